This is an optimization exercise on Yosys and OpenROAD, whose aim is small area, a short achievable clock period and few clock cycles per item, not a production implementation. At most, simulation tests tie the RTL to the original design; equivalence was not proved. Order is by start time. A run may have started before the one above it ended, and the first run may already hold edits. Not every run is shown, and edits may drop behaviour that the tests do not exercise. No functional check of the RTL was part of runs 1 to 9, 12 to 17, 24, 25, 27 to 30, 33, 34, 36 to 39, 43, 44, 46, 47 and 50. No activity file was given, so power comes from the tool's default toggle rates.

===== flow/config.mk =====
export PLATFORM = sky130hd
export DESIGN_NAME = ysyx_divunit
export DESIGN_NICKNAME = ysyx_divunit
export VERILOG_FILES = /design/flow/design.v
export SDC_FILE = /design/flow/constraint.sdc
export NUM_CORES = 8
export LEC_CHECK = 0
export CAP_MARGIN = 20
export CORE_MARGIN = 2
export CORE_UTILIZATION = 50
export PLACE_DENSITY = 0.6
export SETUP_SLACK_MARGIN = 5
export SLEW_MARGIN = 20

===== flow/constraint.sdc =====
create_clock -name core_clock -period 10.0 [get_ports {clk}]
set_input_delay 2.0000 -clock core_clock [delete_from_list [all_inputs] [get_ports {clk}]]
set_output_delay 2.0000 -clock core_clock [all_outputs]
set_load 0.01 [all_outputs]

===== flow/design.v =====
module ysyx_divunit (
    input             clk,
    input             rstn,
    input             div_valid,
    input             div_word,
    input             div_sign,
    input             alu_sec,
    input      [63:0] dividend,
    input      [63:0] divisor,
    output            res_rdy,
    output     [63:0] div_res
);
localparam S_IDLE = 2'd0, S_SHIFT = 2'd1, S_ITER = 2'd2, S_DONE = 2'd3;
reg  [1:0]  state;
reg  [63:0] rem;      
reg  [64:0] dsr;      
reg  [63:0] quo;      
reg  [6:0]  la, lb;   
reg  [4:0]  cnt;
reg         nb_r, neg_r, sec_r, w_r, bz_r;
wire [63:0] a64 = div_word ? {{32{div_sign & dividend[31]}}, dividend[31:0]} : dividend;
wire [63:0] b64 = div_word ? {{32{div_sign & divisor[31]}},  divisor[31:0]}  : divisor;
wire        na  = div_sign & a64[63];
wire        nb  = div_sign & b64[63];
wire [63:0] xa  = a64 ^ {64{na}};    
wire [63:0] xb  = b64 ^ {64{nb}};    
function [6:0] bitlen64(input [63:0] x);
    reg [31:0] v1; reg [1*32-1:0] p1;
    reg [15:0] v2; reg [2*16-1:0] p2;
    reg [7:0]  v3; reg [3*8-1:0]  p3;
    reg [3:0]  v4; reg [4*4-1:0]  p4;
    reg [1:0]  v5; reg [5*2-1:0]  p5;
    reg        v6; reg [5:0]      p6;
    integer i;
    begin
        for (i = 0; i < 32; i = i + 1) begin
            v1[i] = x[2*i+1] | x[2*i];
            p1[i] = x[2*i+1];
        end
        for (i = 0; i < 16; i = i + 1) begin
            v2[i] = v1[2*i+1] | v1[2*i];
            p2[2*i +: 2] = v1[2*i+1] ? {1'b1, p1[(2*i+1)*1 +: 1]} : {1'b0, p1[(2*i)*1 +: 1]};
        end
        for (i = 0; i < 8; i = i + 1) begin
            v3[i] = v2[2*i+1] | v2[2*i];
            p3[3*i +: 3] = v2[2*i+1] ? {1'b1, p2[(2*i+1)*2 +: 2]} : {1'b0, p2[(2*i)*2 +: 2]};
        end
        for (i = 0; i < 4; i = i + 1) begin
            v4[i] = v3[2*i+1] | v3[2*i];
            p4[4*i +: 4] = v3[2*i+1] ? {1'b1, p3[(2*i+1)*3 +: 3]} : {1'b0, p3[(2*i)*3 +: 3]};
        end
        for (i = 0; i < 2; i = i + 1) begin
            v5[i] = v4[2*i+1] | v4[2*i];
            p5[5*i +: 5] = v4[2*i+1] ? {1'b1, p4[(2*i+1)*4 +: 4]} : {1'b0, p4[(2*i)*4 +: 4]};
        end
        v6 = v5[1] | v5[0];
        p6 = v5[1] ? {1'b1, p5[9:5]} : {1'b0, p5[4:0]};
        bitlen64 = v6 ? {1'b0, p6} + 7'd1 : 7'd0;
    end
endfunction
wire [6:0] bla = bitlen64(xa);
wire [6:0] blb = bitlen64(xb);
wire       xb_zero = (blb == 7'd0);
wire [7:0] sdiff = {1'b0, la} - {1'b0, lb};    
wire       k0    = bz_r | sdiff[7];            
wire [4:0] t     = sdiff[5:1];
wire [64:0] y0 = {dsr[63:0], nb_r};
wire [64:0] y1 = t[0] ? {y0[62:0], {2{nb_r}}}  : y0;
wire [64:0] y2 = t[1] ? {y1[60:0], {4{nb_r}}}  : y1;
wire [64:0] y3 = t[2] ? {y2[56:0], {8{nb_r}}}  : y2;
wire [64:0] y4 = t[3] ? {y3[48:0], {16{nb_r}}} : y3;
wire [64:0] y5 = t[4] ? {y4[32:0], {32{nb_r}}} : y4;
wire        cin = ~nb_r;
wire [65:0] s1  = {2'b0, rem} + {1'b0, ~dsr} + cin;
wire        q1  = s1[65];
wire [63:0] r1  = q1 ? s1[63:0] : rem;
wire [64:0] d1  = dsr >> 1;
wire [65:0] s2  = {2'b0, r1} + {1'b0, ~d1} + cin;
wire        q2  = s2[65];
wire [63:0] r2  = q2 ? s2[63:0] : r1;
always @(posedge clk or negedge rstn) begin
    if (!rstn) begin
        state <= S_IDLE;
    end else begin
        case (state)
            S_IDLE:  if (div_valid) state <= S_SHIFT;
            S_SHIFT: state <= k0 ? S_DONE : S_ITER;
            S_ITER:  if (cnt == 5'd0) state <= S_DONE;
            default: state <= S_IDLE;
        endcase
    end
end
always @(posedge clk) begin
    case (state)
        S_IDLE: begin
            rem   <= xa + {63'd0, na};
            dsr   <= {1'b0, xb};
            la    <= bla + {6'd0, na};
            lb    <= xb_zero ? 7'd1 : blb;
            bz_r  <= xb_zero & ~nb;
            quo   <= {64{xb_zero & ~nb}};
            nb_r  <= nb;
            neg_r <= alu_sec ? na : (na ^ nb);
            sec_r <= alu_sec;
            w_r   <= div_word;
        end
        S_SHIFT: begin
            dsr <= y5;
            cnt <= t;
        end
        S_ITER: begin
            rem <= r2;
            dsr <= dsr >> 2;
            quo <= {quo[61:0], q1, q2};
            cnt <= cnt - 5'd1;
        end
        default: ;
    endcase
end
wire [63:0] sel = sec_r ? rem : quo;
wire [63:0] res = (sel ^ {64{neg_r}}) + {63'd0, neg_r};
assign div_res = w_r ? {32'd0, res[31:0]} : res;
assign res_rdy = (state == S_DONE);
endmodule

===== flow/run.sh =====
#!/bin/bash
# synth_recipe.tcl (not shown) runs the flow's synth.tcl, then flattens the netlist and writes it again
# the make line also repeats each setting of config.mk as NAME=value (left out here)
make -C /OpenROAD-flow-scripts/flow DESIGN_CONFIG=/design/flow/config.mk WORK_HOME=/design/flow/orfs CLKGATE_MAP_FILE= SYNTH_SCRIPT=/design/flow/synth_recipe.tcl finish

==> results of run 1 <==
[layer usage]
| layer | routed length, um | share of wire, % | track usage (%) |
|---|---|---|---|
| met1 | 56400 | 38 | 54.5 |
| met2 | 63300 | 43 | 62.9 |
| met3 | 18200 | 12 | 8.98 |
| met4 | 9860 | 6.7 | 21.0 |
| met5 | 0 | 0 | 0 |
[layout by cell type (no fill, tap or decap), types with 31 or more instances in the layout]
cell type	instances
a211oi_1	48
a21o_1	67
a21oi_1	332
a21oi_2	33
a31oi_1	79
and2_1	41
and3_1	32
buf_2	60
buf_4	241
buf_6	72
clkbuf_16	38
clkdlybuf4s50_1	41
dlymetal6s2s_1	48
edfxtp_1	217
ha_1	65
ha_2	31
ha_4	51
inv_1	132
mux2_2	33
mux2i_1	173
nand2_1	551
nand2b_1	35
nand3_1	94
nand4_1	84
nor2_1	345
nor2b_1	36
nor3_1	55
o211ai_1	34
o21a_1	33
o21ai_0	217
xnor2_1	270
xor2_1	59
[critical path: cells and delay by family (launching register included)]
family	cells	cell delay [ps]
fa+ha+maj	2	610
buf+inv	7	1040
mux	2	630
flops	1	430
simple gates	4	900
compound gates	11	2630
[stage by stage]
stage                     hold slack [ps]  setup slack [ps]
after floorplan                       519              4120
after global placement                530              1980
after detailed placement              539              1940
after CTS                             553              3690
after global routing                  591              3450
final                                 552              3570
[logic make-up (layout without fill, tap and decap cells)]
kind of cell	Yosys count	in the layout
DFF	219	219
buffers and inverters	480	791
adders and majority gates	152	152
and+or+nand+nor	1561	1570
xor gates and xnor gates	365	365
muxes	257	257
AOI/OAI and AO/OA	1280	1280
other	0	2
[flip-flops by register name (all words and copies together) (netlist names), 2 cells and up]
name and cells:
cnt 5, dsr 65, la 7, lb 7, quo 64, rem 64
state 2
[worst paths after layout]
kind	startpoint	to	slack, ps	cells after the start
max	dsr[26]	rem[50]	3570	26
min	quo[56]	quo[58]	550	2
max reg2reg	dsr[26]	rem[50]	3570	26
min reg2reg	quo[56]	quo[58]	550	2
max in group asynchronous	rstn	state[0]	8330	1
min in group asynchronous	rstn	state[1]	1550	1
[timing repair]
action / CTS / global route
setup endpoints to repair: 208 / 193
buffers inserted: 191 / 113
gates cloned: 20 / 8
gates resized for setup: 749 / 357
pin swaps: 137 / 134
[area by class of cell]
type | instances | area [um2]
Clock inverter | 16 | 209
Timing Repair Buffer | 560 | 5530
Clock buffer | 39 | 806
Tap cell | 846 | 1060
Fill cell | 5312 | 21200
Timing Repair inverter | 1 | 5.00
Sequential cell | 219 | 6570
Inverter | 175 | 717
Antenna cell | 2 | 5.00
Multi-Input combinational cell | 3624 | 27200
==> impl_metrics.yaml, run 1 <==
drt:
  drcViolationCount: 0
  via_per_inst: 6.77
  wl_per_cell_um: 27.0
  postRouteAntennaNets: 0
  finalWirelength_um: 148000
  first_iter_violations: 5251
  vias: 37100
  firstDrtPassIters: 9
logic_synthesis:
  async_flop_share_pct: 0.913
  yosys.area.top_type: "edfxtp_1"
  muxShareOfSynthArea_pct: 8.83
  synth_compound_area_share_pct: 25.8
  synthXorXnorAreaFrac_pct: 10.1
  synthFlopType: "edfxtp_1"
  avgSynthCellArea_um2: 7.44
  synth_top_family_by_area: "compound AO/OA/AOI/OAI gates"
  syn_inst: 4314
  ys_seq_elements: 219
  yosysMostFrequentCell: "nand2_1"
  ys_warn_count: 1
  syn_nets: 4600
  ys_types: 97
  synthTopCellsByCount: "576 x nand2_1, 374 x a21oi_1, 374 x nor2_1"
  ys_seq_area_share_pct: 20.5
  netlist_area_um2: 32100
  synth.area.top_cells: "edfxtp_1 20%, xnor2_1 8.2%, nand2_1 6.7%"
  yosys.area_share.adder_pct: 6.05
  synth_edf_count: 217
  synth.top_cell.area_share_pct: 20.3
  synth-simple-area-share_pct: 23.1
worst_hold_path:
  hp-class: "flop to flop"
worst_setup_path:
  crit_arrival_ps: 6870
  cp-end-kind: "flop"
  critPathKind: "flop to flop"
  cp_max_fo: 7
  critPathLaunchType: "flop"
  cp_slowest_stage_delay_ps: 520
  slowest_stage: "or4b_4"
  cp_common_cell: "buf_4"
  critPathRequiredTime_ps: 10440
place:
  dpl.hpwl_um: 101000
  dp.cells: 5093
  place_area_um2: 35000
  gp_congestion: 1.02
  portBuffers: 198
clock_network:
  clk_latency_ps: 620
  clk_pin_slew_ps: 60
  numCtsBuffers: 30
  cts_root_buffer: "clkbuf_16"
  cts-hold-fix-buffers: 0
  tritoncts: "yes"
  cts_buffer_depth: 3
  cts_sinks: 219
  htreeDepth: 1
sta:
  finalMaxSlewViolations: 0
  finalClockSkew_ps: 21.6
  setup_tns_ps: 0
  fmax_mhz: 156
  slew_headroom_pct: 26.0
  worst_pin_slew_ps: 1110
  setup-violations-final: 0
  finalHoldViolations: 0
  min_period_over_period_pct: 64.3
  rsz0062_at_grt: "yes"
  layout_min_cycle_time_ps: 6430
grt:
  grt_pass1_wl_um: 210000
  grt_pass1_vias: 33400
  grt.overflow.total: 0
  antenna_found_initial: 2
  grt_max_degree: 161
  grt_usage_pct: 41.1
flow_run:
  max_cap_viol_count: 0
run_status:
  status: "no timing/DRC/antenna violations"
finish:
  fin_cells: 5482
  utilization_pct: 66.6
  nNetsFinal: 4897
  drive_gt1_share_pct: 23.4
  fin_area_um2: 42100
  area_growth_syn_to_layout_pct: 31.4
die:
  core_region_area_um2: 63300
  start_util_pct: 50.7
  io_pins: 199
  dieArea_um2: 66200
  die_y_um: 257
  dieWidth_um: 257
  rows: 92
Power of run 1 is left out: the tool's default activity adds up to more than one toggle a clock period on the data nets, which glitch-free logic cannot reach.
==> run 2: changes to the inputs <==
--- a/flow/config.mk
+++ b/flow/config.mk
@@ -7,7 +7,7 @@
 export LEC_CHECK = 0
 export CAP_MARGIN = 20
 export CORE_MARGIN = 2
-export CORE_UTILIZATION = 50
-export PLACE_DENSITY = 0.6
-export SETUP_SLACK_MARGIN = 5
+export CORE_UTILIZATION = 35
+export GPL_ROUTABILITY_DRIVEN = 1
+export PLACE_DENSITY = 0.45
 export SLEW_MARGIN = 20
==> impl_metrics.yaml, run 2 <==
worst_setup_path:
  crit_path_end: "rem[23]"
  critPathKind: "flop to flop"
  rrSetupSlack_ps: 1370
  crit_arrival_ps: 8910
  critPathRequiredTime_ps: 10280
  cp-end-kind: "flop"
  reg2reg_from: "nb_r"
  cp_max_fo: 27
  reg2reg_to: "rem[23]"
  critPathLaunchType: "flop"
  r2r_cells: 23
  startpoint: "nb_r"
die:
  die_y_um: 307
  core_region_area_um2: 91200
  dieArea_um2: 94100
  start_util_pct: 35.2
  io_pins: 199
  rows: 111
  dieWidth_um: 307
clock_network:
  cts_sinks: 219
  numCtsBuffers: 35
  clk_latency_ps: 570
  post_cts_buffers: 0
  clk_pin_slew_ps: 60
  htreeDepth: 2
  cts.repair.resized: 0
  cts-hold-fix-buffers: 0
  tritoncts: "yes"
  cts_buffer_depth: 3
  cts_root_buffer: "clkbuf_16"
grt:
  grt_pass1_wl_um: 209000
  grt_pass1_vias: 31800
  antenna_found_initial: 4
  grt_usage_pct: 29.2
  grt_max_degree: 107
  grt.overflow.total: 0
sta:
  finalMaxSlewViolations: 0
  rsz0062_at_grt: "no"
  slew_headroom_pct: 22.2
  layout_min_cycle_time_ps: 8630
  setup_tns_ps: 0
  finalHoldViolations: 0
  finalClockSkew_ps: 22.6
  fmax_mhz: 116
  min_period_over_period_pct: 86.3
  worst_pin_slew_ps: 1150
  setup-violations-final: 0
finish:
  layout_commonest_cell: "nand2_1"
  largest_reg_flops: 65
  top_regs: "dsr: 65 flops, quo: 64 flops, rem: 64 flops"
  final_cell_mix: "574 x nand2_1, 374 x a21oi_1, 371 x nor2_1"
  drive_gt1_share_pct: 5.90
  num-fill-cells: 9587
  nNetsFinal: 4588
  fin_area_um2: 36100
  area_growth_syn_to_layout_pct: 12.5
  top_register: "dsr"
place:
  portBuffers: 198
  dpl.hpwl_um: 113000
  place_area_um2: 34900
  gp_congestion: 0.948
worst_hold_path:
  hp-class: "flop to flop"
logic_synthesis:
  syn_nets: 4600
  synthTopCellsByCount: "576 x nand2_1, 374 x a21oi_1, 374 x nor2_1"
  synth_edf_count: 217
  yosysMostFrequentCell: "nand2_1"
  ys_seq_area_share_pct: 20.5
  synth.top_cell.area_share_pct: 20.3
  yosys.area.top_type: "edfxtp_1"
  syn_inst: 4314
  avgSynthCellArea_um2: 7.44
  async_flop_share_pct: 0.913
  netlist_area_um2: 32100
  ys_seq_elements: 219
  synthFlopType: "edfxtp_1"
  ys_types: 97
  ys_warn_count: 1
  synth.area.top_cells: "edfxtp_1 20%, xnor2_1 8.2%, nand2_1 6.7%"
run_status:
  status: "no timing/DRC/antenna violations"
drt:
  wl_per_cell_um: 25.7
  via_per_inst: 6.06
  firstDrtPassIters: 6
  vias: 33400
  first_iter_violations: 3141
  drcViolationCount: 0
  finalWirelength_um: 142000
  postRouteAntennaNets: 0
flow_run:
  max_cap_viol_count: 0
run 2: cell counts after synthesis:
Identical to the previous run, type by type.
run 2: cell families after synthesis:
| family | Yosys count | synth area share, % |
|---|---|---|
| buffers and inverters | 480 | 5.79 |
| and+or+nand+nor | 1561 | 23.1 |
| AOI/OAI and AO/OA | 1280 | 25.8 |
| DFF | 219 | 20.5 |
| xor gates and xnor gates | 365 | 10.1 |
| muxes | 257 | 8.83 |
| adders and majority gates | 152 | 6.05 |
run 2: final cells by class:
class                   instances  area [um2]  area share, %
multi-input cells            3615       23800           65.9
flip-flops and latches        219        6570           18.2
repair buffers                256        2420           6.71
well taps                    1186        1480           4.11
clock buffers                  40         926           2.57
inverters                     175         657           1.82
clock inverters                19         254          0.704
diodes                          1        2.50        0.00694
run 2: worst min path at each step:
| stage | to | cells past startpoint | from |
|---|---|---|---|
| after floorplan | quo[18] | 2 | quo[16] |
| after global placement | quo[18] | 2 | quo[16] |
| after detailed placement | quo[56] | 2 | quo[54] |
| after CTS | quo[62] | 2 | quo[60] |
| after global routing | quo[62] | 2 | quo[60] |
| final | quo[62] | 2 | quo[60] |
run 2: per-stage QoR:
stage	setup WS, ps	util, %	cells	hold slack (ps)
floorplan	2910	-	4314	521
global placement	1550	38.2	5451	529
detailed placement	1510	38.2	5451	534
CTS	1450	39.5	5510	546
global route	684	39.5	5511	585
finish	1370	39.5	5511	546
run 2: critical path, stage by stage (launching register included):
cell and delay, ps:
edfxtp_1 630, inv_1 250, fa_1 280, a211oi_1 120, o21a_1 210, or3_1 410, o211ai_1 390, a21oi_1 250
o221a_2 440, nor2_4 610, buf_4 440, mux2_2 400, ha_1 420, nand2_1 150, nor3_1 400, nand4_1 230
nor3_1 190, a31oi_1 290, a2111oi_0 860, o2111ai_1 310, nand2_2 290, buf_4 390, mux2i_1 250, mux2i_1 90
run 2: per-layer routing:
layer | track usage [%] | up-vias | share of wire, %
li1 | - | 15900 | -
met4 | 8.81 | 4 | 3.3
met1 | 41.0 | 16100 | 46
met3 | 3.31 | 194 | 6.0
met5 | 0 | - | 0.022
met2 | 47.0 | 1148 | 45
Power of run 2 is left out for the same reason.
--- run 3: outline of the changes from run 2 ---
flow/design.v: 124 -> 139 lines; modules unchanged: 0
  ysyx_divunit: edited, 124 -> 139 lines, shown in part
==> module ysyx_divunit, changes in run 3, first 19 of 171 lines <==
@@ -10,27 +10,25 @@
     output            res_rdy,
     output     [63:0] div_res
 );
-localparam S_IDLE = 2'd0, S_SHIFT = 2'd1, S_ITER = 2'd2, S_DONE = 2'd3;
-reg  [1:0]  state;
+localparam S_IDLE = 3'd0, S_BL = 3'd1, S_SHIFT = 3'd2, S_ITER = 3'd3, S_NEG = 3'd4, S_DONE = 3'd5;
+reg  [2:0]  state;
 reg  [63:0] rem;      
-reg  [64:0] dsr;      
+reg  [63:0] dsr;      
 reg  [63:0] quo;      
-reg  [6:0]  la, lb;   
-reg  [4:0]  cnt;
-reg         nb_r, neg_r, sec_r, w_r, bz_r;
+reg  [5:0]  cnt;      
+reg         na_r, nb_r, sec_r, w_r, cin_r, negd_r, done_r;
 wire [63:0] a64 = div_word ? {{32{div_sign & dividend[31]}}, dividend[31:0]} : dividend;
 wire [63:0] b64 = div_word ? {{32{div_sign & divisor[31]}},  divisor[31:0]}  : divisor;
--- a/flow/config.mk
+++ b/flow/config.mk
@@ -7,7 +7,7 @@
 export LEC_CHECK = 0
 export CAP_MARGIN = 20
 export CORE_MARGIN = 2
-export CORE_UTILIZATION = 35
-export GPL_ROUTABILITY_DRIVEN = 1
-export PLACE_DENSITY = 0.45
+export CORE_UTILIZATION = 50
+export PLACE_DENSITY = 0.6
+export SETUP_SLACK_MARGIN = 5
 export SLEW_MARGIN = 20
==> impl_metrics.yaml, run 3 <==
worst_setup_path:
  crit_arrival_ps: 5410
  reg2reg_from: "quo[55]"
  rrSetupSlack_ps: 4890
  critPathKind: "flop to flop"
  r2r_cells: 14
  cp-end-kind: "flop"
  cp_max_fo: 8
  critPathLaunchType: "flop"
  reg2reg_to: "cnt[5]"
  critPathRequiredTime_ps: 10300
sta:
  finalClockSkew_ps: 19.8
  fmax_mhz: 196
  setup-violations-final: 0
  worst_pin_slew_ps: 1120
  rsz0062_at_grt: "yes"
  min_period_over_period_pct: 51.1
  layout_min_cycle_time_ps: 5110
  slew_headroom_pct: 25.5
  setup_tns_ps: 0
  finalHoldViolations: 0
  finalMaxSlewViolations: 0
logic_synthesis:
  synthFlopType: "edfxtp_1"
  syn_nets: 2743
  async_flop_share_pct: 1.92
  avgSynthCellArea_um2: 8.64
  ys_types: 93
  synth_edf_count: 204
  netlist_area_um2: 21800
  synth.top_cell.area_share_pct: 28.1
  ys_seq_elements: 208
  ys_seq_area_share_pct: 28.6
  syn_inst: 2521
  yosys.area.top_type: "edfxtp_1"
  yosysMostFrequentCell: "nand2_1"
  synthTopCellsByCount: "280 x nand2_1, 237 x o21ai_0, 213 x a21oi_1"
  ys_warn_count: 1
  synth.area.top_cells: "edfxtp_1 28%, mux4_2 5.7%, mux2i_1 5.6%"
die:
  rows: 76
  start_util_pct: 50.6
  io_pins: 199
  dieArea_um2: 45300
  core_region_area_um2: 43100
  dieWidth_um: 213
  die_y_um: 213
run_status:
  status: "no timing/DRC/antenna violations"
flow_run:
  max_cap_viol_count: 0
place:
  gp_congestion: 1.00
  place_area_um2: 24000
  portBuffers: 198
  dp.cells: 3144
  dpl.hpwl_um: 61800
grt:
  grt_pass1_vias: 19300
  grt_usage_pct: 35.1
  antenna_found_initial: 7
  grt_max_degree: 89
  grt_pass1_wl_um: 119000
  grt.overflow.total: 0
clock_network:
  tritoncts: "yes"
  clk_pin_slew_ps: 70
  htreeDepth: 1
  cts_buffer_depth: 3
  cts_sinks: 208
  numCtsBuffers: 25
  cts_root_buffer: "clkbuf_16"
  cts-hold-fix-buffers: 0
  clk_latency_ps: 560
finish:
  utilization_pct: 59.4
  area_growth_syn_to_layout_pct: 17.4
  fin_area_um2: 25600
  fin_cells: 3243
  drive_gt1_share_pct: 11.3
  layout_commonest_cell: "nand2_1"
  top_regs: "dsr: 64 flops, quo: 64 flops, rem: 64 flops"
  final_cell_mix: "272 x nand2_1, 234 x o21ai_0, 212 x a21oi_1"
  nNetsFinal: 2858
worst_hold_path:
  whs_endpoint: "dsr[56]"
  hold_start: "dsr[57]"
  hold_path_depth: 2
  hp-class: "flop to flop"
drt:
  via_per_inst: 6.43
  finalWirelength_um: 81300
  wl_per_cell_um: 25.1
  postRouteAntennaNets: 0
  drcViolationCount: 0
  vias: 20900
  first_iter_violations: 2968
  firstDrtPassIters: 6
-- run 3: cell types whose count changed after synthesis, sizes merged, moves of 60 or more --
cell    before  now
xnor2      300  140
nor2       375  175
ha         147   86
a21oi      374  214
a31oi       88   12
nand4       85   25
nand3      108   23
mux2i      192  123
clkbuf     233  144
xor2        63  125
nand2      576  280
-- run 3: through the flow --
stage          setup WS [ps]  hold slack, ps
2_1_floorplan           5180             532
3_3_place_gp            3730             550
3_5_place_dp            3630             570
4_1_cts                 4980             585
5_1_grt                 4990             615
6_report                4890             580
-- run 3: cells by family (layout without fill, tap and decap cells) --
group / count (synthesis) / count (layout) / synth area share (%)
compound gates: 756 / 757 / 21.8
xor+xnor: 265 / 265 / 10.7
fa+ha+maj: 88 / 88 / 5.12
buf+inv: 335 / 467 / 6.38
flops: 208 / 208 / 28.6
mux: 220 / 220 / 13.5
other cells: 0 / 3 / 0
simple gates: 649 / 650 / 14.0
-- run 3: repair_timing --
action | CTS | global route
pin swaps | 6 | 15
cloned | 2 | 1
gates resized for setup | 36 | 35
setup buffers | 13 | 34
endpoints found under the setup margin | 158 | 130
-- run 3: critical path: stages (launching register included) --
cell      delay, ps
edfxtp_1        590
nor4_2          460
nand4_1         340
nor3_1          830
nand4_1         660
nand2_1         240
ha_1            270
ha_1            300
a21o_1          180
a21oi_1         210
o21bai_1        100
a21oi_1         180
xnor2_1         100
xnor2_1         290
a21oi_1         110
-- run 3: worst max-delay path by stage --
| stage | end | cells after the start | startpoint |
|---|---|---|---|
| 3_3_place_gp | rem[43] | 19 | rem[63] |
| 2_1_floorplan | rem[0] | 17 | rem[63] |
| 6_report | cnt[5] | 14 | quo[55] |
| 4_1_cts | rem[43] | 19 | rem[56] |
| 3_5_place_dp | rem[43] | 19 | rem[63] |
| 5_1_grt | rem[0] | 16 | quo[9] |
-- run 3: layout make-up --
class	count	area, um2
flip-flops and latches	208	6230
repair buffers	277	2640
clock inverters	18	155
inverters	144	542
clock buffers	28	637
fillers	3914	17500
well taps	585	732
multi-input cells	1980	14700
diodes	3	7.51
-- run 3: routing by layer --
| metal | GRT usage [%] | up-vias | share of wire (%) |
|---|---|---|---|
| met1 | 50.8 | 10100 | 42 |
| met3 | 6.53 | 130 | 11 |
| met4 | 8.66 | 8 | 2.4 |
| met5 | 0 | - | 0.070 |
| met2 | 54.1 | 1091 | 45 |
| li1 | - | 9501 | - |
Power of run 3 is left out for the same reason.
==> run 4: changes to the inputs <==
==> flow/flow/run.sh (new file) <==
#!/bin/bash
# Standard ORFS layout, with timing repair aimed below the clock period.
set -euo pipefail
bash standard.sh SETUP_SLACK_MARGIN=6.7 finish > standard.log 2>&1
==> flow/standard.sh (new file) <==
#!/bin/bash
# synth_recipe.tcl (not shown) runs the flow's synth.tcl, then flattens the netlist and writes it again
# the make line also repeats each setting of config.mk as NAME=value (left out here)
make -C /OpenROAD-flow-scripts/flow DESIGN_CONFIG=/design/flow/config.mk WORK_HOME=/design/flow/orfs CLKGATE_MAP_FILE= SYNTH_SCRIPT=/design/flow/synth_recipe.tcl "${@:-finish}"
--- a/flow/config.mk
+++ b/flow/config.mk
@@ -9,5 +9,4 @@
 export CORE_MARGIN = 2
 export CORE_UTILIZATION = 50
 export PLACE_DENSITY = 0.6
-export SETUP_SLACK_MARGIN = 5
 export SLEW_MARGIN = 20
removed: flow/run.sh
==> impl_metrics.yaml, run 4 <==
run_status:
  status: "no timing/DRC/antenna violations"
clock_network:
  clk_latency_ps: 580
  cts_sinks: 208
  tritoncts: "yes"
  clk_pin_slew_ps: 60
  cts_buffer_depth: 3
  htreeDepth: 1
  cts_root_buffer: "clkbuf_16"
  numCtsBuffers: 26
die:
  dieArea_um2: 45300
  core_region_area_um2: 43100
  start_util_pct: 50.6
  dieWidth_um: 213
  io_pins: 199
  die_y_um: 213
  rows: 76
logic_synthesis:
  synthFlopType: "edfxtp_1"
  netlist_area_um2: 21800
  ys_types: 93
  synth.top_cell.area_share_pct: 28.1
  async_flop_share_pct: 1.92
  ys_seq_elements: 208
  synth_edf_count: 204
  syn_nets: 2743
  ys_warn_count: 1
  yosysMostFrequentCell: "nand2_1"
  yosys.area.top_type: "edfxtp_1"
  avgSynthCellArea_um2: 8.64
  syn_inst: 2521
  synth.area.top_cells: "edfxtp_1 28%, mux4_2 5.7%, mux2i_1 5.6%"
  synthTopCellsByCount: "280 x nand2_1, 237 x o21ai_0, 213 x a21oi_1"
  ys_seq_area_share_pct: 28.6
drt:
  via_per_inst: 6.38
  wl_per_cell_um: 25.4
  first_iter_violations: 2961
  drcViolationCount: 0
  finalWirelength_um: 87600
  firstDrtPassIters: 6
  vias: 22000
  postRouteAntennaNets: 0
flow_run:
  max_cap_viol_count: 0
place:
  place_area_um2: 24200
  dpl.hpwl_um: 61100
  gp_congestion: 1.02
  post-place-ws_ps: 4000
  portBuffers: 198
worst_setup_path:
  cp-end-kind: "flop"
  cp_common_cell: "buf_12"
  cp_max_fo: 9
  critPathRequiredTime_ps: 10270
  slowest_stage: "or4_4"
  critPathBufInv: 4
  critical-path-top-delay-family: "compound AO/OA/AOI/OAI gates"
  critPathLaunchType: "flop"
  crit_arrival_ps: 5060
  critPathKind: "flop to flop"
  cp_slowest_stage_delay_ps: 620
  crit_chain: "or4_4 > nor2_4 > o311ai_1 > a211oi_4 > ha_1 > a21o_1 > a21oi_1 > nor2b_1 > o21ai_1 > nand3_1 > a311o_2 > o211ai_4 > o21a_4 > buf_4 > buf_12 > buf_12 > buf_16 > mux2i_1"
grt:
  grt_pass1_vias: 20000
  grt_max_degree: 90
  grt_pass1_wl_um: 124000
  grt_usage_pct: 36.7
  grt.overflow.total: 0
  antenna_found_initial: 6
finish:
  nNetsFinal: 3071
  utilization_pct: 66.4
  top_regs: "dsr: 64 flops, quo: 64 flops, rem: 64 flops"
  final_cell_mix: "269 x nand2_1, 221 x o21ai_0, 214 x buf_4"
  area_growth_syn_to_layout_pct: 31.2
  fin_area_um2: 28600
  layout_commonest_cell: "nand2_1"
  drive_gt1_share_pct: 23.8
worst_hold_path:
  hp-class: "flop to flop"
sta:
  finalHoldViolations: 0
  layout_min_cycle_time_ps: 4790
  slew_headroom_pct: 22.6
  min_period_over_period_pct: 47.9
  finalClockSkew_ps: 26.1
  setup_tns_ps: 0
  worst_pin_slew_ps: 1160
  rsz0062_at_grt: "yes"
  fmax_mhz: 209
  finalWorstSetupSlack_ps: 5210
  finalMaxSlewViolations: 0
  setup-violations-final: 0
run 4: cell types whose count changed in the layout (fill, tap and decap cells not counted), sizes merged:
cell | before | now
buf | 78 | 347
clkdlybuf4s50 | 198 | 131
nand2 | 281 | 287
clkbuf | 29 | 34
inv | 143 | 139
dlygate4sd2 | 0 | 3
clkinv | 14 | 16
diode | 3 | 1
o21a | 11 | 10
run 4: timing repair:
action / in CTS / in global routing
cloned: 18 / 2
setup buffers: 71 / 170
pin swaps: 24 / 72
hold buffers: 0 / 0
setup endpoints to repair: 322 / 266
resized for setup: 381 / 154
run 4: cells by family after synthesis:
group	synth area share [%]
XOR/XNOR	10.7
flip-flops	28.6
multiplexers	13.5
buffers and inverters	6.38
AO/OA/AOI/OAI	21.8
AND/OR/NAND/NOR	14.0
adder cells (fa/ha/maj)	5.12
run 4: metal layers:
metal	global-route usage [%]	wire [um]	vias up
met5	0	29	-
met1	50.8	35700	10700
met2	57.5	39700	1242
met3	7.56	8730	187
met4	11.7	3430	4
li1	-	-	9902
run 4: layout make-up:
| class | count | area [um2] |
|---|---|---|
| Multi-Input combinational cell | 1985 | 15700 |
| Fill cell | 3468 | 14500 |
| Sequential cell | 208 | 6230 |
| Timing Repair Buffer | 484 | 4540 |
| Tap cell | 585 | 732 |
| Clock buffer | 31 | 669 |
| Inverter | 144 | 549 |
| Clock inverter | 16 | 149 |
| Antenna cell | 1 | 2.50 |
run 4: final timing paths:
path,start,end,slack [ps],cells past startpoint
hold reg to reg,dsr[17],dsr[16],570,2
setup / recovery,quo[15],rem[27],5210,18
min in group asynchronous,rstn,done_r,1670,1
setup reg to reg,quo[15],rem[27],5210,18
hold / removal,dsr[17],dsr[16],570,2
max in group asynchronous,rstn,state[2],8120,1
run 4: through the flow:
| step | hold WS (ps) | cells |
|---|---|---|
| 6_report | 575 | 3454 |
| 5_1_grt | 600 | 3453 |
| 4_1_cts | 565 | 3279 |
| 3_5_place_dp | 552 | 3143 |
| 3_3_place_gp | 552 | 3143 |
| 2_1_floorplan | 532 | 2521 |
run 4: worst reg2reg max path: stages, from the launching register on:
cell	delay (ps)
edfxtp_1	550
or4_4	630
nor2_4	230
o311ai_1	250
a211oi_4	550
ha_1	340
a21o_1	160
a21oi_1	140
nor2b_1	60
o21ai_1	120
nand3_1	80
a311o_2	380
o211ai_4	230
o21a_4	190
buf_4	130
buf_12	120
buf_12	130
buf_16	130
mux2i_1	80
Power of run 4 is left out for the same reason.
==> run 5: changes to the inputs <==
--- a/flow/design.v
+++ b/flow/design.v
@@ -59,8 +59,9 @@
 wire       va = ma[6], vb = mb[6];
 wire [5:0] pa = ma[5:0], pb = mb[5:0];
 wire       bz   = ~vb & ~nb_r;                                
-wire       lt0  = pa < pb;
-wire       lt1  = {1'b0, pa} + 7'd1 < {1'b0, pb};
+wire [6:0] dab  = {1'b0, pa} - {1'b0, pb};
+wire       lt0  = dab[6];                   
+wire       lt1  = dab[6] & ~(&dab);         
 wire       k0   = bz | (na_r ? (vb & (va ? lt1 : (pb != 6'd0))) : (~va | (vb & lt0)));
 wire [5:0] sdif = (va ? pa + 6'd1 : 6'd0) + {5'd0, na_r} - (vb ? pb + 6'd1 : 6'd1);
 wire [63:0] y0 = quo;
@@ -70,9 +71,9 @@
 wire [63:0] y4 = cnt[3] ? {y3[55:0], {8{nb_r}}}  : y3;
 wire [63:0] y5 = cnt[4] ? {y4[47:0], {16{nb_r}}} : y4;
 wire [63:0] y6 = cnt[5] ? {y5[31:0], {32{nb_r}}} : y5;
-wire [65:0] sum = {1'b0, rem, 1'b1} + {1'b0, ~dsr, cin_r};
-wire        q   = sum[65];
-wire [63:0] t   = sum[64:1];
+wire        q;
+wire [63:0] t;
+add64 u_add (.a(rem), .b(~dsr), .ci(cin_r), .s(t), .co(q));
 wire last  = (cnt == 6'd0);
 wire negq  = ~sec_r & (na_r ^ nb_r);
 wire negr  = sec_r & na_r;
@@ -137,3 +138,26 @@
 assign div_res = {(rem[63:32] ^ {32{negd_r}}) & {32{~w_r}}, rem[31:0] ^ {32{negd_r}}};
 assign res_rdy = done_r;
 endmodule
+module add64 (
+    input  [63:0] a,
+    input  [63:0] b,
+    input         ci,
+    output [63:0] s,
+    output        co
+);
+localparam N = 65;    
+reg [N-1:0] g, p;
+integer d, i;
+always @* begin
+    g = {a & b, ci};
+    p = {a ^ b, 1'b0};
+    for (d = 1; d < N; d = d * 2)
+        for (i = N-1; i >= 0; i = i - 1)
+            if ((i / d) % 2 == 1) begin
+                g[i] = g[i] | (p[i] & g[(i/d)*d - 1]);
+                p[i] = p[i] & p[(i/d)*d - 1];
+            end
+end
+assign s  = (a ^ b) ^ g[N-2:0];
+assign co = g[N-1];
+endmodule
==> flow/flow/run.sh (replaced) <==
#!/bin/bash
# Standard ORFS layout, with timing repair aimed below the clock period.
set -euo pipefail
bash standard.sh SETUP_SLACK_MARGIN=6.7 TNS_END_PERCENT=100 finish > standard.log 2>&1
==> impl_metrics.yaml, run 5 <==
run_status:
  status: "failed layout checks"
  so_faults: "max-capacitance violations, max-slew violations"
logic_synthesis:
  ys_seq_area_share_pct: 30.7
  synth_edf_count: 204
  synthFlopType: "edfxtp_1"
  avgSynthCellArea_um2: 8.87
  ys_types: 78
  syn_inst: 2288
  ys_warn_count: 2
  yosys.area.top_type: "edfxtp_1"
  ys_seq_elements: 208
  yosysMostFrequentCell: "nand2_1"
  async_flop_share_pct: 1.92
  syn_nets: 2514
  netlist_area_um2: 20300
  synth.top_cell.area_share_pct: 30.2
  synth.area.top_cells: "edfxtp_1 30%, mux4_2 6.8%, xnor2_1 5.6%"
  synthTopCellsByCount: "252 x nand2_1, 213 x o21ai_0, 204 x edfxtp_1"
finish:
  top_regs: "dsr: 64 flops, quo: 64 flops, rem: 64 flops"
  nNetsFinal: 2816
  area_growth_syn_to_layout_pct: 31.9
  layout_commonest_cell: "nand2_1"
  num-fill-cells: 3280
  final_cell_mix: "228 x nand2_1, 204 x edfxtp_1, 202 x o21ai_0"
  drive_gt1_share_pct: 25.3
  regArea_um2: 6230
  multi_input_area_um2: 14300
grt:
  antenna_found_initial: 1
  grt.overflow.total: 0
  grt_max_degree: 74
  grt_pass1_wl_um: 119000
  grt_pass1_vias: 19100
  grt_usage_pct: 37.7
sta:
  finalMaxSlewViolations: 9
  min_period_over_period_pct: 49.3
  setup_tns_ps: 0
  worst_pin_slew_ps: 1560
  finalWorstSetupSlack_ps: 5070
  layout_min_cycle_time_ps: 4930
  slew_headroom_pct: -3.96
  fmax_mhz: 203
  setup-violations-final: 0
  finalHoldViolations: 0
  finalClockSkew_ps: 28.6
  rsz0062_at_grt: "yes"
clock_network:
  htreeDepth: 1
  clk_pin_slew_ps: 60
  tritoncts: "yes"
  cts_buffer_depth: 3
  cts-hold-fix-buffers: 0
  cts_root_buffer: "clkbuf_16"
  clk_latency_ps: 580
  numCtsBuffers: 27
  cts_sinks: 208
worst_setup_path:
  reg2reg_from: "rem[14]"
  critPathLaunchType: "flop"
  startpoint: "rem[14]"
  critPathKind: "flop to flop"
  critPathRequiredTime_ps: 10390
  cp-end-kind: "flop"
  crit_arrival_ps: 5320
  cp_max_fo: 8
  r2r_cells: 17
place:
  post-place-ws_ps: 3770
  portBuffers: 198
  dpl.hpwl_um: 54300
  gp_congestion: 0.986
flow_run:
  max_cap_viol_count: 1
drt:
  drcViolationCount: 0
  finalWirelength_um: 82700
  first_iter_violations: 2364
  vias: 20300
  met1_length_um: 32200
  dr_wl_met2_um: 38300
  firstDrtPassIters: 6
  top_layer_used: "met4"
  wl_met3_um: 9210
  via_per_inst: 6.47
  postRouteAntennaNets: 0
  wl_per_cell_um: 26.4
die:
  core_region_area_um2: 39900
  io_pins: 199
  dieArea_um2: 42200
  die_y_um: 205
  start_util_pct: 50.8
  dieWidth_um: 205
  rows: 73
worst_hold_path:
  hold_path_depth: 2
  hp-class: "flop to flop"
  hold_start: "dsr[29]"
==> run 5: changes by cell type in the layout (fill, tap and decap cells not counted), sizes merged, moves of 10 or more <==
cell,before,now
a21o,42,15
nor2b,24,12
nor4,35,24
nand4,25,13
a221o,13,47
a21oi,214,179
mux2i,123,68
xnor2,140,129
nand2,287,259
or4,6,16
buf,347,296
a221oi,66,33
==> run 5: cells by family after synthesis <==
kind of cell	share of synthesized area, %
AOI/OAI and AO/OA	20.9
xor gates and xnor gates	10.9
adders and majority gates	6.01
buffers and inverters	5.79
DFF	30.7
muxes	12.4
and+or+nand+nor	13.3
==> run 5: metrics by stage <==
stage	util (%)	std cells	area [um2]	hold WS [ps]
finish	67.1	3137	26800	562
CTS	64.5	3089	25700	570
global placement	56.7	2871	22600	553
floorplan	-	2288	20400	531
detailed placement	56.7	2871	22600	557
global route	67.1	3137	26800	605
==> run 5: repair_timing <==
item	4_1_cts	5_1_grt
setup endpoints to repair	305	211
endpoints found under the hold margin	0	0
gates cloned	19	9
buffers inserted	149	38
pin swaps	52	25
gates resized for setup	449	122
==> run 5: critical path, cell delays in order, from the launching register on <==
cell and delay, ps:
edfxtp_1 430, or4_4 600, nor2_4 200, o31ai_2 160, a21oi_2 210, nor3b_1 80, or3_4 380, ha_1 330
o21ai_0 120, a2111o_1 390, o211ai_1 120, nand4_1 120, a221o_1 410, a2111oi_4 370, nor2_4 90, buf_12 160
bufbuf_16 290, o31ai_2 250
==> run 5: routing by layer <==
metal	vias up	global-route usage [%]
met5	-	0
met4	0	11.4
met3	178	8.57
met2	1173	60.4
met1	9898	50.8
li1	9037	-
==> run 5: area by class of cell <==
| class | count | share of cell area, % |
|---|---|---|
| clock buffer | 30 | 2.57 |
| clock inverter | 20 | 0.505 |
| tap | 525 | 2.45 |
| sequential | 208 | 23.3 |
| multi-input combinational | 1783 | 53.5 |
| timing repair buffer | 436 | 15.8 |
| inverter | 134 | 1.91 |
| antenna | 1 | 0.00935 |
==> run 5: path summary, 6_finish.rpt <==
check | to | slack, ps
worst max-delay path | rem[41] | 5070
worst min-delay path | dsr[28] | 560
worst max register to register | rem[41] | 5070
worst min register to register | dsr[28] | 560
max in group asynchronous | done_r | 8150
min in group asynchronous | state[1] | 1640
Power of run 5 is left out for the same reason.
--- run 6: outline of the changes from run 5 ---
flow/design.v: 163 -> 193 lines; modules unchanged: 0
  ysyx_divunit: edited, 140 -> 170 lines, not shown
  add_pfx: new, 23 lines, not shown
  removed: add64
removed: flow/flow/run.sh
removed: flow/standard.sh
==> flow/run.sh (new file) <==
#!/bin/bash
# synth_recipe.tcl (not shown) runs the flow's synth.tcl, then flattens the netlist and writes it again
# the make line also repeats each setting of config.mk as NAME=value (left out here)
make -C /OpenROAD-flow-scripts/flow DESIGN_CONFIG=/design/flow/config.mk WORK_HOME=/design/flow/orfs CLKGATE_MAP_FILE= SYNTH_SCRIPT=/design/flow/synth_recipe.tcl finish
--- a/flow/config.mk
+++ b/flow/config.mk
@@ -9,4 +9,5 @@
 export CORE_MARGIN = 2
 export CORE_UTILIZATION = 50
 export PLACE_DENSITY = 0.6
+export SETUP_SLACK_MARGIN = 5
 export SLEW_MARGIN = 20
==> impl_metrics.yaml, run 6 <==
run_status:
  status: "no timing/DRC/antenna violations"
finish:
  final_cell_mix: "258 x nand2_1, 248 x a21oi_1, 209 x edfxtp_1"
  top_regs: "dsr: 65 flops, quo: 64 flops, rem: 64 flops"
  largest_reg_flops: 65
  fin_area_um2: 36000
  layout_commonest_cell: "nand2_1"
  top_register: "dsr"
  drive_gt1_share_pct: 20.5
  nNetsFinal: 3957
  num-fill-cells: 4494
  regArea_um2: 6380
  multi_input_area_um2: 21900
  area_growth_syn_to_layout_pct: 31.1
sta:
  fmax_mhz: 170
  layout_min_cycle_time_ps: 5870
  whs_ps: 573
  finalHoldViolations: 0
  slew_headroom_pct: 23.4
  finalMaxSlewViolations: 0
  finalClockSkew_ps: 13.9
  rsz0062_at_grt: "yes"
  worst_pin_slew_ps: 1140
  finalWorstSetupSlack_ps: 4130
  setup_tns_ps: 0
  setup-violations-final: 0
  min_period_over_period_pct: 58.7
logic_synthesis:
  ys_seq_elements: 213
  syn_nets: 3618
  synth_edf_count: 209
  async_flop_share_pct: 1.88
  synth.top_cell.area_share_pct: 22.9
  synth.area.top_cells: "edfxtp_1 23%, ha_1 9.5%, fa_1 6.1%"
  yosys.area.top_type: "edfxtp_1"
  avgSynthCellArea_um2: 8.61
  netlist_area_um2: 27500
  synthFlopType: "edfxtp_1"
  ys_warn_count: 3
  synthTopCellsByCount: "279 x nand2_1, 269 x a21oi_1, 221 x nor2_1"
  ys_seq_area_share_pct: 23.2
  syn_inst: 3191
  yosysMostFrequentCell: "nand2_1"
  ys_types: 92
grt:
  antenna_found_initial: 8
  grt_usage_pct: 44.4
  grt_pass1_vias: 28300
  grt.overflow.total: 0
  grt_max_degree: 79
  grt_pass1_wl_um: 187000
drt:
  drcViolationCount: 0
  first_iter_violations: 4167
  postRouteAntennaNets: 0
  via_per_inst: 6.92
  vias: 29400
  wl_per_cell_um: 30.8
  firstDrtPassIters: 8
  finalWirelength_um: 131000
die:
  start_util_pct: 50.8
  die_y_um: 238
  core_region_area_um2: 54000
  dieArea_um2: 56800
  dieWidth_um: 238
  rows: 85
  io_pins: 199
worst_setup_path:
  critPathLaunchType: "flop"
  r2r_cells: 21
  cp-end-kind: "flop"
  cp_slowest_stage_delay_ps: 620
  cp_max_fo: 7
  crit_chain: "nor4_2 > nand2_1 > a21oi_1 > a2bb2oi_2 > nand3_1 > xnor2_1 > ha_1 > ha_4 > inv_1 > a31oi_1 > o21ai_1 > a211oi_4 > mux2i_1 > a21oi_2 > o211ai_4 > xnor2_4 > buf_8 > nand2_4 > o21ai_4 > buf_6 > a211o_1"
  crit_arrival_ps: 6330
  critPathKind: "flop to flop"
  critPathRequiredTime_ps: 10460
  slowest_stage: "a21oi_1"
clock_network:
  clk_latency_ps: 620
  tritoncts: "yes"
  cts_root_buffer: "clkbuf_16"
  clk_pin_slew_ps: 70
  cts_buffer_depth: 3
  htreeDepth: 1
  cts_sinks: 213
  cts-hold-fix-buffers: 0
  numCtsBuffers: 29
flow_run:
  max_cap_viol_count: 0
place:
  post-place-ws_ps: 2470
  place_area_um2: 30100
  portBuffers: 198
  gp_congestion: 1.05
  dpl.hpwl_um: 86200
worst_hold_path:
  hold_path_depth: 1
  hp-class: "flop to flop"
[run 6: metal layers]
layer,track usage [%],part of all wire (%),up-vias
li1,-,-,12600
met1,57.6,38,14200
met5,0,0.036,-
met3,15.5,14,469
met4,20.9,5.8,8
met2,66.0,42,2109
[run 6: logic make-up (layout without fill, tap and decap cells)]
logic type | Yosys count | count (layout) | synth area share, %
AOI/OAI and AO/OA | 987 | 990 | 23.5
xor gates and xnor gates | 283 | 284 | 9.09
adders and majority gates | 293 | 293 | 15.6
buffers and inverters | 330 | 686 | 4.79
DFF | 213 | 213 | 23.2
muxes | 207 | 207 | 8.36
other | 0 | 3 | 0
and+or+nand+nor | 878 | 880 | 15.4
[run 6: what timing repair did]
| action | CTS | global route |
|---|---|---|
| resized for setup | 342 | 161 |
| setup buffers | 184 | 34 |
| cloned | 30 | 6 |
| setup endpoints to repair | 207 | 200 |
| pin swaps | 93 | 61 |
[run 6: per-stage QoR]
| stage | utilization, % | cells |
|---|---|---|
| 5_1_grt | 66.6 | 4249 |
| 3_3_place_gp | 55.7 | 3939 |
| 3_5_place_dp | 55.7 | 3939 |
| 4_1_cts | 64.5 | 4207 |
| 2_1_floorplan | - | 3191 |
| 6_report | 66.7 | 4252 |
[run 6: worst paths after layout]
check                             start  endpoint  slack (ps)
worst max-delay path            rem[37]   dsr[15]        4130
worst min-delay path            dsr[34]   dsr[32]         570
worst max register to register  rem[37]   dsr[15]        4130
worst min register to register  dsr[34]   dsr[32]         570
max in group asynchronous          rstn  state[1]        8130
min in group asynchronous          rstn    done_r        1620
[run 6: cell type report]
cell class	instances	share of cell area [%]
timing repair buffer	486	14.9
clock inverter	17	0.493
clock buffer	37	2.18
antenna	3	0.0208
tap	696	2.42
inverter	146	1.54
multi-input combinational	2654	60.7
sequential	213	17.7
[run 6: worst max-delay path: cells and delay by family (launching register included)]
kind	cells	cell delay [ps]
buffers and inverters	3	530
and+or+nand+nor	4	870
muxes	1	140
DFF	1	580
xor gates and xnor gates	2	500
adders and majority gates	2	690
AOI/OAI and AO/OA	9	2360
Power of run 6 is left out for the same reason.
==> run 7: changes to the inputs <==
--- a/flow/config.mk
+++ b/flow/config.mk
@@ -9,5 +9,5 @@
 export CORE_MARGIN = 2
 export CORE_UTILIZATION = 50
 export PLACE_DENSITY = 0.6
-export SETUP_SLACK_MARGIN = 5
+export SETUP_SLACK_MARGIN = 3
 export SLEW_MARGIN = 20
==> impl_metrics.yaml, run 7 <==
run_status:
  status: "no timing/DRC/antenna violations"
grt:
  grt_max_degree: 78
  grt_usage_pct: 37.2
  grt.overflow.total: 0
  grt_pass1_wl_um: 160000
  grt_pass1_vias: 25300
  antenna_found_initial: 10
worst_setup_path:
  r2r_cells: 17
  critPathKind: "flop to flop"
  critPathRequiredTime_ps: 10480
  critical-path-top-delay-family: "compound AO/OA/AOI/OAI gates"
  cp_slowest_stage_delay_ps: 830
  critPathBufInv: 2
  reg2reg_from: "rem[51]"
  crit_chain: "nor4_2 > nand2_1 > a2111oi_0 > o21ai_0 > a32o_1 > ha_1 > and2_1 > ha_1 > fa_4 > xnor2_2 > buf_4 > buf_6 > mux2i_1 > mux2i_1 > mux2i_1 > a2111oi_0 > a2111o_1"
  critPathLaunchType: "flop"
  startpoint: "rem[51]"
  cp_common_cell: "mux2i_1"
  crit_arrival_ps: 7350
  rrSetupSlack_ps: 3140
  reg2reg_to: "dsr[54]"
  cp-end-kind: "flop"
  cp_max_fo: 54
  slowest_stage: "a2111oi_0"
clock_network:
  htreeDepth: 1
  clk_latency_ps: 620
  cts_buffer_depth: 3
  tritoncts: "yes"
  cts_sinks: 213
  cts_root_buffer: "clkbuf_16"
  numCtsBuffers: 29
  clk_pin_slew_ps: 60
finish:
  nNetsFinal: 3715
  area_growth_syn_to_layout_pct: 13.6
  num-fill-cells: 4942
  final_cell_mix: "274 x nand2_1, 269 x a21oi_1, 217 x nor2_1, 217 x o21ai_0"
  top_regs: "dsr: 65 flops, quo: 64 flops, rem: 64 flops"
  drive_gt1_share_pct: 7.46
  top_register: "dsr"
  largest_reg_flops: 65
  layout_commonest_cell: "nand2_1"
  utilization_pct: 57.7
  antennaDiodeCount: 0
place:
  dpl.hpwl_um: 82500
  gp_congestion: 0.978
  portBuffers: 198
logic_synthesis:
  avgSynthCellArea_um2: 8.61
  ys_warn_count: 3
  synthTopCellsByCount: "279 x nand2_1, 269 x a21oi_1, 221 x nor2_1"
  synthFlopType: "edfxtp_1"
  synth.area.top_cells: "edfxtp_1 23%, ha_1 9.5%, fa_1 6.1%"
  syn_nets: 3618
  yosys.area.top_type: "edfxtp_1"
  ys_seq_area_share_pct: 23.2
  netlist_area_um2: 27500
  synth_edf_count: 209
  yosysMostFrequentCell: "nand2_1"
  syn_inst: 3191
  async_flop_share_pct: 1.88
  synth.top_cell.area_share_pct: 22.9
  ys_seq_elements: 213
  ys_types: 92
sta:
  fmax_mhz: 146
  rsz0062_at_grt: "no"
  slew_headroom_pct: 22.7
  finalMaxSlewViolations: 0
  setup_tns_ps: 0
  finalHoldViolations: 0
  setup-violations-final: 0
  layout_min_cycle_time_ps: 6860
  finalClockSkew_ps: 15.1
  worst_pin_slew_ps: 1150
  min_period_over_period_pct: 68.6
drt:
  drcViolationCount: 0
  wl_per_cell_um: 27.0
  postRouteAntennaNets: 0
  vias: 26700
  via_per_inst: 6.67
  first_iter_violations: 3005
  finalWirelength_um: 108000
  firstDrtPassIters: 6
worst_hold_path:
  hold_path_depth: 1
  hold_start: "dsr[27]"
  hp-class: "flop to flop"
  whs_endpoint: "dsr[25]"
die:
  dieWidth_um: 238
  core_region_area_um2: 54000
  io_pins: 199
  die_y_um: 238
  dieArea_um2: 56800
  start_util_pct: 50.8
  rows: 85
flow_run:
  max_cap_viol_count: 0
## run 7: cell counts after synthesis
Identical to the previous run, type by type.
## run 7: what timing repair did
item                       4_1_cts  5_1_grt
buffers inserted                 0        4
pin swaps                        1        2
hold buffers                     0        0
resized for setup                5       11
gates cloned                     1        0
setup endpoints to repair       23       91
## run 7: worst max-delay path by stage
stage / depth (start not counted) / to / slack [ps]
6_report: 17 / dsr[54] / 3140
5_1_grt: 22 / rem[22] / 3000
4_1_cts: 22 / dsr[4] / 3060
3_5_place_dp: 22 / dsr[4] / 2710
3_3_place_gp: 22 / dsr[4] / 2750
2_1_floorplan: 19 / rem[0] / 3710
## run 7: final cells by class
class                           count  area, um2  share of cell area (%)
Clock buffer                       29        726                    2.33
Clock inverter                     23        264                   0.847
Inverter                          146        548                    1.76
Multi-Input combinational cell   2649      20000                    64.0
Sequential cell                   213       6380                    20.4
Tap cell                          696        871                    2.79
Timing Repair Buffer              249       2440                    7.81
## run 7: routing by layer
| layer | part of all wire [%] | vias up | GRT usage, % | routed length, um |
|---|---|---|---|---|
| met1 | 43 | 13100 | 53.1 | 46000 |
| li1 | - | 12100 | - | - |
| met5 | 0.051 | - | 0 | 55 |
| met4 | 3.8 | 8 | 12.8 | 4100 |
| met3 | 9.4 | 200 | 6.09 | 10200 |
| met2 | 44 | 1376 | 57.1 | 47700 |
## run 7: cell families after synthesis
logic type	Yosys count	share of synthesized area (%)
and+or+nand+nor	878	15.4
muxes	207	8.36
adders and majority gates	293	15.6
AOI/OAI and AO/OA	987	23.5
buffers and inverters	330	4.79
DFF	213	23.2
xor gates and xnor gates	283	9.09
## run 7: metrics by stage
stage	setup WS [ps]	instances	area (um2)	hold slack (ps)
floorplan	3710	3191	27500	524
global placement	2750	3946	30000	549
detailed placement	2710	3947	30000	550
CTS	3060	4000	31100	566
global route	3000	4005	31200	595
finish	3140	4005	31200	567
## run 7: worst reg2reg max path, stage by stage, from the launching register on
cell,delay (ps)
edfxtp_1,540
nor4_2,480
nand2_1,230
a2111oi_0,540
o21ai_0,300
a32o_1,360
ha_1,300
and2_1,150
ha_1,330
fa_4,480
xnor2_2,180
buf_4,430
buf_6,540
mux2i_1,210
mux2i_1,450
mux2i_1,170
a2111oi_0,830
a2111o_1,210
Power of run 7 is left out for the same reason.
--- run 8: outline of the changes from run 7 ---
flow/design.v: 193 -> 176 lines; modules unchanged: 1
  ysyx_divunit: edited, 170 -> 153 lines, shown in part
==> module ysyx_divunit, changes in run 8, first 22 of 180 lines <==
@@ -10,13 +10,13 @@
     output            res_rdy,
     output     [63:0] div_res
 );
-localparam S_IDLE = 3'd0, S_BL = 3'd1, S_ITER = 3'd3, S_NEG = 3'd4, S_DONE = 3'd5;
+localparam S_IDLE = 3'd0, S_SHIFT = 3'd1, S_ITER = 3'd2, S_NEG = 3'd3, S_DONE = 3'd4;
 reg  [2:0]  state;
 reg  [63:0] rem;      
-reg  [64:0] dsr;      
+reg  [63:0] dsr;      
 reg  [63:0] quo;      
-reg  [4:0]  cnt;      
-reg         na_r, nb_r, sec_r, w_r, cin_r, done_r;
+reg  [5:0]  cnt;      
+reg         nb_r, sec_r, w_r, cin_r, negq_r, negr_r, done_r;
 reg  [2:0]  f1, f0;
 wire [63:0] a64 = div_word ? {{32{div_sign & dividend[31]}}, dividend[31:0]} : dividend;
 wire [63:0] b64 = div_word ? {{32{div_sign & divisor[31]}},  divisor[31:0]}  : divisor;
@@ -55,48 +55,31 @@
         msb64 = {v5[1] | v5[0], v5[1] ? {1'b1, p5[9:5]} : {1'b0, p5[4:0]}};
     end
 endfunction
--- a/flow/config.mk
+++ b/flow/config.mk
@@ -9,5 +9,5 @@
 export CORE_MARGIN = 2
 export CORE_UTILIZATION = 50
 export PLACE_DENSITY = 0.6
-export SETUP_SLACK_MARGIN = 3
+export SETUP_SLACK_MARGIN = 5
 export SLEW_MARGIN = 20
==> impl_metrics.yaml, run 8 <==
sta:
  setup-violations-final: 0
  rsz0062_at_grt: "yes"
  layout_min_cycle_time_ps: 5940
  slew_headroom_pct: 28.3
  setup_tns_ps: 0
  worst_pin_slew_ps: 1080
  fmax_mhz: 168
  min_period_over_period_pct: 59.4
  finalMaxSlewViolations: 0
  finalHoldViolations: 0
  finalClockSkew_ps: 26.3
logic_synthesis:
  ys_types: 102
  yosysMostFrequentCell: "nand2_1"
  syn_inst: 2563
  ys_seq_elements: 214
  synth.top_cell.area_share_pct: 28.1
  ys_seq_area_share_pct: 28.5
  netlist_area_um2: 22400
  synthFlopType: "edfxtp_1"
  synth_edf_count: 210
  synth.area.top_cells: "edfxtp_1 28%, mux4_2 6.1%, xnor2_1 5.9%"
  ys_warn_count: 2
  syn_nets: 2788
  yosys.area.top_type: "edfxtp_1"
  async_flop_share_pct: 1.87
  synthTopCellsByCount: "286 x nand2_1, 244 x o21ai_0, 210 x edfxtp_1"
  avgSynthCellArea_um2: 8.76
clock_network:
  numCtsBuffers: 27
  cts_sinks: 214
  cts_root_buffer: "clkbuf_16"
  cts_buffer_depth: 3
  clk_pin_slew_ps: 60
  tritoncts: "yes"
  htreeDepth: 1
  clk_latency_ps: 570
place:
  gp_congestion: 0.966
  portBuffers: 198
  dpl.hpwl_um: 60800
finish:
  multi_input_area_um2: 15900
  nNetsFinal: 2946
  top_regs: "dsr: 64 flops, quo: 64 flops, rem: 64 flops"
  area_growth_syn_to_layout_pct: 23.1
  antennaDiodeCount: 0
  drive_gt1_share_pct: 20.7
  final_cell_mix: "279 x nand2_1, 231 x o21ai_0, 210 x edfxtp_1"
  layout_commonest_cell: "nand2_1"
  num-fill-cells: 3792
  utilization_pct: 62.5
  regArea_um2: 6410
drt:
  wl_per_cell_um: 25.4
  first_iter_violations: 2593
  finalWirelength_um: 84700
  firstDrtPassIters: 6
  via_per_inst: 6.58
  vias: 21900
  postRouteAntennaNets: 0
  drcViolationCount: 0
worst_setup_path:
  slowest_stage: "a221o_1"
  critPathBufInv: 3
  crit_chain: "dlygate4sd2_1 > nand4_1 > buf_4 > a31oi_1 > o21ai_1 > a221o_1 > a211oi_2 > o22ai_2 > buf_6 > ha_4 > and2b_1 > ha_4 > ha_4 > a21o_1 > a21oi_2 > o21bai_1 > a21oi_1 > xnor2_1 > xnor2_2 > mux2_4 > nor3_2 > nor3_2"
  critPathRequiredTime_ps: 10310
  cp-end-kind: "flop"
  crit_arrival_ps: 6260
  cp_slowest_stage_delay_ps: 360
  critical-path-top-delay-family: "compound AO/OA/AOI/OAI gates"
  reg2reg_from: "dsr[42]"
  critPathLaunchType: "input pin"
  critPathKind: "input pin to flop"
  rrSetupSlack_ps: 5130
  cp_common_cell: "ha_4"
  r2r_cells: 19
  cp_max_fo: 3
  reg2reg_to: "rem[30]"
pwr:
  p_sw_mw: 4.77
  clkPwrFrac_pct: 10.1
  power_frac_comb_pct: 67.4
  p_int_mw: 4.98
  leakage_nw: 10.8
  peakVddDrop_mv: 0.228
  p_sw_share_pct: 49.0
  pwr_density_cell_nw_per_um2: 353
  seqPwrFrac_pct: 22.5
die:
  dieArea_um2: 46600
  start_util_pct: 50.8
  core_region_area_um2: 44200
  io_pins: 199
  rows: 77
  die_y_um: 216
  dieWidth_um: 216
worst_hold_path:
  hold_path_depth: 2
  hp-class: "flop to flop"
  whs_endpoint: "dsr[7]"
  hold_start: "dsr[8]"
grt:
  grt_max_degree: 85
  grt_usage_pct: 35.3
  antenna_found_initial: 2
  grt_pass1_vias: 21000
  grt.overflow.total: 0
  grt_pass1_wl_um: 127000
run_status:
  status: "no timing/DRC/antenna violations"
flow_run:
  max_cap_viol_count: 0
[run 8: worst max-delay path by stage]
stage	startpoint	to	slack [ps]	cells after the start
detailed placement	div_word	cnt[5]	1820	22
CTS	divisor[63]	cnt[5]	4090	23
floorplan	dividend[63]	cnt[5]	3740	21
finish	dividend[38]	cnt[5]	4060	22
global placement	dividend[63]	cnt[5]	1950	21
global route	dividend[21]	cnt[5]	3940	23
[run 8: timing repair]
action / CTS / global route
pin swaps: 79 / 44
resized for setup: 392 / 58
gates cloned: 14 / 0
setup endpoints to repair: 143 / 137
hold buffers: 0 / 0
buffers inserted: 69 / 16
[run 8: cells by family after synthesis]
group | synth area share (%)
DFF | 28.5
muxes | 14.5
AOI/OAI and AO/OA | 24.0
and+or+nand+nor | 14.7
adders and majority gates | 5.37
buffers and inverters | 6.08
xor gates and xnor gates | 6.75
[run 8: metrics by stage]
step / hold slack, ps / worst slack [ps] / cell area [um2] / power (mW) / std cells
5_1_grt: 603 / 3940 / 27600 / 10.3 / 3333
4_1_cts: 572 / 4090 / 27300 / 9.52 / 3315
6_report: 569 / 4060 / 27600 / 9.75 / 3333
3_5_place_dp: 563 / 1820 / 24700 / 8.26 / 3183
2_1_floorplan: 517 / 3740 / 22600 / 6.21 / 2563
3_3_place_gp: 550 / 1950 / 24700 / 8.18 / 3183
[run 8: per-layer routing]
| metal | global-route usage (%) | routed length (um) | part of all wire [%] | vias up |
|---|---|---|---|---|
| met5 | 0 | 8 | 0.0094 | - |
| met4 | 11.0 | 2970 | 3.5 | 2 |
| met3 | 6.78 | 8290 | 9.8 | 181 |
| met2 | 56.5 | 38500 | 46 | 1174 |
| met1 | 48.4 | 34900 | 41 | 10600 |
| li1 | - | - | - | 9967 |
[run 8: area by class of cell]
class                      count  share of cell area, %
clock buffer                  30                   2.48
clock inverter                19                  0.638
inverter                     146                   2.10
multi-input combinational   2010                   57.4
sequential                   214                   23.2
tap                          592                   2.68
timing repair buffer         320                   11.4
timing repair inverter         2                 0.0634
[run 8: worst min-delay path, cell delays in order (launching register included)]
cell,delay [ps]
edfxtp_1,340
a21oi_1,60
nand2_1,70
[run 8: power groups by stage]
| stage | clock network (mW) | registers, mW | logic (mW) |
|---|---|---|---|
| after floorplan | 0 | 1.97 | 4.23 |
| after global placement | 0 | 2.19 | 5.98 |
| after detailed placement | 0 | 2.21 | 6.05 |
| after CTS | 0.983 | 2.20 | 6.34 |
| after global routing | 1.02 | 2.25 | 7.03 |
| final | 0.981 | 2.20 | 6.57 |
--- run 9: outline of the changes from run 8 ---
flow/design.v: 176 -> 194 lines; modules unchanged: 1
  ysyx_divunit: edited, 153 -> 171 lines, shown in part
==> module ysyx_divunit, changes in run 9, first 24 of 138 lines <==
@@ -10,13 +10,13 @@
     output            res_rdy,
     output     [63:0] div_res
 );
-localparam S_IDLE = 3'd0, S_SHIFT = 3'd1, S_ITER = 3'd2, S_NEG = 3'd3, S_DONE = 3'd4;
+localparam S_IDLE = 3'd0, S_SHIFT = 3'd1, S_ITER = 3'd3, S_NEG = 3'd4, S_DONE = 3'd5;
 reg  [2:0]  state;
 reg  [63:0] rem;      
-reg  [63:0] dsr;      
+reg  [64:0] dsr;      
 reg  [63:0] quo;      
-reg  [5:0]  cnt;      
-reg         nb_r, sec_r, w_r, cin_r, negq_r, negr_r, done_r;
+reg  [4:0]  cnt;      
+reg         na_r, nb_r, sec_r, w_r, cin_r, done_r;
 reg  [2:0]  f1, f0;
 wire [63:0] a64 = div_word ? {{32{div_sign & dividend[31]}}, dividend[31:0]} : dividend;
 wire [63:0] b64 = div_word ? {{32{div_sign & divisor[31]}},  divisor[31:0]}  : divisor;
@@ -65,21 +65,38 @@
 wire       lt1  = dab[6] & ~(&dab);                           
 wire       k0   = bz | (na ? (vb & (va ? lt1 : (pb != 6'd0))) : (~va | (vb & lt0)));
 wire [5:0] sdif = (va ? pa + 6'd1 : 6'd0) + {5'd0, na} - (vb ? pb + 6'd1 : 6'd1);
-wire [63:0] y0 = quo;
-wire [63:0] y1 = cnt[0] ? {y0[62:0], {1{nb_r}}}  : y0;
==> impl_metrics.yaml, run 9 <==
worst_setup_path:
  crit_arrival_ps: 6720
  critPathLaunchType: "input pin"
  cp-end-kind: "flop"
  cp_max_fo: 6
  slowest_stage: "or4_1"
  critPathKind: "input pin to flop"
  cp_slowest_stage_delay_ps: 410
  critPathRequiredTime_ps: 10330
  critPathBufInv: 7
  cp_common_cell: "buf_4"
  critical-path-top-delay-family: "compound AO/OA/AOI/OAI gates"
drt:
  postRouteAntennaNets: 0
  first_iter_violations: 4008
  drcViolationCount: 0
  finalWirelength_um: 126000
  vias: 32000
  firstDrtPassIters: 6
  wl_per_cell_um: 26.8
  via_per_inst: 6.82
grt:
  grt_pass1_wl_um: 184000
  antenna_found_initial: 1
  grt_pass1_vias: 30300
  grt_usage_pct: 37.9
  grt.overflow.total: 0
  grt_max_degree: 103
clock_network:
  tritoncts: "yes"
  cts_root_buffer: "clkbuf_16"
  clk_latency_ps: 580
  cts_buffer_depth: 3
  cts_sinks: 213
  clk_pin_slew_ps: 70
  htreeDepth: 1
  cts-hold-fix-buffers: 0
  numCtsBuffers: 27
finish:
  top_regs: "dsr: 65 flops, quo: 64 flops, rem: 64 flops"
  drive_gt1_share_pct: 19.9
  utilization_pct: 63.2
  area_growth_syn_to_layout_pct: 25.9
  nNetsFinal: 4317
  final_cell_mix: "297 x nand2_1, 278 x o21ai_0, 274 x a21oi_1"
  num-fill-cells: 5079
  largest_reg_flops: 65
  layout_commonest_cell: "nand2_1"
  fin_area_um2: 38000
  top_register: "dsr"
logic_synthesis:
  syn_nets: 4044
  yosys.area.top_type: "edfxtp_1"
  yosysMostFrequentCell: "o21ai_0"
  ys_warn_count: 3
  ys_types: 105
  avgSynthCellArea_um2: 8.34
  ys_seq_area_share_pct: 21.1
  synthTopCellsByCount: "333 x o21ai_0, 303 x nand2_1, 293 x a21oi_1"
  netlist_area_um2: 30200
  ys_seq_elements: 213
  synth.top_cell.area_share_pct: 20.8
  async_flop_share_pct: 1.88
  synth_edf_count: 209
  synthFlopType: "edfxtp_1"
  synth.area.top_cells: "edfxtp_1 21%, ha_1 8.7%, fa_1 5.6%"
  syn_inst: 3617
sta:
  finalHoldViolations: 0
  rsz0062_at_grt: "yes"
  worst_pin_slew_ps: 1030
  layout_min_cycle_time_ps: 6390
  setup-violations-final: 0
  finalMaxSlewViolations: 0
  finalClockSkew_ps: 24.5
  setup_tns_ps: 0
  slew_headroom_pct: 30.9
  min_period_over_period_pct: 63.9
  fmax_mhz: 156
place:
  portBuffers: 198
  place_area_um2: 32700
  gp_congestion: 0.973
  dpl.hpwl_um: 87700
die:
  dieArea_um2: 62300
  core_region_area_um2: 60000
  die_y_um: 250
  io_pins: 199
  start_util_pct: 50.2
  dieWidth_um: 250
  rows: 90
run_status:
  status: "no timing/DRC/antenna violations"
worst_hold_path:
  hp-class: "flop to flop"
flow_run:
  max_cap_viol_count: 0
## run 9: repair_timing
| action | 4_1_cts | 5_1_grt |
|---|---|---|
| resized for setup | 483 | 229 |
| buffers inserted | 142 | 54 |
| pin swaps | 107 | 104 |
| gates cloned | 22 | 9 |
| endpoints found under the setup margin | 141 | 141 |
## run 9: routing by layer
layer / routed length (um) / part of all wire, % / GRT usage [%] / vias to the layer above
met4: 7770 / 6.2 / 18.2 / 0
met5: 0 / 0 / 0 / -
met2: 57300 / 46 / 61.7 / 1808
met1: 49300 / 39 / 49.3 / 15500
met3: 11500 / 9.2 / 6.14 / 385
li1: - / - / - / 14300
## run 9: cell families (layout without fill, tap and decap cells)
logic type	count (synthesis)	in the layout	synth area share, %
AO/OA/AOI/OAI	1260	1260	27.2
buffers and inverters	379	661	5.09
XOR/XNOR	225	225	6.53
flip-flops	213	213	21.1
multiplexers	230	231	9.28
adder cells (fa/ha/maj)	293	293	14.2
other	0	1	0
AND/OR/NAND/NOR	1017	1026	16.5
## run 9: worst paths after layout
kind                               from  endpoint  slack (ps)  cells after the start
setup reg to reg                 dsr[1]   rem[53]        4730                     23
setup / recovery           dividend[63]    cnt[4]        3610                     27
hold reg to reg                     w_r     f0[2]         580                      1
min in group asynchronous          rstn  state[0]        1690                      1
hold / removal                      w_r     f0[2]         580                      1
max in group asynchronous          rstn  state[1]        8060                      1
## run 9: final cells by class
type | count | area, um2 | area share [%]
Antenna cell | 1 | 2.50 | 0.00659
Clock buffer | 28 | 679 | 1.79
Clock inverter | 20 | 284 | 0.748
Inverter | 163 | 646 | 1.70
Multi-Input combinational cell | 3035 | 24300 | 64.0
Sequential cell | 213 | 6380 | 16.8
Tap cell | 782 | 978 | 2.58
Timing Repair Buffer | 448 | 4680 | 12.3
Timing Repair inverter | 2 | 20.0 | 0.0527
## run 9: worst register-to-register path, stage by stage (launching register included)
cell	delay [ps]
edfxtp_1	460
inv_2	100
buf_6	100
fa_2	200
a21o_1	140
nand4_1	140
buf_4	180
a31oi_4	200
o211ai_1	100
buf_4	170
a2111oi_4	360
buf_6	180
o2111ai_4	140
and4_4	190
nor3b_2	180
o21a_1	190
nor2_4	50
fa_2	410
buf_6	140
or2_4	320
buf_12	180
or4_4	490
a32oi_4	260
mux2i_1	120
## run 9: through the flow
step / cells / setup slack, ps / hold WS (ps)
after floorplan: 3617 / 3550 / 532
after global placement: 4414 / 1470 / 558
after detailed placement: 4414 / 1370 / 561
after CTS: 4626 / 3770 / 575
after global routing: 4691 / 3560 / 590
final: 4692 / 3610 / 576
Power of run 9 is not shown: default switching activity piles up to over one toggle a cycle in this logic, so the estimate is an artifact.
--- run 10: outline of the changes from run 9 ---
flow/design.v: 194 -> 175 lines; modules unchanged: 1
  ysyx_divunit: edited, 171 -> 152 lines, shown in part
==> module ysyx_divunit, changes in run 10, first 28 of 154 lines <==
@@ -10,13 +10,13 @@
     output            res_rdy,
     output     [63:0] div_res
 );
-localparam S_IDLE = 3'd0, S_SHIFT = 3'd1, S_ITER = 3'd3, S_NEG = 3'd4, S_DONE = 3'd5;
+localparam S_IDLE = 3'd0, S_SHIFT = 3'd1, S_ITER = 3'd2, S_NEG = 3'd3, S_DONE = 3'd4;
 reg  [2:0]  state;
 reg  [63:0] rem;      
-reg  [64:0] dsr;      
+reg  [63:0] dsr;      
 reg  [63:0] quo;      
-reg  [4:0]  cnt;      
-reg         na_r, nb_r, sec_r, w_r, cin_r, done_r;
+reg  [5:0]  cnt;      
+reg         nb_r, sec_r, w_r, cin_r, negq_r, negr_r, done_r;
 reg  [2:0]  f1, f0;
 wire [63:0] a64 = div_word ? {{32{div_sign & dividend[31]}}, dividend[31:0]} : dividend;
 wire [63:0] b64 = div_word ? {{32{div_sign & divisor[31]}},  divisor[31:0]}  : divisor;
@@ -55,48 +55,30 @@
         msb64 = {v5[1] | v5[0], v5[1] ? {1'b1, p5[9:5]} : {1'b0, p5[4:0]}};
     end
 endfunction
-wire [6:0] ma = msb64(xa);
+wire [63:0] xa2 = na ? {~a64[62:0], 1'b1} : a64;
+wire [6:0] ma = msb64(xa2);
 wire [6:0] mb = msb64(xb);
 wire       va = ma[6], vb = mb[6];
-wire [5:0] pa = ma[5:0], pb = mb[5:0];
==> impl_metrics.yaml, run 10 <==
sta:
  finalWorstSetupSlack_ps: 4160
  setup-violations-final: 0
  layout_min_cycle_time_ps: 5840
  rsz0062_at_grt: "yes"
  min_period_over_period_pct: 58.4
  finalClockSkew_ps: 28.8
  worst_pin_slew_ps: 1110
  finalHoldViolations: 0
  fmax_mhz: 171
  setup_tns_ps: 0
  finalMaxSlewViolations: 0
  slew_headroom_pct: 26.3
finish:
  utilization_pct: 62.7
  nNetsFinal: 2887
  layout_commonest_cell: "nand2_1"
  top_regs: "dsr: 64 flops, quo: 64 flops, rem: 64 flops"
  drive_gt1_share_pct: 18.7
  final_cell_mix: "309 x nand2_1, 265 x o21ai_0, 210 x edfxtp_1"
  area_growth_syn_to_layout_pct: 24.2
clock_network:
  clk_latency_ps: 570
  numCtsBuffers: 27
  cts_sinks: 214
  clk_pin_slew_ps: 60
  tritoncts: "yes"
  htreeDepth: 1
  cts-hold-fix-buffers: 0
  cts_root_buffer: "clkbuf_16"
  cts_buffer_depth: 3
logic_synthesis:
  ys_seq_elements: 214
  synth_top_family_by_area: "compound AO/OA/AOI/OAI gates"
  ys_seq_area_share_pct: 29.6
  synthTopCellsByCount: "316 x nand2_1, 274 x o21ai_0, 210 x edfxtp_1"
  syn_inst: 2518
  synth-simple-area-share_pct: 14.4
  synth_compound_area_share_pct: 23.9
  synthFlopType: "edfxtp_1"
  synth.top_cell.area_share_pct: 29.1
  ys_warn_count: 2
  synthXorXnorAreaFrac_pct: 6.67
  synth.area.top_cells: "edfxtp_1 29%, mux4_2 6.3%, o21ai_0 6.3%"
  avgSynthCellArea_um2: 8.60
  ys_types: 86
  async_flop_share_pct: 1.87
  yosys.area.top_type: "edfxtp_1"
  yosysMostFrequentCell: "nand2_1"
  syn_nets: 2730
  muxShareOfSynthArea_pct: 14.9
  yosys.area_share.adder_pct: 4.78
  netlist_area_um2: 21700
  synth_edf_count: 210
worst_setup_path:
  crit_chain: "buf_12 > buf_12 > buf_4 > a2111oi_4 > a41oi_2 > a211oi_2 > o211ai_1 > or2_1 > buf_4 > a2111oi_0 > o21ai_0 > ha_4 > a21oi_2 > nor2_1 > nor2_1 > nor2b_1 > o21a_1 > o21a_1 > o41a_4 > or4b_4 > a21oi_2"
  rrSetupSlack_ps: 5100
  critPathLaunchType: "input pin"
  cp_slowest_stage_delay_ps: 510
  cp-end-kind: "flop"
  crit_arrival_ps: 6320
  critPathBufInv: 4
  slowest_stage: "or4b_4"
  reg2reg_to: "rem[37]"
  reg2reg_from: "rem[3]"
  critPathRequiredTime_ps: 10490
  critPathKind: "input pin to flop"
  r2r_cells: 20
  critical-path-top-delay-family: "compound AO/OA/AOI/OAI gates"
  cp_max_fo: 8
grt:
  grt_pass1_wl_um: 128000
  grt_pass1_vias: 20600
  grt_usage_pct: 37.7
  grt_max_degree: 85
  antenna_found_initial: 3
  grt.overflow.total: 0
pwr:
  pwr_density_cell_nw_per_um2: 365
  peakVddDrop_mv: 0.224
  leakage_nw: 10.2
drt:
  drcViolationCount: 0
  vias: 21700
  firstDrtPassIters: 8
  finalWirelength_um: 86300
  first_iter_violations: 2898
  via_per_inst: 6.60
  postRouteAntennaNets: 0
  wl_per_cell_um: 26.3
die:
  rows: 76
  core_region_area_um2: 42900
  dieWidth_um: 212
  die_y_um: 212
  start_util_pct: 50.5
  dieArea_um2: 45000
  io_pins: 199
worst_hold_path:
  hp-class: "flop to flop"
  whs_endpoint: "dsr[20]"
  hold_path_depth: 2
  hold_start: "dsr[21]"
place:
  dpl.hpwl_um: 61300
  gp_congestion: 1.03
  post-place-ws_ps: 1880
  portBuffers: 198
flow_run:
  max_cap_viol_count: 0
run_status:
  status: "no timing/DRC/antenna violations"
==> run 10: kinds of logic (layout without fill, tap and decap cells) <==
group                    count (synthesis)  count (layout)
AO/OA/AOI/OAI                          823             824
AND/OR/NAND/NOR                        679             683
buffers and inverters                  326             499
multiplexers                           233             233
flip-flops                             214             214
XOR/XNOR                               165             165
adder cells (fa/ha/maj)                 78              78
other                                    0               2
==> run 10: per-stage QoR <==
stage | hold slack, ps | cell area [um2] | power, mW | instances
floorplan | 529 | 21900 | 6.16 | 2518
global placement | 554 | 24000 | 8.17 | 3129
detailed placement | 554 | 24000 | 8.26 | 3129
CTS | 574 | 26400 | 9.51 | 3262
global route | 600 | 26900 | 10.4 | 3281
finish | 574 | 26900 | 9.82 | 3283
==> run 10: worst min-delay path: cells and delay by family, from the launching register on <==
kind / cells / cell delay (ps)
and+or+nand+nor: 1 / 60
AOI/OAI and AO/OA: 1 / 70
DFF: 1 / 340
==> run 10: metal layers <==
metal  wire, um  global-route usage, %  vias up
met1      35200                   51.5    10400
met4       3930                   15.4        2
met5         13                      0        -
met2      39100                   59.9     1289
met3       8120                   5.54      239
li1           -                      -     9749
==> run 10: worst max path at each step <==
stage / startpoint / endpoint / slack (ps) / cells after the start
global route: div_sign / done_r / 4020 / 21
detailed placement: div_word / done_r / 1880 / 24
global placement: div_word / done_r / 2040 / 24
finish: div_sign / done_r / 4160 / 21
floorplan: divisor[63] / done_r / 4210 / 23
CTS: div_word / done_r / 4420 / 25
==> run 10: final cells by class <==
type / count / area [um2]
Sequential cell: 214 / 6410
Inverter: 129 / 524
Multi-Input combinational cell: 1983 / 15100
Fill cell: 3722 / 16000
Timing Repair inverter: 1 / 8.76
Clock buffer: 34 / 702
Timing Repair Buffer: 319 / 3290
Antenna cell: 2 / 5.00
Tap cell: 585 / 732
Clock inverter: 16 / 129
==> run 10: where the power goes <==
part / internal (mW) / leakage [nW] / switching, mW
sequential: 1.71 / 2.16 / 0.556
combinational: 2.73 / 7.65 / 3.86
clock: 0.546 / 0.408 / 0.415
total: 4.99 / 10.2 / 4.83
==> run 10: timing repair <==
action	in CTS	in global routing
gates resized for setup	247	63
setup buffers	68	18
cloned	15	0
setup endpoints to repair	143	126
pin swaps	34	23
Testbench counts for the RTL of run 10, summed over its fixed seeds: cycles 36,333, divs 3,200.
==> run 11: changes to the inputs <==
--- a/flow/config.mk
+++ b/flow/config.mk
@@ -7,7 +7,7 @@
 export LEC_CHECK = 0
 export CAP_MARGIN = 20
 export CORE_MARGIN = 2
-export CORE_UTILIZATION = 50
-export PLACE_DENSITY = 0.6
+export CORE_UTILIZATION = 65
+export PLACE_DENSITY = 0.75
 export SETUP_SLACK_MARGIN = 5
 export SLEW_MARGIN = 20
==> impl_metrics.yaml, run 11 <==
logic_synthesis:
  synth.area.top_cells: "edfxtp_1 29%, mux4_2 6.3%, o21ai_0 6.3%"
  syn_inst: 2518
  avgSynthCellArea_um2: 8.60
  yosysMostFrequentCell: "nand2_1"
  synth_edf_count: 210
  async_flop_share_pct: 1.87
  ys_warn_count: 2
  synth_compound_area_share_pct: 23.9
  ys_types: 86
  yosys.area_share.adder_pct: 4.78
  syn_nets: 2730
  muxShareOfSynthArea_pct: 14.9
  synthXorXnorAreaFrac_pct: 6.67
  synthTopCellsByCount: "316 x nand2_1, 274 x o21ai_0, 210 x edfxtp_1"
  synth.top_cell.area_share_pct: 29.1
  ys_seq_area_share_pct: 29.6
  synth-simple-area-share_pct: 14.4
  synthFlopType: "edfxtp_1"
  netlist_area_um2: 21700
  synth_top_family_by_area: "compound AO/OA/AOI/OAI gates"
  ys_seq_elements: 214
  yosys.area.top_type: "edfxtp_1"
grt:
  grt.overflow.total: 0
  grt_max_degree: 100
  antenna_found_initial: 5
  grt_usage_pct: 44.9
  grt_pass1_vias: 21400
  grt_pass1_wl_um: 123000
worst_setup_path:
  cp-end-kind: "flop"
  critical-path-top-delay-family: "buffers and inverters"
  crit_chain: "clkdlybuf4s50_1 > nand4_1 > o211ai_1 > nand4_1 > nor2_1 > a21oi_1 > o21ai_0 > a221oi_2 > ha_2 > inv_2 > fa_2 > a21oi_2 > nor2_2 > nor2_2 > buf_4 > buf_4 > buf_4 > buf_4 > buf_4 > buf_4 > buf_4 > xor2_2 > a21oi_1"
  critPathLaunchType: "input pin"
  critPathBufInv: 9
  rrSetupSlack_ps: 5000
  reg2reg_from: "dsr[5]"
  reg2reg_to: "rem[45]"
  slowest_stage: "clkdlybuf4s50_1"
  cp_slowest_stage_delay_ps: 660
  cp_common_cell: "buf_4"
  crit_arrival_ps: 6330
  critPathRequiredTime_ps: 10290
  r2r_cells: 19
  critPathKind: "input pin to flop"
  cp_max_fo: 4
worst_hold_path:
  hp-class: "flop to flop"
  hold_start: "dsr[27]"
  whs_endpoint: "dsr[26]"
  hold_path_depth: 2
clock_network:
  cts_sinks: 214
  numCtsBuffers: 24
  cts_root_buffer: "clkbuf_16"
  tritoncts: "yes"
  htreeDepth: 1
  cts_buffer_depth: 3
  clk_latency_ps: 550
  cts-hold-fix-buffers: 0
  clk_pin_slew_ps: 70
finish:
  num-fill-cells: 2082
  nNetsFinal: 2873
  area_growth_syn_to_layout_pct: 21.6
  multi_input_area_um2: 14800
  regArea_um2: 6410
  drive_gt1_share_pct: 17.8
  final_cell_mix: "310 x nand2_1, 263 x o21ai_0, 210 x edfxtp_1"
  top_regs: "dsr: 64 flops, quo: 64 flops, rem: 64 flops"
  utilization_pct: 80.5
  layout_commonest_cell: "nand2_1"
sta:
  setup-violations-final: 0
  finalClockSkew_ps: 19.9
  slew_headroom_pct: 15.4
  finalWorstSetupSlack_ps: 3960
  min_period_over_period_pct: 60.4
  worst_pin_slew_ps: 1260
  finalMaxSlewViolations: 0
  fmax_mhz: 165
  setup_tns_ps: 0
  layout_min_cycle_time_ps: 6040
  finalHoldViolations: 0
  rsz0062_at_grt: "yes"
die:
  io_pins: 199
  dieWidth_um: 187
  die_y_um: 187
  core_region_area_um2: 32700
  dieArea_um2: 34800
  start_util_pct: 66.2
  rows: 66
place:
  post-place-ws_ps: 2240
  dpl.hpwl_um: 56300
  portBuffers: 198
  gp_congestion: 1.06
drt:
  first_iter_violations: 3385
  vias: 23000
  finalWirelength_um: 83900
  firstDrtPassIters: 9
  wl_per_cell_um: 26.9
  drcViolationCount: 0
  via_per_inst: 7.36
  postRouteAntennaNets: 0
run_status:
  status: "no timing/DRC/antenna violations"
flow_run:
  max_cap_viol_count: 0
[run 11: cell types whose count changed in the layout (fill, tap and decap cells not counted), moves of 7 or more]
cell             delta
ha_1               +10
clkdlybuf4s50_1    +11
dlygate4sd2_1       -7
ha_4                -9
[run 11: routing by layer]
layer / vias to the layer above / global-route usage, % / part of all wire [%]
li1: 9714 / - / -
met5: - / 0 / 0.032
met4: 4 / 22.7 / 7.0
met2: 2127 / 72.8 / 45
met3: 514 / 11.4 / 14
met1: 10600 / 55.9 / 34
[run 11: repair_timing]
item,CTS,global route
buffers inserted,56,19
cloned,14,2
hold endpoints to repair,0,0
endpoints found under the setup margin,143,133
pin swaps,40,31
gates resized for setup,199,64
[run 11: worst min-delay path, delay by kind of cell (launching register included)]
kind	cells	cell delay, ps
DFF	1	350
and+or+nand+nor	1	60
AOI/OAI and AO/OA	1	60
[run 11: worst max path at each step]
stage,startpoint,endpoint,slack [ps],cells after the start
6_report,dividend[61],cnt[4],3960,23
5_1_grt,dividend[54],state[2],3980,22
4_1_cts,div_sign,done_r,4280,23
3_5_place_dp,div_word,done_r,2240,23
3_3_place_gp,div_word,done_r,2400,23
2_1_floorplan,divisor[63],done_r,4210,23
[run 11: through the flow]
step	cell area, um2	cells	hold WS [ps]
2_1_floorplan	21900	2518	529
3_3_place_gp	23800	2985	549
3_5_place_dp	23800	2985	554
4_1_cts	25900	3099	562
5_1_grt	26300	3121	584
6_report	26300	3123	574
[run 11: cell type report]
type | count | area share (%)
timing repair inverter | 4 | 0.133
inverter | 129 | 2.02
multi-input combinational | 1982 | 56.4
clock inverter | 12 | 0.798
clock buffer | 32 | 2.55
sequential | 214 | 24.3
tap | 442 | 2.10
timing repair buffer | 306 | 11.6
antenna | 2 | 0.0190
[run 11: cells by family after synthesis]
logic type,Yosys count
fa+ha+maj,78
buf+inv,326
mux,233
flops,214
simple gates,679
compound gates,823
xor+xnor,165
Power of run 11 is not shown: the default activity estimate is doubtful for this run.
--- run 12: outline of the changes from run 11 ---
flow/design.v: 175 -> 184 lines; modules unchanged: 1
  ysyx_divunit: edited, 152 -> 161 lines, not shown
--- a/flow/config.mk
+++ b/flow/config.mk
@@ -7,7 +7,7 @@
 export LEC_CHECK = 0
 export CAP_MARGIN = 20
 export CORE_MARGIN = 2
-export CORE_UTILIZATION = 65
-export PLACE_DENSITY = 0.75
+export CORE_UTILIZATION = 50
+export PLACE_DENSITY = 0.6
 export SETUP_SLACK_MARGIN = 5
 export SLEW_MARGIN = 20
==> impl_metrics.yaml, run 12 <==
logic_synthesis:
  netlist_area_um2: 22000
  syn_inst: 2569
  avgSynthCellArea_um2: 8.55
  yosys.area_share.adder_pct: 4.89
  synth_compound_area_share_pct: 22.5
  syn_nets: 2784
  synth.top_cell.area_share_pct: 27.9
  synthXorXnorAreaFrac_pct: 7.70
  ys_types: 101
  synthTopCellsByCount: "293 x nand2_1, 285 x o21ai_0, 232 x nor2_1"
  ys_seq_area_share_pct: 29.1
  ys_seq_elements: 216
  yosys.area.top_type: "edfxtp_1"
  muxShareOfSynthArea_pct: 14.3
  yosysMostFrequentCell: "nand2_1"
  ys_warn_count: 2
  synth_top_family_by_area: "compound AO/OA/AOI/OAI gates"
  synth.area.top_cells: "edfxtp_1 28%, xnor2_1 6.5%, o21ai_0 6.5%"
  async_flop_share_pct: 2.78
  synthFlopType: "edfxtp_1"
  synth-simple-area-share_pct: 16.4
  synth_edf_count: 204
die:
  core_region_area_um2: 43200
  rows: 76
  dieWidth_um: 214
  die_y_um: 214
  io_pins: 199
  dieArea_um2: 45600
  start_util_pct: 50.9
worst_setup_path:
  r2r_cells: 17
  rrSetupSlack_ps: 5290
  critPathLaunchType: "input pin"
  cp-end-kind: "flop"
  critPathRequiredTime_ps: 10300
  crit_arrival_ps: 6110
  reg2reg_from: "rem[0]"
  reg2reg_to: "rem[0]"
  critPathKind: "input pin to flop"
  cp_max_fo: 5
clock_network:
  numCtsBuffers: 26
  tritoncts: "yes"
  htreeDepth: 1
  cts_root_buffer: "clkbuf_16"
  clk_latency_ps: 560
  cts-hold-fix-buffers: 0
  cts_sinks: 216
  cts_buffer_depth: 3
  clk_pin_slew_ps: 60
sta:
  layout_min_cycle_time_ps: 5810
  fmax_mhz: 172
  rsz0062_at_grt: "yes"
  worst_pin_slew_ps: 1130
  whs_ps: 625
  slew_headroom_pct: 24.4
  setup-violations-final: 0
  finalMaxSlewViolations: 0
  finalClockSkew_ps: 23.0
  finalHoldViolations: 0
  setup_tns_ps: 0
  min_period_over_period_pct: 58.1
drt:
  postRouteAntennaNets: 0
  finalWirelength_um: 82200
  vias: 21400
  first_iter_violations: 2747
  firstDrtPassIters: 6
  wl_per_cell_um: 24.9
  drcViolationCount: 0
  via_per_inst: 6.48
pwr:
  p_sw_mw: 4.60
  p_sw_share_pct: 49.0
  clkPwrFrac_pct: 10.3
  peakVddDrop_mv: 0.242
  seqPwrFrac_pct: 24.4
  total_power_mw: 9.38
  power_frac_comb_pct: 65.3
  p_int_mw: 4.78
  leakage_nw: 10.4
  pwr_density_cell_nw_per_um2: 354
finish:
  top_regs: "dn: 64 flops, quo: 64 flops, rem: 64 flops"
  antennaDiodeCount: 0
  nNetsFinal: 2907
  fin_cells: 3297
  final_cell_mix: "290 x nand2_1, 272 x o21ai_0, 230 x nor2_1"
  fin_area_um2: 26500
  layout_commonest_cell: "nand2_1"
  drive_gt1_share_pct: 16.0
  area_growth_syn_to_layout_pct: 20.8
place:
  dp.cells: 3178
  portBuffers: 198
  place_area_um2: 24100
  gp_congestion: 0.992
  dpl.hpwl_um: 60900
grt:
  grt_pass1_vias: 19600
  grt_pass1_wl_um: 121000
  grt.overflow.total: 0
  antenna_found_initial: 0
  grt_max_degree: 71
  grt_usage_pct: 35.1
run_status:
  status: "no timing/DRC/antenna violations"
worst_hold_path:
  hp-class: "flop to flop"
  hold_path_depth: 2
  whs_endpoint: "dn[19]"
  hold_start: "dn[20]"
flow_run:
  max_cap_viol_count: 0
-- run 12: metal layers --
metal	global-route usage [%]	wire length, um	vias to the layer above	part of all wire, %
li1	-	-	9770	-
met1	51.6	35500	10300	43
met2	54.1	36600	1184	44
met3	4.45	7640	141	9.3
met4	10.3	2560	0	3.1
met5	0	0	-	0
-- run 12: worst max-delay path, cell delays in order --
cell and delay, ps:
clkdlybuf4s50_1 540, or2_2 370, o22ai_2 210, nand3_2 120, a21oi_4 210, buf_4 160
o31ai_1 90, o22ai_2 210, nor3_2 90, ha_2 200, fa_2 390, nor2b_1 120
o21ai_1 70, nand2b_1 140, xor2_2 100, nand3_1 90, nor4_2 50, a221oi_2 290
nor3_2 90, a31o_2 310, o31a_1 250
-- run 12: final cells by class --
cell class / instances / area, um2
multi-input combinational: 2092 / 15300
tap: 585 / 732
clock inverter: 2 / 15.0
sequential: 216 / 6400
timing repair buffer: 288 / 2980
timing repair inverter: 1 / 8.76
inverter: 67 / 273
fill: 3911 / 16600
clock buffer: 46 / 858
-- run 12: power by group through the flow --
stage / logic, mW / clock network [mW] / registers [mW]
after global placement: 5.78 / 0 / 2.28
after floorplan: 4.13 / 0 / 2.01
after detailed placement: 5.85 / 0 / 2.29
final: 6.13 / 0.968 / 2.29
after global routing: 6.59 / 1.01 / 2.34
after CTS: 5.96 / 0.973 / 2.28
-- run 12: through the flow --
| stage | util [%] | setup WS (ps) |
|---|---|---|
| 6_report | 61.5 | 4190 |
| 5_1_grt | 61.5 | 4030 |
| 4_1_cts | 60.6 | 4250 |
| 3_5_place_dp | 55.8 | 1820 |
| 3_3_place_gp | 55.8 | 1910 |
| 2_1_floorplan | - | 4080 |
-- run 12: logic make-up (layout without fill, tap and decap cells) --
family	after synthesis	after routing
XOR/XNOR	193	193
adder cells (fa/ha/maj)	81	81
flip-flops	216	216
buffers and inverters	267	404
multiplexers	243	243
AND/OR/NAND/NOR	782	787
AO/OA/AOI/OAI	787	788
-- run 12: what timing repair did --
action                                  in CTS  in global routing
endpoints found under the setup margin     105                 48
pin swaps                                   47                 37
resized for setup                          252                 72
endpoints found under the hold margin        0                  0
setup buffers                               46                 10
gates cloned                                13                  1
-- run 12: worst max-delay path by stage --
stage,cells past startpoint,slack (ps),start,endpoint
after floorplan,24,4080,div_sign,f1[0]
after global placement,21,1910,dividend[63],f1[0]
after detailed placement,21,1820,dividend[63],f1[0]
after CTS,18,4250,dividend[40],at_r
after global routing,23,4030,div_word,f1[0]
final,21,4190,dividend[51],f1[0]
==> run 13: changes to the inputs <==
--- a/flow/design.v
+++ b/flow/design.v
@@ -16,7 +16,9 @@
 reg  [63:0] dn;       
 reg  [63:0] quo;      
 reg  [5:0]  cnt;      
-reg         nb_r, sec_r, w_r, cin_r, negq_r, negr_r, done_r;
+reg  [5:0]  pa_r, pb_r;   
+reg         va_r, na_r;
+reg         vb_r, nb_r, sec_r, w_r, cin_r, negq_r, negr_r, done_r;
 reg         at_r, bt_r;   
 reg  [2:0]  f1, f0;
 wire [63:0] a64 = div_word ? {{32{div_sign & dividend[31]}}, dividend[31:0]} : dividend;
@@ -58,21 +60,19 @@
 endfunction
 wire [6:0] ma = msb64(xa);
 wire [6:0] mb = msb64(xb);
-wire       va = ma[6], vb = mb[6];
-wire [5:0] pa = ma[5:0];
-wire [5:0] pb = vb ? mb[5:0] : 6'd0;
-wire       bz   = ~vb & ~nb;                                  
-wire [6:0] dab  = {1'b0, pa} - {1'b0, pb};                    
-wire       k0   = bz | (va ? (dab[6] & (~na | ~(&dab))) : (~na | (pb != 6'd0)));
-wire [5:0] sdif = va ? dab[5:0] + {5'd0, na} : 6'd0;
+wire       bz   = (pb_r == 6'd0) & ~vb_r & ~nb_r;              
+wire [6:0] dab  = {1'b0, pa_r} - {1'b0, pb_r};                
+wire       k0   = bz | (va_r ? (dab[6] & (~na_r | ~(&dab))) : (~na_r | (pb_r != 6'd0)));
+wire [5:0] sdif = va_r ? dab[5:0] + {5'd0, na_r} : 6'd0;
 wire        fl = ~nb_r;
+wire [5:0]  sh = sdif;
 wire [63:0] y0 = quo;
-wire [63:0] y1 = cnt[0] ? {y0[62:0], {1{fl}}}  : y0;
-wire [63:0] y2 = cnt[1] ? {y1[61:0], {2{fl}}}  : y1;
-wire [63:0] y3 = cnt[2] ? {y2[59:0], {4{fl}}}  : y2;
-wire [63:0] y4 = cnt[3] ? {y3[55:0], {8{fl}}}  : y3;
-wire [63:0] y5 = cnt[4] ? {y4[47:0], {16{fl}}} : y4;
-wire [63:0] y6 = cnt[5] ? {y5[31:0], {32{fl}}} : y5;
+wire [63:0] y1 = sh[0] ? {y0[62:0], {1{fl}}}  : y0;
+wire [63:0] y2 = sh[1] ? {y1[61:0], {2{fl}}}  : y1;
+wire [63:0] y3 = sh[2] ? {y2[59:0], {4{fl}}}  : y2;
+wire [63:0] y4 = sh[3] ? {y3[55:0], {8{fl}}}  : y3;
+wire [63:0] y5 = sh[4] ? {y4[47:0], {16{fl}}} : y4;
+wire [63:0] y6 = sh[5] ? {y5[31:0], {32{fl}}} : y5;
 wire        q;
 wire [64:0] sum;
 add_pfx #(.N(65)) u_add (.a({at_r, rem}), .b({bt_r, dn}), .ci(cin_r), .s(sum), .co(q));
@@ -86,16 +86,15 @@
 always @* begin
     nxt = state;
     case (state)
-        S_IDLE:  if (div_valid) nxt = k0 ? S_DONE : S_SHIFT;
-        S_SHIFT: nxt = S_ITER;
+        S_IDLE:  if (div_valid) nxt = S_SHIFT;
+        S_SHIFT: nxt = k0 ? ((sec_r & na_r) ? S_NEG : S_DONE) : S_ITER;
         S_ITER:  if (last) nxt = (negq_r | negr_r) ? S_NEG : S_DONE;
         S_NEG:   nxt = S_DONE;
         default: nxt = S_IDLE;
     endcase
 end
-wire [5:0] cnt_nxt  = (state == S_IDLE) ? sdif : (s_iter ? cnt - 6'd1 : cnt);
-wire [5:0] cnt_it   = s_iter ? cnt - 6'd1 : cnt;
-wire       mvq_nxt  = (nxt == S_ITER) & (cnt_it == 6'd0) & ~sec_r;
+wire [5:0] cnt_nxt  = (state == S_SHIFT) ? sdif : cnt - 6'd1;
+wire       mvq_nxt  = (nxt == S_ITER) & (cnt_nxt == 6'd0) & ~sec_r;
 always @(posedge clk or negedge rstn) begin
     if (!rstn) begin
         state  <= S_IDLE;
@@ -122,21 +121,23 @@
             cin_r  <= na;
             negq_r <= ~alu_sec & (na ^ nb);
             negr_r <= alu_sec & na;
-            if (!k0) begin
+            na_r   <= na;
+            va_r   <= ma[6];
+            vb_r   <= mb[6];
+            pa_r   <= ma[5:0];
+            pb_r   <= mb[6] ? mb[5:0] : 6'd0;
+        end
+        S_SHIFT: begin
+            dn    <= k0 ? {64{1'b1}} : y6;
+            quo   <= 64'd0;
+            cin_r <= ~nb_r & ~k0;
+            if (!k0 || sec_r) begin
                 f1 <= 3'b111;
                 f0 <= 3'b000;
-            end else if (alu_sec) begin    
-                f1 <= {~na & ~div_word, ~na, ~na};
-                f0 <= {na & ~div_word, na, na};
             end else begin                 
-                f1 <= {bz & ~na & ~div_word, bz & ~na, bz};
-                f0 <= {bz & ~na & ~div_word, bz & ~na, bz};
+                f1 <= {bz & ~na_r & ~w_r, bz & ~na_r, bz};
+                f0 <= {bz & ~na_r & ~w_r, bz & ~na_r, bz};
             end
-        end
-        S_SHIFT: begin
-            dn    <= y6;
-            quo   <= 64'd0;
-            cin_r <= ~nb_r;
         end
         S_ITER: begin
             dn  <= last ? {64{1'b1}} : {1'b1, dn[63:1]};
==> impl_metrics.yaml, run 13 <==
run_status:
  status: "no timing/DRC/antenna violations"
logic_synthesis:
  netlist_area_um2: 22000
  yosysMostFrequentCell: "o21ai_0"
  synth.area.top_cells: "edfxtp_1 30%, mux2i_1 11%, xnor2_1 6.0%"
  synth_edf_count: 219
  ys_warn_count: 2
  syn_nets: 2722
  synth.top_cell.area_share_pct: 29.9
  ys_types: 86
  ys_seq_area_share_pct: 31.1
  syn_inst: 2507
  synthFlopType: "edfxtp_1"
  async_flop_share_pct: 2.60
  avgSynthCellArea_um2: 8.79
  yosys.area.top_type: "edfxtp_1"
  ys_seq_elements: 231
  synthTopCellsByCount: "247 x o21ai_0, 233 x mux2i_1, 223 x a21oi_1"
sta:
  finalMaxSlewViolations: 0
  min_period_over_period_pct: 48.4
  setup_tns_ps: 0
  finalHoldViolations: 0
  setup-violations-final: 0
  finalClockSkew_ps: 17.6
  fmax_mhz: 207
  slew_headroom_pct: 26.4
  rsz0062_at_grt: "yes"
  layout_min_cycle_time_ps: 4840
  worst_pin_slew_ps: 1100
die:
  core_region_area_um2: 43300
  start_util_pct: 50.9
  dieWidth_um: 214
  die_y_um: 214
  rows: 76
  io_pins: 199
  dieArea_um2: 45800
grt:
  grt_pass1_wl_um: 115000
  use_met2_pct: 51.6
  grtUsageMet3_pct: 3.75
  grt_max_degree: 105
  use_met1_pct: 45.8
  grt_pass1_vias: 19400
  antenna_found_initial: 2
  grt_usage_pct: 32.2
  grt.overflow.total: 0
  busiest_layer: "met2"
worst_setup_path:
  slowest_stage: "clkdlybuf4s50_1"
  rrSetupSlack_ps: 5270
  critPathKind: "input pin to flop"
  cp_max_fo: 57
  critPathRequiredTime_ps: 10320
  critPathBufInv: 3
  cp_slowest_stage_delay_ps: 460
  cp-end-kind: "flop"
  crit_chain: "clkdlybuf4s50_1 > buf_4 > and2_2 > clkbuf_8 > a311oi_1 > or2_2 > or3_1 > nor2_1 > nand2_1 > o32a_1"
  critPathLaunchType: "input pin"
  crit_arrival_ps: 5160
  critical-path-top-delay-family: "simple AND/OR/NAND/NOR gates"
place:
  place_area_um2: 24200
  gp_congestion: 0.964
  dpl.hpwl_um: 57700
  portBuffers: 198
clock_network:
  cts_buffer_depth: 3
  clk_pin_slew_ps: 70
  tritoncts: "yes"
  numCtsBuffers: 29
  htreeDepth: 1
  cts_sinks: 231
  clk_latency_ps: 580
  cts_root_buffer: "clkbuf_16"
drt:
  vias: 20400
  via_per_inst: 6.41
  finalWirelength_um: 76900
  drcViolationCount: 0
  wl_per_cell_um: 24.1
  postRouteAntennaNets: 0
  first_iter_violations: 2249
  firstDrtPassIters: 6
finish:
  layout_commonest_cell: "o21ai_0"
  nNetsFinal: 2798
  multi_input_area_um2: 14200
  num-fill-cells: 3923
  area_growth_syn_to_layout_pct: 14.9
  top_regs: "dn: 64 flops, quo: 64 flops, rem: 64 flops"
  fin_area_um2: 25300
  regArea_um2: 6850
  utilization_pct: 58.5
  final_cell_mix: "247 x o21ai_0, 233 x mux2i_1, 222 x a21oi_1"
  drive_gt1_share_pct: 8.98
flow_run:
  max_cap_viol_count: 0
worst_hold_path:
  hp-class: "flop to flop"
## run 13: cell count changes after synthesis, sizes merged, moves of 18 or more
cell   previous run  this run
a21oi           186       224
a22oi            28        10
mux2             81       102
mux2i           113       233
mux4             49        12
nand2           297       220
nand3            57        33
nor2            232       168
o21ai           292       255
## run 13: per-layer routing
| metal | part of all wire [%] | vias to the layer above |
|---|---|---|
| met5 | 0.010 | - |
| met4 | 2.8 | 2 |
| met3 | 7.6 | 146 |
| met2 | 45 | 861 |
| met1 | 44 | 9899 |
| li1 | - | 9532 |
## run 13: final cells by class
type / count / area share [%]
clock inverter: 20 / 0.845
inverter: 75 / 1.13
sequential: 231 / 27.0
timing repair inverter: 1 / 0.0198
clock buffer: 33 / 3.01
multi-input combinational: 2014 / 56.1
antenna: 1 / 0.00989
timing repair buffer: 231 / 8.97
tap: 585 / 2.89
## run 13: cells by family (layout without fill, tap and decap cells)
group / after synthesis / count (layout) / share of synthesized area, %
buffers and inverters: 262 / 360 / 4.78
AO/OA/AOI/OAI: 777 / 777 / 21.8
multiplexers: 347 / 347 / 17.0
adder cells (fa/ha/maj): 81 / 81 / 4.87
other: 0 / 1 / 0
flip-flops: 231 / 231 / 31.1
AND/OR/NAND/NOR: 634 / 634 / 13.3
XOR/XNOR: 175 / 175 / 7.09
## run 13: worst paths after layout
| check | startpoint | to | depth (start not counted) |
|---|---|---|---|
| worst min-delay path | w_r | f0[2] | 1 |
| min in group asynchronous | rstn | state[1] | 1 |
| worst max-delay path | div_sign | pb_r[0] | 10 |
| worst min register to register | w_r | f0[2] | 1 |
| worst max register to register | rem[0] | rem[19] | 15 |
| max in group asynchronous | rstn | state[0] | 1 |
## run 13: what timing repair did
action	4_1_cts	5_1_grt
hold buffers	0	0
gates cloned	1	0
resized for setup	4	7
setup buffers	0	4
setup endpoints to repair	108	99
pin swaps	0	1
## run 13: metrics by stage
| step | hold WS (ps) | setup slack [ps] | std cells |
|---|---|---|---|
| after CTS | 541 | 4940 | 3184 |
| after floorplan | 510 | 5260 | 2507 |
| after global routing | 549 | 4990 | 3190 |
| after detailed placement | 548 | 4140 | 3130 |
| final | 543 | 5160 | 3191 |
| after global placement | 536 | 4200 | 3130 |
Power of run 13 is not shown: default switching activity piles up to over one toggle a cycle in this logic, so the estimate is an artifact.
==> run 14: changes to the inputs <==
==> flow/flow/run.sh (new file) <==
#!/bin/bash
# The standard ORFS layout; the port buffers are buf_1 cells instead of the
# resizer's default pick (a delay buffer). Full make output goes to standard.log.
set -euo pipefail
bash standard.sh "BUFFER_PORTS_ARGS=-buffer_cell sky130_fd_sc_hd__buf_1" finish > standard.log 2>&1
==> flow/standard.sh (new file) <==
#!/bin/bash
# synth_recipe.tcl (not shown) runs the flow's synth.tcl, then flattens the netlist and writes it again
# the make line also repeats each setting of config.mk as NAME=value (left out here)
make -C /OpenROAD-flow-scripts/flow DESIGN_CONFIG=/design/flow/config.mk WORK_HOME=/design/flow/orfs CLKGATE_MAP_FILE= SYNTH_SCRIPT=/design/flow/synth_recipe.tcl "${@:-finish}"
removed: flow/run.sh
==> impl_metrics.yaml, run 14 <==
worst_setup_path:
  critPathKind: "input pin to flop"
  critPathRequiredTime_ps: 10310
  critPathLaunchType: "input pin"
  r2r_cells: 14
  crit_arrival_ps: 5160
  cp-end-kind: "flop"
  cp_max_fo: 57
logic_synthesis:
  synth.top_cell.area_share_pct: 29.9
  synthFlopType: "edfxtp_1"
  async_flop_share_pct: 2.60
  avgSynthCellArea_um2: 8.79
  ys_seq_area_share_pct: 31.1
  syn_nets: 2722
  ys_types: 86
  synth.area.top_cells: "edfxtp_1 30%, mux2i_1 11%, xnor2_1 6.0%"
  ys_seq_elements: 231
  synth_edf_count: 219
  yosys.area.top_type: "edfxtp_1"
  ys_warn_count: 2
  netlist_area_um2: 22000
  yosysMostFrequentCell: "o21ai_0"
  synthTopCellsByCount: "247 x o21ai_0, 233 x mux2i_1, 223 x a21oi_1"
  syn_inst: 2507
die:
  core_region_area_um2: 43300
  dieArea_um2: 45800
  start_util_pct: 50.9
  rows: 76
  dieWidth_um: 214
  die_y_um: 214
  io_pins: 199
sta:
  worst_pin_slew_ps: 1100
  rsz0062_at_grt: "yes"
  finalHoldViolations: 0
  setup_tns_ps: 0
  whs_ps: 574
  layout_min_cycle_time_ps: 4850
  finalClockSkew_ps: 21.3
  fmax_mhz: 206
  min_period_over_period_pct: 48.5
  finalMaxSlewViolations: 0
  slew_headroom_pct: 26.9
  setup-violations-final: 0
finish:
  top_regs: "dn: 64 flops, quo: 64 flops, rem: 64 flops"
  drive_gt1_share_pct: 8.65
  area_growth_syn_to_layout_pct: 9.17
  final_cell_mix: "247 x o21ai_0, 233 x mux2i_1, 222 x a21oi_1"
  antennaDiodeCount: 0
  layout_commonest_cell: "o21ai_0"
  utilization_pct: 55.6
  nNetsFinal: 2795
place:
  gp_congestion: 1.02
  dpl.hpwl_um: 57200
  portBuffers: 198
clock_network:
  clk_pin_slew_ps: 60
  clk_latency_ps: 580
  cts_buffer_depth: 3
  tritoncts: "yes"
  cts-hold-fix-buffers: 0
  htreeDepth: 1
  numCtsBuffers: 28
  cts_sinks: 231
  cts_root_buffer: "clkbuf_16"
drt:
  first_iter_violations: 2057
  via_per_inst: 6.34
  vias: 20200
  drcViolationCount: 0
  postRouteAntennaNets: 0
  wl_per_cell_um: 24.0
  finalWirelength_um: 76500
  firstDrtPassIters: 6
grt:
  grt_max_degree: 105
  grt_pass1_wl_um: 116000
  grt.overflow.total: 0
  grt_usage_pct: 32.2
  grt_pass1_vias: 19100
  antenna_found_initial: 6
run_status:
  status: "no timing/DRC/antenna violations"
flow_run:
  max_cap_viol_count: 0
worst_hold_path:
  hold_path_depth: 1
  hp-class: "flop to flop"
[run 14: cell counts after synthesis]
Identical to the previous run, type by type.
[run 14: worst max-delay path, cell delays in order]
cell and delay [ps]:
buf_1 430, and2_2 230, buf_4 560, a311oi_1 340, or2_2 420, or3_1 470, nor2_1 300, nand2_1 80
o32a_1 300
[run 14: logic make-up (layout without fill, tap and decap cells)]
| group | after synthesis | count (layout) | share of synthesized area [%] |
|---|---|---|---|
| xor gates and xnor gates | 175 | 175 | 7.09 |
| adders and majority gates | 81 | 81 | 4.87 |
| muxes | 347 | 347 | 17.0 |
| buffers and inverters | 262 | 357 | 4.78 |
| and+or+nand+nor | 634 | 634 | 13.3 |
| DFF | 231 | 231 | 31.1 |
| AOI/OAI and AO/OA | 777 | 777 | 21.8 |
[run 14: metal layers]
layer,track usage (%),part of all wire (%)
met1,46.8,45
met2,50.9,45
met3,3.95,6.9
met4,7.97,2.5
met5,0,0.075
[run 14: path summary, 6_finish.rpt]
check / slack (ps) / startpoint / endpoint
min in group asynchronous: 1340 / rstn / done_r
worst min register to register: 570 / negq_r / state[2]
worst max-delay path: 5150 / divisor[63] / pb_r[0]
worst max register to register: 5170 / rem[0] / rem[19]
max in group asynchronous: 8350 / rstn / at_r
worst min-delay path: 570 / negq_r / state[2]
[run 14: repair_timing]
action / CTS / global route
setup buffers: 0 / 2
gates resized for setup: 5 / 6
gates cloned: 1 / 0
pin swaps: 0 / 1
endpoints found under the setup margin: 59 / 51
[run 14: stage by stage]
stage | instance area, um2 | std cells | setup WS [ps]
global placement | 23000 | 3131 | 3970
global route | 24000 | 3187 | 5000
finish | 24000 | 3187 | 5150
detailed placement | 23000 | 3131 | 3920
floorplan | 22000 | 2507 | 5260
CTS | 24000 | 3184 | 4870
[run 14: cell type report]
cell class,instances,area [um2]
multi-input cells,2014,14200
fillers,4051,19200
clock buffers,33,741
well taps,585,732
inverters,75,290
repair inverters,1,5.00
clock inverters,19,223
flip-flops and latches,231,6850
repair buffers,229,1020
Power of run 14 is left out for the same reason.
==> run 15: changes to the inputs <==
--- a/flow/design.v
+++ b/flow/design.v
@@ -109,12 +109,16 @@
     end
 end
 always @(posedge clk) begin
+    dn  <= s_idle ? 64'd0 :
+           (state == S_SHIFT) ? (k0 ? {64{1'b1}} : y6) :
+           (s_iter & ~last) ? {1'b1, dn[63:1]} : {64{1'b1}};
+    quo <= s_idle ? ~xb : (state == S_SHIFT) ? 64'd0 : {quo[62:0], qb};
+end
+always @(posedge clk) begin
     rem <= q ? t : alt;
     cnt <= cnt_nxt;
     case (state)
         S_IDLE: begin
-            quo    <= ~xb;
-            dn     <= 64'd0;
             nb_r   <= nb;
             sec_r  <= alu_sec;
             w_r    <= div_word;
@@ -128,8 +132,6 @@
             pb_r   <= mb[6] ? mb[5:0] : 6'd0;
         end
         S_SHIFT: begin
-            dn    <= k0 ? {64{1'b1}} : y6;
-            quo   <= 64'd0;
             cin_r <= ~nb_r & ~k0;
             if (!k0 || sec_r) begin
                 f1 <= 3'b111;
@@ -140,8 +142,6 @@
             end
         end
         S_ITER: begin
-            dn  <= last ? {64{1'b1}} : {1'b1, dn[63:1]};
-            quo <= {quo[62:0], qb};
             if (last) cin_r <= 1'b0;
         end
         S_NEG: begin
==> flow/run.sh (new file) <==
#!/bin/bash
# synth_recipe.tcl (not shown) runs the flow's synth.tcl, then flattens the netlist and writes it again
# the make line also repeats each setting of config.mk as NAME=value (left out here)
make -C /OpenROAD-flow-scripts/flow DESIGN_CONFIG=/design/flow/config.mk WORK_HOME=/design/flow/orfs CLKGATE_MAP_FILE= SYNTH_SCRIPT=/design/flow/synth_recipe.tcl finish
removed: flow/flow/run.sh
removed: flow/standard.sh
==> impl_metrics.yaml, run 15 <==
flow_run:
  max_cap_viol_count: 0
worst_setup_path:
  cp_max_fo: 55
  critPathRequiredTime_ps: 10410
  rrSetupSlack_ps: 5450
  startpoint: "dividend[63]"
  critPathKind: "input pin to flop"
  cp_common_cell: "o21ai_0"
  r2r_cells: 15
  crit_chain: "clkdlybuf4s50_1 > mux2_2 > nand2_8 > inv_2 > buf_8 > nand2_1 > o21ai_0 > o21ai_0 > a22oi_1 > a211oi_1 > o32ai_1 > a31oi_1 > nor3_1"
  slowest_stage: "clkdlybuf4s50_1"
  critPathBufInv: 3
  reg2reg_from: "pa_r[0]"
  worstSetupPathDepth: 13
  reg2reg_to: "dn[51]"
  critical-path-top-delay-family: "compound AO/OA/AOI/OAI gates"
  crit_arrival_ps: 5280
  critPathLaunchType: "input pin"
  cp_slowest_stage_delay_ps: 640
  cp-end-kind: "flop"
logic_synthesis:
  muxShareOfSynthArea_pct: 20.3
  synth_compound_area_share_pct: 20.0
  synth_edf_count: 91
  async_flop_share_pct: 2.60
  yosys.area_share.adder_pct: 5.14
  synth.area.top_cells: "mux2i_1 14%, edfxtp_1 13%, dfxtp_1 13%"
  ys_seq_elements: 231
  ys_types: 98
  ys_seq_area_share_pct: 26.7
  yosysMostFrequentCell: "mux2i_1"
  avgSynthCellArea_um2: 8.45
  synthFlopType: "dfxtp_1"
  yosys.area.top_type: "mux2i_1"
  netlist_area_um2: 20900
  synthTopCellsByCount: "284 x mux2i_1, 236 x nand2_1, 196 x o21ai_0"
  synth-simple-area-share_pct: 15.2
  syn_nets: 2687
  synth.top_cell.area_share_pct: 13.6
  synth_top_family_by_area: "multiplexers"
  synthXorXnorAreaFrac_pct: 7.77
  ys_warn_count: 2
  syn_inst: 2472
grt:
  use_met1_pct: 47.2
  use_met2_pct: 50.4
  grtUsageMet3_pct: 2.67
  grt_pass1_vias: 18300
  grt_max_degree: 99
  grt_usage_pct: 32.3
  grt.overflow.total: 0
  busiest_layer: "met2"
  antenna_found_initial: 0
  grt_pass1_wl_um: 110000
place:
  dpl.hpwl_um: 55800
  gp_congestion: 1.01
  portBuffers: 198
run_status:
  status: "no timing/DRC/antenna violations"
clock_network:
  post_cts_buffers: 0
  tritoncts: "yes"
  cts_root_buffer: "clkbuf_16"
  clk_pin_slew_ps: 60
  htreeDepth: 1
  numCtsBuffers: 28
  clk_latency_ps: 580
  cts-hold-fix-buffers: 0
  cts_buffer_depth: 3
  cts_sinks: 231
sta:
  finalClockSkew_ps: 25.4
  worst_pin_slew_ps: 1090
  layout_min_cycle_time_ps: 4870
  finalHoldViolations: 0
  rsz0062_at_grt: "yes"
  fmax_mhz: 205
  setup-violations-final: 0
  min_period_over_period_pct: 48.7
  slew_headroom_pct: 27.1
  setup_tns_ps: 0
  finalMaxSlewViolations: 0
finish:
  final_cell_mix: "284 x mux2i_1, 232 x nand2_1, 196 x o21ai_0"
  antennaDiodeCount: 0
  drive_gt1_share_pct: 9.69
  top_regs: "dn: 64 flops, quo: 64 flops, rem: 64 flops"
  layout_commonest_cell: "mux2i_1"
  nNetsFinal: 2763
  regArea_um2: 5570
  area_growth_syn_to_layout_pct: 14.8
  multi_input_area_um2: 14400
  num-fill-cells: 3808
drt:
  firstDrtPassIters: 7
  via_per_inst: 6.26
  first_iter_violations: 2058
  vias: 19400
  drcViolationCount: 0
  wl_per_cell_um: 23.2
  finalWirelength_um: 71900
  postRouteAntennaNets: 0
worst_hold_path:
  whs_endpoint: "quo[40]"
  hold_start: "quo[39]"
  hold_path_depth: 2
  hp-class: "flop to flop"
die:
  dieArea_um2: 43400
  rows: 74
  io_pins: 199
  start_util_pct: 50.9
  die_y_um: 208
  dieWidth_um: 208
  core_region_area_um2: 41000
run 15: cell count changes in the layout (fill, tap and decap cells not counted), moves of 32 or more:
cell	previous run	this run
buf_1	197	0
clkdlybuf4s50_1	0	195
dfxtp_1	6	134
edfxtp_1	219	91
mux2i_1	233	284
o21ai_0	247	196
a21oi_1	222	173
o211ai_1	47	12
o221a_2	0	32
run 15: through the flow:
stage / cell area [um2] / std cells / setup WS (ps) / hold slack, ps / util [%]
6_report: 24000 / 3102 / 5130 / 478 / 58.4
5_1_grt: 24000 / 3102 / 4890 / 499 / 58.4
4_1_cts: 24000 / 3102 / 5040 / 473 / 58.4
3_5_place_dp: 22900 / 3050 / 4100 / 465 / 55.9
3_3_place_gp: 22900 / 3050 / 4150 / 464 / 55.9
2_1_floorplan: 20900 / 2472 / 5660 / 440 / -
run 15: tightest hold or removal path, cell delays in order (launching register included):
cell and delay [ps]:
dfxtp_1 340, nand2_1 60, nand2_1 40
run 15: area by class of cell:
cell class | instances | share of cell area, %
clock buffers | 40 | 3.72
flip-flops and latches | 231 | 23.2
clock inverters | 12 | 0.339
repair buffers | 214 | 8.78
inverters | 72 | 1.15
well taps | 532 | 2.78
multi-input cells | 2001 | 60.0
run 15: cell families after synthesis:
group / Yosys count
AND/OR/NAND/NOR: 689
adder cells (fa/ha/maj): 81
XOR/XNOR: 182
flip-flops: 231
multiplexers: 398
AO/OA/AOI/OAI: 651
buffers and inverters: 240
run 15: worst max-delay path by stage:
stage / endpoint / slack [ps]
2_1_floorplan: rem[0] / 5660
3_3_place_gp: pb_r[2] / 4150
3_5_place_dp: pa_r[1] / 4100
4_1_cts: pa_r[1] / 5040
5_1_grt: pa_r[1] / 4890
6_report: pa_r[1] / 5130
run 15: timing repair:
item,4_1_cts,5_1_grt
setup endpoints to repair,6,6
pin swaps,0,0
gates resized for setup,8,7
run 15: layer usage:
layer | wire, um | up-vias | part of all wire, %
li1 | - | 9255 | -
met1 | 33500 | 9276 | 47
met2 | 31500 | 750 | 44
met3 | 4480 | 138 | 6.2
met4 | 2370 | 0 | 3.3
met5 | 0 | - | 0
Power of run 15 is left out for the same reason.
==> run 16: changes to the inputs <==
==> flow/flow/run.sh (new file) <==
#!/bin/bash
# The standard ORFS layout; the port buffers are buf_1 cells instead of the
# resizer's default pick (a delay buffer). Full make output goes to standard.log.
set -euo pipefail
bash standard.sh "BUFFER_PORTS_ARGS=-buffer_cell sky130_fd_sc_hd__buf_1" finish > standard.log 2>&1
==> flow/standard.sh (new file) <==
#!/bin/bash
# synth_recipe.tcl (not shown) runs the flow's synth.tcl, then flattens the netlist and writes it again
# the make line also repeats each setting of config.mk as NAME=value (left out here)
make -C /OpenROAD-flow-scripts/flow DESIGN_CONFIG=/design/flow/config.mk WORK_HOME=/design/flow/orfs CLKGATE_MAP_FILE= SYNTH_SCRIPT=/design/flow/synth_recipe.tcl "${@:-finish}"
--- a/flow/config.mk
+++ b/flow/config.mk
@@ -8,6 +8,8 @@
 export CAP_MARGIN = 20
 export CORE_MARGIN = 2
 export CORE_UTILIZATION = 50
+export CTS_BUF_LIST = sky130_fd_sc_hd__clkbuf_4 sky130_fd_sc_hd__clkbuf_8
+export CTS_CLUSTER_SIZE = 24
 export PLACE_DENSITY = 0.6
 export SETUP_SLACK_MARGIN = 5
 export SLEW_MARGIN = 20
removed: flow/run.sh
==> impl_metrics.yaml, run 16 <==
grt:
  grt_max_degree: 106
  antenna_found_initial: 0
  grt_usage_pct: 32.3
  grt.overflow.total: 0
  grt_pass1_vias: 18000
  grt_pass1_wl_um: 108000
logic_synthesis:
  synthTopCellsByCount: "284 x mux2i_1, 236 x nand2_1, 196 x o21ai_0"
  ys_seq_area_share_pct: 26.7
  syn_inst: 2472
  yosys.area.top_type: "mux2i_1"
  syn_nets: 2687
  synth_edf_count: 91
  synth.area.top_cells: "mux2i_1 14%, edfxtp_1 13%, dfxtp_1 13%"
  synthFlopType: "dfxtp_1"
  avgSynthCellArea_um2: 8.45
  synth.top_cell.area_share_pct: 13.6
  ys_warn_count: 2
  netlist_area_um2: 20900
  ys_types: 98
  ys_seq_elements: 231
  yosysMostFrequentCell: "mux2i_1"
  async_flop_share_pct: 2.60
clock_network:
  cts_buffer_depth: 3
  clk_pin_slew_ps: 70
  numCtsBuffers: 43
  cts-hold-fix-buffers: 0
  cts_sinks: 231
  cts_root_buffer: "clkbuf_8"
  htreeDepth: 2
  post_cts_buffers: 0
  clk_latency_ps: 600
  tritoncts: "yes"
die:
  core_region_area_um2: 41000
  rows: 74
  start_util_pct: 50.9
  dieWidth_um: 208
  die_y_um: 208
  dieArea_um2: 43400
  io_pins: 199
drt:
  firstDrtPassIters: 5
  drcViolationCount: 0
  wl_per_cell_um: 23.1
  vias: 19400
  via_per_inst: 6.19
  finalWirelength_um: 72200
  first_iter_violations: 1781
  postRouteAntennaNets: 0
worst_setup_path:
  critPathRequiredTime_ps: 10340
  cp-end-kind: "flop"
  critPathBufInv: 3
  slowest_stage: "or3_1"
  crit_arrival_ps: 5190
  cp_slowest_stage_delay_ps: 430
  critPathKind: "input pin to flop"
  cp_max_fo: 65
  critical-path-top-delay-family: "compound AO/OA/AOI/OAI gates"
  critPathLaunchType: "input pin"
  crit_chain: "clkbuf_2 > buf_6 > mux2_4 > nand2_4 > inv_4 > or3_1 > a31oi_1 > o21ai_1 > o21a_1 > a221o_1 > o2bb2ai_1 > o31ai_1 > nand4_1"
finish:
  antennaDiodeCount: 0
  area_growth_syn_to_layout_pct: 9.27
  final_cell_mix: "284 x mux2i_1, 232 x nand2_1, 197 x buf_1"
  layout_commonest_cell: "mux2i_1"
  nNetsFinal: 2778
  top_regs: "dn: 64 flops, quo: 64 flops, rem: 64 flops"
  num-fill-cells: 3905
  drive_gt1_share_pct: 10.6
sta:
  finalHoldViolations: 0
  setup-violations-final: 0
  worst_pin_slew_ps: 1090
  slew_headroom_pct: 27.4
  min_period_over_period_pct: 48.6
  layout_min_cycle_time_ps: 4860
  finalMaxSlewViolations: 0
  fmax_mhz: 206
  setup_tns_ps: 0
  finalClockSkew_ps: 17.5
  rsz0062_at_grt: "yes"
worst_hold_path:
  hp-class: "flop to flop"
flow_run:
  max_cap_viol_count: 0
place:
  dpl.hpwl_um: 55800
  gp_congestion: 0.996
  portBuffers: 198
run_status:
  status: "no timing/DRC/antenna violations"
[run 16: cell families (layout without fill, tap and decap cells)]
family	after synthesis	after routing	share of synthesized area, %
buffers and inverters	240	365	4.93
adders and majority gates	81	81	5.14
DFF	231	231	26.7
AOI/OAI and AO/OA	651	651	20.0
xor gates and xnor gates	182	182	7.77
muxes	398	398	20.3
and+or+nand+nor	689	689	15.2
[run 16: path summary, 6_finish.rpt]
kind / startpoint / to / slack (ps) / cells past startpoint
worst min register to register: quo[37] / quo[38] / 470 / 2
worst max-delay path: div_word / pb_r[0] / 5140 / 13
worst min-delay path: quo[37] / quo[38] / 470 / 2
worst max register to register: pb_r[0] / dn[57] / 5530 / 12
max in group asynchronous: rstn / state[1] / 8400 / 1
min in group asynchronous: rstn / at_r / 1300 / 1
[run 16: per-stage QoR]
| stage | setup slack, ps | cell area [um2] | instances | hold WS (ps) | util (%) |
|---|---|---|---|---|---|
| floorplan | 5660 | 20900 | 2472 | 440 | - |
| global placement | 4270 | 21700 | 3050 | 466 | 52.9 |
| detailed placement | 4240 | 21700 | 3050 | 471 | 53.0 |
| CTS | 5010 | 22800 | 3129 | 475 | 55.6 |
| global route | 4890 | 22800 | 3129 | 488 | 55.6 |
| finish | 5140 | 22800 | 3129 | 473 | 55.6 |
[run 16: final cells by class]
| type | count | area (um2) | area share, % |
|---|---|---|---|
| multi-input combinational | 2001 | 14400 | 63.0 |
| sequential | 231 | 5570 | 24.4 |
| inverter | 72 | 275 | 1.21 |
| tap | 532 | 666 | 2.92 |
| clock inverter | 21 | 308 | 1.35 |
| timing repair buffer | 214 | 875 | 3.83 |
| clock buffer | 58 | 761 | 3.33 |
[run 16: timing repair]
item / CTS / global route
endpoints found under the setup margin: 4 / 6
resized for setup: 1 / 6
pin swaps: 0 / 0
[run 16: tightest hold or removal path: cells and delay by family, from the launching register on]
family | cells | cell delay (ps)
and+or+nand+nor | 2 | 100
DFF | 1 | 330
[run 16: metal layers]
layer	vias up	track usage, %	part of all wire [%]
met5	-	0	0
met1	9271	46.5	47
met4	0	10.6	3.0
li1	9270	-	-
met2	724	48.7	43
met3	114	5.60	6.9
Power of run 16 is left out for the same reason.
==> run 17: changes to the inputs <==
==> flow/flow/run.sh (replaced) <==
#!/bin/bash
# The standard ORFS layout; the port buffers are buf_1 cells instead of the
# resizer's default pick (a delay buffer). Full make output goes to standard.log.
set -euo pipefail
bash standard.sh "BUFFER_PORTS_ARGS=-buffer_cell sky130_fd_sc_hd__buf_1" SETUP_SLACK_MARGIN=5.5 finish > standard.log 2>&1
--- a/flow/config.mk
+++ b/flow/config.mk
@@ -8,8 +8,6 @@
 export CAP_MARGIN = 20
 export CORE_MARGIN = 2
 export CORE_UTILIZATION = 50
-export CTS_BUF_LIST = sky130_fd_sc_hd__clkbuf_4 sky130_fd_sc_hd__clkbuf_8
-export CTS_CLUSTER_SIZE = 24
 export PLACE_DENSITY = 0.6
 export SETUP_SLACK_MARGIN = 5
 export SLEW_MARGIN = 20
==> impl_metrics.yaml, run 17 <==
run_status:
  status: "no timing/DRC/antenna violations"
die:
  dieWidth_um: 208
  die_y_um: 208
  io_pins: 199
  rows: 74
  start_util_pct: 50.9
  dieArea_um2: 43400
  core_region_area_um2: 41000
place:
  dpl.hpwl_um: 55800
  portBuffers: 198
  place_area_um2: 21700
  post-place-ws_ps: 4240
  gp_congestion: 0.996
sta:
  setup-violations-final: 0
  rsz0062_at_grt: "yes"
  finalMaxSlewViolations: 0
  finalWorstSetupSlack_ps: 5640
  layout_min_cycle_time_ps: 4360
  fmax_mhz: 230
  worst_pin_slew_ps: 1070
  slew_headroom_pct: 28.6
  min_period_over_period_pct: 43.6
  finalHoldViolations: 0
  setup_tns_ps: 0
  finalClockSkew_ps: 25.5
worst_setup_path:
  critPathRequiredTime_ps: 10280
  crit_arrival_ps: 4640
  cp_max_fo: 58
  cp-end-kind: "flop"
  critPathKind: "input pin to flop"
  critPathLaunchType: "input pin"
clock_network:
  clk_latency_ps: 560
  numCtsBuffers: 28
  tritoncts: "yes"
  cts_buffer_depth: 3
  cts_root_buffer: "clkbuf_16"
  htreeDepth: 1
  clk_pin_slew_ps: 60
  cts_sinks: 231
drt:
  postRouteAntennaNets: 0
  firstDrtPassIters: 8
  vias: 19400
  via_per_inst: 6.24
  wl_per_cell_um: 23.5
  drcViolationCount: 0
  finalWirelength_um: 73000
  first_iter_violations: 1960
logic_synthesis:
  syn_nets: 2687
  synth_top_family_by_area: "multiplexers"
  netlist_area_um2: 20900
  synthFlopType: "dfxtp_1"
  async_flop_share_pct: 2.60
  avgSynthCellArea_um2: 8.45
  yosys.area_share.adder_pct: 5.14
  muxShareOfSynthArea_pct: 20.3
  ys_seq_area_share_pct: 26.7
  yosys.area.top_type: "mux2i_1"
  synth.area.top_cells: "mux2i_1 14%, edfxtp_1 13%, dfxtp_1 13%"
  synth_edf_count: 91
  syn_inst: 2472
  synth.top_cell.area_share_pct: 13.6
  yosysMostFrequentCell: "mux2i_1"
  synth_compound_area_share_pct: 20.0
  ys_types: 98
  synth-simple-area-share_pct: 15.2
  ys_warn_count: 2
  ys_seq_elements: 231
  synthXorXnorAreaFrac_pct: 7.77
  synthTopCellsByCount: "284 x mux2i_1, 236 x nand2_1, 196 x o21ai_0"
grt:
  grt.overflow.total: 0
  grt_max_degree: 106
  grt_usage_pct: 32.1
  antenna_found_initial: 0
  grt_pass1_vias: 18000
  grt_pass1_wl_um: 109000
finish:
  drive_gt1_share_pct: 9.89
  top_regs: "dn: 64 flops, quo: 64 flops, rem: 64 flops"
  multi_input_area_um2: 14500
  nNetsFinal: 2772
  layout_commonest_cell: "mux2i_1"
  area_growth_syn_to_layout_pct: 9.44
  final_cell_mix: "284 x mux2i_1, 232 x nand2_1, 196 x buf_1"
  num-fill-cells: 3914
  regArea_um2: 5570
  antennaDiodeCount: 0
  fin_area_um2: 22900
worst_hold_path:
  hp-class: "flop to flop"
flow_run:
  max_cap_viol_count: 0
-- run 17: cell counts after synthesis --
Identical to the previous run, type by type.
-- run 17: worst max-delay path, cell delays in order --
cell and delay [ps]:
clkbuf_4 180, buf_12 180, mux2_4 380, nand2_8 160, inv_2 60, buf_12 200
o311ai_0 330, a21boi_0 130, a2bb2oi_1 160, o21ai_0 130, o21ai_0 150, a31oi_1 290
a311o_1 160, o211ai_1 80
-- run 17: kinds of logic (layout without fill, tap and decap cells) --
kind of cell               after synthesis  in the layout
xor gates and xnor gates               182            182
muxes                                  398            398
DFF                                    231            231
AOI/OAI and AO/OA                      651            651
buffers and inverters                  240            345
adders and majority gates               81             81
and+or+nand+nor                        689            691
-- run 17: final timing paths --
path	slack, ps	start	depth (start not counted)	end
worst min register to register	480	quo[37]	2	quo[38]
max in group asynchronous	8370	rstn	1	state[1]
worst max-delay path	5640	div_word	14	pa_r[0]
min in group asynchronous	1350	rstn	1	at_r
worst max register to register	5740	pa_r[0]	14	dn[51]
worst min-delay path	480	quo[37]	2	quo[38]
-- run 17: what timing repair did --
item / 4_1_cts / 5_1_grt
pin swaps: 0 / 2
hold buffers: 0 / 0
buffers inserted: 0 / 5
endpoints found under the setup margin: 26 / 44
gates resized for setup: 13 / 17
cloned: 1 / 3
-- run 17: area by class of cell --
cell class | count | area share (%)
Multi-Input combinational cell | 2003 | 63.2
Sequential cell | 231 | 24.4
Timing Repair Buffer | 221 | 4.33
Clock buffer | 49 | 3.85
Tap cell | 532 | 2.91
Inverter | 72 | 1.24
Clock inverter | 3 | 0.0657
-- run 17: per-layer routing --
layer | vias to the layer above | GRT usage, % | wire (um)
li1 | 9258 | - | -
met1 | 9293 | 46.9 | 33600
met2 | 742 | 49.2 | 32000
met3 | 121 | 4.11 | 5110
met4 | 0 | 9.63 | 2280
met5 | - | 0 | 0
-- run 17: stage by stage --
| stage | cells | util (%) | hold WS (ps) |
|---|---|---|---|
| floorplan | 2472 | - | 440 |
| global placement | 3050 | 52.9 | 466 |
| detailed placement | 3050 | 53.0 | 471 |
| CTS | 3103 | 55.3 | 476 |
| global route | 3111 | 55.7 | 490 |
| finish | 3111 | 55.7 | 476 |
Power of run 17 is left out for the same reason.
==> run 18: changes to the inputs <==
--- a/flow/design.v
+++ b/flow/design.v
@@ -27,7 +27,7 @@
 wire        nb  = div_sign & b64[63];
 wire [63:0] xa  = a64 ^ {64{na}};    
 wire [63:0] xb  = b64 ^ {64{nb}};    
-function [6:0] msb64(input [63:0] x);
+function [14:0] msb64(input [63:0] x);    
     reg [31:0] v1; reg [1*32-1:0] p1;
     reg [15:0] v2; reg [2*16-1:0] p2;
     reg [7:0]  v3; reg [3*8-1:0]  p3;
@@ -55,11 +55,20 @@
             v5[i] = v4[2*i+1] | v4[2*i];
             p5[5*i +: 5] = v4[2*i+1] ? {1'b1, p4[(2*i+1)*4 +: 4]} : {1'b0, p4[(2*i)*4 +: 4]};
         end
-        msb64 = {v5[1] | v5[0], v5[1] ? {1'b1, p5[9:5]} : {1'b0, p5[4:0]}};
+        msb64 = {v3, v5[1] | v5[0], v5[1] ? {1'b1, p5[9:5]} : {1'b0, p5[4:0]}};
     end
 endfunction
-wire [6:0] ma = msb64(xa);
-wire [6:0] mb = msb64(xb);
+wire [14:0] ma = msb64(xa);
+wire [14:0] mb = msb64(xb);
+wire [7:0] ab = ma[14:7], bb = mb[14:7];
+wire [7:0] ahi;    
+genvar gj;
+generate
+    for (gj = 0; gj < 8; gj = gj + 1) begin : g_ahi
+        assign ahi[gj] = |ab[7:gj];
+    end
+endgenerate
+wire       k0e = na ? |(bb[7:1] & ~ahi[6:0]) : |(bb & ~ahi);
 wire       bz   = (pb_r == 6'd0) & ~vb_r & ~nb_r;              
 wire [6:0] dab  = {1'b0, pa_r} - {1'b0, pb_r};                
 wire       k0   = bz | (va_r ? (dab[6] & (~na_r | ~(&dab))) : (~na_r | (pb_r != 6'd0)));
@@ -86,7 +95,7 @@
 always @* begin
     nxt = state;
     case (state)
-        S_IDLE:  if (div_valid) nxt = S_SHIFT;
+        S_IDLE:  if (div_valid) nxt = k0e ? S_DONE : S_SHIFT;
         S_SHIFT: nxt = k0 ? ((sec_r & na_r) ? S_NEG : S_DONE) : S_ITER;
         S_ITER:  if (last) nxt = (negq_r | negr_r) ? S_NEG : S_DONE;
         S_NEG:   nxt = S_DONE;
@@ -130,6 +139,8 @@
             vb_r   <= mb[6];
             pa_r   <= ma[5:0];
             pb_r   <= mb[6] ? mb[5:0] : 6'd0;
+            f1     <= alu_sec ? {~na & ~div_word, ~na, ~na} : 3'b000;
+            f0     <= alu_sec ? {na & ~div_word, na, na} : 3'b000;
         end
         S_SHIFT: begin
             cin_r <= ~nb_r & ~k0;
==> flow/flow/run.sh (replaced) <==
#!/bin/bash
# The standard ORFS layout, with two changes: the port buffers are buf_1
# cells instead of the resizer's default pick (a delay buffer), and clock tree
# synthesis adds no dummy loads. Full make output goes to standard.log.
set -euo pipefail
bash standard.sh "BUFFER_PORTS_ARGS=-buffer_cell sky130_fd_sc_hd__buf_1" \
  "CTS_ARGS=-sink_clustering_enable -repair_clock_nets -dont_use_dummy_load" \
  finish > standard.log 2>&1
==> impl_metrics.yaml, run 18 <==
run_status:
  status: "no timing/DRC/antenna violations"
logic_synthesis:
  synth_edf_count: 91
  ys_seq_area_share_pct: 26.2
  syn_inst: 2583
  ys_warn_count: 2
  yosysMostFrequentCell: "mux2i_1"
  async_flop_share_pct: 2.60
  syn_nets: 2798
  ys_types: 85
  synth.top_cell.area_share_pct: 13.2
  yosys.area.top_type: "mux2i_1"
  synthFlopType: "dfxtp_1"
  avgSynthCellArea_um2: 8.24
  netlist_area_um2: 21300
  synthTopCellsByCount: "280 x mux2i_1, 254 x a21oi_1, 232 x nand2_1"
  ys_seq_elements: 231
  synth.area.top_cells: "mux2i_1 13%, edfxtp_1 13%, dfxtp_1 13%"
clock_network:
  clk_pin_slew_ps: 60
  cts_buffer_depth: 3
  htreeDepth: 1
  cts_sinks: 231
  clk_latency_ps: 580
  tritoncts: "yes"
  cts_root_buffer: "clkbuf_16"
  numCtsBuffers: 30
worst_setup_path:
  critPathLaunchType: "input pin"
  worstSetupPathDepth: 13
  crit_chain: "clkbuf_2 > buf_4 > nand2_8 > a211oi_1 > or4b_4 > nor2_1 > and3_1 > inv_2 > and4b_1 > a221o_1 > o211ai_2 > a31oi_1 > o31ai_1"
  slowest_stage: "or4b_4"
  reg2reg_to: "dn[60]"
  critPathRequiredTime_ps: 10450
  critical-path-top-delay-family: "simple AND/OR/NAND/NOR gates"
  cp_max_fo: 44
  r2r_cells: 13
  reg2reg_from: "pb_r[0]"
  critPathKind: "input pin to flop"
  critPathBufInv: 3
  cp-end-kind: "flop"
  crit_path_end: "at_r"
  startpoint: "div_sign"
  crit_arrival_ps: 5190
  rrSetupSlack_ps: 5300
  cp_slowest_stage_delay_ps: 620
sta:
  slew_headroom_pct: 28.8
  setup-violations-final: 0
  setup_tns_ps: 0
  rsz0062_at_grt: "no"
  finalWorstSetupSlack_ps: 5260
  fmax_mhz: 211
  finalClockSkew_ps: 63.2
  finalHoldViolations: 0
  min_period_over_period_pct: 47.4
  worst_pin_slew_ps: 1070
  layout_min_cycle_time_ps: 4740
  finalMaxSlewViolations: 0
drt:
  wl_per_cell_um: 23.8
  firstDrtPassIters: 6
  via_per_inst: 6.37
  drcViolationCount: 0
  postRouteAntennaNets: 0
  vias: 20400
  first_iter_violations: 2160
  finalWirelength_um: 75900
die:
  start_util_pct: 50.7
  dieWidth_um: 210
  die_y_um: 210
  rows: 75
  io_pins: 199
  dieArea_um2: 44200
  core_region_area_um2: 41900
grt:
  busiest_layer: "met1"
  use_met2_pct: 49.7
  antenna_found_initial: 0
  grt_pass1_wl_um: 113000
  grt.overflow.total: 0
  grtUsageMet3_pct: 4.07
  grt_pass1_vias: 18600
  use_met1_pct: 49.8
  grt_usage_pct: 33.2
  grt_max_degree: 100
finish:
  final_cell_mix: "280 x mux2i_1, 253 x a21oi_1, 230 x o21ai_0"
  antennaDiodeCount: 0
  nNetsFinal: 2872
  area_growth_syn_to_layout_pct: 8.33
  top_regs: "dn: 64 flops, quo: 64 flops, rem: 64 flops"
  layout_commonest_cell: "mux2i_1"
  drive_gt1_share_pct: 8.25
place:
  dpl.hpwl_um: 58400
  portBuffers: 198
  gp_congestion: 0.984
  post-place-ws_ps: 3810
flow_run:
  max_cap_viol_count: 0
worst_hold_path:
  hp-class: "flop to flop"
run 18: changes by cell type after synthesis, moves of 17 or more:
cell	previous run	this run
a21oi_1	173	254
nor2_1	190	147
clkbuf_1	86	122
o21ai_0	196	231
o221a_2	32	2
buf_2	53	28
nand2b_1	19	37
a31oi_1	27	44
run 18: final cells by class:
class | instances | area [um2]
Fill cell | 4009 | 18900
Multi-Input combinational cell | 2088 | 14800
Sequential cell | 231 | 5570
Timing Repair Buffer | 226 | 995
Clock buffer | 30 | 751
Tap cell | 539 | 674
Inverter | 79 | 300
Timing Repair inverter | 1 | 5.00
run 18: worst min path at each step:
stage / to / from / depth (start not counted)
after floorplan: quo[15] / quo[14] / 2
after global placement: quo[25] / quo[24] / 2
after detailed placement: quo[20] / quo[19] / 2
after CTS: quo[20] / quo[19] / 2
after global routing: quo[21] / quo[20] / 2
final: quo[20] / quo[19] / 2
run 18: cells by family (layout without fill, tap and decap cells):
logic type | count (synthesis) | count (layout) | share of synthesized area (%)
buf+inv | 264 | 336 | 5.09
mux | 386 | 386 | 19.1
xor+xnor | 184 | 184 | 7.70
flops | 231 | 231 | 26.2
fa+ha+maj | 81 | 81 | 5.05
compound gates | 761 | 761 | 21.5
simple gates | 676 | 676 | 15.3
run 18: worst min-delay path: stages, from the launching register on:
cell and delay, ps:
dfxtp_1 330, nand2_1 60, o21ai_0 60
run 18: what timing repair did:
| item | CTS | global route |
|---|---|---|
| hold endpoints to repair | 0 | 0 |
| resized for setup | 7 | 6 |
| gates cloned | 1 | 0 |
| hold buffers | 0 | 0 |
| pin swaps | 1 | 1 |
| buffers inserted | 0 | 3 |
| endpoints found under the setup margin | 44 | 29 |
run 18: per-layer routing:
metal  vias to the layer above  part of all wire, %
met5                         -                    0
met4                         0                  2.9
met3                       116                  7.6
met2                       851                   43
met1                      9767                   47
li1                       9620                    -
run 18: through the flow:
stage / cells / area, um2 / util (%) / hold slack, ps
finish: 3194 / 23000 / 54.9 / 501
global route: 3194 / 23000 / 54.9 / 534
CTS: 3189 / 23000 / 54.8 / 501
detailed placement: 3158 / 22200 / 52.9 / 495
global placement: 3158 / 22200 / 52.9 / 490
floorplan: 2583 / 21300 / - / 461
Testbench counts for the RTL of run 18, summed over its fixed seeds: cycles 37,018, divs 3,200.
Power of run 18 is left out for the same reason.
==> run 19: changes to the inputs <==
--- a/flow/flow/run.sh
+++ b/flow/flow/run.sh
@@ -5,4 +5,4 @@
 set -euo pipefail
 bash standard.sh "BUFFER_PORTS_ARGS=-buffer_cell sky130_fd_sc_hd__buf_1" \
   "CTS_ARGS=-sink_clustering_enable -repair_clock_nets -dont_use_dummy_load" \
-  finish > standard.log 2>&1
+  SETUP_SLACK_MARGIN=6.0 finish > standard.log 2>&1
==> impl_metrics.yaml, run 19 <==
run_status:
  status: "no timing/DRC/antenna violations"
clock_network:
  tritoncts: "yes"
  numCtsBuffers: 29
  cts_root_buffer: "clkbuf_16"
  cts_buffer_depth: 3
  clk_pin_slew_ps: 60
  cts-hold-fix-buffers: 0
  htreeDepth: 1
  cts_sinks: 231
  clk_latency_ps: 580
sta:
  setup_tns_ps: 0
  setup-violations-final: 0
  fmax_mhz: 244
  finalMaxSlewViolations: 0
  rsz0062_at_grt: "yes"
  slew_headroom_pct: 29.8
  min_period_over_period_pct: 40.9
  finalClockSkew_ps: 43.9
  layout_min_cycle_time_ps: 4090
  worst_pin_slew_ps: 1050
  finalHoldViolations: 0
logic_synthesis:
  ys_seq_area_share_pct: 26.2
  synthFlopType: "dfxtp_1"
  synthTopCellsByCount: "280 x mux2i_1, 254 x a21oi_1, 232 x nand2_1"
  synth.top_cell.area_share_pct: 13.2
  netlist_area_um2: 21300
  synth_edf_count: 91
  ys_warn_count: 2
  ys_types: 85
  yosysMostFrequentCell: "mux2i_1"
  yosys.area.top_type: "mux2i_1"
  avgSynthCellArea_um2: 8.24
  syn_inst: 2583
  syn_nets: 2798
  async_flop_share_pct: 2.60
  synth.area.top_cells: "mux2i_1 13%, edfxtp_1 13%, dfxtp_1 13%"
  ys_seq_elements: 231
drt:
  vias: 21000
  wl_per_cell_um: 25.3
  drcViolationCount: 0
  postRouteAntennaNets: 0
  first_iter_violations: 2347
  via_per_inst: 6.45
  finalWirelength_um: 82300
  firstDrtPassIters: 5
finish:
  final_cell_mix: "270 x mux2i_1, 244 x a21oi_1, 224 x nand2_1"
  num-fill-cells: 3950
  top_regs: "dn: 64 flops, quo: 64 flops, rem: 64 flops"
  multi_input_area_um2: 15400
  regArea_um2: 5570
  area_growth_syn_to_layout_pct: 15.5
  antennaDiodeCount: 0
  fin_area_um2: 24600
  layout_commonest_cell: "mux2i_1"
  nNetsFinal: 2935
  drive_gt1_share_pct: 13.3
die:
  start_util_pct: 50.7
  dieWidth_um: 210
  die_y_um: 210
  core_region_area_um2: 41900
  dieArea_um2: 44200
  io_pins: 199
  rows: 75
worst_setup_path:
  critPathRequiredTime_ps: 10440
  crit_arrival_ps: 4530
  slowest_stage: "a221oi_2"
  cp-end-kind: "flop"
  critPathLaunchType: "input pin"
  cp_slowest_stage_delay_ps: 460
  crit_chain: "clkbuf_16 > buf_12 > buf_4 > mux2i_2 > o211ai_1 > a221oi_2 > and2_4 > and4b_1 > a221o_1 > o211ai_2 > a31oi_2 > o31ai_1"
  critPathKind: "input pin to flop"
  cp_max_fo: 5
worst_hold_path:
  hp-class: "flop to flop"
grt:
  antenna_found_initial: 0
  grt_pass1_wl_um: 121000
  grt_pass1_vias: 19400
  grt_max_degree: 91
  grt_usage_pct: 35.7
  grt.overflow.total: 0
place:
  gp_congestion: 1.00
  portBuffers: 198
  dpl.hpwl_um: 58100
  place_area_um2: 22300
flow_run:
  max_cap_viol_count: 0
-- run 19: cell counts after synthesis --
No cell type changed its count.
-- run 19: critical path: cells and delay by family --
kind,cells,cell delay (ps)
buffers and inverters,3,380
AO/OA/AOI/OAI,6,1320
multiplexers,1,320
AND/OR/NAND/NOR,2,510
-- run 19: area by class of cell --
cell class | count | area share (%)
flip-flops and latches | 231 | 22.6
clock buffers | 29 | 2.95
inverters | 79 | 1.25
multi-input cells | 2097 | 62.7
repair inverters | 1 | 0.0204
well taps | 539 | 2.74
repair buffers | 281 | 7.73
-- run 19: logic make-up (layout without fill, tap and decap cells) --
kind of cell	Yosys count	count (layout)	share of synthesized area (%)
flops	231	231	26.2
compound gates	761	762	21.5
simple gates	676	684	15.3
mux	386	386	19.1
xor+xnor	184	184	7.70
buf+inv	264	390	5.09
fa+ha+maj	81	81	5.05
-- run 19: what timing repair did --
action / CTS / global route
setup buffers: 30 / 17
gates resized for setup: 107 / 52
pin swaps: 21 / 26
endpoints found under the setup margin: 280 / 124
gates cloned: 17 / 4
-- run 19: per-layer routing --
metal / global-route usage [%] / vias to the layer above / wire [um]
li1: - / 9762 / -
met1: 51.7 / 10100 / 37200
met2: 54.7 / 958 / 35600
met3: 4.54 / 176 / 6200
met4: 12.1 / 0 / 3360
met5: 0 / - / 0
-- run 19: path summary, 6_finish.rpt --
kind	end	cells after the start	slack, ps	from
worst max-delay path	at_r	12	5910	div_word
worst min-delay path	quo[15]	2	500	quo[14]
worst max register to register	rem[63]	13	6070	rem[4]
worst min register to register	quo[15]	2	500	quo[14]
max in group asynchronous	bt_r	1	8300	rstn
min in group asynchronous	done_r	1	1340	rstn
-- run 19: metrics by stage --
| step | cells | util [%] | worst slack, ps | hold slack (ps) |
|---|---|---|---|---|
| finish | 3257 | 58.6 | 5910 | 498 |
| global route | 3257 | 58.6 | 5820 | 517 |
| CTS | 3235 | 57.4 | 5920 | 498 |
| detailed placement | 3159 | 53.1 | 3910 | 495 |
| global placement | 3159 | 53.1 | 3950 | 493 |
| floorplan | 2583 | - | 5660 | 461 |
Power of run 19 is left out for the same reason.
==> run 20: changes to the inputs <==
--- a/flow/flow/run.sh
+++ b/flow/flow/run.sh
@@ -5,4 +5,4 @@
 set -euo pipefail
 bash standard.sh "BUFFER_PORTS_ARGS=-buffer_cell sky130_fd_sc_hd__buf_1" \
   "CTS_ARGS=-sink_clustering_enable -repair_clock_nets -dont_use_dummy_load" \
-  SETUP_SLACK_MARGIN=6.0 finish > standard.log 2>&1
+  SETUP_SLACK_MARGIN=6.5 finish > standard.log 2>&1
==> impl_metrics.yaml, run 20 <==
run_status:
  status: "no timing/DRC/antenna violations"
drt:
  first_iter_violations: 2632
  drcViolationCount: 0
  firstDrtPassIters: 6
  postRouteAntennaNets: 0
  finalWirelength_um: 88900
  wl_per_cell_um: 26.5
  via_per_inst: 6.61
  vias: 22200
clock_network:
  numCtsBuffers: 29
  clk_latency_ps: 570
  tritoncts: "yes"
  cts_root_buffer: "clkbuf_16"
  cts_buffer_depth: 3
  clk_pin_slew_ps: 60
  cts-hold-fix-buffers: 0
  cts_sinks: 231
  htreeDepth: 1
die:
  dieWidth_um: 210
  dieArea_um2: 44200
  io_pins: 199
  die_y_um: 210
  rows: 75
  start_util_pct: 50.7
  core_region_area_um2: 41900
sta:
  finalMaxSlewViolations: 0
  layout_min_cycle_time_ps: 4060
  setup-violations-final: 0
  setup_tns_ps: 0
  finalClockSkew_ps: 33.0
  slew_headroom_pct: 32.2
  fmax_mhz: 247
  min_period_over_period_pct: 40.6
  rsz0062_at_grt: "yes"
  worst_pin_slew_ps: 1020
  finalHoldViolations: 0
finish:
  antennaDiodeCount: 0
  drive_gt1_share_pct: 25.2
  nNetsFinal: 3031
  layout_commonest_cell: "nand2_1"
  top_regs: "dn: 64 flops, quo: 64 flops, rem: 64 flops"
  area_growth_syn_to_layout_pct: 30.0
  final_cell_mix: "218 x nand2_1, 202 x a21oi_1, 183 x o21ai_0"
  num-fill-cells: 3449
grt:
  grt_pass1_wl_um: 124000
  antenna_found_initial: 1
  grt_usage_pct: 36.7
  grt_pass1_vias: 20100
  grt.overflow.total: 0
  grt_max_degree: 91
worst_setup_path:
  critPathBufInv: 3
  critPathLaunchType: "input pin"
  crit_chain: "clkbuf_16 > bufbuf_16 > a211o_1 > o22ai_1 > a21oi_2 > buf_4 > a21oi_1 > o21ai_0 > a221o_1 > o211ai_2 > nor2_2 > a211oi_2 > nor3_1"
  cp_slowest_stage_delay_ps: 380
  critical-path-top-delay-family: "compound AO/OA/AOI/OAI gates"
  cp-end-kind: "flop"
  slowest_stage: "a221o_1"
  crit_arrival_ps: 4460
  cp_max_fo: 23
  critPathRequiredTime_ps: 10400
  critPathKind: "input pin to flop"
logic_synthesis:
  synthFlopType: "dfxtp_1"
  synth.top_cell.area_share_pct: 13.2
  ys_types: 85
  avgSynthCellArea_um2: 8.24
  yosys.area.top_type: "mux2i_1"
  ys_seq_elements: 231
  netlist_area_um2: 21300
  synth_edf_count: 91
  yosysMostFrequentCell: "mux2i_1"
  async_flop_share_pct: 2.60
  synth.area.top_cells: "mux2i_1 13%, edfxtp_1 13%, dfxtp_1 13%"
  synthTopCellsByCount: "280 x mux2i_1, 254 x a21oi_1, 232 x nand2_1"
  syn_nets: 2798
  ys_warn_count: 2
  syn_inst: 2583
  ys_seq_area_share_pct: 26.2
flow_run:
  max_cap_viol_count: 0
place:
  portBuffers: 198
  dpl.hpwl_um: 57600
  gp_congestion: 0.977
worst_hold_path:
  hp-class: "flop to flop"
==> run 20: path summary, 6_finish.rpt <==
kind                           from        to  slack (ps)  cells after the start
setup / recovery           div_sign    done_r        5940                     13
hold / removal               dn[41]    dn[40]         510                      2
setup reg to reg           state[2]      at_r        6070                      7
hold reg to reg              dn[41]    dn[40]         510                      2
max in group asynchronous      rstn  state[2]        8420                      1
min in group asynchronous      rstn      at_r        1310                      1
==> run 20: metal layers <==
| layer | vias to the layer above | GRT usage (%) | wire, um |
|---|---|---|---|
| met5 | - | 0 | 0 |
| met4 | 0 | 15.1 | 4340 |
| met3 | 252 | 4.47 | 8150 |
| met2 | 1261 | 56.8 | 39100 |
| met1 | 10700 | 52.0 | 37200 |
| li1 | 9999 | - | - |
==> run 20: kinds of logic (layout without fill, tap and decap cells) <==
group           Yosys count  count (layout)  share of synthesized area [%]
buf+inv                 264             478                           5.09
compound gates          761             762                           21.5
simple gates            676             692                           15.3
fa+ha+maj                81              81                           5.05
mux                     386             386                           19.1
xor+xnor                184             184                           7.70
flops                   231             231                           26.2
==> run 20: stage by stage <==
| stage | std cells | hold slack (ps) | worst slack (ps) | utilization, % | cell area (um2) |
|---|---|---|---|---|---|
| 2_1_floorplan | 2583 | 461 | 5660 | - | 21500 |
| 3_3_place_gp | 3159 | 492 | 3950 | 53.1 | 22300 |
| 3_5_place_dp | 3159 | 490 | 3880 | 53.2 | 22300 |
| 4_1_cts | 3291 | 507 | 5900 | 60.9 | 25500 |
| 5_1_grt | 3353 | 545 | 5810 | 65.9 | 27700 |
| 6_report | 3353 | 505 | 5940 | 65.9 | 27700 |
==> run 20: repair_timing <==
item / CTS / global route
setup endpoints to repair: 312 / 273
gates resized for setup: 284 / 366
buffers inserted: 78 / 49
cloned: 25 / 13
pin swaps: 70 / 71
hold endpoints to repair: 0 / 0
==> run 20: area by class of cell <==
| type | instances | area [um2] | area share (%) |
|---|---|---|---|
| Timing Repair Buffer | 369 | 3280 | 11.9 |
| Sequential cell | 231 | 5570 | 20.1 |
| Clock buffer | 29 | 726 | 2.62 |
| Multi-Input combinational cell | 2105 | 17100 | 61.8 |
| Inverter | 79 | 315 | 1.14 |
| Timing Repair inverter | 1 | 7.51 | 0.0271 |
| Tap cell | 539 | 674 | 2.44 |
==> run 20: tightest hold or removal path, stage by stage (launching register included) <==
cell	delay, ps
dfxtp_1	330
o21ai_0	80
o21ai_0	60
Power of run 20 is left out for the same reason.
==> run 21: changes to the inputs <==
==> flow/flow/run.sh (replaced) <==
#!/bin/bash
set -euo pipefail
bash standard.sh "BUFFER_PORTS_ARGS=-buffer_cell sky130_fd_sc_hd__buf_1" \
  "CTS_ARGS=-sink_clustering_enable -repair_clock_nets -dont_use_dummy_load" \
  SETUP_SLACK_MARGIN=6.0 finish > standard.log 2>&1
==> impl_metrics.yaml, run 21 <==
place:
  dpl.hpwl_um: 58100
  gp_congestion: 1.00
  portBuffers: 198
die:
  start_util_pct: 50.7
  io_pins: 199
  core_region_area_um2: 41900
  die_y_um: 210
  rows: 75
  dieWidth_um: 210
  dieArea_um2: 44200
logic_synthesis:
  synth-simple-area-share_pct: 15.3
  async_flop_share_pct: 2.60
  ys_warn_count: 2
  avgSynthCellArea_um2: 8.24
  ys_seq_elements: 231
  yosysMostFrequentCell: "mux2i_1"
  synthTopCellsByCount: "280 x mux2i_1, 254 x a21oi_1, 232 x nand2_1"
  ys_seq_area_share_pct: 26.2
  syn_nets: 2798
  synth.area.top_cells: "mux2i_1 13%, edfxtp_1 13%, dfxtp_1 13%"
  synth_compound_area_share_pct: 21.5
  ys_types: 85
  synthFlopType: "dfxtp_1"
  yosys.area.top_type: "mux2i_1"
  synth_top_family_by_area: "compound AO/OA/AOI/OAI gates"
  synth.top_cell.area_share_pct: 13.2
  yosys.area_share.adder_pct: 5.05
  netlist_area_um2: 21300
  synthXorXnorAreaFrac_pct: 7.70
  syn_inst: 2583
  muxShareOfSynthArea_pct: 19.1
  synth_edf_count: 91
grt:
  grt.overflow.total: 0
  grt_pass1_wl_um: 121000
  grt_usage_pct: 35.7
  grt_pass1_vias: 19400
  antenna_found_initial: 0
  grt_max_degree: 91
clock_network:
  clk_pin_slew_ps: 60
  htreeDepth: 1
  cts_buffer_depth: 3
  cts_root_buffer: "clkbuf_16"
  cts_sinks: 231
  cts-hold-fix-buffers: 0
  tritoncts: "yes"
  numCtsBuffers: 29
  clk_latency_ps: 580
run_status:
  status: "no timing/DRC/antenna violations"
flow_run:
  max_cap_viol_count: 0
worst_setup_path:
  cp_max_fo: 5
  critPathKind: "input pin to flop"
  critPathLaunchType: "input pin"
  r2r_cells: 13
  crit_chain: "clkbuf_16 > buf_12 > buf_4 > mux2i_2 > o211ai_1 > a221oi_2 > and2_4 > and4b_1 > a221o_1 > o211ai_2 > a31oi_2 > o31ai_1"
  critPathRequiredTime_ps: 10440
  crit_arrival_ps: 4530
  slowest_stage: "a221oi_2"
  cp-end-kind: "flop"
  cp_slowest_stage_delay_ps: 460
finish:
  regArea_um2: 5570
  multi_input_area_um2: 15400
  antennaDiodeCount: 0
  final_cell_mix: "270 x mux2i_1, 244 x a21oi_1, 224 x nand2_1"
  layout_commonest_cell: "mux2i_1"
  drive_gt1_share_pct: 13.3
  num-fill-cells: 3950
  nNetsFinal: 2935
  top_regs: "dn: 64 flops, quo: 64 flops, rem: 64 flops"
  area_growth_syn_to_layout_pct: 15.5
  utilization_pct: 58.6
sta:
  worst_pin_slew_ps: 1050
  setup-violations-final: 0
  slew_headroom_pct: 29.8
  finalMaxSlewViolations: 0
  finalHoldViolations: 0
  fmax_mhz: 244
  setup_tns_ps: 0
  finalClockSkew_ps: 43.9
  rsz0062_at_grt: "yes"
  min_period_over_period_pct: 40.9
  layout_min_cycle_time_ps: 4090
drt:
  wl_per_cell_um: 25.3
  drcViolationCount: 0
  first_iter_violations: 2347
  postRouteAntennaNets: 0
  vias: 21000
  via_per_inst: 6.45
  finalWirelength_um: 82300
  firstDrtPassIters: 5
worst_hold_path:
  hp-class: "flop to flop"
  hold_path_depth: 2
## run 21: cell counts after synthesis
Identical to the previous run, type by type.
## run 21: cell type report
class                   instances  share of cell area (%)
well taps                     539                    2.74
repair inverters                1                  0.0204
multi-input cells            2097                    62.7
flip-flops and latches        231                    22.6
repair buffers                281                    7.73
inverters                      79                    1.25
clock buffers                  29                    2.95
## run 21: routing by layer
metal / part of all wire [%] / GRT usage [%]
met4: 4.1 / 12.1
met3: 7.5 / 4.54
met5: 0 / 0
met2: 43 / 54.7
met1: 45 / 51.7
## run 21: critical path: cells and delay by family
kind	cells	cell delay [ps]
AOI/OAI and AO/OA	6	1320
and+or+nand+nor	2	510
buffers and inverters	3	380
muxes	1	320
## run 21: through the flow
step	area (um2)	std cells	setup WS (ps)	hold slack (ps)
4_1_cts	24100	3235	5920	498
2_1_floorplan	21400	2583	5660	461
5_1_grt	24600	3257	5820	517
6_report	24600	3257	5910	498
3_5_place_dp	22300	3159	3910	495
3_3_place_gp	22300	3159	3950	493
## run 21: final timing paths
| kind | from | endpoint | slack [ps] |
|---|---|---|---|
| min reg2reg | quo[14] | quo[15] | 500 |
| min | quo[14] | quo[15] | 500 |
| min in group asynchronous | rstn | done_r | 1340 |
| max in group asynchronous | rstn | bt_r | 8300 |
| max | div_word | at_r | 5910 |
| max reg2reg | rem[4] | rem[63] | 6070 |
## run 21: cell families (layout without fill, tap and decap cells)
group,count (synthesis),in the layout
AO/OA/AOI/OAI,761,762
XOR/XNOR,184,184
adder cells (fa/ha/maj),81,81
buffers and inverters,264,390
flip-flops,231,231
multiplexers,386,386
AND/OR/NAND/NOR,676,684
## run 21: repair_timing
action                                  CTS  global route
setup buffers                            30            17
endpoints found under the setup margin  280           124
gates resized for setup                 107            52
pin swaps                                21            26
gates cloned                             17             4
Power of run 21 is left out for the same reason.
==> run 22: changes to the inputs <==
--- a/flow/config.mk
+++ b/flow/config.mk
@@ -7,7 +7,7 @@
 export LEC_CHECK = 0
 export CAP_MARGIN = 20
 export CORE_MARGIN = 2
-export CORE_UTILIZATION = 50
-export PLACE_DENSITY = 0.6
+export CORE_UTILIZATION = 60
+export PLACE_DENSITY = 0.7
 export SETUP_SLACK_MARGIN = 5
 export SLEW_MARGIN = 20
==> impl_metrics.yaml, run 22 <==
sta:
  worst_pin_slew_ps: 1060
  finalHoldViolations: 0
  min_period_over_period_pct: 41.1
  finalMaxSlewViolations: 0
  rsz0062_at_grt: "yes"
  layout_min_cycle_time_ps: 4110
  slew_headroom_pct: 29.1
  setup_tns_ps: 0
  finalClockSkew_ps: 34.1
  whs_ps: 505
  fmax_mhz: 243
  setup-violations-final: 0
worst_setup_path:
  critPathKind: "input pin to flop"
  cp_max_fo: 6
  slowest_stage: "or4b_4"
  crit_chain: "clkbuf_16 > buf_12 > mux2i_4 > or4b_4 > a221oi_4 > o211ai_1 > a221o_1 > a221o_1 > o211ai_2 > nor2_2 > a211oi_2 > nor3_1"
  cp_slowest_stage_delay_ps: 510
  critPathRequiredTime_ps: 10410
  cp_common_cell: "a221o_1"
  critPathLaunchType: "input pin"
  cp-end-kind: "flop"
  crit_arrival_ps: 4520
finish:
  drive_gt1_share_pct: 12.7
  area_growth_syn_to_layout_pct: 14.0
  fin_cells: 3167
  final_cell_mix: "271 x mux2i_1, 246 x a21oi_1, 226 x nand2_1"
  nNetsFinal: 2928
  layout_commonest_cell: "mux2i_1"
  top_regs: "dn: 64 flops, quo: 64 flops, rem: 64 flops"
logic_synthesis:
  netlist_area_um2: 21300
  synth.area.top_cells: "mux2i_1 13%, edfxtp_1 13%, dfxtp_1 13%"
  synth.top_cell.area_share_pct: 13.2
  yosysMostFrequentCell: "mux2i_1"
  syn_inst: 2583
  async_flop_share_pct: 2.60
  synthTopCellsByCount: "280 x mux2i_1, 254 x a21oi_1, 232 x nand2_1"
  ys_types: 85
  avgSynthCellArea_um2: 8.24
  yosys.area.top_type: "mux2i_1"
  synth_edf_count: 91
  ys_seq_area_share_pct: 26.2
  synthFlopType: "dfxtp_1"
  ys_seq_elements: 231
  syn_nets: 2798
  ys_warn_count: 2
grt:
  grt_max_degree: 100
  antenna_found_initial: 3
  use_met1_pct: 55.8
  grt_pass1_wl_um: 112000
  use_met2_pct: 60.1
  grt_usage_pct: 39.4
  grtUsageMet3_pct: 6.71
  grt_pass1_vias: 19100
  grt.overflow.total: 0
  busiest_layer: "met2"
die:
  rows: 68
  core_region_area_um2: 34700
  io_pins: 199
  dieWidth_um: 192
  dieArea_um2: 37000
  start_util_pct: 61.3
  die_y_um: 192
drt:
  via_per_inst: 6.71
  firstDrtPassIters: 6
  finalWirelength_um: 76400
  wl_per_cell_um: 24.1
  first_iter_violations: 2726
  vias: 21300
  postRouteAntennaNets: 0
  drcViolationCount: 0
clock_network:
  cts_root_buffer: "clkbuf_16"
  tritoncts: "yes"
  cts_buffer_depth: 3
  htreeDepth: 1
  cts_sinks: 231
  numCtsBuffers: 27
  clk_pin_slew_ps: 60
  clk_latency_ps: 550
place:
  gp_congestion: 1.03
  dp.cells: 3072
  portBuffers: 198
  dpl.hpwl_um: 54300
flow_run:
  max_cap_viol_count: 0
worst_hold_path:
  hp-class: "flop to flop"
run_status:
  status: "no timing/DRC/antenna violations"
-- run 22: final cells by class --
type / count / area [um2]
fill: 2899 / 10500
multi-input combinational: 2096 / 15300
sequential: 231 / 5570
tap: 455 / 569
inverter: 79 / 305
clock buffer: 27 / 676
timing repair inverter: 1 / 5.00
antenna: 1 / 2.50
timing repair buffer: 277 / 1790
-- run 22: cell families after synthesis --
kind of cell	count (synthesis)	synth area share, %
compound gates	761	21.5
xor+xnor	184	7.70
fa+ha+maj	81	5.05
buf+inv	264	5.09
flops	231	26.2
mux	386	19.1
simple gates	676	15.3
-- run 22: what timing repair did --
item / 4_1_cts / 5_1_grt
hold buffers: 0 / 0
gates resized for setup: 91 / 45
pin swaps: 18 / 18
cloned: 16 / 2
setup endpoints to repair: 273 / 136
setup buffers: 27 / 22
endpoints found under the hold margin: 0 / 0
-- run 22: layer usage --
| metal | up-vias | part of all wire (%) |
|---|---|---|
| met5 | - | 0.016 |
| met4 | 2 | 4.4 |
| met3 | 205 | 11 |
| met2 | 1236 | 43 |
| met1 | 10100 | 42 |
| li1 | 9761 | - |
-- run 22: worst max-delay path, delay by kind of cell --
family / cells / cell delay (ps)
AND/OR/NAND/NOR: 3 / 640
buffers and inverters: 2 / 250
multiplexers: 1 / 210
AO/OA/AOI/OAI: 6 / 1400
-- run 22: final timing paths --
kind | start | to | slack, ps | cells past startpoint
worst max-delay path | div_word | state[2] | 5890 | 12
worst min-delay path | dn[47] | dn[46] | 500 | 2
worst max register to register | pa_r[0] | at_r | 5990 | 13
worst min register to register | dn[47] | dn[46] | 500 | 2
max in group asynchronous | rstn | state[1] | 8410 | 1
min in group asynchronous | rstn | state[2] | 1330 | 1
-- run 22: metrics by stage --
stage | cell area [um2] | setup WS [ps] | utilization [%]
3_3_place_gp | 22100 | 3970 | 63.8
2_1_floorplan | 21400 | 5660 | -
6_report | 24200 | 5890 | 69.8
3_5_place_dp | 22100 | 3950 | 63.8
5_1_grt | 24200 | 5770 | 69.8
4_1_cts | 23800 | 5940 | 68.5
Power of run 22 is left out for the same reason.
==> run 23: changes to the inputs <==
==> flow/flow/run.sh (replaced) <==
#!/bin/bash
set -euo pipefail
bash standard.sh "BUFFER_PORTS_ARGS=-buffer_cell sky130_fd_sc_hd__buf_1" \
  "CTS_ARGS=-sink_clustering_enable -repair_clock_nets -dont_use_dummy_load" \
  SETUP_SLACK_MARGIN=5.75 finish > standard.log 2>&1
--- a/flow/config.mk
+++ b/flow/config.mk
@@ -7,7 +7,7 @@
 export LEC_CHECK = 0
 export CAP_MARGIN = 20
 export CORE_MARGIN = 2
-export CORE_UTILIZATION = 60
-export PLACE_DENSITY = 0.7
+export CORE_UTILIZATION = 50
+export PLACE_DENSITY = 0.6
 export SETUP_SLACK_MARGIN = 5
 export SLEW_MARGIN = 20
==> impl_metrics.yaml, run 23 <==
grt:
  grt_pass1_vias: 18900
  grt_pass1_wl_um: 117000
  grtUsageMet3_pct: 3.40
  use_met2_pct: 52.6
  busiest_layer: "met2"
  grt.overflow.total: 0
  grt_max_degree: 91
  antenna_found_initial: 0
  grt_usage_pct: 34.3
  use_met1_pct: 50.7
worst_setup_path:
  crit_chain: "buf_2 > buf_12 > mux2i_4 > or4b_4 > a221oi_4 > o211ai_1 > a221o_1 > a221o_1 > o211ai_4 > nor2_2 > a211oi_2 > nor3_1"
  cp_common_cell: "a221o_1"
  cp-end-kind: "flop"
  reg2reg_from: "rem[4]"
  slowest_stage: "or4b_4"
  rrSetupSlack_ps: 5860
  startpoint: "div_word"
  crit_arrival_ps: 4640
  r2r_cells: 13
  cp_slowest_stage_delay_ps: 520
  critPathBufInv: 2
  reg2reg_to: "rem[7]"
  critPathKind: "input pin to flop"
  critPathLaunchType: "input pin"
  critical-path-top-delay-family: "compound AO/OA/AOI/OAI gates"
  cp_max_fo: 8
  critPathRequiredTime_ps: 10440
logic_synthesis:
  synth.area.top_cells: "mux2i_1 13%, edfxtp_1 13%, dfxtp_1 13%"
  ys_seq_area_share_pct: 26.2
  ys_seq_elements: 231
  synthTopCellsByCount: "280 x mux2i_1, 254 x a21oi_1, 232 x nand2_1"
  avgSynthCellArea_um2: 8.24
  syn_inst: 2583
  ys_warn_count: 2
  async_flop_share_pct: 2.60
  netlist_area_um2: 21300
  synthFlopType: "dfxtp_1"
  syn_nets: 2798
  yosysMostFrequentCell: "mux2i_1"
  synth.top_cell.area_share_pct: 13.2
  ys_types: 85
  synth_edf_count: 91
  yosys.area.top_type: "mux2i_1"
die:
  io_pins: 199
  start_util_pct: 50.7
  dieWidth_um: 210
  core_region_area_um2: 41900
  rows: 75
  die_y_um: 210
  dieArea_um2: 44200
finish:
  regArea_um2: 5570
  area_growth_syn_to_layout_pct: 12.1
  layout_commonest_cell: "mux2i_1"
  nNetsFinal: 2906
  drive_gt1_share_pct: 11.0
  utilization_pct: 56.9
  top_regs: "dn: 64 flops, quo: 64 flops, rem: 64 flops"
  multi_input_area_um2: 15100
  final_cell_mix: "279 x mux2i_1, 250 x a21oi_1, 226 x o21ai_0"
  num-fill-cells: 4024
  antennaDiodeCount: 0
sta:
  finalHoldViolations: 0
  min_period_over_period_pct: 42.0
  finalClockSkew_ps: 55.9
  setup_tns_ps: 0
  worst_pin_slew_ps: 1110
  finalMaxSlewViolations: 0
  fmax_mhz: 238
  rsz0062_at_grt: "yes"
  setup-violations-final: 0
  slew_headroom_pct: 26.1
  layout_min_cycle_time_ps: 4200
worst_hold_path:
  hp-class: "flop to flop"
  whs_endpoint: "dn[40]"
  hold_path_depth: 2
  hold_start: "dn[41]"
drt:
  finalWirelength_um: 79800
  wl_per_cell_um: 24.7
  drcViolationCount: 0
  postRouteAntennaNets: 0
  first_iter_violations: 2305
  vias: 20800
  via_per_inst: 6.43
  firstDrtPassIters: 6
run_status:
  status: "no timing/DRC/antenna violations"
clock_network:
  clk_pin_slew_ps: 50
  htreeDepth: 1
  tritoncts: "yes"
  cts-hold-fix-buffers: 0
  numCtsBuffers: 28
  cts_root_buffer: "clkbuf_16"
  cts_buffer_depth: 3
  cts_sinks: 231
  clk_latency_ps: 580
flow_run:
  max_cap_viol_count: 0
place:
  gp_congestion: 0.994
  portBuffers: 198
  dpl.hpwl_um: 58100
[run 23: cell count changes in the layout (fill, tap and decap cells not counted), sizes merged, moves of 2 or more]
cell    before  now
buf        267  242
clkbuf      32   38
nand2      239  236
nand3       52   54
[run 23: layout make-up]
cell class              instances  area share, %
well taps                     539           2.83
inverters                      79           1.27
clock buffers                  28           2.94
repair inverters                1         0.0210
multi-input cells            2094           63.3
repair buffers                256           6.28
flip-flops and latches        231           23.3
[run 23: logic make-up (layout without fill, tap and decap cells)]
group	Yosys count	count (layout)	synth area share, %
fa+ha+maj	81	81	5.05
compound gates	761	761	21.5
xor+xnor	184	184	7.70
simple gates	676	682	15.3
flops	231	231	26.2
buf+inv	264	364	5.09
mux	386	386	19.1
[run 23: tightest hold or removal path, delay by kind of cell, from the launching register on]
family,cells,cell delay (ps)
flip-flops,1,330
AO/OA/AOI/OAI,2,140
[run 23: repair_timing]
item,CTS,global route
setup buffers,2,22
gates resized for setup,45,53
pin swaps,2,17
endpoints found under the setup margin,179,150
gates cloned,8,8
[run 23: worst max path at each step]
stage,to,slack [ps],cells after the start
after CTS,done_r,5700,12
final,done_r,5800,12
after floorplan,done_r,5660,11
after global routing,dn[45],5640,13
after detailed placement,done_r,4200,13
after global placement,pb_r[1],4240,14
[run 23: metal layers]
layer / part of all wire, % / routed length [um]
met3: 6.9 / 5510
met4: 3.4 / 2750
met2: 44 / 35000
met1: 46 / 36600
met5: 0 / 0
[run 23: stage by stage]
| stage | hold WS (ps) | cells | worst slack [ps] | area [um2] |
|---|---|---|---|---|
| floorplan | 461 | 2583 | 5660 | 21300 |
| global placement | 499 | 3159 | 4240 | 22200 |
| detailed placement | 489 | 3159 | 4200 | 22200 |
| CTS | 506 | 3197 | 5700 | 23300 |
| global route | 534 | 3228 | 5640 | 23900 |
| finish | 508 | 3228 | 5800 | 23900 |
Power of run 23 is left out for the same reason.
==> run 24: changes to the inputs <==
--- a/flow/design.v
+++ b/flow/design.v
@@ -27,39 +27,33 @@
 wire        nb  = div_sign & b64[63];
 wire [63:0] xa  = a64 ^ {64{na}};    
 wire [63:0] xb  = b64 ^ {64{nb}};    
-function [14:0] msb64(input [63:0] x);    
-    reg [31:0] v1; reg [1*32-1:0] p1;
-    reg [15:0] v2; reg [2*16-1:0] p2;
-    reg [7:0]  v3; reg [3*8-1:0]  p3;
-    reg [3:0]  v4; reg [4*4-1:0]  p4;
-    reg [1:0]  v5; reg [5*2-1:0]  p5;
-    integer i;
+function [3:0] msb8(input [7:0] x);
     begin
-        for (i = 0; i < 32; i = i + 1) begin
-            v1[i] = x[2*i+1] | x[2*i];
-            p1[i] = x[2*i+1];
-        end
-        for (i = 0; i < 16; i = i + 1) begin
-            v2[i] = v1[2*i+1] | v1[2*i];
-            p2[2*i +: 2] = v1[2*i+1] ? {1'b1, p1[(2*i+1)*1 +: 1]} : {1'b0, p1[(2*i)*1 +: 1]};
-        end
-        for (i = 0; i < 8; i = i + 1) begin
-            v3[i] = v2[2*i+1] | v2[2*i];
-            p3[3*i +: 3] = v2[2*i+1] ? {1'b1, p2[(2*i+1)*2 +: 2]} : {1'b0, p2[(2*i)*2 +: 2]};
-        end
-        for (i = 0; i < 4; i = i + 1) begin
-            v4[i] = v3[2*i+1] | v3[2*i];
-            p4[4*i +: 4] = v3[2*i+1] ? {1'b1, p3[(2*i+1)*3 +: 3]} : {1'b0, p3[(2*i)*3 +: 3]};
-        end
-        for (i = 0; i < 2; i = i + 1) begin
-            v5[i] = v4[2*i+1] | v4[2*i];
-            p5[5*i +: 5] = v4[2*i+1] ? {1'b1, p4[(2*i+1)*4 +: 4]} : {1'b0, p4[(2*i)*4 +: 4]};
-        end
-        msb64 = {v3, v5[1] | v5[0], v5[1] ? {1'b1, p5[9:5]} : {1'b0, p5[4:0]}};
+        msb8[3]   = |x;
+        msb8[2:0] = x[7] ? 3'd7 : x[6] ? 3'd6 : x[5] ? 3'd5 : x[4] ? 3'd4 :
+                    x[3] ? 3'd3 : x[2] ? 3'd2 : x[1] ? 3'd1 : 3'd0;
     end
 endfunction
-wire [14:0] ma = msb64(xa);
-wire [14:0] mb = msb64(xb);
+function [14:0] lead64(input [63:0] x, input s, input hz);
+    reg [7:0] nz;
+    reg [23:0] ps;
+    reg [3:0] m1, m0, t;
+    reg [2:0] pos;
+    integer j;
+    begin
+        for (j = 0; j < 8; j = j + 1) begin
+            m1 = msb8(x[8*j +: 8]);
+            m0 = msb8(~x[8*j +: 8]);
+            nz[j] = ((j >= 4) & hz) ? 1'b0 : (s ? m0[3] : m1[3]);
+            ps[3*j +: 3] = s ? m0[2:0] : m1[2:0];
+        end
+        t   = msb8(nz);
+        pos = ps[3*t[2:0] +: 3];
+        lead64 = {nz, t[3], t[2:0], pos};
+    end
+endfunction
+wire [14:0] ma = lead64(dividend, na, div_word);
+wire [14:0] mb = lead64(divisor, nb, div_word);
 wire [7:0] ab = ma[14:7], bb = mb[14:7];
 wire [7:0] ahi;    
 genvar gj;
@@ -84,7 +78,8 @@
 wire [63:0] y6 = sh[5] ? {y5[31:0], {32{fl}}} : y5;
 wire        q;
 wire [64:0] sum;
-add_pfx #(.N(65)) u_add (.a({at_r, rem}), .b({bt_r, dn}), .ci(cin_r), .s(sum), .co(q));
+wire        bt = bt_r & ~((state == S_SHIFT) & k0);
+add_pfx #(.N(65)) u_add (.a({at_r, rem}), .b({bt, dn}), .ci(cin_r), .s(sum), .co(q));
 wire [63:0] t = sum[63:0];
 wire        qb = q | (sum[64] & ~at_r);
 wire last   = (cnt == 6'd0);
@@ -96,7 +91,7 @@
     nxt = state;
     case (state)
         S_IDLE:  if (div_valid) nxt = k0e ? S_DONE : S_SHIFT;
-        S_SHIFT: nxt = k0 ? ((sec_r & na_r) ? S_NEG : S_DONE) : S_ITER;
+        S_SHIFT: nxt = k0 ? S_DONE : S_ITER;
         S_ITER:  if (last) nxt = (negq_r | negr_r) ? S_NEG : S_DONE;
         S_NEG:   nxt = S_DONE;
         default: nxt = S_IDLE;
@@ -143,10 +138,13 @@
             f0     <= alu_sec ? {na & ~div_word, na, na} : 3'b000;
         end
         S_SHIFT: begin
-            cin_r <= ~nb_r & ~k0;
-            if (!k0 || sec_r) begin
+            cin_r <= ~nb_r;
+            if (!k0) begin
                 f1 <= 3'b111;
                 f0 <= 3'b000;
+            end else if (sec_r) begin      
+                f1 <= {~na_r & ~w_r, ~na_r, ~na_r};
+                f0 <= {na_r & ~w_r, na_r, na_r};
             end else begin                 
                 f1 <= {bz & ~na_r & ~w_r, bz & ~na_r, bz};
                 f0 <= {bz & ~na_r & ~w_r, bz & ~na_r, bz};
==> impl_metrics.yaml, run 24 <==
run_status:
  status: "no timing/DRC/antenna violations"
logic_synthesis:
  yosys.area.top_type: "mux2i_1"
  synth.top_cell.area_share_pct: 18.1
  synthFlopType: "dfxtp_1"
  synth.area.top_cells: "mux2i_1 18%, edfxtp_1 13%, dfxtp_1 13%"
  ys_seq_area_share_pct: 26.1
  netlist_area_um2: 21400
  synth_edf_count: 91
  yosysMostFrequentCell: "mux2i_1"
  synthTopCellsByCount: "387 x mux2i_1, 232 x nand2_1, 161 x nor2_1"
  ys_warn_count: 2
  ys_seq_elements: 231
  syn_nets: 2655
  syn_inst: 2440
  async_flop_share_pct: 2.60
  ys_types: 97
  avgSynthCellArea_um2: 8.75
clock_network:
  tritoncts: "yes"
  cts_buffer_depth: 3
  htreeDepth: 1
  numCtsBuffers: 28
  cts_sinks: 231
  cts_root_buffer: "clkbuf_16"
  clk_latency_ps: 570
  clk_pin_slew_ps: 60
finish:
  area_growth_syn_to_layout_pct: 12.8
  drive_gt1_share_pct: 14.3
  antennaDiodeCount: 0
  fin_cells: 3098
  final_cell_mix: "383 x mux2i_1, 223 x nand2_1, 183 x buf_1"
  nNetsFinal: 2776
  layout_commonest_cell: "mux2i_1"
  num-fill-cells: 3933
  top_regs: "dn: 64 flops, quo: 64 flops, rem: 64 flops"
grt:
  grt.overflow.total: 0
  grt_max_degree: 97
  grt_pass1_wl_um: 115000
  antenna_found_initial: 2
  grt_usage_pct: 34.4
  grt_pass1_vias: 18500
sta:
  worst_pin_slew_ps: 1370
  layout_min_cycle_time_ps: 4250
  setup_tns_ps: 0
  fmax_mhz: 235
  setup-violations-final: 0
  finalHoldViolations: 0
  min_period_over_period_pct: 42.5
  rsz0062_at_grt: "yes"
  finalMaxSlewViolations: 0
  finalClockSkew_ps: 22.1
  slew_headroom_pct: 8.18
die:
  die_y_um: 211
  start_util_pct: 50.8
  core_region_area_um2: 42000
  io_pins: 199
  dieArea_um2: 44400
  dieWidth_um: 211
  rows: 75
worst_setup_path:
  critPathRequiredTime_ps: 10450
  critPathLaunchType: "flop"
  cp_max_fo: 37
  cp-end-kind: "flop"
  critPathKind: "flop to flop"
  crit_arrival_ps: 4700
drt:
  finalWirelength_um: 80200
  first_iter_violations: 1980
  wl_per_cell_um: 25.9
  drcViolationCount: 0
  postRouteAntennaNets: 0
  vias: 19900
  firstDrtPassIters: 6
  via_per_inst: 6.42
place:
  gp_congestion: 1.02
  dp.cells: 3011
  portBuffers: 198
  dpl.hpwl_um: 58800
worst_hold_path:
  hp-class: "flop to flop"
flow_run:
  max_cap_viol_count: 0
==> run 24: changes by cell type after synthesis, moves of 19 or more <==
cell,change
nand2b_1,-28
xor2_1,+23
mux2i_1,+107
o21ai_0,-79
xnor2_1,-29
o221a_2,+56
a21oi_1,-129
mux2_2,-19
==> run 24: worst paths after layout <==
kind	startpoint	to	slack [ps]	cells after the start
max	pb_r[0]	dn[51]	5750	11
min	quo[38]	quo[39]	470	2
max reg2reg	pb_r[0]	dn[51]	5750	11
min reg2reg	quo[38]	quo[39]	470	2
max in group asynchronous	rstn	bt_r	8450	1
min in group asynchronous	rstn	state[0]	1290	1
==> run 24: kinds of logic (layout without fill, tap and decap cells) <==
kind of cell	after synthesis	in the layout	synth area share, %
mux	483	483	23.5
xor+xnor	177	177	7.32
compound gates	595	596	19.4
flops	231	231	26.1
fa+ha+maj	81	81	5.03
simple gates	618	626	13.4
buf+inv	255	365	5.32
==> run 24: area by class of cell <==
type | count | area (um2) | share of cell area [%]
timing repair inverter | 2 | 17.5 | 0.0727
tap | 539 | 674 | 2.80
multi-input combinational | 1963 | 15300 | 63.7
clock buffer | 28 | 701 | 2.91
inverter | 73 | 313 | 1.30
timing repair buffer | 262 | 1480 | 6.15
sequential | 231 | 5570 | 23.1
==> run 24: routing by layer <==
layer	wire, um	GRT usage, %	share of wire, %
met1	34500	47.0	43
met2	35200	53.3	44
met3	6310	4.67	7.9
met4	4180	17.0	5.2
met5	13	0	0.016
==> run 24: what timing repair did <==
item	4_1_cts	5_1_grt
endpoints found under the hold margin	0	0
hold buffers	0	0
pin swaps	9	25
setup buffers	18	23
gates cloned	13	5
resized for setup	55	61
setup endpoints to repair	191	166
==> run 24: per-stage QoR <==
step	setup WS (ps)	hold slack, ps	util [%]	cell area [um2]
2_1_floorplan	5600	443	-	21500
3_3_place_gp	4010	465	52.8	22200
3_5_place_dp	3900	473	52.8	22200
4_1_cts	5720	476	56.0	23500
5_1_grt	5680	501	57.3	24100
6_report	5750	473	57.3	24100
==> run 24: critical path: stages, from the launching register on <==
cell and delay (ps):
edfxtp_1 420, ha_1 220, inv_1 70, fa_2 460, ha_2 200, or2_2 310, nand3_4 460, a21boi_1 490
mux2_2 390, mux2i_1 590, mux2i_1 210, o221a_2 290
Power of run 24 is left out for the same reason.
==> run 25: changes to the inputs <==
--- a/flow/design.v
+++ b/flow/design.v
@@ -27,33 +27,39 @@
 wire        nb  = div_sign & b64[63];
 wire [63:0] xa  = a64 ^ {64{na}};    
 wire [63:0] xb  = b64 ^ {64{nb}};    
-function [3:0] msb8(input [7:0] x);
+function [14:0] msb64(input [63:0] x);    
+    reg [31:0] v1; reg [1*32-1:0] p1;
+    reg [15:0] v2; reg [2*16-1:0] p2;
+    reg [7:0]  v3; reg [3*8-1:0]  p3;
+    reg [3:0]  v4; reg [4*4-1:0]  p4;
+    reg [1:0]  v5; reg [5*2-1:0]  p5;
+    integer i;
     begin
-        msb8[3]   = |x;
-        msb8[2:0] = x[7] ? 3'd7 : x[6] ? 3'd6 : x[5] ? 3'd5 : x[4] ? 3'd4 :
-                    x[3] ? 3'd3 : x[2] ? 3'd2 : x[1] ? 3'd1 : 3'd0;
+        for (i = 0; i < 32; i = i + 1) begin
+            v1[i] = x[2*i+1] | x[2*i];
+            p1[i] = x[2*i+1];
+        end
+        for (i = 0; i < 16; i = i + 1) begin
+            v2[i] = v1[2*i+1] | v1[2*i];
+            p2[2*i +: 2] = v1[2*i+1] ? {1'b1, p1[(2*i+1)*1 +: 1]} : {1'b0, p1[(2*i)*1 +: 1]};
+        end
+        for (i = 0; i < 8; i = i + 1) begin
+            v3[i] = v2[2*i+1] | v2[2*i];
+            p3[3*i +: 3] = v2[2*i+1] ? {1'b1, p2[(2*i+1)*2 +: 2]} : {1'b0, p2[(2*i)*2 +: 2]};
+        end
+        for (i = 0; i < 4; i = i + 1) begin
+            v4[i] = v3[2*i+1] | v3[2*i];
+            p4[4*i +: 4] = v3[2*i+1] ? {1'b1, p3[(2*i+1)*3 +: 3]} : {1'b0, p3[(2*i)*3 +: 3]};
+        end
+        for (i = 0; i < 2; i = i + 1) begin
+            v5[i] = v4[2*i+1] | v4[2*i];
+            p5[5*i +: 5] = v4[2*i+1] ? {1'b1, p4[(2*i+1)*4 +: 4]} : {1'b0, p4[(2*i)*4 +: 4]};
+        end
+        msb64 = {v3, v5[1] | v5[0], v5[1] ? {1'b1, p5[9:5]} : {1'b0, p5[4:0]}};
     end
 endfunction
-function [14:0] lead64(input [63:0] x, input s, input hz);
-    reg [7:0] nz;
-    reg [23:0] ps;
-    reg [3:0] m1, m0, t;
-    reg [2:0] pos;
-    integer j;
-    begin
-        for (j = 0; j < 8; j = j + 1) begin
-            m1 = msb8(x[8*j +: 8]);
-            m0 = msb8(~x[8*j +: 8]);
-            nz[j] = ((j >= 4) & hz) ? 1'b0 : (s ? m0[3] : m1[3]);
-            ps[3*j +: 3] = s ? m0[2:0] : m1[2:0];
-        end
-        t   = msb8(nz);
-        pos = ps[3*t[2:0] +: 3];
-        lead64 = {nz, t[3], t[2:0], pos};
-    end
-endfunction
-wire [14:0] ma = lead64(dividend, na, div_word);
-wire [14:0] mb = lead64(divisor, nb, div_word);
+wire [14:0] ma = msb64(xa);
+wire [14:0] mb = msb64(xb);
 wire [7:0] ab = ma[14:7], bb = mb[14:7];
 wire [7:0] ahi;    
 genvar gj;
--- a/flow/config.mk
+++ b/flow/config.mk
@@ -7,7 +7,7 @@
 export LEC_CHECK = 0
 export CAP_MARGIN = 20
 export CORE_MARGIN = 2
-export CORE_UTILIZATION = 50
-export PLACE_DENSITY = 0.6
+export CORE_UTILIZATION = 60
+export PLACE_DENSITY = 0.7
 export SETUP_SLACK_MARGIN = 5
 export SLEW_MARGIN = 20
==> impl_metrics.yaml, run 25 <==
worst_setup_path:
  slowest_stage: "a2111o_1"
  critPathRequiredTime_ps: 10440
  crit_arrival_ps: 4670
  critPathBufInv: 2
  r2r_cells: 12
  cp_max_fo: 8
  crit_chain: "clkbuf_4 > buf_12 > mux2_4 > a2111o_1 > o32ai_4 > nor4b_4 > a221oi_1 > a22o_1 > a32o_2 > a21o_1"
  worstSetupPathDepth: 10
  cp_slowest_stage_delay_ps: 440
  critPathLaunchType: "input pin"
  critPathKind: "input pin to flop"
  cp-end-kind: "flop"
  critical-path-top-delay-family: "compound AO/OA/AOI/OAI gates"
die:
  dieWidth_um: 193
  start_util_pct: 60.5
  core_region_area_um2: 35400
  dieArea_um2: 37200
  rows: 69
  die_y_um: 193
  io_pins: 199
sta:
  finalClockSkew_ps: 25.9
  finalMaxSlewViolations: 0
  setup_tns_ps: 0
  fmax_mhz: 236
  finalWorstSetupSlack_ps: 5770
  slew_headroom_pct: 25.8
  worst_pin_slew_ps: 1110
  min_period_over_period_pct: 42.3
  finalHoldViolations: 0
  setup-violations-final: 0
  layout_min_cycle_time_ps: 4230
  rsz0062_at_grt: "yes"
clock_network:
  htreeDepth: 1
  clk_latency_ps: 550
  cts_sinks: 231
  numCtsBuffers: 27
  cts-hold-fix-buffers: 0
  cts_buffer_depth: 3
  cts_root_buffer: "clkbuf_16"
  tritoncts: "yes"
  clk_pin_slew_ps: 60
grt:
  grt_usage_pct: 37.8
  busiest_layer: "met2"
  grt_max_degree: 114
  use_met2_pct: 59.0
  grt_pass1_wl_um: 108000
  use_met1_pct: 54.1
  grtUsageMet3_pct: 4.96
  antenna_found_initial: 1
  grt.overflow.total: 0
  grt_pass1_vias: 18400
logic_synthesis:
  avgSynthCellArea_um2: 8.56
  yosys.area.top_type: "mux2i_1"
  yosysMostFrequentCell: "mux2i_1"
  ys_warn_count: 2
  synth_edf_count: 91
  syn_nets: 2717
  ys_seq_elements: 231
  synthFlopType: "dfxtp_1"
  synth.top_cell.area_share_pct: 15.8
  syn_inst: 2502
  synthTopCellsByCount: "338 x mux2i_1, 218 x o21ai_0, 195 x nand2_1"
  synth.area.top_cells: "mux2i_1 16%, edfxtp_1 13%, dfxtp_1 13%"
  ys_types: 90
  ys_seq_area_share_pct: 26.0
  async_flop_share_pct: 2.60
  netlist_area_um2: 21400
place:
  post-place-ws_ps: 3690
  portBuffers: 198
  dpl.hpwl_um: 54100
  gp_congestion: 0.991
finish:
  area_growth_syn_to_layout_pct: 12.1
  nNetsFinal: 2829
  utilization_pct: 67.8
  layout_commonest_cell: "mux2i_1"
  final_cell_mix: "336 x mux2i_1, 210 x o21ai_0, 191 x buf_1"
  top_regs: "dn: 64 flops, quo: 64 flops, rem: 64 flops"
  drive_gt1_share_pct: 13.1
worst_hold_path:
  hold_path_depth: 2
  hp-class: "flop to flop"
flow_run:
  max_cap_viol_count: 0
drt:
  via_per_inst: 6.73
  vias: 20700
  firstDrtPassIters: 6
  drcViolationCount: 0
  finalWirelength_um: 74600
  first_iter_violations: 2376
  wl_per_cell_um: 24.3
  postRouteAntennaNets: 0
run_status:
  status: "no timing/DRC/antenna violations"
==> run 25: cells by family (layout without fill, tap and decap cells) <==
group / count (synthesis) / in the layout / synth area share, %
compound gates: 679 / 681 / 20.5
xor+xnor: 180 / 180 / 7.43
fa+ha+maj: 81 / 81 / 5.01
buf+inv: 256 / 361 / 4.69
flops: 231 / 231 / 26.0
mux: 457 / 457 / 22.3
other cells: 0 / 1 / 0
simple gates: 618 / 621 / 14.1
==> run 25: per-stage QoR <==
| step | area [um2] | hold WS (ps) | std cells |
|---|---|---|---|
| global placement | 22200 | 478 | 2998 |
| global route | 24000 | 522 | 3073 |
| CTS | 23500 | 486 | 3049 |
| floorplan | 21500 | 444 | 2502 |
| detailed placement | 22200 | 481 | 2998 |
| finish | 24000 | 494 | 3074 |
==> run 25: path summary, 6_finish.rpt <==
path | start | end | slack, ps
worst max-delay path | div_word | at_r | 5770
worst min-delay path | quo[59] | quo[60] | 490
worst max register to register | pb_r[0] | dn[27] | 5850
worst min register to register | quo[59] | quo[60] | 490
max in group asynchronous | rstn | state[1] | 8330
min in group asynchronous | rstn | state[2] | 1360
==> run 25: per-layer routing <==
| layer | vias up | part of all wire [%] | wire, um |
|---|---|---|---|
| met3 | 154 | 9.5 | 7080 |
| met1 | 9838 | 43 | 31900 |
| met2 | 1129 | 44 | 33000 |
| li1 | 9561 | - | - |
| met4 | 2 | 3.4 | 2560 |
| met5 | - | 0.017 | 13 |
==> run 25: worst register-to-register path: cells and delay by family, from the launching register on <==
kind / cells / cell delay (ps)
mux: 5 / 1500
fa+ha+maj: 3 / 1160
simple gates: 2 / 640
flops: 1 / 400
compound gates: 1 / 270
buf+inv: 1 / 70
==> run 25: area by class of cell <==
cell class / count / area [um2]
repair inverters: 1 / 5.00
well taps: 461 / 577
repair buffers: 256 / 1520
multi-input cells: 2020 / 15300
inverters: 77 / 309
fillers: 3000 / 11400
clock buffers: 27 / 676
diodes: 1 / 2.50
flip-flops and latches: 231 / 5570
==> run 25: timing repair <==
| item | 4_1_cts | 5_1_grt |
|---|---|---|
| hold endpoints to repair | 0 | 0 |
| buffers inserted | 15 | 18 |
| endpoints found under the setup margin | 166 | 154 |
| pin swaps | 10 | 18 |
| gates cloned | 9 | 6 |
| resized for setup | 52 | 65 |
Power of run 25 is left out for the same reason.
==> run 26: changes to the inputs <==
--- a/flow/design.v
+++ b/flow/design.v
@@ -84,8 +84,7 @@
 wire [63:0] y6 = sh[5] ? {y5[31:0], {32{fl}}} : y5;
 wire        q;
 wire [64:0] sum;
-wire        bt = bt_r & ~((state == S_SHIFT) & k0);
-add_pfx #(.N(65)) u_add (.a({at_r, rem}), .b({bt, dn}), .ci(cin_r), .s(sum), .co(q));
+add_pfx #(.N(65)) u_add (.a({at_r, rem}), .b({bt_r, dn}), .ci(cin_r), .s(sum), .co(q));
 wire [63:0] t = sum[63:0];
 wire        qb = q | (sum[64] & ~at_r);
 wire last   = (cnt == 6'd0);
@@ -97,7 +96,7 @@
     nxt = state;
     case (state)
         S_IDLE:  if (div_valid) nxt = k0e ? S_DONE : S_SHIFT;
-        S_SHIFT: nxt = k0 ? S_DONE : S_ITER;
+        S_SHIFT: nxt = k0 ? ((sec_r & na_r) ? S_NEG : S_DONE) : S_ITER;
         S_ITER:  if (last) nxt = (negq_r | negr_r) ? S_NEG : S_DONE;
         S_NEG:   nxt = S_DONE;
         default: nxt = S_IDLE;
@@ -144,13 +143,10 @@
             f0     <= alu_sec ? {na & ~div_word, na, na} : 3'b000;
         end
         S_SHIFT: begin
-            cin_r <= ~nb_r;
-            if (!k0) begin
+            cin_r <= ~nb_r & ~k0;
+            if (!k0 || sec_r) begin
                 f1 <= 3'b111;
                 f0 <= 3'b000;
-            end else if (sec_r) begin      
-                f1 <= {~na_r & ~w_r, ~na_r, ~na_r};
-                f0 <= {na_r & ~w_r, na_r, na_r};
             end else begin                 
                 f1 <= {bz & ~na_r & ~w_r, bz & ~na_r, bz};
                 f0 <= {bz & ~na_r & ~w_r, bz & ~na_r, bz};
==> impl_metrics.yaml, run 26 <==
finish:
  nNetsFinal: 2892
  drive_gt1_share_pct: 10.8
  layout_commonest_cell: "mux2i_1"
  num-fill-cells: 2914
  top_regs: "dn: 64 flops, quo: 64 flops, rem: 64 flops"
  multi_input_area_um2: 15100
  final_cell_mix: "278 x mux2i_1, 248 x a21oi_1, 228 x o21ai_0"
  antennaDiodeCount: 0
  regArea_um2: 5570
  area_growth_syn_to_layout_pct: 11.3
place:
  gp_congestion: 1.01
  post-place-ws_ps: 4210
  portBuffers: 198
  dpl.hpwl_um: 54700
worst_hold_path:
  hold_path_depth: 2
  whs_endpoint: "dn[58]"
  hold_start: "dn[59]"
  hp-class: "flop to flop"
sta:
  finalHoldViolations: 0
  layout_min_cycle_time_ps: 4210
  min_period_over_period_pct: 42.1
  setup-violations-final: 0
  worst_pin_slew_ps: 1190
  fmax_mhz: 238
  rsz0062_at_grt: "yes"
  setup_tns_ps: 0
  slew_headroom_pct: 20.6
  finalClockSkew_ps: 24.8
  finalMaxSlewViolations: 0
  finalWorstSetupSlack_ps: 5790
clock_network:
  clk_pin_slew_ps: 60
  tritoncts: "yes"
  cts_sinks: 231
  numCtsBuffers: 27
  htreeDepth: 1
  cts-hold-fix-buffers: 0
  cts_buffer_depth: 3
  clk_latency_ps: 550
  cts_root_buffer: "clkbuf_16"
logic_synthesis:
  synthXorXnorAreaFrac_pct: 7.70
  synth_edf_count: 91
  synth_compound_area_share_pct: 21.5
  syn_inst: 2583
  synthTopCellsByCount: "280 x mux2i_1, 254 x a21oi_1, 232 x nand2_1"
  async_flop_share_pct: 2.60
  ys_seq_elements: 231
  synth-simple-area-share_pct: 15.3
  muxShareOfSynthArea_pct: 19.1
  yosys.area_share.adder_pct: 5.05
  netlist_area_um2: 21300
  synthFlopType: "dfxtp_1"
  avgSynthCellArea_um2: 8.24
  ys_types: 85
  synth.area.top_cells: "mux2i_1 13%, edfxtp_1 13%, dfxtp_1 13%"
  synth_top_family_by_area: "compound AO/OA/AOI/OAI gates"
  yosys.area.top_type: "mux2i_1"
  syn_nets: 2798
  yosysMostFrequentCell: "mux2i_1"
  synth.top_cell.area_share_pct: 13.2
  ys_warn_count: 2
  ys_seq_area_share_pct: 26.2
drt:
  postRouteAntennaNets: 0
  finalWirelength_um: 75800
  vias: 21200
  firstDrtPassIters: 6
  first_iter_violations: 2647
  wl_per_cell_um: 24.2
  drcViolationCount: 0
  via_per_inst: 6.76
worst_setup_path:
  slowest_stage: "or4b_4"
  critPathKind: "input pin to flop"
  crit_chain: "buf_1 > and4_1 > a211oi_2 > or4b_4 > nor2_4 > and3_4 > inv_2 > and4b_1 > a221o_1 > o211ai_2 > a31oi_2 > o31ai_1"
  rrSetupSlack_ps: 5790
  reg2reg_from: "va_r"
  cp_slowest_stage_delay_ps: 600
  crit_arrival_ps: 4610
  critPathRequiredTime_ps: 10400
  cp-end-kind: "flop"
  critPathLaunchType: "input pin"
  critical-path-top-delay-family: "simple AND/OR/NAND/NOR gates"
  reg2reg_to: "dn[47]"
  cp_max_fo: 5
  r2r_cells: 8
  startpoint: "dividend[50]"
  critPathBufInv: 2
die:
  rows: 68
  dieWidth_um: 192
  core_region_area_um2: 34700
  die_y_um: 192
  dieArea_um2: 37000
  io_pins: 199
  start_util_pct: 61.3
grt:
  grt_pass1_wl_um: 111000
  antenna_found_initial: 1
  grt_max_degree: 100
  grt_usage_pct: 39.0
  grt_pass1_vias: 19000
  grt.overflow.total: 0
flow_run:
  max_cap_viol_count: 0
run_status:
  status: "no timing/DRC/antenna violations"
## run 26: cells by family (layout without fill, tap and decap cells)
logic type / count (synthesis) / after routing
AO/OA/AOI/OAI: 761 / 763
AND/OR/NAND/NOR: 676 / 679
multiplexers: 386 / 386
buffers and inverters: 264 / 351
flip-flops: 231 / 231
XOR/XNOR: 184 / 184
adder cells (fa/ha/maj): 81 / 81
## run 26: repair_timing
item / in CTS / in global routing
gates cloned: 10 / 4
resized for setup: 46 / 63
setup buffers: 7 / 10
pin swaps: 6 / 12
setup endpoints to repair: 189 / 138
## run 26: area by class of cell
| cell class | count | area share (%) |
|---|---|---|
| clock buffers | 27 | 2.85 |
| inverters | 79 | 1.29 |
| multi-input cells | 2093 | 63.9 |
| flip-flops and latches | 231 | 23.5 |
| well taps | 455 | 2.40 |
| repair buffers | 244 | 6.06 |
| repair inverters | 1 | 0.0211 |
## run 26: worst max path at each step
stage | cells past startpoint | to | slack, ps
after detailed placement | 14 | pa_r[0] | 4210
after floorplan | 11 | done_r | 5660
after global routing | 13 | dn[47] | 5680
after global placement | 14 | pb_r[1] | 4240
final | 12 | at_r | 5790
after CTS | 13 | dn[47] | 5750
## run 26: tightest hold or removal path, stage by stage, from the launching register on
cell	delay (ps)
dfxtp_1	320
o21ai_0	80
o21ai_0	60
## run 26: layer usage
metal | track usage, % | vias up | routed length (um)
li1 | - | 9671 | -
met1 | 55.8 | 10000 | 32400
met2 | 60.0 | 1256 | 33000
met3 | 5.93 | 200 | 7380
met4 | 13.1 | 0 | 2970
met5 | 0 | - | 0
## run 26: through the flow
stage	instances	util [%]	hold WS [ps]	instance area, um2
2_1_floorplan	2583	-	461	21300
3_3_place_gp	3072	63.6	490	22100
3_5_place_dp	3072	63.7	481	22100
4_1_cts	3116	67.1	490	23300
5_1_grt	3130	68.2	529	23700
6_report	3130	68.2	484	23700
Testbench counts for the RTL of run 26, summed over its fixed seeds: cycles 37,018, divs 3,200.
Power of run 26 is left out for the same reason.
==> run 27: changes to the inputs <==
--- a/flow/design.v
+++ b/flow/design.v
@@ -84,10 +84,16 @@
 wire [63:0] y6 = sh[5] ? {y5[31:0], {32{fl}}} : y5;
 wire        q;
 wire [64:0] sum;
-add_pfx #(.N(65)) u_add (.a({at_r, rem}), .b({bt_r, dn}), .ci(cin_r), .s(sum), .co(q));
+wire        bt = bt_r & ~((state == S_SHIFT) & k0);
+add_pfx #(.N(65)) u_add (.a({at_r, rem}), .b({bt, dn}), .ci(cin_r), .s(sum), .co(q));
 wire [63:0] t = sum[63:0];
 wire        qb = q | (sum[64] & ~at_r);
+wire        q2;
+wire [63:0] sum2_unused;
+add_pfx #(.N(64)) u_cmp (.a(rem), .b({1'b1, dn[63:1]}), .ci(cin_r), .s(sum2_unused), .co(q2));
 wire last   = (cnt == 6'd0);
+wire can2   = (state == S_ITER) & (cnt[5:1] != 5'd0);      
+wire skip   = can2 & ~q & ~q2;
 wire s_idle = (state == S_IDLE), s_iter = (state == S_ITER);
 wire mvq    = s_iter & last & ~sec_r;                 
 wire [63:0] alt = s_idle ? xa : (mvq ? {quo[62:0], qb} : rem);
@@ -96,14 +102,16 @@
     nxt = state;
     case (state)
         S_IDLE:  if (div_valid) nxt = k0e ? S_DONE : S_SHIFT;
-        S_SHIFT: nxt = k0 ? ((sec_r & na_r) ? S_NEG : S_DONE) : S_ITER;
+        S_SHIFT: nxt = k0 ? S_DONE : S_ITER;
         S_ITER:  if (last) nxt = (negq_r | negr_r) ? S_NEG : S_DONE;
         S_NEG:   nxt = S_DONE;
         default: nxt = S_IDLE;
     endcase
 end
-wire [5:0] cnt_nxt  = (state == S_SHIFT) ? sdif : cnt - 6'd1;
-wire       mvq_nxt  = (nxt == S_ITER) & (cnt_nxt == 6'd0) & ~sec_r;
+wire [5:0] cnt_nxt  = (state == S_SHIFT) ? sdif : cnt - (skip ? 6'd2 : 6'd1);
+wire [5:0] cnt_m1   = (state == S_SHIFT) ? sdif : cnt - 6'd1;
+wire [5:0] cnt_m2   = cnt - 6'd2;
+wire       mvq_nxt  = (nxt == S_ITER) & ~sec_r & (skip ? (cnt_m2 == 6'd0) : (cnt_m1 == 6'd0));
 always @(posedge clk or negedge rstn) begin
     if (!rstn) begin
         state  <= S_IDLE;
@@ -120,8 +128,8 @@
 always @(posedge clk) begin
     dn  <= s_idle ? 64'd0 :
            (state == S_SHIFT) ? (k0 ? {64{1'b1}} : y6) :
-           (s_iter & ~last) ? {1'b1, dn[63:1]} : {64{1'b1}};
-    quo <= s_idle ? ~xb : (state == S_SHIFT) ? 64'd0 : {quo[62:0], qb};
+           (s_iter & ~last) ? (skip ? {2'b11, dn[63:2]} : {1'b1, dn[63:1]}) : {64{1'b1}};
+    quo <= s_idle ? ~xb : (state == S_SHIFT) ? 64'd0 : skip ? {quo[61:0], 2'b00} : {quo[62:0], qb};
 end
 always @(posedge clk) begin
     rem <= q ? t : alt;
@@ -143,10 +151,13 @@
             f0     <= alu_sec ? {na & ~div_word, na, na} : 3'b000;
         end
         S_SHIFT: begin
-            cin_r <= ~nb_r & ~k0;
-            if (!k0 || sec_r) begin
+            cin_r <= ~nb_r;
+            if (!k0) begin
                 f1 <= 3'b111;
                 f0 <= 3'b000;
+            end else if (sec_r) begin      
+                f1 <= {~na_r & ~w_r, ~na_r, ~na_r};
+                f0 <= {na_r & ~w_r, na_r, na_r};
             end else begin                 
                 f1 <= {bz & ~na_r & ~w_r, bz & ~na_r, bz};
                 f0 <= {bz & ~na_r & ~w_r, bz & ~na_r, bz};
--- a/flow/config.mk
+++ b/flow/config.mk
@@ -7,7 +7,7 @@
 export LEC_CHECK = 0
 export CAP_MARGIN = 20
 export CORE_MARGIN = 2
-export CORE_UTILIZATION = 60
-export PLACE_DENSITY = 0.7
+export CORE_UTILIZATION = 50
+export PLACE_DENSITY = 0.6
 export SETUP_SLACK_MARGIN = 5
 export SLEW_MARGIN = 20
==> impl_metrics.yaml, run 27 <==
sta:
  layout_min_cycle_time_ps: 4390
  fmax_mhz: 228
  setup-violations-final: 0
  finalMaxSlewViolations: 0
  rsz0062_at_grt: "yes"
  slew_headroom_pct: 23.7
  min_period_over_period_pct: 43.9
  worst_pin_slew_ps: 1140
  finalWorstSetupSlack_ps: 5610
  finalHoldViolations: 0
  setup_tns_ps: 0
  finalClockSkew_ps: 40.6
worst_setup_path:
  cp-end-kind: "flop"
  critPathLaunchType: "flop"
  r2r_cells: 22
  cp_max_fo: 5
  crit_chain: "inv_2 > ha_4 > inv_2 > fa_2 > a21o_1 > a21oi_2 > xnor2_2 > nand3_1 > or3_1 > and3_4 > o21ai_2 > and2_4 > ha_4 > o21a_1 > nor2_2 > a21oi_4 > buf_4 > buf_12 > buf_12 > clkbuf_16 > a221oi_2 > a21oi_1"
  crit_arrival_ps: 4690
  critPathRequiredTime_ps: 10300
  critPathKind: "flop to flop"
  slowest_stage: "a221oi_2"
  cp_slowest_stage_delay_ps: 480
  reg2reg_from: "pa_r[0]"
  rrSetupSlack_ps: 5610
  reg2reg_to: "rem[34]"
drt:
  finalWirelength_um: 91800
  via_per_inst: 6.56
  drcViolationCount: 0
  first_iter_violations: 2478
  vias: 23000
  firstDrtPassIters: 5
  wl_per_cell_um: 26.2
  postRouteAntennaNets: 0
worst_hold_path:
  whs_endpoint: "dn[40]"
  hp-class: "flop to flop"
  hold_start: "dn[42]"
  hold_path_depth: 2
die:
  io_pins: 199
  dieArea_um2: 48500
  dieWidth_um: 220
  core_region_area_um2: 46400
  die_y_um: 220
  start_util_pct: 50.5
  rows: 79
clock_network:
  tritoncts: "yes"
  cts_buffer_depth: 3
  clk_pin_slew_ps: 60
  numCtsBuffers: 30
  htreeDepth: 1
  cts-hold-fix-buffers: 0
  cts_root_buffer: "clkbuf_16"
  cts_sinks: 231
  clk_latency_ps: 580
logic_synthesis:
  synth.top_cell.area_share_pct: 14.5
  syn_nets: 3043
  async_flop_share_pct: 2.60
  yosysMostFrequentCell: "mux2i_1"
  ys_warn_count: 3
  synth.area.top_cells: "mux2i_1 14%, edfxtp_1 12%, dfxtp_1 11%"
  ys_seq_elements: 231
  synthTopCellsByCount: "338 x mux2i_1, 238 x a21oi_1, 185 x nand2_1"
  synth_edf_count: 91
  ys_types: 81
  yosys.area.top_type: "mux2i_1"
  syn_inst: 2759
  ys_seq_area_share_pct: 23.8
  synthFlopType: "dfxtp_1"
  avgSynthCellArea_um2: 8.48
  netlist_area_um2: 23400
flow_run:
  max_cap_viol_count: 0
place:
  dpl.hpwl_um: 64600
  dp.cells: 3381
  post-place-ws_ps: 3660
  gp_congestion: 1.00
  place_area_um2: 24300
  portBuffers: 198
finish:
  final_cell_mix: "331 x mux2i_1, 230 x a21oi_1, 196 x buf_1"
  drive_gt1_share_pct: 13.5
  layout_commonest_cell: "mux2i_1"
  fin_cells: 3499
  fin_area_um2: 27100
  nNetsFinal: 3177
  area_growth_syn_to_layout_pct: 16.0
  top_regs: "dn: 64 flops, quo: 64 flops, rem: 64 flops"
grt:
  grt_pass1_wl_um: 128000
  antenna_found_initial: 4
  grt_usage_pct: 34.7
  grt.overflow.total: 0
  grt_pass1_vias: 20800
  grt_max_degree: 99
run_status:
  status: "no timing/DRC/antenna violations"
-- run 27: cell types whose count changed after synthesis, sizes merged, moves of 18 or more --
cell / delta
o22ai: +34
a22oi: -24
a221oi: +35
nand2: -47
a31oi: -23
o21ai: -62
nand3: +26
mux2i: +57
ha: +68
a211oi: +39
nand4: +23
nor2: +30
and3: +18
-- run 27: kinds of logic after synthesis --
kind of cell / after synthesis / synth area share (%)
AOI/OAI and AO/OA: 804 / 22.2
xor gates and xnor gates: 193 / 7.28
adders and majority gates: 150 / 8.31
buffers and inverters: 277 / 5.15
DFF: 231 / 23.8
muxes: 436 / 19.8
and+or+nand+nor: 668 / 13.6
-- run 27: repair_timing --
action / in CTS / in global routing
setup buffers: 23 / 28
pin swaps: 18 / 58
cloned: 13 / 21
setup endpoints to repair: 277 / 266
resized for setup: 68 / 124
-- run 27: worst max-delay path by stage --
stage	from	endpoint
finish	pa_r[0]	rem[34]
global route	pb_r[1]	cnt[5]
CTS	div_word	pb_r[1]
detailed placement	div_word	pb_r[1]
global placement	div_word	pb_r[1]
floorplan	pa_r[0]	cnt[2]
-- run 27: worst max-delay path: cells and delay by family, from the launching register on --
kind,cells,cell delay (ps)
AOI/OAI and AO/OA,7,1250
and+or+nand+nor,5,900
buffers and inverters,6,730
adders and majority gates,3,680
DFF,1,380
xor gates and xnor gates,1,140
-- run 27: area by class of cell --
type | instances | area [um2]
clock buffers | 30 | 751
repair inverters | 1 | 5.00
fillers | 4266 | 19200
multi-input cells | 2257 | 17600
repair buffers | 299 | 2220
inverters | 73 | 282
diodes | 1 | 2.50
well taps | 607 | 759
flip-flops and latches | 231 | 5570
-- run 27: per-layer routing --
metal	track usage, %	share of wire [%]	up-vias
met5	0	0.014	-
met4	10.4	3.8	2
met3	4.04	8.2	172
met2	55.1	45	1037
met1	49.3	43	11100
li1	-	-	10600
-- run 27: stage by stage --
| step | util, % | hold WS, ps |
|---|---|---|
| 3_5_place_dp | 52.4 | 573 |
| 5_1_grt | 58.6 | 620 |
| 2_1_floorplan | - | 517 |
| 4_1_cts | 55.7 | 586 |
| 3_3_place_gp | 52.4 | 579 |
| 6_report | 58.6 | 590 |
Power of run 27 is left out for the same reason.
==> run 28: changes to the inputs <==
--- a/flow/design.v
+++ b/flow/design.v
@@ -89,11 +89,12 @@
 wire [63:0] t = sum[63:0];
 wire        qb = q | (sum[64] & ~at_r);
 wire        q2;
-wire [63:0] sum2_unused;
-add_pfx #(.N(64)) u_cmp (.a(rem), .b({1'b1, dn[63:1]}), .ci(cin_r), .s(sum2_unused), .co(q2));
+wire [63:0] t2;
+add_pfx #(.N(64)) u_add2 (.a(rem), .b({1'b1, dn[63:1]}), .ci(cin_r), .s(t2), .co(q2));
 wire last   = (cnt == 6'd0);
 wire can2   = (state == S_ITER) & (cnt[5:1] != 5'd0);      
-wire skip   = can2 & ~q & ~q2;
+wire skip   = can2 & ~q;                                   
+wire take2  = skip & q2;
 wire s_idle = (state == S_IDLE), s_iter = (state == S_ITER);
 wire mvq    = s_iter & last & ~sec_r;                 
 wire [63:0] alt = s_idle ? xa : (mvq ? {quo[62:0], qb} : rem);
@@ -108,10 +109,12 @@
         default: nxt = S_IDLE;
     endcase
 end
-wire [5:0] cnt_nxt  = (state == S_SHIFT) ? sdif : cnt - (skip ? 6'd2 : 6'd1);
-wire [5:0] cnt_m1   = (state == S_SHIFT) ? sdif : cnt - 6'd1;
+wire [5:0] cnt_m1   = cnt - 6'd1;
 wire [5:0] cnt_m2   = cnt - 6'd2;
-wire       mvq_nxt  = (nxt == S_ITER) & ~sec_r & (skip ? (cnt_m2 == 6'd0) : (cnt_m1 == 6'd0));
+wire [5:0] cnt_nxt  = (state == S_SHIFT) ? sdif : (skip ? cnt_m2 : cnt_m1);
+wire       sd0      = (sdif == 6'd0);
+wire       lst_nxt  = (state == S_SHIFT) ? sd0 : (skip ? (cnt == 6'd2) : (cnt == 6'd1));
+wire       mvq_nxt  = (nxt == S_ITER) & ~sec_r & lst_nxt;
 always @(posedge clk or negedge rstn) begin
     if (!rstn) begin
         state  <= S_IDLE;
@@ -129,10 +132,10 @@
     dn  <= s_idle ? 64'd0 :
            (state == S_SHIFT) ? (k0 ? {64{1'b1}} : y6) :
            (s_iter & ~last) ? (skip ? {2'b11, dn[63:2]} : {1'b1, dn[63:1]}) : {64{1'b1}};
-    quo <= s_idle ? ~xb : (state == S_SHIFT) ? 64'd0 : skip ? {quo[61:0], 2'b00} : {quo[62:0], qb};
+    quo <= s_idle ? ~xb : (state == S_SHIFT) ? 64'd0 : skip ? {quo[61:0], 1'b0, q2} : {quo[62:0], qb};
 end
 always @(posedge clk) begin
-    rem <= q ? t : alt;
+    rem <= q ? t : take2 ? t2 : alt;
     cnt <= cnt_nxt;
     case (state)
         S_IDLE: begin
==> flow/flow/run.sh (replaced) <==
#!/bin/bash
set -euo pipefail
bash standard.sh "BUFFER_PORTS_ARGS=-buffer_cell sky130_fd_sc_hd__buf_1" \
  "CTS_ARGS=-sink_clustering_enable -repair_clock_nets -dont_use_dummy_load" \
  SETUP_SLACK_MARGIN=6.0 finish > standard.log 2>&1
--- a/flow/config.mk
+++ b/flow/config.mk
@@ -7,7 +7,7 @@
 export LEC_CHECK = 0
 export CAP_MARGIN = 20
 export CORE_MARGIN = 2
-export CORE_UTILIZATION = 50
-export PLACE_DENSITY = 0.6
+export CORE_UTILIZATION = 60
+export PLACE_DENSITY = 0.7
 export SETUP_SLACK_MARGIN = 5
 export SLEW_MARGIN = 20
==> impl_metrics.yaml, run 28 <==
worst_setup_path:
  critPathRequiredTime_ps: 10330
  cp_max_fo: 6
  cp-end-kind: "flop"
  rrSetupSlack_ps: 5350
  critPathLaunchType: "flop"
  crit_chain: "ha_4 > nand3_4 > or3_4 > nor3_4 > o211a_4 > o211ai_1 > a21oi_4 > a31oi_4 > a21oi_2 > o21a_1 > nor2_2 > ha_4 > buf_6 > nand2b_4 > o211ai_1 > o21ai_0 > nor2_4 > a21oi_2"
  slowest_stage: "edfxtp_1"
  crit_arrival_ps: 4980
  reg2reg_to: "rem[31]"
  critPathKind: "flop to flop"
  critical-path-top-delay-family: "compound AO/OA/AOI/OAI gates"
  critPathBufInv: 1
  reg2reg_from: "rem[26]"
  r2r_cells: 18
  cp_slowest_stage_delay_ps: 450
logic_synthesis:
  yosys.area.top_type: "mux2i_1"
  async_flop_share_pct: 2.60
  netlist_area_um2: 25400
  synth.area.top_cells: "mux2i_1 12%, edfxtp_1 11%, dfxtp_1 10%"
  syn_nets: 3426
  ys_warn_count: 3
  ys_seq_area_share_pct: 21.9
  synthTopCellsByCount: "309 x nand2_1, 298 x mux2i_1, 242 x a21oi_1"
  ys_types: 107
  ys_seq_elements: 231
  synthFlopType: "dfxtp_1"
  yosysMostFrequentCell: "nand2_1"
  syn_inst: 3138
  synth_edf_count: 92
  synth.top_cell.area_share_pct: 11.7
  avgSynthCellArea_um2: 8.10
drt:
  wl_per_cell_um: 30.3
  vias: 30100
  drcViolationCount: 0
  postRouteAntennaNets: 0
  first_iter_violations: 4799
  finalWirelength_um: 122000
  via_per_inst: 7.49
  firstDrtPassIters: 8
clock_network:
  cts_sinks: 231
  clk_latency_ps: 600
  cts_buffer_depth: 3
  clk_pin_slew_ps: 60
  tritoncts: "yes"
  htreeDepth: 1
  numCtsBuffers: 29
  cts_root_buffer: "clkbuf_16"
die:
  dieWidth_um: 210
  dieArea_um2: 44000
  core_region_area_um2: 41900
  die_y_um: 210
  rows: 75
  io_pins: 199
  start_util_pct: 60.7
sta:
  finalClockSkew_ps: 40.9
  finalWorstSetupSlack_ps: 5350
  finalHoldViolations: 0
  layout_min_cycle_time_ps: 4650
  setup-violations-final: 0
  min_period_over_period_pct: 46.5
  slew_headroom_pct: 23.5
  whs_ps: 548
  worst_pin_slew_ps: 1150
  rsz0062_at_grt: "yes"
  setup_tns_ps: 0
  finalMaxSlewViolations: 0
  fmax_mhz: 215
finish:
  final_cell_mix: "279 x mux2i_1, 240 x nand2_1, 202 x a21oi_1"
  nNetsFinal: 3767
  utilization_pct: 81.4
  drive_gt1_share_pct: 25.8
  layout_commonest_cell: "mux2i_1"
  area_growth_syn_to_layout_pct: 34.1
  top_regs: "dn: 64 flops, quo: 64 flops, rem: 64 flops"
place:
  gp_congestion: 1.01
  dpl.hpwl_um: 68600
  post-place-ws_ps: 3740
  portBuffers: 198
grt:
  antenna_found_initial: 5
  grt_pass1_vias: 27400
  grt_pass1_wl_um: 166000
  grt_usage_pct: 49.1
  grt.overflow.total: 0
  grt_max_degree: 80
flow_run:
  max_cap_viol_count: 0
worst_hold_path:
  hold_start: "dn[23]"
  hp-class: "flop to flop"
  whs_endpoint: "dn[21]"
  hold_path_depth: 2
run_status:
  status: "no timing/DRC/antenna violations"
## run 28: cell types whose count changed after synthesis, sizes merged, moves of 24 or more
cell / before / now
a31oi: 23 / 47
nor2: 178 / 216
a311oi: 6 / 48
nand2: 185 / 310
o21ai: 173 / 221
mux2i: 338 / 299
xnor2: 155 / 185
## run 28: worst min-delay path, cell delays in order (launching register included)
cell and delay, ps:
dfxtp_2 360, nand2_2 60, a31oi_1 70
## run 28: layer usage
layer	part of all wire, %	vias to the layer above	GRT usage, %	wire, um
met4	11	6	35.8	12800
met2	41	2802	73.8	50100
li1	-	12500	-	-
met5	0.036	-	0	44
met1	34	13900	61.3	41100
met3	15	935	12.3	17700
## run 28: through the flow
stage,instances,cell area [um2]
after floorplan,3138,25800
after detailed placement,3691,26400
after CTS,3921,31800
after global placement,3691,26400
final,4021,34100
after global routing,4016,34100
## run 28: what timing repair did
action,4_1_cts,5_1_grt
resized for setup,453,299
buffers inserted,144,88
pin swaps,116,100
gates cloned,57,7
setup endpoints to repair,343,275
hold buffers,0,0
## run 28: logic make-up (layout without fill, tap and decap cells)
logic type | Yosys count | count (layout) | synth area share [%]
AOI/OAI and AO/OA | 961 | 961 | 24.7
buffers and inverters | 307 | 641 | 5.00
DFF | 231 | 231 | 21.9
muxes | 403 | 403 | 16.7
adders and majority gates | 154 | 154 | 7.99
and+or+nand+nor | 860 | 865 | 15.9
xor gates and xnor gates | 222 | 222 | 7.76
other | 0 | 5 | 0
## run 28: layout make-up
class	count	area (um2)
tap	539	674
fill	2566	7770
inverter	92	393
clock buffer	29	726
sequential	231	5590
antenna	5	12.5
timing repair inverter	3	33.8
multi-input combinational	2605	21400
timing repair buffer	517	5290
## run 28: worst max path at each step
stage                      start       to  depth (start not counted)
floorplan           dividend[55]     at_r                         11
global placement        div_word  pb_r[1]                         13
detailed placement      div_word     at_r                         13
CTS                 dividend[54]     at_r                         11
global route             pa_r[0]   dn[41]                         23
finish                   rem[26]  rem[31]                         18
Power of run 28 is left out for the same reason.
==> run 29: changes to the inputs <==
==> flow/flow/run.sh (replaced) <==
#!/bin/bash
set -euo pipefail
bash standard.sh "BUFFER_PORTS_ARGS=-buffer_cell sky130_fd_sc_hd__buf_1" \
  "CTS_ARGS=-sink_clustering_enable -repair_clock_nets -dont_use_dummy_load" \
  SETUP_SLACK_MARGIN=5.5 finish > standard.log 2>&1
--- a/flow/config.mk
+++ b/flow/config.mk
@@ -7,7 +7,7 @@
 export LEC_CHECK = 0
 export CAP_MARGIN = 20
 export CORE_MARGIN = 2
-export CORE_UTILIZATION = 60
-export PLACE_DENSITY = 0.7
+export CORE_UTILIZATION = 50
+export PLACE_DENSITY = 0.6
 export SETUP_SLACK_MARGIN = 5
 export SLEW_MARGIN = 20
==> impl_metrics.yaml, run 29 <==
finish:
  num-fill-cells: 4619
  multi_input_area_um2: 19400
  nNetsFinal: 3576
  top_regs: "dn: 64 flops, quo: 64 flops, rem: 64 flops"
  antennaDiodeCount: 0
  final_cell_mix: "300 x nand2_1, 297 x mux2i_1, 230 x a21oi_1"
  regArea_um2: 5580
  drive_gt1_share_pct: 13.5
  area_growth_syn_to_layout_pct: 16.1
  layout_commonest_cell: "nand2_1"
drt:
  dr_wl_met2_um: 45800
  first_iter_violations: 2829
  postRouteAntennaNets: 0
  drcViolationCount: 0
  firstDrtPassIters: 5
  wl_per_cell_um: 25.5
  vias: 26200
  top_layer_used: "met5"
  wl_met3_um: 7240
  via_per_inst: 6.61
  met1_length_um: 43600
  finalWirelength_um: 101000
logic_synthesis:
  ys_warn_count: 3
  netlist_area_um2: 25400
  synth.top_cell.area_share_pct: 11.7
  yosysMostFrequentCell: "nand2_1"
  yosys.area.top_type: "mux2i_1"
  synthTopCellsByCount: "309 x nand2_1, 298 x mux2i_1, 242 x a21oi_1"
  synth_edf_count: 92
  ys_seq_area_share_pct: 21.9
  syn_nets: 3426
  syn_inst: 3138
  synth.area.top_cells: "mux2i_1 12%, edfxtp_1 11%, dfxtp_1 10%"
  ys_seq_elements: 231
  avgSynthCellArea_um2: 8.10
  synthFlopType: "dfxtp_1"
  async_flop_share_pct: 2.60
  ys_types: 107
clock_network:
  clk_latency_ps: 550
  htreeDepth: 2
  cts_buffer_depth: 3
  clk_pin_slew_ps: 60
  cts_sinks: 231
  tritoncts: "yes"
  numCtsBuffers: 34
  cts_root_buffer: "clkbuf_16"
  cts-hold-fix-buffers: 0
sta:
  min_period_over_period_pct: 45.6
  finalClockSkew_ps: 39.6
  rsz0062_at_grt: "yes"
  layout_min_cycle_time_ps: 4560
  finalMaxSlewViolations: 0
  setup-violations-final: 0
  fmax_mhz: 219
  slew_headroom_pct: 30.1
  setup_tns_ps: 0
  finalHoldViolations: 0
  worst_pin_slew_ps: 1050
worst_setup_path:
  r2r_cells: 18
  cp_max_fo: 31
  critical-path-top-delay-family: "compound AO/OA/AOI/OAI gates"
  cp-end-kind: "flop"
  slowest_stage: "a221oi_1"
  crit_chain: "ha_4 > a211o_1 > a21oi_4 > o221ai_4 > o211a_4 > o211ai_1 > a21oi_4 > a31oi_4 > a21oi_2 > o21a_1 > nor2_1 > ha_2 > nor2_4 > buf_12 > a221oi_1 > a21oi_1 > nor2_1 > a21oi_1"
  cp_slowest_stage_delay_ps: 700
  critPathBufInv: 1
  critPathRequiredTime_ps: 10270
  critPathKind: "flop to flop"
  crit_arrival_ps: 4830
  crit_path_end: "rem[33]"
  reg2reg_to: "rem[33]"
  reg2reg_from: "rem[8]"
  startpoint: "rem[8]"
  worstSetupPathDepth: 18
  critPathLaunchType: "flop"
  rrSetupSlack_ps: 5440
die:
  dieWidth_um: 229
  dieArea_um2: 52700
  io_pins: 199
  start_util_pct: 50.7
  die_y_um: 229
  core_region_area_um2: 50200
  rows: 82
run_status:
  status: "no timing/DRC/antenna violations"
grt:
  grt_pass1_wl_um: 146000
  grt_max_degree: 89
  antenna_found_initial: 1
  grt.overflow.total: 0
  grt_pass1_vias: 24000
  grt_usage_pct: 35.6
place:
  dpl.hpwl_um: 71800
  portBuffers: 198
  gp_congestion: 0.986
worst_hold_path:
  hp-class: "flop to flop"
flow_run:
  max_cap_viol_count: 0
## run 29: cell counts after synthesis
No cell type changed its count.
## run 29: logic make-up (layout without fill, tap and decap cells)
family / after synthesis / count (layout) / synth area share, %
buf+inv: 307 / 453 / 5.00
simple gates: 860 / 862 / 15.9
flops: 231 / 231 / 21.9
compound gates: 961 / 961 / 24.7
fa+ha+maj: 154 / 154 / 7.99
mux: 403 / 403 / 16.7
xor+xnor: 222 / 222 / 7.76
## run 29: how the worst min path moves through the flow
stage	from	end	depth (start not counted)
floorplan	dn[12]	dn[10]	2
global placement	cnt[3]	cnt[3]	2
detailed placement	dn[33]	dn[31]	2
CTS	dn[33]	dn[31]	2
global route	dn[12]	dn[10]	2
finish	dn[12]	dn[10]	2
## run 29: cell type report
| cell class | count | share of cell area, % |
|---|---|---|
| flip-flops and latches | 231 | 18.9 |
| multi-input cells | 2602 | 65.9 |
| well taps | 672 | 2.85 |
| repair inverters | 1 | 0.0297 |
| repair buffers | 326 | 8.21 |
| clock buffers | 34 | 2.88 |
| inverters | 92 | 1.26 |
## run 29: metrics by stage
step           instances  hold slack (ps)  instance area (um2)  utilization (%)  setup slack, ps
2_1_floorplan       3138              481                25600                -             5260
3_3_place_gp        3826              520                26600             53.0             3800
3_5_place_dp        3826              535                26600             53.0             3650
4_1_cts             3881              540                28200             56.2             5320
5_1_grt             3958              568                29500             58.8             5340
6_report            3958              539                29500             58.8             5440
## run 29: layer usage
| layer | vias to the layer above | track usage (%) |
|---|---|---|
| met5 | - | 0 |
| met4 | 2 | 12.1 |
| li1 | 12100 | - |
| met2 | 1213 | 57.1 |
| met1 | 12600 | 49.6 |
| met3 | 227 | 3.80 |
## run 29: worst min-delay path: stages (launching register included)
cell and delay (ps):
dfxtp_1 350, nand2_1 70, a31oi_1 80
## run 29: timing repair
| item | in CTS | in global routing |
|---|---|---|
| pin swaps | 12 | 36 |
| setup endpoints to repair | 263 | 244 |
| gates resized for setup | 84 | 125 |
| gates cloned | 9 | 14 |
| buffers inserted | 12 | 59 |
Power of run 29 is left out for the same reason.
--- run 30: outline of the changes from run 29 ---
flow/design.v: 210 -> 194 lines; modules unchanged: 1
  ysyx_divunit: edited, 187 -> 171 lines, shown in part
==> module ysyx_divunit, changes in run 30, first 13 of 106 lines <==
@@ -27,7 +27,7 @@
 wire        nb  = div_sign & b64[63];
 wire [63:0] xa  = a64 ^ {64{na}};    
 wire [63:0] xb  = b64 ^ {64{nb}};    
-function [14:0] msb64(input [63:0] x);    
+function [10:0] msb64(input [63:0] x);    
     reg [31:0] v1; reg [1*32-1:0] p1;
     reg [15:0] v2; reg [2*16-1:0] p2;
     reg [7:0]  v3; reg [3*8-1:0]  p3;
@@ -55,20 +55,14 @@
             v5[i] = v4[2*i+1] | v4[2*i];
             p5[5*i +: 5] = v4[2*i+1] ? {1'b1, p4[(2*i+1)*4 +: 4]} : {1'b0, p4[(2*i)*4 +: 4]};
         end
==> flow/flow/run.sh (replaced) <==
#!/bin/bash
set -euo pipefail
bash standard.sh "BUFFER_PORTS_ARGS=-buffer_cell sky130_fd_sc_hd__buf_1" \
  "CTS_ARGS=-sink_clustering_enable -repair_clock_nets -dont_use_dummy_load" \
  SETUP_SLACK_MARGIN=6.0 finish > standard.log 2>&1
--- a/flow/config.mk
+++ b/flow/config.mk
@@ -7,7 +7,7 @@
 export LEC_CHECK = 0
 export CAP_MARGIN = 20
 export CORE_MARGIN = 2
-export CORE_UTILIZATION = 50
-export PLACE_DENSITY = 0.6
+export CORE_UTILIZATION = 60
+export PLACE_DENSITY = 0.7
 export SETUP_SLACK_MARGIN = 5
 export SLEW_MARGIN = 20
==> impl_metrics.yaml, run 30 <==
run_status:
  status: "no timing/DRC/antenna violations"
sta:
  slew_headroom_pct: 20.9
  finalHoldViolations: 0
  min_period_over_period_pct: 40.2
  worst_pin_slew_ps: 1180
  setup-violations-final: 0
  finalClockSkew_ps: 36.9
  fmax_mhz: 249
  rsz0062_at_grt: "yes"
  finalMaxSlewViolations: 0
  setup_tns_ps: 0
  layout_min_cycle_time_ps: 4020
logic_synthesis:
  synthFlopType: "dfxtp_1"
  ys_seq_area_share_pct: 25.5
  ys_seq_elements: 231
  yosys.area.top_type: "dfxtp_1"
  yosysMostFrequentCell: "mux2i_1"
  avgSynthCellArea_um2: 8.46
  netlist_area_um2: 21000
  synthTopCellsByCount: "282 x mux2i_1, 243 x nand2_1, 205 x o21ai_0"
  async_flop_share_pct: 2.60
  ys_types: 88
  ys_warn_count: 2
  synth.area.top_cells: "dfxtp_1 15%, mux2i_1 13%, edfxtp_1 10%"
  synth.top_cell.area_share_pct: 14.7
  syn_inst: 2485
  syn_nets: 2700
  synth_edf_count: 71
grt:
  antenna_found_initial: 1
  grt_max_degree: 112
  grt_pass1_vias: 18600
  grt_pass1_wl_um: 111000
  grt_usage_pct: 39.6
  grt.overflow.total: 0
worst_setup_path:
  rrSetupSlack_ps: 6080
  cp-end-kind: "flop"
  slowest_stage: "or3_4"
  crit_arrival_ps: 4410
  reg2reg_from: "pa_r[0]"
  critPathRequiredTime_ps: 10390
  critPathKind: "input pin to flop"
  critPathLaunchType: "input pin"
  cp_slowest_stage_delay_ps: 450
  cp_common_cell: "buf_4"
  crit_chain: "clkbuf_16 > clkinvlp_4 > buf_4 > buf_4 > o21ai_0 > o22ai_2 > and4bb_4 > buf_4 > o221ai_2 > a41oi_2 > or3_4"
  r2r_cells: 13
  reg2reg_to: "dn[48]"
  cp_max_fo: 43
clock_network:
  cts_root_buffer: "clkbuf_16"
  cts_sinks: 231
  cts-hold-fix-buffers: 0
  tritoncts: "yes"
  htreeDepth: 1
  clk_latency_ps: 540
  cts_buffer_depth: 3
  clk_pin_slew_ps: 60
  numCtsBuffers: 26
drt:
  drcViolationCount: 0
  postRouteAntennaNets: 0
  via_per_inst: 6.67
  finalWirelength_um: 75500
  first_iter_violations: 2513
  wl_per_cell_um: 24.6
  firstDrtPassIters: 6
  vias: 20500
place:
  dp.cells: 2982
  gp_congestion: 1.02
  portBuffers: 198
  dpl.hpwl_um: 53500
  place_area_um2: 21800
worst_hold_path:
  whs_endpoint: "quo[60]"
  hp-class: "flop to flop"
  hold_start: "quo[59]"
  hold_path_depth: 2
die:
  dieArea_um2: 36500
  start_util_pct: 60.8
  core_region_area_um2: 34500
  rows: 68
  dieWidth_um: 191
  io_pins: 199
  die_y_um: 191
finish:
  top_regs: "dn: 64 flops, quo: 64 flops, rem: 64 flops"
  nNetsFinal: 2826
  final_cell_mix: "278 x mux2i_1, 236 x nand2_1, 199 x o21ai_0"
  drive_gt1_share_pct: 14.3
  fin_area_um2: 23800
  num-fill-cells: 2856
  layout_commonest_cell: "mux2i_1"
  utilization_pct: 68.8
  area_growth_syn_to_layout_pct: 13.2
  fin_cells: 3065
flow_run:
  max_cap_viol_count: 0
-- run 30: kinds of logic after synthesis --
group	after synthesis	synth area share [%]
xor+xnor	189	8.09
flops	231	25.5
buf+inv	247	4.87
compound gates	667	20.0
simple gates	652	14.6
mux	418	21.8
fa+ha+maj	81	5.11
-- run 30: metal layers --
layer	track usage, %	share of wire [%]
met5	0	0
met4	15.2	4.9
met3	5.78	9.5
met2	61.1	44
met1	55.8	42
-- run 30: layout make-up --
class | instances | area, um2 | share of cell area [%]
Timing Repair Buffer | 267 | 1690 | 7.09
Clock buffer | 26 | 651 | 2.74
Inverter | 70 | 277 | 1.16
Timing Repair inverter | 1 | 5.00 | 0.0210
Tap cell | 455 | 569 | 2.39
Antenna cell | 1 | 2.50 | 0.0105
Sequential cell | 231 | 5370 | 22.6
Multi-Input combinational cell | 2014 | 15200 | 64.0
-- run 30: critical path, delay by kind of cell --
family | cells | cell delay, ps
simple gates | 2 | 730
compound gates | 4 | 820
buf+inv | 5 | 840
-- run 30: stage by stage --
step                      hold WS, ps  setup WS [ps]
after CTS                         480           5990
final                             481           5980
after global placement            467           4630
after detailed placement          473           4520
after floorplan                   440           5830
after global routing              501           5880
-- run 30: worst max path at each step --
stage / start / endpoint / slack (ps) / cells after the start
2_1_floorplan: dividend[31] / done_r / 5830 / 10
3_3_place_gp: div_word / pb_r[1] / 4630 / 12
3_5_place_dp: div_sign / done_r / 4520 / 10
4_1_cts: div_word / done_r / 5990 / 11
5_1_grt: rem[37] / rem[0] / 5880 / 13
6_report: div_sign / pa_r[1] / 5980 / 11
-- run 30: repair_timing --
item,4_1_cts,5_1_grt
setup endpoints to repair,269,235
pin swaps,15,22
gates cloned,12,5
gates resized for setup,83,48
buffers inserted,24,15
Power of run 30 is not shown: the default activity estimate is doubtful for this run.
==> run 31: changes to the inputs <==
--- a/flow/design.v
+++ b/flow/design.v
@@ -27,7 +27,7 @@
 wire        nb  = div_sign & b64[63];
 wire [63:0] xa  = a64 ^ {64{na}};    
 wire [63:0] xb  = b64 ^ {64{nb}};    
-function [10:0] msb64(input [63:0] x);    
+function [14:0] msb64(input [63:0] x);    
     reg [31:0] v1; reg [1*32-1:0] p1;
     reg [15:0] v2; reg [2*16-1:0] p2;
     reg [7:0]  v3; reg [3*8-1:0]  p3;
@@ -55,14 +55,20 @@
             v5[i] = v4[2*i+1] | v4[2*i];
             p5[5*i +: 5] = v4[2*i+1] ? {1'b1, p4[(2*i+1)*4 +: 4]} : {1'b0, p4[(2*i)*4 +: 4]};
         end
-        msb64 = {v4, v5[1] | v5[0], v5[1] ? {1'b1, p5[9:5]} : {1'b0, p5[4:0]}};
+        msb64 = {v3, v5[1] | v5[0], v5[1] ? {1'b1, p5[9:5]} : {1'b0, p5[4:0]}};
     end
 endfunction
-wire [10:0] ma = msb64(xa);
-wire [10:0] mb = msb64(xb);
-wire [3:0] ag = ma[10:7], bg = mb[10:7];
-wire [3:0] ahi = {ag[3], |ag[3:2], |ag[3:1], |ag};    
-wire       k0e = na ? |(bg[3:1] & ~ahi[2:0]) : |(bg & ~ahi);
+wire [14:0] ma = msb64(xa);
+wire [14:0] mb = msb64(xb);
+wire [7:0] ab = ma[14:7], bb = mb[14:7];
+wire [7:0] ahi;    
+genvar gj;
+generate
+    for (gj = 0; gj < 8; gj = gj + 1) begin : g_ahi
+        assign ahi[gj] = |ab[7:gj];
+    end
+endgenerate
+wire       k0e = na ? |(bb[7:1] & ~ahi[6:0]) : |(bb & ~ahi);
 wire       bz   = (pb_r == 6'd0) & ~vb_r & ~nb_r;              
 wire [6:0] dab  = {1'b0, pa_r} - {1'b0, pb_r};                
 wire       k0   = bz | (va_r ? (dab[6] & (~na_r | ~(&dab))) : (~na_r | (pb_r != 6'd0)));
==> impl_metrics.yaml, run 31 <==
finish:
  antennaDiodeCount: 0
  area_growth_syn_to_layout_pct: 13.5
  fin_cells: 3074
  nNetsFinal: 2830
  top_regs: "dn: 64 flops, quo: 64 flops, rem: 64 flops"
  num-fill-cells: 2909
  regArea_um2: 5370
  layout_commonest_cell: "mux2i_1"
  drive_gt1_share_pct: 14.0
  multi_input_area_um2: 15500
  final_cell_mix: "356 x mux2i_1, 194 x buf_1, 175 x nand2_1"
logic_synthesis:
  ys_seq_elements: 231
  yosysMostFrequentCell: "mux2i_1"
  avgSynthCellArea_um2: 8.62
  syn_nets: 2688
  synth_edf_count: 71
  netlist_area_um2: 21300
  yosys.area.top_type: "mux2i_1"
  synth_compound_area_share_pct: 21.3
  synth-simple-area-share_pct: 13.8
  yosys.area_share.adder_pct: 5.04
  synthXorXnorAreaFrac_pct: 7.50
  synth.area.top_cells: "mux2i_1 17%, dfxtp_1 14%, edfxtp_1 10%"
  synthTopCellsByCount: "365 x mux2i_1, 183 x nand2_1, 180 x o21ai_0"
  muxShareOfSynthArea_pct: 22.3
  syn_inst: 2473
  synthFlopType: "dfxtp_1"
  ys_types: 92
  synth.top_cell.area_share_pct: 17.1
  ys_seq_area_share_pct: 25.2
  async_flop_share_pct: 2.60
  ys_warn_count: 2
  synth_top_family_by_area: "multiplexers"
die:
  io_pins: 199
  start_util_pct: 60.4
  dieArea_um2: 37100
  dieWidth_um: 192
  die_y_um: 192
  rows: 69
  core_region_area_um2: 35300
worst_setup_path:
  critPathLaunchType: "input pin"
  cp_max_fo: 7
  rrSetupSlack_ps: 6080
  reg2reg_to: "rem[0]"
  reg2reg_from: "rem[8]"
  r2r_cells: 14
  critPathRequiredTime_ps: 10450
  critPathKind: "input pin to flop"
  cp-end-kind: "flop"
  crit_arrival_ps: 4450
clock_network:
  cts-hold-fix-buffers: 0
  cts_sinks: 231
  numCtsBuffers: 27
  tritoncts: "yes"
  cts_root_buffer: "clkbuf_16"
  clk_pin_slew_ps: 60
  htreeDepth: 1
  cts_buffer_depth: 3
  clk_latency_ps: 550
drt:
  postRouteAntennaNets: 0
  wl_per_cell_um: 25.2
  firstDrtPassIters: 6
  via_per_inst: 6.81
  finalWirelength_um: 77400
  vias: 20900
  first_iter_violations: 2155
  drcViolationCount: 0
sta:
  fmax_mhz: 250
  setup_tns_ps: 0
  rsz0062_at_grt: "yes"
  slew_headroom_pct: 28.5
  finalClockSkew_ps: 17.8
  layout_min_cycle_time_ps: 4000
  whs_ps: 498
  min_period_over_period_pct: 40.0
  finalMaxSlewViolations: 0
  worst_pin_slew_ps: 1070
  finalHoldViolations: 0
  setup-violations-final: 0
worst_hold_path:
  whs_endpoint: "quo[62]"
  hold_start: "quo[61]"
  hp-class: "flop to flop"
  hold_path_depth: 2
grt:
  antenna_found_initial: 0
  grtUsageMet3_pct: 8.13
  grt.overflow.total: 0
  busiest_layer: "met2"
  grt_max_degree: 111
  grt_usage_pct: 40.3
  use_met1_pct: 56.7
  grt_pass1_vias: 19000
  use_met2_pct: 59.9
  grt_pass1_wl_um: 114000
run_status:
  status: "no timing/DRC/antenna violations"
flow_run:
  max_cap_viol_count: 0
place:
  portBuffers: 198
  dp.cells: 2974
  gp_congestion: 1.02
  dpl.hpwl_um: 54100
[run 31: cell type report]
| type | instances | share of cell area [%] |
|---|---|---|
| Multi-Input combinational cell | 1995 | 64.1 |
| Sequential cell | 231 | 22.2 |
| Timing Repair Buffer | 280 | 7.29 |
| Clock buffer | 27 | 2.79 |
| Tap cell | 461 | 2.38 |
| Inverter | 80 | 1.26 |
[run 31: through the flow]
| stage | utilization (%) | area (um2) | setup slack, ps |
|---|---|---|---|
| final | 68.5 | 24200 | 6000 |
| after CTS | 67.8 | 23900 | 5940 |
| after detailed placement | 62.6 | 22100 | 4480 |
| after floorplan | - | 21400 | 5780 |
| after global routing | 68.5 | 24200 | 5880 |
| after global placement | 62.6 | 22100 | 4560 |
[run 31: critical path: stages]
cell and delay, ps:
buf_1 220, or4_1 650, a211oi_2 260, a21oi_2 120
o211ai_1 210, a221o_1 180, a211oi_2 90, a22oi_2 240
nand4_1 190, a221oi_2 270
[run 31: cells by family after synthesis]
kind of cell	Yosys count
AO/OA/AOI/OAI	659
flip-flops	231
buffers and inverters	255
multiplexers	457
XOR/XNOR	181
AND/OR/NAND/NOR	609
adder cells (fa/ha/maj)	81
[run 31: how the worst max path moves through the flow]
| stage | from | to | cells after the start |
|---|---|---|---|
| global route | dividend[27] | done_r | 10 |
| finish | dividend[11] | state[2] | 10 |
| floorplan | divisor[63] | bt_r | 10 |
| CTS | pa_r[0] | dn[50] | 12 |
| detailed placement | div_sign | state[2] | 11 |
| global placement | div_sign | state[2] | 11 |
[run 31: repair_timing]
item / in CTS / in global routing
resized for setup: 84 / 43
setup endpoints to repair: 279 / 174
gates cloned: 15 / 1
buffers inserted: 48 / 9
endpoints found under the hold margin: 0 / 0
pin swaps: 26 / 22
[run 31: metal layers]
| metal | up-vias | wire length [um] |
|---|---|---|
| met3 | 196 | 8210 |
| met2 | 1170 | 33000 |
| li1 | 9546 | - |
| met5 | - | 0 |
| met4 | 0 | 3320 |
| met1 | 10000 | 32800 |
Testbench counts for the RTL of run 31, summed over its fixed seeds: cycles 36,922, divs 3,200.
Power of run 31 is not shown: the default activity estimate is doubtful for this run.
==> run 32: changes to the inputs <==
==> flow/flow/run.sh (replaced) <==
#!/bin/bash
set -euo pipefail
bash standard.sh "BUFFER_PORTS_ARGS=-buffer_cell sky130_fd_sc_hd__buf_1" \
  "CTS_ARGS=-sink_clustering_enable -repair_clock_nets -dont_use_dummy_load" \
  SETUP_SLACK_MARGIN=6.0 TNS_END_PERCENT=10 finish > standard.log 2>&1
==> impl_metrics.yaml, run 32 <==
run_status:
  status: "failed layout checks"
  so_faults: "max-capacitance violations, max-slew violations"
drt:
  wl_per_cell_um: 24.6
  vias: 20500
  drcViolationCount: 0
  via_per_inst: 6.76
  firstDrtPassIters: 6
  first_iter_violations: 2092
  postRouteAntennaNets: 0
  finalWirelength_um: 74800
sta:
  rsz0062_at_grt: "yes"
  setup_tns_ps: 0
  finalMaxSlewViolations: 5
  worst_pin_slew_ps: 1630
  setup-violations-final: 0
  slew_headroom_pct: -10.0
  finalHoldViolations: 0
  fmax_mhz: 242
  finalWorstSetupSlack_ps: 5860
  layout_min_cycle_time_ps: 4140
  finalClockSkew_ps: 50.9
  min_period_over_period_pct: 41.4
logic_synthesis:
  yosysMostFrequentCell: "mux2i_1"
  yosys.area.top_type: "mux2i_1"
  ys_warn_count: 2
  syn_inst: 2473
  netlist_area_um2: 21300
  async_flop_share_pct: 2.60
  synth.area.top_cells: "mux2i_1 17%, dfxtp_1 14%, edfxtp_1 10%"
  synth_edf_count: 71
  synthFlopType: "dfxtp_1"
  ys_seq_area_share_pct: 25.2
  ys_types: 92
  synthTopCellsByCount: "365 x mux2i_1, 183 x nand2_1, 180 x o21ai_0"
  ys_seq_elements: 231
  synth.top_cell.area_share_pct: 17.1
  avgSynthCellArea_um2: 8.62
  syn_nets: 2688
worst_setup_path:
  critPathKind: "input pin to flop"
  rrSetupSlack_ps: 5930
  critPathLaunchType: "input pin"
  r2r_cells: 17
  reg2reg_to: "rem[53]"
  critPathRequiredTime_ps: 10390
  reg2reg_from: "pb_r[0]"
  cp_max_fo: 4
  crit_arrival_ps: 4520
  cp-end-kind: "flop"
clock_network:
  clk_latency_ps: 560
  cts_root_buffer: "clkbuf_16"
  tritoncts: "yes"
  cts_sinks: 231
  cts-hold-fix-buffers: 0
  htreeDepth: 1
  clk_pin_slew_ps: 60
  numCtsBuffers: 26
  cts_buffer_depth: 3
die:
  dieArea_um2: 37100
  dieWidth_um: 192
  core_region_area_um2: 35300
  start_util_pct: 60.4
  io_pins: 199
  die_y_um: 192
  rows: 69
finish:
  drive_gt1_share_pct: 12.0
  top_regs: "dn: 64 flops, quo: 64 flops, rem: 64 flops"
  area_growth_syn_to_layout_pct: 11.0
  nNetsFinal: 2795
  layout_commonest_cell: "mux2i_1"
  final_cell_mix: "363 x mux2i_1, 195 x buf_1, 178 x o21ai_0"
  num-fill-cells: 2992
place:
  portBuffers: 198
  dpl.hpwl_um: 54600
  gp_congestion: 0.988
  post-place-ws_ps: 4180
grt:
  grt_pass1_wl_um: 109000
  grt_max_degree: 116
  grtUsageMet3_pct: 5.67
  use_met2_pct: 59.7
  use_met1_pct: 54.7
  busiest_layer: "met2"
  grt_usage_pct: 38.5
  grt_pass1_vias: 18500
  grt.overflow.total: 0
  antenna_found_initial: 3
worst_hold_path:
  hold_start: "quo[61]"
  hold_path_depth: 2
  hp-class: "flop to flop"
  whs_endpoint: "quo[62]"
flow_run:
  max_cap_viol_count: 1
==> run 32: cell counts after synthesis <==
No cell type changed its count.
==> run 32: through the flow <==
| step | hold slack (ps) | util, % | instance area (um2) | std cells |
|---|---|---|---|---|
| after floorplan | 444 | - | 21400 | 2473 |
| after global placement | 483 | 62.5 | 22100 | 2972 |
| after detailed placement | 480 | 62.5 | 22100 | 2972 |
| after CTS | 485 | 65.9 | 23300 | 3020 |
| after global routing | 518 | 67.0 | 23700 | 3040 |
| final | 493 | 67.0 | 23700 | 3040 |
==> run 32: per-layer routing <==
layer / share of wire (%) / vias up
met1: 43 / 9799
met3: 9.4 / 176
met5: 0.028 / -
li1: - / 9466
met4: 3.7 / 4
met2: 44 / 1103
==> run 32: critical path, stage by stage <==
cell,delay (ps)
clkbuf_8,140
buf_12,130
mux2_4,330
a2111o_1,410
a221oi_4,330
o211ai_1,140
a221o_1,320
a211oi_2,320
a22oi_2,150
nand4_1,170
a221oi_2,90
==> run 32: layout make-up <==
class / count / area, um2 / area share, %
timing repair inverter: 1 / 5.00 / 0.0212
timing repair buffer: 247 / 1390 / 5.86
inverter: 80 / 304 / 1.29
antenna: 1 / 2.50 / 0.0106
tap: 461 / 577 / 2.44
clock buffer: 26 / 651 / 2.75
sequential: 231 / 5370 / 22.7
multi-input combinational: 1993 / 15400 / 64.9
==> run 32: logic make-up after synthesis <==
kind of cell | share of synthesized area, %
adder cells (fa/ha/maj) | 5.04
XOR/XNOR | 7.50
AO/OA/AOI/OAI | 21.3
multiplexers | 22.3
AND/OR/NAND/NOR | 13.8
flip-flops | 25.2
buffers and inverters | 4.98
==> run 32: repair_timing <==
action                                  CTS  global route
pin swaps                                14            20
cloned                                    9             3
resized for setup                        56            34
endpoints found under the setup margin  278           266
setup buffers                            13            15
==> run 32: how the worst max path moves through the flow <==
stage	from	cells after the start	to	slack, ps
after global placement	dividend[63]	10	done_r	4410
after global routing	div_word	11	done_r	5780
final	div_word	11	done_r	5860
after detailed placement	dividend[63]	10	done_r	4180
after CTS	rem[7]	14	rem[0]	5770
after floorplan	divisor[63]	10	bt_r	5780
Power of run 32 is not shown: the default activity estimate is doubtful for this run.
==> run 33: changes to the inputs <==
--- a/flow/design.v
+++ b/flow/design.v
@@ -10,15 +10,14 @@
     output            res_rdy,
     output     [63:0] div_res
 );
-localparam S_IDLE = 3'd0, S_SHIFT = 3'd1, S_ITER = 3'd2, S_NEG = 3'd3, S_DONE = 3'd4;
-reg  [2:0]  state;
+reg         st_sh, st_it, st_ng, st_dn;
 reg  [63:0] rem;      
 reg  [63:0] dn;       
 reg  [63:0] quo;      
 reg  [5:0]  cnt;      
 reg  [5:0]  pa_r, pb_r;   
 reg         va_r, na_r;
-reg         vb_r, nb_r, sec_r, w_r, cin_r, negq_r, negr_r, done_r;
+reg         vb_r, nb_r, sec_r, w_r, cin_r, negq_r, negr_r;
 reg         at_r, bt_r;   
 reg  [2:0]  f1, f0;
 wire [63:0] a64 = div_word ? {{32{div_sign & dividend[31]}}, dividend[31:0]} : dividend;
@@ -84,38 +83,36 @@
 wire [63:0] y6 = sh[5] ? {y5[31:0], {32{fl}}} : y5;
 wire        q;
 wire [64:0] sum;
-wire        bt = bt_r & ~((state == S_SHIFT) & k0);
+wire        bt = bt_r & ~(st_sh & k0);
 add_pfx #(.N(65)) u_add (.a({at_r, rem}), .b({bt, dn}), .ci(cin_r), .s(sum), .co(q));
 wire [63:0] t = sum[63:0];
 wire        qb = q | (sum[64] & ~at_r);
 wire last   = (cnt == 6'd0);
-wire s_idle = (state == S_IDLE), s_iter = (state == S_ITER);
+wire s_idle = ~(st_sh | st_it | st_ng | st_dn), s_iter = st_it;
 wire mvq    = s_iter & last & ~sec_r;                 
 wire [63:0] alt = s_idle ? xa : (mvq ? {quo[62:0], qb} : rem);
-reg  [2:0] nxt;
-always @* begin
-    nxt = state;
-    case (state)
-        S_IDLE:  if (div_valid) nxt = k0e ? S_DONE : S_SHIFT;
-        S_SHIFT: nxt = k0 ? S_DONE : S_ITER;
-        S_ITER:  if (last) nxt = (negq_r | negr_r) ? S_NEG : S_DONE;
-        S_NEG:   nxt = S_DONE;
-        default: nxt = S_IDLE;
-    endcase
-end
-wire [5:0] cnt_nxt  = (state == S_SHIFT) ? sdif : cnt - 6'd1;
-wire       mvq_nxt  = (nxt == S_ITER) & (cnt_nxt == 6'd0) & ~sec_r;
+wire go      = s_idle & div_valid;
+wire to_sh   = go & ~k0e;
+wire to_it   = (st_sh & ~k0) | (st_it & ~last);
+wire to_ng   = st_it & last & (negq_r | negr_r);
+wire to_dn   = (go & k0e) | (st_sh & k0) | (st_it & last & ~(negq_r | negr_r)) | st_ng;
+wire [5:0] cnt_nxt  = st_sh ? sdif : cnt - 6'd1;
+wire       mvq_nxt  = to_it & (cnt_nxt == 6'd0) & ~sec_r;
 always @(posedge clk or negedge rstn) begin
     if (!rstn) begin
-        state  <= S_IDLE;
-        done_r <= 1'b0;
-        at_r   <= 1'b0;
-        bt_r   <= 1'b0;
+        st_sh <= 1'b0;
+        st_it <= 1'b0;
+        st_ng <= 1'b0;
+        st_dn <= 1'b0;
+        at_r  <= 1'b0;
+        bt_r  <= 1'b0;
     end else begin
-        state  <= nxt;
-        done_r <= (nxt == S_DONE);
-        at_r   <= (nxt == S_SHIFT) | (nxt == S_NEG) | ((nxt == S_ITER) & ~mvq_nxt);
-        bt_r   <= (nxt == S_SHIFT) | (nxt == S_NEG);
+        st_sh <= to_sh;
+        st_it <= to_it;
+        st_ng <= to_ng;
+        st_dn <= to_dn;
+        at_r  <= to_sh | to_ng | (to_it & ~mvq_nxt);
+        bt_r  <= to_sh | to_ng;
     end
 end
 always @(posedge clk) begin
@@ -130,20 +127,20 @@
     pa_r   <= ma[5:0];
     pb_r   <= mb[5:0];
     dn  <= s_idle ? 64'd0 :
-           (state == S_SHIFT) ? (k0 ? {64{1'b1}} : y6) :
+           st_sh ? (k0 ? {64{1'b1}} : y6) :
            (s_iter & ~last) ? {1'b1, dn[63:1]} : {64{1'b1}};
-    quo <= s_idle ? ~xb : (state == S_SHIFT) ? 64'd0 : {quo[62:0], qb};
+    quo <= s_idle ? ~xb : st_sh ? 64'd0 : {quo[62:0], qb};
 end
 always @(posedge clk) begin
     rem <= q ? t : alt;
     cnt <= cnt_nxt;
-    case (state)
-        S_IDLE: begin
+    case (1'b1)
+        s_idle: begin
             cin_r  <= na;
             f1     <= alu_sec ? {~na & ~div_word, ~na, ~na} : 3'b000;
             f0     <= alu_sec ? {na & ~div_word, na, na} : 3'b000;
         end
-        S_SHIFT: begin
+        st_sh: begin
             cin_r <= ~nb_r;
             if (!k0) begin
                 f1 <= 3'b111;
@@ -156,10 +153,10 @@
                 f0 <= {bz & ~na_r & ~w_r, bz & ~na_r, bz};
             end
         end
-        S_ITER: begin
+        st_it: begin
             if (last) cin_r <= 1'b0;
         end
-        S_NEG: begin
+        st_ng: begin
             f1 <= 3'b000;
             f0 <= {~w_r, 2'b11};
         end
@@ -173,7 +170,7 @@
         assign div_res[gi] = rem[gi] ? f1[G] : f0[G];
     end
 endgenerate
-assign res_rdy = done_r;
+assign res_rdy = st_dn;
 endmodule
 module add_pfx #(parameter N = 64) (
     input  [N-1:0] a,
==> flow/flow/run.sh (replaced) <==
#!/bin/bash
set -euo pipefail
bash standard.sh "BUFFER_PORTS_ARGS=-buffer_cell sky130_fd_sc_hd__buf_1" \
  "CTS_ARGS=-sink_clustering_enable -repair_clock_nets -dont_use_dummy_load" \
  SETUP_SLACK_MARGIN=6.0 finish > standard.log 2>&1
==> impl_metrics.yaml, run 33 <==
logic_synthesis:
  netlist_area_um2: 20600
  syn_nets: 2741
  syn_inst: 2525
  async_flop_share_pct: 2.60
  ys_types: 87
  avgSynthCellArea_um2: 8.17
  synth.top_cell.area_share_pct: 15.0
  synthFlopType: "dfxtp_1"
  ys_seq_area_share_pct: 26.0
  ys_warn_count: 2
  synth.area.top_cells: "dfxtp_1 15%, mux2i_1 12%, edfxtp_1 10%"
  yosys.area.top_type: "dfxtp_1"
  synthTopCellsByCount: "239 x mux2i_1, 220 x nand2_1, 213 x a21oi_1"
  ys_seq_elements: 231
  synth_edf_count: 71
  yosysMostFrequentCell: "mux2i_1"
sta:
  finalClockSkew_ps: 27.7
  worst_pin_slew_ps: 1120
  finalMaxSlewViolations: 0
  rsz0062_at_grt: "yes"
  setup_tns_ps: 0
  finalHoldViolations: 0
  fmax_mhz: 238
  slew_headroom_pct: 24.9
  layout_min_cycle_time_ps: 4190
  min_period_over_period_pct: 41.9
  setup-violations-final: 0
  whs_ps: 515
finish:
  area_growth_syn_to_layout_pct: 12.7
  nNetsFinal: 2866
  layout_commonest_cell: "mux2i_1"
  top_regs: "dn: 64 flops, quo: 64 flops, rem: 64 flops"
  fin_cells: 3097
  drive_gt1_share_pct: 12.7
  final_cell_mix: "237 x mux2i_1, 214 x nand2_1, 207 x a21oi_1"
drt:
  firstDrtPassIters: 9
  drcViolationCount: 0
  vias: 20800
  via_per_inst: 6.72
  wl_per_cell_um: 24.1
  first_iter_violations: 2589
  finalWirelength_um: 74800
  postRouteAntennaNets: 0
clock_network:
  cts-hold-fix-buffers: 0
  tritoncts: "yes"
  numCtsBuffers: 26
  clk_latency_ps: 550
  cts_buffer_depth: 3
  cts_root_buffer: "clkbuf_16"
  cts_sinks: 231
  htreeDepth: 1
  clk_pin_slew_ps: 60
worst_setup_path:
  slowest_stage: "a222oi_1"
  crit_chain: "clkbuf_16 > buf_12 > mux2_4 > nand2_8 > inv_16 > or3_4 > a222oi_1 > and3_4 > buf_4 > a221oi_2 > o211ai_1 > a21oi_2 > a211o_1"
  reg2reg_from: "pa_r[0]"
  critPathKind: "input pin to flop"
  reg2reg_to: "dn[41]"
  critPathLaunchType: "input pin"
  rrSetupSlack_ps: 6040
  crit_arrival_ps: 4610
  worstSetupPathDepth: 13
  crit_path_end: "at_r"
  r2r_cells: 14
  cp_slowest_stage_delay_ps: 430
  critical-path-top-delay-family: "compound AO/OA/AOI/OAI gates"
  cp-end-kind: "flop"
  cp_max_fo: 5
  critPathRequiredTime_ps: 10420
  startpoint: "div_word"
  critPathBufInv: 4
die:
  die_y_um: 189
  dieArea_um2: 35900
  io_pins: 199
  core_region_area_um2: 33700
  rows: 67
  start_util_pct: 61.2
  dieWidth_um: 189
place:
  portBuffers: 198
  dp.cells: 3011
  dpl.hpwl_um: 53400
  gp_congestion: 1.02
run_status:
  status: "no timing/DRC/antenna violations"
worst_hold_path:
  hp-class: "flop to flop"
grt:
  antenna_found_initial: 4
  grt_max_degree: 93
  grt_usage_pct: 40.1
  grt.overflow.total: 0
  grt_pass1_wl_um: 112000
  grt_pass1_vias: 19200
flow_run:
  max_cap_viol_count: 0
-- run 33: tightest hold or removal path: cells and delay by family (launching register included) --
kind / cells / cell delay, ps
DFF: 1 / 340
and+or+nand+nor: 2 / 140
-- run 33: final cells by class --
class / instances / area [um2]
timing repair buffer: 273 / 1600
clock buffer: 26 / 651
tap: 448 / 561
fill: 2854 / 10500
timing repair inverter: 2 / 17.5
multi-input combinational: 2038 / 14700
antenna: 1 / 2.50
inverter: 78 / 309
sequential: 231 / 5370
-- run 33: timing repair --
| action | 4_1_cts | 5_1_grt |
|---|---|---|
| gates resized for setup | 50 | 57 |
| setup endpoints to repair | 244 | 206 |
| setup buffers | 30 | 19 |
| pin swaps | 13 | 32 |
| cloned | 9 | 1 |
-- run 33: cell families after synthesis --
logic type	after synthesis	share of synthesized area (%)
buffers and inverters	259	4.98
muxes	332	17.0
DFF	231	26.0
adders and majority gates	82	5.27
and+or+nand+nor	689	15.5
AOI/OAI and AO/OA	754	23.5
xor gates and xnor gates	178	7.69
-- run 33: worst min-delay path by stage --
stage,from,endpoint,cells past startpoint
2_1_floorplan,negq_r,st_ng,2
3_3_place_gp,negq_r,st_ng,2
3_5_place_dp,negq_r,st_ng,2
4_1_cts,cnt[0],cnt[0],1
5_1_grt,quo[45],quo[46],2
6_report,quo[45],quo[46],2
-- run 33: metal layers --
layer  routed length [um]  vias up  GRT usage, %
met3                 7920      210          7.12
li1                     -     9534             -
met1                31400     9823          56.7
met2                32000     1239          61.0
met5                   14        -             0
met4                 3430        2          14.8
-- run 33: through the flow --
stage,area (um2),utilization (%),worst slack [ps]
floorplan,20700,-,4530
global placement,21500,63.8,4310
detailed placement,21500,63.8,4250
CTS,22800,67.6,5820
global route,23200,68.9,5750
finish,23200,68.9,5810
Power of run 33 is not shown: the default activity estimate is doubtful for this run.
==> run 34: changes to the inputs <==
--- a/flow/design.v
+++ b/flow/design.v
@@ -10,14 +10,15 @@
     output            res_rdy,
     output     [63:0] div_res
 );
-reg         st_sh, st_it, st_ng, st_dn;
+localparam S_IDLE = 3'd0, S_SHIFT = 3'd1, S_ITER = 3'd2, S_NEG = 3'd3, S_DONE = 3'd4;
+reg  [2:0]  state;
 reg  [63:0] rem;      
 reg  [63:0] dn;       
 reg  [63:0] quo;      
 reg  [5:0]  cnt;      
 reg  [5:0]  pa_r, pb_r;   
 reg         va_r, na_r;
-reg         vb_r, nb_r, sec_r, w_r, cin_r, negq_r, negr_r;
+reg         vb_r, nb_r, sec_r, w_r, cin_r, negq_r, negr_r, done_r;
 reg         at_r, bt_r;   
 reg  [2:0]  f1, f0;
 wire [63:0] a64 = div_word ? {{32{div_sign & dividend[31]}}, dividend[31:0]} : dividend;
@@ -59,11 +60,15 @@
 endfunction
 wire [14:0] ma = msb64(xa);
 wire [14:0] mb = msb64(xb);
-wire [7:0] ab = ma[14:7], bb = mb[14:7];
+wire [7:0] ab, bb;
 wire [7:0] ahi;    
 genvar gj;
 generate
     for (gj = 0; gj < 8; gj = gj + 1) begin : g_ahi
+        wire [7:0] ay = dividend[8*gj +: 8], by = divisor[8*gj +: 8];
+        wire       hz = (gj >= 4) & div_word;
+        assign ab[gj]  = ~hz & (na ? ~&ay : |ay);
+        assign bb[gj]  = ~hz & (nb ? ~&by : |by);
         assign ahi[gj] = |ab[7:gj];
     end
 endgenerate
@@ -83,36 +88,38 @@
 wire [63:0] y6 = sh[5] ? {y5[31:0], {32{fl}}} : y5;
 wire        q;
 wire [64:0] sum;
-wire        bt = bt_r & ~(st_sh & k0);
+wire        bt = bt_r & ~((state == S_SHIFT) & k0);
 add_pfx #(.N(65)) u_add (.a({at_r, rem}), .b({bt, dn}), .ci(cin_r), .s(sum), .co(q));
 wire [63:0] t = sum[63:0];
 wire        qb = q | (sum[64] & ~at_r);
 wire last   = (cnt == 6'd0);
-wire s_idle = ~(st_sh | st_it | st_ng | st_dn), s_iter = st_it;
+wire s_idle = (state == S_IDLE), s_iter = (state == S_ITER);
 wire mvq    = s_iter & last & ~sec_r;                 
 wire [63:0] alt = s_idle ? xa : (mvq ? {quo[62:0], qb} : rem);
-wire go      = s_idle & div_valid;
-wire to_sh   = go & ~k0e;
-wire to_it   = (st_sh & ~k0) | (st_it & ~last);
-wire to_ng   = st_it & last & (negq_r | negr_r);
-wire to_dn   = (go & k0e) | (st_sh & k0) | (st_it & last & ~(negq_r | negr_r)) | st_ng;
-wire [5:0] cnt_nxt  = st_sh ? sdif : cnt - 6'd1;
-wire       mvq_nxt  = to_it & (cnt_nxt == 6'd0) & ~sec_r;
+reg  [2:0] nxt;
+always @* begin
+    nxt = state;
+    case (state)
+        S_IDLE:  if (div_valid) nxt = k0e ? S_DONE : S_SHIFT;
+        S_SHIFT: nxt = k0 ? S_DONE : S_ITER;
+        S_ITER:  if (last) nxt = (negq_r | negr_r) ? S_NEG : S_DONE;
+        S_NEG:   nxt = S_DONE;
+        default: nxt = S_IDLE;
+    endcase
+end
+wire [5:0] cnt_nxt  = (state == S_SHIFT) ? sdif : cnt - 6'd1;
+wire       mvq_nxt  = (nxt == S_ITER) & (cnt_nxt == 6'd0) & ~sec_r;
 always @(posedge clk or negedge rstn) begin
     if (!rstn) begin
-        st_sh <= 1'b0;
-        st_it <= 1'b0;
-        st_ng <= 1'b0;
-        st_dn <= 1'b0;
-        at_r  <= 1'b0;
-        bt_r  <= 1'b0;
+        state  <= S_IDLE;
+        done_r <= 1'b0;
+        at_r   <= 1'b0;
+        bt_r   <= 1'b0;
     end else begin
-        st_sh <= to_sh;
-        st_it <= to_it;
-        st_ng <= to_ng;
-        st_dn <= to_dn;
-        at_r  <= to_sh | to_ng | (to_it & ~mvq_nxt);
-        bt_r  <= to_sh | to_ng;
+        state  <= nxt;
+        done_r <= (nxt == S_DONE);
+        at_r   <= (nxt == S_SHIFT) | (nxt == S_NEG) | ((nxt == S_ITER) & ~mvq_nxt);
+        bt_r   <= (nxt == S_SHIFT) | (nxt == S_NEG);
     end
 end
 always @(posedge clk) begin
@@ -127,20 +134,20 @@
     pa_r   <= ma[5:0];
     pb_r   <= mb[5:0];
     dn  <= s_idle ? 64'd0 :
-           st_sh ? (k0 ? {64{1'b1}} : y6) :
+           (state == S_SHIFT) ? (k0 ? {64{1'b1}} : y6) :
            (s_iter & ~last) ? {1'b1, dn[63:1]} : {64{1'b1}};
-    quo <= s_idle ? ~xb : st_sh ? 64'd0 : {quo[62:0], qb};
+    quo <= s_idle ? ~xb : (state == S_SHIFT) ? 64'd0 : {quo[62:0], qb};
 end
 always @(posedge clk) begin
     rem <= q ? t : alt;
     cnt <= cnt_nxt;
-    case (1'b1)
-        s_idle: begin
+    case (state)
+        S_IDLE: begin
             cin_r  <= na;
             f1     <= alu_sec ? {~na & ~div_word, ~na, ~na} : 3'b000;
             f0     <= alu_sec ? {na & ~div_word, na, na} : 3'b000;
         end
-        st_sh: begin
+        S_SHIFT: begin
             cin_r <= ~nb_r;
             if (!k0) begin
                 f1 <= 3'b111;
@@ -153,10 +160,10 @@
                 f0 <= {bz & ~na_r & ~w_r, bz & ~na_r, bz};
             end
         end
-        st_it: begin
+        S_ITER: begin
             if (last) cin_r <= 1'b0;
         end
-        st_ng: begin
+        S_NEG: begin
             f1 <= 3'b000;
             f0 <= {~w_r, 2'b11};
         end
@@ -170,7 +177,7 @@
         assign div_res[gi] = rem[gi] ? f1[G] : f0[G];
     end
 endgenerate
-assign res_rdy = st_dn;
+assign res_rdy = done_r;
 endmodule
 module add_pfx #(parameter N = 64) (
     input  [N-1:0] a,
==> impl_metrics.yaml, run 34 <==
worst_hold_path:
  hold_start: "quo[55]"
  whs_endpoint: "quo[56]"
  hp-class: "flop to flop"
  hold_path_depth: 2
clock_network:
  cts_buffer_depth: 3
  clk_pin_slew_ps: 60
  tritoncts: "yes"
  cts_root_buffer: "clkbuf_16"
  cts_sinks: 231
  htreeDepth: 1
  clk_latency_ps: 560
  numCtsBuffers: 28
  cts-hold-fix-buffers: 0
run_status:
  status: "no timing/DRC/antenna violations"
sta:
  finalClockSkew_ps: 42.1
  setup-violations-final: 0
  finalWorstSetupSlack_ps: 5790
  slew_headroom_pct: 28.8
  min_period_over_period_pct: 42.1
  rsz0062_at_grt: "yes"
  fmax_mhz: 237
  finalMaxSlewViolations: 0
  finalHoldViolations: 0
  worst_pin_slew_ps: 1070
  layout_min_cycle_time_ps: 4210
  setup_tns_ps: 0
place:
  post-place-ws_ps: 4210
  portBuffers: 198
  place_area_um2: 22100
  dpl.hpwl_um: 55600
  gp_congestion: 0.994
die:
  start_util_pct: 60.4
  rows: 69
  dieArea_um2: 37100
  core_region_area_um2: 35300
  io_pins: 199
  dieWidth_um: 193
  die_y_um: 193
grt:
  grt_usage_pct: 41.4
  grt_max_degree: 102
  grt_pass1_vias: 19800
  grtUsageMet3_pct: 8.29
  busiest_layer: "met2"
  grt_pass1_wl_um: 117000
  use_met1_pct: 54.9
  grt.overflow.total: 0
  antenna_found_initial: 5
  use_met2_pct: 65.8
worst_setup_path:
  r2r_cells: 21
  cp_max_fo: 8
  reg2reg_from: "pa_r[0]"
  rrSetupSlack_ps: 5790
  slowest_stage: "or4_4"
  reg2reg_to: "rem[36]"
  critPathKind: "flop to flop"
  critPathRequiredTime_ps: 10370
  critical-path-top-delay-family: "simple AND/OR/NAND/NOR gates"
  crit_chain: "inv_1 > ha_2 > inv_2 > fa_2 > a21o_1 > a21oi_4 > xnor2_2 > or4_4 > o21ai_2 > a21oi_2 > nor2_2 > nor2_2 > nor2b_1 > ha_2 > nor2_4 > nor2_4 > o31a_4 > clkinvlp_4 > buf_12 > buf_12 > o31ai_2"
  cp_slowest_stage_delay_ps: 510
  crit_arrival_ps: 4580
  critPathBufInv: 5
  cp-end-kind: "flop"
  critPathLaunchType: "flop"
logic_synthesis:
  syn_nets: 2777
  synth.area.top_cells: "mux2i_1 15%, dfxtp_1 14%, edfxtp_1 10%"
  synthXorXnorAreaFrac_pct: 6.80
  synth_compound_area_share_pct: 22.3
  ys_types: 76
  yosysMostFrequentCell: "mux2i_1"
  ys_seq_area_share_pct: 25.2
  synthTopCellsByCount: "318 x mux2i_1, 213 x nand2_1, 205 x nor2_1"
  synth-simple-area-share_pct: 15.3
  yosys.area.top_type: "mux2i_1"
  netlist_area_um2: 21300
  ys_warn_count: 2
  synth_edf_count: 71
  muxShareOfSynthArea_pct: 19.9
  syn_inst: 2562
  synth_top_family_by_area: "compound AO/OA/AOI/OAI gates"
  yosys.area_share.adder_pct: 5.03
  avgSynthCellArea_um2: 8.32
  synthFlopType: "dfxtp_1"
  async_flop_share_pct: 2.60
  synth.top_cell.area_share_pct: 14.9
  ys_seq_elements: 231
drt:
  vias: 22100
  postRouteAntennaNets: 0
  drcViolationCount: 0
  wl_per_cell_um: 26.2
  finalWirelength_um: 83400
  first_iter_violations: 2766
  via_per_inst: 6.93
  firstDrtPassIters: 6
finish:
  area_growth_syn_to_layout_pct: 20.3
  final_cell_mix: "307 x mux2i_1, 202 x nand2_1, 195 x nor2_1"
  layout_commonest_cell: "mux2i_1"
  top_regs: "dn: 64 flops, quo: 64 flops, rem: 64 flops"
  nNetsFinal: 2939
  utilization_pct: 72.6
  drive_gt1_share_pct: 18.0
  fin_area_um2: 25600
flow_run:
  max_cap_viol_count: 0
[run 34: cell types whose count changed in the layout (fill, tap and decap cells not counted), sizes merged, moves of 15 or more]
cell,previous run,this run
mux2i,239,318
nand3,83,44
nand4,10,38
a211oi,22,46
or3,10,26
a21oi,214,145
buf,267,306
nor4,17,32
o211ai,48,18
o21ai,205,162
[run 34: metal layers]
layer  part of all wire [%]  up-vias
met4                    5.4        6
met3                     11      312
met1                     39    10400
li1                       -     9933
met2                     45     1450
met5                  0.044        -
[run 34: worst max path at each step]
stage,start,endpoint,slack (ps),depth (start not counted)
global placement,pa_r[0],rem[63],4280,19
floorplan,div_word,done_r,5920,10
detailed placement,pa_r[0],rem[63],4210,19
global route,pa_r[0],rem[36],5650,21
CTS,pa_r[0],rem[36],5930,21
finish,pa_r[0],rem[36],5790,21
[run 34: metrics by stage]
stage | hold slack (ps) | instances
CTS | 476 | 3138
global route | 504 | 3184
detailed placement | 470 | 3033
floorplan | 439 | 2562
finish | 481 | 3186
global placement | 467 | 3033
[run 34: repair_timing]
item                                    in CTS  in global routing
pin swaps                                   29                 49
resized for setup                          141                147
hold endpoints to repair                     0                  0
endpoints found under the setup margin     274                194
buffers inserted                            61                 29
cloned                                      16                 16
[run 34: layout make-up]
type	instances	area [um2]
timing repair inverter	2	27.5
fill	2722	9670
tap	461	577
antenna	3	7.51
timing repair buffer	316	2230
sequential	231	5370
clock buffer	28	701
inverter	83	363
multi-input combinational	2062	16400
[run 34: cells by family (layout without fill, tap and decap cells)]
kind of cell               after synthesis  count (layout)
AOI/OAI and AO/OA                      688             694
xor gates and xnor gates               164             164
adders and majority gates               81              81
buffers and inverters                  288             429
DFF                                    231             231
muxes                                  408             408
other                                    0               3
and+or+nand+nor                        702             715
[run 34: worst register-to-register path: cells and delay by family (launching register included)]
family / cells / cell delay (ps)
AO/OA/AOI/OAI: 6 / 1110
XOR/XNOR: 1 / 90
adder cells (fa/ha/maj): 3 / 780
buffers and inverters: 5 / 620
flip-flops: 1 / 300
AND/OR/NAND/NOR: 6 / 1140
Power of run 34 is not shown: the default activity estimate is doubtful for this run.
==> run 35: changes to the inputs <==
--- a/flow/design.v
+++ b/flow/design.v
@@ -60,15 +60,11 @@
 endfunction
 wire [14:0] ma = msb64(xa);
 wire [14:0] mb = msb64(xb);
-wire [7:0] ab, bb;
+wire [7:0] ab = ma[14:7], bb = mb[14:7];
 wire [7:0] ahi;    
 genvar gj;
 generate
     for (gj = 0; gj < 8; gj = gj + 1) begin : g_ahi
-        wire [7:0] ay = dividend[8*gj +: 8], by = divisor[8*gj +: 8];
-        wire       hz = (gj >= 4) & div_word;
-        assign ab[gj]  = ~hz & (na ? ~&ay : |ay);
-        assign bb[gj]  = ~hz & (nb ? ~&by : |by);
         assign ahi[gj] = |ab[7:gj];
     end
 endgenerate
--- a/flow/config.mk
+++ b/flow/config.mk
@@ -7,7 +7,7 @@
 export LEC_CHECK = 0
 export CAP_MARGIN = 20
 export CORE_MARGIN = 2
-export CORE_UTILIZATION = 60
-export PLACE_DENSITY = 0.7
+export CORE_UTILIZATION = 70
+export PLACE_DENSITY = 0.8
 export SETUP_SLACK_MARGIN = 5
 export SLEW_MARGIN = 20
==> impl_metrics.yaml, run 35 <==
run_status:
  status: "no timing/DRC/antenna violations"
die:
  start_util_pct: 71.5
  io_pins: 199
  rows: 63
  core_region_area_um2: 29800
  dieWidth_um: 179
  dieArea_um2: 31900
  die_y_um: 179
worst_setup_path:
  cp_slowest_stage_delay_ps: 780
  critPathKind: "flop to flop"
  crit_chain: "inv_1 > ha_1 > inv_1 > fa_1 > ha_4 > nand2_8 > mux2i_1 > mux2i_1 > mux2i_1 > mux2i_1 > mux2i_1 > mux2i_1 > o221a_2"
  slowest_stage: "mux2i_1"
  startpoint: "pa_r[0]"
  crit_arrival_ps: 5050
  cp-end-kind: "flop"
  critPathRequiredTime_ps: 10430
  cp_common_cell: "mux2i_1"
  reg2reg_from: "pa_r[0]"
  critPathLaunchType: "flop"
  cp_max_fo: 33
sta:
  finalMaxSlewViolations: 0
  fmax_mhz: 217
  rsz0062_at_grt: "yes"
  setup_tns_ps: 0
  whs_ps: 502
  worst_pin_slew_ps: 1230
  finalWorstSetupSlack_ps: 5390
  finalHoldViolations: 0
  setup-violations-final: 0
  slew_headroom_pct: 17.3
  layout_min_cycle_time_ps: 4610
  finalClockSkew_ps: 26.1
  min_period_over_period_pct: 46.1
logic_synthesis:
  netlist_area_um2: 21300
  synthTopCellsByCount: "365 x mux2i_1, 183 x nand2_1, 180 x o21ai_0"
  async_flop_share_pct: 2.60
  ys_seq_area_share_pct: 25.2
  avgSynthCellArea_um2: 8.62
  syn_nets: 2688
  ys_warn_count: 2
  synth.area.top_cells: "mux2i_1 17%, dfxtp_1 14%, edfxtp_1 10%"
  syn_inst: 2473
  synth_edf_count: 71
  ys_seq_elements: 231
  yosysMostFrequentCell: "mux2i_1"
  yosys.area.top_type: "mux2i_1"
  synthFlopType: "dfxtp_1"
  synth.top_cell.area_share_pct: 17.1
  ys_types: 92
place:
  dpl.hpwl_um: 54700
  dp.cells: 2901
  post-place-ws_ps: 4440
  gp_congestion: 1.04
  portBuffers: 198
clock_network:
  numCtsBuffers: 26
  clk_pin_slew_ps: 60
  cts_root_buffer: "clkbuf_16"
  clk_latency_ps: 550
  tritoncts: "yes"
  htreeDepth: 1
  cts_sinks: 231
  cts_buffer_depth: 3
  cts-hold-fix-buffers: 0
drt:
  firstDrtPassIters: 13
  first_iter_violations: 3778
  vias: 22400
  via_per_inst: 7.49
  postRouteAntennaNets: 0
  finalWirelength_um: 82200
  wl_per_cell_um: 27.5
  drcViolationCount: 0
grt:
  antenna_found_initial: 4
  grt_pass1_wl_um: 117000
  grt_max_degree: 115
  grt_pass1_vias: 20100
  grt.overflow.total: 0
  grt_usage_pct: 47.6
finish:
  nNetsFinal: 2812
  area_growth_syn_to_layout_pct: 12.5
  drive_gt1_share_pct: 13.3
  final_cell_mix: "361 x mux2i_1, 193 x buf_1, 177 x o21ai_0"
  fin_cells: 2990
  layout_commonest_cell: "mux2i_1"
  top_regs: "dn: 64 flops, quo: 64 flops, rem: 64 flops"
  num-fill-cells: 1917
worst_hold_path:
  hp-class: "flop to flop"
  hold_start: "quo[42]"
flow_run:
  max_cap_viol_count: 0
-- run 35: cell types whose count changed in the layout (fill, tap and decap cells not counted), sizes merged, moves of 11 or more --
| cell | delta |
|---|---|
| nor3 | -15 |
| nor2 | -50 |
| xnor2 | +16 |
| a22oi | +11 |
| a211oi | -26 |
| nand4 | -11 |
| buf | -51 |
| nor4 | -15 |
| o21ai | +19 |
| a211o | -12 |
| nand2 | -42 |
| mux2i | +47 |
-- run 35: logic make-up (layout without fill, tap and decap cells) --
logic type | count (synthesis) | in the layout | share of synthesized area (%)
mux | 457 | 457 | 22.3
fa+ha+maj | 81 | 81 | 5.04
simple gates | 609 | 611 | 13.8
flops | 231 | 231 | 25.2
other cells | 0 | 5 | 0
compound gates | 659 | 663 | 21.3
buf+inv | 255 | 371 | 4.98
xor+xnor | 181 | 181 | 7.50
-- run 35: critical path: cells and delay by family (launching register included) --
| family | cells | cell delay, ps |
|---|---|---|
| AOI/OAI and AO/OA | 1 | 300 |
| and+or+nand+nor | 1 | 240 |
| DFF | 1 | 300 |
| muxes | 6 | 2430 |
| buffers and inverters | 2 | 110 |
| adders and majority gates | 3 | 1120 |
-- run 35: layout make-up --
cell class	count	area, um2	area share, %
clock buffer	26	651	2.71
timing repair inverter	1	7.51	0.0313
inverter	80	304	1.27
tap	390	488	2.03
timing repair buffer	264	1630	6.80
sequential	231	5370	22.4
multi-input combinational	1993	15500	64.7
antenna	5	12.5	0.0522
-- run 35: path summary, 6_finish.rpt --
kind                            depth (start not counted)  endpoint  slack (ps)
worst max-delay path                                   13    dn[50]        5390
worst min-delay path                                    2   quo[43]         500
worst max register to register                         13    dn[50]        5390
worst min register to register                          2   quo[43]         500
max in group asynchronous                               1      at_r        8440
min in group asynchronous                               1  state[0]        1310
-- run 35: metal layers --
layer	wire [um]	track usage, %
met5	109	0
met4	5690	25.8
met3	12000	12.4
met2	34700	72.1
met1	29600	61.9
-- run 35: metrics by stage --
stage | area [um2] | utilization [%]
2_1_floorplan | 21400 | -
3_3_place_gp | 22000 | 73.9
3_5_place_dp | 22000 | 73.9
4_1_cts | 23500 | 78.9
5_1_grt | 24000 | 80.4
6_report | 24000 | 80.5
-- run 35: what timing repair did --
item                                    CTS  global route
resized for setup                        81            54
gates cloned                             12             2
pin swaps                                24            22
endpoints found under the setup margin  277           227
buffers inserted                         26            18
Testbench counts for the RTL of run 35, summed over its fixed seeds: cycles 36,922, divs 3,200.
Power of run 35 is not shown: the default activity estimate is doubtful for this run.
==> run 36: changes to the inputs <==
--- a/flow/design.v
+++ b/flow/design.v
@@ -27,7 +27,7 @@
 wire        nb  = div_sign & b64[63];
 wire [63:0] xa  = a64 ^ {64{na}};    
 wire [63:0] xb  = b64 ^ {64{nb}};    
-function [14:0] msb64(input [63:0] x);    
+function [6:0] msb64(input [63:0] x);    
     reg [31:0] v1; reg [1*32-1:0] p1;
     reg [15:0] v2; reg [2*16-1:0] p2;
     reg [7:0]  v3; reg [3*8-1:0]  p3;
@@ -55,20 +55,12 @@
             v5[i] = v4[2*i+1] | v4[2*i];
             p5[5*i +: 5] = v4[2*i+1] ? {1'b1, p4[(2*i+1)*4 +: 4]} : {1'b0, p4[(2*i)*4 +: 4]};
         end
-        msb64 = {v3, v5[1] | v5[0], v5[1] ? {1'b1, p5[9:5]} : {1'b0, p5[4:0]}};
+        msb64 = {v5[1] | v5[0], v5[1] ? {1'b1, p5[9:5]} : {1'b0, p5[4:0]}};
     end
 endfunction
-wire [14:0] ma = msb64(xa);
-wire [14:0] mb = msb64(xb);
-wire [7:0] ab = ma[14:7], bb = mb[14:7];
-wire [7:0] ahi;    
-genvar gj;
-generate
-    for (gj = 0; gj < 8; gj = gj + 1) begin : g_ahi
-        assign ahi[gj] = |ab[7:gj];
-    end
-endgenerate
-wire       k0e = na ? |(bb[7:1] & ~ahi[6:0]) : |(bb & ~ahi);
+wire [6:0] ma = msb64(xa);
+wire [6:0] mb = msb64(xb);
+wire       bzi = ~|(div_word ? {32'd0, divisor[31:0]} : divisor);    
 wire       bz   = (pb_r == 6'd0) & ~vb_r & ~nb_r;              
 wire [6:0] dab  = {1'b0, pa_r} - {1'b0, pb_r};                
 wire       k0   = bz | (va_r ? (dab[6] & (~na_r | ~(&dab))) : (~na_r | (pb_r != 6'd0)));
@@ -84,8 +76,7 @@
 wire [63:0] y6 = sh[5] ? {y5[31:0], {32{fl}}} : y5;
 wire        q;
 wire [64:0] sum;
-wire        bt = bt_r & ~((state == S_SHIFT) & k0);
-add_pfx #(.N(65)) u_add (.a({at_r, rem}), .b({bt, dn}), .ci(cin_r), .s(sum), .co(q));
+add_pfx #(.N(65)) u_add (.a({at_r, rem}), .b({bt_r, dn}), .ci(cin_r), .s(sum), .co(q));
 wire [63:0] t = sum[63:0];
 wire        qb = q | (sum[64] & ~at_r);
 wire last   = (cnt == 6'd0);
@@ -96,8 +87,8 @@
 always @* begin
     nxt = state;
     case (state)
-        S_IDLE:  if (div_valid) nxt = k0e ? S_DONE : S_SHIFT;
-        S_SHIFT: nxt = k0 ? S_DONE : S_ITER;
+        S_IDLE:  if (div_valid) nxt = S_SHIFT;
+        S_SHIFT: nxt = k0 ? S_IDLE : S_ITER;
         S_ITER:  if (last) nxt = (negq_r | negr_r) ? S_NEG : S_DONE;
         S_NEG:   nxt = S_DONE;
         default: nxt = S_IDLE;
@@ -140,21 +131,13 @@
     case (state)
         S_IDLE: begin
             cin_r  <= na;
-            f1     <= alu_sec ? {~na & ~div_word, ~na, ~na} : 3'b000;
-            f0     <= alu_sec ? {na & ~div_word, na, na} : 3'b000;
+            f1     <= alu_sec ? {~na & ~div_word, ~na, ~na} : {bzi & ~na & ~div_word, bzi & ~na, bzi};
+            f0     <= alu_sec ? {na & ~div_word, na, na} : {bzi & ~na & ~div_word, bzi & ~na, bzi};
         end
         S_SHIFT: begin
             cin_r <= ~nb_r;
-            if (!k0) begin
-                f1 <= 3'b111;
-                f0 <= 3'b000;
-            end else if (sec_r) begin      
-                f1 <= {~na_r & ~w_r, ~na_r, ~na_r};
-                f0 <= {na_r & ~w_r, na_r, na_r};
-            end else begin                 
-                f1 <= {bz & ~na_r & ~w_r, bz & ~na_r, bz};
-                f0 <= {bz & ~na_r & ~w_r, bz & ~na_r, bz};
-            end
+            f1    <= 3'b111;
+            f0    <= 3'b000;
         end
         S_ITER: begin
             if (last) cin_r <= 1'b0;
@@ -173,7 +156,7 @@
         assign div_res[gi] = rem[gi] ? f1[G] : f0[G];
     end
 endgenerate
-assign res_rdy = done_r;
+assign res_rdy = done_r | ((state == S_SHIFT) & k0);
 endmodule
 module add_pfx #(parameter N = 64) (
     input  [N-1:0] a,
--- a/flow/config.mk
+++ b/flow/config.mk
@@ -7,7 +7,7 @@
 export LEC_CHECK = 0
 export CAP_MARGIN = 20
 export CORE_MARGIN = 2
-export CORE_UTILIZATION = 70
-export PLACE_DENSITY = 0.8
+export CORE_UTILIZATION = 60
+export PLACE_DENSITY = 0.7
 export SETUP_SLACK_MARGIN = 5
 export SLEW_MARGIN = 20
==> impl_metrics.yaml, run 36 <==
logic_synthesis:
  ys_warn_count: 2
  yosys.area.top_type: "dfxtp_1"
  ys_seq_elements: 231
  netlist_area_um2: 21100
  ys_seq_area_share_pct: 25.4
  synth_edf_count: 71
  syn_inst: 2548
  synthTopCellsByCount: "238 x mux2i_1, 235 x o21ai_0, 220 x nand2_1"
  yosysMostFrequentCell: "mux2i_1"
  ys_types: 79
  synthFlopType: "dfxtp_1"
  synth.top_cell.area_share_pct: 14.6
  avgSynthCellArea_um2: 8.28
  synth.area.top_cells: "dfxtp_1 15%, mux2i_1 11%, edfxtp_1 10%"
  syn_nets: 2763
  async_flop_share_pct: 2.60
worst_hold_path:
  hp-class: "flop to flop"
  whs_endpoint: "cnt[0]"
  hold_path_depth: 1
  hold_start: "cnt[0]"
clock_network:
  cts_buffer_depth: 3
  cts_root_buffer: "clkbuf_16"
  cts_sinks: 231
  clk_pin_slew_ps: 60
  numCtsBuffers: 28
  tritoncts: "yes"
  htreeDepth: 1
  clk_latency_ps: 560
worst_setup_path:
  reg2reg_from: "pa_r[0]"
  crit_chain: "inv_2 > ha_4 > fa_2 > nor2b_2 > o21ai_2 > a21boi_2 > nor2_2 > a41oi_2 > a21oi_2 > o21bai_1 > buf_2"
  critPathKind: "flop to primary output"
  rrSetupSlack_ps: 5420
  critPathBufInv: 2
  cp_max_fo: 3
  critPathRequiredTime_ps: 8000
  cp-end-kind: "primary output"
  crit_arrival_ps: 2790
  slowest_stage: "fa_2"
  cp_slowest_stage_delay_ps: 380
  critPathLaunchType: "flop"
  critical-path-top-delay-family: "compound AO/OA/AOI/OAI gates"
  r2r_cells: 13
  reg2reg_to: "dn[47]"
run_status:
  status: "no timing/DRC/antenna violations"
finish:
  layout_commonest_cell: "mux2i_1"
  top_regs: "dn: 64 flops, quo: 64 flops, rem: 64 flops"
  nNetsFinal: 2870
  num-fill-cells: 2958
  final_cell_mix: "236 x mux2i_1, 229 x o21ai_0, 214 x nand2_1"
  drive_gt1_share_pct: 14.4
  area_growth_syn_to_layout_pct: 12.8
grt:
  grt_pass1_vias: 19500
  grt_pass1_wl_um: 113000
  grt.overflow.total: 0
  grt_max_degree: 96
  grt_usage_pct: 40.0
  antenna_found_initial: 4
place:
  portBuffers: 198
  gp_congestion: 1.01
  dpl.hpwl_um: 55400
sta:
  layout_min_cycle_time_ps: 4790
  rsz0062_at_grt: "yes"
  setup_tns_ps: 0
  min_period_over_period_pct: 47.9
  finalHoldViolations: 0
  finalMaxSlewViolations: 0
  setup-violations-final: 0
  worst_pin_slew_ps: 1070
  finalClockSkew_ps: 25.2
  slew_headroom_pct: 28.5
  fmax_mhz: 209
drt:
  finalWirelength_um: 76800
  firstDrtPassIters: 6
  drcViolationCount: 0
  via_per_inst: 6.79
  postRouteAntennaNets: 0
  wl_per_cell_um: 24.7
  vias: 21100
  first_iter_violations: 2079
flow_run:
  max_cap_viol_count: 0
die:
  dieArea_um2: 36700
  io_pins: 199
  die_y_um: 192
  start_util_pct: 61.1
  rows: 68
  dieWidth_um: 192
  core_region_area_um2: 34500
run 36: cell types whose count changed in the layout (fill, tap and decap cells not counted), sizes merged, moves of 14 or more:
cell,change
a211oi,+31
o221a,-35
a22oi,-17
a21oi,+47
o21a,+14
mux2,+28
nor2,+18
a221oi,+18
nor3,+20
nand2,+37
o21ai,+64
mux2i,-127
run 36: cell type report:
type / instances / area (um2) / area share, %
Timing Repair Buffer: 262 / 1560 / 6.56
Multi-Input combinational cell: 2055 / 15300 / 64.1
Timing Repair inverter: 2 / 17.5 / 0.0736
Antenna cell: 2 / 5.00 / 0.0210
Tap cell: 455 / 569 / 2.39
Sequential cell: 231 / 5370 / 22.6
Clock buffer: 28 / 701 / 2.95
Inverter: 75 / 307 / 1.29
run 36: logic make-up after synthesis:
logic type,count (synthesis),share of synthesized area (%)
AOI/OAI and AO/OA,765,23.4
xor gates and xnor gates,168,7.11
adders and majority gates,81,5.09
buffers and inverters,263,5.02
DFF,231,25.4
muxes,369,19.1
and+or+nand+nor,671,14.8
run 36: worst max-delay path by stage:
stage                   end  cells past startpoint  slack, ps        start
finish              res_rdy                     11       5210      pa_r[0]
global route        res_rdy                     11       5160      pa_r[0]
detailed placement  pa_r[1]                     12       4080     div_word
floorplan           pb_r[0]                     11       5970  divisor[63]
CTS                 res_rdy                     11       5270      pb_r[1]
global placement    pa_r[2]                     12       4140     div_word
run 36: per-layer routing:
metal | share of wire, % | up-vias | routed length (um) | track usage [%]
met3 | 12 | 218 | 8840 | 8.02
met5 | 0.017 | - | 13 | 0
met2 | 44 | 1239 | 33500 | 62.0
li1 | - | 9634 | - | -
met1 | 40 | 10000 | 31000 | 54.6
met4 | 4.5 | 2 | 3430 | 15.7
run 36: timing repair:
| item | CTS | global route |
|---|---|---|
| pin swaps | 15 | 24 |
| gates cloned | 7 | 3 |
| hold endpoints to repair | 0 | 0 |
| hold buffers | 0 | 0 |
| setup endpoints to repair | 268 | 179 |
| buffers inserted | 14 | 22 |
| gates resized for setup | 65 | 60 |
run 36: per-stage QoR:
step	utilization [%]	hold WS, ps	instances	cell area, um2	worst slack (ps)
6_report	68.9	483	3110	23800	5210
5_1_grt	68.9	504	3110	23800	5160
4_1_cts	67.2	486	3083	23200	5270
3_5_place_dp	63.5	477	3034	21900	4080
3_3_place_gp	63.5	455	3034	21900	4140
2_1_floorplan	-	440	2548	21200	5970
Power of run 36 is not shown: the default activity estimate is doubtful for this run.
==> run 37: changes to the inputs <==
--- a/flow/design.v
+++ b/flow/design.v
@@ -62,9 +62,16 @@
 wire [6:0] mb = msb64(xb);
 wire       bzi = ~|(div_word ? {32'd0, divisor[31:0]} : divisor);    
 wire       bz   = (pb_r == 6'd0) & ~vb_r & ~nb_r;              
-wire [6:0] dab  = {1'b0, pa_r} - {1'b0, pb_r};                
-wire       k0   = bz | (va_r ? (dab[6] & (~na_r | ~(&dab))) : (~na_r | (pb_r != 6'd0)));
-wire [5:0] sdif = va_r ? dab[5:0] + {5'd0, na_r} : 6'd0;
+wire [6:0] dx   = {1'b0, pa_r};
+wire [6:0] dy   = ~{1'b0, pb_r};
+wire [6:0] dz   = {6'd0, na_r};
+wire [6:0] ds   = dx ^ dy ^ dz;
+wire [6:0] dc   = (dx & dy) | (dx & dz) | (dy & dz);
+wire [6:0] d7;
+wire       d7_co;
+add_pfx #(.N(7)) u_d (.a(ds), .b({dc[5:0], 1'b0}), .ci(1'b1), .s(d7), .co(d7_co));
+wire       k0   = bz | (va_r ? d7[6] : (~na_r | (pb_r != 6'd0)));
+wire [5:0] sdif = va_r ? d7[5:0] : 6'd0;
 wire        fl = ~nb_r;
 wire [5:0]  sh = sdif;
 wire [63:0] y0 = quo;
==> impl_metrics.yaml, run 37 <==
worst_setup_path:
  cp-end-kind: "primary output"
  critPathLaunchType: "flop"
  cp_max_fo: 2
  crit_arrival_ps: 2880
  critPathKind: "flop to primary output"
  critPathRequiredTime_ps: 8000
sta:
  worst_pin_slew_ps: 1150
  finalWorstSetupSlack_ps: 5120
  finalClockSkew_ps: 33.4
  layout_min_cycle_time_ps: 4880
  setup-violations-final: 0
  fmax_mhz: 205
  setup_tns_ps: 0
  rsz0062_at_grt: "yes"
  finalMaxSlewViolations: 0
  finalHoldViolations: 0
  min_period_over_period_pct: 48.8
  slew_headroom_pct: 23.1
logic_synthesis:
  synthTopCellsByCount: "280 x mux2i_1, 257 x o21ai_0, 233 x nand2_1"
  synth_compound_area_share_pct: 21.2
  yosysMostFrequentCell: "mux2i_1"
  async_flop_share_pct: 2.60
  synthXorXnorAreaFrac_pct: 7.38
  avgSynthCellArea_um2: 8.09
  ys_types: 78
  netlist_area_um2: 20800
  ys_seq_elements: 231
  yosys.area_share.adder_pct: 5.48
  synth.top_cell.area_share_pct: 14.8
  synth_edf_count: 71
  ys_warn_count: 3
  muxShareOfSynthArea_pct: 19.6
  syn_nets: 2786
  syn_inst: 2567
  synth.area.top_cells: "dfxtp_1 15%, mux2i_1 13%, edfxtp_1 10%"
  synth-simple-area-share_pct: 15.5
  ys_seq_area_share_pct: 25.8
  yosys.area.top_type: "dfxtp_1"
  synthFlopType: "dfxtp_1"
  synth_top_family_by_area: "compound AO/OA/AOI/OAI gates"
grt:
  grt.overflow.total: 0
  grt_usage_pct: 39.9
  use_met2_pct: 63.3
  grt_pass1_wl_um: 111000
  grtUsageMet3_pct: 6.77
  busiest_layer: "met2"
  grt_max_degree: 114
  antenna_found_initial: 4
  use_met1_pct: 55.2
  grt_pass1_vias: 19000
die:
  die_y_um: 190
  rows: 68
  start_util_pct: 60.6
  core_region_area_um2: 34300
  dieWidth_um: 190
  io_pins: 199
  dieArea_um2: 36100
clock_network:
  tritoncts: "yes"
  cts_root_buffer: "clkbuf_16"
  cts_sinks: 231
  cts_buffer_depth: 3
  clk_latency_ps: 560
  htreeDepth: 1
  cts-hold-fix-buffers: 0
  numCtsBuffers: 28
  clk_pin_slew_ps: 60
drt:
  drcViolationCount: 0
  first_iter_violations: 2613
  firstDrtPassIters: 6
  finalWirelength_um: 76400
  via_per_inst: 6.72
  postRouteAntennaNets: 0
  vias: 21100
  wl_per_cell_um: 24.3
finish:
  num-fill-cells: 2895
  multi_input_area_um2: 15000
  drive_gt1_share_pct: 13.1
  nNetsFinal: 2904
  layout_commonest_cell: "mux2i_1"
  regArea_um2: 5370
  top_regs: "dn: 64 flops, quo: 64 flops, rem: 64 flops"
  area_growth_syn_to_layout_pct: 13.8
  final_cell_mix: "274 x mux2i_1, 243 x o21ai_0, 225 x nand2_1"
worst_hold_path:
  hp-class: "flop to flop"
place:
  dpl.hpwl_um: 53500
  post-place-ws_ps: 3310
  portBuffers: 198
  gp_congestion: 1.01
run_status:
  status: "no timing/DRC/antenna violations"
flow_run:
  max_cap_viol_count: 0
[run 37: final cells by class]
cell class	count	area share [%]
well taps	455	2.41
multi-input cells	2080	63.4
repair buffers	264	7.19
diodes	1	0.0106
clock buffers	28	2.96
inverters	80	1.35
flip-flops and latches	231	22.7
[run 37: repair_timing]
action,4_1_cts,5_1_grt
setup buffers,20,15
cloned,13,6
setup endpoints to repair,279,191
resized for setup,70,72
pin swaps,16,29
[run 37: metrics by stage]
step	util (%)	area, um2	hold WS [ps]	instances
2_1_floorplan	-	20900	453	2567
3_3_place_gp	63.1	21600	487	3055
3_5_place_dp	63.1	21600	494	3055
4_1_cts	67.4	23100	501	3116
5_1_grt	69.0	23600	530	3138
6_report	69.0	23700	503	3139
[run 37: metal layers]
metal  vias to the layer above  part of all wire [%]  wire, um
met5                         -                 0.037        28
met4                         4                   4.1      3130
met3                       233                    11      8500
met2                      1343                    45     34000
met1                      9884                    40     30700
li1                       9618                     -         -
[run 37: logic make-up after synthesis]
| family | after synthesis |
|---|---|
| adders and majority gates | 85 |
| buffers and inverters | 263 |
| AOI/OAI and AO/OA | 716 |
| DFF | 231 |
| and+or+nand+nor | 705 |
| muxes | 392 |
| xor gates and xnor gates | 175 |
[run 37: worst paths after layout]
check | to | cells past startpoint | from | slack, ps
worst max-delay path | res_rdy | 12 | pb_r[0] | 5120
worst min-delay path | quo[27] | 2 | quo[26] | 500
worst max register to register | dn[35] | 14 | pb_r[0] | 5890
worst min register to register | quo[27] | 2 | quo[26] | 500
max in group asynchronous | done_r | 1 | rstn | 8370
min in group asynchronous | state[2] | 1 | rstn | 1350
[run 37: critical path: stages, from the launching register on]
cell and delay, ps:
dfxtp_2 350, inv_2 40, fa_2 360, ha_4 220
a21o_1 160, a21oi_2 150, o21bai_1 90, a21o_1 190
a21oi_2 140, xor2_1 160, a21o_1 170, a21o_1 160
buf_2 140
Power of run 37 is not shown: the default activity estimate is doubtful for this run.
==> run 38: changes to the inputs <==
--- a/flow/design.v
+++ b/flow/design.v
@@ -19,6 +19,7 @@
 reg  [5:0]  pa_r, pb_r;   
 reg         va_r, na_r;
 reg         vb_r, nb_r, sec_r, w_r, cin_r, negq_r, negr_r, done_r;
+reg         k0e_r;        
 reg         at_r, bt_r;   
 reg  [2:0]  f1, f0;
 wire [63:0] a64 = div_word ? {{32{div_sign & dividend[31]}}, dividend[31:0]} : dividend;
@@ -27,7 +28,7 @@
 wire        nb  = div_sign & b64[63];
 wire [63:0] xa  = a64 ^ {64{na}};    
 wire [63:0] xb  = b64 ^ {64{nb}};    
-function [6:0] msb64(input [63:0] x);    
+function [14:0] msb64(input [63:0] x);    
     reg [31:0] v1; reg [1*32-1:0] p1;
     reg [15:0] v2; reg [2*16-1:0] p2;
     reg [7:0]  v3; reg [3*8-1:0]  p3;
@@ -55,23 +56,24 @@
             v5[i] = v4[2*i+1] | v4[2*i];
             p5[5*i +: 5] = v4[2*i+1] ? {1'b1, p4[(2*i+1)*4 +: 4]} : {1'b0, p4[(2*i)*4 +: 4]};
         end
-        msb64 = {v5[1] | v5[0], v5[1] ? {1'b1, p5[9:5]} : {1'b0, p5[4:0]}};
+        msb64 = {v3, v5[1] | v5[0], v5[1] ? {1'b1, p5[9:5]} : {1'b0, p5[4:0]}};
     end
 endfunction
-wire [6:0] ma = msb64(xa);
-wire [6:0] mb = msb64(xb);
-wire       bzi = ~|(div_word ? {32'd0, divisor[31:0]} : divisor);    
+wire [14:0] ma = msb64(xa);
+wire [14:0] mb = msb64(xb);
+wire [7:0] ab = ma[14:7], bb = mb[14:7];
+wire [7:0] ahi;    
+genvar gj;
+generate
+    for (gj = 0; gj < 8; gj = gj + 1) begin : g_ahi
+        assign ahi[gj] = |ab[7:gj];
+    end
+endgenerate
+wire       k0e = na ? |(bb[7:1] & ~ahi[6:0]) : |(bb & ~ahi);
 wire       bz   = (pb_r == 6'd0) & ~vb_r & ~nb_r;              
-wire [6:0] dx   = {1'b0, pa_r};
-wire [6:0] dy   = ~{1'b0, pb_r};
-wire [6:0] dz   = {6'd0, na_r};
-wire [6:0] ds   = dx ^ dy ^ dz;
-wire [6:0] dc   = (dx & dy) | (dx & dz) | (dy & dz);
-wire [6:0] d7;
-wire       d7_co;
-add_pfx #(.N(7)) u_d (.a(ds), .b({dc[5:0], 1'b0}), .ci(1'b1), .s(d7), .co(d7_co));
-wire       k0   = bz | (va_r ? d7[6] : (~na_r | (pb_r != 6'd0)));
-wire [5:0] sdif = va_r ? d7[5:0] : 6'd0;
+wire [6:0] dab  = {1'b0, pa_r} - {1'b0, pb_r};                
+wire       k0   = bz | (va_r ? (dab[6] & (~na_r | ~(&dab))) : (~na_r | (pb_r != 6'd0)));
+wire [5:0] sdif = va_r ? dab[5:0] + {5'd0, na_r} : 6'd0;
 wire        fl = ~nb_r;
 wire [5:0]  sh = sdif;
 wire [63:0] y0 = quo;
@@ -83,7 +85,8 @@
 wire [63:0] y6 = sh[5] ? {y5[31:0], {32{fl}}} : y5;
 wire        q;
 wire [64:0] sum;
-add_pfx #(.N(65)) u_add (.a({at_r, rem}), .b({bt_r, dn}), .ci(cin_r), .s(sum), .co(q));
+wire        bt = bt_r & ~((state == S_SHIFT) & k0);
+add_pfx #(.N(65)) u_add (.a({at_r, rem}), .b({bt, dn}), .ci(cin_r), .s(sum), .co(q));
 wire [63:0] t = sum[63:0];
 wire        qb = q | (sum[64] & ~at_r);
 wire last   = (cnt == 6'd0);
@@ -95,7 +98,7 @@
     nxt = state;
     case (state)
         S_IDLE:  if (div_valid) nxt = S_SHIFT;
-        S_SHIFT: nxt = k0 ? S_IDLE : S_ITER;
+        S_SHIFT: nxt = k0e_r ? S_IDLE : k0 ? S_DONE : S_ITER;
         S_ITER:  if (last) nxt = (negq_r | negr_r) ? S_NEG : S_DONE;
         S_NEG:   nxt = S_DONE;
         default: nxt = S_IDLE;
@@ -117,6 +120,7 @@
     end
 end
 always @(posedge clk) begin
+    k0e_r  <= k0e;
     nb_r   <= nb;
     sec_r  <= alu_sec;
     w_r    <= div_word;
@@ -138,13 +142,21 @@
     case (state)
         S_IDLE: begin
             cin_r  <= na;
-            f1     <= alu_sec ? {~na & ~div_word, ~na, ~na} : {bzi & ~na & ~div_word, bzi & ~na, bzi};
-            f0     <= alu_sec ? {na & ~div_word, na, na} : {bzi & ~na & ~div_word, bzi & ~na, bzi};
+            f1     <= alu_sec ? {~na & ~div_word, ~na, ~na} : 3'b000;
+            f0     <= alu_sec ? {na & ~div_word, na, na} : 3'b000;
         end
         S_SHIFT: begin
             cin_r <= ~nb_r;
-            f1    <= 3'b111;
-            f0    <= 3'b000;
+            if (!k0) begin
+                f1 <= 3'b111;
+                f0 <= 3'b000;
+            end else if (sec_r) begin      
+                f1 <= {~na_r & ~w_r, ~na_r, ~na_r};
+                f0 <= {na_r & ~w_r, na_r, na_r};
+            end else begin                 
+                f1 <= {bz & ~na_r & ~w_r, bz & ~na_r, bz};
+                f0 <= {bz & ~na_r & ~w_r, bz & ~na_r, bz};
+            end
         end
         S_ITER: begin
             if (last) cin_r <= 1'b0;
@@ -163,7 +175,7 @@
         assign div_res[gi] = rem[gi] ? f1[G] : f0[G];
     end
 endgenerate
-assign res_rdy = done_r | ((state == S_SHIFT) & k0);
+assign res_rdy = done_r | ((state == S_SHIFT) & k0e_r);
 endmodule
 module add_pfx #(parameter N = 64) (
     input  [N-1:0] a,
==> impl_metrics.yaml, run 38 <==
sta:
  finalMaxSlewViolations: 0
  setup-violations-final: 0
  min_period_over_period_pct: 42.1
  finalHoldViolations: 0
  finalClockSkew_ps: 48.5
  whs_ps: 491
  worst_pin_slew_ps: 1090
  slew_headroom_pct: 27.4
  fmax_mhz: 237
  rsz0062_at_grt: "yes"
  setup_tns_ps: 0
  layout_min_cycle_time_ps: 4210
logic_synthesis:
  async_flop_share_pct: 2.59
  yosysMostFrequentCell: "nand2_1"
  synth.area.top_cells: "dfxtp_1 15%, mux2i_1 12%, edfxtp_1 10%"
  synth-simple-area-share_pct: 15.7
  synthXorXnorAreaFrac_pct: 7.34
  syn_nets: 2708
  yosys.area.top_type: "dfxtp_1"
  syn_inst: 2493
  synth_compound_area_share_pct: 22.0
  synth_edf_count: 71
  ys_warn_count: 2
  synth.top_cell.area_share_pct: 15.1
  synthFlopType: "dfxtp_1"
  synthTopCellsByCount: "246 x nand2_1, 244 x mux2i_1, 203 x o21ai_0"
  muxShareOfSynthArea_pct: 18.4
  yosys.area_share.adder_pct: 5.23
  ys_seq_elements: 232
  ys_seq_area_share_pct: 26.2
  netlist_area_um2: 20500
  synth_top_family_by_area: "compound AO/OA/AOI/OAI gates"
  avgSynthCellArea_um2: 8.23
  ys_types: 88
grt:
  grt.overflow.total: 0
  antenna_found_initial: 0
  grt_pass1_vias: 19700
  grt_usage_pct: 42.1
  grt_pass1_wl_um: 117000
  grt_max_degree: 98
worst_setup_path:
  r2r_cells: 21
  cp-end-kind: "flop"
  cp_max_fo: 7
  critPathRequiredTime_ps: 10280
  critPathKind: "flop to flop"
  critPathLaunchType: "flop"
  crit_arrival_ps: 4490
clock_network:
  cts_root_buffer: "clkbuf_16"
  tritoncts: "yes"
  cts-hold-fix-buffers: 0
  cts_sinks: 232
  htreeDepth: 1
  numCtsBuffers: 28
  cts_buffer_depth: 3
  clk_latency_ps: 570
  clk_pin_slew_ps: 60
finish:
  drive_gt1_share_pct: 19.8
  fin_area_um2: 25200
  final_cell_mix: "243 x mux2i_1, 227 x nand2_1, 195 x buf_1"
  area_growth_syn_to_layout_pct: 22.9
  utilization_pct: 75.0
  num-fill-cells: 2561
  nNetsFinal: 2907
  top_regs: "dn: 64 flops, quo: 64 flops, rem: 64 flops"
  layout_commonest_cell: "mux2i_1"
drt:
  first_iter_violations: 2802
  postRouteAntennaNets: 0
  wl_per_cell_um: 25.4
  finalWirelength_um: 79600
  vias: 21500
  firstDrtPassIters: 7
  drcViolationCount: 0
  via_per_inst: 6.83
die:
  rows: 67
  start_util_pct: 61.0
  die_y_um: 189
  dieArea_um2: 35700
  io_pins: 199
  core_region_area_um2: 33600
  dieWidth_um: 189
worst_hold_path:
  hp-class: "flop to flop"
  hold_path_depth: 2
place:
  place_area_um2: 21400
  portBuffers: 198
  gp_congestion: 1.02
  dpl.hpwl_um: 51700
flow_run:
  max_cap_viol_count: 0
run_status:
  status: "no timing/DRC/antenna violations"
run 38: logic make-up (layout without fill, tap and decap cells):
kind of cell	Yosys count	after routing
adders and majority gates	81	81
and+or+nand+nor	693	697
other	0	1
xor gates and xnor gates	172	172
AOI/OAI and AO/OA	705	711
buffers and inverters	254	441
muxes	356	356
DFF	232	232
run 38: stage by stage:
step	cells	setup WS, ps
after floorplan	2493	5760
after global placement	2980	3520
after detailed placement	2980	3500
after CTS	3102	5800
after global routing	3138	5670
final	3139	5790
run 38: routing by layer:
metal / track usage [%] / vias to the layer above / routed length [um]
li1: - / 9588 / -
met1: 57.6 / 10100 / 31800
met2: 64.9 / 1420 / 34600
met3: 6.90 / 304 / 8440
met4: 19.9 / 0 / 4830
met5: 0 / - / 0
run 38: layout make-up:
type                    count  area [um2]  share of cell area [%]
diodes                      1        2.50                 0.00992
multi-input cells        2017       15600                    61.8
flip-flops and latches    232        5390                    21.4
inverters                  75         318                    1.26
clock buffers              28         701                    2.78
well taps                 448         561                    2.22
repair buffers            336        2650                    10.5
repair inverters            2        23.8                  0.0943
run 38: path summary, 6_finish.rpt:
path	from	end	slack [ps]
setup / recovery	pb_r[0]	rem[24]	5790
hold / removal	quo[60]	quo[61]	490
setup reg to reg	pb_r[0]	rem[24]	5790
hold reg to reg	quo[60]	quo[61]	490
max in group asynchronous	rstn	state[2]	8310
min in group asynchronous	rstn	done_r	1350
run 38: timing repair:
| action | 4_1_cts | 5_1_grt |
|---|---|---|
| gates cloned | 29 | 7 |
| pin swaps | 40 | 46 |
| gates resized for setup | 171 | 141 |
| setup buffers | 65 | 29 |
| setup endpoints to repair | 253 | 204 |
run 38: critical path, cell delays in order (launching register included):
cell,delay [ps]
dfxtp_2,360
ha_4,140
inv_2,30
fa_2,330
a21o_1,190
a21oi_4,170
xnor2_2,140
nand3_1,120
o31ai_2,200
nand2_1,120
a21oi_4,250
buf_12,120
o31a_1,170
ha_4,240
buf_6,130
a211oi_4,260
o31ai_4,150
buf_12,160
buf_8,120
buf_16,150
a211oi_4,290
a21oi_2,60
Power of run 38 is not shown: the default activity estimate is doubtful for this run.
==> run 39: changes to the inputs <==
--- a/flow/design.v
+++ b/flow/design.v
@@ -71,9 +71,16 @@
 endgenerate
 wire       k0e = na ? |(bb[7:1] & ~ahi[6:0]) : |(bb & ~ahi);
 wire       bz   = (pb_r == 6'd0) & ~vb_r & ~nb_r;              
-wire [6:0] dab  = {1'b0, pa_r} - {1'b0, pb_r};                
-wire       k0   = bz | (va_r ? (dab[6] & (~na_r | ~(&dab))) : (~na_r | (pb_r != 6'd0)));
-wire [5:0] sdif = va_r ? dab[5:0] + {5'd0, na_r} : 6'd0;
+wire [6:0] dx   = {1'b0, pa_r};
+wire [6:0] dy   = ~{1'b0, pb_r};
+wire [6:0] dz   = {6'd0, na_r};
+wire [6:0] ds   = dx ^ dy ^ dz;
+wire [6:0] dc   = (dx & dy) | (dx & dz) | (dy & dz);
+wire [6:0] d7;
+wire       d7_co;
+add_pfx #(.N(7)) u_d (.a(ds), .b({dc[5:0], 1'b0}), .ci(1'b1), .s(d7), .co(d7_co));
+wire       k0   = bz | (va_r ? d7[6] : (~na_r | (pb_r != 6'd0)));
+wire [5:0] sdif = va_r ? d7[5:0] : 6'd0;
 wire        fl = ~nb_r;
 wire [5:0]  sh = sdif;
 wire [63:0] y0 = quo;
==> impl_metrics.yaml, run 39 <==
logic_synthesis:
  synth.top_cell.area_share_pct: 15.1
  ys_types: 77
  syn_nets: 2764
  async_flop_share_pct: 2.59
  yosys.area.top_type: "dfxtp_1"
  netlist_area_um2: 20600
  ys_warn_count: 3
  synth_edf_count: 71
  synth-simple-area-share_pct: 16.7
  yosys.area_share.adder_pct: 5.54
  yosysMostFrequentCell: "nand2_1"
  syn_inst: 2545
  ys_seq_elements: 232
  muxShareOfSynthArea_pct: 15.1
  synthXorXnorAreaFrac_pct: 7.67
  avgSynthCellArea_um2: 8.08
  synth_top_family_by_area: "compound AO/OA/AOI/OAI gates"
  synthTopCellsByCount: "262 x nand2_1, 230 x mux2i_1, 217 x a21oi_1"
  synthFlopType: "dfxtp_1"
  ys_seq_area_share_pct: 26.2
  synth_compound_area_share_pct: 23.8
  synth.area.top_cells: "dfxtp_1 15%, mux2i_1 11%, edfxtp_1 10%"
drt:
  via_per_inst: 6.94
  finalWirelength_um: 81600
  wl_per_cell_um: 25.7
  drcViolationCount: 0
  postRouteAntennaNets: 0
  first_iter_violations: 3214
  vias: 22100
  firstDrtPassIters: 6
sta:
  setup-violations-final: 0
  finalClockSkew_ps: 64.4
  min_period_over_period_pct: 41.5
  finalMaxSlewViolations: 5
  fmax_mhz: 241
  rsz0062_at_grt: "yes"
  slew_headroom_pct: -31.2
  layout_min_cycle_time_ps: 4150
  worst_pin_slew_ps: 1950
  setup_tns_ps: 0
  finalHoldViolations: 0
worst_setup_path:
  rrSetupSlack_ps: 5850
  reg2reg_from: "state[1]"
  reg2reg_to: "rem[25]"
  r2r_cells: 5
  cp-end-kind: "flop"
  critPathLaunchType: "flop"
  critPathRequiredTime_ps: 10270
  cp_max_fo: 89
  crit_arrival_ps: 4430
  critPathKind: "flop to flop"
die:
  dieArea_um2: 35800
  rows: 67
  dieWidth_um: 189
  io_pins: 199
  start_util_pct: 61.2
  die_y_um: 189
  core_region_area_um2: 33600
clock_network:
  cts_root_buffer: "clkbuf_16"
  numCtsBuffers: 27
  htreeDepth: 1
  cts-hold-fix-buffers: 0
  tritoncts: "yes"
  cts_sinks: 232
  clk_latency_ps: 580
  clk_pin_slew_ps: 50
  cts_buffer_depth: 3
grt:
  grt_usage_pct: 41.9
  grt.overflow.total: 0
  grt_pass1_wl_um: 116000
  grt_pass1_vias: 20000
  antenna_found_initial: 0
  grt_max_degree: 90
finish:
  drive_gt1_share_pct: 18.5
  nNetsFinal: 2953
  multi_input_area_um2: 15500
  top_regs: "dn: 64 flops, quo: 64 flops, rem: 64 flops"
  area_growth_syn_to_layout_pct: 21.8
  layout_commonest_cell: "nand2_1"
  final_cell_mix: "254 x nand2_1, 212 x mux2i_1, 203 x nor2_1"
  regArea_um2: 5390
  num-fill-cells: 2540
place:
  dpl.hpwl_um: 53600
  portBuffers: 198
  gp_congestion: 1.05
flow_run:
  max_cap_viol_count: 1
worst_hold_path:
  hold_start: "quo[58]"
  whs_endpoint: "quo[59]"
  hold_path_depth: 2
  hp-class: "flop to flop"
run_status:
  status: "failed layout checks"
  so_faults: "max-capacitance violations, max-slew violations"
[run 39: cell types whose count changed in the layout (fill, tap and decap cells not counted), sizes merged, moves of 7 or more]
cell / change
nor2: +38
mux2: -36
a211oi: +33
o21ai: -23
a21oi: +19
a31oi: -14
mux2i: -14
nand2: +14
nor3: -9
o21a: +8
a2111oi: -7
[run 39: per-stage QoR]
step | area, um2 | worst slack (ps) | hold WS (ps) | cells | util, %
2_1_floorplan | 20700 | 6000 | 440 | 2545 | -
3_3_place_gp | 21400 | 4050 | 459 | 3036 | 63.8
3_5_place_dp | 21400 | 3990 | 469 | 3036 | 63.8
4_1_cts | 23800 | 5910 | 476 | 3121 | 70.8
5_1_grt | 25000 | 5810 | 530 | 3180 | 74.5
6_report | 25000 | 5850 | 497 | 3181 | 74.5
[run 39: cell type report]
type                    count  area share [%]
inverters                  67            1.15
flip-flops and latches    232            21.5
multi-input cells        2069            61.8
diodes                      1         0.00999
clock buffers              27            2.70
repair buffers            334            10.5
well taps                 448            2.24
repair inverters            3           0.110
[run 39: how the worst max path moves through the flow]
| stage | from | endpoint | slack (ps) | cells after the start |
|---|---|---|---|---|
| after floorplan | div_word | pb_r[1] | 6000 | 10 |
| after global placement | div_word | pb_r[1] | 4050 | 11 |
| after detailed placement | div_word | pb_r[1] | 3990 | 11 |
| after CTS | na_r | rem[62] | 5910 | 21 |
| after global routing | cin_r | rem[52] | 5810 | 15 |
| final | state[1] | rem[25] | 5850 | 5 |
[run 39: repair_timing]
action / in CTS / in global routing
setup endpoints to repair: 274 / 198
buffers inserted: 38 / 44
pin swaps: 35 / 39
gates resized for setup: 166 / 135
gates cloned: 20 / 15
[run 39: worst max-delay path: stages (launching register included)]
cell     delay [ps]
dfrtp_1         760
or3_4           830
buf_4           600
buf_6           640
o21ai_0         530
o21a_1          320
[run 39: per-layer routing]
| layer | global-route usage [%] | part of all wire, % | vias to the layer above |
|---|---|---|---|
| met4 | 21.6 | 7.3 | 0 |
| met1 | 57.0 | 38 | 10400 |
| li1 | - | - | 9746 |
| met3 | 5.95 | 11 | 363 |
| met5 | 0 | 0 | - |
| met2 | 64.9 | 43 | 1546 |
[run 39: cell families after synthesis]
group,Yosys count
and+or+nand+nor,749
buffers and inverters,250
DFF,232
muxes,301
adders and majority gates,85
xor gates and xnor gates,180
AOI/OAI and AO/OA,748
Power of run 39 is not shown: the default activity estimate is doubtful for this run.
==> run 40: changes to the inputs <==
--- a/flow/design.v
+++ b/flow/design.v
@@ -19,7 +19,6 @@
 reg  [5:0]  pa_r, pb_r;   
 reg         va_r, na_r;
 reg         vb_r, nb_r, sec_r, w_r, cin_r, negq_r, negr_r, done_r;
-reg         k0e_r;        
 reg         at_r, bt_r;   
 reg  [2:0]  f1, f0;
 wire [63:0] a64 = div_word ? {{32{div_sign & dividend[31]}}, dividend[31:0]} : dividend;
@@ -71,16 +70,9 @@
 endgenerate
 wire       k0e = na ? |(bb[7:1] & ~ahi[6:0]) : |(bb & ~ahi);
 wire       bz   = (pb_r == 6'd0) & ~vb_r & ~nb_r;              
-wire [6:0] dx   = {1'b0, pa_r};
-wire [6:0] dy   = ~{1'b0, pb_r};
-wire [6:0] dz   = {6'd0, na_r};
-wire [6:0] ds   = dx ^ dy ^ dz;
-wire [6:0] dc   = (dx & dy) | (dx & dz) | (dy & dz);
-wire [6:0] d7;
-wire       d7_co;
-add_pfx #(.N(7)) u_d (.a(ds), .b({dc[5:0], 1'b0}), .ci(1'b1), .s(d7), .co(d7_co));
-wire       k0   = bz | (va_r ? d7[6] : (~na_r | (pb_r != 6'd0)));
-wire [5:0] sdif = va_r ? d7[5:0] : 6'd0;
+wire [6:0] dab  = {1'b0, pa_r} - {1'b0, pb_r};                
+wire       k0   = bz | (va_r ? (dab[6] & (~na_r | ~(&dab))) : (~na_r | (pb_r != 6'd0)));
+wire [5:0] sdif = va_r ? dab[5:0] + {5'd0, na_r} : 6'd0;
 wire        fl = ~nb_r;
 wire [5:0]  sh = sdif;
 wire [63:0] y0 = quo;
@@ -104,8 +96,8 @@
 always @* begin
     nxt = state;
     case (state)
-        S_IDLE:  if (div_valid) nxt = S_SHIFT;
-        S_SHIFT: nxt = k0e_r ? S_IDLE : k0 ? S_DONE : S_ITER;
+        S_IDLE:  if (div_valid) nxt = k0e ? S_DONE : S_SHIFT;
+        S_SHIFT: nxt = k0 ? S_DONE : S_ITER;
         S_ITER:  if (last) nxt = (negq_r | negr_r) ? S_NEG : S_DONE;
         S_NEG:   nxt = S_DONE;
         default: nxt = S_IDLE;
@@ -127,7 +119,6 @@
     end
 end
 always @(posedge clk) begin
-    k0e_r  <= k0e;
     nb_r   <= nb;
     sec_r  <= alu_sec;
     w_r    <= div_word;
@@ -182,7 +173,7 @@
         assign div_res[gi] = rem[gi] ? f1[G] : f0[G];
     end
 endgenerate
-assign res_rdy = done_r | ((state == S_SHIFT) & k0e_r);
+assign res_rdy = done_r;
 endmodule
 module add_pfx #(parameter N = 64) (
     input  [N-1:0] a,
--- a/flow/config.mk
+++ b/flow/config.mk
@@ -5,6 +5,7 @@
 export SDC_FILE = /design/flow/constraint.sdc
 export NUM_CORES = 8
 export LEC_CHECK = 0
+export ABC_AREA = 1
 export CAP_MARGIN = 20
 export CORE_MARGIN = 2
 export CORE_UTILIZATION = 60
==> impl_metrics.yaml, run 40 <==
place:
  place_area_um2: 21800
  dpl.hpwl_um: 57900
  gp_congestion: 1.02
  portBuffers: 198
worst_setup_path:
  reg2reg_from: "pb_r[0]"
  critPathLaunchType: "input pin"
  startpoint: "div_word"
  cp_max_fo: 6
  critPathRequiredTime_ps: 10380
  reg2reg_to: "rem[31]"
  crit_arrival_ps: 4430
  cp-end-kind: "flop"
  rrSetupSlack_ps: 6200
  critPathKind: "input pin to flop"
  crit_path_end: "rem[44]"
  r2r_cells: 18
clock_network:
  cts_buffer_depth: 3
  numCtsBuffers: 25
  tritoncts: "yes"
  clk_latency_ps: 560
  cts_sinks: 231
  htreeDepth: 1
  cts-hold-fix-buffers: 0
  cts_root_buffer: "clkbuf_16"
  clk_pin_slew_ps: 70
logic_synthesis:
  syn_inst: 3495
  ys_warn_count: 2
  synth.top_cell.area_share_pct: 20.2
  netlist_area_um2: 21200
  synth_edf_count: 71
  synthTopCellsByCount: "1146 x nand2_1, 467 x o21ai_0, 323 x inv_1"
  yosys.area.top_type: "nand2_1"
  syn_nets: 3710
  async_flop_share_pct: 2.60
  ys_seq_area_share_pct: 25.3
  synthFlopType: "dfxtp_1"
  synth.area.top_cells: "nand2_1 20%, dfxtp_1 15%, o21ai_0 11%"
  ys_types: 53
  ys_seq_elements: 231
  yosysMostFrequentCell: "nand2_1"
  avgSynthCellArea_um2: 6.08
sta:
  min_period_over_period_pct: 40.5
  worst_pin_slew_ps: 1020
  rsz0062_at_grt: "yes"
  whs_ps: 491
  finalClockSkew_ps: 52.8
  setup-violations-final: 0
  fmax_mhz: 247
  setup_tns_ps: 0
  slew_headroom_pct: 32.1
  finalHoldViolations: 0
  layout_min_cycle_time_ps: 4050
  finalMaxSlewViolations: 0
grt:
  antenna_found_initial: 5
  grt_pass1_wl_um: 124000
  grt_pass1_vias: 22400
  grt.overflow.total: 0
  grt_usage_pct: 43.3
  grt_max_degree: 114
finish:
  layout_commonest_cell: "nand2_1"
  final_cell_mix: "1067 x nand2_1, 445 x o21ai_0, 313 x inv_1"
  top_regs: "dn: 64 flops, quo: 64 flops, rem: 64 flops"
  drive_gt1_share_pct: 11.0
  nNetsFinal: 3871
  fin_area_um2: 25000
  area_growth_syn_to_layout_pct: 17.8
die:
  die_y_um: 192
  start_util_pct: 61.2
  dieArea_um2: 36900
  rows: 68
  core_region_area_um2: 34700
  io_pins: 199
  dieWidth_um: 192
drt:
  via_per_inst: 6.16
  postRouteAntennaNets: 0
  vias: 25300
  first_iter_violations: 3229
  wl_per_cell_um: 20.5
  drcViolationCount: 0
  firstDrtPassIters: 7
  finalWirelength_um: 84400
run_status:
  status: "no timing/DRC/antenna violations"
worst_hold_path:
  hp-class: "flop to flop"
flow_run:
  max_cap_viol_count: 0
-- run 40: repair_timing --
item,CTS,global route
setup endpoints to repair,305,230
pin swaps,23,82
cloned,25,12
setup buffers,36,48
resized for setup,124,182
-- run 40: routing by layer --
layer	global-route usage [%]	vias up	routed length, um
met1	58.3	11400	33100
met5	0	-	49
met3	7.84	358	9800
li1	-	11800	-
met4	22.2	6	5740
met2	66.0	1737	35800
-- run 40: logic make-up after synthesis --
| group | count (synthesis) | synth area share [%] |
|---|---|---|
| adder cells (fa/ha/maj) | 81 | 5.05 |
| AND/OR/NAND/NOR | 1693 | 32.7 |
| multiplexers | 23 | 1.08 |
| XOR/XNOR | 106 | 4.44 |
| flip-flops | 231 | 25.3 |
| AO/OA/AOI/OAI | 817 | 20.9 |
| buffers and inverters | 544 | 10.6 |
-- run 40: final cells by class --
cell class / count / area, um2
multi-input combinational: 2726 / 14500
fill: 3011 / 9690
sequential: 231 / 5370
timing repair buffer: 329 / 2620
inverter: 336 / 1330
clock buffer: 25 / 626
tap: 455 / 569
timing repair inverter: 7 / 47.5
antenna: 2 / 5.00
-- run 40: worst max-delay path, cell delays in order --
cell     delay (ps)
buf_8            80
buf_12          130
nand2_8          70
buf_12          150
nand3_4         120
buf_12          180
buf_16          130
nand2_1          60
nand2_2         100
inv_1            60
buf_4           130
buf_4           120
buf_4           120
o21ai_0         720
nand2_1         130
nand2_1         100
-- run 40: worst min-delay path by stage --
| stage | start | to | slack, ps | cells after the start |
|---|---|---|---|---|
| floorplan | quo[31] | quo[32] | 460 | 2 |
| global placement | quo[48] | quo[49] | 490 | 2 |
| detailed placement | dn[51] | dn[50] | 490 | 2 |
| CTS | dn[36] | dn[35] | 490 | 2 |
| global route | quo[17] | quo[18] | 510 | 2 |
| finish | quo[17] | quo[18] | 490 | 2 |
-- run 40: through the flow --
stage / worst slack (ps) / std cells / util [%]
6_report: 5950 / 4111 / 72.1
5_1_grt: 5870 / 4110 / 72.1
4_1_cts: 5990 / 4049 / 68.7
3_5_place_dp: 3930 / 3963 / 62.9
3_3_place_gp: 3980 / 3963 / 62.9
2_1_floorplan: 6100 / 3495 / -
Testbench counts for the RTL of run 40, summed over its fixed seeds: cycles 36,922, divs 3,200.
Power of run 40 is not shown: the default activity estimate is doubtful for this run.
==> run 41: changes to the inputs <==
--- a/flow/config.mk
+++ b/flow/config.mk
@@ -5,10 +5,10 @@
 export SDC_FILE = /design/flow/constraint.sdc
 export NUM_CORES = 8
 export LEC_CHECK = 0
-export ABC_AREA = 1
 export CAP_MARGIN = 20
 export CORE_MARGIN = 2
 export CORE_UTILIZATION = 60
+export GPL_ROUTABILITY_DRIVEN = 0
 export PLACE_DENSITY = 0.7
 export SETUP_SLACK_MARGIN = 5
 export SLEW_MARGIN = 20
==> impl_metrics.yaml, run 41 <==
worst_hold_path:
  hp-class: "flop to flop"
drt:
  postRouteAntennaNets: 0
  via_per_inst: 6.85
  finalWirelength_um: 76300
  wl_per_cell_um: 24.8
  drcViolationCount: 0
  first_iter_violations: 2866
  firstDrtPassIters: 6
  vias: 21100
worst_setup_path:
  rrSetupSlack_ps: 5930
  cp_max_fo: 4
  crit_arrival_ps: 4490
  critPathRequiredTime_ps: 10400
  cp-end-kind: "flop"
  critPathLaunchType: "input pin"
  critPathKind: "input pin to flop"
logic_synthesis:
  synth.top_cell.area_share_pct: 17.1
  ys_seq_elements: 231
  synthFlopType: "dfxtp_1"
  syn_nets: 2688
  ys_types: 92
  netlist_area_um2: 21300
  synth.area.top_cells: "mux2i_1 17%, dfxtp_1 14%, edfxtp_1 10%"
  yosys.area.top_type: "mux2i_1"
  async_flop_share_pct: 2.60
  synth_edf_count: 71
  yosysMostFrequentCell: "mux2i_1"
  ys_warn_count: 2
  syn_inst: 2473
  synthTopCellsByCount: "365 x mux2i_1, 183 x nand2_1, 180 x o21ai_0"
  ys_seq_area_share_pct: 25.2
  avgSynthCellArea_um2: 8.62
sta:
  finalClockSkew_ps: 38.7
  finalHoldViolations: 0
  whs_ps: 506
  slew_headroom_pct: 30.5
  fmax_mhz: 245
  setup-violations-final: 0
  finalMaxSlewViolations: 0
  rsz0062_at_grt: "yes"
  worst_pin_slew_ps: 1040
  layout_min_cycle_time_ps: 4090
  setup_tns_ps: 0
  min_period_over_period_pct: 40.9
clock_network:
  cts_buffer_depth: 3
  cts-hold-fix-buffers: 0
  clk_latency_ps: 560
  tritoncts: "yes"
  htreeDepth: 1
  cts_sinks: 231
  numCtsBuffers: 28
  clk_pin_slew_ps: 60
  cts_root_buffer: "clkbuf_16"
finish:
  drive_gt1_share_pct: 14.2
  area_growth_syn_to_layout_pct: 13.9
  num-fill-cells: 2862
  layout_commonest_cell: "mux2i_1"
  top_regs: "dn: 64 flops, quo: 64 flops, rem: 64 flops"
  utilization_pct: 68.7
  antennaDiodeCount: 0
  final_cell_mix: "355 x mux2i_1, 194 x buf_1, 175 x nand2_1, 175 x o21ai_0, 156 x xnor2_1"
  nNetsFinal: 2829
  fin_area_um2: 24300
die:
  rows: 69
  dieArea_um2: 37100
  core_region_area_um2: 35300
  dieWidth_um: 192
  io_pins: 199
  start_util_pct: 60.4
  die_y_um: 192
grt:
  grt.overflow.total: 0
  antenna_found_initial: 1
  grt_usage_pct: 39.2
  grt_max_degree: 108
  grt_pass1_vias: 18900
  grt_pass1_wl_um: 112000
place:
  portBuffers: 198
  place_area_um2: 22100
  dpl.hpwl_um: 53400
flow_run:
  max_cap_viol_count: 0
run_status:
  status: "no timing/DRC/antenna violations"
==> run 41: cell types whose count changed after synthesis, moves of 61 or more <==
cell	delta
nand2_1	-963
mux2i_1	+342
o21ai_0	-287
inv_1	-245
xnor2_1	+107
nand3_1	-101
nor2_1	-83
mux2_2	+80
o221a_2	+61
==> run 41: cells by family (layout without fill, tap and decap cells) <==
logic type	after synthesis	count (layout)	share of synthesized area, %
and+or+nand+nor	609	611	13.8
adders and majority gates	81	81	5.04
muxes	457	457	22.3
AOI/OAI and AO/OA	659	663	21.3
buffers and inverters	255	388	4.98
xor gates and xnor gates	181	181	7.50
DFF	231	231	25.2
==> run 41: what timing repair did <==
item / 4_1_cts / 5_1_grt
setup endpoints to repair: 290 / 201
cloned: 12 / 4
buffers inserted: 31 / 25
pin swaps: 18 / 27
resized for setup: 82 / 53
==> run 41: worst max-delay path, cell delays in order <==
cell,delay [ps]
clkbuf_16,120
buf_12,120
mux2_4,320
a2111o_1,460
a221oi_4,300
o211ai_1,140
a221o_1,340
a211oi_4,280
a22oi_2,140
nand4_1,180
a221oi_2,90
==> run 41: metrics by stage <==
stage | std cells | worst slack (ps)
finish | 3073 | 5910
global route | 3073 | 5810
CTS | 3043 | 5830
detailed placement | 2972 | 4190
global placement | 2972 | 4370
floorplan | 2473 | 5780
==> run 41: final timing paths <==
| kind | depth (start not counted) | start | end |
|---|---|---|---|
| min in group asynchronous | 1 | rstn | state[2] |
| max reg2reg | 12 | pb_r[0] | dn[54] |
| min | 2 | quo[61] | quo[62] |
| max | 11 | div_word | done_r |
| min reg2reg | 2 | quo[61] | quo[62] |
| max in group asynchronous | 1 | rstn | bt_r |
==> run 41: layer usage <==
metal | share of wire [%] | GRT usage [%] | vias to the layer above | wire length (um)
met3 | 11 | 5.76 | 254 | 8470
met2 | 43 | 60.0 | 1381 | 32700
li1 | - | - | 9536 | -
met5 | 0.017 | 0 | - | 13
met4 | 5.1 | 15.9 | 2 | 3880
met1 | 41 | 55.2 | 9886 | 31200
==> run 41: layout make-up <==
type	instances	area, um2	area share (%)
timing repair inverter	1	7.51	0.0309
sequential	231	5370	22.1
clock buffer	28	701	2.89
timing repair buffer	279	1810	7.47
inverter	80	304	1.25
multi-input combinational	1993	15500	63.9
tap	461	577	2.38
Power of run 41 is not shown: the default activity estimate is doubtful for this run.
==> run 42: changes to the inputs <==
==> flow/flow/run.sh (replaced) <==
#!/bin/bash
set -euo pipefail
bash standard.sh "BUFFER_PORTS_ARGS=-buffer_cell sky130_fd_sc_hd__buf_1" \
  "CTS_ARGS=-sink_clustering_enable -repair_clock_nets -dont_use_dummy_load" \
  SETUP_SLACK_MARGIN=5.75 finish > standard.log 2>&1
--- a/flow/config.mk
+++ b/flow/config.mk
@@ -8,7 +8,6 @@
 export CAP_MARGIN = 20
 export CORE_MARGIN = 2
 export CORE_UTILIZATION = 60
-export GPL_ROUTABILITY_DRIVEN = 0
 export PLACE_DENSITY = 0.7
 export SETUP_SLACK_MARGIN = 5
 export SLEW_MARGIN = 20
==> impl_metrics.yaml, run 42 <==
worst_setup_path:
  startpoint: "div_word"
  cp-end-kind: "flop"
  cp_max_fo: 15
  critPathRequiredTime_ps: 10410
  critPathLaunchType: "input pin"
  r2r_cells: 13
  reg2reg_from: "pa_r[0]"
  rrSetupSlack_ps: 5820
  reg2reg_to: "dn[50]"
  crit_path_end: "pb_r[0]"
  critPathKind: "input pin to flop"
  crit_arrival_ps: 4590
grt:
  grt_pass1_vias: 18600
  grtUsageMet3_pct: 5.20
  grt.overflow.total: 0
  antenna_found_initial: 1
  grt_max_degree: 113
  grt_pass1_wl_um: 108000
  use_met2_pct: 57.8
  busiest_layer: "met2"
  use_met1_pct: 54.4
  grt_usage_pct: 37.8
logic_synthesis:
  syn_nets: 2688
  yosys.area.top_type: "mux2i_1"
  netlist_area_um2: 21300
  ys_types: 92
  ys_seq_elements: 231
  synth.top_cell.area_share_pct: 17.1
  synthTopCellsByCount: "365 x mux2i_1, 183 x nand2_1, 180 x o21ai_0"
  synth_edf_count: 71
  syn_inst: 2473
  ys_warn_count: 2
  synthFlopType: "dfxtp_1"
  ys_seq_area_share_pct: 25.2
  avgSynthCellArea_um2: 8.62
  yosysMostFrequentCell: "mux2i_1"
  synth.area.top_cells: "mux2i_1 17%, dfxtp_1 14%, edfxtp_1 10%"
  async_flop_share_pct: 2.60
place:
  dp.cells: 2974
  dpl.hpwl_um: 54100
  gp_congestion: 0.977
  portBuffers: 198
worst_hold_path:
  hp-class: "flop to flop"
finish:
  antennaDiodeCount: 0
  top_regs: "dn: 64 flops, quo: 64 flops, rem: 64 flops"
  utilization_pct: 66.3
  fin_cells: 3031
  layout_commonest_cell: "mux2i_1"
  num-fill-cells: 3111
  final_cell_mix: "363 x mux2i_1, 195 x buf_1, 178 x o21ai_0"
  nNetsFinal: 2787
  drive_gt1_share_pct: 11.0
  area_growth_syn_to_layout_pct: 9.84
clock_network:
  cts_sinks: 231
  cts-hold-fix-buffers: 0
  clk_pin_slew_ps: 60
  cts_root_buffer: "clkbuf_16"
  numCtsBuffers: 27
  htreeDepth: 1
  cts_buffer_depth: 3
  tritoncts: "yes"
  clk_latency_ps: 540
die:
  rows: 69
  dieWidth_um: 192
  io_pins: 199
  dieArea_um2: 37100
  die_y_um: 192
  start_util_pct: 60.4
  core_region_area_um2: 35300
drt:
  drcViolationCount: 0
  first_iter_violations: 2319
  wl_per_cell_um: 24.1
  via_per_inst: 6.72
  vias: 20400
  firstDrtPassIters: 6
  finalWirelength_um: 73000
  postRouteAntennaNets: 0
sta:
  layout_min_cycle_time_ps: 4180
  setup_tns_ps: 0
  finalHoldViolations: 0
  worst_pin_slew_ps: 1430
  setup-violations-final: 0
  fmax_mhz: 239
  slew_headroom_pct: 3.95
  finalMaxSlewViolations: 0
  rsz0062_at_grt: "yes"
  finalClockSkew_ps: 22.6
  min_period_over_period_pct: 41.8
flow_run:
  max_cap_viol_count: 0
run_status:
  status: "no timing/DRC/antenna violations"
## run 42: cell types whose count changed in the layout (fill, tap and decap cells not counted), moves of 3 or more
| cell | delta |
|---|---|
| a21oi_2 | -8 |
| buf_6 | -7 |
| mux2i_1 | +8 |
| buf_12 | -8 |
| a211oi_1 | +3 |
| buf_4 | -22 |
| mux2i_2 | -8 |
| nor2_1 | +3 |
| clkbuf_16 | -4 |
| o21ai_0 | +3 |
| a21oi_1 | +9 |
## run 42: layout make-up
cell class | instances | area [um2] | share of cell area [%]
repair buffers | 239 | 1260 | 5.38
flip-flops and latches | 231 | 5370 | 22.9
well taps | 461 | 577 | 2.46
clock buffers | 27 | 676 | 2.89
multi-input cells | 1992 | 15200 | 65.0
repair inverters | 1 | 7.51 | 0.0321
inverters | 80 | 304 | 1.30
## run 42: per-layer routing
layer	part of all wire [%]	up-vias
met5	0.015	-
met4	3.9	2
met3	9.3	170
met2	43	1005
met1	44	9741
li1	-	9450
## run 42: cell families (layout without fill, tap and decap cells)
group / Yosys count / in the layout / synth area share [%]
AND/OR/NAND/NOR: 609 / 611 / 13.8
AO/OA/AOI/OAI: 659 / 662 / 21.3
flip-flops: 231 / 231 / 25.2
adder cells (fa/ha/maj): 81 / 81 / 5.04
XOR/XNOR: 181 / 181 / 7.50
multiplexers: 457 / 457 / 22.3
buffers and inverters: 255 / 347 / 4.98
## run 42: how the worst min path moves through the flow
stage                     slack, ps  depth (start not counted)     from       to
after floorplan                 440                          2  quo[61]  quo[62]
after global placement          480                          2  quo[61]  quo[62]
after CTS                       500                          2  quo[61]  quo[62]
after global routing            520                          2  quo[18]  quo[19]
final                           500                          2  quo[18]  quo[19]
after detailed placement        480                          2  quo[61]  quo[62]
## run 42: repair_timing
item | in CTS | in global routing
resized for setup | 39 | 30
endpoints found under the hold margin | 0 | 0
setup endpoints to repair | 175 | 156
buffers inserted | 7 | 13
cloned | 8 | 2
pin swaps | 4 | 9
## run 42: metrics by stage
stage               hold WS, ps  worst slack, ps  instance area, um2
finish                      501             5820               23400
global route                516             5680               23400
CTS                         496             5760               23100
detailed placement          481             4230               22100
global placement            477             4420               22100
floorplan                   444             5770               21300
## run 42: critical path: stages
cell and delay, ps:
clkbuf_2 190, buf_12 140, mux2_4 340, nand2_2 200, clkinvlp_4 290, or3_1 430, a31oi_1 200, o211ai_1 120
a31oi_1 330, o31ai_1 100, o21ai_0 180, nand2_1 70
Power of run 42 is not shown: the default activity estimate is doubtful for this run.
==> run 43: changes to the inputs <==
--- a/flow/design.v
+++ b/flow/design.v
@@ -183,17 +183,19 @@
     output         co
 );
 localparam M = N + 1;    
-reg [M-1:0] g, p;
+reg [M-1:0] g, p, gn, pn;
 integer d, i;
 always @* begin
     g = {a & b, ci};
     p = {a ^ b, 1'b0};
-    for (d = 1; d < M; d = d * 2)
-        for (i = M-1; i >= 0; i = i - 1)
-            if ((i / d) % 2 == 1) begin
-                g[i] = g[i] | (p[i] & g[(i/d)*d - 1]);
-                p[i] = p[i] & p[(i/d)*d - 1];
-            end
+    for (d = 1; d < M; d = d * 2) begin
+        gn = g; pn = p;
+        for (i = d; i < M; i = i + 1) begin
+            gn[i] = g[i] | (p[i] & g[i-d]);
+            pn[i] = p[i] & p[i-d];
+        end
+        g = gn; p = pn;
+    end
 end
 assign s  = (a ^ b) ^ g[M-2:0];
 assign co = g[M-1];
==> flow/flow/run.sh (replaced) <==
#!/bin/bash
set -euo pipefail
bash standard.sh "BUFFER_PORTS_ARGS=-buffer_cell sky130_fd_sc_hd__buf_1" \
  "CTS_ARGS=-sink_clustering_enable -repair_clock_nets -dont_use_dummy_load" \
  SETUP_SLACK_MARGIN=6.0 finish > standard.log 2>&1
==> impl_metrics.yaml, run 43 <==
finish:
  drive_gt1_share_pct: 16.5
  num-fill-cells: 2838
  final_cell_mix: "250 x a21oi_1, 240 x o21ai_0, 229 x mux2i_1"
  fin_area_um2: 25900
  top_regs: "dn: 64 flops, quo: 64 flops, rem: 64 flops"
  regArea_um2: 5370
  nNetsFinal: 3074
  layout_commonest_cell: "a21oi_1"
  area_growth_syn_to_layout_pct: 18.2
  multi_input_area_um2: 16700
grt:
  grt_usage_pct: 43.7
  grt.overflow.total: 0
  grt_max_degree: 123
  antenna_found_initial: 1
  grt_pass1_wl_um: 130000
  grt_pass1_vias: 22000
die:
  core_region_area_um2: 35700
  dieArea_um2: 38000
  dieWidth_um: 195
  io_pins: 199
  rows: 69
  start_util_pct: 61.3
  die_y_um: 195
worst_setup_path:
  critical-path-top-delay-family: "compound AO/OA/AOI/OAI gates"
  cp-end-kind: "flop"
  cp_common_cell: "buf_16"
  crit_arrival_ps: 4500
  cp_max_fo: 8
  critPathKind: "flop to flop"
  slowest_stage: "or4b_4"
  cp_slowest_stage_delay_ps: 580
  crit_chain: "inv_1 > ha_1 > nor2b_1 > o21ai_0 > a21boi_2 > or4b_4 > a31oi_4 > o31ai_4 > a21oi_2 > o21a_1 > ha_4 > a21oi_4 > o21ai_4 > buf_6 > buf_16 > buf_16 > a221oi_4 > a21oi_1"
  critPathRequiredTime_ps: 10280
  critPathLaunchType: "flop"
  critPathBufInv: 4
clock_network:
  clk_latency_ps: 550
  cts_buffer_depth: 3
  clk_pin_slew_ps: 60
  cts_root_buffer: "clkbuf_16"
  numCtsBuffers: 27
  cts-hold-fix-buffers: 0
  tritoncts: "yes"
  htreeDepth: 1
  cts_sinks: 231
logic_synthesis:
  yosysMostFrequentCell: "a21oi_1"
  syn_inst: 2731
  ys_seq_elements: 231
  ys_types: 94
  ys_warn_count: 2
  netlist_area_um2: 21900
  ys_seq_area_share_pct: 24.5
  syn_nets: 2941
  synth.area.top_cells: "dfxtp_1 14%, mux2i_1 11%, edfxtp_1 9.7%"
  synthFlopType: "dfxtp_1"
  synth_edf_count: 71
  yosys.area.top_type: "dfxtp_1"
  async_flop_share_pct: 2.60
  avgSynthCellArea_um2: 8.02
  synth.top_cell.area_share_pct: 14.1
  synthTopCellsByCount: "269 x a21oi_1, 249 x o21ai_0, 233 x mux2i_1"
place:
  place_area_um2: 22700
  dpl.hpwl_um: 60300
  portBuffers: 198
  gp_congestion: 1.04
flow_run:
  max_cap_viol_count: 0
run_status:
  status: "no timing/DRC/antenna violations"
worst_hold_path:
  hp-class: "flop to flop"
drt:
  first_iter_violations: 3226
  finalWirelength_um: 87700
  drcViolationCount: 0
  vias: 23600
  postRouteAntennaNets: 0
  firstDrtPassIters: 6
  via_per_inst: 7.10
  wl_per_cell_um: 26.4
sta:
  min_period_over_period_pct: 42.2
  finalMaxSlewViolations: 0
  worst_pin_slew_ps: 1080
  finalHoldViolations: 0
  slew_headroom_pct: 28.1
  setup_tns_ps: 0
  setup-violations-final: 0
  finalClockSkew_ps: 27.5
  rsz0062_at_grt: "yes"
  fmax_mhz: 237
  layout_min_cycle_time_ps: 4220
## run 43: cell types whose count changed in the layout (fill, tap and decap cells not counted), sizes merged, moves of 28 or more
| cell | change |
|---|---|
| buf | +58 |
| a221oi | +28 |
| a211oi | +38 |
| nor2 | +33 |
| mux2 | +31 |
| a21oi | +125 |
| mux2i | -132 |
| o21ai | +74 |
| o221a | -28 |
| nand2 | +49 |
## run 43: routing by layer
layer  up-vias  routed length [um]  GRT usage [%]
met1     11100               35100           59.4
met2      1701               37700           67.4
met4         2                5250           21.6
li1      10400                   -              -
met3       383                9640           7.18
met5         -                  12              0
## run 43: cells by family after synthesis
group	synth area share [%]
DFF	24.5
buffers and inverters	5.02
adders and majority gates	4.41
AOI/OAI and AO/OA	26.5
muxes	16.9
and+or+nand+nor	15.1
xor gates and xnor gates	7.56
## run 43: path summary, 6_finish.rpt
path | cells after the start | start | slack, ps | to
worst max register to register | 18 | pb_r[1] | 5780 | rem[37]
worst min-delay path | 1 | cnt[0] | 490 | cnt[0]
min in group asynchronous | 1 | rstn | 1370 | at_r
worst min register to register | 1 | cnt[0] | 490 | cnt[0]
worst max-delay path | 18 | pb_r[1] | 5780 | rem[37]
max in group asynchronous | 1 | rstn | 8350 | state[0]
## run 43: cell type report
cell class	count	share of cell area (%)
clock buffers	27	2.61
repair inverters	1	0.0629
repair buffers	304	8.69
multi-input cells	2235	64.6
inverters	64	1.03
well taps	461	2.23
diodes	2	0.0193
flip-flops and latches	231	20.7
## run 43: through the flow
step           hold slack [ps]  instances  utilization [%]  setup slack, ps
6_report                   489       3325             72.4             5780
5_1_grt                    516       3323             72.4             5640
4_1_cts                    482       3308             71.3             5860
3_5_place_dp               478       3202             63.5             3980
3_3_place_gp               456       3201             63.5             4050
2_1_floorplan              440       2731                -             5770
## run 43: what timing repair did
action / in CTS / in global routing
endpoints found under the hold margin: 0 / 0
resized for setup: 192 / 50
pin swaps: 43 / 20
setup endpoints to repair: 280 / 217
gates cloned: 25 / 1
buffers inserted: 54 / 13
Power of run 43 is not shown: the default activity estimate is doubtful for this run.
==> run 44: changes to the inputs <==
--- a/flow/design.v
+++ b/flow/design.v
@@ -183,19 +183,21 @@
     output         co
 );
 localparam M = N + 1;    
-reg [M-1:0] g, p, gn, pn;
+reg [M-1:0] g, p;
 integer d, i;
 always @* begin
     g = {a & b, ci};
     p = {a ^ b, 1'b0};
-    for (d = 1; d < M; d = d * 2) begin
-        gn = g; pn = p;
-        for (i = d; i < M; i = i + 1) begin
-            gn[i] = g[i] | (p[i] & g[i-d]);
-            pn[i] = p[i] & p[i-d];
-        end
-        g = gn; p = pn;
-    end
+    for (d = 1; d < M; d = d * 2)            
+        for (i = 2*d-1; i < M; i = i + 2*d) begin
+            g[i] = g[i] | (p[i] & g[i-d]);
+            p[i] = p[i] & p[i-d];
+        end
+    for (d = 64; d >= 1; d = d / 2)          
+        for (i = 3*d-1; i < M; i = i + 2*d) begin
+            g[i] = g[i] | (p[i] & g[i-d]);
+            p[i] = p[i] & p[i-d];
+        end
 end
 assign s  = (a ^ b) ^ g[M-2:0];
 assign co = g[M-1];
==> impl_metrics.yaml, run 44 <==
place:
  portBuffers: 198
  post-place-ws_ps: 4150
  gp_congestion: 1.01
  dp.cells: 3008
  dpl.hpwl_um: 56900
finish:
  nNetsFinal: 2951
  top_regs: "dn: 64 flops, quo: 64 flops, rem: 64 flops"
  layout_commonest_cell: "nand2_1"
  area_growth_syn_to_layout_pct: 21.6
  antennaDiodeCount: 0
  final_cell_mix: "275 x nand2_1, 231 x mux2i_1, 185 x o21ai_0"
  fin_cells: 3163
  drive_gt1_share_pct: 17.7
  num-fill-cells: 2550
die:
  io_pins: 199
  start_util_pct: 60.8
  dieArea_um2: 36400
  dieWidth_um: 191
  core_region_area_um2: 34500
  die_y_um: 191
  rows: 68
worst_hold_path:
  hp-class: "flop to flop"
  hold_path_depth: 2
logic_synthesis:
  syn_nets: 2759
  yosysMostFrequentCell: "nand2_1"
  ys_warn_count: 2
  netlist_area_um2: 20900
  ys_types: 103
  synthTopCellsByCount: "285 x nand2_1, 235 x mux2i_1, 210 x o21ai_0"
  synth_edf_count: 71
  async_flop_share_pct: 2.60
  ys_seq_elements: 231
  synth.top_cell.area_share_pct: 14.7
  avgSynthCellArea_um2: 8.32
  syn_inst: 2518
  yosys.area.top_type: "dfxtp_1"
  ys_seq_area_share_pct: 25.6
  synthFlopType: "dfxtp_1"
  synth.area.top_cells: "dfxtp_1 15%, mux2i_1 11%, edfxtp_1 10%"
clock_network:
  numCtsBuffers: 27
  cts-hold-fix-buffers: 0
  tritoncts: "yes"
  cts_root_buffer: "clkbuf_16"
  clk_pin_slew_ps: 60
  cts_buffer_depth: 3
  htreeDepth: 1
  cts_sinks: 231
  clk_latency_ps: 550
sta:
  fmax_mhz: 234
  finalMaxSlewViolations: 9
  setup-violations-final: 0
  finalHoldViolations: 0
  setup_tns_ps: 0
  finalWorstSetupSlack_ps: 5730
  min_period_over_period_pct: 42.7
  rsz0062_at_grt: "yes"
  layout_min_cycle_time_ps: 4270
  finalClockSkew_ps: 21.5
  worst_pin_slew_ps: 1580
  slew_headroom_pct: -5.49
grt:
  grt.overflow.total: 0
  grt_max_degree: 93
  grt_pass1_wl_um: 122000
  grt_pass1_vias: 19900
  grt_usage_pct: 43.9
  antenna_found_initial: 1
drt:
  wl_met3_um: 10300
  vias: 22200
  met1_length_um: 33600
  dr_wl_met2_um: 37000
  firstDrtPassIters: 8
  wl_per_cell_um: 27.3
  postRouteAntennaNets: 0
  top_layer_used: "met5"
  first_iter_violations: 2949
  finalWirelength_um: 86300
  via_per_inst: 7.03
  drcViolationCount: 0
worst_setup_path:
  critPathRequiredTime_ps: 10390
  cp_max_fo: 7
  cp-end-kind: "flop"
  critPathLaunchType: "flop"
  critPathKind: "flop to flop"
  crit_arrival_ps: 4660
  r2r_cells: 19
run_status:
  so_faults: "max-capacitance violations, max-slew violations"
  status: "failed layout checks"
flow_run:
  max_cap_viol_count: 1
-- run 44: changes by cell type after synthesis, moves of 19 or more --
cell / previous run / this run
a211oi_1: 57 / 29
a21o_1: 43 / 24
a21oi_1: 269 / 134
a221oi_1: 34 / 12
clkbuf_1: 139 / 105
fa_1: 2 / 34
nand2_1: 228 / 285
o211ai_1: 19 / 44
o21ai_0: 249 / 210
o221a_2: 32 / 2
xnor2_1: 151 / 128
-- run 44: layout make-up --
cell class	instances	area, um2	area share (%)
sequential	231	5370	21.1
tap	455	569	2.24
multi-input combinational	2039	15700	61.7
inverter	76	309	1.21
timing repair buffer	335	2840	11.1
clock buffer	27	676	2.65
-- run 44: per-layer routing --
layer	GRT usage [%]	up-vias
li1	-	9622
met1	60.8	10600
met2	66.3	1685
met3	8.15	339
met4	20.2	2
met5	0	-
-- run 44: repair_timing --
item / in CTS / in global routing
setup endpoints to repair: 273 / 241
cloned: 26 / 15
pin swaps: 35 / 47
endpoints found under the hold margin: 0 / 0
setup buffers: 41 / 46
resized for setup: 170 / 154
-- run 44: per-stage QoR --
step / hold slack, ps / utilization (%) / area [um2]
floorplan: 442 / - / 21100
global placement: 463 / 63.2 / 21800
detailed placement: 474 / 63.2 / 21800
CTS: 478 / 70.1 / 24200
global route: 501 / 73.9 / 25500
finish: 483 / 73.9 / 25500
-- run 44: path summary, 6_finish.rpt --
kind | from | to | slack (ps)
worst max-delay path | pb_r[2] | rem[28] | 5730
min in group asynchronous | rstn | done_r | 1350
max in group asynchronous | rstn | state[1] | 8390
worst max register to register | pb_r[2] | rem[28] | 5730
worst min-delay path | quo[59] | quo[60] | 480
worst min register to register | quo[59] | quo[60] | 480
-- run 44: cell families after synthesis --
group	share of synthesized area, %
AO/OA/AOI/OAI	21.6
buffers and inverters	5.15
multiplexers	16.9
AND/OR/NAND/NOR	16.4
adder cells (fa/ha/maj)	7.61
XOR/XNOR	6.71
flip-flops	25.6
-- run 44: worst max-delay path, cell delays in order, from the launching register on --
cell,delay [ps]
dfxtp_1,340
inv_2,70
ha_4,240
o21a_1,220
o31ai_4,60
or4b_1,450
o311a_1,170
o41ai_2,440
a32o_2,290
nor2_4,60
nor2b_4,190
ha_4,250
nand2_4,90
nor2_4,40
a211oi_4,280
buf_6,210
buf_12,130
buf_16,170
o211ai_1,240
o21ai_1,160
Power of run 44 is not shown: the default activity estimate is doubtful for this run.
==> run 45: changes to the inputs <==
--- a/flow/design.v
+++ b/flow/design.v
@@ -188,16 +188,12 @@
 always @* begin
     g = {a & b, ci};
     p = {a ^ b, 1'b0};
-    for (d = 1; d < M; d = d * 2)            
-        for (i = 2*d-1; i < M; i = i + 2*d) begin
-            g[i] = g[i] | (p[i] & g[i-d]);
-            p[i] = p[i] & p[i-d];
-        end
-    for (d = 64; d >= 1; d = d / 2)          
-        for (i = 3*d-1; i < M; i = i + 2*d) begin
-            g[i] = g[i] | (p[i] & g[i-d]);
-            p[i] = p[i] & p[i-d];
-        end
+    for (d = 1; d < M; d = d * 2)
+        for (i = M-1; i >= 0; i = i - 1)
+            if ((i / d) % 2 == 1) begin
+                g[i] = g[i] | (p[i] & g[(i/d)*d - 1]);
+                p[i] = p[i] & p[(i/d)*d - 1];
+            end
 end
 assign s  = (a ^ b) ^ g[M-2:0];
 assign co = g[M-1];
==> flow/flow/run.sh (replaced) <==
#!/bin/bash
set -euo pipefail
bash standard.sh "BUFFER_PORTS_ARGS=-buffer_cell sky130_fd_sc_hd__buf_1" \
  "CTS_ARGS=-sink_clustering_enable -repair_clock_nets -dont_use_dummy_load" \
  SETUP_SLACK_MARGIN=6.0 RECOVER_POWER=20 finish > standard.log 2>&1
==> impl_metrics.yaml, run 45 <==
run_status:
  so_faults: "max-capacitance violations, max-slew violations"
  status: "failed layout checks"
die:
  io_pins: 199
  core_region_area_um2: 35300
  start_util_pct: 60.4
  dieArea_um2: 37100
  rows: 69
  die_y_um: 192
  dieWidth_um: 192
clock_network:
  cts_root_buffer: "clkbuf_16"
  cts_buffer_depth: 3
  clk_pin_slew_ps: 60
  clk_latency_ps: 550
  numCtsBuffers: 27
  tritoncts: "yes"
  htreeDepth: 1
  cts_sinks: 231
finish:
  final_cell_mix: "356 x mux2i_1, 192 x buf_1, 178 x nand2_1"
  top_regs: "dn: 64 flops, quo: 64 flops, rem: 64 flops"
  layout_commonest_cell: "mux2i_1"
  num-fill-cells: 2932
  utilization_pct: 68.0
  area_growth_syn_to_layout_pct: 12.7
  drive_gt1_share_pct: 13.4
  nNetsFinal: 2830
  antennaDiodeCount: 0
worst_setup_path:
  slowest_stage: "clkbuf_1"
  critPathRequiredTime_ps: 10430
  critPathKind: "flop to flop"
  reg2reg_from: "pa_r[0]"
  cp_max_fo: 66
  crit_chain: "inv_1 > ha_1 > inv_1 > fa_1 > ha_1 > nand2_1 > and4b_1 > o21ai_4 > clkbuf_1 > nor2_2 > a21oi_1 > mux2i_1 > o221a_2"
  cp-end-kind: "flop"
  startpoint: "pa_r[0]"
  critPathLaunchType: "flop"
  crit_arrival_ps: 7090
  r2r_cells: 13
  rrSetupSlack_ps: 3340
  crit_path_end: "dn[47]"
  reg2reg_to: "dn[47]"
  cp_slowest_stage_delay_ps: 2920
logic_synthesis:
  async_flop_share_pct: 2.60
  synth_edf_count: 71
  synth.area.top_cells: "mux2i_1 17%, dfxtp_1 14%, edfxtp_1 10%"
  syn_nets: 2688
  ys_seq_area_share_pct: 25.2
  ys_warn_count: 2
  netlist_area_um2: 21300
  ys_types: 92
  yosysMostFrequentCell: "mux2i_1"
  syn_inst: 2473
  yosys.area.top_type: "mux2i_1"
  synth.top_cell.area_share_pct: 17.1
  avgSynthCellArea_um2: 8.62
  ys_seq_elements: 231
  synthFlopType: "dfxtp_1"
  synthTopCellsByCount: "365 x mux2i_1, 183 x nand2_1, 180 x o21ai_0"
drt:
  vias: 21000
  first_iter_violations: 2274
  drcViolationCount: 0
  firstDrtPassIters: 6
  via_per_inst: 6.82
  finalWirelength_um: 77300
  wl_per_cell_um: 25.1
  postRouteAntennaNets: 0
sta:
  slew_headroom_pct: -177
  rsz0062_at_grt: "yes"
  min_period_over_period_pct: 66.6
  finalClockSkew_ps: 18.5
  setup-violations-final: 0
  finalMaxSlewViolations: 418
  fmax_mhz: 150
  setup_tns_ps: 0
  finalHoldViolations: 0
  worst_pin_slew_ps: 4150
  layout_min_cycle_time_ps: 6660
grt:
  grt_pass1_vias: 19000
  grt_max_degree: 111
  grt_usage_pct: 40.3
  grt_pass1_wl_um: 114000
  antenna_found_initial: 0
  grt.overflow.total: 0
worst_hold_path:
  hp-class: "flop to flop"
place:
  gp_congestion: 1.02
  dpl.hpwl_um: 54100
  portBuffers: 198
flow_run:
  max_cap_viol_count: 7
## run 45: critical path: cells and delay by family, from the launching register on
family	cells	cell delay, ps
buffers and inverters	3	3030
and+or+nand+nor	3	1030
muxes	1	270
AOI/OAI and AO/OA	3	1010
adders and majority gates	3	890
DFF	1	310
## run 45: worst min path at each step
stage	startpoint	end	depth (start not counted)
4_1_cts	quo[61]	quo[62]	2
6_report	quo[61]	quo[62]	2
2_1_floorplan	quo[61]	quo[62]	2
3_3_place_gp	quo[61]	quo[62]	2
3_5_place_dp	quo[61]	quo[62]	2
5_1_grt	quo[59]	quo[60]	2
## run 45: cell type report
class	instances	area, um2	share of cell area, %
Clock buffer	27	676	2.81
Inverter	80	304	1.27
Multi-Input combinational cell	1995	15500	64.3
Sequential cell	231	5370	22.3
Tap cell	461	577	2.40
Timing Repair Buffer	280	1650	6.87
## run 45: per-stage QoR
stage / hold WS, ps / area, um2 / worst slack [ps] / cells
3_3_place_gp: 479 / 22100 / 4560 / 2974
2_1_floorplan: 444 / 21400 / 5780 / 2473
5_1_grt: 508 / 24000 / 2980 / 3074
6_report: 489 / 24000 / 3340 / 3074
4_1_cts: 488 / 23900 / 5940 / 3064
3_5_place_dp: 480 / 22100 / 4480 / 2974
## run 45: what timing repair did
| item | in CTS | in global routing |
|---|---|---|
| pin swaps | 26 | 22 |
| buffers inserted | 48 | 9 |
| hold buffers | 0 | 0 |
| gates cloned | 15 | 1 |
| gates resized for setup | 84 | 43 |
| endpoints found under the setup margin | 279 | 174 |
## run 45: cells by family after synthesis
kind of cell,share of synthesized area (%)
xor+xnor,7.50
flops,25.2
mux,22.3
simple gates,13.8
buf+inv,4.98
compound gates,21.3
fa+ha+maj,5.04
## run 45: per-layer routing
metal  wire (um)  GRT usage (%)  vias to the layer above  part of all wire, %
met5           0              0                        -                    0
met3        8290           8.13                      221                   11
met1       32600           56.7                    10000                   42
met4        3570           16.7                        0                  4.6
met2       32900           59.9                     1183                   43
li1            -              -                     9558                    -
Testbench counts for the RTL of run 45, summed over its fixed seeds: cycles 36,922, divs 3,200.
Power of run 45 is not shown: the default activity estimate is doubtful for this run.
==> run 46: changes to the inputs <==
--- a/flow/design.v
+++ b/flow/design.v
@@ -70,9 +70,16 @@
 endgenerate
 wire       k0e = na ? |(bb[7:1] & ~ahi[6:0]) : |(bb & ~ahi);
 wire       bz   = (pb_r == 6'd0) & ~vb_r & ~nb_r;              
-wire [6:0] dab  = {1'b0, pa_r} - {1'b0, pb_r};                
-wire       k0   = bz | (va_r ? (dab[6] & (~na_r | ~(&dab))) : (~na_r | (pb_r != 6'd0)));
-wire [5:0] sdif = va_r ? dab[5:0] + {5'd0, na_r} : 6'd0;
+wire [6:0] dx   = {1'b0, pa_r};
+wire [6:0] dy   = ~{1'b0, pb_r};
+wire [6:0] dz   = {6'd0, na_r};
+wire [6:0] ds   = dx ^ dy ^ dz;
+wire [6:0] dc   = (dx & dy) | (dx & dz) | (dy & dz);
+wire [6:0] d7;
+wire       d7_co;
+add_pfx #(.N(7)) u_d (.a(ds), .b({dc[5:0], 1'b0}), .ci(1'b1), .s(d7), .co(d7_co));
+wire       k0   = bz | (va_r ? d7[6] : (~na_r | (pb_r != 6'd0)));
+wire [5:0] sdif = va_r ? d7[5:0] : 6'd0;
 wire        fl = ~nb_r;
 wire [5:0]  sh = sdif;
 wire [63:0] y0 = quo;
==> flow/flow/run.sh (replaced) <==
#!/bin/bash
set -euo pipefail
bash standard.sh "BUFFER_PORTS_ARGS=-buffer_cell sky130_fd_sc_hd__buf_1" \
  "CTS_ARGS=-sink_clustering_enable -repair_clock_nets -dont_use_dummy_load" \
  SETUP_SLACK_MARGIN=6.0 finish > standard.log 2>&1
==> impl_metrics.yaml, run 46 <==
run_status:
  status: "no timing/DRC/antenna violations"
grt:
  grt.overflow.total: 0
  grt_usage_pct: 42.2
  grt_pass1_wl_um: 118000
  antenna_found_initial: 0
  grt_pass1_vias: 20000
  grt_max_degree: 120
worst_setup_path:
  critPathRequiredTime_ps: 10240
  critPathKind: "flop to flop"
  critPathLaunchType: "flop"
  crit_arrival_ps: 4350
  cp_max_fo: 8
  cp-end-kind: "flop"
logic_synthesis:
  syn_nets: 2832
  syn_inst: 2613
  synthTopCellsByCount: "311 x nand2_1, 274 x mux2i_1, 214 x o21ai_0"
  ys_seq_area_share_pct: 25.7
  ys_seq_elements: 231
  synth.area.top_cells: "dfxtp_1 15%, mux2i_1 13%, edfxtp_1 10%"
  async_flop_share_pct: 2.60
  avgSynthCellArea_um2: 7.99
  synth_edf_count: 71
  yosysMostFrequentCell: "nand2_1"
  ys_types: 85
  yosys.area.top_type: "dfxtp_1"
  synth.top_cell.area_share_pct: 14.8
  netlist_area_um2: 20900
  synthFlopType: "dfxtp_1"
  ys_warn_count: 3
sta:
  whs_ps: 468
  layout_min_cycle_time_ps: 4110
  setup_tns_ps: 0
  finalHoldViolations: 0
  min_period_over_period_pct: 41.1
  setup-violations-final: 0
  slew_headroom_pct: 28.3
  finalClockSkew_ps: 25.1
  worst_pin_slew_ps: 1070
  fmax_mhz: 243
  finalMaxSlewViolations: 0
  rsz0062_at_grt: "yes"
die:
  io_pins: 199
  core_region_area_um2: 34400
  start_util_pct: 60.7
  die_y_um: 191
  dieWidth_um: 191
  rows: 68
  dieArea_um2: 36300
place:
  dpl.hpwl_um: 54400
  portBuffers: 198
  place_area_um2: 21800
  gp_congestion: 1.03
worst_hold_path:
  hp-class: "flop to flop"
clock_network:
  numCtsBuffers: 27
  cts_root_buffer: "clkbuf_16"
  htreeDepth: 1
  tritoncts: "yes"
  clk_pin_slew_ps: 60
  clk_latency_ps: 560
  cts_sinks: 231
  cts-hold-fix-buffers: 0
  cts_buffer_depth: 3
drt:
  via_per_inst: 6.85
  finalWirelength_um: 82200
  firstDrtPassIters: 8
  first_iter_violations: 2663
  postRouteAntennaNets: 0
  wl_per_cell_um: 25.4
  drcViolationCount: 0
  vias: 22200
finish:
  final_cell_mix: "299 x nand2_1, 262 x mux2i_1, 190 x o21ai_0"
  antennaDiodeCount: 0
  num-fill-cells: 2693
  nNetsFinal: 3002
  area_growth_syn_to_layout_pct: 19.5
  fin_area_um2: 25000
  drive_gt1_share_pct: 15.9
  utilization_pct: 72.6
  top_regs: "dn: 64 flops, quo: 64 flops, rem: 64 flops"
  layout_commonest_cell: "nand2_1"
flow_run:
  max_cap_viol_count: 0
## run 46: timing repair
action,4_1_cts,5_1_grt
pin swaps,22,29
endpoints found under the setup margin,274,228
gates resized for setup,103,160
buffers inserted,46,36
gates cloned,22,10
## run 46: metrics by stage
stage,worst slack (ps),cells
3_3_place_gp,4480,3095
6_report,5890,3236
5_1_grt,5760,3236
2_1_floorplan,5800,2613
4_1_cts,5910,3190
3_5_place_dp,4390,3095
## run 46: metal layers
layer	wire length (um)	share of wire (%)	GRT usage (%)
met1	32100	39	57.2
met2	35800	44	65.7
met4	5020	6.1	18.9
met3	9230	11	7.51
met5	0	0	0
## run 46: logic make-up (layout without fill, tap and decap cells)
group | after synthesis | after routing | share of synthesized area, %
simple gates | 787 | 800 | 17.2
compound gates | 726 | 726 | 22.5
mux | 348 | 349 | 17.2
buf+inv | 272 | 426 | 5.03
flops | 231 | 231 | 25.7
xor+xnor | 164 | 164 | 6.88
fa+ha+maj | 85 | 85 | 5.45
## run 46: critical path: stages (launching register included)
cell      delay, ps
dfxtp_2         330
fa_2            390
inv_2            80
ha_4            200
nor2b_4         120
o21a_1          190
o21a_1          190
o41a_1          350
xor2_2          170
a31oi_4         220
a21boi_2         90
ha_1            370
nand2_2          90
nor2_4          110
o31ai_4          90
buf_12          170
and2_4          210
buf_12          140
buf_16          150
nand2_8         140
## run 46: area by class of cell
cell class	count	area [um2]	area share (%)
Multi-Input combinational cell	2124	15500	62.3
Sequential cell	231	5370	21.5
Timing Repair Buffer	320	2470	9.88
Clock buffer	27	676	2.71
Tap cell	455	569	2.28
Inverter	79	339	1.36
## run 46: final timing paths
path,slack (ps),start,cells after the start,end
max,5890,pb_r[0],19,rem[52]
min,470,quo[61],2,quo[62]
min reg2reg,470,quo[61],2,quo[62]
max in group asynchronous,8320,rstn,1,state[0]
max reg2reg,5890,pb_r[0],19,rem[52]
min in group asynchronous,1370,rstn,1,done_r
Power of run 46 is not shown: the default activity estimate is doubtful for this run.
==> run 47: changes to the inputs <==
--- a/flow/design.v
+++ b/flow/design.v
@@ -19,6 +19,7 @@
 reg  [5:0]  pa_r, pb_r;   
 reg         va_r, na_r;
 reg         vb_r, nb_r, sec_r, w_r, cin_r, negq_r, negr_r, done_r;
+reg         k0e_r;        
 reg         at_r, bt_r;   
 reg  [2:0]  f1, f0;
 wire [63:0] a64 = div_word ? {{32{div_sign & dividend[31]}}, dividend[31:0]} : dividend;
@@ -27,7 +28,7 @@
 wire        nb  = div_sign & b64[63];
 wire [63:0] xa  = a64 ^ {64{na}};    
 wire [63:0] xb  = b64 ^ {64{nb}};    
-function [14:0] msb64(input [63:0] x);    
+function [10:0] msb64(input [63:0] x);    
     reg [31:0] v1; reg [1*32-1:0] p1;
     reg [15:0] v2; reg [2*16-1:0] p2;
     reg [7:0]  v3; reg [3*8-1:0]  p3;
@@ -55,31 +56,18 @@
             v5[i] = v4[2*i+1] | v4[2*i];
             p5[5*i +: 5] = v4[2*i+1] ? {1'b1, p4[(2*i+1)*4 +: 4]} : {1'b0, p4[(2*i)*4 +: 4]};
         end
-        msb64 = {v3, v5[1] | v5[0], v5[1] ? {1'b1, p5[9:5]} : {1'b0, p5[4:0]}};
+        msb64 = {v4, v5[1] | v5[0], v5[1] ? {1'b1, p5[9:5]} : {1'b0, p5[4:0]}};
     end
 endfunction
-wire [14:0] ma = msb64(xa);
-wire [14:0] mb = msb64(xb);
-wire [7:0] ab = ma[14:7], bb = mb[14:7];
-wire [7:0] ahi;    
-genvar gj;
-generate
-    for (gj = 0; gj < 8; gj = gj + 1) begin : g_ahi
-        assign ahi[gj] = |ab[7:gj];
-    end
-endgenerate
-wire       k0e = na ? |(bb[7:1] & ~ahi[6:0]) : |(bb & ~ahi);
+wire [10:0] ma = msb64(xa);
+wire [10:0] mb = msb64(xb);
+wire [3:0] ag = ma[10:7], bg = mb[10:7];
+wire [3:0] ahi = {ag[3], |ag[3:2], |ag[3:1], |ag};    
+wire       k0e = na ? |(bg[3:1] & ~ahi[2:0]) : |(bg & ~ahi);
 wire       bz   = (pb_r == 6'd0) & ~vb_r & ~nb_r;              
-wire [6:0] dx   = {1'b0, pa_r};
-wire [6:0] dy   = ~{1'b0, pb_r};
-wire [6:0] dz   = {6'd0, na_r};
-wire [6:0] ds   = dx ^ dy ^ dz;
-wire [6:0] dc   = (dx & dy) | (dx & dz) | (dy & dz);
-wire [6:0] d7;
-wire       d7_co;
-add_pfx #(.N(7)) u_d (.a(ds), .b({dc[5:0], 1'b0}), .ci(1'b1), .s(d7), .co(d7_co));
-wire       k0   = bz | (va_r ? d7[6] : (~na_r | (pb_r != 6'd0)));
-wire [5:0] sdif = va_r ? d7[5:0] : 6'd0;
+wire [6:0] dab  = {1'b0, pa_r} - {1'b0, pb_r};                
+wire       k0   = bz | (va_r ? (dab[6] & (~na_r | ~(&dab))) : (~na_r | (pb_r != 6'd0)));
+wire [5:0] sdif = va_r ? dab[5:0] + {5'd0, na_r} : 6'd0;
 wire        fl = ~nb_r;
 wire [5:0]  sh = sdif;
 wire [63:0] y0 = quo;
@@ -103,8 +91,8 @@
 always @* begin
     nxt = state;
     case (state)
-        S_IDLE:  if (div_valid) nxt = k0e ? S_DONE : S_SHIFT;
-        S_SHIFT: nxt = k0 ? S_DONE : S_ITER;
+        S_IDLE:  if (div_valid) nxt = S_SHIFT;
+        S_SHIFT: nxt = k0e_r ? S_IDLE : k0 ? S_DONE : S_ITER;
         S_ITER:  if (last) nxt = (negq_r | negr_r) ? S_NEG : S_DONE;
         S_NEG:   nxt = S_DONE;
         default: nxt = S_IDLE;
@@ -126,6 +114,7 @@
     end
 end
 always @(posedge clk) begin
+    k0e_r  <= k0e;
     nb_r   <= nb;
     sec_r  <= alu_sec;
     w_r    <= div_word;
@@ -180,7 +169,7 @@
         assign div_res[gi] = rem[gi] ? f1[G] : f0[G];
     end
 endgenerate
-assign res_rdy = done_r;
+assign res_rdy = done_r | ((state == S_SHIFT) & k0e_r);
 endmodule
 module add_pfx #(parameter N = 64) (
     input  [N-1:0] a,
==> impl_metrics.yaml, run 47 <==
run_status:
  status: "no timing/DRC/antenna violations"
clock_network:
  cts-hold-fix-buffers: 0
  numCtsBuffers: 27
  cts_root_buffer: "clkbuf_16"
  cts_sinks: 232
  clk_latency_ps: 550
  cts_buffer_depth: 3
  htreeDepth: 1
  tritoncts: "yes"
  clk_pin_slew_ps: 60
logic_synthesis:
  ys_seq_elements: 232
  ys_warn_count: 2
  yosysMostFrequentCell: "mux2i_1"
  netlist_area_um2: 21200
  ys_types: 94
  avgSynthCellArea_um2: 8.42
  synth.top_cell.area_share_pct: 14.6
  ys_seq_area_share_pct: 25.4
  synthFlopType: "dfxtp_1"
  synth.area.top_cells: "dfxtp_1 15%, mux2i_1 14%, edfxtp_1 10%"
  yosys.area.top_type: "dfxtp_1"
  synth_edf_count: 71
  synthTopCellsByCount: "293 x mux2i_1, 236 x nand2_1, 210 x o21ai_0"
  syn_nets: 2738
  async_flop_share_pct: 2.59
  syn_inst: 2523
finish:
  layout_commonest_cell: "mux2i_1"
  area_growth_syn_to_layout_pct: 15.6
  num-fill-cells: 2806
  final_cell_mix: "290 x mux2i_1, 228 x nand2_1, 206 x o21ai_0"
  utilization_pct: 70.7
  drive_gt1_share_pct: 15.4
  top_regs: "dn: 64 flops, quo: 64 flops, rem: 64 flops"
  antennaDiodeCount: 0
  fin_cells: 3131
  nNetsFinal: 2893
  fin_area_um2: 24500
die:
  io_pins: 199
  die_y_um: 192
  start_util_pct: 61.2
  dieWidth_um: 192
  dieArea_um2: 36900
  core_region_area_um2: 34700
  rows: 68
grt:
  grt.overflow.total: 0
  grt_max_degree: 100
  grt_pass1_vias: 19100
  grt_pass1_wl_um: 113000
  antenna_found_initial: 2
  grt_usage_pct: 39.6
flow_run:
  max_cap_viol_count: 0
worst_setup_path:
  reg2reg_to: "rem[6]"
  critPathLaunchType: "flop"
  crit_arrival_ps: 4370
  reg2reg_from: "pa_r[0]"
  rrSetupSlack_ps: 5880
  critPathKind: "flop to flop"
  crit_path_end: "rem[6]"
  cp_max_fo: 8
  r2r_cells: 19
  cp-end-kind: "flop"
  critPathRequiredTime_ps: 10250
  startpoint: "pa_r[0]"
place:
  place_area_um2: 22100
  gp_congestion: 0.995
  dp.cells: 3020
  portBuffers: 198
  post-place-ws_ps: 4010
  dpl.hpwl_um: 54500
sta:
  setup-violations-final: 0
  worst_pin_slew_ps: 1030
  min_period_over_period_pct: 41.2
  layout_min_cycle_time_ps: 4120
  finalClockSkew_ps: 23.6
  rsz0062_at_grt: "yes"
  finalHoldViolations: 0
  setup_tns_ps: 0
  finalMaxSlewViolations: 0
  fmax_mhz: 243
  whs_ps: 481
  finalWorstSetupSlack_ps: 5880
  slew_headroom_pct: 31.2
drt:
  postRouteAntennaNets: 0
  vias: 21300
  drcViolationCount: 0
  first_iter_violations: 2531
  firstDrtPassIters: 8
  wl_per_cell_um: 25.3
  finalWirelength_um: 79200
  via_per_inst: 6.80
worst_hold_path:
  hp-class: "flop to flop"
-- run 47: cell count changes after synthesis, moves of 11 or more --
cell / before / now
buf_2: 11 / 24
a211oi_1: 27 / 13
nand2_1: 311 / 236
a31oi_1: 33 / 22
nor2_1: 172 / 153
mux2_2: 72 / 117
mux4_2: 2 / 16
clkbuf_1: 148 / 116
mux2i_1: 274 / 293
nand3_1: 96 / 46
-- run 47: kinds of logic (layout without fill, tap and decap cells) --
logic type / count (synthesis) / count (layout) / synth area share, %
AOI/OAI and AO/OA: 686 / 686 / 20.5
xor gates and xnor gates: 175 / 175 / 7.42
muxes: 430 / 430 / 21.9
buffers and inverters: 259 / 399 / 5.01
adders and majority gates: 81 / 81 / 5.05
and+or+nand+nor: 660 / 673 / 14.7
DFF: 232 / 232 / 25.4
-- run 47: repair_timing --
action,CTS,global route
setup buffers,34,24
setup endpoints to repair,265,224
cloned,15,11
endpoints found under the hold margin,0,0
resized for setup,62,95
pin swaps,16,28
-- run 47: final cells by class --
cell class                      count  area [um2]  share of cell area [%]
Sequential cell                   232        5390                    21.9
Multi-Input combinational cell   2045       15700                    63.9
Timing Repair inverter              1        8.76                  0.0357
Clock buffer                       27         676                    2.75
Tap cell                          455         569                    2.32
Inverter                           85         355                    1.45
Timing Repair Buffer              286        1870                    7.64
-- run 47: critical path: stages, from the launching register on --
cell and delay, ps:
dfxtp_1 290, inv_1 50, ha_2 190, inv_2 40, fa_2 390, a21o_1 210
a21oi_2 220, xnor2_2 160, and3_4 230, a31oi_4 90, or3_4 380, a21boi_4 190
ha_4 250, a21o_4 240, a21o_4 210, o31ai_4 70, buf_6 190, buf_12 160
buf_4 150, nand2_8 100
-- run 47: per-layer routing --
layer / global-route usage [%] / vias up / wire length [um]
li1: - / 9609 / -
met1: 55.7 / 10100 / 32700
met2: 60.8 / 1316 / 34200
met3: 5.81 / 256 / 8010
met4: 15.6 / 4 / 4240
met5: 0 / - / 25
-- run 47: worst min-delay path by stage --
stage / start / end / depth (start not counted)
4_1_cts: quo[49] / quo[50] / 2
6_report: quo[50] / quo[51] / 2
5_1_grt: quo[50] / quo[51] / 2
2_1_floorplan: quo[55] / quo[56] / 2
3_5_place_dp: quo[49] / quo[50] / 2
3_3_place_gp: quo[49] / quo[50] / 2
Power of run 47 is not shown: the default activity estimate is doubtful for this run.
==> run 48: changes to the inputs <==
==> flow/design.v: back to that of run 31 <==
==> flow/flow/run.sh (replaced) <==
#!/bin/bash
set -euo pipefail
bash standard.sh "BUFFER_PORTS_ARGS=-buffer_cell sky130_fd_sc_hd__buf_1" \
  "CTS_ARGS=-sink_clustering_enable -repair_clock_nets -dont_use_dummy_load" \
  SETUP_SLACK_MARGIN=6.0 SKIP_LAST_GASP=1 finish > standard.log 2>&1
==> impl_metrics.yaml, run 48 <==
run_status:
  status: "no timing/DRC/antenna violations"
finish:
  top_regs: "dn: 64 flops, quo: 64 flops, rem: 64 flops"
  antennaDiodeCount: 0
  num-fill-cells: 2909
  layout_commonest_cell: "mux2i_1"
  nNetsFinal: 2830
  drive_gt1_share_pct: 14.0
  final_cell_mix: "356 x mux2i_1, 194 x buf_1, 175 x nand2_1"
  area_growth_syn_to_layout_pct: 13.5
place:
  post-place-ws_ps: 4480
  portBuffers: 198
  dpl.hpwl_um: 54100
  gp_congestion: 1.02
worst_hold_path:
  hold_path_depth: 2
  whs_endpoint: "quo[62]"
  hp-class: "flop to flop"
  hold_start: "quo[61]"
clock_network:
  htreeDepth: 1
  cts_buffer_depth: 3
  cts_root_buffer: "clkbuf_16"
  tritoncts: "yes"
  numCtsBuffers: 27
  cts_sinks: 231
  clk_latency_ps: 550
  clk_pin_slew_ps: 60
logic_synthesis:
  synth.area.top_cells: "mux2i_1 17%, dfxtp_1 14%, edfxtp_1 10%"
  ys_seq_elements: 231
  synth_edf_count: 71
  synthXorXnorAreaFrac_pct: 7.50
  yosysMostFrequentCell: "mux2i_1"
  ys_types: 92
  synth.top_cell.area_share_pct: 17.1
  netlist_area_um2: 21300
  ys_seq_area_share_pct: 25.2
  async_flop_share_pct: 2.60
  ys_warn_count: 2
  syn_inst: 2473
  syn_nets: 2688
  yosys.area_share.adder_pct: 5.04
  avgSynthCellArea_um2: 8.62
  synthTopCellsByCount: "365 x mux2i_1, 183 x nand2_1, 180 x o21ai_0"
  synth_top_family_by_area: "multiplexers"
  synth_compound_area_share_pct: 21.3
  synthFlopType: "dfxtp_1"
  synth-simple-area-share_pct: 13.8
  muxShareOfSynthArea_pct: 22.3
  yosys.area.top_type: "mux2i_1"
worst_setup_path:
  rrSetupSlack_ps: 6080
  critPathBufInv: 1
  crit_arrival_ps: 4450
  cp_max_fo: 7
  critPathLaunchType: "input pin"
  crit_chain: "buf_1 > or4_1 > a211oi_2 > a21oi_2 > o211ai_1 > a221o_1 > a211oi_2 > a22oi_2 > nand4_1 > a221oi_2"
  slowest_stage: "or4_1"
  cp-end-kind: "flop"
  cp_common_cell: "a211oi_2"
  reg2reg_from: "rem[8]"
  r2r_cells: 14
  cp_slowest_stage_delay_ps: 650
  critPathRequiredTime_ps: 10450
  critPathKind: "input pin to flop"
  reg2reg_to: "rem[0]"
  critical-path-top-delay-family: "compound AO/OA/AOI/OAI gates"
die:
  dieWidth_um: 192
  dieArea_um2: 37100
  start_util_pct: 60.4
  io_pins: 199
  core_region_area_um2: 35300
  rows: 69
  die_y_um: 192
sta:
  setup_tns_ps: 0
  layout_min_cycle_time_ps: 4000
  rsz0062_at_grt: "yes"
  slew_headroom_pct: 28.5
  finalWorstSetupSlack_ps: 6000
  finalHoldViolations: 0
  setup-violations-final: 0
  min_period_over_period_pct: 40.0
  fmax_mhz: 250
  worst_pin_slew_ps: 1070
  finalClockSkew_ps: 17.8
  finalMaxSlewViolations: 0
drt:
  via_per_inst: 6.81
  first_iter_violations: 2155
  firstDrtPassIters: 6
  finalWirelength_um: 77400
  postRouteAntennaNets: 0
  vias: 20900
  drcViolationCount: 0
  wl_per_cell_um: 25.2
grt:
  antenna_found_initial: 0
  grt_usage_pct: 40.3
  grt_pass1_vias: 19000
  grt.overflow.total: 0
  grt_pass1_wl_um: 114000
  grt_max_degree: 111
flow_run:
  max_cap_viol_count: 0
run 48: changes by cell type after synthesis, sizes merged, moves of 9 or more:
cell    previous run  this run
nand2            238       183
o221a             22        61
or4                5        14
mux2             121        87
nor2b              8        19
clkbuf           116       107
nor3              54        37
mux2i            293       365
a31oi             22        35
a21oi            190       145
o21ai            217       181
mux4              16         5
xnor2            148       158
buf               58        68
run 48: per-layer routing:
metal	vias to the layer above	share of wire, %	track usage [%]
met4	0	4.3	16.7
met5	-	0	0
met1	10000	42	56.7
met3	196	11	8.13
li1	9546	-	-
met2	1170	43	59.9
run 48: worst max-delay path by stage:
stage	depth (start not counted)	slack, ps	to	startpoint
after CTS	12	5940	dn[50]	pa_r[0]
final	10	6000	state[2]	dividend[11]
after detailed placement	11	4480	state[2]	div_sign
after global placement	11	4560	state[2]	div_sign
after floorplan	10	5780	bt_r	divisor[63]
after global routing	10	5880	done_r	dividend[27]
run 48: kinds of logic (layout without fill, tap and decap cells):
group,Yosys count,count (layout)
AOI/OAI and AO/OA,659,663
and+or+nand+nor,609,613
muxes,457,457
buffers and inverters,255,387
DFF,231,231
xor gates and xnor gates,181,181
adders and majority gates,81,81
run 48: layout make-up:
| class | instances | area (um2) | share of cell area, % |
|---|---|---|---|
| multi-input combinational | 1995 | 15500 | 64.1 |
| sequential | 231 | 5370 | 22.2 |
| timing repair buffer | 280 | 1760 | 7.29 |
| tap | 461 | 577 | 2.38 |
| inverter | 80 | 304 | 1.26 |
| clock buffer | 27 | 676 | 2.79 |
run 48: worst min-delay path: cells and delay by family, from the launching register on:
kind | cells | cell delay, ps
DFF | 1 | 340
and+or+nand+nor | 2 | 110
run 48: per-stage QoR:
stage | cell area (um2) | hold slack (ps) | std cells | utilization, %
global placement | 22100 | 479 | 2974 | 62.6
detailed placement | 22100 | 480 | 2974 | 62.6
floorplan | 21400 | 444 | 2473 | -
CTS | 23900 | 488 | 3064 | 67.8
finish | 24200 | 498 | 3074 | 68.5
global route | 24200 | 508 | 3074 | 68.5
run 48: what timing repair did:
| item | in CTS | in global routing |
|---|---|---|
| cloned | 15 | 1 |
| hold buffers | 0 | 0 |
| pin swaps | 26 | 22 |
| endpoints found under the setup margin | 279 | 174 |
| hold endpoints to repair | 0 | 0 |
| gates resized for setup | 84 | 43 |
| buffers inserted | 48 | 9 |
Testbench counts for the RTL of run 48, summed over its fixed seeds: cycles 36,922, divs 3,200.
Power of run 48 is not shown: the default activity estimate is doubtful for this run.
==> run 49: changes to the inputs <==
==> flow/flow/run.sh (replaced) <==
#!/bin/bash
set -euo pipefail
bash standard.sh "BUFFER_PORTS_ARGS=-buffer_cell sky130_fd_sc_hd__buf_1" \
  "CTS_ARGS=-sink_clustering_enable -repair_clock_nets -dont_use_dummy_load" \
  SETUP_SLACK_MARGIN=6.0 SKIP_GATE_CLONING=1 finish > standard.log 2>&1
==> impl_metrics.yaml, run 49 <==
run_status:
  status: "no timing/DRC/antenna violations"
place:
  dpl.hpwl_um: 54100
  portBuffers: 198
  dp.cells: 2974
  post-place-ws_ps: 4480
  gp_congestion: 1.02
logic_synthesis:
  avgSynthCellArea_um2: 8.62
  netlist_area_um2: 21300
  synth_edf_count: 71
  ys_seq_area_share_pct: 25.2
  yosys.area.top_type: "mux2i_1"
  yosysMostFrequentCell: "mux2i_1"
  syn_nets: 2688
  syn_inst: 2473
  ys_seq_elements: 231
  synth.area.top_cells: "mux2i_1 17%, dfxtp_1 14%, edfxtp_1 10%"
  ys_types: 92
  ys_warn_count: 2
  synthFlopType: "dfxtp_1"
  synthTopCellsByCount: "365 x mux2i_1, 183 x nand2_1, 180 x o21ai_0"
  synth.top_cell.area_share_pct: 17.1
  async_flop_share_pct: 2.60
worst_hold_path:
  hp-class: "flop to flop"
finish:
  nNetsFinal: 2832
  num-fill-cells: 2900
  antennaDiodeCount: 0
  final_cell_mix: "361 x mux2i_1, 193 x buf_1, 175 x nand2_1"
  top_regs: "dn: 64 flops, quo: 64 flops, rem: 64 flops"
  layout_commonest_cell: "mux2i_1"
  fin_cells: 3076
  multi_input_area_um2: 15300
  area_growth_syn_to_layout_pct: 13.2
  regArea_um2: 5370
  drive_gt1_share_pct: 13.7
clock_network:
  clk_latency_ps: 540
  htreeDepth: 1
  clk_pin_slew_ps: 60
  cts_sinks: 231
  cts_root_buffer: "clkbuf_16"
  tritoncts: "yes"
  cts-hold-fix-buffers: 0
  numCtsBuffers: 27
  cts_buffer_depth: 3
worst_setup_path:
  slowest_stage: "a2111oi_4"
  cp-end-kind: "flop"
  cp_max_fo: 8
  cp_slowest_stage_delay_ps: 420
  critPathKind: "input pin to flop"
  crit_chain: "buf_6 > buf_12 > buf_16 > a211oi_4 > nor2_2 > a2111oi_4 > a31oi_4 > nor4_4 > buf_4 > a21oi_4 > a22oi_2 > nand4_1 > a221oi_2"
  critPathRequiredTime_ps: 10450
  critPathLaunchType: "input pin"
  crit_arrival_ps: 4480
die:
  start_util_pct: 60.4
  rows: 69
  dieWidth_um: 192
  die_y_um: 192
  dieArea_um2: 37100
  io_pins: 199
  core_region_area_um2: 35300
grt:
  grt_usage_pct: 39.6
  grt_max_degree: 111
  grt.overflow.total: 0
  antenna_found_initial: 1
  grt_pass1_vias: 18900
  grt_pass1_wl_um: 112000
sta:
  rsz0062_at_grt: "yes"
  finalHoldViolations: 0
  min_period_over_period_pct: 40.3
  setup-violations-final: 0
  layout_min_cycle_time_ps: 4030
  worst_pin_slew_ps: 1200
  finalWorstSetupSlack_ps: 5970
  finalMaxSlewViolations: 0
  finalClockSkew_ps: 16.1
  slew_headroom_pct: 20.1
  fmax_mhz: 248
  setup_tns_ps: 0
drt:
  dr_wl_met2_um: 32500
  wl_met3_um: 7750
  via_per_inst: 6.78
  top_layer_used: "met5"
  first_iter_violations: 2201
  met1_length_um: 32800
  wl_per_cell_um: 24.9
  vias: 20900
  finalWirelength_um: 76500
  drcViolationCount: 0
  firstDrtPassIters: 6
  postRouteAntennaNets: 0
flow_run:
  max_cap_viol_count: 0
[run 49: cell type report]
type,count,share of cell area (%)
repair buffers,290,7.78
clock buffers,27,2.80
inverters,80,1.26
multi-input cells,1987,63.5
well taps,461,2.39
flip-flops and latches,231,22.2
[run 49: timing repair]
| item | 4_1_cts | 5_1_grt |
|---|---|---|
| hold endpoints to repair | 0 | 0 |
| resized for setup | 60 | 58 |
| pin swaps | 20 | 25 |
| buffers inserted | 56 | 19 |
| endpoints found under the setup margin | 279 | 199 |
[run 49: worst paths after layout]
path / start / end / slack, ps / cells after the start
max reg2reg: pa_r[0] / dn[50] / 6040 / 12
min in group asynchronous: rstn / done_r / 1330 / 1
max in group asynchronous: rstn / state[1] / 8410 / 1
min reg2reg: quo[61] / quo[62] / 500 / 2
max: div_sign / state[2] / 5970 / 13
min: quo[61] / quo[62] / 500 / 2
[run 49: critical path: cells and delay by family]
kind / cells / cell delay [ps]
and+or+nand+nor: 3 / 540
buffers and inverters: 4 / 560
AOI/OAI and AO/OA: 6 / 1380
[run 49: kinds of logic (layout without fill, tap and decap cells)]
family          count (synthesis)  after routing  share of synthesized area [%]
compound gates                659            659                           21.3
xor+xnor                      181            181                           7.50
fa+ha+maj                      81             81                           5.04
flops                         231            231                           25.2
buf+inv                       255            397                           4.98
mux                           457            457                           22.3
simple gates                  609            609                           13.8
[run 49: stage by stage]
stage                     util [%]  hold WS [ps]  area (um2)
final                         68.4           497       24100
after global routing          68.4           509       24100
after CTS                     67.1           488       23700
after detailed placement      62.6           480       22100
after global placement        62.6           479       22100
after floorplan                  -           444       21400
[run 49: per-layer routing]
metal	vias up	GRT usage (%)
met1	9882	56.1
li1	9533	-
met3	241	7.51
met4	2	14.3
met2	1205	59.6
met5	-	0
Power of run 49 is not shown: the default activity estimate is doubtful for this run.
==> run 50: changes to the inputs <==
--- a/flow/design.v
+++ b/flow/design.v
@@ -21,12 +21,12 @@
 reg         vb_r, nb_r, sec_r, w_r, cin_r, negq_r, negr_r, done_r;
 reg         at_r, bt_r;   
 reg  [2:0]  f1, f0;
-wire [63:0] a64 = div_word ? {{32{div_sign & dividend[31]}}, dividend[31:0]} : dividend;
-wire [63:0] b64 = div_word ? {{32{div_sign & divisor[31]}},  divisor[31:0]}  : divisor;
-wire        na  = div_sign & a64[63];
-wire        nb  = div_sign & b64[63];
-wire [63:0] xa  = a64 ^ {64{na}};    
-wire [63:0] xb  = b64 ^ {64{nb}};    
+wire        na  = div_sign & (div_word ? dividend[31] : dividend[63]);
+wire        nb  = div_sign & (div_word ? divisor[31]  : divisor[63]);
+wire [63:0] xa  = {{32{~div_word}} & (dividend[63:32] ^ {32{div_sign & dividend[63]}}),
+                   dividend[31:0] ^ {32{na}}};
+wire [63:0] xb  = {{32{~div_word}} & (divisor[63:32]  ^ {32{div_sign & divisor[63]}}),
+                   divisor[31:0]  ^ {32{nb}}};
 function [14:0] msb64(input [63:0] x);    
     reg [31:0] v1; reg [1*32-1:0] p1;
     reg [15:0] v2; reg [2*16-1:0] p2;
==> flow/flow/run.sh (replaced) <==
#!/bin/bash
set -euo pipefail
bash standard.sh "BUFFER_PORTS_ARGS=-buffer_cell sky130_fd_sc_hd__buf_1" \
  "CTS_ARGS=-sink_clustering_enable -repair_clock_nets -dont_use_dummy_load" \
  SETUP_SLACK_MARGIN=6.0 finish > standard.log 2>&1
==> impl_metrics.yaml, run 50 <==
logic_synthesis:
  synth.area.top_cells: "dfxtp_1 15%, mux2i_1 13%, edfxtp_1 10%"
  synth.top_cell.area_share_pct: 14.6
  ys_seq_elements: 231
  yosys.area.top_type: "dfxtp_1"
  ys_warn_count: 2
  synthFlopType: "dfxtp_1"
  syn_inst: 2484
  netlist_area_um2: 21100
  avgSynthCellArea_um2: 8.48
  ys_types: 89
  async_flop_share_pct: 2.60
  yosysMostFrequentCell: "mux2i_1"
  synth_edf_count: 71
  syn_nets: 2699
  synthTopCellsByCount: "283 x mux2i_1, 216 x a21oi_1, 186 x nand2_1"
  ys_seq_area_share_pct: 25.5
die:
  start_util_pct: 61.0
  dieArea_um2: 36600
  rows: 68
  die_y_um: 191
  dieWidth_um: 191
  core_region_area_um2: 34500
  io_pins: 199
finish:
  antennaDiodeCount: 0
  area_growth_syn_to_layout_pct: 16.7
  drive_gt1_share_pct: 16.5
  nNetsFinal: 2867
  utilization_pct: 71.2
  layout_commonest_cell: "mux2i_1"
  num-fill-cells: 2747
  top_regs: "dn: 64 flops, quo: 64 flops, rem: 64 flops"
  final_cell_mix: "277 x mux2i_1, 210 x a21oi_1, 193 x buf_1"
drt:
  dr_wl_met2_um: 34700
  via_per_inst: 6.85
  drcViolationCount: 0
  first_iter_violations: 2640
  firstDrtPassIters: 8
  wl_per_cell_um: 25.2
  wl_met3_um: 7540
  postRouteAntennaNets: 0
  finalWirelength_um: 78200
  vias: 21300
  top_layer_used: "met4"
  met1_length_um: 32200
worst_hold_path:
  hp-class: "flop to flop"
  whs_endpoint: "quo[58]"
  hold_start: "quo[57]"
  hold_path_depth: 2
clock_network:
  htreeDepth: 1
  clk_latency_ps: 550
  cts-hold-fix-buffers: 0
  clk_pin_slew_ps: 60
  cts_buffer_depth: 3
  cts_root_buffer: "clkbuf_16"
  cts_sinks: 231
  tritoncts: "yes"
  numCtsBuffers: 26
worst_setup_path:
  reg2reg_from: "dn[12]"
  rrSetupSlack_ps: 5920
  cp-end-kind: "flop"
  r2r_cells: 14
  critPathRequiredTime_ps: 10460
  crit_arrival_ps: 4560
  cp_max_fo: 13
  critPathKind: "input pin to flop"
  critPathLaunchType: "input pin"
  reg2reg_to: "rem[0]"
sta:
  min_period_over_period_pct: 41.0
  setup_tns_ps: 0
  finalClockSkew_ps: 48.1
  worst_pin_slew_ps: 1110
  rsz0062_at_grt: "yes"
  slew_headroom_pct: 26.3
  fmax_mhz: 244
  finalMaxSlewViolations: 0
  finalWorstSetupSlack_ps: 5900
  layout_min_cycle_time_ps: 4100
  setup-violations-final: 0
  finalHoldViolations: 0
grt:
  grt_pass1_vias: 19200
  antenna_found_initial: 0
  grt_pass1_wl_um: 113000
  grt.overflow.total: 0
  grt_max_degree: 122
  grt_usage_pct: 39.9
place:
  gp_congestion: 0.988
  post-place-ws_ps: 3960
  portBuffers: 198
  dpl.hpwl_um: 54500
flow_run:
  max_cap_viol_count: 0
run_status:
  status: "no timing/DRC/antenna violations"
-- run 50: cell count changes after synthesis, sizes merged, moves of 7 or more --
cell	previous run	this run
a211o	2	11
a21boi	7	15
a21o	27	18
a21oi	145	218
a31oi	35	27
mux2	87	119
mux2i	365	283
mux4	5	16
nor3	37	52
o221a	61	29
o22ai	11	18
o31ai	15	8
-- run 50: through the flow --
step                hold WS (ps)  cell area (um2)  instances
finish                       483            24600       3105
global placement             468            22000       2990
detailed placement           472            22100       2991
global route                 506            24600       3105
CTS                          477            23600       3057
floorplan                    443            21200       2484
-- run 50: worst max path at each step --
stage / start / endpoint / slack [ps] / cells after the start
6_report: div_sign / state[2] / 5900 / 13
5_1_grt: rem[11] / rem[0] / 5860 / 14
4_1_cts: div_word / at_r / 5920 / 12
3_5_place_dp: div_word / at_r / 3960 / 13
3_3_place_gp: div_word / at_r / 4250 / 13
2_1_floorplan: dividend[63] / at_r / 5890 / 10
-- run 50: per-layer routing --
| layer | track usage (%) | vias to the layer above |
|---|---|---|
| met5 | 0 | - |
| met4 | 15.0 | 0 |
| met3 | 5.34 | 227 |
| met2 | 62.6 | 1291 |
| met1 | 55.8 | 10200 |
| li1 | - | 9589 |
-- run 50: logic make-up after synthesis --
group | after synthesis | share of synthesized area, %
flip-flops | 231 | 25.5
AND/OR/NAND/NOR | 622 | 14.1
multiplexers | 418 | 21.5
XOR/XNOR | 178 | 7.61
buffers and inverters | 251 | 4.80
AO/OA/AOI/OAI | 703 | 21.4
adder cells (fa/ha/maj) | 81 | 5.10
-- run 50: final cells by class --
cell class                 count  area, um2  area share [%]
clock buffer                  26        651            2.65
inverter                      79        307            1.25
multi-input combinational   2005      15500            63.2
sequential                   231       5370            21.8
tap                          455        569            2.32
timing repair buffer         308       2140            8.70
timing repair inverter         1       5.00          0.0204
-- run 50: what timing repair did --
action                     CTS  global route
resized for setup           86            93
pin swaps                   20            31
buffers inserted            30            40
setup endpoints to repair  237           229
gates cloned                10             8
-- run 50: worst max-delay path, cell delays in order --
cell	delay, ps
clkbuf_4	180
clkbuf_16	220
a2111o_1	420
o22ai_4	250
a31oi_2	190
nor3_4	290
inv_2	110
nor2_1	130
a21oi_1	90
a31oi_2	250
buf_4	170
a221oi_4	60
nor3_1	180
Power of run 50 is not shown: the default activity estimate is doubtful for this run.

## port drivers added, routing unchanged
No port has a modelled driver above. Below, the same layouts with a new extraction and two added sets of constraints.
Step 1: set_driving_cell puts a clkbuf_16 on clk and a buf_2 on each other input, an assumption about the parent block.
Step 2, shift: input delay + t, output delay - t, t = (earliest + latest rising clock arrival at the registers) / 2. This alone moves slack from input paths to output paths.
a / b / c = no drivers / after step 1 / after step 2; a / b = the first two.
run | t (ns) | setup WS [ns] | hold slack, ns | worst data-port slew with drivers (ns)
run 1 | 0.673 | 3.572 / 3.548 / 3.426 | 0.552 / 0.552 / 0.552 | 0.15
run 2 | 0.633 | 1.370 / 1.370 / 1.370 | 0.546 / 0.546 / 0.546 | 0.11
run 3 | 0.608 | 4.891 / 4.891 / 4.618 | 0.580 / 0.580 / 0.580 | 0.05
run 4 | 0.621 | 5.208 / 5.208 / 5.160 | 0.575 / 0.575 / 0.575 | 0.06
run 5 | 0.622 | 5.066 / 5.066 / 5.066 | 0.562 / 0.562 / 0.562 | 0.05
run 6 | 0.673 | 4.134 / 4.134 / 4.134 | 0.573 / 0.573 / 0.573 | 0.06
run 7 | 0.677 | 3.136 / 3.136 / 3.136 | 0.567 / 0.567 / 0.567 | 0.06
run 8 | 0.613 | 4.057 / 4.002 / 3.389 | 0.569 / 0.569 / 0.569 | 0.16
run 9 | 0.635 | 3.610 / 3.587 / 2.951 | 0.576 / 0.576 / 0.576 | 0.18
run 10 | 0.613 | 4.163 / 4.163 / 3.550 | 0.574 / 0.574 / 0.574 | 0.07
run 11 | 0.593 | 3.955 / 3.981 / 3.387 | 0.574 / 0.574 / 0.574 | 0.06
run 12 | 0.601 | 4.194 / 4.170 / 3.570 | 0.625 / 0.625 / 0.625 | 0.15
run 13 | 0.636 | 5.159 / 5.196 / 4.560 | 0.543 / 0.543 / 0.543 | 0.04
run 14 | 0.627 | 5.148 / 5.174 / 4.559 | 0.574 / 0.574 / 0.574 | 0.08
run 15 | 0.626 | 5.131 / 5.169 / 4.543 | 0.478 / 0.478 / 0.478 | 0.05
run 16 | 0.653 | 5.141 / 5.176 / 4.523 | 0.473 / 0.473 / 0.473 | 0.06
run 17 | 0.616 | 5.643 / 5.683 / 5.067 | 0.476 / 0.476 / 0.476 | 0.06
run 18 | 0.613 | 5.263 / 5.302 / 4.689 | 0.501 / 0.501 / 0.501 | 0.07
run 19 | 0.615 | 5.905 / 5.923 / 5.308 | 0.498 / 0.498 / 0.498 | 0.07
run 20 | 0.623 | 5.943 / 5.968 / 5.345 | 0.505 / 0.505 / 0.505 | 0.07
run 21 | 0.615 | 5.905 / 5.923 / 5.308 | 0.498 / 0.498 / 0.498 | 0.07
run 22 | 0.597 | 5.887 / 5.910 / 5.312 | 0.505 / 0.505 / 0.505 | 0.07
run 23 | 0.609 | 5.800 / 5.830 / 5.225 | 0.508 / 0.508 / 0.508 | 0.09
run 24 | 0.620 | 5.751 / 5.751 / 5.175 | 0.473 / 0.473 / 0.473 | 0.07
run 25 | 0.595 | 5.768 / 5.788 / 5.210 | 0.494 / 0.494 / 0.494 | 0.08
run 26 | 0.595 | 5.794 / 5.795 / 5.236 | 0.484 / 0.484 / 0.484 | 0.06
run 27 | 0.629 | 5.608 / 5.608 / 5.182 | 0.590 / 0.590 / 0.590 | 0.06
run 28 | 0.643 | 5.346 / 5.346 / 4.966 | 0.548 / 0.548 / 0.548 | 0.08
run 29 | 0.599 | 5.443 / 5.443 / 4.947 | 0.539 / 0.539 / 0.539 | 0.07
run 30 | 0.583 | 5.979 / 5.961 / 5.402 | 0.481 / 0.481 / 0.481 | 0.07
run 31 | 0.598 | 6.002 / 6.035 / 5.437 | 0.498 / 0.498 / 0.498 | 0.07
run 32 | 0.593 | 5.863 / 5.851 / 5.301 | 0.493 / 0.493 / 0.493 | 0.08
run 33 | 0.599 | 5.806 / 5.827 / 5.228 | 0.515 / 0.515 / 0.515 | 0.05
run 34 | 0.602 | 5.785 / 5.785 / 5.412 | 0.481 / 0.481 / 0.481 | 0.08
run 35 | 0.588 | 5.385 / 5.385 / 5.385 | 0.502 / 0.502 / 0.502 | 0.08
run 36 | 0.607 | 5.212 / 5.156 / 5.416 | 0.483 / 0.483 / 0.483 | 0.08
run 37 | 0.597 | 5.125 / 5.066 / 5.427 | 0.503 / 0.503 / 0.503 | 0.06
run 38 | 0.602 | 5.786 / 5.786 / 5.200 | 0.491 / 0.491 / 0.491 | 0.06
run 39 | 0.601 | 5.846 / 5.831 / 5.443 | 0.497 / 0.497 / 0.497 | 0.06
run 40 | 0.588 | 5.946 / 5.915 / 5.328 | 0.491 / 0.491 / 0.491 | 0.09
run 41 | 0.597 | 5.912 / 5.931 / 5.335 | 0.506 / 0.506 / 0.506 | 0.05
run 42 | 0.591 | 5.819 / 5.824 / 5.264 | 0.501 / 0.501 / 0.501 | 0.09
run 43 | 0.599 | 5.782 / 5.782 / 5.420 | 0.489 / 0.489 / 0.489 | 0.06
run 44 | 0.593 | 5.733 / 5.733 / 5.350 | 0.483 / 0.483 / 0.483 | 0.06
run 45 | 0.597 | 3.342 / 3.342 / 2.800 | 0.489 / 0.489 / 0.489 | 0.06
run 46 | 0.605 | 5.890 / 5.890 / 5.422 | 0.468 / 0.468 / 0.468 | 0.06
run 47 | 0.600 | 5.877 / 5.877 / 5.431 | 0.481 / 0.481 / 0.481 | 0.06
run 48 | 0.598 | 6.002 / 6.035 / 5.437 | 0.498 / 0.498 / 0.498 | 0.07
run 49 | 0.593 | 5.965 / 5.991 / 5.398 | 0.497 / 0.497 / 0.497 | 0.06
run 50 | 0.582 | 5.900 / 5.921 / 5.352 | 0.483 / 0.483 / 0.483 | 0.07
The setup slack of run 8, which loses most, moves by -0.055 ns with the drivers and by -0.668 ns with both steps.
